Source: an optimization exercise on an open RTL-to-GDS flow (aim: small area). Production flows keep margins and buffers that such runs may drop.
Where RTL was checked, it was by simulation tests only, not by an equivalence proof against the original.
Order is by start time. A run may have started before the one above it ended, and the first run may already hold edits.
The series may have gaps, and a smaller design here may also do less where the tests do not look.
The RTL of runs 2 to 7, 11, 12, 17 and 24 was laid out without a check of its function.
Power is estimated from default activity; no workload was simulated.

--- design/flow/config.mk ---
export PLATFORM = sky130hd
export DESIGN_NAME = timer_top
export DESIGN_NICKNAME = timer_top
export VERILOG_FILES = /design/flow/design.v
export SDC_FILE = /design/flow/constraint.sdc
export NUM_CORES = 4
export LEC_CHECK = 0
export CAP_MARGIN = 20
export CORE_MARGIN = 2
export CORE_UTILIZATION = 40
export SLEW_MARGIN = 20
--- design/flow/constraint.sdc ---
create_clock -name core_clock -period 5.5 [get_ports {sys_clk}]
set_input_delay 1.1000 -clock core_clock [delete_from_list [all_inputs] [get_ports {sys_clk}]]
set_output_delay 1.1000 -clock core_clock [all_outputs]
set_load 0.01 [all_outputs]
--- design/flow/design.v ---
module timer_top (
input wire sys_clk,
input wire sys_rst_n,
input wire dbg_mode,
input wire [11:0] tim_paddr,
input wire tim_psel,
input wire tim_penable,
input wire tim_pwrite,
input wire [31:0] tim_pwdata,
input wire [3:0] tim_pstrb,
output wire [31:0] tim_prdata,
output wire tim_pready,
output wire tim_pslverr,
output wire tim_int
);
wire [63:0] cnt_64b;
wire timer_en;
wire div_en;
wire [3:0] div_val;
wire halt_req;
wire cnt_en;
wire int_en;
wire int_st;
apb_reg_cnt u_apb_reg_cnt(
	.clk(sys_clk), 
	.rst_n(sys_rst_n),
	.paddr(tim_paddr),
	.pstrb(tim_pstrb),
	.pwdata(tim_pwdata),
	.psel(tim_psel),
	.pwrite(tim_pwrite),
	.penable(tim_penable),
	.pready(tim_pready),
	.prdata(tim_prdata),
	.pslverr(tim_pslverr),
	.cnt_en(cnt_en),
	.timer_en(timer_en),
	.div_en(div_en),
	.div_val(div_val),
	.halt_req(halt_req),
	.cnt_64b(cnt_64b),
	.int_en(int_en),
	.int_st(int_st),
	.dbg_mode(dbg_mode)
);
cnt_ctrl u_cnt_ctrl(
	.clk(sys_clk),
	.rst_n(sys_rst_n),
	.timer_en(timer_en),
	.div_en(div_en),
	.div_val(div_val),
	.dbg_mode(dbg_mode),
	.halt_req(halt_req),
	.cnt_en(cnt_en)
);
interrupt u_interrupt(
      .int_en(int_en),
      .int_st(int_st),
      .interrupt(tim_int)
);
endmodule
module cnt_ctrl
(
input wire clk,
input wire rst_n,
input wire halt_req,
input wire timer_en,
input wire div_en,
input wire [3:0] div_val,
input wire dbg_mode,
output wire cnt_en
);
reg [7:0] int_cnt;
wire [7:0] int_cnt_pre;
wire int_cnt_rst;
reg [7:0] max_val;
wire [7:0] tmp0;
wire [7:0] tmp1;
wire tmp3;
wire pulse;
assign int_cnt_pre = (halt_req & dbg_mode) ? int_cnt : tmp0;
assign tmp0 = int_cnt_rst ? 8'b0 : tmp1;
assign tmp1 = (timer_en && div_en && (div_val !=0)) ? (int_cnt + 1'b1) : int_cnt; 
always @(posedge clk or negedge rst_n) begin
	  if(!rst_n) begin
		int_cnt <= 8'b0;
	  end else begin
		int_cnt <= int_cnt_pre;
	end
end
assign int_cnt_rst = (!div_en) | (!timer_en) | pulse;
always @(*) begin
	max_val = (8'b1 << div_val) - 8'b1;  
end
assign cnt_en = (halt_req & dbg_mode ) ? 1'b0: tmp3;
assign tmp3 = (timer_en && div_en && (div_val == 4'h0) )  | (timer_en && (div_en == 1'b0) ) | ( (timer_en && div_en && ( div_val != 0)) & pulse ) ;
assign pulse = (int_cnt == max_val);
endmodule
module interrupt 
(
input wire int_en,
input wire int_st,
output wire interrupt
);
assign interrupt = int_en & int_st;
endmodule
module apb_reg_cnt
(
input wire clk,
input wire rst_n,
input wire [11:0] paddr,
input wire [3:0]  pstrb,
input wire [31:0] pwdata,
input wire psel,
input wire pwrite,
input wire penable,
output reg pready,
output reg [31:0] prdata,
output wire pslverr,
input reg cnt_en,
output reg timer_en,
output reg div_en,
output reg [3:0] div_val,
output reg halt_req,
output wire [63:0] cnt_64b,
output reg int_en,
output reg int_st,
input wire dbg_mode
);
localparam TCR     = 12'h00;
localparam TDR0    = 12'h04;
localparam TDR1    = 12'h08;
localparam TCMP0   = 12'h0C;
localparam TCMP1   = 12'h10;
localparam TIER    = 12'h14;
localparam TISR    = 12'h18;
localparam THCSR   = 12'h1C;
reg wr_en, rd_en;
always @(posedge clk or negedge rst_n) begin
	if(!rst_n) begin
		wr_en <= 1'b0;
	end else begin
		wr_en <= psel & pwrite & penable & (!wr_en);
	end
end
always @(posedge clk or negedge rst_n) begin
	if(!rst_n) begin
		rd_en <= 1'b0;
	end else begin
		rd_en <= psel & (!pwrite) & penable & (!rd_en);
	end
end
wire tcr_sel;
assign tcr_sel = (paddr == TCR) && (wr_en == 1)  ;
wire timer_en_pre,timer_en_pre_pre;
wire pwdata_timer_en_check1,pwdata_timer_en_check2;
wire pwdata_timer_en_check1_reset;
wire timer_en_clr;
wire check;
always @(posedge clk or negedge rst_n) begin
	if(!rst_n) begin
		timer_en <= 1'b0;
	end else begin
		timer_en <= timer_en_pre;
	end
end
assign timer_en_pre = timer_en_clr ? 1'b0 : timer_en_pre_pre;
assign timer_en_pre_pre = (tcr_sel && (pstrb[0]==1)) ? pwdata_timer_en_check1 : timer_en;
assign pwdata_timer_en_check1 = (pwdata_timer_en_check1_reset  )? timer_en: pwdata_timer_en_check2; 
assign pwdata_timer_en_check2 = ( check )? timer_en : pwdata[0] ; 
assign pwdata_timer_en_check1_reset =  (pstrb[1] == 1)  &  ( pwdata[11:8] > 8 | ( (pwdata[11:8]<9)&&(timer_en==1) ) );
assign timer_en_clr =     ( (pstrb[1:0]== 2'b11) && (pwdata ==32'h0)   &&                                           (wr_en == 1) && (paddr == TCR))
		  	| ( (pstrb[0] == 1)      && (timer_en == 1)    && (div_en==0) && (pwdata[1:0] == 2'b00)  && (wr_en == 1) && (paddr == TCR) && (pwdata[11:8] == div_val))     
		  	| ( (pstrb[0] == 1)      && (timer_en == 1)    && (div_en==1) && (pwdata[1:0] == 2'b10)  && (wr_en == 1) && (paddr == TCR) && (pwdata[11:8] == div_val) );
assign check = ( ((pstrb[0] == 1) && (timer_en == 1) && (div_en==0) && ((pwdata[1:0] == 2'b10)|(pwdata[1:0] == 2'b11) )  )   ) | ((pstrb[0] == 1) && (timer_en == 1) && (div_en==1) && ((pwdata[1:0] == 2'b00)|(pwdata[1:0] == 2'b01) )  )  ;
wire div_en_pre;
wire pwdata_div_en_check;
always @(posedge clk or negedge rst_n) begin
	if(!rst_n) begin
		div_en <= 1'b0;
	end else begin
		div_en <= div_en_pre;
	end
end
assign div_en_pre = (tcr_sel && (pstrb[0]==1) && (timer_en == 0))  ? pwdata_div_en_check : div_en;
assign pwdata_div_en_check= ((pwdata[11:8] > 8) && (pstrb[1]==1) ) ? div_en : pwdata[1];
wire [3:0] div_val_pre;
wire [3:0] pwdata_div_val_check;
always @(posedge clk or negedge rst_n) begin
	if(!rst_n) begin
		div_val <= 4'b0001;
	end else begin
		div_val <= div_val_pre;
	end
end
assign div_val_pre =  (tcr_sel && (pstrb[1]==1) && (timer_en==0)) ? pwdata_div_val_check  : div_val;
assign pwdata_div_val_check= (pwdata[11:8] < 9) ? pwdata[11:8] : div_val;
reg [31:0] tdr0, tdr1;
wire [31:0] tdr0_pre , tdr1_pre;
wire tdr0_sel, tdr1_sel;
always @(posedge clk or negedge rst_n) begin
	if(!rst_n) begin
		tdr0 <= 32'b0;
		tdr1 <= 32'b0;
	end else if( (timer_en==1) && (timer_en_pre==0)) begin
		tdr0 <= 32'b0;
		tdr1 <= 32'b0;
	end else begin
		tdr0 <= tdr0_pre;
		tdr1 <= tdr1_pre;
	end
end
    assign tdr0_sel =  (paddr == 12'h4) && wr_en;
    assign tdr0_pre[7:0] = (tdr0_sel && pstrb[0]) ? pwdata[7:0] : cnt_64b[7:0]; 
    assign tdr0_pre[15:8] = (tdr0_sel && pstrb[1]) ? pwdata[15:8] : cnt_64b[15:8]; 
    assign tdr0_pre[23:16] = (tdr0_sel && pstrb[2]) ? pwdata[23:16] : cnt_64b[23:16]; 
    assign tdr0_pre[31:24] = (tdr0_sel && pstrb[3]) ? pwdata[31:24] : cnt_64b[31:24]; 
    assign tdr1_sel =  (paddr == 12'h8) && wr_en;
   assign tdr1_pre[7:0] = (tdr1_sel && pstrb[0]) ? pwdata[7:0] : cnt_64b[39:32]; 
    assign tdr1_pre[15:8] = (tdr1_sel && pstrb[1]) ? pwdata[15:8] : cnt_64b[47:40]; 
    assign tdr1_pre[23:16] = (tdr1_sel && pstrb[2]) ? pwdata[23:16] : cnt_64b[55:48]; 
    assign tdr1_pre[31:24] = (tdr1_sel && pstrb[3]) ? pwdata[31:24] : cnt_64b[63:56]; 
assign cnt_64b = cnt_en ?  ( {tdr1,tdr0} + 1 ) : {tdr1,tdr0};
reg [31:0] tcmp0, tcmp1;
wire [31:0] tcmp0_pre , tcmp1_pre;
wire tcmp0_sel, tcmp1_sel;
reg [63:0] cmp_64b;
always @(posedge clk or negedge rst_n) begin
	if(!rst_n) begin
		tcmp0 <= 32'hffff_ffff;
	end else begin
		tcmp0 <= tcmp0_pre;
	end
end
assign tcmp0_sel = (paddr == TCMP0) && (wr_en == 1) ;
assign tcmp0_pre[7:0]   = (tcmp0_sel && (pstrb[0]==1)) ? pwdata[7:0] : tcmp0[7:0];
assign tcmp0_pre[15:8]  = (tcmp0_sel && (pstrb[1]==1)) ? pwdata[15:8] : tcmp0[15:8];
assign tcmp0_pre[23:16] = (tcmp0_sel && (pstrb[2]==1)) ? pwdata[23:16] : tcmp0[23:16];
assign tcmp0_pre[31:24] = (tcmp0_sel && (pstrb[3]==1)) ? pwdata[31:24] : tcmp0[31:24];
always @(posedge clk or negedge rst_n) begin
	if(!rst_n) begin
		tcmp1 <= 32'hffff_ffff;
	end else begin
		tcmp1 <= tcmp1_pre;
	end
end
assign tcmp1_sel = (paddr == TCMP1) && (wr_en == 1) ;
assign tcmp1_pre[7:0]   = (tcmp1_sel && (pstrb[0]==1)) ? pwdata[7:0] : tcmp1[7:0];
assign tcmp1_pre[15:8]  = (tcmp1_sel && (pstrb[1]==1)) ? pwdata[15:8] : tcmp1[15:8];
assign tcmp1_pre[23:16] = (tcmp1_sel && (pstrb[2]==1)) ? pwdata[23:16] : tcmp1[23:16];
assign tcmp1_pre[31:24] = (tcmp1_sel && (pstrb[3]==1)) ? pwdata[31:24] : tcmp1[31:24];
always @(*) begin
	cmp_64b = { tcmp1,tcmp0 };
end
wire int_en_pre;
wire int_en_sel;
always @(posedge clk or negedge rst_n) begin
	if(!rst_n) begin
		int_en <= 1'b0;
	end else begin
		int_en <= int_en_pre;
	end
end
assign int_en_sel = (paddr == TIER) && (wr_en == 1) && (pstrb[0] == 1'b1);
assign int_en_pre = int_en_sel ? pwdata[0] : int_en;
wire int_st_pre;
wire int_st_clr;
wire int_st_back;
always @(posedge clk or negedge rst_n) begin
	if(!rst_n) begin
		int_st <= 1'b0;
	end else begin
		int_st <= int_st_pre;
	end
end
assign int_st_clr = (paddr == TISR) && (wr_en == 1) && (pstrb[0] == 1'b1) && (pwdata[0] == 1);
assign int_st_pre = int_st_clr ? 1'b0 : int_st_back;
assign int_st_back = (cnt_64b == cmp_64b) ? 1'b1 : int_st;
reg halt_ack;
wire  halt_req_pre , halt_ack_pre;
wire thcsr_sel;
always @(posedge clk or negedge rst_n) begin
	if(!rst_n) begin
		halt_req <= 1'b0;
	end else begin
		halt_req <= halt_req_pre;
	end
end
assign thcsr_sel = (paddr == THCSR) && (wr_en == 1) && (pstrb[0] == 1'b1);
assign halt_req_pre = thcsr_sel ? pwdata[0] : halt_req;
always @(posedge clk or negedge rst_n) begin
	if(!rst_n) begin
		halt_ack <= 1'b0;
	end else begin
		halt_ack <= halt_ack_pre;
	end
end
assign halt_ack_pre = dbg_mode ? halt_req : 1'b0;
wire tmp20, tmp21, tmp22, tmp23;
assign pslverr = (tmp20 == 1) && (tcr_sel==1); 
assign tmp20 = tmp21 | tmp22 | tmp23;
assign tmp21 = (timer_en == 1) && (pstrb[1] == 1'b1) && ( pwdata[11:8] != div_val );
assign tmp22 = (timer_en == 1) && (pstrb[0] == 1'b1) && ( pwdata[1] != div_en );
assign tmp23 = (pwdata[11:8] > 4'h8) && (pstrb[1] == 1'b1);
always @(*) begin
	pready = wr_en | rd_en;
end
always @(*) begin
	case(rd_en)
		0: prdata = 32'h0;
		1: case(paddr)
			  TCR   : prdata = {20'b0, div_val, 6'b0, div_en, timer_en};
			  TDR0  : prdata = cnt_64b[31:0];
			  TDR1  : prdata = cnt_64b[63:32];
			  TCMP0 : prdata = cmp_64b[31:0];
			  TCMP1 : prdata = cmp_64b[63:32];
			  TIER  : prdata = {31'b0, int_en};
			  TISR  : prdata = {31'b0, int_st};
			  THCSR : prdata = {30'b0, halt_ack, halt_req};
			  default    : prdata = 32'h0000_0000;
		  endcase
	endcase
end
endmodule
--- design/flow/run.sh ---
#!/bin/bash
# synth_recipe.tcl (not shown) runs the flow's synth.tcl, then flattens the netlist and writes it again
# the make line also repeats each setting of config.mk as NAME=value (left out here)
make -C /OpenROAD-flow-scripts/flow DESIGN_CONFIG=/design/flow/config.mk WORK_HOME=/design/flow/orfs CLKGATE_MAP_FILE= SYNTH_SCRIPT=/design/flow/synth_recipe.tcl finish
==> run notes, run 1 <==
- After the last flow step, the layout net total stands at 1363.
- The clock reaches the later pin of the worst-skew pair after roughly 440 ps.
- In this run the worst path has a maximum fanout of 22.
- In this run the clock root is driven by a sky130_fd_sc_hd__clkbuf_16.
- Based on the critical path, the design can be clocked at up to around 180 MHz.
- Hold repair after CTS inserted 0 buffers.
- The remaining global-route overflow is 0.
- The synthesized netlist contains 76 unique library cells.
- The chip height is about 170 um.
- The per-cell routed wire length is approximately 26 um.
- The max-capacitance violation count is 0.
- The global routing met3 resource utilization is 0.0755.
- The number of levels in the clock H-tree is 4.
- In this run the critical register-to-register path is launched from u_apb_reg_cnt.div_val[2]$_DFFE_PN0P_.
- The number of I/O pins is 89.
- The met1 track utilization from global routing is 0.434.
- The initial utilization of the core area, before any placement, comes to 0.405.
- Setup slack on the critical path of the routed design comes to 64.2 ps.
- TritonCTS created 17 clock buffers.
- Dividing the final minimum period by the clock period gives 0.988.
- The final number of max-transition violations is 0.
- The number of cells produced by synthesis is about 1200.
- The antenna violation net count after detailed routing is 0.
- The shortest clock period the worst path allows after layout is between 5000 and 6000 ps.
- The clock transition at the registers of the reported paths is approximately 70 ps.
- IR analysis of the VDD net gives a maximum drop of 0.000170 V.
- The TritonCTS clock tree is built.
- Setup violations remaining at the end of the flow were counted as 0.
- Entering global routing, the biggest net connects between 70 and 80 pins.
- The critical path startpoint is u_apb_reg_cnt.div_val[2]$_DFFE_PN0P_.
- The launch point of the worst hold path is u_apb_reg_cnt.rd_en$_DFF_PN0_.
- The die area is around 0.028 mm2.
- The half-perimeter wire length of the detailed placement result is roughly 32 mm.
- The global routing usage on met2 is 0.456.
- The via count of the first global-routing pass came to approximately 10000.
- In this run the core area contains 60 standard-cell rows.
- The count of yosys warnings during synthesis is 2.
- The core region is around 0.027 mm2.
- The die extent in x is between 150 and 200 um.
- The flow ran to the end and the layout has no timing, DRC or antenna violations.
- The count of input and output buffers is 88.
- At the end of routability-driven placement, the weighted congestion stood at roughly 0.99.
- STA classifies the critical path endpoint as an output port.
- For this run, asynchronously set or reset flops after synthesis account for 1.00.
- The overall power of the completed layout is ~2.4 mW.
- The prevailing post-synth register cell is sky130_fd_sc_hd__dfrtp_1.
- Data on the critical path is required at its endpoint by 4400 ps.
- After global routing, the most crowded layer is met2.
- The power density over the cells is 180 mW/mm2.
- The share of the yosys chip area belonging to registers is 0.350.
- The standby leakage power is roughly 5.4 nW.
- For the pin with the worst max-slew slack, the measured transition is about 1200 ps.
- The signed area change from the synthesized netlist to the final layout is 25.2%.
- In this run the tightest slew margin relative to its limit is 0.216.
- In the final layout, the share of cells above drive strength 1 is 0.250.
- The number of antenna violations at the first check in global routing is 2.
- The number of synthesized flops with an enable pin is 0.
- Prior to clock tree synthesis, the placed netlist has a worst setup slack of about 96 ps.
- Dividing the detail-routed via count by the number of cells gives 6.38.
- The worst-case clock skew is 17.7 ps.
- The detailed router finished its first iteration with 1225 violations.
- The critical path startpoint category is a register.
- The first-pass GRT wire length is between 60 and 70 mm.
- The buffer levels on the longest clock path is 2.
- The class of the tightest hold or removal check is reg -> reg.
- The post-synthesis instance area is between 0.01 and 0.015 mm2.
- The number of sinks on the clock net is ~150.
- Setup repair after global routing could not meet its margin everywhere.
- The signal arrival time at the worst endpoint is 4340 ps.
- After synthesis the netlist holds a flip-flop and latch count of 148.
- The DRC violation count after routing is 0.
- The synthesized area per cell is between 9 and 10 um2.
- The aggregate routed wire length is between 40 and 50 mm.
- The library cell used most frequently in the layout, excluding fill and tap cells, is sky130_fd_sc_hd__nor2_1.
- The number of failing hold endpoints at the final stage is 0.
- The total track usage is 0.306.
- The critical setup path kind is reg -> out.
- The detailed-router iteration count before antenna repair is 7.
- The final route contains between 10000 and 15000 vias.
- The count of antenna diodes in the layout is 0.
- The top cell types in the final layout, fill and taps aside, are 117 x sky130_fd_sc_hd__nor2_1, 86 x sky130_fd_sc_hd__buf_4, 83 x sky130_fd_sc_hd__dfrtp_1.
-- metal layers --
layer,share of wire,vias up
met5,0.00064,-
li1,-,4683
met4,0.031,4
met3,0.096,92
met1,0.44,5250
met2,0.43,568
-- cell type report --
| type | count | area (um2) |
|---|---|---|
| Clock buffer | 18 | 429 |
| Clock inverter | 14 | 168 |
| Fill cell | 2519 | 13200 |
| Inverter | 18 | 67.6 |
| Multi-Input combinational cell | 938 | 6970 |
| Sequential cell | 148 | 3780 |
| Tap cell | 341 | 427 |
| Timing Repair Buffer | 183 | 1690 |
-- cells by family (layout without fill, tap and decap cells) --
| logic type | Yosys count | count (layout) | share of synthesized area |
|---|---|---|---|
| AND/OR/NAND/NOR | 489 | 489 | 0.240 |
| AO/OA/AOI/OAI | 232 | 232 | 0.162 |
| flip-flops | 148 | 148 | 0.350 |
| XOR/XNOR | 133 | 133 | 0.127 |
| buffers and inverters | 94 | 233 | 0.0335 |
| multiplexers | 81 | 81 | 0.0833 |
| adder cells (fa/ha/maj) | 3 | 3 | 0.00347 |
-- power breakdown --
part | switching [mW] | total (mW) | internal [mW]
clock network | 0.546 | 1.23 | 0.684
logic | 0.0655 | 0.112 | 0.0463
registers | 0.00395 | 1.10 | 1.09
-- worst max-delay path, cell delays in order, from the launching register on --
cell and delay, ps:
sky130_fd_sc_hd__dfrtp_1 380, sky130_fd_sc_hd__or4_4 580, sky130_fd_sc_hd__ha_4 200, sky130_fd_sc_hd__or3_1 320
sky130_fd_sc_hd__a21o_1 180, sky130_fd_sc_hd__o211a_1 180, sky130_fd_sc_hd__o41a_1 370, sky130_fd_sc_hd__buf_12 190
sky130_fd_sc_hd__nor4_4 320, sky130_fd_sc_hd__buf_4 180, sky130_fd_sc_hd__xnor2_1 80, sky130_fd_sc_hd__o221ai_1 200
sky130_fd_sc_hd__nor2b_1 160, sky130_fd_sc_hd__clkdlybuf4s50_1 540
-- repair_timing --
| action | in CTS | in global routing |
|---|---|---|
| gates cloned | 0 | 0 |
| endpoints found under the hold margin | 0 | 0 |
| setup buffers | 3 | 10 |
| resized for setup | 33 | 47 |
| pin swaps | 5 | 11 |
| setup endpoints to repair | 29 | 31 |
-- flip-flops by register name (all words and copies together), names as in the netlist --
name and count:
u_apb_reg_cnt.halt_req 1, u_apb_reg_cnt.tdr0 32, u_cnt_ctrl.int_cnt 8, u_apb_reg_cnt.int_st 1
u_apb_reg_cnt.tcmp0 32, u_apb_reg_cnt.wr_en 1, u_apb_reg_cnt.halt_ack 1, u_apb_reg_cnt.tcmp1 32
u_apb_reg_cnt.div_val 4, u_apb_reg_cnt.tdr1 32, u_apb_reg_cnt.div_en 1, u_apb_reg_cnt.rd_en 1
u_apb_reg_cnt.int_en 1, u_apb_reg_cnt.timer_en 1
-- Yosys cell counts (10+ instances only) --
master                       n  area [um2]
sky130_fd_sc_hd__dfstp_2    65        1710
sky130_fd_sc_hd__nor2_1    121         454
sky130_fd_sc_hd__a22oi_1    23         173
sky130_fd_sc_hd__and3_1     20         125
sky130_fd_sc_hd__nor3_1     39         195
sky130_fd_sc_hd__clkbuf_1   68         255
sky130_fd_sc_hd__and4_1     11        96.3
sky130_fd_sc_hd__o221ai_1   15         131
sky130_fd_sc_hd__dfrtp_1    83        2080
sky130_fd_sc_hd__nor4_1     34         213
sky130_fd_sc_hd__o211ai_1   10        75.1
sky130_fd_sc_hd__nand3_1    59         295
sky130_fd_sc_hd__a21oi_1    24         120
sky130_fd_sc_hd__a211oi_1   61         458
sky130_fd_sc_hd__and2_1     12        75.1
sky130_fd_sc_hd__nor2b_1    22         138
sky130_fd_sc_hd__xnor2_1    68         596
sky130_fd_sc_hd__nand2_1    73         274
sky130_fd_sc_hd__or4_1      13        97.6
sky130_fd_sc_hd__xor2_1     50         438
sky130_fd_sc_hd__nand4_1    28         175
sky130_fd_sc_hd__nand2b_1   11        68.8
sky130_fd_sc_hd__inv_1      18        67.6
sky130_fd_sc_hd__o21ai_0    23         115
sky130_fd_sc_hd__or3_1      13        81.3
sky130_fd_sc_hd__mux2_2     72         811
-- worst paths after layout --
| check | cells past startpoint | slack (ps) | to |
|---|---|---|---|
| max | 13 | 60 | tim_prdata[6] |
| min | 1 | 450 | u_apb_reg_cnt.rd_en$_DFF_PN0_ |
| min reg2reg | 1 | 450 | u_apb_reg_cnt.rd_en$_DFF_PN0_ |
| max reg2reg | 16 | 720 | u_apb_reg_cnt.int_st$_DFFE_PN0P_ |
| max in group asynchronous | 2 | 3740 | u_apb_reg_cnt.tdr1[5]$_DFF_PN0_ |
| min in group asynchronous | 1 | 700 | u_apb_reg_cnt.tdr1[21]$_DFF_PN0_ |
-- stage by stage --
| step | area [um2] | utilization | hold slack (ps) | instances | setup TNS, ps |
|---|---|---|---|---|---|
| detailed placement | 12500 | 0.468 | 446 | 1615 | 0 |
| finish | 13500 | 0.507 | 451 | 1660 | 0 |
| CTS | 13300 | 0.496 | 458 | 1650 | -203 |
| global placement | 12500 | 0.468 | 442 | 1615 | 0 |
| floorplan | 10800 | - | 422 | 1180 | 0 |
| global route | 13500 | 0.507 | 474 | 1660 | -539 |
==> inputs of run 2 (changes only) <==
==> design/flow/design.v (replaced) <==
module timer_top (
input wire sys_clk,
input wire sys_rst_n,
input wire dbg_mode,
input wire [11:0] tim_paddr,
input wire tim_psel,
input wire tim_penable,
input wire tim_pwrite,
input wire [31:0] tim_pwdata,
input wire [3:0] tim_pstrb,
output reg [31:0] tim_prdata,
output wire tim_pready,
output wire tim_pslverr,
output wire tim_int
);
reg rdy;
always @(posedge sys_clk or negedge sys_rst_n)
	if (!sys_rst_n) rdy <= 1'b0;
	else            rdy <= tim_psel & tim_penable & ~rdy;
wire wr = rdy & tim_pwrite;
wire rd = rdy & ~tim_pwrite;
assign tim_pready = rdy;
wire       a_ok = (tim_paddr[11:5] == 7'd0) && (tim_paddr[1:0] == 2'd0);
wire [2:0] ai   = tim_paddr[4:2];
wire [31:0] d   = tim_pwdata;
wire [3:0]  s   = tim_pstrb;
wire tcr_w   = wr & a_ok & (ai == 3'd0);
wire tdr0_w  = wr & a_ok & (ai == 3'd1);
wire tdr1_w  = wr & a_ok & (ai == 3'd2);
wire tcmp0_w = wr & a_ok & (ai == 3'd3);
wire tcmp1_w = wr & a_ok & (ai == 3'd4);
wire tier_w  = wr & a_ok & (ai == 3'd5) & s[0];
wire tisr_w  = wr & a_ok & (ai == 3'd6) & s[0];
wire thcsr_w = wr & a_ok & (ai == 3'd7) & s[0];
reg       timer_en, div_en, int_en, int_st, halt_req, halt_ack;
reg [3:0] div_val;
wire [3:0] pdv    = d[11:8];
wire       pdv_bad = pdv[3] & (pdv[2:0] != 3'd0);
wire       dv_same = (pdv == div_val);
wire te_clr = tcr_w & ( ((s[1:0] == 2'b11) && (d == 32'h0))
			| (s[0] && timer_en && !div_en && (d[1:0] == 2'b00) && dv_same)
			| (s[0] && timer_en &&  div_en && (d[1:0] == 2'b10) && dv_same) );
wire te_keep = (s[1] & (pdv_bad | timer_en)) | (timer_en & (d[1] ^ div_en));
wire te_nxt  = te_clr ? 1'b0 : ((tcr_w & s[0]) ? (te_keep ? timer_en : d[0]) : timer_en);
wire de_nxt = (tcr_w & s[0] & ~timer_en) ? ((pdv_bad & s[1]) ? div_en : d[1]) : div_en;
wire [3:0] dv_nxt = (tcr_w & s[1] & ~timer_en & ~pdv_bad) ? pdv : div_val;
assign tim_pslverr = tcr_w & ( (timer_en & s[1] & ~dv_same)
			| (timer_en & s[0] & (d[1] ^ div_en))
			| (pdv_bad & s[1]) );
wire halt = halt_req & dbg_mode;
reg  [7:0] int_cnt;
wire [7:0] max_val;
genvar gi;
generate for (gi = 0; gi < 8; gi = gi + 1) begin : g_max
	assign max_val[gi] = div_val[3] | (div_val[2:0] > gi);
end endgenerate
wire dv_nz  = (div_val != 4'd0);
wire pulse  = (int_cnt == max_val);
wire cnt_en = ~halt & timer_en & (~div_en | ~dv_nz | pulse);
wire [7:0] ic_nxt = halt ? int_cnt :
		(~div_en | ~timer_en | pulse) ? 8'd0 :
		(dv_nz ? int_cnt + 8'd1 : int_cnt);
reg  [63:0] cnt;
wire [7:0] blk_one, blk_pre;
wire [63:0] cy;
generate for (gi = 0; gi < 8; gi = gi + 1) begin : g_blk
	assign blk_one[gi] = &cnt[8*gi+7:8*gi];
	if (gi == 0) begin : g0
		assign blk_pre[gi] = 1'b1;
	end else begin : gn
		assign blk_pre[gi] = blk_pre[gi-1] & blk_one[gi-1];
	end
end endgenerate
generate for (gi = 0; gi < 64; gi = gi + 1) begin : g_cy
	if (gi % 8 == 0) begin : gb
		assign cy[gi] = cnt_en & blk_pre[gi/8];
	end else begin : gr
		assign cy[gi] = cy[gi-1] & cnt[gi-1];
	end
end endgenerate
wire [63:0] inc = cnt ^ cy;
wire cnt_clr = timer_en & ~te_nxt;
wire [7:0] wb = {{4{tdr1_w}} & s, {4{tdr0_w}} & s};
reg  [63:0] cnt_nxt;
integer k;
always @(*) begin
	for (k = 0; k < 64; k = k + 1)
		cnt_nxt[k] = cnt_clr ? 1'b0 : (wb[k/8] ? d[k%32] : inc[k]);
end
reg  [63:0] cmp;
wire [7:0] cb = {{4{tcmp1_w}} & s, {4{tcmp0_w}} & s};
reg  [63:0] cmp_nxt;
always @(*) begin
	for (k = 0; k < 64; k = k + 1)
		cmp_nxt[k] = cb[k/8] ? d[k%32] : cmp[k];
end
wire eq = (inc == cmp);
always @(posedge sys_clk or negedge sys_rst_n) begin
	if (!sys_rst_n) begin
		timer_en <= 1'b0;
		div_en   <= 1'b0;
		div_val  <= 4'd1;
		int_en   <= 1'b0;
		int_st   <= 1'b0;
		halt_req <= 1'b0;
		halt_ack <= 1'b0;
		int_cnt  <= 8'd0;
		cnt      <= 64'd0;
		cmp      <= {64{1'b1}};
	end else begin
		timer_en <= te_nxt;
		div_en   <= de_nxt;
		div_val  <= dv_nxt;
		int_en   <= tier_w ? d[0] : int_en;
		int_st   <= (tisr_w & d[0]) ? 1'b0 : (eq | int_st);
		halt_req <= thcsr_w ? d[0] : halt_req;
		halt_ack <= dbg_mode & halt_req;
		int_cnt  <= ic_nxt;
		cnt      <= cnt_nxt;
		cmp      <= cmp_nxt;
	end
end
assign tim_int = int_en & int_st;
always @(*) begin
	tim_prdata = 32'h0;
	if (rd & a_ok)
		case (ai)
			3'd0: tim_prdata = {20'b0, div_val, 6'b0, div_en, timer_en};
			3'd1: tim_prdata = inc[31:0];
			3'd2: tim_prdata = inc[63:32];
			3'd3: tim_prdata = cmp[31:0];
			3'd4: tim_prdata = cmp[63:32];
			3'd5: tim_prdata = {31'b0, int_en};
			3'd6: tim_prdata = {31'b0, int_st};
			3'd7: tim_prdata = {30'b0, halt_ack, halt_req};
		endcase
end
endmodule
==> run 2 against run 1 <==
Effect of this change: non-clock buffer count fell by 43; worst setup slack improved by 140 ps; count of clock-buffer cells in the layout grew 1; combinational power grew 28%; highest routed layer is now met4.
==> run notes, run 2 <==
- Result of the run: finished clean (unchanged).
- The mean number of vias per cell was 5.86 (was 6.38).
- The critical path startpoint category is a register (unchanged).
- The synthesized area per cell is 9.98 um2 (was 9.17 um2).
- The starting density of the core was 0.404 (was 0.405).
- The required time of the worst setup path is 4400 ps (about the same).
- The number of cells produced by synthesis is 908 (was 1180).
- The aggregate routed wire length is 28.6 mm (was 43.6 mm).
- Synth top area cells: sky130_fd_sc_hd__dfrtp_1 23%, sky130_fd_sc_hd__dfstp_2 19%, sky130_fd_sc_hd__mux2_2 8.4% (was sky130_fd_sc_hd__dfrtp_1 19%, sky130_fd_sc_hd__dfstp_2 16%, sky130_fd_sc_hd__mux2_2 7.5%).
- The number of vias in the routed layout is 7734 (was 10597).
- The most common cell after layout, fill and taps aside is sky130_fd_sc_hd__nand2_1 (was sky130_fd_sc_hd__nor2_1).
- The buffer levels on the longest clock path came to 2 (unchanged).
- The detailed-router iteration count before antenna repair is 6 (was 7).
- RSZ-0062 raised after global routing: true (unchanged).
- The filler cell count in the final layout is 2059 (was 2519).
- The top routing layer in use is met4 (was met5).
- The die extent in x is 155 um (was 168 um).
- The number of antenna violations at the first check in global routing is 0 (was 2).
- The prevailing post-synth register cell is sky130_fd_sc_hd__dfrtp_1 (unchanged).
- The shortest clock period the worst path allows after layout is 5300 ps (was 5440 ps).
- The signed area change from the synthesized netlist to the final layout was 23.1% (was 25.2%).
- The count of antenna diodes in the layout is 0 (unchanged).
- The number of sinks on the clock net is 147 (was 148).
- The count of state elements after synthesis is 147 (was 148).
- The antenna violation net count after detailed routing is 0 (unchanged).
- The clock latency of the later-clocked register in the worst-skew pair is 430 ps (was 440 ps).
- The count of yosys warnings during synthesis came to 1 (was 2).
- The post-layout instance count excluding filler cells was 1319 (was 1660).
- Most frequent cells in the layout: 104 x sky130_fd_sc_hd__nand2_1, 96 x sky130_fd_sc_hd__a21oi_1, 80 x sky130_fd_sc_hd__dfrtp_1 (was 117 x sky130_fd_sc_hd__nor2_1, 86 x sky130_fd_sc_hd__buf_4, 83 x sky130_fd_sc_hd__dfrtp_1).
- The total track usage is 0.245 (was 0.306).
- The core utilization of the finished layout is 0.497 (was 0.507).
- The via count of the first global-routing pass is 7721 (was 10143).
- The clock transition at the registers of the reported paths is 70 ps (about the same).
- The power density over the cells was 216 mW/mm2 (was 180 mW/mm2).
- The overall power of the completed layout is 2.41 mW (was 2.44 mW).
- The area share of the largest cell type after synthesis is 0.226 (was 0.192).
- The count of placed standard cells including taps is 1281 (was 1615).
- The critical setup path kind is reg -> out (unchanged).
- The final number of max-transition violations came to 0 (unchanged).
- The met3 routed wirelength is 1.90 mm (was 4.19 mm).
- The most frequently used cell type in the post-synthesis netlist is sky130_fd_sc_hd__nand2_1 (was sky130_fd_sc_hd__nor2_1).
- The wire length on met2 is 13.6 mm (was 18.9 mm).
- The maximum fanout count along the critical path is 7 (was 22).
- The number of failing hold endpoints at the final stage is 0 (unchanged).
- The number of placement rows is 55 (was 60).
- The iteration-0 DRC count of the detailed router is 593 (was 1225).
- The maximum operating frequency is 189 MHz (was 184 MHz).
- The DRC violation count after routing is 0 (unchanged).
- The floorplan core area was 0.0224 mm2 (was 0.0267 mm2).
- The number of nets in the layout is 1132 (was 1363).
- The number of levels in the clock H-tree is 4 (unchanged).
- The chip height is 155 um (was 168 um).
- The signal arrival time at the worst endpoint is 4200 ps (was 4340 ps).
- The worst-case vdd ir drop came to 0.000185 V (was 0.000170 V).
- The slew at the pin closest to its max-slew limit came to 796 ps (was 1170 ps).
- The placement-stage cell area is 0.0105 mm2 (was 0.0125 mm2).
- The placer's final routability congestion estimate is 0.863 (was 0.994).
- Top post-synthesis cells by count: 104 x sky130_fd_sc_hd__nand2_1, 96 x sky130_fd_sc_hd__a21oi_1, 82 x sky130_fd_sc_hd__dfrtp_1, 71 x sky130_fd_sc_hd__nand3_1, 68 x sky130_fd_sc_hd__mux2_2 (was 121 x sky130_fd_sc_hd__nor2_1, 83 x sky130_fd_sc_hd__dfrtp_1, 73 x sky130_fd_sc_hd__nand2_1, 72 x sky130_fd_sc_hd__mux2_2).
- The final number of setup-violating endpoints came to 0 (unchanged).
- The share of the yosys chip area belonging to registers is 0.415 (was 0.350).
- The most area-hungry cell type in the Yosys netlist is sky130_fd_sc_hd__dfrtp_1 (unchanged).
- The worst-case clock skew is 8.67 ps (was 17.7 ps).
- The routed metal-1 wire length is 12.5 mm (was 19.1 mm).
- The number of synthesized flops with an enable pin came to 0 (unchanged).
- The clock root buffer is sky130_fd_sc_hd__clkbuf_16 (unchanged).
- The number of distinct standard cells referenced by the synthesized netlist came to 70 (was 76).
- The largest net degree at the start of global routing is 67 (was 78).
- The quantity of hold-fixing buffers added after cts is 0 (unchanged).
- The die area is 0.0239 mm2 (was 0.0284 mm2).
- The TritonCTS clock tree is built (unchanged).
- The class of the tightest hold or removal check was reg -> reg (unchanged).
- The design area was 0.0112 mm2 (was 0.0135 mm2).
- The standby leakage power is 5.15 nW (was 5.40 nW).
- The share of flip-flops with an asynchronous set or reset after synthesis is 1.00 (unchanged).
- The remaining global-route overflow was 0 (unchanged).
- The register area was 0.00376 mm2 (was 0.00378 mm2).
- The worst max-slew margin expressed relative to the limit is 0.469 (was 0.216).
- The largest registers in the layout are cmp: 64 flops, cnt: 64 flops, int_cnt: 8 flops.
- The per-cell routed wire length is 21.7 um (was 26.3 um).
- The multi-input logic area is 0.00512 mm2 (was 0.00697 mm2).
- The max-capacitance violation count was 0 (unchanged).
- The half-perimeter wire length of the detailed placement result is 20.4 mm (was 32.4 mm).
- The fraction of final layout cells sized beyond drive strength 1 is 0.248 (was 0.250).
- The critical path endpoint category was an output port (unchanged).
- The number of buffers created by CTS is 17 (unchanged).
- The first-pass GRT wire length is 44.9 mm (was 65.0 mm).
- The count of input and output buffers was 88 (unchanged).
- The worst slack on hold paths is 444 ps (was 451 ps).
- The number of I/O pins is 89 (unchanged).
- The final period utilization came to 0.964 (was 0.988).
- The post-synthesis instance area is 0.00906 mm2 (was 0.0108 mm2).
## run 2: cell count changes after synthesis, sizes merged, moves of 48 or more
cell,previous run,this run
nor2,121,30
a21oi,24,96
xnor2,68,20
clkbuf,68,17
a211oi,61,4
ha,3,57
## run 2: final cells by class
class | instances | share of cell area
clock buffers | 19 | 0.0407
clock inverters | 13 | 0.0120
inverters | 8 | 0.00269
multi-input cells | 707 | 0.459
flip-flops and latches | 147 | 0.337
well taps | 285 | 0.0320
repair buffers | 140 | 0.116
## run 2: worst max-delay path, stage by stage, from the launching register on
cell	delay [ps]
sky130_fd_sc_hd__dfrtp_2	450
sky130_fd_sc_hd__or2_4	260
sky130_fd_sc_hd__or3_4	340
sky130_fd_sc_hd__and2_4	190
sky130_fd_sc_hd__o21a_4	130
sky130_fd_sc_hd__a2111oi_4	310
sky130_fd_sc_hd__buf_4	200
sky130_fd_sc_hd__and3_1	160
sky130_fd_sc_hd__ha_1	160
sky130_fd_sc_hd__ha_1	150
sky130_fd_sc_hd__ha_1	150
sky130_fd_sc_hd__ha_1	150
sky130_fd_sc_hd__ha_1	160
sky130_fd_sc_hd__ha_1	150
sky130_fd_sc_hd__ha_1	160
sky130_fd_sc_hd__xor2_1	180
sky130_fd_sc_hd__a22oi_1	90
sky130_fd_sc_hd__a21oi_1	210
sky130_fd_sc_hd__buf_2	170
## run 2: routing by layer
layer,up-vias,track usage
met5,-,0
met4,0,0.0855
met3,42,0.0490
met2,304,0.390
met1,3820,0.334
li1,3568,-
## run 2: final timing paths
check / start / slack (ps) / endpoint / cells after the start
max: div_val[2]$_DFFE_PN0P_ / 200 / tim_prdata[31] / 18
min: rdy$_DFF_PN0_ / 440 / rdy$_DFF_PN0_ / 1
min reg2reg: rdy$_DFF_PN0_ / 440 / rdy$_DFF_PN0_ / 1
max reg2reg: div_val[2]$_DFFE_PN0P_ / 880 / int_st$_DFF_PN0_ / 21
min in group asynchronous: sys_rst_n / 640 / int_cnt[7]$_DFFE_PN0P_ / 1
max in group asynchronous: sys_rst_n / 3790 / cnt[3]$_DFF_PN0_ / 2
## run 2: timing repair
| item | 4_1_cts | 5_1_grt |
|---|---|---|
| gates resized for setup | 10 | 27 |
| setup buffers | 5 | 1 |
| setup endpoints to repair | 9 | 13 |
| pin swaps | 1 | 9 |
## run 2: cell families after synthesis
group	synth area share
AND/OR/NAND/NOR	0.161
adder cells (fa/ha/maj)	0.0787
buffers and inverters	0.0286
flip-flops	0.415
AO/OA/AOI/OAI	0.139
multiplexers	0.0979
XOR/XNOR	0.0802
## run 2: per-stage QoR
stage               TNS [ps]  setup WS [ps]
floorplan                  0           1040
global placement        -261           -117
detailed placement      -209          -93.7
CTS                        0           10.4
global route           -20.8          -20.8
finish                     0            199
## run 2: report_power, final
group / internal, mW / switching [mW] / total (mW)
sequential: 1.09 / 0.000795 / 1.09
clock: 0.692 / 0.484 / 1.18
combinational: 0.0522 / 0.0912 / 0.143
==> inputs of run 3 (changes only) <==
--- a/design/flow/design.v
+++ b/design/flow/design.v
@@ -88,11 +88,12 @@
 		cnt_nxt[k] = cnt_clr ? 1'b0 : (wb[k/8] ? d[k%32] : inc[k]);
 end
-reg  [63:0] cmp;
+reg  [63:0] ncmp;    
 wire [7:0] cb = {{4{tcmp1_w}} & s, {4{tcmp0_w}} & s};
 reg  [63:0] cmp_nxt;
 always @(*) begin
 	for (k = 0; k < 64; k = k + 1)
-		cmp_nxt[k] = cb[k/8] ? d[k%32] : cmp[k];
+		cmp_nxt[k] = cb[k/8] ? ~d[k%32] : ncmp[k];
 end
+wire [63:0] cmp = ~ncmp;
 wire eq = (inc == cmp);
 always @(posedge sys_clk or negedge sys_rst_n) begin
@@ -107,5 +108,5 @@
 		int_cnt  <= 8'd0;
 		cnt      <= 64'd0;
-		cmp      <= {64{1'b1}};
+		ncmp     <= 64'd0;
 	end else begin
 		timer_en <= te_nxt;
@@ -118,5 +119,5 @@
 		int_cnt  <= ic_nxt;
 		cnt      <= cnt_nxt;
-		cmp      <= cmp_nxt;
+		ncmp     <= cmp_nxt;
 	end
 end
==> design/flow/flow/run.sh (new file) <==
#!/bin/bash
set -o pipefail
bash standard.sh > standard.log 2>&1
==> design/flow/standard.sh (new file) <==
#!/bin/bash
# synth_recipe.tcl (not shown) runs the flow's synth.tcl, then flattens the netlist and writes it again
# the make line also repeats each setting of config.mk as NAME=value (left out here)
make -C /OpenROAD-flow-scripts/flow DESIGN_CONFIG=/design/flow/config.mk WORK_HOME=/design/flow/orfs CLKGATE_MAP_FILE= SYNTH_SCRIPT=/design/flow/synth_recipe.tcl "${@:-finish}"
removed: design/flow/run.sh
==> run 3 against run 2 <==
Effect of this change: still clean; global-route usage is essentially flat; worst hold slack lost 2.7 ps; cell count is 4.1% higher; clock power is 8% higher; sequential share of layout area down 0.71 points; largest power group unchanged.
==> run notes, run 3 <==
- The filler cell count in the final layout is 2029 (was 2059).
- The signal arrival time at the worst endpoint was 4310 ps (was 4200 ps).
- The max-capacitance violation count is 0 (unchanged).
- The register area is 0.00368 mm2 (was 0.00376 mm2).
- The number of synthesized flops with an enable pin is 0 (unchanged).
- The count of yosys warnings during synthesis is 1 (unchanged).
- The smallest setup slack after layout came to 85.4 ps (was 199 ps).
- The post-layout instance count excluding filler cells came to 1373 (was 1319).
- The shortest clock period the worst path allows after layout came to 5410 ps (was 5300 ps).
- The required time of the worst setup path is 4400 ps (about the same).
- The number of vias in the routed layout is 7845 (was 7734).
- The largest net degree at the start of global routing is 67 (unchanged).
- The number of antenna violations at the first check in global routing is 0 (unchanged).
- The number of I/O pins is 89 (unchanged).
- The post-synthesis instance area is 0.00885 mm2 (was 0.00906 mm2).
- The number of distinct standard cells referenced by the synthesized netlist is 61 (was 70).
- The most area-hungry cell type in the Yosys netlist is sky130_fd_sc_hd__dfrtp_1 (unchanged).
- The count of placed standard cells including taps is 1332 (was 1281).
- The worst slack on hold paths came to 441 ps (was 444 ps).
- The total track usage is 0.246 (was 0.245).
- The most common cell after layout, fill and taps aside is sky130_fd_sc_hd__nor2_1 (was sky130_fd_sc_hd__nand2_1).
- Most frequent cells in the layout: 184 x sky130_fd_sc_hd__nor2_1, 142 x sky130_fd_sc_hd__dfrtp_1, 122 x sky130_fd_sc_hd__a21oi_1 (was 104 x sky130_fd_sc_hd__nand2_1, 96 x sky130_fd_sc_hd__a21oi_1, 80 x sky130_fd_sc_hd__dfrtp_1).
- The half-perimeter wire length of the detailed placement result is 20.6 mm (was 20.4 mm).
- The worst-case clock skew was 10.5 ps (was 8.67 ps).
- Largest registers: cnt: 64 flops, ncmp: 64 flops, int_cnt: 8 flops (was cmp: 64 flops, cnt: 64 flops, int_cnt: 8 flops).
- The number of failing hold endpoints at the final stage came to 0 (unchanged).
- The number of placement rows was 54 (was 55).
- The share of the yosys chip area belonging to registers is 0.416 (was 0.415).
- The detailed-router iteration count before antenna repair came to 5 (was 6).
- The prevailing post-synth register cell is sky130_fd_sc_hd__dfrtp_1 (unchanged).
- The buffer levels on the longest clock path is 2 (unchanged).
- The floorplan core area came to 0.0218 mm2 (was 0.0224 mm2).
- The mean number of vias per cell is 5.71 (was 5.86).
- RSZ-0062 raised after global routing: true (unchanged).
- The starting density of the core is 0.407 (was 0.404).
- The remaining global-route overflow is 0 (unchanged).
- The critical path endpoint category is an output port (unchanged).
- The antenna violation net count after detailed routing is 0 (unchanged).
- The maximum fanout count along the critical path was 8 (was 7).
- The clock root buffer is sky130_fd_sc_hd__clkbuf_16 (unchanged).
- The die extent in x was 153 um (was 155 um).
- The iteration-0 DRC count of the detailed router was 472 (was 593).
- The slew at the pin closest to its max-slew limit was 738 ps (was 796 ps).
- The clock latency of the later-clocked register in the worst-skew pair was 430 ps (about the same).
- The first-pass GRT wire length is 44.7 mm (was 44.9 mm).
- The number of buffers created by CTS was 17 (unchanged).
- The post-placement worst setup slack was -183 ps (was -93.7 ps).
- The per-cell routed wire length is 20.9 um (was 21.7 um).
- The aggregate routed wire length is 28.7 mm (was 28.6 mm).
- The standby leakage power is 5.39 nW (was 5.15 nW).
- Synth top area cells: sky130_fd_sc_hd__dfrtp_1 41%, sky130_fd_sc_hd__ha_1 8.1%, sky130_fd_sc_hd__nor2_1 8.1% (was sky130_fd_sc_hd__dfrtp_1 23%, sky130_fd_sc_hd__dfstp_2 19%, sky130_fd_sc_hd__mux2_2 8.4%).
- Result of the run: finished clean (unchanged).
- The overall power of the completed layout is 2.52 mW (was 2.41 mW).
- The critical setup path kind is reg -> out (unchanged).
- The sum of negative setup slack is 0 ps (unchanged).
- The number of cells produced by synthesis is 955 (was 908).
- The die area is 0.0233 mm2 (was 0.0239 mm2).
- The number of sinks on the clock net is 147 (unchanged).
- Crit path cell chain: o21a_1, or3_1, a221o_1, nor2_4, o2111ai_1, buf_4, nor4_4, ha_1, ha_1, ha_1, ha_1, ha_1, ha_1, ha_2, xor2_2, a221oi_2, nor2_1, dlygate4sd2_1 (was or2_4, or3_4, and2_4, o21a_4, a2111oi_4, buf_4, and3_1, ha_1, ha_1, ha_1, ha_1, ha_1, ha_1, ha_1, xor2_1, a22oi_1, a21oi_1, buf_2).
- The cell at the slowest stage of the critical path is sky130_fd_sc_hd__dfrtp_2 (unchanged).
- The final number of max-transition violations came to 0 (unchanged).
- The maximum operating frequency was 185 MHz (was 189 MHz).
- The DRC violation count after routing was 0 (unchanged).
- The number of nets in the layout is 1192 (was 1132).
- The count of state elements after synthesis came to 147 (unchanged).
- The count of antenna diodes in the layout is 0 (unchanged).
- The most numerous cell on the critical path is sky130_fd_sc_hd__ha_1 (unchanged).
- The chip height is 153 um (was 155 um).
- Top post-synthesis cells by count: 190 x sky130_fd_sc_hd__nor2_1, 146 x sky130_fd_sc_hd__dfrtp_1, 123 x sky130_fd_sc_hd__a21oi_1, 60 x sky130_fd_sc_hd__mux2i_1, 57 x sky130_fd_sc_hd__ha_1 (was 104 x sky130_fd_sc_hd__nand2_1, 96 x sky130_fd_sc_hd__a21oi_1, 82 x sky130_fd_sc_hd__dfrtp_1, 71 x sky130_fd_sc_hd__nand3_1, 68 x sky130_fd_sc_hd__mux2_2).
- The power density over the cells came to 226 mW/mm2 (was 216 mW/mm2).
- The area share of the largest cell type after synthesis is 0.413 (was 0.226).
- The synthesized area per cell is 9.27 um2 (was 9.98 um2).
- The count of input and output buffers was 88 (unchanged).
- The maximum single-stage delay on the critical path is 470 ps (was 450 ps).
- The multi-input logic area was 0.00503 mm2 (was 0.00512 mm2).
- The class of the tightest hold or removal check is reg -> reg (unchanged).
- The clock transition at the registers of the reported paths came to 60 ps (was 70 ps).
- The worst max-slew margin expressed relative to the limit was 0.508 (was 0.469).
- The via count of the first global-routing pass was 7777 (was 7721).
- The final number of setup-violating endpoints came to 0 (unchanged).
- The worst-case vdd ir drop is 0.000170 V (was 0.000185 V).
- The TritonCTS clock tree is built (unchanged).
- The share of flip-flops with an asynchronous set or reset after synthesis was 1.00 (unchanged).
- The fraction of final layout cells sized beyond drive strength 1 was 0.145 (was 0.248).
- The critical path startpoint category is a register (unchanged).
- The final period utilization came to 0.984 (was 0.964).
- The signed area change from the synthesized netlist to the final layout is 26.1% (was 23.1%).
- The number of levels in the clock H-tree is 4 (unchanged).
- The placer's final routability congestion estimate is 0.895 (was 0.863).
- The most frequently used cell type in the post-synthesis netlist is sky130_fd_sc_hd__nor2_1 (was sky130_fd_sc_hd__nand2_1).
run 3: metrics by stage:
stage	util	area (um2)
final	0.513	11200
after global routing	0.513	11200
after CTS	0.506	11000
after detailed placement	0.474	10300
after global placement	0.474	10300
after floorplan	-	8850
run 3: worst max-delay path, delay by kind of cell, from the launching register on:
kind                     cells  cell delay (ps)
AO/OA/AOI/OAI                4              750
adder cells (fa/ha/maj)      7             1090
buffers and inverters        2              480
AND/OR/NAND/NOR              4              880
XOR/XNOR                     1              200
flip-flops                   1              470
run 3: final timing paths:
path	start	to	slack (ps)	cells past startpoint
setup / recovery	div_val[1]$_DFFE_PN0P_	tim_prdata[31]	90	18
hold / removal	rdy$_DFF_PN0_	rdy$_DFF_PN0_	440	1
setup reg to reg	div_val[1]$_DFFE_PN0P_	int_st$_DFF_PN0_	410	21
hold reg to reg	rdy$_DFF_PN0_	rdy$_DFF_PN0_	440	1
max in group asynchronous	sys_rst_n	int_cnt[6]$_DFFE_PN0P_	3620	2
min in group asynchronous	sys_rst_n	cnt[22]$_DFF_PN0_	660	1
run 3: logic make-up after synthesis:
group / count (synthesis) / synth area share
buffers and inverters: 64 / 0.0321
adder cells (fa/ha/maj): 57 / 0.0806
XOR/XNOR: 80 / 0.0791
multiplexers: 67 / 0.0767
AND/OR/NAND/NOR: 336 / 0.178
AO/OA/AOI/OAI: 204 / 0.137
flip-flops: 147 / 0.416
run 3: power breakdown:
part / internal (mW) / switching [mW]
Combinational: 0.0577 / 0.0985
Clock: 0.801 / 0.479
Sequential: 1.08 / 0.000995
run 3: area by class of cell:
class | count | area share
Sequential cell | 147 | 0.330
Clock inverter | 14 | 0.0191
Multi-Input combinational cell | 744 | 0.451
Inverter | 13 | 0.00437
Timing Repair Buffer | 158 | 0.126
Tap cell | 280 | 0.0314
Clock buffer | 17 | 0.0381
run 3: per-layer routing:
layer | GRT usage | part of all wire | wire length [um] | vias up
met4 | 0.0648 | 0.020 | 566 | 0
li1 | - | - | - | 3661
met3 | 0.0503 | 0.058 | 1670 | 40
met2 | 0.394 | 0.47 | 13500 | 257
met5 | 0 | 0 | 0 | -
met1 | 0.340 | 0.45 | 13000 | 3887
run 3: repair_timing:
item / CTS / global route
setup buffers: 2 / 8
hold buffers: 0 / 0
gates resized for setup: 16 / 23
endpoints found under the setup margin: 14 / 19
pin swaps: 4 / 8
==> inputs of run 4 (changes only) <==
==> design/flow/flow/run.sh (replaced) <==
#!/bin/bash
# Standard ORFS layout with lighter port buffers, no CTS dummy loads and
# power recovery (downsizing of non-critical cells) after global routing.
set -o pipefail
export BUFFER_PORTS_ARGS="-buffer_cell sky130_fd_sc_hd__buf_1"
export CTS_ARGS="-sink_clustering_enable -repair_clock_nets -dont_use_dummy_load"
export RECOVER_POWER=100
bash standard.sh > standard.log 2>&1
--- a/design/flow/config.mk
+++ b/design/flow/config.mk
@@ -8,4 +8,4 @@
 export CAP_MARGIN = 20
 export CORE_MARGIN = 2
-export CORE_UTILIZATION = 40
+export CORE_UTILIZATION = 60
 export SLEW_MARGIN = 20
==> run 4 against run 3 <==
Effect of this change: the layout now fails its checks (max-capacitance violations, max-slew violations); fmax grew 0.87%; critical endpoint unchanged; worst hold slack lost 8.0 ps; sequential cell count is the same; combinational power shrank 18%; core utilization grew 18 points; sequential share of layout area grew 3.8 points; global-route usage grew 9.9 points; total power shrank 15%; clock skew grew 1.2 ps.
==> run notes, run 4 <==
- Result of the run: finished with violations (was finished clean).
- The reasons given for failing layout checks are max-capacitance violations, max-slew violations.
- The mean number of vias per cell is 6.42 (was 5.71).
- The number of failing hold endpoints at the final stage is 0 (unchanged).
- The clock root buffer was sky130_fd_sc_hd__clkbuf_16 (unchanged).
- The signal arrival time at the worst endpoint is 4270 ps (was 4310 ps).
- The max-capacitance violation count is 1 (was 0).
- The post-placement worst setup slack came to 157 ps (was -183 ps).
- The worst reg2reg path endpoint is int_st$_DFF_PN0_ (unchanged).
- The placement-stage cell area was 0.00932 mm2 (was 0.0103 mm2).
- The top routing layer in use is met4 (unchanged).
- The critical path startpoint category is a register (unchanged).
- The clock latency of the later-clocked register in the worst-skew pair is 420 ps (was 430 ps).
- The count of yosys warnings during synthesis is 1 (unchanged).
- Most frequent cells in the layout: 190 x sky130_fd_sc_hd__nor2_1, 141 x sky130_fd_sc_hd__dfrtp_1, 123 x sky130_fd_sc_hd__a21oi_1 (was 184 x sky130_fd_sc_hd__nor2_1, 142 x sky130_fd_sc_hd__dfrtp_1, 122 x sky130_fd_sc_hd__a21oi_1).
- The reg2reg setup slack is 500 ps (was 410 ps).
- The number of buffers created by CTS came to 17 (unchanged).
- The number of sinks on the clock net is 147 (unchanged).
- The maximum fanout count along the critical path is 7 (was 8).
- The largest net degree at the start of global routing is 67 (unchanged).
- The starting density of the core was 0.611 (was 0.407).
- The share of the yosys chip area belonging to registers is 0.416 (unchanged).
- The final number of max-transition violations is 67 (was 0).
- The die area is 0.0157 mm2 (was 0.0233 mm2).
- Largest registers: cnt: 64 flops, ncmp: 64 flops, int_cnt: 8 flops (unchanged).
- The class of the tightest hold or removal check is reg -> reg (unchanged).
- The DRC violation count after routing is 0 (unchanged).
- The multi-input logic area is 0.00502 mm2 (was 0.00503 mm2).
- The post-synthesis instance area was 0.00885 mm2 (unchanged).
- The buffer levels on the longest clock path was 2 (unchanged).
- The met3 routed wirelength is 2.04 mm (was 1.67 mm).
- The via count of the first global-routing pass is 7724 (was 7777).
- The depth of the worst register-to-register path is 19 (was 21).
- The capturing element of the worst setup path is tim_prdata[31] (unchanged).
- The most area-hungry cell type in the Yosys netlist was sky130_fd_sc_hd__dfrtp_1 (unchanged).
- The final number of setup-violating endpoints is 0 (unchanged).
- The number of vias in the routed layout came to 7913 (was 7845).
- The placer's final routability congestion estimate is 0.927 (was 0.895).
- The count of antenna diodes in the layout came to 0 (unchanged).
- The clock transition at the registers of the reported paths came to 60 ps (about the same).
- The standby leakage power is 4.74 nW (was 5.39 nW).
- The quantity of hold-fixing buffers added after cts was 0 (unchanged).
- The die extent in x was 125 um (was 153 um).
- The register area was 0.00369 mm2 (was 0.00368 mm2).
- The number of cells produced by synthesis is 955 (unchanged).
- The fraction of final layout cells sized beyond drive strength 1 came to 0.0954 (was 0.145).
- The TritonCTS clock tree is built (unchanged).
- The aggregate routed wire length came to 27.3 mm (was 28.7 mm).
- The antenna violation net count after detailed routing is 0 (unchanged).
- The worst-case vdd ir drop is 0.000209 V (was 0.000170 V).
- The share of flip-flops with an asynchronous set or reset after synthesis is 1.00 (unchanged).
- The per-cell routed wire length is 22.1 um (was 20.9 um).
- The number of I/O pins is 89 (unchanged).
- The wire length on met2 is 13.3 mm (was 13.5 mm).
- The reg-to-reg startpoint is div_val[1]$_DFFE_PN0P_ (unchanged).
- The worst-case clock skew came to 11.7 ps (was 10.5 ps).
- The critical path startpoint was div_val[1]$_DFFE_PN0P_ (unchanged).
- Top post-synthesis cells by count: 190 x sky130_fd_sc_hd__nor2_1, 146 x sky130_fd_sc_hd__dfrtp_1, 123 x sky130_fd_sc_hd__a21oi_1, 60 x sky130_fd_sc_hd__mux2i_1, 57 x sky130_fd_sc_hd__ha_1 (unchanged).
- The signed area change from the synthesized netlist to the final layout was 13.0% (was 26.1%).
- Synth top area cells: sky130_fd_sc_hd__dfrtp_1 41%, sky130_fd_sc_hd__ha_1 8.1%, sky130_fd_sc_hd__nor2_1 8.1% (unchanged).
- The half-perimeter wire length of the detailed placement result is 19.4 mm (was 20.6 mm).
- The floorplan core area is 0.0145 mm2 (was 0.0218 mm2).
- The final period utilization is 0.976 (was 0.984).
- The overall power of the completed layout came to 2.15 mW (was 2.52 mW).
- The slew at the pin closest to its max-slew limit is 3680 ps (was 738 ps).
- The detailed-router iteration count before antenna repair is 7 (was 5).
- The maximum operating frequency is 186 MHz (was 185 MHz).
- The power density over the cells is 215 mW/mm2 (was 226 mW/mm2).
- The required time of the worst setup path came to 4400 ps (about the same).
- The worst slack on hold paths is 433 ps (was 441 ps).
- The most frequently used cell type in the post-synthesis netlist is sky130_fd_sc_hd__nor2_1 (unchanged).
- The critical setup path kind was reg -> out (unchanged).
- The design area is 0.0100 mm2 (was 0.0112 mm2).
- The number of antenna violations at the first check in global routing is 0 (unchanged).
- The synthesized area per cell is 9.27 um2 (unchanged).
- The total track usage is 0.344 (was 0.246).
- The remaining global-route overflow is 0 (unchanged).
- The number of levels in the clock H-tree is 4 (unchanged).
- The launch point of the worst hold path is rdy$_DFF_PN0_ (unchanged).
- The filler cell count in the final layout is 1181 (was 2029).
- The smallest setup slack after layout was 132 ps (was 85.4 ps).
- The number of synthesized flops with an enable pin was 0 (unchanged).
- The iteration-0 DRC count of the detailed router came to 662 (was 472).
- The chip height is 125 um (was 153 um).
- The first-pass GRT wire length came to 42.1 mm (was 44.7 mm).
- The shortest clock period the worst path allows after layout is 5370 ps (was 5410 ps).
- The area share of the largest cell type after synthesis came to 0.413 (unchanged).
- The number of distinct standard cells referenced by the synthesized netlist is 61 (unchanged).
- The number of nets in the layout is 1161 (was 1192).
- The count of state elements after synthesis is 147 (unchanged).
- The count of input and output buffers is 88 (unchanged).
- The routed metal-1 wire length is 10.8 mm (was 13.0 mm).
- The prevailing post-synth register cell is sky130_fd_sc_hd__dfrtp_1 (unchanged).
- The most common cell after layout, fill and taps aside was sky130_fd_sc_hd__nor2_1 (unchanged).
- The critical path endpoint category is an output port (unchanged).
- The number of placement rows is 44 (was 54).
- The worst max-slew margin expressed relative to the limit came to -1.45 (was 0.508).
==> run 4: worst max-delay path: stages, from the launching register on <==
cell and delay (ps):
sky130_fd_sc_hd__dfrtp_2 460, sky130_fd_sc_hd__o21a_1 220, sky130_fd_sc_hd__or3_1 320, sky130_fd_sc_hd__a221o_1 380, sky130_fd_sc_hd__nor2_4 190, sky130_fd_sc_hd__o2111ai_1 140, sky130_fd_sc_hd__buf_4 200, sky130_fd_sc_hd__nor4_2 300
sky130_fd_sc_hd__ha_2 220, sky130_fd_sc_hd__ha_1 140, sky130_fd_sc_hd__ha_1 140, sky130_fd_sc_hd__ha_1 140, sky130_fd_sc_hd__ha_1 140, sky130_fd_sc_hd__ha_1 130, sky130_fd_sc_hd__ha_1 180, sky130_fd_sc_hd__xor2_2 210
sky130_fd_sc_hd__a221oi_2 90, sky130_fd_sc_hd__nor2_1 110, sky130_fd_sc_hd__buf_1 160
==> run 4: logic make-up (layout without fill, tap and decap cells) <==
logic type      after synthesis  count (layout)  synth area share
simple gates                336             336             0.178
compound gates              204             204             0.137
flops                       147             147             0.416
xor+xnor                     80              80            0.0791
mux                          67              67            0.0767
buf+inv                      64             157            0.0321
fa+ha+maj                    57              57            0.0806
==> run 4: report_power, final <==
group / internal [mW] / total (mW) / switching, mW
clock: 0.535 / 0.935 / 0.400
combinational: 0.0309 / 0.128 / 0.0975
sequential: 1.08 / 1.08 / 0.000991
==> run 4: cell type report <==
cell class              instances  area share
clock buffers                  17      0.0425
inverters                      13     0.00488
multi-input cells             744       0.502
flip-flops and latches        147       0.369
well taps                     184      0.0230
repair buffers                127      0.0592
==> run 4: metal layers <==
metal | track usage | vias up
met5 | 0 | -
met4 | 0.146 | 0
met3 | 0.0672 | 89
met2 | 0.567 | 385
met1 | 0.446 | 3857
li1 | - | 3582
==> run 4: worst min-delay path by stage <==
stage                               end  slack [ps]  cells past startpoint
after floorplan           rdy$_DFF_PN0_         470                      1
after global placement    rdy$_DFF_PN0_         430                      1
after detailed placement  rdy$_DFF_PN0_         430                      1
after CTS                 rdy$_DFF_PN0_         440                      1
after global routing      rdy$_DFF_PN0_         460                      1
final                     rdy$_DFF_PN0_         430                      1
==> run 4: through the flow <==
stage	utilization	cells	setup TNS, ps
6_report	0.691	1232	0
5_1_grt	0.691	1232	-220
4_1_cts	0.676	1210	0
3_5_place_dp	0.644	1193	0
3_3_place_gp	0.644	1193	0
2_1_floorplan	-	955	0
==> run 4: what timing repair did <==
item / 4_1_cts / 5_1_grt
setup buffers: 0 / 21
resized for setup: 10 / 20
endpoints found under the setup margin: 5 / 8
pin swaps: 3 / 7
==> inputs of run 5 (changes only) <==
--- a/design/flow/config.mk
+++ b/design/flow/config.mk
@@ -8,4 +8,4 @@
 export CAP_MARGIN = 20
 export CORE_MARGIN = 2
-export CORE_UTILIZATION = 60
+export CORE_UTILIZATION = 40
 export SLEW_MARGIN = 20
==> run 5 against run 4 <==
Effect of this change: still fails the layout checks on max-capacitance violations, max-slew violations; clock power is 1% higher; first-iteration DRC count is 12% lower; count of clock-buffer cells in the layout stayed put; sequential cell count stayed put; combinational power hardly changed; clock skew is 18 ps higher; routed wire length is 2.0% higher; global-route usage is 10 points lower; critical path type unchanged; largest cell class unchanged.
==> run notes, run 5 <==
- Result of the run: finished with violations (unchanged).
- The signal arrival time at the worst endpoint was 4230 ps (was 4270 ps).
- The synthesized area per cell is 9.27 um2 (unchanged).
- The placement-stage cell area was 0.00941 mm2 (was 0.00932 mm2).
- The shortest clock period the worst path allows after layout is 5330 ps (was 5370 ps).
- The share of the yosys chip area belonging to registers was 0.416 (unchanged).
- The post-layout instance count excluding filler cells was 1304 (was 1232).
- The number of vias in the routed layout is 7554 (was 7913).
- Most frequent cells in the layout: 185 x sky130_fd_sc_hd__nor2_1, 142 x sky130_fd_sc_hd__dfrtp_1, 123 x sky130_fd_sc_hd__a21oi_1 (was 190 x sky130_fd_sc_hd__nor2_1, 141 x sky130_fd_sc_hd__dfrtp_1, 123 x sky130_fd_sc_hd__a21oi_1).
- The number of synthesized flops with an enable pin was 0 (unchanged).
- The number of sinks on the clock net is 147 (unchanged).
- The remaining global-route overflow was 0 (unchanged).
- The post-synthesis instance area is 0.00885 mm2 (unchanged).
- The share of flip-flops with an asynchronous set or reset after synthesis was 1.00 (unchanged).
- Top post-synthesis cells by count: 190 x sky130_fd_sc_hd__nor2_1, 146 x sky130_fd_sc_hd__dfrtp_1, 123 x sky130_fd_sc_hd__a21oi_1, 60 x sky130_fd_sc_hd__mux2i_1, 57 x sky130_fd_sc_hd__ha_1 (unchanged).
- The number of cells on the worst hold path is 1 (unchanged).
- The largest family of logic cells by synthesized area is simple AND/OR/NAND/NOR gates (unchanged).
- Largest registers: cnt: 64 flops, ncmp: 64 flops, int_cnt: 8 flops (unchanged).
- The adder and majority cell fraction of the synthesized area is 0.0806 (unchanged).
- The count of placed standard cells including taps came to 1283 (was 1193).
- The total track usage was 0.241 (was 0.344).
- The number of distinct standard cells referenced by the synthesized netlist is 61 (unchanged).
- The half-perimeter wire length of the detailed placement result is 20.1 mm (was 19.4 mm).
- The floorplan core area is 0.0218 mm2 (was 0.0145 mm2).
- The number of buffers created by CTS is 17 (unchanged).
- The DRC violation count after routing is 0 (unchanged).
- The most area-hungry cell type in the Yosys netlist is sky130_fd_sc_hd__dfrtp_1 (unchanged).
- The synthesized-area fraction occupied by xor and xnor cells is 0.0791 (unchanged).
- The power density over the cells is 217 mW/mm2 (was 215 mW/mm2).
- The number of cells produced by synthesis is 955 (unchanged).
- The class of the tightest hold or removal check is reg -> reg (unchanged).
- The maximum fanout count along the critical path is 11 (was 7).
- The prevailing post-synth register cell is sky130_fd_sc_hd__dfrtp_1 (unchanged).
- The starting density of the core is 0.407 (was 0.611).
- The TritonCTS clock tree was built (unchanged).
- The filler cell count in the final layout came to 2132 (was 1181).
- The required time of the worst setup path was 4400 ps (about the same).
- The buffer levels on the longest clock path is 2 (unchanged).
- The number of levels in the clock H-tree was 4 (unchanged).
- The maximum operating frequency came to 188 MHz (was 186 MHz).
- The multiplexer share of the synthesized area is 0.0767 (unchanged).
- The count of state elements after synthesis was 147 (unchanged).
- The number of nets in the layout is 1137 (was 1161).
- The reg2reg setup slack was 590 ps (was 500 ps).
- The signed area change from the synthesized netlist to the final layout was 12.5% (was 13.0%).
- The critical path endpoint category is an output port (unchanged).
- The largest net degree at the start of global routing was 83 (was 67).
- The count of antenna diodes in the layout is 0 (unchanged).
- The final number of max-transition violations is 66 (was 67).
- The clock root buffer is sky130_fd_sc_hd__clkbuf_16 (unchanged).
- The area share of the largest cell type after synthesis came to 0.413 (unchanged).
- The depth of the worst register-to-register path came to 20 (was 19).
- The most common cell after layout, fill and taps aside is sky130_fd_sc_hd__nor2_1 (unchanged).
- The mean number of vias per cell is 5.79 (was 6.42).
- The per-cell routed wire length is 21.3 um (was 22.1 um).
- The number of antenna violations at the first check in global routing is 0 (unchanged).
- The max-capacitance violation count is 1 (unchanged).
- The critical path startpoint category is a register (unchanged).
- The antenna violation net count after detailed routing was 0 (unchanged).
- The number of placement rows was 54 (was 44).
- The die area is 0.0233 mm2 (was 0.0157 mm2).
- The design area is 0.00996 mm2 (was 0.0100 mm2).
- The detailed-router iteration count before antenna repair is 5 (was 7).
- The multi-input logic area is 0.00500 mm2 (was 0.00502 mm2).
- The worst max-slew margin expressed relative to the limit is -1.50 (was -1.45).
- The number of failing hold endpoints at the final stage came to 0 (unchanged).
- The fraction of final layout cells sized beyond drive strength 1 is 0.0732 (was 0.0954).
- The standby leakage power is 4.64 nW (was 4.74 nW).
- The register area came to 0.00368 mm2 (was 0.00369 mm2).
- The iteration-0 DRC count of the detailed router is 584 (was 662).
- The placer's final routability congestion estimate is 0.887 (was 0.927).
- The final number of setup-violating endpoints came to 0 (unchanged).
- The critical setup path kind was reg -> out (unchanged).
- The quantity of hold-fixing buffers added after cts is 0 (unchanged).
- The via count of the first global-routing pass was 7418 (was 7724).
- The count of yosys warnings during synthesis is 1 (unchanged).
- The clock latency of the later-clocked register in the worst-skew pair is 440 ps (was 420 ps).
- The worst-case clock skew is 30.1 ps (was 11.7 ps).
- The slew at the pin closest to its max-slew limit came to 3740 ps (was 3680 ps).
- The share of the synthesized area in compound gates (AO/OA/AOI/OAI) is 0.137 (unchanged).
- The most frequently used cell type in the post-synthesis netlist was sky130_fd_sc_hd__nor2_1 (unchanged).
- The number of I/O pins was 89 (unchanged).
- The share of synthesized cell area in and, or, nand and nor gates came to 0.178 (unchanged).
- The die extent in x is 153 um (was 125 um).
- Reasons for failing layout checks: max-capacitance violations, max-slew violations (unchanged).
- The clock transition at the registers of the reported paths is 60 ps (about the same).
- The final period utilization is 0.969 (was 0.976).
- The core utilization of the finished layout was 0.458 (was 0.691).
- The chip height was 153 um (was 125 um).
- The first-pass GRT wire length came to 43.9 mm (was 42.1 mm).
- The aggregate routed wire length is 27.8 mm (was 27.3 mm).
- The count of input and output buffers is 88 (unchanged).
- The worst-case vdd ir drop is 0.000163 V (was 0.000209 V).
- Synth top area cells: sky130_fd_sc_hd__dfrtp_1 41%, sky130_fd_sc_hd__ha_1 8.1%, sky130_fd_sc_hd__nor2_1 8.1% (unchanged).
==> run 5: cell counts after synthesis <==
Identical to the previous run, type by type.
==> run 5: path summary, 6_finish.rpt <==
kind | startpoint | end
worst max-delay path | div_val[0]$_DFFE_PN1P_ | tim_prdata[6]
min in group asynchronous | sys_rst_n | ncmp[52]$_DFFE_PN0P_
worst min-delay path | rdy$_DFF_PN0_ | rdy$_DFF_PN0_
worst max register to register | div_val[1]$_DFFE_PN0P_ | int_st$_DFF_PN0_
worst min register to register | rdy$_DFF_PN0_ | rdy$_DFF_PN0_
max in group asynchronous | sys_rst_n | ncmp[39]$_DFFE_PN0P_
==> run 5: timing repair <==
item                       4_1_cts  5_1_grt
setup endpoints to repair        6       10
buffers inserted                 0        4
resized for setup                3       15
pin swaps                        1        3
gates cloned                     0        0
==> run 5: area by class of cell <==
cell class | count | area share
multi-input combinational | 744 | 0.502
sequential | 147 | 0.370
timing repair buffer | 103 | 0.0453
clock buffer | 17 | 0.0427
tap | 280 | 0.0352
inverter | 13 | 0.00490
==> run 5: critical path, cell delays in order (launching register included) <==
cell and delay, ps:
sky130_fd_sc_hd__dfstp_2 620, sky130_fd_sc_hd__nor4bb_1 80, sky130_fd_sc_hd__a211oi_1 260, sky130_fd_sc_hd__a221o_1 270, sky130_fd_sc_hd__nor2_4 70, sky130_fd_sc_hd__o2111ai_4 330, sky130_fd_sc_hd__inv_1 120, sky130_fd_sc_hd__ha_1 200
sky130_fd_sc_hd__ha_1 180, sky130_fd_sc_hd__ha_1 180, sky130_fd_sc_hd__ha_1 190, sky130_fd_sc_hd__ha_1 180, sky130_fd_sc_hd__ha_1 180, sky130_fd_sc_hd__ha_1 370, sky130_fd_sc_hd__a21oi_1 90, sky130_fd_sc_hd__a21oi_1 280
sky130_fd_sc_hd__buf_1 200
==> run 5: routing by layer <==
layer	up-vias	track usage	part of all wire
li1	3528	-	-
met2	236	0.376	0.46
met5	-	0	0
met1	3752	0.348	0.46
met4	0	0.0666	0.018
met3	38	0.0407	0.059
==> run 5: power breakdown <==
group	leakage, nW	switching, mW	internal [mW]
Clock	0.209	0.410	0.535
Sequential	2.04	0.000990	1.08
Combinational	2.40	0.0987	0.0321
Total	4.64	0.509	1.65
==> run 5: per-stage QoR <==
step	hold WS, ps	setup TNS (ps)	setup WS (ps)	power, mW
after floorplan	475	0	953	1.15
after global placement	432	0	280	1.23
after detailed placement	453	0	178	1.23
after CTS	450	0	4.88	2.18
after global routing	472	-39.3	-21.0	2.23
final	441	0	169	2.16
==> run 5: logic make-up after synthesis <==
group | count (synthesis)
xor+xnor | 80
mux | 67
flops | 147
compound gates | 204
fa+ha+maj | 57
buf+inv | 64
simple gates | 336
==> inputs of run 6 (changes only) <==
==> design/flow/flow/run.sh (replaced) <==
#!/bin/bash
# Standard ORFS layout with lighter port buffers and no CTS dummy loads.
set -o pipefail
export BUFFER_PORTS_ARGS="-buffer_cell sky130_fd_sc_hd__buf_1"
export CTS_ARGS="-sink_clustering_enable -repair_clock_nets -dont_use_dummy_load -buf_list sky130_fd_sc_hd__clkbuf_8"
bash standard.sh > standard.log 2>&1
==> run 6 against run 5 <==
Effect of this change: now clean on timing, DRC and antenna; global-route usage down 0.077 points; worst setup slack worse by 4.8 ps; routed wire length up 0.48%; combinational power about the same; sequential power about the same; sequential cell count unchanged; synthesized cell count unchanged; clock power down 33%; sequential share of layout area up 0.33 points; design area down 0.89%; first-iteration DRC count up 16%; core utilization down 0.41 points; critical path type unchanged; critical endpoint unchanged.
==> run notes, run 6 <==
- Result of the run: finished clean (was finished with violations).
- The starting density of the core was 0.407 (unchanged).
- The power density over the cells is 188 mW/mm2 (was 217 mW/mm2).
- The signal arrival time at the worst endpoint is 4240 ps (was 4230 ps).
- The buffer levels on the longest clock path is 2 (unchanged).
- Top post-synthesis cells by count: 190 x sky130_fd_sc_hd__nor2_1, 146 x sky130_fd_sc_hd__dfrtp_1, 123 x sky130_fd_sc_hd__a21oi_1, 60 x sky130_fd_sc_hd__mux2i_1, 57 x sky130_fd_sc_hd__ha_1 (unchanged).
- The most common cell after layout, fill and taps aside is sky130_fd_sc_hd__nor2_1 (unchanged).
- The mean number of vias per cell is 5.80 (was 5.79).
- The most area-hungry cell type in the Yosys netlist is sky130_fd_sc_hd__dfrtp_1 (unchanged).
- The worst-case clock skew is 35.4 ps (was 30.1 ps).
- The final number of setup-violating endpoints is 0 (unchanged).
- The floorplan core area is 0.0218 mm2 (unchanged).
- The final period utilization is 0.970 (was 0.969).
- The post-placement worst setup slack is 178 ps (unchanged).
- Largest registers: cnt: 64 flops, ncmp: 64 flops, int_cnt: 8 flops (unchanged).
- The DRC violation count after routing is 0 (unchanged).
- The area share of the largest cell type after synthesis was 0.413 (unchanged).
- The per-cell routed wire length is 21.3 um (about the same).
- The number of I/O pins is 89 (unchanged).
- The number of placement rows is 54 (unchanged).
- The share of synthesized cell area in and, or, nand and nor gates is 0.178 (unchanged).
- The worst-case vdd ir drop is 0.000118 V (was 0.000163 V).
- The critical setup path kind is reg -> out (unchanged).
- The fraction of final layout cells sized beyond drive strength 1 was 0.0912 (was 0.0732).
- The slew at the pin closest to its max-slew limit is 1030 ps (was 3740 ps).
- The depth of the worst register-to-register path was 21 (was 20).
- The number of cells on the worst hold path is 1 (unchanged).
- Most frequent cells in the layout: 185 x sky130_fd_sc_hd__nor2_1, 142 x sky130_fd_sc_hd__dfrtp_1, 123 x sky130_fd_sc_hd__a21oi_1 (unchanged).
- The die extent in x was 153 um (unchanged).
- The antenna violation net count after detailed routing is 0 (unchanged).
- The signed area change from the synthesized netlist to the final layout is 11.5% (was 12.5%).
- The required time of the worst setup path is 4400 ps (about the same).
- The synthesized-area fraction occupied by xor and xnor cells is 0.0791 (unchanged).
- The total track usage came to 0.240 (was 0.241).
- The number of sinks on the clock net is 147 (unchanged).
- The shortest clock period the worst path allows after layout is 5340 ps (was 5330 ps).
- The number of antenna violations at the first check in global routing is 0 (unchanged).
- The die area is 0.0233 mm2 (unchanged).
- The remaining global-route overflow was 0 (unchanged).
- The share of the yosys chip area belonging to registers was 0.416 (unchanged).
- The max-capacitance violation count was 0 (was 1).
- The via count of the first global-routing pass is 7449 (was 7418).
- The first-pass GRT wire length is 44.0 mm (was 43.9 mm).
- The sum of negative setup slack is 0 ps (unchanged).
- The share of flip-flops with an asynchronous set or reset after synthesis is 1.00 (unchanged).
- The overall power of the completed layout is 1.85 mW (was 2.16 mW).
- The iteration-0 DRC count of the detailed router is 676 (was 584).
- The standby leakage power is 4.63 nW (was 4.64 nW).
- The share of the synthesized area in compound gates (AO/OA/AOI/OAI) is 0.137 (unchanged).
- The worst max-slew margin expressed relative to the limit is 0.313 (was -1.50).
- The clock root buffer is sky130_fd_sc_hd__clkbuf_8 (was sky130_fd_sc_hd__clkbuf_16).
- The number of vias in the routed layout came to 7600 (was 7554).
- The adder and majority cell fraction of the synthesized area is 0.0806 (unchanged).
- The detailed-router iteration count before antenna repair was 5 (unchanged).
- The worst reg2reg path endpoint is int_st$_DFF_PN0_ (unchanged).
- The post-synthesis instance area is 0.00885 mm2 (unchanged).
- The number of distinct standard cells referenced by the synthesized netlist is 61 (unchanged).
- The aggregate routed wire length is 27.9 mm (was 27.8 mm).
- The number of cells produced by synthesis is 955 (unchanged).
- The worst slack on hold paths is 443 ps (was 441 ps).
- The TritonCTS clock tree is built (unchanged).
- The class of the tightest hold or removal check is reg -> reg (unchanged).
- The placer's final routability congestion estimate was 0.887 (unchanged).
- The count of input and output buffers is 88 (unchanged).
- The worst-case hold path end point is rdy$_DFF_PN0_ (unchanged).
- The clock latency of the later-clocked register in the worst-skew pair came to 470 ps (was 440 ps).
- The number of synthesized flops with an enable pin is 0 (unchanged).
- The largest net degree at the start of global routing was 83 (unchanged).
- The prevailing post-synth register cell is sky130_fd_sc_hd__dfrtp_1 (unchanged).
- The count of yosys warnings during synthesis is 1 (unchanged).
- The critical path endpoint category is an output port (unchanged).
- The clock transition at the registers of the reported paths came to 70 ps (was 60 ps).
- The number of levels in the clock H-tree came to 4 (unchanged).
- The largest family of logic cells by synthesized area was simple AND/OR/NAND/NOR gates (unchanged).
- The number of nets in the layout is 1144 (was 1137).
- The synthesized area per cell came to 9.27 um2 (unchanged).
- The count of antenna diodes in the layout is 0 (unchanged).
- The core utilization of the finished layout is 0.454 (was 0.458).
- The number of buffers created by CTS was 17 (unchanged).
- The critical path startpoint category is a register (unchanged).
- The count of state elements after synthesis is 147 (unchanged).
- The launch point of the worst hold path is rdy$_DFF_PN0_ (unchanged).
- The final number of max-transition violations was 0 (was 66).
- The maximum fanout count along the critical path was 7 (was 11).
- The most frequently used cell type in the post-synthesis netlist is sky130_fd_sc_hd__nor2_1 (unchanged).
- The half-perimeter wire length of the detailed placement result is 20.1 mm (unchanged).
- The smallest setup slack after layout is 164 ps (was 169 ps).
- The number of failing hold endpoints at the final stage is 0 (unchanged).
- The reg2reg setup slack is 650 ps (was 590 ps).
- The maximum operating frequency came to 187 MHz (was 188 MHz).
- Synth top area cells: sky130_fd_sc_hd__dfrtp_1 41%, sky130_fd_sc_hd__ha_1 8.1%, sky130_fd_sc_hd__nor2_1 8.1% (unchanged).
- The multiplexer share of the synthesized area is 0.0767 (unchanged).
- The reg-to-reg startpoint is div_val[0]$_DFFE_PN1P_ (was div_val[1]$_DFFE_PN0P_).
- The chip height was 153 um (unchanged).
-- run 6: cell counts after synthesis --
No cell type changed its count.
-- run 6: worst max-delay path by stage --
stage                            from              to
3_5_place_dp   div_val[1]$_DFFE_PN0P_  tim_prdata[31]
3_3_place_gp   div_val[1]$_DFFE_PN0P_  tim_prdata[31]
4_1_cts        div_val[1]$_DFFE_PN0P_  tim_prdata[23]
6_report       div_val[0]$_DFFE_PN1P_   tim_prdata[6]
5_1_grt        div_val[0]$_DFFE_PN1P_  tim_prdata[15]
2_1_floorplan  div_val[3]$_DFFE_PN0P_  tim_prdata[31]
-- run 6: kinds of logic after synthesis --
group	after synthesis
AND/OR/NAND/NOR	336
multiplexers	67
adder cells (fa/ha/maj)	57
flip-flops	147
XOR/XNOR	80
buffers and inverters	64
AO/OA/AOI/OAI	204
-- run 6: layout make-up --
cell class | count | area [um2]
fillers | 2135 | 11900
multi-input cells | 744 | 5050
flip-flops and latches | 147 | 3680
repair buffers | 110 | 509
well taps | 280 | 350
clock buffers | 17 | 234
inverters | 13 | 48.8
-- run 6: routing by layer --
metal	vias up	global-route usage	routed length (um)
met5	-	0	0
met4	0	0.0595	397
met3	31	0.0447	1790
met2	268	0.373	13000
met1	3765	0.348	12800
li1	3536	-	-
-- run 6: what timing repair did --
item | CTS | global route
pin swaps | 2 | 6
resized for setup | 5 | 23
endpoints found under the setup margin | 6 | 7
buffers inserted | 1 | 10
endpoints found under the hold margin | 0 | 0
hold buffers | 0 | 0
gates cloned | 0 | 0
-- run 6: power by group --
group | internal (mW) | leakage, nW | switching, mW
logic | 0.0324 | 2.47 | 0.0992
clock network | 0.272 | 0.122 | 0.365
registers | 1.08 | 2.04 | 0.000992
total | 1.39 | 4.63 | 0.465
-- run 6: through the flow --
stage                     cell area (um2)  cells
final                                9870   1311
after global routing                 9870   1311
after CTS                            9690   1301
after detailed placement             9410   1283
after global placement               9410   1283
after floorplan                      8850    955
-- run 6: critical path: stages (launching register included) --
cell and delay (ps):
sky130_fd_sc_hd__dfstp_2 590, sky130_fd_sc_hd__clkbuf_2 180, sky130_fd_sc_hd__o21a_1 150, sky130_fd_sc_hd__or3_1 100
sky130_fd_sc_hd__a221o_1 210, sky130_fd_sc_hd__nor2_4 70, sky130_fd_sc_hd__o2111ai_4 330, sky130_fd_sc_hd__inv_1 130
sky130_fd_sc_hd__ha_1 200, sky130_fd_sc_hd__ha_1 180, sky130_fd_sc_hd__ha_1 170, sky130_fd_sc_hd__ha_1 190
sky130_fd_sc_hd__ha_1 180, sky130_fd_sc_hd__ha_1 180, sky130_fd_sc_hd__ha_1 360, sky130_fd_sc_hd__a21oi_1 90
sky130_fd_sc_hd__a21oi_1 280, sky130_fd_sc_hd__buf_1 200
==> inputs of run 7 (changes only) <==
==> design/flow/flow/run.sh (replaced) <==
#!/bin/bash
# Standard ORFS layout with lighter port buffers and no CTS dummy loads.
set -o pipefail
export BUFFER_PORTS_ARGS="-buffer_cell sky130_fd_sc_hd__buf_1"
export CTS_ARGS="-sink_clustering_enable -repair_clock_nets -dont_use_dummy_load"
bash standard.sh > standard.log 2>&1
==> run 7 against run 6 <==
Effect of this change: register-to-register slack about the same; non-clock buffer count decreased by 7; sequential power hardly changed; critical path type unchanged; die area unchanged; largest cell class unchanged; still clean on timing, DRC and antenna; first-iteration DRC count down 17%; worst setup slack improved by 8.8 ps; combinational power hardly changed; critical endpoint unchanged; synthesized cell count stayed put; critical path depth decreased by 1; global-route usage grew 0.077 points.
==> run notes, run 7 <==
- The launch point of the worst hold path is rdy$_DFF_PN0_ (unchanged).
- The signed area change from the synthesized netlist to the final layout is 12.7% (was 11.5%).
- The slew at the pin closest to its max-slew limit is 1060 ps (was 1030 ps).
- The worst-case hold path end point was rdy$_DFF_PN0_ (unchanged).
- The number of cells on the worst hold path is 1 (unchanged).
- The critical path startpoint is div_val[0]$_DFFE_PN1P_ (unchanged).
- The number of placement rows is 54 (unchanged).
- The remaining global-route overflow is 0 (unchanged).
- The per-cell routed wire length is 21.4 um (was 21.3 um).
- The floorplan core area is 0.0218 mm2 (unchanged).
- The count of yosys warnings during synthesis is 1 (unchanged).
- The number of levels in the clock H-tree came to 4 (unchanged).
- The number of buffers created by CTS is 17 (unchanged).
- The class of the tightest hold or removal check is reg -> reg (unchanged).
- The reg2reg setup slack came to 650 ps (about the same).
- The final number of max-transition violations is 0 (unchanged).
- The final period utilization was 0.969 (was 0.970).
- The worst-case clock skew is 29.6 ps (was 35.4 ps).
- The first-pass GRT wire length is 43.9 mm (was 44.0 mm).
- The max-capacitance violation count is 0 (unchanged).
- The area share of the largest cell type after synthesis is 0.413 (unchanged).
- The clock latency of the later-clocked register in the worst-skew pair is 440 ps (was 470 ps).
- The post-synthesis instance area is 0.00885 mm2 (unchanged).
- Synth top area cells: sky130_fd_sc_hd__dfrtp_1 41%, sky130_fd_sc_hd__ha_1 8.1%, sky130_fd_sc_hd__nor2_1 8.1% (unchanged).
- The share of the yosys chip area belonging to registers was 0.416 (unchanged).
- The number of antenna violations at the first check in global routing is 0 (unchanged).
- The critical path endpoint category is an output port (unchanged).
- Result of the run: finished clean (unchanged).
- Largest registers: cnt: 64 flops, ncmp: 64 flops, int_cnt: 8 flops (unchanged).
- The clock root buffer is sky130_fd_sc_hd__clkbuf_16 (was sky130_fd_sc_hd__clkbuf_8).
- The die extent in x is 153 um (unchanged).
- The aggregate routed wire length was 27.8 mm (was 27.9 mm).
- The die area is 0.0233 mm2 (unchanged).
- The filler cell count in the final layout is 2131 (was 2135).
- The prevailing post-synth register cell is sky130_fd_sc_hd__dfrtp_1 (unchanged).
- The TritonCTS clock tree was built (unchanged).
- The number of failing hold endpoints at the final stage is 0 (unchanged).
- The detailed-router iteration count before antenna repair is 5 (unchanged).
- The routed metal-1 wire length is 12.8 mm (about the same).
- The required time of the worst setup path is 4400 ps (about the same).
- The met3 routed wirelength is 1.64 mm (was 1.79 mm).
- The largest net degree at the start of global routing is 83 (unchanged).
- The number of nets in the layout was 1137 (was 1144).
- The number of synthesized flops with an enable pin is 0 (unchanged).
- The final number of setup-violating endpoints came to 0 (unchanged).
- The number of cells produced by synthesis is 955 (unchanged).
- The worst reg2reg path endpoint is int_st$_DFF_PN0_ (unchanged).
- The signal arrival time at the worst endpoint is 4230 ps (was 4240 ps).
- The synthesized area per cell is 9.27 um2 (unchanged).
- The wire length on met2 is 12.9 mm (was 13.0 mm).
- The number of I/O pins is 89 (unchanged).
- The antenna violation net count after detailed routing is 0 (unchanged).
- The count of state elements after synthesis came to 147 (unchanged).
- The most frequently used cell type in the post-synthesis netlist is sky130_fd_sc_hd__nor2_1 (unchanged).
- The number of distinct standard cells referenced by the synthesized netlist is 61 (unchanged).
- Most frequent cells in the layout: 185 x sky130_fd_sc_hd__nor2_1, 142 x sky130_fd_sc_hd__dfrtp_1, 123 x sky130_fd_sc_hd__a21oi_1 (unchanged).
- The number of vias in the routed layout was 7534 (was 7600).
- The clock transition at the registers of the reported paths is 60 ps (was 70 ps).
- The count of antenna diodes in the layout is 0 (unchanged).
- The iteration-0 DRC count of the detailed router is 562 (was 676).
- The fraction of final layout cells sized beyond drive strength 1 is 0.0762 (was 0.0912).
- The quantity of hold-fixing buffers added after cts is 0 (unchanged).
- The post-layout instance count excluding filler cells is 1304 (was 1311).
- The overall power of the completed layout came to 2.16 mW (was 1.85 mW).
- The chip height is 153 um (unchanged).
- The power density over the cells came to 217 mW/mm2 (was 188 mW/mm2).
- The starting density of the core is 0.407 (unchanged).
- The share of flip-flops with an asynchronous set or reset after synthesis came to 1.00 (unchanged).
- The reg-to-reg startpoint was div_val[1]$_DFFE_PN0P_ (was div_val[0]$_DFFE_PN1P_).
- The mean number of vias per cell came to 5.78 (was 5.80).
- The maximum fanout count along the critical path is 11 (was 7).
- The count of input and output buffers was 88 (unchanged).
- The DRC violation count after routing was 0 (unchanged).
- The standby leakage power came to 4.66 nW (was 4.63 nW).
- The placer's final routability congestion estimate was 0.887 (unchanged).
- The maximum operating frequency came to 188 MHz (was 187 MHz).
- The critical path startpoint category is a register (unchanged).
- The shortest clock period the worst path allows after layout is 5330 ps (was 5340 ps).
- The most common cell after layout, fill and taps aside is sky130_fd_sc_hd__nor2_1 (unchanged).
- The total track usage came to 0.241 (was 0.240).
- The critical setup path kind is reg -> out (unchanged).
- Top post-synthesis cells by count: 190 x sky130_fd_sc_hd__nor2_1, 146 x sky130_fd_sc_hd__dfrtp_1, 123 x sky130_fd_sc_hd__a21oi_1, 60 x sky130_fd_sc_hd__mux2i_1, 57 x sky130_fd_sc_hd__ha_1 (unchanged).
- The count of placed standard cells including taps is 1283 (unchanged).
- The buffer levels on the longest clock path was 2 (unchanged).
- The worst-case vdd ir drop is 0.000163 V (was 0.000118 V).
- The worst max-slew margin expressed relative to the limit is 0.294 (was 0.313).
- The half-perimeter wire length of the detailed placement result is 20.1 mm (unchanged).
- The via count of the first global-routing pass is 7418 (was 7449).
- The top routing layer in use is met4 (unchanged).
- The most area-hungry cell type in the Yosys netlist is sky130_fd_sc_hd__dfrtp_1 (unchanged).
- The number of sinks on the clock net is 147 (unchanged).
- The depth of the worst register-to-register path is 19 (was 21).
==> run 7: cell counts after synthesis <==
Identical to the previous run, type by type.
==> run 7: routing by layer <==
layer  GRT usage  up-vias
met5           0        -
met4      0.0666        0
met3      0.0407       32
met2       0.376      239
met1       0.348     3735
li1            -     3528
==> run 7: repair_timing <==
action / 4_1_cts / 5_1_grt
pin swaps: 1 / 3
buffers inserted: 0 / 4
gates resized for setup: 3 / 15
cloned: 0 / 0
setup endpoints to repair: 6 / 10
==> run 7: final cells by class <==
| cell class | count | area, um2 | share of cell area |
|---|---|---|---|
| Multi-Input combinational cell | 744 | 5010 | 0.502 |
| Timing Repair Buffer | 103 | 459 | 0.0460 |
| Sequential cell | 147 | 3680 | 0.369 |
| Inverter | 13 | 48.8 | 0.00489 |
| Clock buffer | 17 | 425 | 0.0426 |
| Tap cell | 280 | 350 | 0.0351 |
==> run 7: kinds of logic after synthesis <==
logic type      synth area share
mux                       0.0767
simple gates               0.178
buf+inv                   0.0321
flops                      0.416
fa+ha+maj                 0.0806
compound gates             0.137
xor+xnor                  0.0791
==> run 7: worst max-delay path, stage by stage, from the launching register on <==
cell and delay (ps):
sky130_fd_sc_hd__dfstp_2 620, sky130_fd_sc_hd__nor4bb_1 80, sky130_fd_sc_hd__a211oi_1 250, sky130_fd_sc_hd__a221o_1 270, sky130_fd_sc_hd__nor2_4 70, sky130_fd_sc_hd__o2111ai_4 340, sky130_fd_sc_hd__inv_1 120, sky130_fd_sc_hd__ha_1 200
sky130_fd_sc_hd__ha_1 180, sky130_fd_sc_hd__ha_1 180, sky130_fd_sc_hd__ha_1 190, sky130_fd_sc_hd__ha_1 180, sky130_fd_sc_hd__ha_1 180, sky130_fd_sc_hd__ha_1 380, sky130_fd_sc_hd__a21oi_1 90, sky130_fd_sc_hd__a21oi_1 280
sky130_fd_sc_hd__buf_1 200
==> run 7: worst max path at each step <==
stage	cells after the start	slack [ps]	endpoint
after floorplan	16	950	tim_prdata[31]
after global placement	17	280	tim_prdata[31]
after detailed placement	17	180	tim_prdata[31]
after CTS	17	5	tim_prdata[15]
after global routing	17	-20	tim_prdata[15]
final	16	170	tim_prdata[6]
==> run 7: power by group <==
| group | switching (mW) | internal, mW | total (mW) |
|---|---|---|---|
| Combinational | 0.0988 | 0.0322 | 0.131 |
| Clock | 0.411 | 0.535 | 0.946 |
| Sequential | 0.000990 | 1.08 | 1.08 |
| Total | 0.511 | 1.65 | 2.16 |
==> run 7: metrics by stage <==
step / TNS (ps) / hold WS (ps) / util / cell area [um2] / worst slack, ps
3_5_place_dp: 0 / 453 / 0.433 / 9410 / 178
5_1_grt: -41.0 / 472 / 0.458 / 9970 / -22.0
4_1_cts: 0 / 450 / 0.453 / 9850 / 4.88
2_1_floorplan: 0 / 475 / - / 8850 / 953
3_3_place_gp: 0 / 432 / 0.433 / 9410 / 280
6_report: 0 / 441 / 0.458 / 9970 / 173
==> inputs of run 8 (changes only) <==
--- a/design/flow/design.v
+++ b/design/flow/design.v
@@ -14,4 +14,5 @@
 output wire tim_int
 );
+reg rst_q;    
 reg rdy;
 always @(posedge sys_clk or negedge sys_rst_n)
@@ -80,5 +81,5 @@
 end endgenerate
 wire [63:0] inc = cnt ^ cy;
-wire cnt_clr = timer_en & ~te_nxt;
+wire cnt_clr = (timer_en & ~te_nxt) | ~rst_q;
 wire [7:0] wb = {{4{tdr1_w}} & s, {4{tdr0_w}} & s};
 reg  [63:0] cnt_nxt;
@@ -89,14 +90,18 @@
 end
 reg  [63:0] ncmp;    
-wire [7:0] cb = {{4{tcmp1_w}} & s, {4{tcmp0_w}} & s};
+wire [7:0] cb = {{4{tcmp1_w}} & s, {4{tcmp0_w}} & s} | {8{~rst_q}};
+wire [31:0] ncd = ~d & {32{rst_q}};
 reg  [63:0] cmp_nxt;
 always @(*) begin
 	for (k = 0; k < 64; k = k + 1)
-		cmp_nxt[k] = cb[k/8] ? ~d[k%32] : ncmp[k];
+		cmp_nxt[k] = cb[k/8] ? ncd[k%32] : ncmp[k];
 end
 wire [63:0] cmp = ~ncmp;
 wire eq = (inc == cmp);
-always @(posedge sys_clk or negedge sys_rst_n) begin
-	if (!sys_rst_n) begin
+always @(posedge sys_clk or negedge sys_rst_n)
+	if (!sys_rst_n) rst_q <= 1'b0;
+	else            rst_q <= 1'b1;
+always @(posedge sys_clk) begin
+	if (!rst_q) begin
 		timer_en <= 1'b0;
 		div_en   <= 1'b0;
@@ -107,6 +112,4 @@
 		halt_ack <= 1'b0;
 		int_cnt  <= 8'd0;
-		cnt      <= 64'd0;
-		ncmp     <= 64'd0;
 	end else begin
 		timer_en <= te_nxt;
@@ -118,9 +121,11 @@
 		halt_ack <= dbg_mode & halt_req;
 		int_cnt  <= ic_nxt;
-		cnt      <= cnt_nxt;
-		ncmp     <= cmp_nxt;
 	end
 end
-assign tim_int = int_en & int_st;
+always @(posedge sys_clk) begin
+	cnt  <= cnt_nxt;
+	ncmp <= cmp_nxt;
+end
+assign tim_int = int_en & int_st & rst_q;
 always @(*) begin
 	tim_prdata = 32'h0;
==> design/flow/flow/run.sh (replaced) <==
#!/bin/bash
# Standard ORFS layout with lighter port buffers and no CTS dummy loads.
set -o pipefail
export BUFFER_PORTS_ARGS="-buffer_cell sky130_fd_sc_hd__buf_1"
export CTS_ARGS="-sink_clustering_enable -repair_clock_nets -dont_use_dummy_load -buf_list sky130_fd_sc_hd__clkbuf_8"
bash standard.sh > standard.log 2>&1
==> run 8 against run 7 <==
Effect of this change: still clean on timing, DRC and antenna; design area shrank 5.6%; total power shrank 7.6%; die area shrank 5.7%; non-clock buffer count grew 17; critical path type unchanged.
==> run notes, run 8 <==
- The worst max-slew margin expressed relative to the limit came to 0.363 (was 0.294).
- The count of state elements after synthesis was 148 (was 147).
- The TritonCTS clock tree is built (unchanged).
- The via count of the first global-routing pass is 6822 (was 7418).
- The cell-internal power is 1.50 mW (was 1.65 mW).
- The placer's final routability congestion estimate is 0.856 (was 0.887).
- The detailed-router iteration count before antenna repair is 5 (unchanged).
- The power density over the cells is 212 mW/mm2 (was 217 mW/mm2).
- The worst reg2reg path endpoint is int_st$_SDFF_PP0_ (was int_st$_DFF_PN0_).
- The clock transition at the registers of the reported paths was 80 ps (was 60 ps).
- The number of sinks on the clock net was 148 (was 147).
- The maximum fanout count along the critical path is 11 (unchanged).
- The chip height was 148 um (was 153 um).
- The count of yosys warnings during synthesis is 1 (unchanged).
- The number of I/O pins was 89 (unchanged).
- The signed area change from the synthesized netlist to the final layout came to 13.0% (was 12.7%).
- The per-cell routed wire length came to 20.4 um (was 21.4 um).
- The count of input and output buffers is 88 (unchanged).
- The buffer levels on the longest clock path came to 2 (unchanged).
- The max-capacitance violation count is 0 (unchanged).
- The fraction of final layout cells sized beyond drive strength 1 is 0.0746 (was 0.0762).
- The placement-stage cell area is 0.00907 mm2 (was 0.00941 mm2).
- The number of synthesized flops with an enable pin is 64 (was 0).
- The remaining global-route overflow is 0 (unchanged).
- The clock root buffer is sky130_fd_sc_hd__clkbuf_8 (was sky130_fd_sc_hd__clkbuf_16).
- The number of nets in the layout was 1092 (was 1137).
- The first-pass GRT wire length is 38.9 mm (was 43.9 mm).
- The number of antenna violations at the first check in global routing came to 1 (was 0).
- The fraction of power spent switching nets came to 0.247 (was 0.236).
- The area share of the largest cell type after synthesis is 0.230 (was 0.413).
- The synthesized area per cell was 9.35 um2 (was 9.27 um2).
- Most frequent cells in the layout: 154 x sky130_fd_sc_hd__nor2_1, 88 x sky130_fd_sc_hd__buf_1, 80 x sky130_fd_sc_hd__a21oi_1 (was 185 x sky130_fd_sc_hd__nor2_1, 142 x sky130_fd_sc_hd__dfrtp_1, 123 x sky130_fd_sc_hd__a21oi_1).
- The half-perimeter wire length of the detailed placement result came to 19.0 mm (was 20.1 mm).
- The share of the yosys chip area belonging to registers came to 0.433 (was 0.416).
- The worst slack on hold paths is 425 ps (was 441 ps).
- The iteration-0 DRC count of the detailed router is 538 (was 562).
- The signal arrival time at the worst endpoint is 4200 ps (was 4230 ps).
- The prevailing post-synth register cell is sky130_fd_sc_hd__dfxtp_1 (was sky130_fd_sc_hd__dfrtp_1).
- The maximum operating frequency is 189 MHz (was 188 MHz).
- Setup repair after global routing could not meet its margin everywhere.
- Largest registers: cnt: 64 flops, ncmp: 64 flops, int_cnt: 8 flops (unchanged).
- The worst-case vdd ir drop was 0.000131 V (was 0.000163 V).
- The final period utilization was 0.964 (was 0.969).
- The number of levels in the clock H-tree is 4 (unchanged).
- The critical path endpoint category is an output port (unchanged).
- The design area was 0.00942 mm2 (was 0.00997 mm2).
- The final number of setup-violating endpoints is 0 (unchanged).
- The number of distinct standard cells referenced by the synthesized netlist is 58 (was 61).
- Synth top area cells: sky130_fd_sc_hd__edfxtp_1 23%, sky130_fd_sc_hd__dfxtp_1 20%, sky130_fd_sc_hd__ha_1 8.6% (was sky130_fd_sc_hd__dfrtp_1 41%, sky130_fd_sc_hd__ha_1 8.1%, sky130_fd_sc_hd__nor2_1 8.1%).
- The largest net degree at the start of global routing is 65 (was 83).
- The power share of the clock group came to 0.314 (was 0.438).
- The required time of the worst setup path is 4400 ps (about the same).
- The most area-hungry cell type in the Yosys netlist is sky130_fd_sc_hd__edfxtp_1 (was sky130_fd_sc_hd__dfrtp_1).
- The post-layout instance count excluding filler cells came to 1250 (was 1304).
- The share of flip-flops with an asynchronous set or reset after synthesis came to 0.0135 (was 1.00).
- The class of the tightest hold or removal check was in -> async (was reg -> reg).
- The final number of max-transition violations was 0 (unchanged).
- The critical path startpoint category is a register (unchanged).
- The aggregate routed wire length is 25.6 mm (was 27.8 mm).
- The mean number of vias per cell was 5.70 (was 5.78).
- The number of placement rows came to 52 (was 54).
- The most common cell after layout, fill and taps aside was sky130_fd_sc_hd__nor2_1 (unchanged).
- The count of placed standard cells including taps is 1230 (was 1283).
- The fraction of power consumed by combinational cells was 0.086 (was 0.061).
- The number of vias in the routed layout is 7129 (was 7534).
- The depth of the worst register-to-register path is 20 (was 19).
- The reg2reg setup slack is 880 ps (was 650 ps).
- The total track usage was 0.235 (was 0.241).
- Top post-synthesis cells by count: 156 x sky130_fd_sc_hd__nor2_1, 82 x sky130_fd_sc_hd__dfxtp_1, 80 x sky130_fd_sc_hd__a21oi_1, 64 x sky130_fd_sc_hd__edfxtp_1, 57 x sky130_fd_sc_hd__ha_1 (was 190 x sky130_fd_sc_hd__nor2_1, 146 x sky130_fd_sc_hd__dfrtp_1, 123 x sky130_fd_sc_hd__a21oi_1, 60 x sky130_fd_sc_hd__mux2i_1, 57 x sky130_fd_sc_hd__ha_1).
- The most frequently used cell type in the post-synthesis netlist is sky130_fd_sc_hd__nor2_1 (unchanged).
- The post-synthesis instance area came to 0.00834 mm2 (was 0.00885 mm2).
- The switching power of the nets is 493 uW (was 511 uW).
- The antenna violation net count after detailed routing is 0 (unchanged).
- The clock latency of the later-clocked register in the worst-skew pair is 440 ps (about the same).
- The standby leakage power is 3.91 nW (was 4.66 nW).
- The reg-to-reg startpoint is div_val[0]$_SDFFE_PN1P_ (was div_val[1]$_DFFE_PN0P_).
- The DRC violation count after routing is 0 (unchanged).
- The quantity of hold-fixing buffers added after cts is 0 (unchanged).
- The sequential fraction of design power is 0.600 (was 0.502).
- The worst-case clock skew is 20.8 ps (was 29.6 ps).
- The number of failing hold endpoints at the final stage came to 0 (unchanged).
- The slew at the pin closest to its max-slew limit came to 955 ps (was 1060 ps).
- The floorplan core area was 0.0204 mm2 (was 0.0218 mm2).
- The number of cells produced by synthesis is 892 (was 955).
- The starting density of the core is 0.409 (was 0.407).
- The die extent in x came to 148 um (was 153 um).
- The die area is 0.0220 mm2 (was 0.0233 mm2).
- The number of buffers created by CTS is 17 (unchanged).
- Result of the run: finished clean (unchanged).
- The shortest clock period the worst path allows after layout is 5300 ps (was 5330 ps).
- The critical setup path kind is reg -> out (unchanged).
-- run 8: worst max path at each step --
stage	cells past startpoint	slack [ps]	endpoint	start
finish	18	200	tim_prdata[31]	div_val[0]$_SDFFE_PN1P_
global route	18	-40	tim_prdata[31]	div_val[3]$_SDFFE_PN0P_
CTS	18	1	tim_prdata[31]	div_val[0]$_SDFFE_PN1P_
detailed placement	18	150	tim_prdata[31]	dbg_mode
global placement	18	170	tim_prdata[31]	dbg_mode
floorplan	15	860	tim_prdata[15]	dbg_mode
-- run 8: logic make-up after synthesis --
logic type	after synthesis	synth area share
adders and majority gates	57	0.0855
AOI/OAI and AO/OA	157	0.113
muxes	57	0.0699
other	1	0.000450
and+or+nand+nor	333	0.187
DFF	148	0.433
buffers and inverters	60	0.0272
xor gates and xnor gates	79	0.0830
-- run 8: layout make-up --
cell class / count / area (um2)
tap: 270 / 338
timing repair buffer: 120 / 583
sequential: 148 / 3620
fill: 2010 / 10900
clock buffer: 17 / 234
inverter: 10 / 37.5
antenna: 1 / 2.50
multi-input combinational: 684 / 4610
-- run 8: critical path: stages (launching register included) --
cell,delay [ps]
sky130_fd_sc_hd__dfxtp_2,380
sky130_fd_sc_hd__or4_1,530
sky130_fd_sc_hd__or3_1,340
sky130_fd_sc_hd__o211ai_2,120
sky130_fd_sc_hd__a31oi_4,150
sky130_fd_sc_hd__nor2_1,270
sky130_fd_sc_hd__and2_1,190
sky130_fd_sc_hd__ha_1,140
sky130_fd_sc_hd__ha_1,130
sky130_fd_sc_hd__ha_1,150
sky130_fd_sc_hd__ha_1,160
sky130_fd_sc_hd__ha_1,150
sky130_fd_sc_hd__ha_1,150
sky130_fd_sc_hd__ha_1,160
sky130_fd_sc_hd__xnor2_1,150
sky130_fd_sc_hd__nor3_1,80
sky130_fd_sc_hd__nor3_2,280
sky130_fd_sc_hd__nor2_1,80
sky130_fd_sc_hd__buf_1,140
-- run 8: per-stage QoR --
step	worst slack, ps	total power [mW]	TNS, ps	utilization
2_1_floorplan	862	1.31	0	-
3_3_place_gp	166	1.39	0	0.445
3_5_place_dp	148	1.39	0	0.445
4_1_cts	1.48	2.01	0	0.459
5_1_grt	-40.9	2.07	-40.9	0.462
6_report	198	2.00	0	0.463
-- run 8: metal layers --
layer / global-route usage / vias to the layer above / routed length, um
li1: - / 3401 / -
met1: 0.328 / 3375 / 11300
met2: 0.362 / 326 / 11500
met3: 0.0635 / 27 / 2340
met4: 0.0590 / 0 / 414
met5: 0 / - / 0
-- run 8: power groups by stage --
stage	clock [mW]	combinational (mW)	sequential, mW
after floorplan	0	0.0909	1.22
after CTS	0.642	0.168	1.20
final	0.628	0.171	1.20
after detailed placement	0	0.167	1.22
after global routing	0.687	0.185	1.20
after global placement	0	0.167	1.22
-- run 8: timing repair --
| item | 4_1_cts | 5_1_grt |
|---|---|---|
| gates resized for setup | 7 | 11 |
| buffers inserted | 1 | 1 |
| endpoints found under the setup margin | 6 | 6 |
| pin swaps | 1 | 4 |
==> inputs of run 9 (changes only) <==
==> design/flow/flow/run.sh (replaced) <==
#!/bin/bash
# The standard ORFS layout, with:
#  - port buffers of sky130_fd_sc_hd__buf_1
#  - clock tree of clkbuf_8, without dummy loads
#  - the standard flow's synthesis script, with only ABC's mapping script replaced by flow/abc.script
set -o pipefail
here=$(pwd)
export BUFFER_PORTS_ARGS="-buffer_cell sky130_fd_sc_hd__buf_1"
export CTS_ARGS="-sink_clustering_enable -repair_clock_nets -dont_use_dummy_load -buf_list sky130_fd_sc_hd__clkbuf_8"
{
  echo "proc abc {args} {"
  echo "  set i [lsearch -exact \$args -script]"
  echo "  if {\$i >= 0} { lset args [expr {\$i + 1}] $here/flow/abc.script }"
  echo "  yosys abc {*}\$args"
  echo "}"
  cat synth_recipe.tcl
} > my_synth.tcl
sed "s#SYNTH_SCRIPT=[^ ]*#SYNTH_SCRIPT=$here/my_synth.tcl#" standard.sh > my_standard.sh
bash my_standard.sh > standard.log 2>&1
==> design/flow/flow/abc.script (new file) <==
strash
dch
&get -n
&st
&dch
&nf
&put
==> run 9 against run 8 <==
Effect of this change: sequential power hardly changed; synthesized cell count fell by 4.0%; core utilization increased by 2.0 points; sequential cell count unchanged; still clean; fmax is 0.94% lower; design area hardly changed; via count grew 1.7%; total power barely moved; routed wire length increased by 2.2%; largest power group unchanged.
==> run notes, run 9 <==
- The post-layout instance count excluding filler cells is 1249 (was 1250).
- The register area came to 0.00362 mm2 (about the same).
- The most frequently used cell type in the post-synthesis netlist is sky130_fd_sc_hd__nand2_1 (was sky130_fd_sc_hd__nor2_1).
- The quantity of hold-fixing buffers added after cts is 0 (unchanged).
- The gate family responsible for the most delay along the worst path is adder cells (was simple AND/OR/NAND/NOR gates).
- The share of flip-flops with an asynchronous set or reset after synthesis is 0.0135 (unchanged).
- The most common cell after layout, fill and taps aside is sky130_fd_sc_hd__nand2_1 (was sky130_fd_sc_hd__nor2_1).
- The number of distinct standard cells referenced by the synthesized netlist is 46 (was 58).
- The critical setup path kind is reg -> out (unchanged).
- The total track usage is 0.245 (was 0.235).
- The number of vias in the routed layout is 7248 (was 7129).
- The synthesized-area fraction occupied by xor and xnor cells is 0.0791 (was 0.0830).
- The critical path startpoint is div_val[3]$_SDFFE_PN0P_ (was div_val[0]$_SDFFE_PN1P_).
- The half-perimeter wire length of the detailed placement result is 19.1 mm (was 19.0 mm).
- Largest registers: cnt: 64 flops, ncmp: 64 flops, int_cnt: 8 flops (unchanged).
- The count of input and output buffers is 88 (unchanged).
- The worst max-slew margin expressed relative to the limit is 0.456 (was 0.363).
- The multi-input logic area is 0.00469 mm2 (was 0.00461 mm2).
- The clock root buffer is sky130_fd_sc_hd__clkbuf_8 (unchanged).
- The worst-case vdd ir drop is 0.000156 V (was 0.000131 V).
- The buffer levels on the longest clock path is 2 (unchanged).
- The mean number of vias per cell is 5.80 (was 5.70).
- The number of levels in the clock H-tree is 4 (unchanged).
- The clock latency of the later-clocked register in the worst-skew pair came to 470 ps (was 440 ps).
- The capturing element of the worst setup path was tim_prdata[15] (was tim_prdata[31]).
- The number of failing hold endpoints at the final stage is 0 (unchanged).
- The count of yosys warnings during synthesis was 1 (unchanged).
- The depth of the worst register-to-register path came to 20 (unchanged).
- The most numerous cell on the critical path was sky130_fd_sc_hd__ha_2 (was sky130_fd_sc_hd__ha_1).
- The multiplexer share of the synthesized area is 0.0201 (was 0.0699).
- The buffer and inverter count on the worst path is 3 (was 1).
- The count of state elements after synthesis is 148 (unchanged).
- The filler cell count in the final layout is 1931 (was 2010).
- The reg-to-reg startpoint is div_val[3]$_SDFFE_PN0P_ (was div_val[0]$_SDFFE_PN1P_).
- The power density over the cells is 212 mW/mm2 (about the same).
- The max-capacitance violation count came to 0 (unchanged).
- The worst slack on hold paths is 421 ps (was 425 ps).
- The path length in cells of the critical path is 20 (was 18).
- The chip height is 145 um (was 148 um).
- The clock transition at the registers of the reported paths came to 60 ps (was 80 ps).
- The share of the yosys chip area belonging to registers is 0.453 (was 0.433).
- The via count of the first global-routing pass was 6969 (was 6822).
- The die area is 0.0211 mm2 (was 0.0220 mm2).
- The final number of setup-violating endpoints is 0 (unchanged).
- The largest family of logic cells by synthesized area is simple AND/OR/NAND/NOR gates (unchanged).
- The critical path startpoint category is a register (unchanged).
- The share of synthesized cell area in and, or, nand and nor gates is 0.215 (was 0.187).
- The post-synthesis instance area is 0.00798 mm2 (was 0.00834 mm2).
- The count of placed standard cells including taps was 1226 (was 1230).
- The antenna violation net count after detailed routing is 0 (unchanged).
- The signal arrival time at the worst endpoint is 4250 ps (was 4200 ps).
- The floorplan core area is 0.0195 mm2 (was 0.0204 mm2).
- The signed area change from the synthesized netlist to the final layout is 18.1% (was 13.0%).
- The number of sinks on the clock net was 148 (unchanged).
- The number of buffers created by CTS is 17 (unchanged).
- The core utilization of the finished layout is 0.483 (was 0.463).
- The standby leakage power is 3.35 nW (was 3.91 nW).
- The number of nets in the layout is 1097 (was 1092).
- The final period utilization was 0.973 (was 0.964).
- The slew at the pin closest to its max-slew limit is 813 ps (was 955 ps).
- The reg2reg setup slack is 760 ps (was 880 ps).
- The largest net degree at the start of global routing is 65 (unchanged).
- Synth top area cells: sky130_fd_sc_hd__edfxtp_1 24%, sky130_fd_sc_hd__dfxtp_1 21%, sky130_fd_sc_hd__ha_1 8.9% (was sky130_fd_sc_hd__edfxtp_1 23%, sky130_fd_sc_hd__dfxtp_1 20%, sky130_fd_sc_hd__ha_1 8.6%).
- Crit path cell chain: buf_8, or3_4, and3_4, o2111ai_4, o221ai_4, nand4_1, buf_6, nor2_4, ha_2, ha_2, ha_2, ha_1, ha_2, ha_2, ha_4, xnor2_4, o22ai_2, nor2_1, nor2_1, buf_2 (was or4_1, or3_1, o211ai_2, a31oi_4, nor2_1, and2_1, ha_1, ha_1, ha_1, ha_1, ha_1, ha_1, ha_1, xnor2_1, nor3_1, nor3_2, nor2_1, buf_1).
- The placer's final routability congestion estimate came to 0.868 (was 0.856).
- The area share of the largest cell type after synthesis is 0.241 (was 0.230).
- The fraction of final layout cells sized beyond drive strength 1 came to 0.0894 (was 0.0746).
- The required time of the worst setup path came to 4400 ps (about the same).
- The shortest clock period the worst path allows after layout is 5350 ps (was 5300 ps).
- The aggregate routed wire length came to 26.1 mm (was 25.6 mm).
- The share of the synthesized area in compound gates (AO/OA/AOI/OAI) is 0.141 (was 0.113).
- The detailed-router iteration count before antenna repair is 5 (unchanged).
- The TritonCTS clock tree is built (unchanged).
- The first-pass GRT wire length is 39.7 mm (was 38.9 mm).
- The maximum fanout count along the critical path is 9 (was 11).
- The worst-case clock skew is 27.6 ps (was 20.8 ps).
- The maximum single-stage delay on the critical path is 400 ps (was 530 ps).
- The number of synthesized flops with an enable pin is 64 (unchanged).
- The class of the tightest hold or removal check is in -> async (unchanged).
- Result of the run: finished clean (unchanged).
- The per-cell routed wire length was 20.9 um (was 20.4 um).
- The number of cells produced by synthesis is 856 (was 892).
- The critical path endpoint category is an output port (unchanged).
- The number of I/O pins is 89 (unchanged).
- The iteration-0 DRC count of the detailed router is 593 (was 538).
- The remaining global-route overflow is 0 (unchanged).
- The DRC violation count after routing is 0 (unchanged).
- The starting density of the core is 0.408 (was 0.409).
- The maximum operating frequency is 187 MHz (was 189 MHz).
- Most frequent cells in the layout: 155 x sky130_fd_sc_hd__nand2_1, 102 x sky130_fd_sc_hd__nor2_1, 86 x sky130_fd_sc_hd__a21oi_1 (was 154 x sky130_fd_sc_hd__nor2_1, 88 x sky130_fd_sc_hd__buf_1, 80 x sky130_fd_sc_hd__a21oi_1).
- The adder and majority cell fraction of the synthesized area is 0.0894 (was 0.0855).
- The prevailing post-synth register cell was sky130_fd_sc_hd__dfxtp_1 (unchanged).
- The synthesized area per cell is 9.32 um2 (was 9.35 um2).
- The die extent in x is 145 um (was 148 um).
- The worst reg2reg path endpoint is int_st$_SDFF_PP0_ (unchanged).
- The cell at the slowest stage of the critical path is sky130_fd_sc_hd__or3_4 (was sky130_fd_sc_hd__or4_1).
- The final number of max-transition violations is 0 (unchanged).
- The sum of negative setup slack is 0 ps (unchanged).
- The count of antenna diodes in the layout is 0 (was 1).
- Top post-synthesis cells by count: 155 x sky130_fd_sc_hd__nand2_1, 103 x sky130_fd_sc_hd__nor2_1, 87 x sky130_fd_sc_hd__a21oi_1, 82 x sky130_fd_sc_hd__dfxtp_1, 64 x sky130_fd_sc_hd__edfxtp_1 (was 156 x sky130_fd_sc_hd__nor2_1, 82 x sky130_fd_sc_hd__dfxtp_1, 80 x sky130_fd_sc_hd__a21oi_1, 64 x sky130_fd_sc_hd__edfxtp_1, 57 x sky130_fd_sc_hd__ha_1).
- The most area-hungry cell type in the Yosys netlist is sky130_fd_sc_hd__edfxtp_1 (unchanged).
- The number of placement rows was 51 (was 52).
- The number of antenna violations at the first check in global routing is 0 (was 1).
-- run 9: cell count changes in the layout (fill, tap and decap cells not counted), moves of 10 or more --
cell / delta
sky130_fd_sc_hd__nand2_1: +110
sky130_fd_sc_hd__and2_0: +11
sky130_fd_sc_hd__ha_4: +10
sky130_fd_sc_hd__a22oi_1: +10
sky130_fd_sc_hd__nand3_1: -16
sky130_fd_sc_hd__nor2_1: -52
sky130_fd_sc_hd__ha_1: -19
sky130_fd_sc_hd__buf_4: -12
sky130_fd_sc_hd__inv_1: -10
sky130_fd_sc_hd__o221ai_1: +16
sky130_fd_sc_hd__mux2i_1: -40
-- run 9: report_power, final --
group | leakage [nW] | internal, mW | switching, mW
clock network | 0.122 | 0.272 | 0.366
logic | 1.88 | 0.0475 | 0.112
registers | 1.35 | 1.18 | 0.0219
total | 3.35 | 1.50 | 0.500
-- run 9: timing repair --
action,4_1_cts,5_1_grt
resized for setup,4,69
endpoints found under the setup margin,9,9
buffers inserted,0,6
pin swaps,0,16
hold endpoints to repair,0,0
-- run 9: final cells by class --
cell class                 count  share of cell area
sequential                   148               0.384
multi-input combinational    703               0.498
tap                          265              0.0352
inverter                       5             0.00199
clock buffer                  17              0.0248
timing repair buffer         111              0.0558
-- run 9: per-layer routing --
metal | global-route usage | vias to the layer above | wire [um]
li1 | - | 3432 | -
met1 | 0.321 | 3503 | 11200
met2 | 0.398 | 265 | 12300
met3 | 0.0462 | 48 | 1680
met4 | 0.105 | 0 | 975
met5 | 0 | - | 0
-- run 9: worst register-to-register path: cells and delay by family (launching register included) --
kind                       cells  cell delay [ps]
and+or+nand+nor                5             1510
adders and majority gates      7             1000
AOI/OAI and AO/OA              4              980
xor gates and xnor gates       2              480
DFF                            1              360
buffers and inverters          2              360
-- run 9: stage by stage --
stage	setup WS [ps]	instance area [um2]	total power [mW]
after floorplan	579	7980	1.29
after global routing	-30.9	9420	2.06
after global placement	307	8790	1.38
after detailed placement	254	8790	1.38
final	148	9420	2.00
after CTS	-43.4	9050	2.00
-- run 9: worst min-delay path by stage --
stage,to,cells past startpoint,slack (ps),startpoint
after floorplan,int_en$_SDFFE_PN0P_,2,430,int_en$_SDFFE_PN0P_
after global placement,int_en$_SDFFE_PN0P_,2,440,int_en$_SDFFE_PN0P_
after detailed placement,int_en$_SDFFE_PN0P_,2,440,int_en$_SDFFE_PN0P_
after CTS,rdy$_DFF_PN0_,1,400,sys_rst_n
after global routing,rdy$_DFF_PN0_,1,410,sys_rst_n
final,rdy$_DFF_PN0_,1,420,sys_rst_n
-- run 9: logic make-up (layout without fill, tap and decap cells) --
group / count (synthesis) / after routing
AOI/OAI and AO/OA: 178 / 178
xor gates and xnor gates: 72 / 72
adders and majority gates: 57 / 57
buffers and inverters: 5 / 133
DFF: 148 / 148
muxes: 16 / 16
other: 1 / 1
and+or+nand+nor: 379 / 379
==> inputs of run 10 (changes only) <==
==> design/flow/flow/abc.script (replaced) <==
strash
dch -f
amap
==> run 10 against run 9 <==
Effect of this change: critical path type unchanged; sequential power about the same; clock power increased by 0.8%; worst setup slack got worse by 630 ps; now fails the layout checks on negative setup slack; critical endpoint is now tim_prdata[31]; routed wire length increased by 6.9%; via count increased by 9.6%; design area increased by 6.5%; largest power group unchanged; synthesized cell count increased by 4.3%; area after synthesis decreased by 0.72%.
==> run notes, run 10 <==
- The reg2reg setup slack is 30 ps (was 760 ps).
- The die area was 0.0209 mm2 (was 0.0211 mm2).
- The chip height is 145 um (about the same).
- The iteration-0 DRC count of the detailed router came to 551 (was 593).
- The area share of the largest cell type after synthesis was 0.243 (was 0.241).
- The maximum operating frequency was 167 MHz (was 187 MHz).
- The critical setup path kind is reg -> out (unchanged).
- The count of input and output buffers was 88 (unchanged).
- The quantity of hold-fixing buffers added after cts is 0 (unchanged).
- The clock root buffer is sky130_fd_sc_hd__clkbuf_8 (unchanged).
- The synthesized area per cell is 8.87 um2 (was 9.32 um2).
- The final number of setup-violating endpoints is 18 (was 0).
- The die extent in x was 145 um (about the same).
- The power density over the cells is 200 mW/mm2 (was 212 mW/mm2).
- The most frequently used cell type in the post-synthesis netlist is sky130_fd_sc_hd__nor2_1 (was sky130_fd_sc_hd__nand2_1).
- The count of state elements after synthesis came to 148 (unchanged).
- The cell at the slowest stage of the critical path is sky130_fd_sc_hd__dfxtp_4 (was sky130_fd_sc_hd__or3_4).
- The signed area change from the synthesized netlist to the final layout is 26.7% (was 18.1%).
- The depth of the worst register-to-register path is 33 (was 20).
- The worst reg2reg path endpoint is int_st$_SDFF_PP0_ (unchanged).
- The count of placed standard cells including taps is 1322 (was 1226).
- The DRC violation count after routing came to 0 (unchanged).
- Synth top area cells: sky130_fd_sc_hd__edfxtp_1 24%, sky130_fd_sc_hd__dfxtp_1 21%, sky130_fd_sc_hd__nor2_1 10% (was sky130_fd_sc_hd__edfxtp_1 24%, sky130_fd_sc_hd__dfxtp_1 21%, sky130_fd_sc_hd__ha_1 8.9%).
- The antenna violation net count after detailed routing is 0 (unchanged).
- Largest registers: cnt: 64 flops, ncmp: 64 flops, int_cnt: 8 flops (unchanged).
- The number of cells produced by synthesis is 893 (was 856).
- The TritonCTS clock tree was built (unchanged).
- The remaining global-route overflow is 0 (unchanged).
- The required time of the worst setup path is 4400 ps (about the same).
- Setup repair after global routing could not meet its margin everywhere.
- Result of the run: finished with violations (was finished clean).
- The worst-case vdd ir drop is 0.000162 V (was 0.000156 V).
- The floorplan core area was 0.0195 mm2 (about the same).
- The most numerous cell on the critical path is sky130_fd_sc_hd__ha_4 (was sky130_fd_sc_hd__ha_2).
- The number of sinks on the clock net is 148 (unchanged).
- The number of placement rows came to 51 (unchanged).
- The clock latency of the later-clocked register in the worst-skew pair was 470 ps (about the same).
- The standby leakage power came to 3.59 nW (was 3.35 nW).
- The count of yosys warnings during synthesis is 1 (unchanged).
- The number of antenna violations at the first check in global routing is 1 (was 0).
- The share of the yosys chip area belonging to registers came to 0.456 (was 0.453).
- The number of vias in the routed layout is 7946 (was 7248).
- The number of distinct standard cells referenced by the synthesized netlist is 35 (was 46).
- The total track usage came to 0.273 (was 0.245).
- The half-perimeter wire length of the detailed placement result was 20.2 mm (was 19.1 mm).
- The worst-case clock skew is 26.4 ps (was 27.6 ps).
- The overall power of the completed layout was 2.01 mW (was 2.00 mW).
- The sum of negative setup slack came to -4830 ps (was 0 ps).
- The number of nets in the layout came to 1199 (was 1097).
- The prevailing post-synth register cell is sky130_fd_sc_hd__dfxtp_1 (unchanged).
- The post-layout instance count excluding filler cells was 1351 (was 1249).
- The shortest clock period the worst path allows after layout came to 5980 ps (was 5350 ps).
- The maximum fanout count along the critical path is 4 (was 9).
- The post-synthesis instance area is 0.00792 mm2 (was 0.00798 mm2).
- The worst max-slew margin expressed relative to the limit is 0.295 (was 0.456).
- The number of failing hold endpoints at the final stage is 0 (unchanged).
- The per-cell routed wire length is 20.7 um (was 20.9 um).
- The first-pass GRT wire length is 42.3 mm (was 39.7 mm).
- The buffer levels on the longest clock path came to 2 (unchanged).
- The aggregate routed wire length is 27.9 mm (was 26.1 mm).
- The mean number of vias per cell is 5.88 (was 5.80).
- The maximum single-stage delay on the critical path came to 380 ps (was 400 ps).
- The most common cell after layout, fill and taps aside is sky130_fd_sc_hd__nor2_1 (was sky130_fd_sc_hd__nand2_1).
- The reg-to-reg startpoint is div_val[3]$_SDFFE_PN0P_ (unchanged).
- The number of synthesized flops with an enable pin came to 64 (unchanged).
- The detailed-router iteration count before antenna repair is 6 (was 5).
- The slew at the pin closest to its max-slew limit is 1050 ps (was 813 ps).
- The share of flip-flops with an asynchronous set or reset after synthesis is 0.0135 (unchanged).
- The max-capacitance violation count came to 0 (unchanged).
- The signal arrival time at the worst endpoint came to 4880 ps (was 4250 ps).
- Most frequent cells in the layout: 208 x sky130_fd_sc_hd__nor2_1, 85 x sky130_fd_sc_hd__buf_4, 79 x sky130_fd_sc_hd__dfxtp_1 (was 155 x sky130_fd_sc_hd__nand2_1, 102 x sky130_fd_sc_hd__nor2_1, 86 x sky130_fd_sc_hd__a21oi_1).
- Top post-synthesis cells by count: 215 x sky130_fd_sc_hd__nor2_1, 82 x sky130_fd_sc_hd__dfxtp_1, 65 x sky130_fd_sc_hd__clkinv_1, 64 x sky130_fd_sc_hd__edfxtp_1, 63 x sky130_fd_sc_hd__a22oi_1 (was 155 x sky130_fd_sc_hd__nand2_1, 103 x sky130_fd_sc_hd__nor2_1, 87 x sky130_fd_sc_hd__a21oi_1, 82 x sky130_fd_sc_hd__dfxtp_1, 64 x sky130_fd_sc_hd__edfxtp_1).
- The count of antenna diodes in the layout came to 0 (unchanged).
- The number of buffers created by CTS was 17 (unchanged).
- The via count of the first global-routing pass came to 7513 (was 6969).
- The largest net degree at the start of global routing is 44 (was 65).
- The final period utilization came to 1.09 (was 0.973).
- The smallest setup slack after layout is -481 ps (was 148 ps).
- The number of levels in the clock H-tree is 4 (unchanged).
- The final number of max-transition violations is 0 (unchanged).
- The number of I/O pins came to 89 (unchanged).
- The placer's final routability congestion estimate is 0.949 (was 0.868).
- The critical path startpoint category is a register (unchanged).
- The class of the tightest hold or removal check is in -> async (unchanged).
- The starting density of the core is 0.407 (was 0.408).
- The most area-hungry cell type in the Yosys netlist is sky130_fd_sc_hd__edfxtp_1 (unchanged).
- The run did not pass the layout checks because of negative setup slack.
- The clock transition at the registers of the reported paths is 80 ps (was 60 ps).
- The fraction of final layout cells sized beyond drive strength 1 is 0.174 (was 0.0894).
- The critical path endpoint category is an output port (unchanged).
[run 10: changes by cell type after synthesis, moves of 43 or more]
cell	delta
sky130_fd_sc_hd__clkinv_1	+60
sky130_fd_sc_hd__nand2_1	-117
sky130_fd_sc_hd__a21oi_1	-43
sky130_fd_sc_hd__xnor2_1	-54
sky130_fd_sc_hd__a22oi_1	+53
sky130_fd_sc_hd__nor2_1	+112
[run 10: what timing repair did]
action                                  in CTS  in global routing
pin swaps                                   19                 21
endpoints found under the setup margin      31                 31
buffers inserted                             9                  6
gates resized for setup                     89                 35
[run 10: worst max-delay path, delay by kind of cell (launching register included)]
kind | cells | cell delay [ps]
flip-flops | 1 | 380
AND/OR/NAND/NOR | 7 | 940
adder cells (fa/ha/maj) | 7 | 970
AO/OA/AOI/OAI | 8 | 1290
buffers and inverters | 6 | 790
[run 10: per-stage QoR]
step	util	setup slack (ps)	hold WS, ps	area (um2)
final	0.516	-481	401	10000
after global routing	0.516	-760	389	10000
after CTS	0.506	-461	391	9850
after detailed placement	0.471	-625	496	9170
after global placement	0.471	-472	487	9170
after floorplan	-	16.5	443	7920
[run 10: routing by layer]
metal | GRT usage | wire [um] | vias to the layer above | share of wire
li1 | - | - | 3773 | -
met1 | 0.363 | 11900 | 3774 | 0.42
met2 | 0.448 | 12900 | 350 | 0.46
met3 | 0.0582 | 2470 | 47 | 0.088
met4 | 0.0833 | 678 | 2 | 0.024
met5 | 0 | 13 | - | 0.00047
[run 10: worst max-delay path by stage]
stage / slack (ps) / depth (start not counted) / startpoint / to
after floorplan: 20 / 25 / div_val[1]$_SDFFE_PN0P_ / tim_prdata[31]
after global placement: -470 / 27 / div_val[2]$_SDFFE_PN0P_ / tim_prdata[31]
after detailed placement: -620 / 27 / div_val[2]$_SDFFE_PN0P_ / tim_prdata[31]
after CTS: -460 / 28 / div_val[3]$_SDFFE_PN0P_ / tim_prdata[31]
after global routing: -760 / 28 / div_val[3]$_SDFFE_PN0P_ / tim_prdata[31]
final: -480 / 28 / div_val[3]$_SDFFE_PN0P_ / tim_prdata[31]
[run 10: area by class of cell]
cell class                 instances  area, um2
clock buffer                      17        234
multi-input combinational        680       4570
fill                            1894       9430
sequential                       148       3620
tap                              265        332
inverter                          65        260
timing repair buffer             176       1020
[run 10: logic make-up (layout without fill, tap and decap cells)]
group,count (synthesis),count (layout),share of synthesized area
and+or+nand+nor,369,369,0.205
AOI/OAI and AO/OA,253,253,0.217
other,1,1,0.000474
buffers and inverters,65,258,0.0308
DFF,148,148,0.456
adders and majority gates,57,57,0.0901
[run 10: power breakdown]
part	switching, mW	internal, mW	total [mW]
Sequential	0.0231	1.18	1.20
Combinational	0.122	0.0471	0.169
Clock	0.371	0.272	0.643
==> inputs of run 11 (changes only) <==
--- a/design/flow/design.v
+++ b/design/flow/design.v
@@ -51,15 +51,16 @@
 wire halt = halt_req & dbg_mode;
 reg  [7:0] int_cnt;
-wire [7:0] max_val;
+reg        pulse;
+wire [7:0] max_nxt;
 genvar gi;
 generate for (gi = 0; gi < 8; gi = gi + 1) begin : g_max
-	assign max_val[gi] = div_val[3] | (div_val[2:0] > gi);
+	assign max_nxt[gi] = dv_nxt[3] | (dv_nxt[2:0] > gi);
 end endgenerate
 wire dv_nz  = (div_val != 4'd0);
-wire pulse  = (int_cnt == max_val);
 wire cnt_en = ~halt & timer_en & (~div_en | ~dv_nz | pulse);
 wire [7:0] ic_nxt = halt ? int_cnt :
 		(~div_en | ~timer_en | pulse) ? 8'd0 :
 		(dv_nz ? int_cnt + 8'd1 : int_cnt);
+wire pulse_nxt = (ic_nxt == max_nxt);
 reg  [63:0] cnt;
 wire [7:0] blk_one, blk_pre;
@@ -112,4 +113,5 @@
 		halt_ack <= 1'b0;
 		int_cnt  <= 8'd0;
+		pulse    <= 1'b0;
 	end else begin
 		timer_en <= te_nxt;
@@ -121,4 +123,5 @@
 		halt_ack <= dbg_mode & halt_req;
 		int_cnt  <= ic_nxt;
+		pulse    <= pulse_nxt;
 	end
 end
==> design/flow/flow/abc.script (replaced) <==
strash
dch
&get -n
&st
&dch
&nf
&put
==> run 11 against run 10 <==
Effect of this change: worst setup slack better by 290 ps; area after synthesis up 0.35%; design area down 5.4%; cell count down 5.3%; sequential share of layout area up 2.2 points; global-route usage down 2.1 points; die area up 0.34%; synthesized cell count down 2.9%; the layout still fails its checks (negative setup slack); combinational power about the same; first-iteration DRC count up 16%.
==> run notes, run 11 <==
- Largest registers: cnt: 64 flops, ncmp: 64 flops, int_cnt: 8 flops (unchanged).
- The critical setup path kind is reg -> out (unchanged).
- The worst max-slew margin expressed relative to the limit is 0.346 (was 0.295).
- The number of sinks on the clock net was 149 (was 148).
- The number of I/O pins came to 89 (unchanged).
- The number of antenna violations at the first check in global routing is 0 (was 1).
- Result of the run: finished with violations (unchanged).
- The smallest setup slack after layout came to -189 ps (was -481 ps).
- The cell at the slowest stage of the critical path is sky130_fd_sc_hd__or4_4 (was sky130_fd_sc_hd__dfxtp_4).
- The signal on the critical path passes through or4_4, a221oi_4, and3_4, nand2_2, or3_4, or3_4, nor3_4, and4_1, ha_2, ha_4, ha_4, ha_4, ha_4, ha_4, ha_4, xor2_2, nand2_1, o221ai_1, a21oi_1, nor2_1, buf_2.
- The post-synthesis instance area is 0.00795 mm2 (was 0.00792 mm2).
- The floorplan core area is 0.0195 mm2 (unchanged).
- The required time of the worst setup path is 4400 ps (about the same).
- The most area-hungry cell type in the Yosys netlist is sky130_fd_sc_hd__edfxtp_1 (unchanged).
- The DRC violation count after routing is 0 (unchanged).
- The fraction of final layout cells sized beyond drive strength 1 is 0.108 (was 0.174).
- The total track usage came to 0.252 (was 0.273).
- The max-capacitance violation count is 0 (unchanged).
- The most frequently used cell type in the post-synthesis netlist was sky130_fd_sc_hd__nand2_1 (was sky130_fd_sc_hd__nor2_1).
- The starting density of the core is 0.408 (was 0.407).
- The area share of the largest cell type after synthesis is 0.242 (was 0.243).
- The power density over the cells is 212 mW/mm2 (was 200 mW/mm2).
- The largest family of logic cells by synthesized area was simple AND/OR/NAND/NOR gates (was compound AO/OA/AOI/OAI gates).
- The number of synthesized flops with an enable pin came to 64 (unchanged).
- The aggregate routed wire length is 26.4 mm (was 27.9 mm).
- The chip height is 145 um (about the same).
- The number of failing hold endpoints at the final stage is 0 (unchanged).
- The maximum single-stage delay on the critical path is 570 ps (was 380 ps).
- The class of the tightest hold or removal check is in -> async (unchanged).
- The share of synthesized cell area in and, or, nand and nor gates is 0.227 (was 0.205).
- The post-layout instance count excluding filler cells is 1280 (was 1351).
- The prevailing post-synth register cell is sky130_fd_sc_hd__dfxtp_1 (unchanged).
- The per-cell routed wire length is 20.6 um (was 20.7 um).
- The iteration-0 DRC count of the detailed router is 640 (was 551).
- The count of antenna diodes in the layout is 0 (unchanged).
- The final number of max-transition violations was 0 (unchanged).
- The final period utilization came to 1.03 (was 1.09).
- The count of input and output buffers was 88 (unchanged).
- The buffer levels on the longest clock path came to 2 (unchanged).
- The die area is 0.0210 mm2 (was 0.0209 mm2).
- The largest net degree at the start of global routing was 39 (was 44).
- The most common cell after layout, fill and taps aside is sky130_fd_sc_hd__nand2_1 (was sky130_fd_sc_hd__nor2_1).
- The antenna violation net count after detailed routing is 0 (unchanged).
- The die extent in x is 145 um (about the same).
- The worst reg2reg path endpoint is int_st$_SDFF_PP0_ (unchanged).
- The reg-to-reg startpoint is div_val[2]$_SDFF_PN0_ (was div_val[3]$_SDFFE_PN0P_).
- The clock transition at the registers of the reported paths is 70 ps (was 80 ps).
- The maximum operating frequency was 176 MHz (was 167 MHz).
- The half-perimeter wire length of the detailed placement result was 19.4 mm (was 20.2 mm).
- The number of cells produced by synthesis is 867 (was 893).
- The synthesized area per cell was 9.17 um2 (was 8.87 um2).
- The depth of the worst register-to-register path came to 21 (was 33).
- The worst-case clock skew was 31.0 ps (was 26.4 ps).
- The overall power of the completed layout is 2.01 mW (about the same).
- The mean number of vias per cell was 5.89 (was 5.88).
- The clock latency of the later-clocked register in the worst-skew pair is 460 ps (was 470 ps).
- Top post-synthesis cells by count: 129 x sky130_fd_sc_hd__nand2_1, 116 x sky130_fd_sc_hd__a21oi_1, 98 x sky130_fd_sc_hd__nor2_1, 83 x sky130_fd_sc_hd__dfxtp_1, 64 x sky130_fd_sc_hd__edfxtp_1 (was 215 x sky130_fd_sc_hd__nor2_1, 82 x sky130_fd_sc_hd__dfxtp_1, 65 x sky130_fd_sc_hd__clkinv_1, 64 x sky130_fd_sc_hd__edfxtp_1, 63 x sky130_fd_sc_hd__a22oi_1).
- The share of flip-flops with an asynchronous set or reset after synthesis was 0.0134 (was 0.0135).
- The via count of the first global-routing pass came to 7209 (was 7513).
- The critical path startpoint category is a register (unchanged).
- Reasons for failing layout checks: negative setup slack (unchanged).
- The most numerous cell on the critical path is sky130_fd_sc_hd__ha_4 (unchanged).
- The core utilization of the finished layout came to 0.488 (was 0.516).
- The first-pass GRT wire length was 40.8 mm (was 42.3 mm).
- The critical path endpoint category is an output port (unchanged).
- Synth top area cells: sky130_fd_sc_hd__edfxtp_1 24%, sky130_fd_sc_hd__dfxtp_1 21%, sky130_fd_sc_hd__ha_1 9.0% (was sky130_fd_sc_hd__edfxtp_1 24%, sky130_fd_sc_hd__dfxtp_1 21%, sky130_fd_sc_hd__nor2_1 10%).
- Most frequent cells in the layout: 127 x sky130_fd_sc_hd__nand2_1, 111 x sky130_fd_sc_hd__a21oi_1, 96 x sky130_fd_sc_hd__nor2_1 (was 208 x sky130_fd_sc_hd__nor2_1, 85 x sky130_fd_sc_hd__buf_4, 79 x sky130_fd_sc_hd__dfxtp_1).
- The number of distinct standard cells referenced by the synthesized netlist is 43 (was 35).
- The worst-case vdd ir drop is 0.000160 V (was 0.000162 V).
- The TritonCTS clock tree is built (unchanged).
- The count of placed standard cells including taps is 1260 (was 1322).
- The number of nets in the layout is 1128 (was 1199).
- The reg2reg setup slack is 530 ps (was 30 ps).
- The final number of setup-violating endpoints came to 6 (was 18).
- The standby leakage power is 3.34 nW (was 3.59 nW).
- The shortest clock period the worst path allows after layout came to 5690 ps (was 5980 ps).
- The number of placement rows was 51 (unchanged).
- The synthesized-area fraction occupied by xor and xnor cells came to 0.0794 (was 0).
- The post-placement worst setup slack came to -326 ps (was -625 ps).
- The maximum fanout count along the critical path is 4 (unchanged).
- The placer's final routability congestion estimate is 0.921 (was 0.949).
- The detailed-router iteration count before antenna repair is 5 (was 6).
- The clock root buffer is sky130_fd_sc_hd__clkbuf_8 (unchanged).
- The signed area change from the synthesized netlist to the final layout came to 19.4% (was 26.7%).
- The adder and majority cell fraction of the synthesized area is 0.0897 (was 0.0901).
- The signal arrival time at the worst endpoint was 4590 ps (was 4880 ps).
- The number of buffers created by CTS is 17 (unchanged).
- The multiplexer share of the synthesized area is 0.00504 (was 0).
- The count of state elements after synthesis came to 149 (was 148).
- The number of vias in the routed layout was 7540 (was 7946).
- The critical path startpoint is div_val[2]$_SDFF_PN0_ (was div_val[3]$_SDFFE_PN0P_).
- The share of the synthesized area in compound gates (AO/OA/AOI/OAI) was 0.137 (was 0.217).
- The remaining global-route overflow is 0 (unchanged).
- The number of levels in the clock H-tree is 4 (unchanged).
- The slew at the pin closest to its max-slew limit is 974 ps (was 1050 ps).
- RSZ-0062 raised after global routing: true (unchanged).
- The count of yosys warnings during synthesis is 1 (unchanged).
- The share of the yosys chip area belonging to registers is 0.457 (was 0.456).
## run 11: cell count changes in the layout (fill, tap and decap cells not counted), sizes merged, moves of 23 or more
cell,previous run,this run
a211oi,29,4
xnor2,0,55
a22oi,63,2
nand3,14,56
nand2,38,129
nor2,215,98
buf,174,128
clkinv,61,9
nor3,40,17
a21oi,44,116
## run 11: critical path, delay by kind of cell (launching register included)
family                   cells  cell delay (ps)
AO/OA/AOI/OAI                3              470
XOR/XNOR                     1              140
adder cells (fa/ha/maj)      7              940
buffers and inverters        1              130
flip-flops                   1              310
AND/OR/NAND/NOR              9             2140
## run 11: worst max path at each step
| stage | slack [ps] | to |
|---|---|---|
| floorplan | 50 | tim_prdata[31] |
| detailed placement | -330 | tim_prdata[31] |
| CTS | -330 | tim_prdata[31] |
| finish | -190 | tim_prdata[31] |
| global placement | -240 | tim_prdata[31] |
| global route | -410 | tim_prdata[31] |
## run 11: power by group
part	internal (mW)	switching (mW)
sequential	1.18	0.0223
clock	0.272	0.367
combinational	0.0487	0.119
total	1.51	0.508
## run 11: per-stage QoR
stage / TNS [ps] / instance area [um2] / hold slack (ps)
after floorplan: 0 / 7980 / 429
after global placement: -499 / 8980 / 443
after detailed placement: -927 / 8980 / 450
after CTS: -1050 / 9420 / 400
after global routing: -2130 / 9490 / 400
final: -471 / 9490 / 422
## run 11: what timing repair did
| action | in CTS | in global routing |
|---|---|---|
| pin swaps | 15 | 10 |
| resized for setup | 38 | 19 |
| setup buffers | 1 | 2 |
| endpoints found under the setup margin | 12 | 13 |
| hold buffers | 0 | 0 |
## run 11: area by class of cell
type,count,area [um2]
inverter,9,33.8
clock buffer,17,234
fill,1880,9970
tap,265,332
multi-input combinational,709,4580
timing repair buffer,131,678
sequential,149,3630
## run 11: cell families after synthesis
| family | after synthesis |
|---|---|
| and+or+nand+nor | 389 |
| AOI/OAI and AO/OA | 186 |
| DFF | 149 |
| xor gates and xnor gates | 72 |
| adders and majority gates | 57 |
| buffers and inverters | 9 |
| muxes | 4 |
| other | 1 |
## run 11: layer usage
metal	vias up	global-route usage	wire length, um
li1	3531	-	-
met1	3599	0.349	11400
met4	0	0.0876	636
met5	-	0	0
met2	368	0.396	12100
met3	42	0.0462	2250
==> inputs of run 12 (changes only) <==
--- a/design/flow/flow/run.sh
+++ b/design/flow/flow/run.sh
@@ -7,5 +7,5 @@
 here=$(pwd)
 export BUFFER_PORTS_ARGS="-buffer_cell sky130_fd_sc_hd__buf_1"
-export CTS_ARGS="-sink_clustering_enable -repair_clock_nets -dont_use_dummy_load -buf_list sky130_fd_sc_hd__clkbuf_8"
+export CTS_ARGS="-sink_clustering_enable -repair_clock_nets -dont_use_dummy_load -buf_list sky130_fd_sc_hd__clkbuf_8 -sink_clustering_size 30 -sink_clustering_max_diameter 100"
 {
   echo "proc abc {args} {"
==> run 12 against run 11 <==
Effect of this change: still fails the layout checks on negative setup slack; first-iteration DRC count stayed put; synthesized cell count is the same; sequential cell count is the same; global-route usage unchanged; combinational power barely moved; sequential share of layout area stayed put; sequential power about the same; area after synthesis unchanged; design area stayed put; worst hold slack unchanged; via count unchanged; largest power group unchanged; highest routed layer unchanged.
==> run notes, run 12 <==
- Result of the run: finished with violations (unchanged).
- Reasons for failing layout checks: negative setup slack (unchanged).
- The first-pass GRT wire length came to 40.8 mm (unchanged).
- The number of I/O pins came to 89 (unchanged).
- The post-synthesis instance area was 0.00795 mm2 (unchanged).
- The count of yosys warnings during synthesis is 1 (unchanged).
- The worst-case vdd ir drop came to 0.000160 V (unchanged).
- The required time of the worst setup path was 4400 ps (about the same).
- The antenna violation net count after detailed routing came to 0 (unchanged).
- The reg2reg setup slack came to 530 ps (about the same).
- The number of distinct standard cells referenced by the synthesized netlist is 43 (unchanged).
- The iteration-0 DRC count of the detailed router is 640 (unchanged).
- The synthesized area per cell was 9.17 um2 (unchanged).
- The quantity of hold-fixing buffers added after cts is 0 (unchanged).
- The aggregate routed wire length is 26.4 mm (unchanged).
- The post-layout instance count excluding filler cells came to 1280 (unchanged).
- The number of antenna violations at the first check in global routing was 0 (unchanged).
- The core utilization of the finished layout is 0.488 (unchanged).
- The worst-case clock skew is 31.0 ps (unchanged).
- The via count of the first global-routing pass is 7209 (unchanged).
- The remaining global-route overflow is 0 (unchanged).
- Crit path cell chain: or4_4, a221oi_4, and3_4, nand2_2, or3_4, or3_4, nor3_4, and4_1, ha_2, ha_4, ha_4, ha_4, ha_4, ha_4, ha_4, xor2_2, nand2_1, o221ai_1, a21oi_1, nor2_1, buf_2 (unchanged).
- The maximum operating frequency was 176 MHz (unchanged).
- The most common cell after layout, fill and taps aside is sky130_fd_sc_hd__nand2_1 (unchanged).
- The fraction of final layout cells sized beyond drive strength 1 is 0.108 (unchanged).
- The total track usage is 0.252 (unchanged).
- The max-capacitance violation count came to 0 (unchanged).
- The area share of the largest cell type after synthesis is 0.242 (unchanged).
- The clock latency of the later-clocked register in the worst-skew pair is 460 ps (about the same).
- The half-perimeter wire length of the detailed placement result is 19.4 mm (unchanged).
- The TritonCTS clock tree is built (unchanged).
- The slew at the pin closest to its max-slew limit is 974 ps (unchanged).
- The DRC violation count after routing is 0 (unchanged).
- The cell at the slowest stage of the critical path is sky130_fd_sc_hd__or4_4 (unchanged).
- RSZ-0062 raised after global routing: true (unchanged).
- The final number of setup-violating endpoints is 6 (unchanged).
- The signed area change from the synthesized netlist to the final layout came to 19.4% (unchanged).
- The worst slack on hold paths is 422 ps (unchanged).
- The per-cell routed wire length came to 20.6 um (unchanged).
- The number of placement rows was 51 (unchanged).
- The buffer and inverter count on the worst path is 1 (unchanged).
- The shortest clock period the worst path allows after layout is 5690 ps (unchanged).
- The mean number of vias per cell is 5.89 (unchanged).
- The count of antenna diodes in the layout was 0 (unchanged).
- The critical path startpoint category is a register (unchanged).
- The clock root buffer is sky130_fd_sc_hd__clkbuf_8 (unchanged).
- The reg-to-reg startpoint is div_val[2]$_SDFF_PN0_ (unchanged).
- The starting density of the core was 0.408 (unchanged).
- The most area-hungry cell type in the Yosys netlist is sky130_fd_sc_hd__edfxtp_1 (unchanged).
- The number of vias in the routed layout is 7540 (unchanged).
- The prevailing post-synth register cell is sky130_fd_sc_hd__dfxtp_1 (unchanged).
- The critical path startpoint was div_val[2]$_SDFF_PN0_ (unchanged).
- The buffer levels on the longest clock path came to 2 (unchanged).
- Top post-synthesis cells by count: 129 x sky130_fd_sc_hd__nand2_1, 116 x sky130_fd_sc_hd__a21oi_1, 98 x sky130_fd_sc_hd__nor2_1, 83 x sky130_fd_sc_hd__dfxtp_1, 64 x sky130_fd_sc_hd__edfxtp_1 (unchanged).
- The worst max-slew margin expressed relative to the limit is 0.346 (unchanged).
- The number of sinks on the clock net came to 149 (unchanged).
- The power density over the cells was 212 mW/mm2 (unchanged).
- The clock transition at the registers of the reported paths came to 70 ps (about the same).
- The maximum single-stage delay on the critical path is 570 ps (about the same).
- The maximum fanout count along the critical path is 4 (unchanged).
- The number of failing hold endpoints at the final stage was 0 (unchanged).
- The count of placed standard cells including taps is 1260 (unchanged).
- The placer's final routability congestion estimate is 0.921 (unchanged).
- The critical setup path kind was reg -> out (unchanged).
- The chip height is 145 um (unchanged).
- The detailed-router iteration count before antenna repair was 5 (unchanged).
- The final period utilization is 1.03 (unchanged).
- The number of synthesized flops with an enable pin was 64 (unchanged).
- The final number of max-transition violations came to 0 (unchanged).
- The number of nets in the layout is 1128 (unchanged).
- The count of state elements after synthesis is 149 (unchanged).
- The smallest setup slack after layout is -189 ps (unchanged).
- The most numerous cell on the critical path is sky130_fd_sc_hd__ha_4 (unchanged).
- The die extent in x is 145 um (unchanged).
- Largest registers: cnt: 64 flops, ncmp: 64 flops, int_cnt: 8 flops (unchanged).
- The number of cells produced by synthesis is 867 (unchanged).
- The standby leakage power is 3.34 nW (unchanged).
- The largest net degree at the start of global routing was 39 (unchanged).
- The critical path endpoint category is an output port (unchanged).
- The number of buffers created by CTS came to 17 (unchanged).
- The signal arrival time at the worst endpoint is 4590 ps (about the same).
- The number of levels in the clock H-tree is 4 (unchanged).
- The share of flip-flops with an asynchronous set or reset after synthesis is 0.0134 (unchanged).
- The count of input and output buffers is 88 (unchanged).
- The filler cell count in the final layout is 1880 (unchanged).
- The most frequently used cell type in the post-synthesis netlist is sky130_fd_sc_hd__nand2_1 (unchanged).
- Most frequent cells in the layout: 127 x sky130_fd_sc_hd__nand2_1, 111 x sky130_fd_sc_hd__a21oi_1, 96 x sky130_fd_sc_hd__nor2_1 (unchanged).
- The class of the tightest hold or removal check is in -> async (unchanged).
- The share of the yosys chip area belonging to registers was 0.457 (unchanged).
- The die area is 0.0210 mm2 (unchanged).
- The floorplan core area is 0.0195 mm2 (unchanged).
- The gate family responsible for the most delay along the worst path was simple AND/OR/NAND/NOR gates (unchanged).
- Synth top area cells: sky130_fd_sc_hd__edfxtp_1 24%, sky130_fd_sc_hd__dfxtp_1 21%, sky130_fd_sc_hd__ha_1 9.0% (unchanged).
-- run 12: cell counts after synthesis --
No cell type changed its count.
-- run 12: layout make-up --
class,count,area (um2),share of cell area
multi-input cells,709,4580,0.482
well taps,265,332,0.0349
flip-flops and latches,149,3630,0.383
inverters,9,33.8,0.00356
repair buffers,131,678,0.0714
clock buffers,17,234,0.0247
-- run 12: final timing paths --
check / to / cells past startpoint
setup / recovery: tim_prdata[31] / 21
hold / removal: rst_q$_DFF_PN0_ / 1
setup reg to reg: int_st$_SDFF_PP0_ / 21
hold reg to reg: int_en$_SDFFE_PN0P_ / 2
max in group asynchronous: rdy$_DFF_PN0_ / 1
min in group core_clock: int_en$_SDFFE_PN0P_ / 2
-- run 12: stage by stage --
| step | power, mW | setup TNS [ps] | worst slack, ps | cell area (um2) |
|---|---|---|---|---|
| 2_1_floorplan | 1.30 | 0 | 48.8 | 7980 |
| 3_3_place_gp | 1.39 | -499 | -239 | 8980 |
| 3_5_place_dp | 1.39 | -927 | -326 | 8980 |
| 4_1_cts | 2.02 | -1050 | -329 | 9420 |
| 5_1_grt | 2.08 | -2130 | -414 | 9490 |
| 6_report | 2.01 | -471 | -189 | 9490 |
-- run 12: where the power goes --
group	internal [mW]	leakage (nW)	switching (mW)
Sequential	1.18	1.35	0.0223
Combinational	0.0487	1.86	0.119
Clock	0.272	0.122	0.367
-- run 12: kinds of logic after synthesis --
family / share of synthesized area
multiplexers: 0.00504
XOR/XNOR: 0.0794
adder cells (fa/ha/maj): 0.0897
AND/OR/NAND/NOR: 0.227
buffers and inverters: 0.00425
flip-flops: 0.457
other: 0.000472
AO/OA/AOI/OAI: 0.137
-- run 12: what timing repair did --
item / in CTS / in global routing
hold endpoints to repair: 0 / 0
pin swaps: 15 / 10
setup endpoints to repair: 12 / 13
gates resized for setup: 38 / 19
gates cloned: 0 / 0
setup buffers: 1 / 2
-- run 12: worst register-to-register path, stage by stage, from the launching register on --
cell and delay, ps:
sky130_fd_sc_hd__dfxtp_1 310, sky130_fd_sc_hd__or4_4 570, sky130_fd_sc_hd__a221oi_4 340, sky130_fd_sc_hd__and3_4 250
sky130_fd_sc_hd__nand2_2 60, sky130_fd_sc_hd__or3_4 370, sky130_fd_sc_hd__or3_4 360, sky130_fd_sc_hd__buf_4 140
sky130_fd_sc_hd__clkinv_1 50, sky130_fd_sc_hd__ha_1 140, sky130_fd_sc_hd__ha_1 150, sky130_fd_sc_hd__ha_1 140
sky130_fd_sc_hd__ha_1 160, sky130_fd_sc_hd__ha_2 170, sky130_fd_sc_hd__ha_1 150, sky130_fd_sc_hd__ha_1 270
sky130_fd_sc_hd__xnor2_1 180, sky130_fd_sc_hd__nor4_1 420, sky130_fd_sc_hd__nand4_1 150, sky130_fd_sc_hd__nor4_1 270
sky130_fd_sc_hd__a31oi_1 130, sky130_fd_sc_hd__nor2_1 120
-- run 12: per-layer routing --
layer,share of wire,global-route usage
met5,0,0
met4,0.024,0.0876
met3,0.085,0.0462
met2,0.46,0.396
met1,0.43,0.349
==> inputs of run 13 (changes only) <==
--- a/design/flow/design.v
+++ b/design/flow/design.v
@@ -58,5 +58,5 @@
 end endgenerate
 wire dv_nz  = (div_val != 4'd0);
-wire cnt_en = ~halt & timer_en & (~div_en | ~dv_nz | pulse);
+wire run_en = timer_en & (~div_en | ~dv_nz | pulse);
 wire [7:0] ic_nxt = halt ? int_cnt :
 		(~div_en | ~timer_en | pulse) ? 8'd0 :
@@ -74,7 +74,10 @@
 	end
 end endgenerate
+wire [7:0] blk_cy;
+timer_cen u_cen (.halt_req(halt_req), .dbg_mode(dbg_mode),
+	.run_en(run_en), .blk_pre(blk_pre), .cy(blk_cy));
 generate for (gi = 0; gi < 64; gi = gi + 1) begin : g_cy
 	if (gi % 8 == 0) begin : gb
-		assign cy[gi] = cnt_en & blk_pre[gi/8];
+		assign cy[gi] = blk_cy[gi/8];
 	end else begin : gr
 		assign cy[gi] = cy[gi-1] & cnt[gi-1];
@@ -146,2 +149,11 @@
 end
 endmodule
+module timer_cen (
+input wire halt_req,
+input wire dbg_mode,
+input wire run_en,
+input wire [7:0] blk_pre,
+output wire [7:0] cy
+);
+assign cy = blk_pre & {8{run_en & ~(halt_req & dbg_mode)}};
+endmodule
--- a/design/flow/flow/run.sh
+++ b/design/flow/flow/run.sh
@@ -7,5 +7,5 @@
 here=$(pwd)
 export BUFFER_PORTS_ARGS="-buffer_cell sky130_fd_sc_hd__buf_1"
-export CTS_ARGS="-sink_clustering_enable -repair_clock_nets -dont_use_dummy_load -buf_list sky130_fd_sc_hd__clkbuf_8 -sink_clustering_size 30 -sink_clustering_max_diameter 100"
+export CTS_ARGS="-sink_clustering_enable -repair_clock_nets -dont_use_dummy_load -buf_list sky130_fd_sc_hd__clkbuf_8"
 {
   echo "proc abc {args} {"
--- a/design/flow/config.mk
+++ b/design/flow/config.mk
@@ -6,6 +6,7 @@
 export NUM_CORES = 4
 export LEC_CHECK = 0
-export CAP_MARGIN = 20
+export CAP_MARGIN = 0
 export CORE_MARGIN = 2
 export CORE_UTILIZATION = 40
-export SLEW_MARGIN = 20
+export SLEW_MARGIN = 0
+export SYNTH_HIERARCHICAL = 1
==> run 13 against run 12 <==
Effect of this change: the run now finishes clean; register-to-register slack gained 250 ps; count of clock-buffer cells in the layout did not move; synthesized cell count grew 0.12%; largest power group unchanged; via count grew 0.12%; first-iteration DRC count rose by 0.47%; routed wire length grew 4.3%; cell count down 0.39%; global-route usage increased by 0.53 points.
==> run notes, run 13 <==
- The overall power of the completed layout is 2.01 mW (about the same).
- The number of antenna violations at the first check in global routing was 0 (unchanged).
- The synthesized area per cell is 9.23 um2 (was 9.17 um2).
- The standby leakage power is 3.35 nW (was 3.34 nW).
- The critical path endpoint category is an output port (unchanged).
- The number of synthesized flops with an enable pin is 64 (unchanged).
- The count of placed standard cells including taps came to 1253 (was 1260).
- The floorplan core area was 0.0195 mm2 (about the same).
- The mean number of vias per cell came to 5.92 (was 5.89).
- The iteration-0 DRC count of the detailed router is 643 (was 640).
- The fraction of final layout cells sized beyond drive strength 1 is 0.0782 (was 0.108).
- The number of vias in the routed layout is 7549 (was 7540).
- The number of failing hold endpoints at the final stage is 0 (unchanged).
- The reg2reg setup slack is 780 ps (was 530 ps).
- The per-cell routed wire length is 21.6 um (was 20.6 um).
- Result of the run: finished clean (was finished with violations).
- The count of yosys warnings during synthesis is 7 (was 1).
- The most frequently used cell type in the post-synthesis netlist is sky130_fd_sc_hd__a21oi_1 (was sky130_fd_sc_hd__nand2_1).
- The maximum fanout count along the critical path came to 2 (was 4).
- The clock latency of the later-clocked register in the worst-skew pair is 460 ps (about the same).
- The number of placement rows is 51 (unchanged).
- The final number of max-transition violations is 0 (unchanged).
- The clock root buffer was sky130_fd_sc_hd__clkbuf_8 (unchanged).
- The starting density of the core is 0.410 (was 0.408).
- The total track usage was 0.257 (was 0.252).
- The count of state elements after synthesis is 149 (unchanged).
- The post-synthesis instance area came to 0.00801 mm2 (was 0.00795 mm2).
- The aggregate routed wire length is 27.6 mm (was 26.4 mm).
- The share of the yosys chip area belonging to registers is 0.454 (was 0.457).
- The shortest clock period the worst path allows after layout is 5400 ps (was 5690 ps).
- RSZ-0062 raised after global routing: true (unchanged).
- The maximum single-stage delay on the critical path is 380 ps (was 570 ps).
- The final number of setup-violating endpoints is 0 (was 6).
- The chip height came to 145 um (about the same).
- The required time of the worst setup path came to 4400 ps (about the same).
- The number of nets in the layout is 1123 (was 1128).
- The critical path startpoint category is a register (unchanged).
- The clock transition at the registers of the reported paths came to 80 ps (was 70 ps).
- The core utilization of the finished layout was 0.479 (was 0.488).
- The slew at the pin closest to its max-slew limit was 1070 ps (was 974 ps).
- The remaining global-route overflow is 0 (unchanged).
- The DRC violation count after routing is 0 (unchanged).
- The number of distinct standard cells referenced by the synthesized netlist is 46 (was 43).
- The number of levels in the clock H-tree is 4 (unchanged).
- The area share of the largest cell type after synthesis is 0.240 (was 0.242).
- The depth of the worst register-to-register path was 21 (unchanged).
- The number of buffers created by CTS is 17 (unchanged).
- The number of sinks on the clock net came to 149 (unchanged).
- The maximum operating frequency was 185 MHz (was 176 MHz).
- The die extent in x is 145 um (about the same).
- The most common cell after layout, fill and taps aside is sky130_fd_sc_hd__a21oi_1 (was sky130_fd_sc_hd__nand2_1).
- Most frequent cells in the layout: 123 x sky130_fd_sc_hd__a21oi_1, 114 x sky130_fd_sc_hd__nand2_1, 87 x sky130_fd_sc_hd__nor2_1 (was 127 x sky130_fd_sc_hd__nand2_1, 111 x sky130_fd_sc_hd__a21oi_1, 96 x sky130_fd_sc_hd__nor2_1).
- The detailed-router iteration count before antenna repair is 5 (unchanged).
- The number of I/O pins came to 89 (unchanged).
- The class of the tightest hold or removal check is in -> async (unchanged).
- The die area is 0.0212 mm2 (was 0.0210 mm2).
- The prevailing post-synth register cell was sky130_fd_sc_hd__dfxtp_1 (unchanged).
- Top post-synthesis cells by count: 123 x sky130_fd_sc_hd__a21oi_1, 114 x sky130_fd_sc_hd__nand2_1, 87 x sky130_fd_sc_hd__nor2_1, 83 x sky130_fd_sc_hd__dfxtp_1, 64 x sky130_fd_sc_hd__edfxtp_1 (was 129 x sky130_fd_sc_hd__nand2_1, 116 x sky130_fd_sc_hd__a21oi_1, 98 x sky130_fd_sc_hd__nor2_1, 83 x sky130_fd_sc_hd__dfxtp_1, 64 x sky130_fd_sc_hd__edfxtp_1).
- The final period utilization is 0.982 (was 1.03).
- The count of input and output buffers is 88 (unchanged).
- The TritonCTS clock tree is built (unchanged).
- The number of cells produced by synthesis was 868 (was 867).
- The worst max-slew margin expressed relative to the limit came to 0.282 (was 0.346).
- The most numerous cell on the critical path was sky130_fd_sc_hd__ha_4 (unchanged).
- The worst-case vdd ir drop came to 0.000139 V (was 0.000160 V).
- The worst-case clock skew was 35.5 ps (was 31.0 ps).
- Crit path cell chain: nand4_1, nor4_2, nand2_1, or3_4, or3_4, nor3_4, and4_1, and2_4, ha_4, ha_4, ha_4, ha_4, ha_4, ha_4, ha_4, xor2_2, nand2_1, o221ai_2, a21oi_1, nor2_1, buf_2 (was or4_4, a221oi_4, and3_4, nand2_2, or3_4, or3_4, nor3_4, and4_1, ha_2, ha_4, ha_4, ha_4, ha_4, ha_4, ha_4, xor2_2, nand2_1, o221ai_1, a21oi_1, nor2_1, buf_2).
- The post-layout instance count excluding filler cells is 1275 (was 1280).
- The critical setup path kind is reg -> out (unchanged).
- The antenna violation net count after detailed routing came to 0 (unchanged).
- The share of flip-flops with an asynchronous set or reset after synthesis is 0.0134 (unchanged).
- The sum of negative setup slack was 0 ps (was -471 ps).
- The largest net degree at the start of global routing was 44 (was 39).
- The max-capacitance violation count is 0 (unchanged).
- The quantity of hold-fixing buffers added after cts is 0 (unchanged).
- The most area-hungry cell type in the Yosys netlist is sky130_fd_sc_hd__edfxtp_1 (unchanged).
- The power density over the cells is 215 mW/mm2 (was 212 mW/mm2).
- The first-pass GRT wire length came to 41.6 mm (was 40.8 mm).
- The worst slack on hold paths was 411 ps (was 422 ps).
- The signal arrival time at the worst endpoint is 4300 ps (was 4590 ps).
- The count of antenna diodes in the layout came to 0 (unchanged).
- The signed area change from the synthesized netlist to the final layout came to 16.9% (was 19.4%).
- Synth top area cells: sky130_fd_sc_hd__edfxtp_1 24%, sky130_fd_sc_hd__dfxtp_1 21%, sky130_fd_sc_hd__ha_1 8.9% (was sky130_fd_sc_hd__edfxtp_1 24%, sky130_fd_sc_hd__dfxtp_1 21%, sky130_fd_sc_hd__ha_1 9.0%).
- The half-perimeter wire length of the detailed placement result was 19.9 mm (was 19.4 mm).
- The filler cell count in the final layout is 1963 (was 1880).
- Largest registers: cnt: 64 flops, ncmp: 64 flops, int_cnt: 8 flops (unchanged).
- The cell at the slowest stage of the critical path is sky130_fd_sc_hd__nor4_2 (was sky130_fd_sc_hd__or4_4).
- The placer's final routability congestion estimate is 0.908 (was 0.921).
- The buffer levels on the longest clock path is 2 (unchanged).
- The via count of the first global-routing pass is 7168 (was 7209).
[run 13: critical path: cells and delay by family, from the launching register on]
kind | cells | cell delay, ps
AND/OR/NAND/NOR | 10 | 2200
buffers and inverters | 1 | 150
adder cells (fa/ha/maj) | 7 | 890
AO/OA/AOI/OAI | 2 | 130
flip-flops | 1 | 330
XOR/XNOR | 1 | 130
[run 13: area by class of cell]
type / instances / area [um2] / area share
multi-input combinational: 708 / 4500 / 0.480
sequential: 149 / 3640 / 0.389
timing repair buffer: 124 / 616 / 0.0658
tap: 265 / 332 / 0.0354
clock buffer: 17 / 234 / 0.0250
inverter: 12 / 45.0 / 0.00481
[run 13: metal layers]
layer	GRT usage	wire length [um]
met5	0	0
met4	0.0946	838
met3	0.0621	2220
met2	0.411	12800
met1	0.340	11700
[run 13: modules after synthesis, one instance, submodules excluded]
module / area (um2) / flops+latches / cells inside / copies in the design
timer_cen: 57.6 / 0 / 9 / 1
timer_top: 7950 / 149 / 859 / 1
[run 13: where the power goes]
part	switching, mW	total (mW)	internal, mW
clock	0.360	0.632	0.272
combinational	0.122	0.173	0.0515
sequential	0.0235	1.21	1.18
total	0.505	2.01	1.51
[run 13: kinds of logic (layout without fill, tap and decap cells)]
group / count (synthesis) / in the layout / synth area share
simple gates: 367 / 367 / 0.217
compound gates: 208 / 208 / 0.152
flops: 149 / 149 / 0.454
xor+xnor: 70 / 70 / 0.0766
fa+ha+maj: 57 / 57 / 0.0891
buf+inv: 12 / 153 / 0.00562
mux: 4 / 4 / 0.00500
other cells: 1 / 2 / 0.000468
[run 13: metrics by stage]
| step | cell area, um2 | setup WS (ps) |
|---|---|---|
| floorplan | 8020 | 636 |
| global placement | 8940 | 389 |
| detailed placement | 8940 | 122 |
| CTS | 9210 | 14.1 |
| global route | 9360 | -123 |
| finish | 9360 | 97.3 |
[run 13: path summary, 6_finish.rpt]
check / start / endpoint
min: sys_rst_n / rdy$_DFF_PN0_
min reg2reg: int_en$_SDFFE_PN0P_ / int_en$_SDFFE_PN0P_
min in group core_clock: int_en$_SDFFE_PN0P_ / int_en$_SDFFE_PN0P_
max reg2reg: cnt[6]$_SDFF_PP0_ / int_st$_SDFF_PP0_
max in group asynchronous: sys_rst_n / rst_q$_DFF_PN0_
max: cnt[6]$_SDFF_PP0_ / tim_prdata[31]
[run 13: timing repair]
item,in CTS,in global routing
endpoints found under the setup margin,6,5
gates resized for setup,5,27
pin swaps,5,11
buffers inserted,2,3
==> inputs of run 14 (changes only) <==
--- a/design/flow/config.mk
+++ b/design/flow/config.mk
@@ -9,4 +9,5 @@
 export CORE_MARGIN = 2
 export CORE_UTILIZATION = 40
+export GPL_TIMING_DRIVEN = 0
 export SLEW_MARGIN = 0
 export SYNTH_HIERARCHICAL = 1
==> run 14 against run 13 <==
Effect of this change: non-clock buffer count shrank 16; critical path type unchanged; die area is the same; largest cell class unchanged; cell count is 1.3% lower; the layout now fails its checks (negative setup slack).
==> run notes, run 14 <==
- The post-layout instance count excluding filler cells was 1259 (was 1275).
- The DRC violation count after routing is 0 (unchanged).
- The clock transition at the registers of the reported paths came to 100 ps (was 80 ps).
- The critical setup path kind is reg -> out (unchanged).
- The number of placement rows is 51 (unchanged).
- The post-synthesis instance area was 0.00801 mm2 (unchanged).
- Top post-synthesis cells by count: 123 x sky130_fd_sc_hd__a21oi_1, 114 x sky130_fd_sc_hd__nand2_1, 87 x sky130_fd_sc_hd__nor2_1, 83 x sky130_fd_sc_hd__dfxtp_1, 64 x sky130_fd_sc_hd__edfxtp_1 (unchanged).
- The worst-case clock skew is 34.9 ps (was 35.5 ps).
- The number of sinks on the clock net is 149 (unchanged).
- The shortest clock period the worst path allows after layout is 5810 ps (was 5400 ps).
- The signed area change from the synthesized netlist to the final layout is 18.3% (was 16.9%).
- The reg-to-reg startpoint is cnt[3]$_SDFF_PP0_ (was cnt[6]$_SDFF_PP0_).
- The worst max-slew margin expressed relative to the limit is 0.161 (was 0.282).
- The reg2reg setup slack was 600 ps (was 780 ps).
- The chip height was 145 um (unchanged).
- Synth top area cells: sky130_fd_sc_hd__edfxtp_1 24%, sky130_fd_sc_hd__dfxtp_1 21%, sky130_fd_sc_hd__ha_1 8.9% (unchanged).
- The per-cell routed wire length came to 21.4 um (was 21.6 um).
- The synthesized area per cell came to 9.23 um2 (unchanged).
- The worst slack on hold paths is 409 ps (was 411 ps).
- The number of synthesized flops with an enable pin is 64 (unchanged).
- The buffer levels on the longest clock path came to 2 (unchanged).
- The number of failing hold endpoints at the final stage is 0 (unchanged).
- The area share of the largest cell type after synthesis is 0.240 (unchanged).
- The slew at the pin closest to its max-slew limit is 1260 ps (was 1070 ps).
- The final number of setup-violating endpoints is 6 (was 0).
- The clock root buffer is sky130_fd_sc_hd__clkbuf_8 (unchanged).
- The depth of the worst register-to-register path is 19 (was 21).
- The first-pass GRT wire length came to 41.7 mm (was 41.6 mm).
- The number of nets in the layout is 1107 (was 1123).
- Result of the run: finished with violations (was finished clean).
- The via count of the first global-routing pass is 7246 (was 7168).
- Most frequent cells in the layout: 121 x sky130_fd_sc_hd__a21oi_1, 113 x sky130_fd_sc_hd__nand2_1, 87 x sky130_fd_sc_hd__nor2_1 (was 123 x sky130_fd_sc_hd__a21oi_1, 114 x sky130_fd_sc_hd__nand2_1, 87 x sky130_fd_sc_hd__nor2_1).
- The number of cells produced by synthesis was 868 (unchanged).
- The final period utilization is 1.06 (was 0.982).
- The maximum operating frequency is 172 MHz (was 185 MHz).
- The number of antenna violations at the first check in global routing is 0 (unchanged).
- The final number of max-transition violations is 0 (unchanged).
- The critical path startpoint category was a register (unchanged).
- The worst reg2reg path endpoint is int_st$_SDFF_PP0_ (unchanged).
- The count of placed standard cells including taps is 1234 (was 1253).
- The maximum fanout count along the critical path is 2 (unchanged).
- The placer's final routability congestion estimate is 0.888 (was 0.908).
- The post-placement worst setup slack is -1090 ps (was 122 ps).
- The iteration-0 DRC count of the detailed router came to 629 (was 643).
- The required time of the worst setup path came to 4400 ps (about the same).
- The half-perimeter wire length of the detailed placement result is 19.8 mm (was 19.9 mm).
- The number of distinct standard cells referenced by the synthesized netlist was 46 (unchanged).
- The class of the tightest hold or removal check was in -> async (unchanged).
- The worst-case vdd ir drop is 0.000145 V (was 0.000139 V).
- The critical path endpoint category is an output port (unchanged).
- The largest net degree at the start of global routing is 45 (was 44).
- The most area-hungry cell type in the Yosys netlist is sky130_fd_sc_hd__edfxtp_1 (unchanged).
- The share of the yosys chip area belonging to registers is 0.454 (unchanged).
- The quantity of hold-fixing buffers added after cts is 0 (unchanged).
- The clock latency of the later-clocked register in the worst-skew pair is 480 ps (was 460 ps).
- The detailed-router iteration count before antenna repair is 6 (was 5).
- The core utilization of the finished layout was 0.485 (was 0.479).
- The aggregate routed wire length came to 26.9 mm (was 27.6 mm).
- The layout checks failed on negative setup slack.
- The number of I/O pins is 89 (unchanged).
- The mean number of vias per cell is 5.91 (was 5.92).
- The number of levels in the clock H-tree is 4 (unchanged).
- The fraction of final layout cells sized beyond drive strength 1 is 0.0845 (was 0.0782).
- The most common cell after layout, fill and taps aside was sky130_fd_sc_hd__a21oi_1 (unchanged).
- The count of input and output buffers is 88 (unchanged).
- The share of flip-flops with an asynchronous set or reset after synthesis is 0.0134 (unchanged).
- The starting density of the core is 0.410 (unchanged).
- The TritonCTS clock tree is built (unchanged).
- The standby leakage power is 3.33 nW (was 3.35 nW).
- The number of vias in the routed layout is 7439 (was 7549).
- The floorplan core area came to 0.0195 mm2 (unchanged).
- The count of state elements after synthesis is 149 (unchanged).
- The die extent in x is 145 um (unchanged).
- The max-capacitance violation count was 0 (unchanged).
- The most frequently used cell type in the post-synthesis netlist is sky130_fd_sc_hd__a21oi_1 (unchanged).
- Largest registers: cnt: 64 flops, ncmp: 64 flops, int_cnt: 8 flops (unchanged).
- The count of yosys warnings during synthesis was 7 (unchanged).
- The remaining global-route overflow is 0 (unchanged).
- The signal arrival time at the worst endpoint came to 4710 ps (was 4300 ps).
- The prevailing post-synth register cell was sky130_fd_sc_hd__dfxtp_1 (unchanged).
- The power density over the cells was 214 mW/mm2 (was 215 mW/mm2).
- The die area is 0.0212 mm2 (unchanged).
- The number of buffers created by CTS is 17 (unchanged).
- The antenna violation net count after detailed routing is 0 (unchanged).
- The count of antenna diodes in the layout was 0 (unchanged).
- The total track usage was 0.256 (was 0.257).
- RSZ-0062 raised after global routing: true (unchanged).
- The smallest setup slack after layout is -314 ps (was 97.3 ps).
-- run 14: cell counts after synthesis --
No cell type changed its count.
-- run 14: modules after synthesis (local to each module, per instance) --
| module | flops+latches | cell area (um2) |
|---|---|---|
| timer_cen | 0 | 57.6 |
| timer_top | 149 | 7950 |
-- run 14: kinds of logic (layout without fill, tap and decap cells) --
kind of cell	count (synthesis)	after routing	share of synthesized area
xor+xnor	70	70	0.0766
fa+ha+maj	57	57	0.0891
other cells	1	2	0.000468
mux	4	4	0.00500
buf+inv	12	137	0.00562
flops	149	149	0.454
compound gates	208	208	0.152
simple gates	367	367	0.217
-- run 14: worst max-delay path by stage --
stage | from | slack, ps | endpoint | depth (start not counted)
2_1_floorplan | cnt[6]$_SDFF_PP0_ | 640 | tim_prdata[31] | 20
6_report | cnt[3]$_SDFF_PP0_ | -310 | tim_prdata[31] | 21
5_1_grt | cnt[7]$_SDFF_PP0_ | -430 | tim_prdata[31] | 21
4_1_cts | cnt[3]$_SDFF_PP0_ | -240 | tim_prdata[31] | 21
3_3_place_gp | tim_paddr[4] | -3160 | cnt[60]$_SDFF_PP0_ | 7
3_5_place_dp | cnt[6]$_SDFF_PP0_ | -1090 | tim_prdata[31] | 21
-- run 14: final cells by class --
| type | instances | area, um2 |
|---|---|---|
| sequential | 149 | 3640 |
| timing repair buffer | 108 | 582 |
| multi-input combinational | 708 | 4640 |
| tap | 265 | 332 |
| clock buffer | 17 | 234 |
| fill | 1929 | 10100 |
| inverter | 12 | 46.3 |
-- run 14: power breakdown --
part	internal [mW]	switching, mW	total [mW]	leakage [nW]
Clock	0.272	0.373	0.645	0.122
Combinational	0.0506	0.121	0.172	1.85
Sequential	1.18	0.0222	1.21	1.36
Total	1.51	0.516	2.02	3.33
-- run 14: what timing repair did --
action / CTS / global route
pin swaps: 16 / 0
setup buffers: 6 / 1
setup endpoints to repair: 22 / 13
cloned: 0 / 0
gates resized for setup: 42 / 18
-- run 14: critical path, stage by stage (launching register included) --
cell and delay (ps):
sky130_fd_sc_hd__dfxtp_2 350, sky130_fd_sc_hd__nand4_1 220, sky130_fd_sc_hd__nor4_4 410, sky130_fd_sc_hd__nand2_1 150, sky130_fd_sc_hd__or3_4 390, sky130_fd_sc_hd__or3_4 400
sky130_fd_sc_hd__nor3_4 260, sky130_fd_sc_hd__and4_1 250, sky130_fd_sc_hd__and2_4 150, sky130_fd_sc_hd__ha_4 130, sky130_fd_sc_hd__ha_4 130, sky130_fd_sc_hd__ha_4 150
sky130_fd_sc_hd__ha_4 130, sky130_fd_sc_hd__ha_4 130, sky130_fd_sc_hd__ha_4 140, sky130_fd_sc_hd__ha_4 150, sky130_fd_sc_hd__xor2_4 200, sky130_fd_sc_hd__nand2_1 90
sky130_fd_sc_hd__o221ai_2 70, sky130_fd_sc_hd__a21oi_2 80, sky130_fd_sc_hd__nor2_1 90, sky130_fd_sc_hd__buf_2 160
-- run 14: metrics by stage --
stage | TNS (ps) | area [um2] | total power, mW
3_5_place_dp | -6620 | 8880 | 1.40
3_3_place_gp | -220680 | 8680 | 1.39
6_report | -817 | 9470 | 2.02
2_1_floorplan | 0 | 8020 | 1.30
5_1_grt | -1670 | 9470 | 2.09
4_1_cts | -615 | 9370 | 2.02
-- run 14: per-layer routing --
metal	routed length, um	up-vias	GRT usage
li1	-	3517	-
met4	929	0	0.103
met5	0	-	0
met2	12200	317	0.397
met3	1920	55	0.0483
met1	11800	3550	0.352
==> inputs of run 15 (changes only) <==
--- a/design/flow/config.mk
+++ b/design/flow/config.mk
@@ -6,8 +6,7 @@
 export NUM_CORES = 4
 export LEC_CHECK = 0
-export CAP_MARGIN = 0
+export CAP_MARGIN = 20
 export CORE_MARGIN = 2
 export CORE_UTILIZATION = 40
-export GPL_TIMING_DRIVEN = 0
-export SLEW_MARGIN = 0
+export SLEW_MARGIN = 20
 export SYNTH_HIERARCHICAL = 1
==> run 15 against run 14 <==
Effect of this change: now clean on timing, DRC and antenna; clock skew up 0.64 ps; first-iteration DRC count increased by 2.2%; sequential share of layout area increased by 0.45 points; cell count grew 1.3%; worst setup slack improved by 410 ps; largest power group unchanged; highest routed layer unchanged.
==> run notes, run 15 <==
- The design area came to 0.00936 mm2 (was 0.00947 mm2).
- The count of input and output buffers is 88 (unchanged).
- The worst-case vdd ir drop is 0.000139 V (was 0.000145 V).
- The number of antenna violations at the first check in global routing is 0 (unchanged).
- The clock transition at the registers of the reported paths is 80 ps (was 100 ps).
- The TritonCTS clock tree is built (unchanged).
- The worst-case clock skew is 35.5 ps (was 34.9 ps).
- The smallest setup slack after layout is 97.3 ps (was -314 ps).
- The most area-hungry cell type in the Yosys netlist is sky130_fd_sc_hd__edfxtp_1 (unchanged).
- The worst max-slew margin expressed relative to the limit was 0.282 (was 0.161).
- The detailed-router iteration count before antenna repair came to 5 (was 6).
- The count of yosys warnings during synthesis is 7 (unchanged).
- The met1 track utilization from global routing is 0.340 (was 0.352).
- Synth top area cells: sky130_fd_sc_hd__edfxtp_1 24%, sky130_fd_sc_hd__dfxtp_1 21%, sky130_fd_sc_hd__ha_1 8.9% (unchanged).
- The max-capacitance violation count is 0 (unchanged).
- The share of the yosys chip area belonging to registers is 0.454 (unchanged).
- The first-pass GRT wire length is 41.6 mm (was 41.7 mm).
- The starting density of the core came to 0.410 (unchanged).
- The number of vias in the routed layout is 7549 (was 7439).
- The per-cell routed wire length was 21.6 um (was 21.4 um).
- The shortest clock period the worst path allows after layout is 5400 ps (was 5810 ps).
- The placement-stage cell area is 0.00894 mm2 (was 0.00888 mm2).
- The die area is 0.0212 mm2 (unchanged).
- The quantity of hold-fixing buffers added after cts is 0 (unchanged).
- The number of I/O pins was 89 (unchanged).
- The critical setup path kind was reg -> out (unchanged).
- The number of cells produced by synthesis was 868 (unchanged).
- The half-perimeter wire length of the detailed placement result was 19.9 mm (was 19.8 mm).
- The sum of negative setup slack is 0 ps (was -817 ps).
- The number of synthesized flops with an enable pin is 64 (unchanged).
- The critical path startpoint category is a register (unchanged).
- RSZ-0062 raised after global routing: true (unchanged).
- The fraction of final layout cells sized beyond drive strength 1 is 0.0782 (was 0.0845).
- The required time of the worst setup path is 4400 ps (about the same).
- The post-placement worst setup slack is 122 ps (was -1090 ps).
- The slew at the pin closest to its max-slew limit is 1070 ps (was 1260 ps).
- Largest registers: cnt: 64 flops, ncmp: 64 flops, int_cnt: 8 flops (unchanged).
- The global routing usage on met2 is 0.411 (was 0.397).
- The number of placement rows was 51 (unchanged).
- The total track usage came to 0.257 (was 0.256).
- The post-synthesis instance area came to 0.00801 mm2 (unchanged).
- The area share of the largest cell type after synthesis was 0.240 (unchanged).
- The count of antenna diodes in the layout was 0 (unchanged).
- The via count of the first global-routing pass is 7168 (was 7246).
- The most frequently used cell type in the post-synthesis netlist is sky130_fd_sc_hd__a21oi_1 (unchanged).
- The clock latency of the later-clocked register in the worst-skew pair is 460 ps (was 480 ps).
- The global routing met3 resource utilization is 0.0621 (was 0.0483).
- The share of flip-flops with an asynchronous set or reset after synthesis is 0.0134 (unchanged).
- The aggregate routed wire length was 27.6 mm (was 26.9 mm).
- The largest net degree at the start of global routing is 44 (was 45).
- Result of the run: finished clean (was finished with violations).
- The power density over the cells came to 215 mW/mm2 (was 214 mW/mm2).
- The number of failing hold endpoints at the final stage came to 0 (unchanged).
- The number of nets in the layout is 1123 (was 1107).
- The count of state elements after synthesis is 149 (unchanged).
- The DRC violation count after routing is 0 (unchanged).
- The core utilization of the finished layout was 0.479 (was 0.485).
- The mean number of vias per cell is 5.92 (was 5.91).
- The buffer levels on the longest clock path is 2 (unchanged).
- The signal arrival time at the worst endpoint came to 4300 ps (was 4710 ps).
- The remaining global-route overflow was 0 (unchanged).
- The number of buffers created by CTS is 17 (unchanged).
- The standby leakage power is 3.35 nW (was 3.33 nW).
- The busiest layer in global routing is met2 (unchanged).
- The synthesized area per cell was 9.23 um2 (unchanged).
- The most common cell after layout, fill and taps aside is sky130_fd_sc_hd__a21oi_1 (unchanged).
- The final number of setup-violating endpoints is 0 (was 6).
- The final period utilization is 0.982 (was 1.06).
- The chip height was 145 um (unchanged).
- The prevailing post-synth register cell is sky130_fd_sc_hd__dfxtp_1 (unchanged).
- Top post-synthesis cells by count: 123 x sky130_fd_sc_hd__a21oi_1, 114 x sky130_fd_sc_hd__nand2_1, 87 x sky130_fd_sc_hd__nor2_1, 83 x sky130_fd_sc_hd__dfxtp_1, 64 x sky130_fd_sc_hd__edfxtp_1 (unchanged).
- The floorplan core area was 0.0195 mm2 (unchanged).
- The maximum fanout count along the critical path is 2 (unchanged).
- The placer's final routability congestion estimate was 0.908 (was 0.888).
- The number of levels in the clock H-tree is 4 (unchanged).
- The maximum operating frequency came to 185 MHz (was 172 MHz).
- The final number of max-transition violations was 0 (unchanged).
- The critical path endpoint category is an output port (unchanged).
- The antenna violation net count after detailed routing came to 0 (unchanged).
- Most frequent cells in the layout: 123 x sky130_fd_sc_hd__a21oi_1, 114 x sky130_fd_sc_hd__nand2_1, 87 x sky130_fd_sc_hd__nor2_1 (was 121 x sky130_fd_sc_hd__a21oi_1, 113 x sky130_fd_sc_hd__nand2_1, 87 x sky130_fd_sc_hd__nor2_1).
- The clock root buffer is sky130_fd_sc_hd__clkbuf_8 (unchanged).
- The class of the tightest hold or removal check is in -> async (unchanged).
- The die extent in x came to 145 um (unchanged).
- The iteration-0 DRC count of the detailed router is 643 (was 629).
- The number of sinks on the clock net is 149 (unchanged).
- The signed area change from the synthesized netlist to the final layout is 16.9% (was 18.3%).
- The number of distinct standard cells referenced by the synthesized netlist was 46 (unchanged).
## run 15: cell counts after synthesis
No cell type changed its count.
## run 15: report_power, final
group	switching [mW]	internal, mW	total (mW)
Clock	0.360	0.272	0.632
Sequential	0.0235	1.18	1.21
Combinational	0.122	0.0515	0.173
Total	0.505	1.51	2.01
## run 15: Yosys stat by module (local to each module, per instance)
module / cells / copies in the design / cell area, um2
timer_cen: 9 / 1 / 57.6
timer_top: 859 / 1 / 7950
## run 15: layout make-up
class / instances / area, um2
clock buffers: 17 / 234
fillers: 1963 / 10200
inverters: 12 / 45.0
multi-input cells: 708 / 4500
flip-flops and latches: 149 / 3640
well taps: 265 / 332
repair buffers: 124 / 616
## run 15: worst max-delay path, stage by stage (launching register included)
cell and delay [ps]:
sky130_fd_sc_hd__dfxtp_2 330, sky130_fd_sc_hd__nand4_1 180, sky130_fd_sc_hd__nor4_2 380, sky130_fd_sc_hd__nand2_1 120, sky130_fd_sc_hd__or3_4 350, sky130_fd_sc_hd__or3_4 360, sky130_fd_sc_hd__nor3_4 220, sky130_fd_sc_hd__and4_1 230
sky130_fd_sc_hd__and2_4 150, sky130_fd_sc_hd__ha_4 130, sky130_fd_sc_hd__ha_4 120, sky130_fd_sc_hd__ha_4 120, sky130_fd_sc_hd__ha_4 130, sky130_fd_sc_hd__ha_4 130, sky130_fd_sc_hd__ha_4 130, sky130_fd_sc_hd__ha_4 130
sky130_fd_sc_hd__xor2_2 130, sky130_fd_sc_hd__nand2_1 80, sky130_fd_sc_hd__o221ai_2 70, sky130_fd_sc_hd__a21oi_1 60, sky130_fd_sc_hd__nor2_1 130, sky130_fd_sc_hd__buf_2 150
## run 15: cells by family (layout without fill, tap and decap cells)
kind of cell | count (synthesis) | count (layout) | synth area share
and+or+nand+nor | 367 | 367 | 0.217
AOI/OAI and AO/OA | 208 | 208 | 0.152
DFF | 149 | 149 | 0.454
xor gates and xnor gates | 70 | 70 | 0.0766
adders and majority gates | 57 | 57 | 0.0891
buffers and inverters | 12 | 153 | 0.00562
muxes | 4 | 4 | 0.00500
other | 1 | 2 | 0.000468
## run 15: stage by stage
stage | instances | power (mW) | hold slack, ps
floorplan | 869 | 1.30 | 425
global placement | 1253 | 1.40 | 441
detailed placement | 1253 | 1.40 | 444
CTS | 1272 | 2.02 | 393
global route | 1275 | 2.08 | 398
finish | 1275 | 2.01 | 411
## run 15: worst paths after layout
| kind | startpoint | endpoint | slack [ps] | cells after the start |
|---|---|---|---|---|
| min in group core_clock | int_en$_SDFFE_PN0P_ | int_en$_SDFFE_PN0P_ | 460 | 2 |
| max in group asynchronous | sys_rst_n | rst_q$_DFF_PN0_ | 4960 | 1 |
| worst max register to register | cnt[6]$_SDFF_PP0_ | int_st$_SDFF_PP0_ | 780 | 21 |
| worst max-delay path | cnt[6]$_SDFF_PP0_ | tim_prdata[31] | 100 | 21 |
| worst min register to register | int_en$_SDFFE_PN0P_ | int_en$_SDFFE_PN0P_ | 460 | 2 |
| worst min-delay path | sys_rst_n | rdy$_DFF_PN0_ | 410 | 1 |
## run 15: routing by layer
metal	up-vias	part of all wire	routed length (um)
met5	-	0	0
met4	0	0.030	838
met3	50	0.081	2220
met2	349	0.46	12800
met1	3616	0.42	11700
li1	3534	-	-
## run 15: what timing repair did
item,CTS,global route
pin swaps,5,11
resized for setup,5,27
cloned,0,0
buffers inserted,2,3
setup endpoints to repair,6,5
==> inputs of run 16 (changes only) <==
--- a/design/flow/config.mk
+++ b/design/flow/config.mk
@@ -8,5 +8,5 @@
 export CAP_MARGIN = 20
 export CORE_MARGIN = 2
-export CORE_UTILIZATION = 40
+export CORE_UTILIZATION = 50
 export SLEW_MARGIN = 20
 export SYNTH_HIERARCHICAL = 1
==> run 16 against run 15 <==
Effect of this change: still clean; sequential share of layout area is 0.18 points lower; global-route usage is 6.6 points higher; area after synthesis stayed put; count of clock-buffer cells in the layout stayed put; first-iteration DRC count is 20% higher; routed wire length is 0.56% lower; combinational power hardly changed; fmax is 0.51% higher; worst setup slack better by 27 ps; non-clock buffer count is 11 higher; sequential power hardly changed; critical endpoint is now tim_prdata[15]; largest cell class unchanged.
==> run notes, run 16 <==
- The TritonCTS clock tree is built (unchanged).
- The most area-hungry cell type in the Yosys netlist is sky130_fd_sc_hd__edfxtp_1 (unchanged).
- The most common cell after layout, fill and taps aside is sky130_fd_sc_hd__a21oi_1 (unchanged).
- The count of state elements after synthesis is 149 (unchanged).
- The area share of the largest cell type after synthesis is 0.240 (unchanged).
- The number of antenna violations at the first check in global routing was 0 (unchanged).
- The cell-internal power is 1.51 mW (about the same).
- The fraction of power consumed by combinational cells is 0.084 (was 0.086).
- The number of distinct standard cells referenced by the synthesized netlist is 46 (unchanged).
- The post-placement worst setup slack is 114 ps (was 122 ps).
- The slew at the pin closest to its max-slew limit was 961 ps (was 1070 ps).
- The floorplan core area is 0.0158 mm2 (was 0.0195 mm2).
- The power density over the cells is 214 mW/mm2 (was 215 mW/mm2).
- The maximum fanout count along the critical path is 2 (unchanged).
- The die area came to 0.0170 mm2 (was 0.0212 mm2).
- The clock transition at the registers of the reported paths is 70 ps (was 80 ps).
- The share of flip-flops with an asynchronous set or reset after synthesis is 0.0134 (unchanged).
- The number of synthesized flops with an enable pin is 64 (unchanged).
- The final number of setup-violating endpoints is 0 (unchanged).
- The worst max-slew margin expressed relative to the limit is 0.359 (was 0.282).
- The max-capacitance violation count was 0 (unchanged).
- The required time of the worst setup path is 4400 ps (about the same).
- The number of buffers created by CTS is 17 (unchanged).
- Top post-synthesis cells by count: 123 x sky130_fd_sc_hd__a21oi_1, 114 x sky130_fd_sc_hd__nand2_1, 87 x sky130_fd_sc_hd__nor2_1, 83 x sky130_fd_sc_hd__dfxtp_1, 64 x sky130_fd_sc_hd__edfxtp_1 (unchanged).
- The most frequently used cell type in the post-synthesis netlist is sky130_fd_sc_hd__a21oi_1 (unchanged).
- The placement-stage cell area is 0.00884 mm2 (was 0.00894 mm2).
- The maximum operating frequency is 186 MHz (was 185 MHz).
- The aggregate routed wire length was 27.4 mm (was 27.6 mm).
- The shortest clock period the worst path allows after layout is 5380 ps (was 5400 ps).
- The count of antenna diodes in the layout is 0 (unchanged).
- The sum of negative setup slack is 0 ps (unchanged).
- The standby leakage power is 3.40 nW (was 3.35 nW).
- The remaining global-route overflow is 0 (unchanged).
- Largest registers: cnt: 64 flops, ncmp: 64 flops, int_cnt: 8 flops (unchanged).
- The die extent in x was 131 um (was 145 um).
- The synthesized area per cell is 9.23 um2 (unchanged).
- The count of input and output buffers is 88 (unchanged).
- The design area came to 0.00942 mm2 (was 0.00936 mm2).
- The number of placement rows is 46 (was 51).
- The critical path endpoint category is an output port (unchanged).
- The DRC violation count after routing was 0 (unchanged).
- The quantity of hold-fixing buffers added after cts came to 0 (unchanged).
- The power share of the clock group is 0.317 (was 0.314).
- The via count of the first global-routing pass was 7016 (was 7168).
- Synth top area cells: sky130_fd_sc_hd__edfxtp_1 24%, sky130_fd_sc_hd__dfxtp_1 21%, sky130_fd_sc_hd__ha_1 8.9% (unchanged).
- The number of vias in the routed layout is 7591 (was 7549).
- The detailed-router iteration count before antenna repair is 5 (unchanged).
- The buffer levels on the longest clock path is 2 (unchanged).
- The number of I/O pins is 89 (unchanged).
- The class of the tightest hold or removal check is in -> async (unchanged).
- The number of levels in the clock H-tree is 4 (unchanged).
- Result of the run: finished clean (unchanged).
- The worst-case vdd ir drop was 0.000121 V (was 0.000139 V).
- The switching power of the nets is 511 uW (was 505 uW).
- The fraction of final layout cells sized beyond drive strength 1 is 0.0979 (was 0.0782).
- The share of the yosys chip area belonging to registers is 0.454 (unchanged).
- The clock latency of the later-clocked register in the worst-skew pair is 460 ps (about the same).
- The total track usage is 0.324 (was 0.257).
- The smallest setup slack after layout is 125 ps (was 97.3 ps).
- The iteration-0 DRC count of the detailed router is 774 (was 643).
- The worst slack on hold paths came to 431 ps (was 411 ps).
- The starting density of the core came to 0.508 (was 0.410).
- The critical setup path kind is reg -> out (unchanged).
- The final number of max-transition violations is 0 (unchanged).
- The signal arrival time at the worst endpoint is 4280 ps (was 4300 ps).
- The critical path startpoint category is a register (unchanged).
- The number of cells produced by synthesis is 868 (unchanged).
- The sequential fraction of design power came to 0.599 (was 0.600).
- The number of sinks on the clock net came to 149 (unchanged).
- The final period utilization was 0.977 (was 0.982).
- The placer's final routability congestion estimate was 0.952 (was 0.908).
- The count of yosys warnings during synthesis is 7 (unchanged).
- The number of nets in the layout is 1134 (was 1123).
- The signed area change from the synthesized netlist to the final layout is 17.7% (was 16.9%).
- The mean number of vias per cell was 6.14 (was 5.92).
- The chip height is 131 um (was 145 um).
- The post-layout instance count excluding filler cells came to 1237 (was 1275).
- The number of failing hold endpoints at the final stage is 0 (unchanged).
- The antenna violation net count after detailed routing is 0 (unchanged).
- The prevailing post-synth register cell is sky130_fd_sc_hd__dfxtp_1 (unchanged).
- The count of placed standard cells including taps is 1200 (was 1253).
- The post-synthesis instance area came to 0.00801 mm2 (unchanged).
- The clock root buffer is sky130_fd_sc_hd__clkbuf_8 (unchanged).
- The half-perimeter wire length of the detailed placement result was 20.0 mm (was 19.9 mm).
- The worst-case clock skew is 21.6 ps (was 35.5 ps).
- Most frequent cells in the layout: 122 x sky130_fd_sc_hd__a21oi_1, 114 x sky130_fd_sc_hd__nand2_1, 87 x sky130_fd_sc_hd__nor2_1 (was 123 x sky130_fd_sc_hd__a21oi_1, 114 x sky130_fd_sc_hd__nand2_1, 87 x sky130_fd_sc_hd__nor2_1).
- The per-cell routed wire length came to 22.2 um (was 21.6 um).
- The fraction of power spent switching nets is 0.253 (was 0.251).
- The first-pass GRT wire length is 40.8 mm (was 41.6 mm).
- The largest net degree at the start of global routing came to 45 (was 44).
## run 16: changes by cell type in the layout (fill, tap and decap cells not counted), moves of 3 or more
cell                      delta
sky130_fd_sc_hd__ha_1        -4
sky130_fd_sc_hd__dfxtp_2     +5
sky130_fd_sc_hd__dfxtp_1     -5
sky130_fd_sc_hd__buf_4      +12
sky130_fd_sc_hd__ha_2        +3
## run 16: kinds of logic (layout without fill, tap and decap cells)
logic type,after synthesis,after routing,share of synthesized area
AO/OA/AOI/OAI,208,208,0.152
XOR/XNOR,70,70,0.0766
adder cells (fa/ha/maj),57,57,0.0891
buffers and inverters,12,164,0.00562
flip-flops,149,149,0.454
multiplexers,4,4,0.00500
other,1,2,0.000468
AND/OR/NAND/NOR,367,367,0.217
## run 16: modules after synthesis, one instance, submodules excluded
module | cells | copies in the design | area (um2)
timer_cen | 9 | 1 | 57.6
timer_top | 859 | 1 | 7950
## run 16: layout make-up
class	count	area [um2]
fillers	1456	6350
multi-input cells	708	4540
flip-flops and latches	149	3640
repair buffers	135	686
well taps	216	270
clock buffers	17	234
inverters	12	45.0
## run 16: power by group through the flow
stage                     sequential (mW)  combinational (mW)  clock (mW)
after floorplan                      1.22              0.0733           0
after detailed placement             1.23               0.166           0
after global placement               1.23               0.165           0
after global routing                 1.21               0.182       0.687
after CTS                            1.21               0.167       0.648
final                                1.21               0.170       0.639
## run 16: worst max-delay path, stage by stage (launching register included)
cell and delay [ps]:
sky130_fd_sc_hd__dfxtp_2 330, sky130_fd_sc_hd__nand4_1 120, sky130_fd_sc_hd__buf_4 150, sky130_fd_sc_hd__buf_4 120, sky130_fd_sc_hd__buf_4 130, sky130_fd_sc_hd__buf_4 120, sky130_fd_sc_hd__buf_4 120, sky130_fd_sc_hd__buf_4 120
sky130_fd_sc_hd__buf_4 120, sky130_fd_sc_hd__buf_4 120, sky130_fd_sc_hd__buf_4 120, sky130_fd_sc_hd__buf_4 120, sky130_fd_sc_hd__buf_4 120, sky130_fd_sc_hd__buf_4 120, sky130_fd_sc_hd__buf_4 120, sky130_fd_sc_hd__nor2_1 80
sky130_fd_sc_hd__and2_1 140, sky130_fd_sc_hd__ha_2 160, sky130_fd_sc_hd__ha_1 140, sky130_fd_sc_hd__ha_1 140, sky130_fd_sc_hd__ha_2 160, sky130_fd_sc_hd__ha_2 190, sky130_fd_sc_hd__ha_4 130, sky130_fd_sc_hd__ha_4 150
sky130_fd_sc_hd__xor2_4 160, sky130_fd_sc_hd__a21oi_2 90, sky130_fd_sc_hd__nor2_1 120, sky130_fd_sc_hd__buf_2 140
## run 16: layer usage
metal | global-route usage | up-vias | wire length (um)
li1 | - | 3545 | -
met1 | 0.443 | 3617 | 11700
met2 | 0.535 | 379 | 12900
met3 | 0.0452 | 50 | 2130
met4 | 0.0995 | 0 | 701
met5 | 0 | - | 0
## run 16: per-stage QoR
step | power [mW] | utilization
floorplan | 1.30 | -
global placement | 1.40 | 0.560
detailed placement | 1.40 | 0.560
CTS | 2.02 | 0.584
global route | 2.08 | 0.597
finish | 2.02 | 0.597
## run 16: what timing repair did
| action | 4_1_cts | 5_1_grt |
|---|---|---|
| endpoints found under the setup margin | 7 | 9 |
| buffers inserted | 15 | 5 |
| gates resized for setup | 7 | 39 |
| pin swaps | 5 | 11 |
## run 16: worst paths after layout
path	from	endpoint	slack, ps	cells past startpoint
max	cnt[3]$_SDFF_PP0_	tim_prdata[15]	120	27
min	sys_rst_n	rst_q$_DFF_PN0_	430	1
max reg2reg	cnt[3]$_SDFF_PP0_	int_st$_SDFF_PP0_	870	28
min reg2reg	int_en$_SDFFE_PN0P_	int_en$_SDFFE_PN0P_	460	2
max in group asynchronous	sys_rst_n	rdy$_DFF_PN0_	4950	1
min in group core_clock	int_en$_SDFFE_PN0P_	int_en$_SDFFE_PN0P_	460	2
==> inputs of run 17 (changes only) <==
--- a/design/flow/design.v
+++ b/design/flow/design.v
@@ -87,9 +87,11 @@
 wire cnt_clr = (timer_en & ~te_nxt) | ~rst_q;
 wire [7:0] wb = {{4{tdr1_w}} & s, {4{tdr0_w}} & s};
+wire [7:0] cnt_ld  = wb & ~{8{cnt_clr}};
+wire [7:0] cnt_inc = ~wb & ~{8{cnt_clr}};
 reg  [63:0] cnt_nxt;
 integer k;
 always @(*) begin
 	for (k = 0; k < 64; k = k + 1)
-		cnt_nxt[k] = cnt_clr ? 1'b0 : (wb[k/8] ? d[k%32] : inc[k]);
+		cnt_nxt[k] = (cnt_ld[k/8] & d[k%32]) | (cnt_inc[k/8] & inc[k]);
 end
 reg  [63:0] ncmp;    
--- a/design/flow/config.mk
+++ b/design/flow/config.mk
@@ -8,5 +8,5 @@
 export CAP_MARGIN = 20
 export CORE_MARGIN = 2
-export CORE_UTILIZATION = 50
+export CORE_UTILIZATION = 40
 export SLEW_MARGIN = 20
 export SYNTH_HIERARCHICAL = 1
==> run 17 against run 16 <==
Effect of this change: still clean; fmax is 1.9% higher; area after synthesis is 3.1% lower; core utilization is 11 points lower; worst setup slack better by 100 ps; total power is 1.5% lower; design area is 2.8% lower; sequential power hardly changed; critical endpoint is now tim_prdata[31]; largest cell class unchanged; largest power group unchanged.
==> run notes, run 17 <==
- Result of the run: finished clean (unchanged).
- The antenna violation net count after detailed routing was 0 (unchanged).
- The count of placed standard cells including taps is 1117 (was 1200).
- The placement-stage cell area is 0.00852 mm2 (was 0.00884 mm2).
- The switching power of the nets is 488 uW (was 511 uW).
- The maximum fanout count along the critical path is 2 (unchanged).
- The reg-to-reg startpoint is cnt[4]$_DFF_P_ (was cnt[3]$_SDFF_PP0_).
- The share of flip-flops with an asynchronous set or reset after synthesis is 0.0134 (unchanged).
- The remaining global-route overflow is 0 (unchanged).
- Largest registers: cnt: 64 flops, ncmp: 64 flops, int_cnt: 8 flops (unchanged).
- The power density over the cells was 217 mW/mm2 (was 214 mW/mm2).
- The mean number of vias per cell is 6.01 (was 6.14).
- The post-layout instance count excluding filler cells came to 1150 (was 1237).
- The number of failing hold endpoints at the final stage is 0 (unchanged).
- The worst-case vdd ir drop is 0.000134 V (was 0.000121 V).
- The die area came to 0.0205 mm2 (was 0.0170 mm2).
- The share of the yosys chip area belonging to registers is 0.468 (was 0.454).
- The number of I/O pins was 89 (unchanged).
- The signal arrival time at the worst endpoint was 4170 ps (was 4280 ps).
- The sum of negative setup slack is 0 ps (unchanged).
- The number of levels in the clock H-tree is 4 (unchanged).
- The number of cells produced by synthesis is 756 (was 868).
- The final number of setup-violating endpoints was 0 (unchanged).
- The count of input and output buffers is 88 (unchanged).
- The final period utilization was 0.959 (was 0.977).
- The most area-hungry cell type in the Yosys netlist is sky130_fd_sc_hd__edfxtp_1 (unchanged).
- The detailed-router iteration count before antenna repair is 5 (unchanged).
- The aggregate routed wire length is 25.4 mm (was 27.4 mm).
- The power share of the clock group is 0.314 (was 0.317).
- Synth top area cells: sky130_fd_sc_hd__edfxtp_1 25%, sky130_fd_sc_hd__dfxtp_1 21%, sky130_fd_sc_hd__ha_1 9.2% (was sky130_fd_sc_hd__edfxtp_1 24%, sky130_fd_sc_hd__dfxtp_1 21%, sky130_fd_sc_hd__ha_1 8.9%).
- The number of nets in the layout came to 1003 (was 1134).
- The number of distinct standard cells referenced by the synthesized netlist is 51 (was 46).
- The placer's final routability congestion estimate is 0.886 (was 0.952).
- The final number of max-transition violations is 0 (unchanged).
- The DRC violation count after routing was 0 (unchanged).
- The per-cell routed wire length came to 22.1 um (was 22.2 um).
- The synthesized area per cell came to 10.3 um2 (was 9.23 um2).
- The die extent in x was 143 um (was 131 um).
- The depth of the worst register-to-register path is 21 (was 28).
- The chip height is 143 um (was 131 um).
- The TritonCTS clock tree is built (unchanged).
- The synthesized-area fraction occupied by xor and xnor cells is 0.0666 (was 0.0766).
- The adder and majority cell fraction of the synthesized area came to 0.0920 (was 0.0891).
- The design area is 0.00916 mm2 (was 0.00942 mm2).
- The quantity of hold-fixing buffers added after cts is 0 (unchanged).
- The most common cell after layout, fill and taps aside is sky130_fd_sc_hd__nor2_1 (was sky130_fd_sc_hd__a21oi_1).
- The iteration-0 DRC count of the detailed router is 588 (was 774).
- Setup repair after global routing could not meet its margin everywhere.
- The fraction of final layout cells sized beyond drive strength 1 came to 0.0989 (was 0.0979).
- The slew at the pin closest to its max-slew limit is 929 ps (was 961 ps).
- The post-synthesis instance area is 0.00776 mm2 (was 0.00801 mm2).
- Most frequent cells in the layout: 97 x sky130_fd_sc_hd__nor2_1, 84 x sky130_fd_sc_hd__buf_1, 78 x sky130_fd_sc_hd__dfxtp_1 (was 122 x sky130_fd_sc_hd__a21oi_1, 114 x sky130_fd_sc_hd__nand2_1, 87 x sky130_fd_sc_hd__nor2_1).
- The starting density of the core is 0.411 (was 0.508).
- The fraction of power spent switching nets came to 0.246 (was 0.253).
- The required time of the worst setup path is 4400 ps (about the same).
- The maximum operating frequency was 190 MHz (was 186 MHz).
- The worst slack on hold paths was 432 ps (was 431 ps).
- The count of yosys warnings during synthesis was 7 (unchanged).
- The critical path startpoint category was a register (unchanged).
- The class of the tightest hold or removal check is in -> async (unchanged).
- The total track usage is 0.250 (was 0.324).
- The critical path endpoint category is an output port (unchanged).
- The largest family of logic cells by synthesized area is compound AO/OA/AOI/OAI gates (was simple AND/OR/NAND/NOR gates).
- The critical setup path kind is reg -> out (unchanged).
- The share of synthesized cell area in and, or, nand and nor gates came to 0.165 (was 0.217).
- The critical path startpoint was cnt[4]$_DFF_P_ (was cnt[3]$_SDFF_PP0_).
- The filler cell count in the final layout is 1827 (was 1456).
- The signed area change from the synthesized netlist to the final layout is 18.1% (was 17.7%).
- The number of vias in the routed layout is 6908 (was 7591).
- The number of antenna violations at the first check in global routing is 0 (unchanged).
- The number of buffers created by CTS is 17 (unchanged).
- The worst max-slew margin expressed relative to the limit was 0.381 (was 0.359).
- The max-capacitance violation count is 0 (unchanged).
- The count of antenna diodes in the layout is 0 (unchanged).
- The largest net degree at the start of global routing came to 46 (was 45).
- The fraction of power consumed by combinational cells is 0.078 (was 0.084).
- The number of sinks on the clock net is 149 (unchanged).
- The via count of the first global-routing pass is 6507 (was 7016).
- The standby leakage power is 3.48 nW (was 3.40 nW).
- The area share of the largest cell type after synthesis came to 0.248 (was 0.240).
- The multiplexer share of the synthesized area is 0.00516 (was 0.00500).
- The clock transition at the registers of the reported paths came to 70 ps (about the same).
- The clock root buffer is sky130_fd_sc_hd__clkbuf_8 (unchanged).
- The first-pass GRT wire length is 38.1 mm (was 40.8 mm).
- The buffer levels on the longest clock path is 2 (unchanged).
- The share of the synthesized area in compound gates (AO/OA/AOI/OAI) is 0.198 (was 0.152).
- The number of placement rows is 50 (was 46).
- Top post-synthesis cells by count: 97 x sky130_fd_sc_hd__nor2_1, 83 x sky130_fd_sc_hd__dfxtp_1, 64 x sky130_fd_sc_hd__a22o_1, 64 x sky130_fd_sc_hd__edfxtp_1, 59 x sky130_fd_sc_hd__nand2_1 (was 123 x sky130_fd_sc_hd__a21oi_1, 114 x sky130_fd_sc_hd__nand2_1, 87 x sky130_fd_sc_hd__nor2_1, 83 x sky130_fd_sc_hd__dfxtp_1, 64 x sky130_fd_sc_hd__edfxtp_1).
- The number of synthesized flops with an enable pin is 64 (unchanged).
- The prevailing post-synth register cell is sky130_fd_sc_hd__dfxtp_1 (unchanged).
- The sequential fraction of design power is 0.608 (was 0.599).
- The floorplan core area came to 0.0189 mm2 (was 0.0158 mm2).
- The cell-internal power is 1.50 mW (was 1.51 mW).
- The worst-case clock skew is 23.8 ps (was 21.6 ps).
- The most frequently used cell type in the post-synthesis netlist is sky130_fd_sc_hd__nor2_1 (was sky130_fd_sc_hd__a21oi_1).
- The clock latency of the later-clocked register in the worst-skew pair is 450 ps (was 460 ps).
- The half-perimeter wire length of the detailed placement result is 18.5 mm (was 20.0 mm).
- The count of state elements after synthesis is 149 (unchanged).
- The shortest clock period the worst path allows after layout is 5270 ps (was 5380 ps).
-- run 17: changes by cell type in the layout (fill, tap and decap cells not counted), moves of 6 or more --
cell	change
sky130_fd_sc_hd__xnor2_1	-23
sky130_fd_sc_hd__nand2_1	-56
sky130_fd_sc_hd__buf_4	-19
sky130_fd_sc_hd__a21oi_1	-69
sky130_fd_sc_hd__a22o_1	+64
sky130_fd_sc_hd__xor2_1	+11
sky130_fd_sc_hd__ha_4	+6
sky130_fd_sc_hd__nand3_1	-48
sky130_fd_sc_hd__o21ai_0	-12
sky130_fd_sc_hd__nor2_1	+10
-- run 17: power groups by stage --
| stage | Clock [mW] | Combinational (mW) | Sequential (mW) |
|---|---|---|---|
| 6_report | 0.625 | 0.155 | 1.21 |
| 5_1_grt | 0.680 | 0.166 | 1.21 |
| 4_1_cts | 0.638 | 0.152 | 1.21 |
| 3_5_place_dp | 0 | 0.151 | 1.23 |
| 3_3_place_gp | 0 | 0.151 | 1.23 |
| 2_1_floorplan | 0 | 0.0712 | 1.22 |
-- run 17: timing repair --
item | CTS | global route
pin swaps | 5 | 11
setup endpoints to repair | 7 | 10
buffers inserted | 10 | 6
resized for setup | 10 | 54
-- run 17: kinds of logic after synthesis --
family	count (synthesis)
other	1
DFF	149
xor gates and xnor gates	59
buffers and inverters	9
AOI/OAI and AO/OA	210
adders and majority gates	57
and+or+nand+nor	267
muxes	4
-- run 17: worst max-delay path, stage by stage, from the launching register on --
cell and delay (ps):
sky130_fd_sc_hd__dfxtp_2 330, sky130_fd_sc_hd__nand4_1 180, sky130_fd_sc_hd__nor4_4 340, sky130_fd_sc_hd__nand2_1 120, sky130_fd_sc_hd__or3_4 350, sky130_fd_sc_hd__or3_4 410
sky130_fd_sc_hd__nor3_4 130, sky130_fd_sc_hd__and4_1 200, sky130_fd_sc_hd__and2_4 140, sky130_fd_sc_hd__ha_4 130, sky130_fd_sc_hd__ha_4 120, sky130_fd_sc_hd__ha_4 130
sky130_fd_sc_hd__ha_4 130, sky130_fd_sc_hd__ha_4 130, sky130_fd_sc_hd__ha_4 120, sky130_fd_sc_hd__ha_4 120, sky130_fd_sc_hd__xor2_2 160, sky130_fd_sc_hd__nand2_1 90
sky130_fd_sc_hd__o221ai_2 80, sky130_fd_sc_hd__a21oi_1 60, sky130_fd_sc_hd__nor2_1 110, sky130_fd_sc_hd__buf_2 130
-- run 17: per-layer routing --
metal  wire (um)  share of wire  GRT usage
met5           0              0          0
met2       11600           0.45      0.397
met4         720          0.028     0.0826
met3        2130          0.084     0.0510
met1       11000           0.43      0.342
-- run 17: final cells by class --
| cell class | instances | area [um2] | area share |
|---|---|---|---|
| Sequential cell | 149 | 3640 | 0.398 |
| Inverter | 9 | 33.8 | 0.00369 |
| Timing Repair Buffer | 116 | 546 | 0.0596 |
| Multi-Input combinational cell | 599 | 4380 | 0.478 |
| Tap cell | 260 | 325 | 0.0355 |
| Clock buffer | 17 | 234 | 0.0256 |
-- run 17: path summary, 6_finish.rpt --
check	end	slack, ps
min	rdy$_DFF_PN0_	430
max reg2reg	int_st$_SDFF_PP0_	650
min in group core_clock	int_en$_SDFFE_PN0P_	450
max	tim_prdata[31]	230
min reg2reg	int_en$_SDFFE_PN0P_	450
max in group asynchronous	rst_q$_DFF_PN0_	4950
-- run 17: Yosys stat by module, one instance, submodules excluded --
module / flip-flops and latches / cells inside / cell area, um2
timer_cen: 0 / 9 / 57.6
timer_top: 149 / 747 / 7700
-- run 17: metrics by stage --
stage / setup WS, ps / utilization / total power, mW
global route: -51.7 / 0.485 / 2.06
finish: 225 / 0.485 / 1.99
floorplan: 600 / - / 1.30
CTS: 17.3 / 0.470 / 2.00
detailed placement: 139 / 0.451 / 1.38
global placement: 367 / 0.451 / 1.38
==> inputs of run 18 (changes only) <==
--- a/design/flow/design.v
+++ b/design/flow/design.v
@@ -68,10 +68,16 @@
 generate for (gi = 0; gi < 8; gi = gi + 1) begin : g_blk
 	assign blk_one[gi] = &cnt[8*gi+7:8*gi];
-	if (gi == 0) begin : g0
-		assign blk_pre[gi] = 1'b1;
-	end else begin : gn
-		assign blk_pre[gi] = blk_pre[gi-1] & blk_one[gi-1];
-	end
 end endgenerate
+wire p2, p4;
+assign blk_pre[0] = 1'b1;
+assign blk_pre[1] = blk_one[0];
+timer_and2 u_p2 (.a(blk_one[0]), .b(blk_one[1]), .y(p2));
+timer_and2 u_p3 (.a(p2), .b(blk_one[2]), .y(blk_pre[3]));
+timer_and3 u_p4 (.a(p2), .b(blk_one[2]), .c(blk_one[3]), .y(p4));
+timer_and2 u_p5 (.a(p4), .b(blk_one[4]), .y(blk_pre[5]));
+timer_and3 u_p6 (.a(p4), .b(blk_one[4]), .c(blk_one[5]), .y(blk_pre[6]));
+timer_and4 u_p7 (.a(p4), .b(blk_one[4]), .c(blk_one[5]), .d(blk_one[6]), .y(blk_pre[7]));
+assign blk_pre[2] = p2;
+assign blk_pre[4] = p4;
 wire [7:0] blk_cy;
 timer_cen u_cen (.halt_req(halt_req), .dbg_mode(dbg_mode),
@@ -160,2 +166,11 @@
 assign cy = blk_pre & {8{run_en & ~(halt_req & dbg_mode)}};
 endmodule
+module timer_and2 (input wire a, input wire b, output wire y);
+assign y = a & b;
+endmodule
+module timer_and3 (input wire a, input wire b, input wire c, output wire y);
+assign y = a & b & c;
+endmodule
+module timer_and4 (input wire a, input wire b, input wire c, input wire d, output wire y);
+assign y = a & b & c & d;
+endmodule
==> run 18 against run 17 <==
Effect of this change: still clean on timing, DRC and antenna; synthesized cell count shrank 0.66%; first-iteration DRC count grew 9.0%; sequential share of layout area grew 1.2 points; design area shrank 3.0%; sequential cell count unchanged; non-clock buffer count fell by 3.
==> run notes, run 18 <==
- The final number of max-transition violations is 0 (unchanged).
- The worst slack on hold paths is 417 ps (was 432 ps).
- The worst max-slew margin expressed relative to the limit is 0.276 (was 0.381).
- The shortest clock period the worst path allows after layout is 4960 ps (was 5270 ps).
- The placer's final routability congestion estimate is 0.879 (was 0.886).
- The fraction of final layout cells sized beyond drive strength 1 came to 0.0499 (was 0.0989).
- The aggregate routed wire length is 25.3 mm (was 25.4 mm).
- The number of sinks on the clock net is 149 (unchanged).
- The DRC violation count after routing is 0 (unchanged).
- The area share of the largest cell type after synthesis is 0.247 (was 0.248).
- Synth top area cells: sky130_fd_sc_hd__edfxtp_1 25%, sky130_fd_sc_hd__dfxtp_1 21%, sky130_fd_sc_hd__ha_1 9.2% (unchanged).
- The count of placed standard cells including taps is 1125 (was 1117).
- The starting density of the core came to 0.411 (about the same).
- The required time of the worst setup path is 4400 ps (about the same).
- The most common cell after layout, fill and taps aside is sky130_fd_sc_hd__nor2_1 (unchanged).
- The half-perimeter wire length of the detailed placement result is 18.7 mm (was 18.5 mm).
- The first-pass GRT wire length is 38.8 mm (was 38.1 mm).
- The count of antenna diodes in the layout came to 0 (unchanged).
- The TritonCTS clock tree is built (unchanged).
- The worst-case vdd ir drop is 0.000183 V (was 0.000134 V).
- The critical setup path kind is reg -> out (unchanged).
- The number of distinct standard cells referenced by the synthesized netlist is 50 (was 51).
- The synthesized area per cell is 10.4 um2 (was 10.3 um2).
- The chip height is 143 um (about the same).
- The via count of the first global-routing pass is 6602 (was 6507).
- The critical path startpoint category is a register (unchanged).
- The number of synthesized flops with an enable pin came to 64 (unchanged).
- The placement-stage cell area is 0.00864 mm2 (was 0.00852 mm2).
- The final number of setup-violating endpoints came to 0 (unchanged).
- The number of placement rows is 50 (unchanged).
- The quantity of hold-fixing buffers added after cts is 0 (unchanged).
- The number of cells produced by synthesis is 751 (was 756).
- Result of the run: finished clean (unchanged).
- RSZ-0062 raised after global routing: false (was true).
- The detailed-router iteration count before antenna repair was 5 (unchanged).
- The per-cell routed wire length came to 22.1 um (about the same).
- The worst-case clock skew is 24.8 ps (was 23.8 ps).
- Top post-synthesis cells by count: 93 x sky130_fd_sc_hd__nor2_1, 83 x sky130_fd_sc_hd__dfxtp_1, 65 x sky130_fd_sc_hd__a21oi_1, 64 x sky130_fd_sc_hd__a22o_1, 64 x sky130_fd_sc_hd__edfxtp_1 (was 97 x sky130_fd_sc_hd__nor2_1, 83 x sky130_fd_sc_hd__dfxtp_1, 64 x sky130_fd_sc_hd__a22o_1, 64 x sky130_fd_sc_hd__edfxtp_1, 59 x sky130_fd_sc_hd__nand2_1).
- The class of the tightest hold or removal check is in -> async (unchanged).
- The reg2reg setup slack is 1070 ps (was 650 ps).
- The number of buffers created by CTS is 17 (unchanged).
- The count of state elements after synthesis came to 149 (unchanged).
- The most area-hungry cell type in the Yosys netlist is sky130_fd_sc_hd__edfxtp_1 (unchanged).
- The prevailing post-synth register cell is sky130_fd_sc_hd__dfxtp_1 (unchanged).
- The remaining global-route overflow came to 0 (unchanged).
- The die extent in x is 143 um (about the same).
- Most frequent cells in the layout: 93 x sky130_fd_sc_hd__nor2_1, 88 x sky130_fd_sc_hd__buf_1, 83 x sky130_fd_sc_hd__dfxtp_1 (was 97 x sky130_fd_sc_hd__nor2_1, 84 x sky130_fd_sc_hd__buf_1, 78 x sky130_fd_sc_hd__dfxtp_1).
- The number of levels in the clock H-tree is 4 (unchanged).
- The critical path startpoint is div_val[1]$_SDFF_PN0_ (was cnt[4]$_DFF_P_).
- The number of antenna violations at the first check in global routing is 0 (unchanged).
- The clock root buffer is sky130_fd_sc_hd__clkbuf_8 (unchanged).
- The share of the yosys chip area belonging to registers is 0.467 (was 0.468).
- The antenna violation net count after detailed routing came to 0 (unchanged).
- The total track usage was 0.253 (was 0.250).
- The count of input and output buffers is 88 (unchanged).
- The post-synthesis instance area was 0.00777 mm2 (was 0.00776 mm2).
- The most frequently used cell type in the post-synthesis netlist is sky130_fd_sc_hd__nor2_1 (unchanged).
- The largest net degree at the start of global routing came to 44 (was 46).
- The final period utilization is 0.902 (was 0.959).
- The signed area change from the synthesized netlist to the final layout is 14.2% (was 18.1%).
- The worst reg2reg path endpoint is int_st$_SDFF_PP0_ (unchanged).
- The count of yosys warnings during synthesis is 7 (unchanged).
- The depth of the worst register-to-register path is 16 (was 21).
- The buffer levels on the longest clock path is 2 (unchanged).
- The number of failing hold endpoints at the final stage came to 0 (unchanged).
- The capturing element of the worst setup path is tim_prdata[31] (unchanged).
- The floorplan core area came to 0.0189 mm2 (unchanged).
- The post-layout instance count excluding filler cells was 1142 (was 1150).
- The number of gates resized after CTS is 0 (was 10).
- The max-capacitance violation count is 0 (unchanged).
- The critical path endpoint category is an output port (unchanged).
- The maximum fanout count along the critical path was 8 (was 2).
- The mean number of vias per cell is 5.97 (was 6.01).
- The filler cell count in the final layout was 1851 (was 1827).
- The power density over the cells came to 226 mW/mm2 (was 217 mW/mm2).
- The maximum operating frequency came to 202 MHz (was 190 MHz).
- The number of vias in the routed layout came to 6815 (was 6908).
- The number of nets in the layout is 995 (was 1003).
- The signal arrival time at the worst endpoint is 3860 ps (was 4170 ps).
- The slew at the pin closest to its max-slew limit was 1080 ps (was 929 ps).
- The clock transition at the registers of the reported paths was 80 ps (was 70 ps).
- The post-CTS setup buffer count was 0 (was 10).
- The die area came to 0.0206 mm2 (was 0.0205 mm2).
- The clock latency of the later-clocked register in the worst-skew pair is 450 ps (about the same).
- The share of flip-flops with an asynchronous set or reset after synthesis was 0.0134 (unchanged).
- Largest registers: cnt: 64 flops, ncmp: 64 flops, int_cnt: 8 flops (unchanged).
- The sum of negative setup slack is 0 ps (unchanged).
- The reg-to-reg startpoint is div_val[1]$_SDFF_PN0_ (was cnt[4]$_DFF_P_).
- The iteration-0 DRC count of the detailed router is 641 (was 588).
- The design area is 0.00888 mm2 (was 0.00916 mm2).
- The standby leakage power is 3.35 nW (was 3.48 nW).
- The number of I/O pins was 89 (unchanged).
[run 18: changes by cell type in the layout (fill, tap and decap cells not counted), sizes merged, moves of 4 or more]
| cell | change |
|---|---|
| a21oi | +11 |
| clkinv | +4 |
| nand2 | -26 |
| nor2 | -4 |
| nor3 | -4 |
| nor4 | +11 |
| o21ai | +5 |
| o221ai | -4 |
| xnor2 | +24 |
| xor2 | -16 |
[run 18: cells by family (layout without fill, tap and decap cells)]
| group | after synthesis | count (layout) | share of synthesized area |
|---|---|---|---|
| AND/OR/NAND/NOR | 250 | 250 | 0.162 |
| AO/OA/AOI/OAI | 210 | 210 | 0.192 |
| flip-flops | 149 | 149 | 0.467 |
| XOR/XNOR | 67 | 67 | 0.0755 |
| adder cells (fa/ha/maj) | 57 | 57 | 0.0917 |
| buffers and inverters | 13 | 143 | 0.00628 |
| multiplexers | 4 | 4 | 0.00515 |
| other | 1 | 2 | 0.000482 |
[run 18: cell type report]
| type | count | area, um2 | area share |
|---|---|---|---|
| well taps | 260 | 325 | 0.0366 |
| multi-input cells | 590 | 4110 | 0.462 |
| clock buffers | 17 | 234 | 0.0264 |
| inverters | 13 | 48.8 | 0.00550 |
| repair buffers | 113 | 531 | 0.0598 |
| flip-flops and latches | 149 | 3630 | 0.409 |
[run 18: layer usage]
metal  routed length, um  part of all wire  GRT usage
met1               11400              0.45      0.345
met4                 519             0.021     0.0722
met2               11600              0.46      0.402
met3                1760             0.069     0.0566
met5                   0                 0          0
[run 18: worst max-delay path, stage by stage (launching register included)]
cell	delay, ps
sky130_fd_sc_hd__dfxtp_1	350
sky130_fd_sc_hd__nor4_1	490
sky130_fd_sc_hd__o31a_1	220
sky130_fd_sc_hd__a21boi_0	200
sky130_fd_sc_hd__buf_4	210
sky130_fd_sc_hd__and2_0	160
sky130_fd_sc_hd__ha_1	150
sky130_fd_sc_hd__ha_1	140
sky130_fd_sc_hd__ha_1	140
sky130_fd_sc_hd__ha_1	150
sky130_fd_sc_hd__ha_1	150
sky130_fd_sc_hd__ha_1	150
sky130_fd_sc_hd__ha_1	160
sky130_fd_sc_hd__xor2_1	250
sky130_fd_sc_hd__nand2_1	90
sky130_fd_sc_hd__o221ai_1	80
sky130_fd_sc_hd__a21oi_1	70
sky130_fd_sc_hd__nor2_1	100
sky130_fd_sc_hd__buf_1	150
[run 18: modules after synthesis, one instance, submodules excluded]
| module | flops+latches | area (um2) | cells inside |
|---|---|---|---|
| timer_top | 149 | 7680 | 736 |
| timer_cen | 0 | 57.6 | 9 |
| timer_and4 | 0 | 8.76 | 1 |
| timer_and2 | 0 | 6.26 | 1 |
| timer_and3 | 0 | 6.26 | 1 |
[run 18: power by group]
group / total, mW / internal, mW / switching, mW
combinational: 0.163 / 0.0472 / 0.116
clock: 0.634 / 0.272 / 0.361
sequential: 1.21 / 1.18 / 0.0219
total: 2.00 / 1.50 / 0.499
[run 18: worst min-delay path by stage]
| stage | start | end | slack, ps | cells past startpoint |
|---|---|---|---|---|
| after global placement | int_en$_SDFFE_PN0P_ | int_en$_SDFFE_PN0P_ | 450 | 2 |
| after detailed placement | int_en$_SDFFE_PN0P_ | int_en$_SDFFE_PN0P_ | 450 | 2 |
| after floorplan | int_en$_SDFFE_PN0P_ | int_en$_SDFFE_PN0P_ | 430 | 2 |
| final | sys_rst_n | rdy$_DFF_PN0_ | 420 | 1 |
| after CTS | sys_rst_n | rdy$_DFF_PN0_ | 380 | 1 |
| after global routing | sys_rst_n | rdy$_DFF_PN0_ | 390 | 1 |
[run 18: metrics by stage]
| step | utilization | setup slack (ps) | total power [mW] |
|---|---|---|---|
| after global routing | 0.470 | 201 | 2.08 |
| after floorplan | - | 464 | 1.30 |
| final | 0.470 | 538 | 2.00 |
| after CTS | 0.470 | 526 | 2.01 |
| after detailed placement | 0.457 | 708 | 1.39 |
| after global placement | 0.457 | 733 | 1.39 |
==> inputs of run 19 (changes only) <==
--- a/design/flow/flow/run.sh
+++ b/design/flow/flow/run.sh
@@ -7,4 +7,5 @@
 here=$(pwd)
 export BUFFER_PORTS_ARGS="-buffer_cell sky130_fd_sc_hd__buf_1"
+export DONT_USE_CELLS="sky130_fd_sc_hd__buf_4 sky130_fd_sc_hd__buf_6 sky130_fd_sc_hd__buf_8 sky130_fd_sc_hd__buf_12 sky130_fd_sc_hd__buf_16"
 export CTS_ARGS="-sink_clustering_enable -repair_clock_nets -dont_use_dummy_load -buf_list sky130_fd_sc_hd__clkbuf_8"
 {
==> run 19 against run 18 <==
Effect of this change: highest routed layer unchanged; still clean; routed wire length did not move; non-clock buffer count is the same; sequential power hardly changed.
==> run notes, run 19 <==
- The maximum operating frequency is 202 MHz (unchanged).
- The final period utilization came to 0.902 (unchanged).
- The number of buffers created by CTS is 17 (unchanged).
- The fraction of final layout cells sized beyond drive strength 1 is 0.0499 (unchanged).
- The count of placed standard cells including taps is 1125 (unchanged).
- The worst max-slew margin expressed relative to the limit came to 0.276 (unchanged).
- The signed area change from the synthesized netlist to the final layout is 14.2% (unchanged).
- The count of yosys warnings during synthesis was 7 (unchanged).
- The count of state elements after synthesis came to 149 (unchanged).
- The core utilization of the finished layout is 0.470 (unchanged).
- The smallest setup slack after layout is 538 ps (unchanged).
- The total track usage is 0.253 (unchanged).
- Most frequent cells in the layout: 93 x sky130_fd_sc_hd__nor2_1, 88 x sky130_fd_sc_hd__buf_1, 83 x sky130_fd_sc_hd__dfxtp_1 (unchanged).
- The floorplan core area is 0.0189 mm2 (unchanged).
- The mean number of vias per cell was 5.97 (unchanged).
- The number of antenna violations at the first check in global routing is 0 (unchanged).
- The wire length on met2 was 11.6 mm (unchanged).
- The post-placement worst setup slack is 708 ps (unchanged).
- The design area is 0.00888 mm2 (unchanged).
- The DRC violation count after routing is 0 (unchanged).
- The worst-case clock skew is 24.8 ps (unchanged).
- The chip height was 143 um (unchanged).
- The required time of the worst setup path was 4400 ps (about the same).
- The most numerous cell on the critical path was sky130_fd_sc_hd__ha_1 (unchanged).
- The class of the tightest hold or removal check is in -> async (unchanged).
- The quantity of hold-fixing buffers added after cts was 0 (unchanged).
- The number of synthesized flops with an enable pin came to 64 (unchanged).
- The overall power of the completed layout is 2.00 mW (unchanged).
- The worst reg2reg path endpoint is int_st$_SDFF_PP0_ (unchanged).
- The antenna violation net count after detailed routing is 0 (unchanged).
- The number of cells produced by synthesis is 751 (unchanged).
- The remaining global-route overflow is 0 (unchanged).
- The per-cell routed wire length came to 22.1 um (unchanged).
- The die extent in x is 143 um (unchanged).
- The fraction of power spent switching nets came to 0.249 (unchanged).
- The met3 routed wirelength is 1.76 mm (unchanged).
- The sum of negative setup slack was 0 ps (unchanged).
- The buffer and inverter count on the worst path is 2 (unchanged).
- The sequential fraction of design power came to 0.602 (about the same).
- The via count of the first global-routing pass is 6602 (unchanged).
- Synth top area cells: sky130_fd_sc_hd__edfxtp_1 25%, sky130_fd_sc_hd__dfxtp_1 21%, sky130_fd_sc_hd__ha_1 9.2% (unchanged).
- The aggregate routed wire length is 25.3 mm (unchanged).
- The fraction of power consumed by combinational cells is 0.082 (about the same).
- The power share of the clock group is 0.316 (about the same).
- The cell at the slowest stage of the critical path was sky130_fd_sc_hd__nor4_1 (unchanged).
- The critical path endpoint category is an output port (unchanged).
- Crit path cell chain: nor4_1, o31a_1, a21boi_0, buf_4, and2_0, ha_1, ha_1, ha_1, ha_1, ha_1, ha_1, ha_1, xor2_1, nand2_1, o221ai_1, a21oi_1, nor2_1, buf_1 (unchanged).
- The critical setup path kind is reg -> out (unchanged).
- The most common cell after layout, fill and taps aside is sky130_fd_sc_hd__nor2_1 (unchanged).
- The number of gates resized after CTS came to 0 (unchanged).
- Result of the run: finished clean (unchanged).
- RSZ-0062 raised after global routing: false (unchanged).
- The synthesized area per cell is 10.4 um2 (unchanged).
- The die area is 0.0206 mm2 (unchanged).
- The final number of max-transition violations is 0 (unchanged).
- The clock latency of the later-clocked register in the worst-skew pair is 450 ps (about the same).
- The max-capacitance violation count came to 0 (unchanged).
- The post-synthesis instance area came to 0.00777 mm2 (unchanged).
- The TritonCTS clock tree is built (unchanged).
- The number of I/O pins is 89 (unchanged).
- The share of the yosys chip area belonging to registers is 0.467 (unchanged).
- The depth of the worst register-to-register path came to 16 (unchanged).
- The number of vias in the routed layout is 6815 (unchanged).
- The worst slack on hold paths is 417 ps (unchanged).
- The prevailing post-synth register cell is sky130_fd_sc_hd__dfxtp_1 (unchanged).
- The shortest clock period the worst path allows after layout was 4960 ps (unchanged).
- Top post-synthesis cells by count: 93 x sky130_fd_sc_hd__nor2_1, 83 x sky130_fd_sc_hd__dfxtp_1, 65 x sky130_fd_sc_hd__a21oi_1, 64 x sky130_fd_sc_hd__a22o_1, 64 x sky130_fd_sc_hd__edfxtp_1 (unchanged).
- The first-pass GRT wire length is 38.8 mm (unchanged).
- The number of levels in the clock H-tree is 4 (unchanged).
- The signal arrival time at the worst endpoint came to 3860 ps (about the same).
- The buffer levels on the longest clock path is 2 (unchanged).
- The iteration-0 DRC count of the detailed router is 641 (unchanged).
- The half-perimeter wire length of the detailed placement result is 18.7 mm (unchanged).
- The worst-case vdd ir drop is 0.000183 V (unchanged).
- The number of distinct standard cells referenced by the synthesized netlist was 50 (unchanged).
- The reg-to-reg startpoint was div_val[1]$_SDFF_PN0_ (unchanged).
- The placement-stage cell area is 0.00864 mm2 (unchanged).
- The number of nets in the layout was 995 (unchanged).
- The clock transition at the registers of the reported paths is 80 ps (about the same).
- The switching power of the nets is 499 uW (unchanged).
- The critical path startpoint category is a register (unchanged).
- The share of flip-flops with an asynchronous set or reset after synthesis is 0.0134 (unchanged).
- The standby leakage power is 3.35 nW (unchanged).
- The count of antenna diodes in the layout is 0 (unchanged).
- The gate family responsible for the most delay along the worst path was adder cells (unchanged).
- The maximum fanout count along the critical path is 8 (unchanged).
- The routed metal-1 wire length was 11.4 mm (unchanged).
- Largest registers: cnt: 64 flops, ncmp: 64 flops, int_cnt: 8 flops (unchanged).
- The most area-hungry cell type in the Yosys netlist is sky130_fd_sc_hd__edfxtp_1 (unchanged).
- The largest net degree at the start of global routing was 44 (unchanged).
- The number of sinks on the clock net is 149 (unchanged).
- The detailed-router iteration count before antenna repair came to 5 (unchanged).
- The starting density of the core is 0.411 (unchanged).
- The slew at the pin closest to its max-slew limit is 1080 ps (unchanged).
- The area share of the largest cell type after synthesis is 0.247 (unchanged).
- The number of failing hold endpoints at the final stage is 0 (unchanged).
- The post-layout instance count excluding filler cells came to 1142 (unchanged).
- The clock root buffer is sky130_fd_sc_hd__clkbuf_8 (unchanged).
- The count of input and output buffers came to 88 (unchanged).
- The number of placement rows is 50 (unchanged).
- The placer's final routability congestion estimate is 0.879 (unchanged).
- The cell-internal power is 1.50 mW (unchanged).
- The top routing layer in use is met4 (unchanged).
- The reg2reg setup slack came to 1070 ps (about the same).
- The post-CTS setup buffer count is 0 (unchanged).
- The maximum single-stage delay on the critical path was 490 ps (about the same).
- The most frequently used cell type in the post-synthesis netlist is sky130_fd_sc_hd__nor2_1 (unchanged).
- The final number of setup-violating endpoints is 0 (unchanged).
- The power density over the cells was 226 mW/mm2 (unchanged).
## run 19: cell counts after synthesis
Identical to the previous run, type by type.
## run 19: cell families after synthesis
kind of cell / Yosys count / share of synthesized area
muxes: 4 / 0.00515
xor gates and xnor gates: 67 / 0.0755
and+or+nand+nor: 250 / 0.162
DFF: 149 / 0.467
AOI/OAI and AO/OA: 210 / 0.192
buffers and inverters: 13 / 0.00628
adders and majority gates: 57 / 0.0917
other: 1 / 0.000482
## run 19: metal layers
metal	GRT usage	vias to the layer above
met3	0.0566	32
met1	0.345	3313
met2	0.402	282
met4	0.0722	0
met5	0	-
li1	-	3188
## run 19: worst max path at each step
stage | from | to | cells after the start
after detailed placement | dbg_mode | tim_prdata[7] | 16
after global routing | div_val[1]$_SDFF_PN0_ | tim_prdata[23] | 18
final | div_val[1]$_SDFF_PN0_ | tim_prdata[31] | 18
after floorplan | tim_paddr[2] | tim_prdata[7] | 5
after global placement | dbg_mode | tim_prdata[15] | 17
after CTS | div_val[1]$_SDFF_PN0_ | tim_prdata[31] | 18
## run 19: layout make-up
class,count,area [um2]
Tap cell,260,325
Fill cell,1851,10000
Multi-Input combinational cell,590,4110
Sequential cell,149,3630
Clock buffer,17,234
Timing Repair Buffer,113,531
Inverter,13,48.8
## run 19: Yosys stat by module (local to each module, per instance)
module	flops+latches	area (um2)
timer_top	149	7680
timer_cen	0	57.6
timer_and4	0	8.76
timer_and2	0	6.26
timer_and3	0	6.26
## run 19: power by group through the flow
stage               clock, mW  sequential [mW]  combinational (mW)
floorplan                   0             1.22              0.0754
global placement            0             1.23               0.160
detailed placement          0             1.23               0.160
CTS                     0.642             1.21               0.161
global route            0.694             1.21               0.174
finish                  0.634             1.21               0.163
## run 19: worst reg2reg max path, stage by stage (launching register included)
cell	delay (ps)
sky130_fd_sc_hd__dfxtp_1	350
sky130_fd_sc_hd__nor4_1	490
sky130_fd_sc_hd__o31a_1	220
sky130_fd_sc_hd__a21boi_0	200
sky130_fd_sc_hd__buf_4	210
sky130_fd_sc_hd__and2_0	160
sky130_fd_sc_hd__ha_1	150
sky130_fd_sc_hd__ha_1	140
sky130_fd_sc_hd__ha_1	140
sky130_fd_sc_hd__ha_1	150
sky130_fd_sc_hd__ha_1	260
sky130_fd_sc_hd__a221o_1	350
sky130_fd_sc_hd__a2111oi_0	660
sky130_fd_sc_hd__nand4_1	210
sky130_fd_sc_hd__nor4_1	240
sky130_fd_sc_hd__a31oi_1	170
sky130_fd_sc_hd__a211oi_1	220
==> inputs of run 20 (changes only) <==
--- a/design/flow/design.v
+++ b/design/flow/design.v
@@ -104,9 +104,6 @@
 wire [7:0] cb = {{4{tcmp1_w}} & s, {4{tcmp0_w}} & s} | {8{~rst_q}};
 wire [31:0] ncd = ~d & {32{rst_q}};
-reg  [63:0] cmp_nxt;
-always @(*) begin
-	for (k = 0; k < 64; k = k + 1)
-		cmp_nxt[k] = cb[k/8] ? ncd[k%32] : ncmp[k];
-end
+wire [63:0] cmp_nxt;
+timer_hold u_hold (.ld(cb), .hold(~cb), .d({ncd, ncd}), .q(ncmp), .y(cmp_nxt));
 wire [63:0] cmp = ~ncmp;
 wire eq = (inc == cmp);
@@ -175,2 +172,14 @@
 assign y = a & b & c & d;
 endmodule
+module timer_hold (
+input wire [7:0] ld,
+input wire [7:0] hold,
+input wire [63:0] d,
+input wire [63:0] q,
+output reg [63:0] y
+);
+integer i;
+always @(*)
+	for (i = 0; i < 64; i = i + 1)
+		y[i] = (ld[i/8] & d[i]) | (hold[i/8] & q[i]);
+endmodule
--- a/design/flow/flow/run.sh
+++ b/design/flow/flow/run.sh
@@ -7,5 +7,4 @@
 here=$(pwd)
 export BUFFER_PORTS_ARGS="-buffer_cell sky130_fd_sc_hd__buf_1"
-export DONT_USE_CELLS="sky130_fd_sc_hd__buf_4 sky130_fd_sc_hd__buf_6 sky130_fd_sc_hd__buf_8 sky130_fd_sc_hd__buf_12 sky130_fd_sc_hd__buf_16"
 export CTS_ARGS="-sink_clustering_enable -repair_clock_nets -dont_use_dummy_load -buf_list sky130_fd_sc_hd__clkbuf_8"
 {
==> design/flow/flow/abc.script (replaced) <==
strash
dch
&get -n
&st
&dch
&nf
&put
strash
dch
&get -n
&st
&dch
&nf
&put
strash
dch
&get -n
&st
&dch
&nf
&put
==> run 20 against run 19 <==
Effect of this change: largest power group unchanged; core utilization fell by 0.99 points; cell count grew 4.5%; clock power rose by 2%; count of clock-buffer cells in the layout did not move; still clean on timing, DRC and antenna; design area decreased by 2.7%; via count rose by 12%; total power increased by 0.75%.
==> run notes, run 20 <==
- Result of the run: finished clean (unchanged).
- The fraction of power consumed by combinational cells is 0.102 (was 0.082).
- The chip height is 143 um (about the same).
- The half-perimeter wire length of the detailed placement result is 20.2 mm (was 18.7 mm).
- The clock root buffer is sky130_fd_sc_hd__clkbuf_8 (unchanged).
- The number of levels in the clock H-tree came to 4 (unchanged).
- The post-placement worst setup slack came to 580 ps (was 708 ps).
- The most area-hungry cell type in the Yosys netlist is sky130_fd_sc_hd__dfxtp_1 (was sky130_fd_sc_hd__edfxtp_1).
- The post-layout instance count excluding filler cells is 1193 (was 1142).
- The switching power of the nets is 556 uW (was 499 uW).
- The mean number of vias per cell came to 6.38 (was 5.97).
- The maximum single-stage delay on the critical path was 350 ps (was 490 ps).
- The final number of max-transition violations is 0 (unchanged).
- The die area is 0.0203 mm2 (was 0.0206 mm2).
- The clock transition at the registers of the reported paths is 80 ps (about the same).
- The die extent in x is 143 um (about the same).
- The shortest clock period the worst path allows after layout was 5150 ps (was 4960 ps).
- The total track usage is 0.278 (was 0.253).
- The count of yosys warnings during synthesis was 8 (was 7).
- The worst max-slew margin expressed relative to the limit came to 0.485 (was 0.276).
- The number of vias in the routed layout is 7616 (was 6815).
- The critical path startpoint category is a register (unchanged).
- The worst slack on hold paths was 414 ps (was 417 ps).
- The maximum fanout count along the critical path came to 4 (was 8).
- The number of failing hold endpoints at the final stage is 0 (unchanged).
- The worst-case clock skew came to 23.5 ps (was 24.8 ps).
- Most frequent cells in the layout: 147 x sky130_fd_sc_hd__dfxtp_1, 128 x sky130_fd_sc_hd__a22o_1, 115 x sky130_fd_sc_hd__nor2_1 (was 93 x sky130_fd_sc_hd__nor2_1, 88 x sky130_fd_sc_hd__buf_1, 83 x sky130_fd_sc_hd__dfxtp_1).
- The number of synthesized flops with an enable pin was 0 (was 64).
- The number of buffers created by CTS is 17 (unchanged).
- The cell at the slowest stage of the critical path is sky130_fd_sc_hd__dfxtp_1 (was sky130_fd_sc_hd__nor4_1).
- The first-pass GRT wire length is 42.7 mm (was 38.8 mm).
- Top post-synthesis cells by count: 147 x sky130_fd_sc_hd__dfxtp_1, 128 x sky130_fd_sc_hd__a22o_1, 115 x sky130_fd_sc_hd__nor2_1, 86 x sky130_fd_sc_hd__a21oi_1, 57 x sky130_fd_sc_hd__ha_1 (was 93 x sky130_fd_sc_hd__nor2_1, 83 x sky130_fd_sc_hd__dfxtp_1, 65 x sky130_fd_sc_hd__a21oi_1, 64 x sky130_fd_sc_hd__a22o_1, 64 x sky130_fd_sc_hd__edfxtp_1).
- The count of placed standard cells including taps is 1176 (was 1125).
- The clock latency of the later-clocked register in the worst-skew pair came to 460 ps (was 450 ps).
- The sequential fraction of design power was 0.579 (was 0.602).
- The number of placement rows is 50 (unchanged).
- The largest net degree at the start of global routing is 44 (unchanged).
- The iteration-0 DRC count of the detailed router is 704 (was 641).
- The signal arrival time at the worst endpoint is 4050 ps (was 3860 ps).
- The number of distinct standard cells referenced by the synthesized netlist came to 49 (was 50).
- The final number of setup-violating endpoints came to 0 (unchanged).
- The cell-internal power is 1.46 mW (was 1.50 mW).
- The slew at the pin closest to its max-slew limit was 773 ps (was 1080 ps).
- The floorplan core area was 0.0188 mm2 (was 0.0189 mm2).
- The number of I/O pins is 89 (unchanged).
- The final period utilization came to 0.936 (was 0.902).
- The share of the yosys chip area belonging to registers is 0.389 (was 0.467).
- The TritonCTS clock tree is built (unchanged).
- The prevailing post-synth register cell is sky130_fd_sc_hd__dfxtp_1 (unchanged).
- The power share of the clock group is 0.319 (was 0.316).
- The area share of the largest cell type after synthesis is 0.383 (was 0.247).
- The count of input and output buffers was 88 (unchanged).
- The overall power of the completed layout is 2.02 mW (was 2.00 mW).
- The most numerous cell on the critical path is sky130_fd_sc_hd__ha_1 (unchanged).
- The DRC violation count after routing is 0 (unchanged).
- The critical path endpoint category is an output port (unchanged).
- The number of nets in the layout came to 1072 (was 995).
- The count of state elements after synthesis is 149 (unchanged).
- The power density over the cells is 234 mW/mm2 (was 226 mW/mm2).
- The remaining global-route overflow is 0 (unchanged).
- The share of flip-flops with an asynchronous set or reset after synthesis is 0.0134 (unchanged).
- The class of the tightest hold or removal check was in -> async (unchanged).
- The antenna violation net count after detailed routing is 0 (unchanged).
- The post-CTS setup buffer count is 0 (unchanged).
- The smallest setup slack after layout is 351 ps (was 538 ps).
- The detailed-router iteration count before antenna repair is 6 (was 5).
- The number of sinks on the clock net was 149 (unchanged).
- The worst-case vdd ir drop came to 0.000145 V (was 0.000183 V).
- The synthesized area per cell is 9.11 um2 (was 10.4 um2).
- The signed area change from the synthesized netlist to the final layout was 12.3% (was 14.2%).
- The most frequently used cell type in the post-synthesis netlist is sky130_fd_sc_hd__dfxtp_1 (was sky130_fd_sc_hd__nor2_1).
- The post-synthesis instance area is 0.00769 mm2 (was 0.00777 mm2).
- The number of cells produced by synthesis is 844 (was 751).
- The core utilization of the finished layout is 0.460 (was 0.470).
- Synth top area cells: sky130_fd_sc_hd__dfxtp_1 38%, sky130_fd_sc_hd__a22o_1 15%, sky130_fd_sc_hd__ha_1 9.3% (was sky130_fd_sc_hd__edfxtp_1 25%, sky130_fd_sc_hd__dfxtp_1 21%, sky130_fd_sc_hd__ha_1 9.2%).
- The maximum operating frequency is 194 MHz (was 202 MHz).
- The number of antenna violations at the first check in global routing is 0 (unchanged).
- The sum of negative setup slack came to 0 ps (unchanged).
- The max-capacitance violation count came to 0 (unchanged).
- The placement-stage cell area came to 0.00839 mm2 (was 0.00864 mm2).
- The per-cell routed wire length is 23.4 um (was 22.1 um).
- The buffer levels on the longest clock path is 2 (unchanged).
- The count of antenna diodes in the layout is 0 (unchanged).
- The placer's final routability congestion estimate was 0.933 (was 0.879).
- RSZ-0062 raised after global routing: false (unchanged).
- The fraction of final layout cells sized beyond drive strength 1 is 0.0302 (was 0.0499).
- The starting density of the core is 0.410 (was 0.411).
- The aggregate routed wire length came to 27.9 mm (was 25.3 mm).
- Crit path cell chain: nand4_1, nor2_1, and2_1, and3_1, and4_1, and2_0, ha_1, ha_1, ha_1, ha_1, ha_1, ha_1, ha_1, xor2_1, nand2_1, o221ai_1, a21oi_1, nor2_1, buf_1 (was nor4_1, o31a_1, a21boi_0, buf_4, and2_0, ha_1, ha_1, ha_1, ha_1, ha_1, ha_1, ha_1, xor2_1, nand2_1, o221ai_1, a21oi_1, nor2_1, buf_1).
- The quantity of hold-fixing buffers added after cts is 0 (unchanged).
- The design area is 0.00863 mm2 (was 0.00888 mm2).
- The via count of the first global-routing pass came to 7320 (was 6602).
- The required time of the worst setup path came to 4400 ps (about the same).
- The critical setup path kind is reg -> out (unchanged).
- Largest registers: cnt: 64 flops, ncmp: 64 flops, int_cnt: 8 flops (unchanged).
- The standby leakage power is 3.53 nW (was 3.35 nW).
- The most common cell after layout, fill and taps aside is sky130_fd_sc_hd__dfxtp_1 (was sky130_fd_sc_hd__nor2_1).
- The fraction of power spent switching nets is 0.276 (was 0.249).
[run 20: cell types whose count changed after synthesis, moves of 18 or more]
cell                       previous run  this run
sky130_fd_sc_hd__nand2_1             33        53
sky130_fd_sc_hd__edfxtp_1            64         0
sky130_fd_sc_hd__nor2_1              93       115
sky130_fd_sc_hd__a21oi_1             65        86
sky130_fd_sc_hd__dfxtp_1             83       147
sky130_fd_sc_hd__xnor2_1             45        11
sky130_fd_sc_hd__a22o_1              64       128
sky130_fd_sc_hd__nor4_1              32        14
[run 20: worst paths after layout]
kind | startpoint | endpoint | slack, ps | cells after the start
setup / recovery | cnt[3]$_DFF_P_ | tim_prdata[31] | 350 | 19
hold / removal | sys_rst_n | rdy$_DFF_PN0_ | 410 | 1
setup reg to reg | cnt[3]$_DFF_P_ | int_st$_SDFF_PP0_ | 850 | 21
hold reg to reg | int_en$_SDFFE_PN0P_ | int_en$_SDFFE_PN0P_ | 470 | 2
max in group asynchronous | sys_rst_n | rst_q$_DFF_PN0_ | 4960 | 1
min in group core_clock | int_en$_SDFFE_PN0P_ | int_en$_SDFFE_PN0P_ | 470 | 2
[run 20: Yosys stat by module, one instance, submodules excluded]
module      flip-flops and latches  cell area, um2
timer_and3                       0            6.26
timer_hold                       0             561
timer_and4                       0            8.76
timer_top                      149            7030
timer_and2                       0            6.26
timer_cen                        0            57.6
[run 20: power by group through the flow]
stage / registers (mW) / clock network [mW] / logic, mW
2_1_floorplan: 1.17 / 0 / 0.114
3_3_place_gp: 1.19 / 0 / 0.202
3_5_place_dp: 1.19 / 0 / 0.200
4_1_cts: 1.17 / 0.646 / 0.202
5_1_grt: 1.17 / 0.692 / 0.221
6_report: 1.17 / 0.644 / 0.206
[run 20: cells by family after synthesis]
kind of cell,Yosys count,synth area share
mux,4,0.00521
buf+inv,13,0.00635
xor+xnor,40,0.0456
fa+ha+maj,57,0.0928
compound gates,309,0.295
simple gates,271,0.166
flops,149,0.389
other cells,1,0.000488
[run 20: layout make-up]
cell class / count / area [um2]
fillers: 1883 / 10100
flip-flops and latches: 149 / 2990
repair buffers: 97 / 398
inverters: 13 / 48.8
multi-input cells: 683 / 4670
clock buffers: 17 / 234
well taps: 234 / 293
[run 20: critical path: cells and delay by family, from the launching register on]
family | cells | cell delay, ps
and+or+nand+nor | 8 | 1580
adders and majority gates | 7 | 1060
buffers and inverters | 1 | 170
xor gates and xnor gates | 1 | 290
DFF | 1 | 350
AOI/OAI and AO/OA | 2 | 150
[run 20: repair_timing]
action	in CTS	in global routing
setup endpoints to repair	0	1
resized for setup	0	2
endpoints found under the hold margin	0	0
[run 20: routing by layer]
| metal | wire length, um | part of all wire | up-vias | global-route usage |
|---|---|---|---|---|
| met2 | 12600 | 0.45 | 350 | 0.440 |
| met5 | 0 | 0 | - | 0 |
| li1 | - | - | 3526 | - |
| met4 | 753 | 0.027 | 0 | 0.0954 |
| met3 | 2330 | 0.083 | 55 | 0.0684 |
| met1 | 12200 | 0.44 | 3685 | 0.372 |
==> inputs of run 21 (changes only) <==
==> design/flow/flow/abc.script (replaced) <==
strash
dch
&get -n
&st
&dch
&nf
&put
strash
dch
&get -n
&st
&dch
&nf
&put
==> run 21 against run 20 <==
Effect of this change: global-route usage is 0.28 points higher; design area grew 1.1%; non-clock buffer count increased by 12; worst setup slack better by 21 ps; sequential cell count stayed put; cell count rose by 1.0%; die area increased by 0.11%; clock skew is 1.2 ps lower; via count fell by 0.38%; register-to-register slack got worse by 70 ps; critical path type unchanged; largest power group unchanged.
==> run notes, run 21 <==
- Result of the run: finished clean (unchanged).
- The number of levels in the clock H-tree is 4 (unchanged).
- The number of vias in the routed layout is 7587 (was 7616).
- The most numerous cell on the critical path is sky130_fd_sc_hd__ha_1 (unchanged).
- The count of antenna diodes in the layout came to 0 (unchanged).
- The iteration-0 DRC count of the detailed router came to 802 (was 704).
- The number of antenna violations at the first check in global routing is 0 (unchanged).
- The first-pass GRT wire length was 42.9 mm (was 42.7 mm).
- The number of cells produced by synthesis was 844 (unchanged).
- The fraction of final layout cells sized beyond drive strength 1 was 0.0412 (was 0.0302).
- The slew at the pin closest to its max-slew limit is 892 ps (was 773 ps).
- The detailed-router iteration count before antenna repair is 8 (was 6).
- The power density over the cells is 231 mW/mm2 (was 234 mW/mm2).
- The area share of the largest cell type after synthesis is 0.382 (was 0.383).
- The half-perimeter wire length of the detailed placement result was 20.7 mm (was 20.2 mm).
- RSZ-0062 raised after global routing: false (unchanged).
- The clock root buffer is sky130_fd_sc_hd__clkbuf_8 (unchanged).
- The maximum operating frequency is 195 MHz (was 194 MHz).
- The TritonCTS clock tree is built (unchanged).
- The number of nets in the layout was 1084 (was 1072).
- The DRC violation count after routing is 0 (unchanged).
- The overall power of the completed layout came to 2.02 mW (about the same).
- The worst slack on hold paths is 435 ps (was 414 ps).
- The maximum single-stage delay on the critical path is 350 ps (about the same).
- The post-CTS setup buffer count is 0 (unchanged).
- The count of state elements after synthesis was 149 (unchanged).
- The number of placement rows came to 50 (unchanged).
- The per-cell routed wire length is 23.5 um (was 23.4 um).
- The standby leakage power is 3.48 nW (was 3.53 nW).
- Crit path cell chain: nand4_1, nor2_1, and2_0, and3_1, and4_1, and2_0, ha_1, ha_1, ha_1, ha_1, ha_1, ha_1, ha_1, xor2_1, nand2_1, o221ai_1, a21oi_1, nor2_1, buf_1 (was nand4_1, nor2_1, and2_1, and3_1, and4_1, and2_0, ha_1, ha_1, ha_1, ha_1, ha_1, ha_1, ha_1, xor2_1, nand2_1, o221ai_1, a21oi_1, nor2_1, buf_1).
- The maximum fanout count along the critical path is 4 (unchanged).
- The reg-to-reg startpoint is div_val[1]$_SDFF_PN0_ (was cnt[3]$_DFF_P_).
- The remaining global-route overflow is 0 (unchanged).
- The prevailing post-synth register cell is sky130_fd_sc_hd__dfxtp_1 (unchanged).
- The die extent in x is 143 um (about the same).
- The number of distinct standard cells referenced by the synthesized netlist is 46 (was 49).
- The worst-case vdd ir drop is 0.000143 V (was 0.000145 V).
- The most area-hungry cell type in the Yosys netlist is sky130_fd_sc_hd__dfxtp_1 (unchanged).
- The number of synthesized flops with an enable pin is 0 (unchanged).
- The most frequently used cell type in the post-synthesis netlist is sky130_fd_sc_hd__dfxtp_1 (unchanged).
- The number of sinks on the clock net is 149 (unchanged).
- The final period utilization is 0.932 (was 0.936).
- The sum of negative setup slack is 0 ps (unchanged).
- Top post-synthesis cells by count: 147 x sky130_fd_sc_hd__dfxtp_1, 129 x sky130_fd_sc_hd__a22o_1, 115 x sky130_fd_sc_hd__nor2_1, 76 x sky130_fd_sc_hd__a21oi_1, 57 x sky130_fd_sc_hd__ha_1 (was 147 x sky130_fd_sc_hd__dfxtp_1, 128 x sky130_fd_sc_hd__a22o_1, 115 x sky130_fd_sc_hd__nor2_1, 86 x sky130_fd_sc_hd__a21oi_1, 57 x sky130_fd_sc_hd__ha_1).
- The aggregate routed wire length came to 28.4 mm (was 27.9 mm).
- The clock latency of the later-clocked register in the worst-skew pair is 460 ps (about the same).
- The worst max-slew margin expressed relative to the limit is 0.388 (was 0.485).
- Synth top area cells: sky130_fd_sc_hd__dfxtp_1 38%, sky130_fd_sc_hd__a22o_1 15%, sky130_fd_sc_hd__ha_1 9.3% (unchanged).
- The antenna violation net count after detailed routing came to 0 (unchanged).
- The cell at the slowest stage of the critical path is sky130_fd_sc_hd__dfxtp_1 (unchanged).
- The signal arrival time at the worst endpoint came to 4030 ps (was 4050 ps).
- Most frequent cells in the layout: 147 x sky130_fd_sc_hd__dfxtp_1, 129 x sky130_fd_sc_hd__a22o_1, 115 x sky130_fd_sc_hd__nor2_1 (was 147 x sky130_fd_sc_hd__dfxtp_1, 128 x sky130_fd_sc_hd__a22o_1, 115 x sky130_fd_sc_hd__nor2_1).
- The post-synthesis instance area is 0.00770 mm2 (was 0.00769 mm2).
- The mean number of vias per cell is 6.30 (was 6.38).
- The largest net degree at the start of global routing is 44 (unchanged).
- The number of failing hold endpoints at the final stage is 0 (unchanged).
- The via count of the first global-routing pass came to 7238 (was 7320).
- The gate family responsible for the most delay along the worst path is simple AND/OR/NAND/NOR gates (unchanged).
- The chip height is 143 um (about the same).
- The placer's final routability congestion estimate was 0.931 (was 0.933).
- The share of flip-flops with an asynchronous set or reset after synthesis is 0.0134 (unchanged).
- The count of yosys warnings during synthesis is 8 (unchanged).
- The signed area change from the synthesized netlist to the final layout is 13.4% (was 12.3%).
- The most common cell after layout, fill and taps aside was sky130_fd_sc_hd__dfxtp_1 (unchanged).
- The shortest clock period the worst path allows after layout is 5130 ps (was 5150 ps).
- The reg2reg setup slack was 780 ps (was 850 ps).
- The buffer levels on the longest clock path is 2 (unchanged).
- The core utilization of the finished layout is 0.465 (was 0.460).
- The count of input and output buffers is 88 (unchanged).
- The critical path startpoint category was a register (unchanged).
- The critical setup path kind is reg -> out (unchanged).
- The worst-case clock skew came to 22.3 ps (was 23.5 ps).
- The number of buffers created by CTS is 17 (unchanged).
- The required time of the worst setup path is 4400 ps (about the same).
- The share of the yosys chip area belonging to registers is 0.389 (about the same).
- The floorplan core area is 0.0188 mm2 (unchanged).
- The number of gates resized after CTS came to 0 (unchanged).
- The die area came to 0.0204 mm2 (was 0.0203 mm2).
- The total track usage was 0.281 (was 0.278).
- The synthesized area per cell was 9.12 um2 (was 9.11 um2).
- The design area came to 0.00873 mm2 (was 0.00863 mm2).
- Largest registers: cnt: 64 flops, ncmp: 64 flops, int_cnt: 8 flops (unchanged).
- The clock transition at the registers of the reported paths came to 70 ps (was 80 ps).
- The critical path startpoint was cnt[14]$_DFF_P_ (was cnt[3]$_DFF_P_).
- The class of the tightest hold or removal check is in -> async (unchanged).
- The buffer and inverter count on the worst path came to 1 (unchanged).
- The final number of setup-violating endpoints is 0 (unchanged).
- The final number of max-transition violations came to 0 (unchanged).
- The critical path endpoint category is an output port (unchanged).
- The max-capacitance violation count was 0 (unchanged).
- The starting density of the core was 0.410 (about the same).
- The number of I/O pins is 89 (unchanged).
- The quantity of hold-fixing buffers added after cts came to 0 (unchanged).
- The placement-stage cell area is 0.00849 mm2 (was 0.00839 mm2).
## run 21: changes by cell type in the layout (fill, tap and decap cells not counted), sizes merged, moves of 5 or more
cell	before	now
nor4	14	22
buf	97	109
xor2	29	18
a21oi	86	76
o221ai	16	10
xnor2	11	21
o22ai	11	17
and2	22	17
## run 21: metrics by stage
| step | std cells | setup WS, ps |
|---|---|---|
| 3_5_place_dp | 1188 | 601 |
| 4_1_cts | 1205 | 450 |
| 2_1_floorplan | 845 | 690 |
| 5_1_grt | 1205 | 65.9 |
| 3_3_place_gp | 1188 | 608 |
| 6_report | 1205 | 373 |
## run 21: final cells by class
cell class	count	area (um2)
well taps	234	293
clock buffers	17	234
flip-flops and latches	149	2990
fillers	1912	10000
inverters	17	63.8
repair buffers	109	488
multi-input cells	679	4650
## run 21: per-layer routing
layer	vias up	part of all wire	track usage
met4	0	0.030	0.106
met3	52	0.091	0.0704
met2	369	0.45	0.435
met1	3614	0.43	0.378
li1	3552	-	-
met5	-	0	0
## run 21: per-module statistics from Yosys, one instance, submodules excluded
module / times used / flops+latches
timer_cen: 1 / 0
timer_hold: 1 / 0
timer_and3: 2 / 0
timer_top: 1 / 149
timer_and4: 1 / 0
timer_and2: 3 / 0
## run 21: worst reg2reg max path, cell delays in order (launching register included)
cell and delay, ps:
sky130_fd_sc_hd__dfxtp_1 390, sky130_fd_sc_hd__nor4_1 90, sky130_fd_sc_hd__buf_4 150, sky130_fd_sc_hd__o31a_1 230, sky130_fd_sc_hd__a21boi_0 130, sky130_fd_sc_hd__buf_4 180
sky130_fd_sc_hd__and2_0 170, sky130_fd_sc_hd__ha_1 180, sky130_fd_sc_hd__ha_1 180, sky130_fd_sc_hd__ha_1 180, sky130_fd_sc_hd__ha_1 180, sky130_fd_sc_hd__ha_1 180
sky130_fd_sc_hd__ha_1 180, sky130_fd_sc_hd__ha_1 370, sky130_fd_sc_hd__nor2_1 80, sky130_fd_sc_hd__a211oi_1 190, sky130_fd_sc_hd__o2111ai_1 210, sky130_fd_sc_hd__a221oi_1 250
sky130_fd_sc_hd__o2111ai_1 140, sky130_fd_sc_hd__a2111oi_0 520, sky130_fd_sc_hd__a21oi_1 160, sky130_fd_sc_hd__a311oi_1 310
## run 21: final timing paths
kind	end	depth (start not counted)
worst max-delay path	tim_prdata[31]	19
worst min-delay path	rdy$_DFF_PN0_	1
worst max register to register	int_st$_SDFF_PP0_	21
worst min register to register	int_en$_SDFFE_PN0P_	2
max in group asynchronous	rst_q$_DFF_PN0_	1
min in group core_clock	int_en$_SDFFE_PN0P_	2
## run 21: report_power, final
group / internal (mW) / switching (mW)
Combinational: 0.0737 / 0.136
Clock: 0.272 / 0.367
Sequential: 1.12 / 0.0509
## run 21: cell families (layout without fill, tap and decap cells)
| group | Yosys count | count (layout) | synth area share |
|---|---|---|---|
| and+or+nand+nor | 277 | 277 | 0.171 |
| xor gates and xnor gates | 39 | 39 | 0.0444 |
| buffers and inverters | 17 | 143 | 0.00829 |
| DFF | 149 | 149 | 0.389 |
| muxes | 4 | 4 | 0.00520 |
| other | 1 | 2 | 0.000487 |
| adders and majority gates | 57 | 57 | 0.0927 |
| AOI/OAI and AO/OA | 300 | 300 | 0.289 |
==> inputs of run 22 (changes only) <==
==> design/flow/flow/abc.script (replaced) <==
strash
dch -f
&get -n
&st
&dch -f
&nf
&put
==> run 22 against run 21 <==
Effect of this change: worst hold slack worse by 8.4 ps; via count shrank 0.58%; sequential power is essentially flat; total power is 0.36% higher; first-iteration DRC count increased by 2.9%; register-to-register slack better by 50 ps; critical path depth down 1; routed wire length down 4.8%; sequential cell count unchanged; critical endpoint is now tim_prdata[15]; largest power group unchanged; highest routed layer unchanged.
==> run notes, run 22 <==
- Result of the run: finished clean (unchanged).
- Top post-synthesis cells by count: 147 x sky130_fd_sc_hd__dfxtp_1, 128 x sky130_fd_sc_hd__a22o_1, 101 x sky130_fd_sc_hd__nor2_1, 61 x sky130_fd_sc_hd__nand2_1, 57 x sky130_fd_sc_hd__ha_1 (was 147 x sky130_fd_sc_hd__dfxtp_1, 129 x sky130_fd_sc_hd__a22o_1, 115 x sky130_fd_sc_hd__nor2_1, 76 x sky130_fd_sc_hd__a21oi_1, 57 x sky130_fd_sc_hd__ha_1).
- The busiest layer in global routing is met2 (unchanged).
- The signal arrival time at the worst endpoint came to 4000 ps (was 4030 ps).
- The area share of the largest cell type after synthesis is 0.381 (was 0.382).
- The starting density of the core is 0.410 (about the same).
- The required time of the worst setup path came to 4400 ps (about the same).
- The number of cells produced by synthesis came to 836 (was 844).
- The number of vias in the routed layout was 7543 (was 7587).
- The post-CTS setup buffer count is 0 (unchanged).
- The largest net degree at the start of global routing is 45 (was 44).
- The placer's final routability congestion estimate is 0.975 (was 0.931).
- The buffer and inverter count on the worst path is 2 (was 1).
- The count of yosys warnings during synthesis is 8 (unchanged).
- The die area is 0.0204 mm2 (about the same).
- The power density over the cells is 233 mW/mm2 (was 231 mW/mm2).
- The worst slack on hold paths is 427 ps (was 435 ps).
- The number of sinks on the clock net is 149 (unchanged).
- The critical setup path kind was reg -> out (unchanged).
- The most numerous cell on the critical path is sky130_fd_sc_hd__ha_1 (unchanged).
- The remaining global-route overflow came to 0 (unchanged).
- The die extent in x is 143 um (about the same).
- The clock latency of the later-clocked register in the worst-skew pair is 460 ps (about the same).
- The slew at the pin closest to its max-slew limit is 794 ps (was 892 ps).
- The maximum operating frequency is 196 MHz (was 195 MHz).
- The max-capacitance violation count is 0 (unchanged).
- The multiplexer share of the synthesized area is 0.00648 (was 0.00520).
- The share of synthesized cell area in and, or, nand and nor gates came to 0.168 (was 0.171).
- The antenna violation net count after detailed routing is 0 (unchanged).
- The number of failing hold endpoints at the final stage is 0 (unchanged).
- The share of the synthesized area in compound gates (AO/OA/AOI/OAI) is 0.285 (was 0.289).
- The final period utilization is 0.927 (was 0.932).
- The maximum single-stage delay on the critical path is 590 ps (was 350 ps).
- The first-pass GRT wire length is 41.4 mm (was 42.9 mm).
- The iteration-0 DRC count of the detailed router is 825 (was 802).
- The number of levels in the clock H-tree is 4 (unchanged).
- The prevailing post-synth register cell was sky130_fd_sc_hd__dfxtp_1 (unchanged).
- The synthesized area per cell is 9.23 um2 (was 9.12 um2).
- The number of gates resized after CTS was 0 (unchanged).
- The count of input and output buffers was 88 (unchanged).
- The global routing usage on met2 is 0.400 (was 0.435).
- The per-cell routed wire length came to 22.3 um (was 23.5 um).
- Crit path cell chain: or4_1, a21boi_1, a21boi_0, buf_4, and2_0, ha_1, ha_1, ha_1, ha_1, ha_1, ha_1, ha_1, xor2_1, nand2_1, o221ai_1, a21oi_1, nor2_1, buf_1 (was nand4_1, nor2_1, and2_0, and3_1, and4_1, and2_0, ha_1, ha_1, ha_1, ha_1, ha_1, ha_1, ha_1, xor2_1, nand2_1, o221ai_1, a21oi_1, nor2_1, buf_1).
- The worst-case vdd ir drop is 0.000144 V (was 0.000143 V).
- Synth top area cells: sky130_fd_sc_hd__dfxtp_1 38%, sky130_fd_sc_hd__a22o_1 15%, sky130_fd_sc_hd__ha_1 9.2% (was sky130_fd_sc_hd__dfxtp_1 38%, sky130_fd_sc_hd__a22o_1 15%, sky130_fd_sc_hd__ha_1 9.3%).
- The number of synthesized flops with an enable pin is 0 (unchanged).
- The mean number of vias per cell is 6.22 (was 6.30).
- The met1 track utilization from global routing is 0.369 (was 0.378).
- The critical path endpoint category is an output port (unchanged).
- The worst max-slew margin expressed relative to the limit is 0.470 (was 0.388).
- The via count of the first global-routing pass is 7094 (was 7238).
- The reg2reg setup slack is 830 ps (was 780 ps).
- The standby leakage power is 3.47 nW (was 3.48 nW).
- The global routing met3 resource utilization is 0.0624 (was 0.0704).
- The final number of setup-violating endpoints came to 0 (unchanged).
- The shortest clock period the worst path allows after layout came to 5100 ps (was 5130 ps).
- The number of placement rows is 50 (unchanged).
- The most common cell after layout, fill and taps aside is sky130_fd_sc_hd__dfxtp_1 (unchanged).
- The post-synthesis instance area is 0.00772 mm2 (was 0.00770 mm2).
- The count of antenna diodes in the layout is 0 (unchanged).
- The register area is 0.00299 mm2 (unchanged).
- The TritonCTS clock tree is built (unchanged).
- The filler cell count in the final layout came to 1862 (was 1912).
- The half-perimeter wire length of the detailed placement result is 19.8 mm (was 20.7 mm).
- RSZ-0062 raised after global routing: false (unchanged).
- Largest registers: cnt: 64 flops, ncmp: 64 flops, int_cnt: 8 flops (unchanged).
- The most area-hungry cell type in the Yosys netlist is sky130_fd_sc_hd__dfxtp_1 (unchanged).
- Most frequent cells in the layout: 147 x sky130_fd_sc_hd__dfxtp_1, 128 x sky130_fd_sc_hd__a22o_1, 101 x sky130_fd_sc_hd__nor2_1 (was 147 x sky130_fd_sc_hd__dfxtp_1, 129 x sky130_fd_sc_hd__a22o_1, 115 x sky130_fd_sc_hd__nor2_1).
- The clock root buffer is sky130_fd_sc_hd__clkbuf_8 (unchanged).
- The final number of max-transition violations is 0 (unchanged).
- The number of nets in the layout is 1066 (was 1084).
- The floorplan core area is 0.0188 mm2 (about the same).
- The maximum fanout count along the critical path is 8 (was 4).
- The number of I/O pins is 89 (unchanged).
- The detailed-router iteration count before antenna repair is 5 (was 8).
- The number of distinct standard cells referenced by the synthesized netlist is 48 (was 46).
- The aggregate routed wire length is 27.0 mm (was 28.4 mm).
- The count of state elements after synthesis was 149 (unchanged).
- The DRC violation count after routing was 0 (unchanged).
- The most frequently used cell type in the post-synthesis netlist was sky130_fd_sc_hd__dfxtp_1 (unchanged).
- The critical path startpoint category is a register (unchanged).
- The quantity of hold-fixing buffers added after cts is 0 (unchanged).
- The cell at the slowest stage of the critical path is sky130_fd_sc_hd__or4_1 (was sky130_fd_sc_hd__dfxtp_1).
- The worst-case clock skew is 25.6 ps (was 22.3 ps).
- The class of the tightest hold or removal check was in -> async (unchanged).
- The chip height came to 143 um (about the same).
- The clock transition at the registers of the reported paths is 70 ps (about the same).
- The fraction of final layout cells sized beyond drive strength 1 is 0.0325 (was 0.0412).
- The adder and majority cell fraction of the synthesized area is 0.0924 (was 0.0927).
- The synthesized-area fraction occupied by xor and xnor cells is 0.0522 (was 0.0444).
- The sum of negative setup slack is 0 ps (unchanged).
- The share of flip-flops with an asynchronous set or reset after synthesis is 0.0134 (unchanged).
- The number of antenna violations at the first check in global routing is 0 (unchanged).
- The largest family of logic cells by synthesized area is compound AO/OA/AOI/OAI gates (unchanged).
- The number of buffers created by CTS is 17 (unchanged).
- The multi-input logic area was 0.00469 mm2 (was 0.00465 mm2).
- The gate family responsible for the most delay along the worst path is adder cells (was simple AND/OR/NAND/NOR gates).
- The share of the yosys chip area belonging to registers came to 0.388 (was 0.389).
- The signed area change from the synthesized netlist to the final layout is 12.8% (was 13.4%).
- The buffer levels on the longest clock path is 2 (unchanged).
- The total track usage is 0.268 (was 0.281).
run 22: final cells by class:
class | instances | share of cell area
repair buffers | 99 | 0.0474
well taps | 260 | 0.0373
clock buffers | 17 | 0.0269
multi-input cells | 673 | 0.538
flip-flops and latches | 149 | 0.344
inverters | 15 | 0.00646
run 22: path summary, 6_finish.rpt:
path / start / end / cells after the start
setup reg to reg: div_val[2]$_SDFF_PN0_ / int_st$_SDFF_PP0_ / 20
max in group asynchronous: sys_rst_n / rst_q$_DFF_PN0_ / 1
hold reg to reg: int_en$_SDFFE_PN0P_ / int_en$_SDFFE_PN0P_ / 2
min in group core_clock: int_en$_SDFFE_PN0P_ / int_en$_SDFFE_PN0P_ / 2
setup / recovery: div_val[2]$_SDFF_PN0_ / tim_prdata[15] / 18
hold / removal: sys_rst_n / rdy$_DFF_PN0_ / 1
run 22: modules after synthesis, one instance, submodules excluded:
module / flip-flops and latches / copies in the design / area [um2]
timer_and3: 0 / 2 / 6.26
timer_cen: 0 / 1 / 57.6
timer_and4: 0 / 1 / 8.76
timer_top: 149 / 1 / 7060
timer_hold: 0 / 1 / 561
timer_and2: 0 / 3 / 6.26
run 22: routing by layer:
| metal | wire length, um | vias up | part of all wire |
|---|---|---|---|
| li1 | - | 3493 | - |
| met1 | 11900 | 3589 | 0.44 |
| met2 | 11700 | 393 | 0.43 |
| met3 | 2310 | 68 | 0.086 |
| met4 | 1100 | 0 | 0.041 |
| met5 | 0 | - | 0 |
run 22: cells by family (layout without fill, tap and decap cells):
| group | count (synthesis) | after routing |
|---|---|---|
| AOI/OAI and AO/OA | 290 | 290 |
| xor gates and xnor gates | 46 | 46 |
| adders and majority gates | 57 | 57 |
| buffers and inverters | 15 | 131 |
| DFF | 149 | 149 |
| muxes | 5 | 5 |
| other | 1 | 2 |
| and+or+nand+nor | 273 | 273 |
run 22: per-stage QoR:
| step | total power, mW | cells | util | setup slack, ps | instance area, um2 |
|---|---|---|---|---|---|
| 6_report | 2.03 | 1213 | 0.463 | 401 | 8710 |
| 5_1_grt | 2.10 | 1213 | 0.463 | 9.39 | 8710 |
| 4_1_cts | 2.03 | 1213 | 0.462 | 281 | 8700 |
| 3_5_place_dp | 1.40 | 1196 | 0.450 | 579 | 8470 |
| 3_3_place_gp | 1.40 | 1196 | 0.450 | 618 | 8470 |
| 2_1_floorplan | 1.29 | 837 | - | 716 | 7720 |
run 22: power by group:
| part | internal [mW] | switching (mW) | leakage (nW) |
|---|---|---|---|
| registers | 1.12 | 0.0485 | 1.23 |
| logic | 0.0765 | 0.137 | 2.13 |
| clock network | 0.273 | 0.373 | 0.122 |
==> inputs of run 23 (changes only) <==
==> design/flow/flow/abc.script (replaced) <==
strash
dch
&get -n
&st
&dch
&nf
&put
strash
dch
&get -n
&st
&dch
&nf
&put
strash
dch
&get -n
&st
&dch
&nf
&put
--- a/design/flow/config.mk
+++ b/design/flow/config.mk
@@ -8,5 +8,5 @@
 export CAP_MARGIN = 20
 export CORE_MARGIN = 2
-export CORE_UTILIZATION = 40
+export CORE_UTILIZATION = 45
 export SLEW_MARGIN = 20
 export SYNTH_HIERARCHICAL = 1
==> run 23 against run 22 <==
Effect of this change: still clean; count of clock-buffer cells in the layout did not move; cell count shrank 2.6%; global-route usage is 3.6 points higher; non-clock buffer count unchanged; sequential power about the same; clock power down 2%; clock skew is 4.6 ps lower; combinational power is 4% lower; register-to-register slack lost 130 ps; area after synthesis decreased by 0.41%; largest cell class unchanged; largest power group unchanged; highest routed layer unchanged.
==> run notes, run 23 <==
- The count of yosys warnings during synthesis is 8 (unchanged).
- The die area was 0.0181 mm2 (was 0.0204 mm2).
- The largest family of logic cells by synthesized area is compound AO/OA/AOI/OAI gates (unchanged).
- The critical path endpoint category is an output port (unchanged).
- The cell at the slowest stage of the critical path is sky130_fd_sc_hd__dfxtp_1 (was sky130_fd_sc_hd__or4_1).
- The largest net degree at the start of global routing is 44 (was 45).
- The design area is 0.00863 mm2 (was 0.00871 mm2).
- The most frequently used cell type in the post-synthesis netlist is sky130_fd_sc_hd__dfxtp_1 (unchanged).
- The half-perimeter wire length of the detailed placement result is 20.2 mm (was 19.8 mm).
- The sum of negative setup slack is 0 ps (unchanged).
- The post-synthesis instance area was 0.00769 mm2 (was 0.00772 mm2).
- Top post-synthesis cells by count: 147 x sky130_fd_sc_hd__dfxtp_1, 128 x sky130_fd_sc_hd__a22o_1, 115 x sky130_fd_sc_hd__nor2_1, 86 x sky130_fd_sc_hd__a21oi_1, 57 x sky130_fd_sc_hd__ha_1 (was 147 x sky130_fd_sc_hd__dfxtp_1, 128 x sky130_fd_sc_hd__a22o_1, 101 x sky130_fd_sc_hd__nor2_1, 61 x sky130_fd_sc_hd__nand2_1, 57 x sky130_fd_sc_hd__ha_1).
- Largest registers: cnt: 64 flops, ncmp: 64 flops, int_cnt: 8 flops (unchanged).
- The clock latency of the later-clocked register in the worst-skew pair is 460 ps (about the same).
- The count of state elements after synthesis is 149 (unchanged).
- RSZ-0062 raised after global routing: false (unchanged).
- Crit path cell chain: nand4_1, nor2_1, and2_0, and3_2, and4_1, and2_0, ha_1, ha_1, ha_1, ha_1, ha_1, ha_1, ha_1, xor2_1, nand2_1, o221ai_1, a21oi_1, nor2_1, buf_1 (was or4_1, a21boi_1, a21boi_0, buf_4, and2_0, ha_1, ha_1, ha_1, ha_1, ha_1, ha_1, ha_1, xor2_1, nand2_1, o221ai_1, a21oi_1, nor2_1, buf_1).
- The class of the tightest hold or removal check is in -> async (unchanged).
- The number of sinks on the clock net came to 149 (unchanged).
- The starting density of the core came to 0.462 (was 0.410).
- The adder and majority cell fraction of the synthesized area came to 0.0928 (was 0.0924).
- The count of input and output buffers is 88 (unchanged).
- The core utilization of the finished layout came to 0.518 (was 0.463).
- The aggregate routed wire length is 27.1 mm (was 27.0 mm).
- The most numerous cell on the critical path is sky130_fd_sc_hd__ha_1 (unchanged).
- The share of the yosys chip area belonging to registers is 0.389 (was 0.388).
- The share of the synthesized area in compound gates (AO/OA/AOI/OAI) was 0.295 (was 0.285).
- The worst-case clock skew is 21.0 ps (was 25.6 ps).
- The mean number of vias per cell came to 6.38 (was 6.22).
- Most frequent cells in the layout: 147 x sky130_fd_sc_hd__dfxtp_1, 128 x sky130_fd_sc_hd__a22o_1, 115 x sky130_fd_sc_hd__nor2_1 (was 147 x sky130_fd_sc_hd__dfxtp_1, 128 x sky130_fd_sc_hd__a22o_1, 101 x sky130_fd_sc_hd__nor2_1).
- The number of placement rows is 47 (was 50).
- The per-cell routed wire length was 23.0 um (was 22.3 um).
- Result of the run: finished clean (unchanged).
- The maximum single-stage delay on the critical path came to 350 ps (was 590 ps).
- The number of distinct standard cells referenced by the synthesized netlist is 49 (was 48).
- The number of cells produced by synthesis came to 844 (was 836).
- The floorplan core area is 0.0166 mm2 (was 0.0188 mm2).
- The clock root buffer was sky130_fd_sc_hd__clkbuf_8 (unchanged).
- The iteration-0 DRC count of the detailed router was 796 (was 825).
- The signal arrival time at the worst endpoint is 4040 ps (was 4000 ps).
- The remaining global-route overflow is 0 (unchanged).
- The number of failing hold endpoints at the final stage was 0 (unchanged).
- The number of antenna violations at the first check in global routing is 0 (unchanged).
- The buffer and inverter count on the worst path is 1 (was 2).
- The most area-hungry cell type in the Yosys netlist was sky130_fd_sc_hd__dfxtp_1 (unchanged).
- The final period utilization came to 0.934 (was 0.927).
- The number of I/O pins is 89 (unchanged).
- The signed area change from the synthesized netlist to the final layout is 12.2% (was 12.8%).
- The synthesized-area fraction occupied by xor and xnor cells is 0.0456 (was 0.0522).
- The standby leakage power is 3.54 nW (was 3.47 nW).
- The max-capacitance violation count is 0 (unchanged).
- The synthesized area per cell is 9.11 um2 (was 9.23 um2).
- The fraction of final layout cells sized beyond drive strength 1 is 0.0323 (was 0.0325).
- The die extent in x came to 135 um (was 143 um).
- The reg2reg setup slack is 700 ps (was 830 ps).
- The gate family responsible for the most delay along the worst path is simple AND/OR/NAND/NOR gates (was adder cells).
- The filler cell count in the final layout is 1631 (was 1862).
- The share of flip-flops with an asynchronous set or reset after synthesis is 0.0134 (unchanged).
- The overall power of the completed layout is 2.00 mW (was 2.03 mW).
- The chip height is 135 um (was 143 um).
- The TritonCTS clock tree is built (unchanged).
- The maximum operating frequency is 195 MHz (was 196 MHz).
- The placer's final routability congestion estimate is 0.980 (was 0.975).
- The depth of the worst register-to-register path is 21 (was 20).
- The required time of the worst setup path is 4400 ps (about the same).
- The worst max-slew margin expressed relative to the limit came to 0.474 (was 0.470).
- The final number of setup-violating endpoints was 0 (unchanged).
- The post-CTS setup buffer count came to 0 (unchanged).
- The via count of the first global-routing pass is 7058 (was 7094).
- Synth top area cells: sky130_fd_sc_hd__dfxtp_1 38%, sky130_fd_sc_hd__a22o_1 15%, sky130_fd_sc_hd__ha_1 9.3% (was sky130_fd_sc_hd__dfxtp_1 38%, sky130_fd_sc_hd__a22o_1 15%, sky130_fd_sc_hd__ha_1 9.2%).
- The clock transition at the registers of the reported paths is 70 ps (about the same).
- The prevailing post-synth register cell is sky130_fd_sc_hd__dfxtp_1 (unchanged).
- The shortest clock period the worst path allows after layout is 5140 ps (was 5100 ps).
- The power density over the cells is 232 mW/mm2 (was 233 mW/mm2).
- The share of synthesized cell area in and, or, nand and nor gates is 0.166 (was 0.168).
- The reg-to-reg startpoint was cnt[4]$_DFF_P_ (was div_val[2]$_SDFF_PN0_).
- The maximum fanout count along the critical path is 5 (was 8).
- The placement-stage cell area was 0.00839 mm2 (was 0.00847 mm2).
- The antenna violation net count after detailed routing came to 0 (unchanged).
- The slew at the pin closest to its max-slew limit is 790 ps (was 794 ps).
- The DRC violation count after routing is 0 (unchanged).
- The worst reg2reg path endpoint is int_st$_SDFF_PP0_ (unchanged).
- The critical path startpoint category is a register (unchanged).
- The worst-case vdd ir drop came to 0.000150 V (was 0.000144 V).
- The critical setup path kind is reg -> out (unchanged).
- The area share of the largest cell type after synthesis was 0.383 (was 0.381).
- The total track usage was 0.304 (was 0.268).
- The number of buffers created by CTS is 17 (unchanged).
- The first-pass GRT wire length is 42.0 mm (was 41.4 mm).
- The number of vias in the routed layout is 7538 (was 7543).
- The final number of max-transition violations came to 0 (unchanged).
- The most common cell after layout, fill and taps aside was sky130_fd_sc_hd__dfxtp_1 (unchanged).
- The number of synthesized flops with an enable pin is 0 (unchanged).
- The number of levels in the clock H-tree is 4 (unchanged).
- The detailed-router iteration count before antenna repair is 6 (was 5).
- The buffer levels on the longest clock path is 2 (unchanged).
- The number of nets in the layout is 1074 (was 1066).
- The multiplexer share of the synthesized area was 0.00521 (was 0.00648).
## run 23: cell types whose count changed in the layout (fill, tap and decap cells not counted), sizes merged, moves of 6 or more
cell,previous run,this run
a22oi,13,4
nand2,61,53
nor2,101,115
nand4,33,26
o22a,11,2
xnor2,17,11
a21oi,52,86
## run 23: timing repair
| action | CTS | global route |
|---|---|---|
| setup endpoints to repair | 0 | 1 |
| hold buffers | 0 | 0 |
| gates resized for setup | 0 | 1 |
## run 23: modules after synthesis, one instance, submodules excluded
module	flip-flops and latches	cell area, um2
timer_and2	0	6.26
timer_hold	0	561
timer_top	149	7030
timer_cen	0	57.6
timer_and4	0	8.76
timer_and3	0	6.26
## run 23: how the worst max path moves through the flow
| stage | startpoint | endpoint | slack [ps] | depth (start not counted) |
|---|---|---|---|---|
| after global placement | dbg_mode | int_st$_SDFF_PP0_ | 500 | 19 |
| after floorplan | tim_paddr[2] | tim_prdata[0] | 710 | 3 |
| after detailed placement | dbg_mode | int_st$_SDFF_PP0_ | 530 | 19 |
| final | cnt[4]$_DFF_P_ | tim_prdata[31] | 360 | 19 |
| after CTS | cnt[4]$_DFF_P_ | tim_prdata[31] | 340 | 19 |
| after global routing | cnt[4]$_DFF_P_ | tim_prdata[31] | 50 | 19 |
## run 23: through the flow
| stage | hold WS, ps | setup slack (ps) | std cells |
|---|---|---|---|
| after floorplan | 425 | 712 | 845 |
| after global placement | 442 | 495 | 1164 |
| after detailed placement | 455 | 531 | 1164 |
| after CTS | 420 | 340 | 1181 |
| after global routing | 405 | 48.8 | 1181 |
| final | 428 | 362 | 1182 |
## run 23: cell families (layout without fill, tap and decap cells)
kind of cell | count (synthesis) | after routing
simple gates | 271 | 271
buf+inv | 13 | 129
mux | 4 | 4
flops | 149 | 149
other cells | 1 | 3
xor+xnor | 40 | 40
compound gates | 309 | 309
fa+ha+maj | 57 | 57
## run 23: per-layer routing
metal / track usage / share of wire / vias up
met4: 0.101 / 0.029 / 0
met5: 0 / 0 / -
met3: 0.0563 / 0.082 / 60
met2: 0.480 / 0.46 / 349
met1: 0.421 / 0.43 / 3600
li1: - / - / 3529
## run 23: power breakdown
part | internal (mW) | leakage, nW | switching (mW) | total [mW]
registers | 1.12 | 1.23 | 0.0493 | 1.17
logic | 0.0718 | 2.19 | 0.132 | 0.204
clock network | 0.272 | 0.122 | 0.358 | 0.631
## run 23: area by class of cell
type	count	area, um2	share of cell area
antenna	1	2.50	0.000290
clock buffer	17	234	0.0271
inverter	13	48.8	0.00566
multi-input combinational	683	4660	0.540
sequential	149	2990	0.347
tap	220	275	0.0319
timing repair buffer	99	413	0.0479
==> inputs of run 24 (changes only) <==
--- a/design/flow/design.v
+++ b/design/flow/design.v
@@ -9,5 +9,5 @@
 input wire [31:0] tim_pwdata,
 input wire [3:0] tim_pstrb,
-output reg [31:0] tim_prdata,
+output wire [31:0] tim_prdata,
 output wire tim_pready,
 output wire tim_pslverr,
@@ -106,6 +106,5 @@
 wire [63:0] cmp_nxt;
 timer_hold u_hold (.ld(cb), .hold(~cb), .d({ncd, ncd}), .q(ncmp), .y(cmp_nxt));
-wire [63:0] cmp = ~ncmp;
-wire eq = (inc == cmp);
+wire eq = (inc == ~ncmp);
 always @(posedge sys_clk or negedge sys_rst_n)
 	if (!sys_rst_n) rst_q <= 1'b0;
@@ -139,18 +138,28 @@
 end
 assign tim_int = int_en & int_st & rst_q;
-always @(*) begin
-	tim_prdata = 32'h0;
-	if (rd & a_ok)
-		case (ai)
-			3'd0: tim_prdata = {20'b0, div_val, 6'b0, div_en, timer_en};
-			3'd1: tim_prdata = inc[31:0];
-			3'd2: tim_prdata = inc[63:32];
-			3'd3: tim_prdata = cmp[31:0];
-			3'd4: tim_prdata = cmp[63:32];
-			3'd5: tim_prdata = {31'b0, int_en};
-			3'd6: tim_prdata = {31'b0, int_st};
-			3'd7: tim_prdata = {30'b0, halt_ack, halt_req};
-		endcase
-end
+wire rd_ok = rd & a_ok;
+wire rs_tdr0  = rd_ok & (ai == 3'd1);
+wire rs_tdr1  = rd_ok & (ai == 3'd2);
+wire rs_ncmp0 = ~(rd_ok & (ai == 3'd3));
+wire rs_ncmp1 = ~(rd_ok & (ai == 3'd4));
+wire [31:0] rd_misc;
+assign rd_misc[0]     = rd_ok & (((ai == 3'd0) & timer_en) | ((ai == 3'd5) & int_en)
+				| ((ai == 3'd6) & int_st) | ((ai == 3'd7) & halt_req));
+assign rd_misc[1]     = rd_ok & (((ai == 3'd0) & div_en) | ((ai == 3'd7) & halt_ack));
+assign rd_misc[7:2]   = 6'd0;
+assign rd_misc[11:8]  = {4{rd_ok & (ai == 3'd0)}} & div_val;
+assign rd_misc[31:12] = 20'd0;
+genvar ri;
+generate for (ri = 0; ri < 32; ri = ri + 1) begin : g_rd
+	if (ri < 2 || (ri >= 8 && ri < 12)) begin : gx
+		timer_rdbitx u_rd (.s0(rs_tdr0), .s1(rs_tdr1), .ns2(rs_ncmp0), .ns3(rs_ncmp1),
+			.a(inc[ri]), .b(inc[32+ri]), .nc(ncmp[ri]), .nd(ncmp[32+ri]),
+			.e(rd_misc[ri]), .y(tim_prdata[ri]));
+	end else begin : gn
+		timer_rdbit u_rd (.s0(rs_tdr0), .s1(rs_tdr1), .ns2(rs_ncmp0), .ns3(rs_ncmp1),
+			.a(inc[ri]), .b(inc[32+ri]), .nc(ncmp[ri]), .nd(ncmp[32+ri]),
+			.y(tim_prdata[ri]));
+	end
+end endgenerate
 endmodule
 module timer_cen (
@@ -184,2 +193,16 @@
 		y[i] = (ld[i/8] & d[i]) | (hold[i/8] & q[i]);
 endmodule
+module timer_rdbit (
+input wire s0, input wire s1, input wire ns2, input wire ns3,
+input wire a, input wire b, input wire nc, input wire nd,
+output wire y
+);
+assign y = ~(~((s0 & a) | (s1 & b)) & ((ns2 | nc) & (ns3 | nd)));
+endmodule
+module timer_rdbitx (
+input wire s0, input wire s1, input wire ns2, input wire ns3,
+input wire a, input wire b, input wire nc, input wire nd, input wire e,
+output wire y
+);
+assign y = ~(~((s0 & a) | (s1 & b)) & ((ns2 | nc) & (ns3 | nd)) & ~e);
+endmodule
--- a/design/flow/config.mk
+++ b/design/flow/config.mk
@@ -8,5 +8,5 @@
 export CAP_MARGIN = 20
 export CORE_MARGIN = 2
-export CORE_UTILIZATION = 45
+export CORE_UTILIZATION = 40
 export SLEW_MARGIN = 20
 export SYNTH_HIERARCHICAL = 1
==> run 24 against run 23 <==
Effect of this change: design area up 0.99%; core utilization fell by 5.6 points; first-iteration DRC count down 6.8%; clock skew about the same; register-to-register slack improved by 550 ps; non-clock buffer count up 2; critical path depth is 2 lower; sequential cell count is the same; largest power group unchanged.
==> run notes, run 24 <==
- The detailed-router iteration count before antenna repair was 6 (unchanged).
- The number of antenna violations at the first check in global routing was 0 (unchanged).
- RSZ-0062 raised after global routing: false (unchanged).
- The critical path endpoint category is an output port (unchanged).
- The power density over the cells is 227 mW/mm2 (was 232 mW/mm2).
- The aggregate routed wire length is 27.5 mm (was 27.1 mm).
- The share of the yosys chip area belonging to registers is 0.388 (was 0.389).
- The count of state elements after synthesis came to 149 (unchanged).
- Largest registers: cnt: 64 flops, ncmp: 64 flops, int_cnt: 8 flops (unchanged).
- The TritonCTS clock tree is built (unchanged).
- The placer's final routability congestion estimate is 0.949 (was 0.980).
- The worst-case vdd ir drop is 0.000172 V (was 0.000150 V).
- The number of placement rows is 50 (was 47).
- The worst slack on hold paths is 421 ps (was 428 ps).
- The quantity of hold-fixing buffers added after cts is 0 (unchanged).
- The starting density of the core is 0.410 (was 0.462).
- Crit path cell chain: nand4_1, nor2_1, and2_0, and3_1, and2_0, and2_0, ha_1, ha_1, ha_1, ha_1, ha_1, ha_1, ha_1, xor2_1, a22oi_1, nand2_1, buf_1 (was nand4_1, nor2_1, and2_0, and3_2, and4_1, and2_0, ha_1, ha_1, ha_1, ha_1, ha_1, ha_1, ha_1, xor2_1, nand2_1, o221ai_1, a21oi_1, nor2_1, buf_1).
- The buffer levels on the longest clock path was 2 (unchanged).
- The chip height is 143 um (was 135 um).
- Top post-synthesis cells by count: 147 x sky130_fd_sc_hd__dfxtp_1, 128 x sky130_fd_sc_hd__a22o_1, 76 x sky130_fd_sc_hd__nor2_1, 68 x sky130_fd_sc_hd__nand2_1, 57 x sky130_fd_sc_hd__ha_1 (was 147 x sky130_fd_sc_hd__dfxtp_1, 128 x sky130_fd_sc_hd__a22o_1, 115 x sky130_fd_sc_hd__nor2_1, 86 x sky130_fd_sc_hd__a21oi_1, 57 x sky130_fd_sc_hd__ha_1).
- The share of flip-flops with an asynchronous set or reset after synthesis is 0.0134 (unchanged).
- The overall power of the completed layout is 1.98 mW (was 2.00 mW).
- The mean number of vias per cell came to 6.32 (was 6.38).
- The critical setup path kind is reg -> out (unchanged).
- The clock transition at the registers of the reported paths is 70 ps (about the same).
- The number of buffers created by CTS came to 17 (unchanged).
- The number of distinct standard cells referenced by the synthesized netlist is 55 (was 49).
- The count of placed standard cells including taps is 1179 (was 1164).
- The placement-stage cell area is 0.00848 mm2 (was 0.00839 mm2).
- The number of I/O pins is 89 (unchanged).
- The slew at the pin closest to its max-slew limit is 1010 ps (was 790 ps).
- The half-perimeter wire length of the detailed placement result came to 20.6 mm (was 20.2 mm).
- The standby leakage power is 3.62 nW (was 3.54 nW).
- The required time of the worst setup path is 4400 ps (about the same).
- The maximum fanout count along the critical path came to 4 (was 5).
- The reg-to-reg startpoint was cnt[6]$_DFF_P_ (was cnt[4]$_DFF_P_).
- The die extent in x is 143 um (was 135 um).
- The worst-case clock skew came to 20.8 ps (was 21.0 ps).
- The count of yosys warnings during synthesis was 8 (unchanged).
- The number of synthesized flops with an enable pin came to 0 (unchanged).
- The post-CTS setup buffer count was 0 (unchanged).
- The signal arrival time at the worst endpoint was 3830 ps (was 4040 ps).
- The final number of setup-violating endpoints is 0 (unchanged).
- The post-placement worst setup slack is 779 ps (was 531 ps).
- The clock latency of the later-clocked register in the worst-skew pair is 460 ps (about the same).
- The prevailing post-synth register cell is sky130_fd_sc_hd__dfxtp_1 (unchanged).
- The design area is 0.00871 mm2 (was 0.00863 mm2).
- The worst reg2reg path endpoint is int_st$_SDFF_PP0_ (unchanged).
- The die area came to 0.0204 mm2 (was 0.0181 mm2).
- The clock root buffer is sky130_fd_sc_hd__clkbuf_8 (unchanged).
- The worst max-slew margin expressed relative to the limit was 0.324 (was 0.474).
- The number of vias in the routed layout is 7561 (was 7538).
- The post-synthesis instance area is 0.00772 mm2 (was 0.00769 mm2).
- The per-cell routed wire length is 23.0 um (about the same).
- The most common cell after layout, fill and taps aside is sky130_fd_sc_hd__dfxtp_1 (unchanged).
- The gate family responsible for the most delay along the worst path is simple AND/OR/NAND/NOR gates (unchanged).
- The sum of negative setup slack is 0 ps (unchanged).
- The max-capacitance violation count is 0 (unchanged).
- The post-layout instance count excluding filler cells is 1196 (was 1182).
- The count of antenna diodes in the layout came to 0 (was 1).
- The iteration-0 DRC count of the detailed router was 742 (was 796).
- The shortest clock period the worst path allows after layout was 4930 ps (was 5140 ps).
- The most frequently used cell type in the post-synthesis netlist was sky130_fd_sc_hd__dfxtp_1 (unchanged).
- The class of the tightest hold or removal check is in -> async (unchanged).
- The antenna violation net count after detailed routing is 0 (unchanged).
- The synthesized area per cell is 9.45 um2 (was 9.11 um2).
- The critical path startpoint category is a register (unchanged).
- The number of sinks on the clock net is 149 (unchanged).
- The first-pass GRT wire length is 41.9 mm (was 42.0 mm).
- The remaining global-route overflow is 0 (unchanged).
- The filler cell count in the final layout was 1860 (was 1631).
- The most numerous cell on the critical path is sky130_fd_sc_hd__ha_1 (unchanged).
- The most area-hungry cell type in the Yosys netlist is sky130_fd_sc_hd__dfxtp_1 (unchanged).
- The number of nets in the layout came to 1049 (was 1074).
- The count of input and output buffers came to 88 (unchanged).
- The area share of the largest cell type after synthesis is 0.381 (was 0.383).
- The signed area change from the synthesized netlist to the final layout is 12.9% (was 12.2%).
- The cell at the slowest stage of the critical path is sky130_fd_sc_hd__dfxtp_1 (unchanged).
- The reg2reg setup slack is 1250 ps (was 700 ps).
- The number of failing hold endpoints at the final stage is 0 (unchanged).
- The final number of max-transition violations came to 0 (unchanged).
- The final period utilization is 0.896 (was 0.934).
- The via count of the first global-routing pass is 7033 (was 7058).
- The fraction of final layout cells sized beyond drive strength 1 is 0.0342 (was 0.0323).
- Synth top area cells: sky130_fd_sc_hd__dfxtp_1 38%, sky130_fd_sc_hd__a22o_1 15%, sky130_fd_sc_hd__ha_1 9.2% (was sky130_fd_sc_hd__dfxtp_1 38%, sky130_fd_sc_hd__a22o_1 15%, sky130_fd_sc_hd__ha_1 9.3%).
- The total track usage was 0.274 (was 0.304).
- The number of levels in the clock H-tree was 4 (unchanged).
- Result of the run: finished clean (unchanged).
- Most frequent cells in the layout: 147 x sky130_fd_sc_hd__dfxtp_1, 128 x sky130_fd_sc_hd__a22o_1, 88 x sky130_fd_sc_hd__buf_1 (was 147 x sky130_fd_sc_hd__dfxtp_1, 128 x sky130_fd_sc_hd__a22o_1, 115 x sky130_fd_sc_hd__nor2_1).
- The maximum single-stage delay on the critical path is 350 ps (about the same).
- The buffer and inverter count on the worst path is 1 (unchanged).
- The DRC violation count after routing is 0 (unchanged).
- The core utilization of the finished layout is 0.463 (was 0.518).
- The floorplan core area is 0.0188 mm2 (was 0.0166 mm2).
- The largest net degree at the start of global routing came to 44 (unchanged).
- The number of gates resized after CTS was 0 (unchanged).
- The number of cells produced by synthesis is 817 (was 844).
- The depth of the worst register-to-register path is 20 (was 21).
- The maximum operating frequency is 203 MHz (was 195 MHz).
- The smallest setup slack after layout is 570 ps (was 362 ps).
-- run 24: cell types whose count changed after synthesis, sizes merged, moves of 5 or more --
cell,previous run,this run
a21oi,86,29
nor2,115,76
a22oi,4,32
o22a,2,26
nand2,53,68
o221ai,16,2
a221oi,14,4
xor2,29,20
xnor2,11,18
a2bb2oi,0,6
nand4,26,31
o211ai,3,8
-- run 24: cell type report --
class,count,area (um2),area share
well taps,260,325,0.0373
clock buffers,17,234,0.0269
multi-input cells,656,4680,0.538
flip-flops and latches,149,2990,0.343
inverters,13,48.8,0.00560
repair buffers,101,428,0.0491
-- run 24: worst register-to-register path, stage by stage (launching register included) --
cell,delay [ps]
sky130_fd_sc_hd__dfxtp_1,350
sky130_fd_sc_hd__nand4_1,100
sky130_fd_sc_hd__nor2_1,270
sky130_fd_sc_hd__and2_0,280
sky130_fd_sc_hd__and3_1,280
sky130_fd_sc_hd__and2_0,230
sky130_fd_sc_hd__and2_0,170
sky130_fd_sc_hd__ha_1,160
sky130_fd_sc_hd__ha_1,150
sky130_fd_sc_hd__ha_1,150
sky130_fd_sc_hd__ha_1,150
sky130_fd_sc_hd__ha_1,140
sky130_fd_sc_hd__ha_1,140
sky130_fd_sc_hd__ha_1,150
sky130_fd_sc_hd__xor2_1,270
sky130_fd_sc_hd__xnor2_1,150
sky130_fd_sc_hd__nor4_1,320
sky130_fd_sc_hd__nand4_1,110
sky130_fd_sc_hd__nor4_1,250
sky130_fd_sc_hd__a41o_1,240
sky130_fd_sc_hd__o311a_1,160
-- run 24: worst max-delay path by stage --
stage / startpoint / to / cells after the start
finish: cnt[6]$_DFF_P_ / tim_prdata[15] / 17
global route: div_val[2]$_SDFF_PN0_ / tim_prdata[31] / 17
CTS: div_val[2]$_SDFF_PN0_ / tim_prdata[15] / 17
detailed placement: dbg_mode / tim_prdata[15] / 15
global placement: dbg_mode / tim_prdata[15] / 15
floorplan: dbg_mode / tim_prdata[23] / 12
-- run 24: cell families after synthesis --
kind of cell / Yosys count / share of synthesized area
adder cells (fa/ha/maj): 57 / 0.0924
other: 1 / 0.000486
AO/OA/AOI/OAI: 297 / 0.302
buffers and inverters: 13 / 0.00632
AND/OR/NAND/NOR: 262 / 0.167
flip-flops: 149 / 0.388
XOR/XNOR: 38 / 0.0431
-- run 24: modules after synthesis (local to each module, per instance) --
module | cell area (um2) | cells | times used
timer_top | 6410 | 642 | 1
timer_hold | 561 | 64 | 1
timer_cen | 57.6 | 9 | 1
timer_rdbitx | 21.3 | 3 | 6
timer_rdbit | 20.0 | 3 | 26
timer_and4 | 8.76 | 1 | 1
timer_and2 | 6.26 | 1 | 3
timer_and3 | 6.26 | 1 | 2
-- run 24: power by group --
group / switching [mW] / internal, mW / total, mW
logic: 0.108 / 0.0612 / 0.169
registers: 0.0554 / 1.12 / 1.17
clock network: 0.364 / 0.272 / 0.637
-- run 24: metal layers --
layer	vias to the layer above	track usage	routed length (um)
met5	-	0	0
met4	0	0.122	1150
met3	82	0.0600	2530
met2	416	0.397	11600
met1	3582	0.388	12300
li1	3481	-	-

what the ideal ports hide:
The flow's constraints put no driver on any port. The routed layouts listed below were extracted and timed again, unchanged, in two steps. Step 1, drivers: a clkbuf_16 drives sys_clk and a buf_2 each remaining input, both assumed. Step 2 also shifts input and output timing later by t, the mid clock arrival at the registers, as if the neighbouring blocks saw the same clock. a / b / c = ideal ports / drivers / drivers and shift; a / b = the first two.
run | t (ns) | setup WS [ns] | hold WS [ns] | worst setup path at the end | worst register clock-pin slew, ns
run 1 | 0.484 | 0.064 / 0.013 / 0.297 | 0.451 / 0.451 / 0.451 | input to output | 0.07 / 0.07
run 2 | 0.477 | 0.199 / 0.152 / 0.208 | 0.444 / 0.444 / 0.444 | input to output | 0.07 / 0.07
run 3 | 0.474 | 0.085 / 0.037 / 0.111 | 0.441 / 0.441 / 0.441 | input to output | 0.07 / 0.07
run 4 | 0.457 | 0.132 / 0.087 / 0.405 | 0.433 / 0.433 / 0.433 | input, reset recovery | 0.06 / 0.06
run 5 | 0.474 | 0.169 / 0.119 / 0.570 | 0.441 / 0.441 / 0.441 | input to output | 0.07 / 0.07
run 6 | 0.494 | 0.164 / 0.120 / 0.610 | 0.443 / 0.443 / 0.443 | input to output | 0.10 / 0.10
run 7 | 0.473 | 0.173 / 0.123 / 0.565 | 0.441 / 0.441 / 0.441 | input to output | 0.07 / 0.07
run 8 | 0.478 | 0.198 / 0.153 / 0.382 | 0.425 / 0.402 / 0.454 | input to output | 0.08 / 0.08
run 9 | 0.498 | 0.148 / 0.107 / 0.531 | 0.421 / 0.409 / 0.457 | input to output | 0.09 / 0.09
run 10 | 0.499 | -0.481 / -0.522 / -0.023 | 0.401 / 0.382 / 0.506 | register to output | 0.08 / 0.08
run 11 | 0.485 | -0.189 / -0.230 / -0.141 | 0.422 / 0.406 / 0.459 | input to output | 0.09 / 0.09
run 12 | 0.485 | -0.189 / -0.230 / -0.141 | 0.422 / 0.406 / 0.459 | input to output | 0.09 / 0.09
run 13 | 0.484 | 0.097 / 0.060 / 0.544 | 0.411 / 0.395 / 0.456 | register to output | 0.09 / 0.09
run 14 | 0.496 | -0.314 / -0.352 / 0.145 | 0.409 / 0.393 / 0.453 | register to output | 0.10 / 0.10
run 15 | 0.484 | 0.097 / 0.060 / 0.544 | 0.411 / 0.395 / 0.456 | register to output | 0.09 / 0.09
run 16 | 0.487 | 0.125 / 0.085 / 0.535 | 0.431 / 0.415 / 0.461 | input to output | 0.09 / 0.09
run 17 | 0.478 | 0.225 / 0.183 / 0.544 | 0.432 / 0.416 / 0.452 | input to output | 0.09 / 0.09
run 18 | 0.480 | 0.538 / 0.498 / 0.652 | 0.417 / 0.399 / 0.462 | input to output | 0.08 / 0.08
run 19 | 0.480 | 0.538 / 0.498 / 0.652 | 0.417 / 0.399 / 0.462 | input to output | 0.08 / 0.08
run 20 | 0.490 | 0.351 / 0.312 / 0.519 | 0.414 / 0.397 / 0.471 | input to register | 0.09 / 0.09
run 21 | 0.490 | 0.373 / 0.330 / 0.431 | 0.435 / 0.416 / 0.461 | input to register | 0.09 / 0.09
run 22 | 0.489 | 0.401 / 0.359 / 0.553 | 0.427 / 0.410 / 0.461 | input to register | 0.09 / 0.09
run 23 | 0.483 | 0.362 / 0.324 / 0.425 | 0.428 / 0.412 / 0.468 | input to register | 0.08 / 0.08
run 24 | 0.489 | 0.570 / 0.526 / 0.724 | 0.421 / 0.401 / 0.469 | input to output | 0.08 / 0.08
Setup slack includes reset recovery checks.
